This design comes from an exercise in tuning for a short achievable clock period and few clock cycles on the open sky130 flow, not from production work. Function was checked by simulation only, so behaviour that the tests miss may differ from the original. Runs are listed by start time; runs that overlapped did not see each other's results, and the first one shown may already differ from the original design. Not every run is shown, and edits may drop behaviour that the tests do not exercise. Power figures rest on the tool's default switching activity, not on a simulated workload.

$ cat flow/design.v
module ALU2 (A,B, OpSel,zero, Res);
input [31:0] A;
input [31:0] B;
input [3:0] OpSel;
output zero;
output reg [31:0] Res;
always @(*)
begin
case(OpSel)
	4'h1: Res = A | B;             
	4'h2: Res = A + B;             
	4'h0: Res = A & B;             
	4'h6: Res = A - B;             
	4'h7: Res = (A < B)?  32'b1 : 32'b0;   
	default: Res = 32'b0;
endcase
end
assign zero = (Res==32'b0)? 1'b1 : 1'b0;
endmodule
module ALUControl2 (
	input [1:0] ALUOp,
	input [5:0] funct,
	output reg [3:0] OpSel
	);
	localparam
			AND = 4'h0,
			OR = 4'h1,
			ADD = 4'h2,
			SUB = 4'h6,
			SLT = 4'h7,
			ZERO = 4'hf;
	always @(*) begin
		case(ALUOp)
			2'b00: OpSel = ADD;  
			2'b01: OpSel = SUB;  
			2'b11: OpSel = ADD;  
			default: case(funct)   
				6'h24: OpSel = AND;
				6'h25: OpSel = OR;
				6'h20: OpSel = ADD;
				6'h22: OpSel = SUB;
				6'h2a: OpSel = SLT;
				default: OpSel = ZERO;  
			endcase
		endcase
	end
endmodule
module Control_unit (
	input [5:0] Opcode,
	output RegDst,ALUSrc,MemtoReg,RegWrite,
	       MemRead,MemWrite,Branch,extd,jump,
	output [1:0] ALUOp
	);
	 reg [10:0] controls;
	always @(*) begin
		case(Opcode)
			6'h23: controls = 11'b011_1100_0010;  
			6'h2b: controls = 11'b010_0010_0010;  
			6'h04: controls = 11'b000_0001_0110;  
			6'h08: controls = 11'b010_1000_1110;  
			6'h00: controls = 11'b100_1000_1010;  
			6'h02: controls = 11'b000_0000_0001;  
			default: controls = 11'b000_0000_0000;  
		endcase
	end
assign RegDst = controls[10];   assign ALUSrc = controls[9];
assign MemtoReg = controls[8];  assign RegWrite = controls[7];
assign MemRead = controls[6];   assign MemWrite = controls[5];
assign Branch = controls[4];    assign extd = controls[1];
assign jump = controls[0];      assign ALUOp = controls[3:2];
endmodule
module EX_MEM (input clk, input reset,
input RegWrite_1,input MemtoReg_1,            
input Branch_1,input MemRead_1,input MemWrite_1,    
input [31:0] Add_1,
input Zero_1,
input [31:0] AluRes_1,
input [31:0] ID_EX_1,
input [4:0] Mux_1,
output reg RegWrite_2,output reg MemtoReg_2,            
output reg Branch_2,output reg MemRead_2,output reg MemWrite_2,    
output reg [31:0] Add_2,
output reg Zero_2,
output reg [31:0] AluRes_2,
output reg [31:0] ID_EX_2,
output reg [4:0] Mux_2);
always @ (posedge clk) begin
if(reset==1) begin
RegWrite_2<=0;
Branch_2<=0;
MemRead_2<=0;
MemWrite_2<=0;
end
else begin
RegWrite_2<=RegWrite_1;
Branch_2<=Branch_1;
MemRead_2<=MemRead_1;
MemWrite_2<=MemWrite_1;
end
MemtoReg_2<=MemtoReg_1;
Add_2<=Add_1;
Zero_2<=Zero_1;
AluRes_2<=AluRes_1;
ID_EX_2<=ID_EX_1;
Mux_2<=Mux_1;
end
endmodule
module forwarding_unit
(
	input [4:0] Rs, Rt, ex_mem_Rd, mem_wb_Rd,
	input ex_mem_wb, mem_wb_wb,  
	output reg [1:0] forwardA, forwardB
);
always@*begin
	if(ex_mem_wb && (ex_mem_Rd != 0) && (ex_mem_Rd == Rs))
		forwardA = 2'b10;
	else if(mem_wb_wb && (mem_wb_Rd != 0) && (mem_wb_Rd == Rs))
		forwardA = 2'b01;
	else
		forwardA = 2'b00;
	if(ex_mem_wb && (ex_mem_Rd != 0) && (ex_mem_Rd == Rt))
		forwardB = 2'b10;
	else if(mem_wb_wb && (mem_wb_Rd != 0) && (mem_wb_Rd == Rt))
		forwardB = 2'b01;
	else
		forwardB = 2'b00;
end
endmodule
module Hazard (rt_ex,rs_id,rt_id,memread,branch,branch_b,jump,stall_pc,stall_control);
input [4:0] rt_ex,rs_id,rt_id;  
input memread,branch,branch_b,jump;  
output reg stall_pc,stall_control;  
always @(*)
begin
if ((memread==1 && (rt_ex==rs_id || rt_ex==rt_id)) || branch==1 || branch_b==1 || jump==1) 
stall_control = 1;  
else
stall_control = 0;
if((memread==1 && (rt_ex==rs_id || rt_ex==rt_id)) || branch==1 || branch_b==1)
stall_pc = 1;  
else
stall_pc = 0;
end
endmodule
module ID_EX (clk,reset,
RegWrite_1,MemtoReg_1,            
Branch_1,MemRead_1,MemWrite_1,    
RegDst_1,ALUOp_1,ALUSrc_1,         
IF_ID_1,                           
R1_1,R2_1,                         
SignEx_1,                          
Itwentyfive_1,                       
Itwenty_1,                         
Ififteen_1,                        
RegWrite_2,MemtoReg_2,
Branch_2,MemRead_2,MemWrite_2,
RegDst_2,ALUOp_2,ALUSrc_2,
IF_ID_2,
R1_2,R2_2,
SignEx_2,
Itwentyfive_2,
Itwenty_2,
Ififteen_2);
input clk,reset,RegWrite_1,MemtoReg_1,
Branch_1,MemRead_1,MemWrite_1,
RegDst_1,ALUSrc_1 ;
input [1:0] ALUOp_1;
input [31:0] IF_ID_1,
R1_1,R2_1,
SignEx_1 ;
input [4:0] Itwentyfive_1,Itwenty_1,Ififteen_1;
output reg RegWrite_2,MemtoReg_2,
Branch_2,MemRead_2,MemWrite_2,
RegDst_2,ALUSrc_2 ;
output reg [1:0] ALUOp_2;
output reg [31:0] IF_ID_2,
R1_2,R2_2,
SignEx_2 ;
output reg [4:0] Itwentyfive_2,Itwenty_2,Ififteen_2;
always @ (posedge clk) begin
if(reset==1) begin
RegWrite_2<=0;
Branch_2<=0;
MemRead_2<=0;
MemWrite_2<=0;
end
else begin
RegWrite_2<=RegWrite_1;
Branch_2<=Branch_1;
MemRead_2<=MemRead_1;
MemWrite_2<=MemWrite_1;
end
MemtoReg_2<=MemtoReg_1;
RegDst_2<=RegDst_1;
ALUOp_2<=ALUOp_1;
ALUSrc_2<=ALUSrc_1;
IF_ID_2<=IF_ID_1;
R1_2<=R1_1;
R2_2<=R2_1;
SignEx_2<=SignEx_1;
Itwentyfive_2<= Itwentyfive_1;
Itwenty_2<=Itwenty_1;
Ififteen_2<=Ififteen_1;
end
endmodule
module IF_ID (clk,reset,PCadder_1,InsMem_1,branch_1,stall,PCadder_2,InsMem_2,branch_2,stall_2);
input clk,reset;
input [31:0] PCadder_1;
input [31:0] InsMem_1;
input stall;
input branch_1;
output reg [31:0] PCadder_2;
output reg [31:0] InsMem_2;
output reg stall_2;
output reg branch_2;
always @ (posedge clk) begin
PCadder_2<=PCadder_1;
if(reset==1) begin
InsMem_2<=0;
stall_2<=1;
branch_2<=0;
end
else begin
InsMem_2<=InsMem_1;
stall_2<=stall;
branch_2<=branch_1;
end
end
endmodule
module MEM_WB (input clk, input reset,
input RegWrite_1,input MemtoReg_1,            
input [31:0] Read_data_1,
input [31:0] Address_1,
input [4:0] EX_MEM_1,
output reg RegWrite_2,output reg MemtoReg_2,            
output reg [31:0] Read_data_2,
output reg [31:0] Address_2,
output reg [4:0] EX_MEM_2
);
always @ (posedge clk) begin
if(reset==1)
RegWrite_2<=0;
else
RegWrite_2<=RegWrite_1;
MemtoReg_2<=MemtoReg_1;
Read_data_2<=Read_data_1;
Address_2<=Address_1;
EX_MEM_2<=EX_MEM_1;
end
endmodule
module Extender_32b_2 (
	input [15:0] immediate,	 
	input extd,  
	output [31:0] extendedno  
);
	assign extendedno = (extd==1) ?
	((immediate[15] == 1) ? {16'hFFFF,immediate}: {16'h0000,immediate}):{16'h0000,immediate};
endmodule
module Adder32bits (
	input [31:0] A,
	input [31:0] B,
	input stall,
	output [31:0] added,
	output Carry
);
	wire [32:0] sumandcarry;
	assign sumandcarry = (stall == 0) ? {1'b0,B} + {1'b0,A} : {1'b0,A};
	assign added = sumandcarry[31:0];
	assign Carry = sumandcarry[32];
endmodule
module Mux_2_to_1_32bits (
	input   [31:0]  passzero,
	input   [31:0]  passone,
	input   selection,
	output  [31:0]  selectedout
					);
assign  selectedout = (selection)? passone : passzero;
endmodule
module Mux_2_to_1_5bits (
	input   [4:0]  passzero,
	input   [4:0]  passone,
	input   selection,
	output  [4:0]  selectedout
					);
assign  selectedout = (selection)? passone : passzero;
endmodule
module Mux_3_to_1_32bits (
	input   [31:0]  passzero_zero, passzero_one, passone_zero,
	input   [1:0]   selection,
	output reg  [31:0]  selectedout
					);
	always@(*)begin
		case(selection)
		2'b00: selectedout = passzero_zero;
		2'b01: selectedout = passzero_one;
		default: selectedout = passone_zero;
		endcase
	end
endmodule
module Mux_16_to_8 (
	input RegWrite,MemtoReg,Branch,MemRead,MemWrite,RegDst,
	input [1:0] ALUOp,
	input ALUSrc,
	input selection,
	output reg RegWrite_f,MemtoReg_f,Branch_f,MemRead_f,MemWrite_f,RegDst_f,
	output reg [1:0] ALUOp_f,
	output reg ALUSrc_f
			);
always @(*) begin
if (selection == 0) begin
RegWrite_f = RegWrite; MemtoReg_f = MemtoReg; Branch_f = Branch; MemRead_f = MemRead;
MemWrite_f = MemWrite; RegDst_f = RegDst; ALUOp_f = ALUOp; ALUSrc_f = ALUSrc;
end
else begin
RegWrite_f = 0; MemtoReg_f = 0; Branch_f = 0; MemRead_f = 0;
MemWrite_f = 0; RegDst_f = 0;  ALUOp_f = 0; ALUSrc_f = 0;
end
end
endmodule
module And(input A,B, output c);
assign c = A & B;
endmodule
module shift2_32bits(input [31:0] A, output [31:0] c);
assign c = A << 2;
endmodule
module shift2_Jump(input [25:0] A, output [27:0] c);
assign c = {A ,2'b0};
endmodule
module PC (clk,DataIn,reset,DataOut);
input clk,reset;
input [31:0] DataIn;
output reg [31:0] DataOut;
always @ (posedge clk) begin
if(reset==1)
DataOut<=0;
else
DataOut<=DataIn;
end
endmodule
module registerfile(clk,RegWrite,R1,R2,W,WData,Out1,Out2);
input clk;
input RegWrite;
input [4:0] R1,R2;
input [4:0] W;
input [31:0] WData;
output reg [31:0] Out1,Out2;
reg [31:0] rf[1:31];
always@(*) begin
if(R1==0)
Out1=0;
else if(RegWrite==1 && W==R1)
Out1=WData;
else
Out1=rf[R1];
if(R2==0)
Out2=0;
else if(RegWrite==1 && W==R2)
Out2=WData;
else
Out2=rf[R2];
end
always@(posedge clk)
if(RegWrite ==1)
	if(W!=0) begin
		rf[W]<=WData;
end
endmodule
module mips_pipeline (
input clk,
input reset,
output [31:0] imem_addr,      
input  [31:0] imem_data,      
output [31:0] dmem_addr,      
output [31:0] dmem_wdata,     
output dmem_we,               
input  [31:0] dmem_rdata      
);
wire [31:0] outPC;
wire [31:0] pcin,outAdder4;       
wire [31:0] outInstruction;       
wire addercarr1,addercarr2;
wire [31:0] outInstruction_2;
wire [31:0] outAdder4_2;
wire RegWrite_2,MemtoReg_2,
Branch_2,MemRead_2,MemWrite_2,
RegDst_2,ALUSrc_2 ;
wire [1:0] ALUOp_2;
wire [31:0] outAdder4_3,
ReadData1_2,ReadData2_2,
OutExtender_2;
wire [14:0] outInstruction_3;
wire RegWrite_3,MemtoReg_3,
Branch_3,MemRead_3,MemWrite_3;
wire ALUzero_2;
wire [31:0] outAdderb_2,aluresult_2,ReadData2_3;
wire [4:0] writeRegister_2;
wire RegWrite_4,MemtoReg_4;
wire [31:0] memorydataout_2,aluresult_3;
wire [4:0] writeRegister_3;
wire stall_pc,stall_control,stall_control_2;
PC PC (clk,pcin,reset,outPC);  
assign imem_addr = outPC;
assign outInstruction = imem_data;
Adder32bits MyAdder (outPC,32'h4,stall_pc,outAdder4,addercarr1);   
wire RegWrite;
wire [31:0] W1Data;
wire [31:0] ReadData1;
wire [31:0] ReadData2;
wire [4:0] writeRegister;   
registerfile Register_File(clk,RegWrite_4,outInstruction_2 [25:21],outInstruction_2 [20:16],writeRegister_3,W1Data,ReadData1,ReadData2);
wire [3:0] OpSel;
wire [1:0] ALUOp,ALUOp_f;
wire RegDst,ALUSrc,MemtoReg,MemRead,MemWrite,Branch,extd,jump;
wire RegWrite_f,MemtoReg_f,Branch_f,Branch_b,MemRead_f,MemWrite_f,RegDst_f,ALUSrc_f;
wire ALUzero;
wire [31:0] aluresult;  
wire [31:0] mux_forward1_output, mux_forward2_output, mux_sec_stage_output;
wire [1:0] forwardA, forwardB;
ALU2 ALU (mux_forward1_output,mux_sec_stage_output,OpSel,ALUzero,aluresult);
wire MemRead_v = MemRead & ~stall_control_2;
wire Branch_v = Branch & ~stall_control_2;
wire jump_v = jump & ~stall_control_2;
Hazard my_hazard(outInstruction_2 [20:16],outInstruction [25:21],outInstruction [20:16],MemRead_v,Branch_v,Branch_b,jump_v,stall_pc,stall_control);
forwarding_unit my_fw(outInstruction_3[14:10], outInstruction_3[9:5], writeRegister_2, writeRegister_3,RegWrite_3, RegWrite_4,forwardA, forwardB);
Mux_3_to_1_32bits mux_forward1(ReadData1_2,W1Data, aluresult_2, forwardA,mux_forward1_output);
Mux_3_to_1_32bits mux_forward2(ReadData2_2,W1Data,aluresult_2,forwardB,mux_forward2_output);
Mux_2_to_1_32bits mux_sec_stage(mux_forward2_output,OutExtender_2,ALUSrc_2,mux_sec_stage_output);
Control_unit CU (
	outInstruction_2 [31:26],
	RegDst,ALUSrc,MemtoReg,RegWrite,
	       MemRead,MemWrite,Branch,extd,jump
	,ALUOp);
ALUControl2 CU_ALU (
	ALUOp_2,
OutExtender_2	[5:0],
	OpSel
	);
wire [31:0] OutExtender;   
Extender_32b_2 MyExt (
	outInstruction_2 [15:0],	 
	extd,  
	 OutExtender  
);
Mux_2_to_1_5bits  MuxRegister(
	outInstruction_3 [9:5],
	outInstruction_3 [4:0],
	RegDst_2,
	writeRegister
					);
wire [31:0] memorydataout,shiftout,outAdderb;
wire andgate;
assign dmem_addr = aluresult_2;
assign dmem_wdata = ReadData2_3;
assign dmem_we = MemWrite_3;
assign memorydataout = dmem_rdata;
Mux_2_to_1_32bits MUXdatamemory(aluresult_3,memorydataout_2,MemtoReg_4,W1Data);
Adder32bits MyAdder2 (outAdder4_3,shiftout,1'b0,outAdderb,addercarr2);
wire [31:0] BranchToJumpMuxs;
Mux_2_to_1_32bits MUXbranch(outAdder4,outAdderb,andgate,BranchToJumpMuxs);
And andbranch(Branch_2,ALUzero,andgate);
shift2_32bits branchshift(OutExtender_2,shiftout);
wire [27:0] OutputJumpShifter;
shift2_Jump JumpShifter(outInstruction_2 [25:0], OutputJumpShifter);
wire [31:0] JumpAddress= { outAdder4_2 [31:28] ,OutputJumpShifter};
Mux_2_to_1_32bits MUXjump (
	BranchToJumpMuxs,
	JumpAddress,
	jump_v,
	pcin
					);
IF_ID My_IF_ID (clk,reset,outAdder4,outInstruction,Branch_v,stall_control,
outAdder4_2,outInstruction_2,Branch_b,stall_control_2);
Mux_16_to_8 control_mux(RegWrite,MemtoReg,Branch,MemRead,MemWrite,RegDst,ALUOp,ALUSrc,stall_control_2,
RegWrite_f,MemtoReg_f,Branch_f,MemRead_f,MemWrite_f,RegDst_f,ALUOp_f,ALUSrc_f);
ID_EX My_ID_EX (clk,reset,
RegWrite_f,MemtoReg_f,Branch_f,MemRead_f,MemWrite_f,RegDst_f,ALUOp_f,ALUSrc_f,
outAdder4_2,ReadData1,ReadData2,OutExtender,outInstruction_2[25:21],outInstruction_2 [20:16],outInstruction_2 [15:11],
RegWrite_2,MemtoReg_2,Branch_2,MemRead_2,MemWrite_2,RegDst_2,ALUOp_2,ALUSrc_2,
outAdder4_3,ReadData1_2,ReadData2_2,OutExtender_2,outInstruction_3[14:10],outInstruction_3 [9:5],outInstruction_3 [4:0]);
EX_MEM My_EX_MEM (clk,reset,RegWrite_2,MemtoReg_2,Branch_2,MemRead_2,MemWrite_2,outAdderb,ALUzero,aluresult,mux_forward2_output,writeRegister,
RegWrite_3,MemtoReg_3,Branch_3,MemRead_3,MemWrite_3,outAdderb_2,ALUzero_2,aluresult_2,ReadData2_3,writeRegister_2);
MEM_WB My_MEM_WB (clk,reset,RegWrite_3,MemtoReg_3,memorydataout,aluresult_2,writeRegister_2,
RegWrite_4,MemtoReg_4,memorydataout_2,aluresult_3,writeRegister_3);
endmodule
$ cat flow/run.sh
#!/bin/bash
# synth_recipe.tcl (not shown) runs the flow's synth.tcl, then flattens the netlist and writes it again
# the make line also repeats each setting of config.mk as NAME=value (left out here)
make -C /OpenROAD-flow-scripts/flow DESIGN_CONFIG=/design/flow/config.mk WORK_HOME=/design/flow/orfs CLKGATE_MAP_FILE= SYNTH_SCRIPT=/design/flow/synth_recipe.tcl finish
$ cat flow/config.mk
export PLATFORM = sky130hd
export DESIGN_NAME = mips_pipeline
export DESIGN_NICKNAME = mips_pipeline
export VERILOG_FILES = /design/flow/design.v
export SDC_FILE = /design/flow/constraint.sdc
export NUM_CORES = 4
export LEC_CHECK = 0
export CAP_MARGIN = 20
export CORE_MARGIN = 2
export CORE_UTILIZATION = 40
export SLEW_MARGIN = 20
$ cat flow/constraint.sdc
create_clock -name core_clock -period 8.0 [get_ports {clk}]
set_input_delay 1.6000 -clock core_clock [delete_from_list [all_inputs] [get_ports {clk}]]
set_output_delay 1.6000 -clock core_clock [all_outputs]
set_load 0.01 [all_outputs]
==> results.txt, run 1 <==
Run status
The flow ran to the end and the layout has no timing, DRC or antenna violations.

Die
The initial utilization of the core area, before any placement, comes to 40.27%. The number of primary I/O pins is 163. The vertical die dimension is 406.1 um. The core region is 160600 um^2. The area enclosed by the die boundary is 164900 um^2. The die is 406.1 um wide. In this run the core area contains 147 standard-cell rows.

Worst setup path
The critical path depth in cells is 24. The worst setup path is captured at a flop. The worst path buffer plus inverter count is 3. On the critical path, the stage with the largest delay is an instance of o31ai_1.

The category of cells accounting for the largest share of critical-path delay is compound AO/OA/AOI/OAI gates. Traced cell by cell, the critical path runs through or3_1 > o31ai_1 > nor4_2 > buf_12 > mux2i_1 > o21ai_0 > mux2_2 > ha_1 > inv_1 > fa_1 > nand2b_1 > a211oi_1 > o211a_1 > o31ai_1 > a21oi_1 > o31ai_1 > nand3_1 > nand4b_1 > nor4_1 > nand4b_1 > or3_1 > buf_4 > nor4_1 > a221o_1. In this design, the stage delay of the slowest critical-path cell is 0.89 ns. The cell that appears most often on the critical path is o31ai_1.

The kind of start point of the critical path is a flop. Data arrives at the worst endpoint at 8.17 ns. The depth of the worst register-to-register path is 24. Along the worst path, the maximum fanout reaches 27. The required arrival time at the worst endpoint is 8.74 ns.

The worst setup path is of the flop to flop kind.

Drt
The number of detailed-route iterations in the first pass is 6. The final routed wirelength across all metal layers is 211000 um. The routed wire length per instance is 30.61 um. After detailed routing, the number of remaining DRC violations is 0.

After detailed routing, the number of vias per cell comes to 6.174. Once detail routing completed, the nets flagged for antenna violations numbered 0. The via count is 42570.

For this block, the initial DRC count from the detailed router was 4983.

Synth
A synthesized cell averages 14.34 um^2. The mux cell area share after synthesis is 20.96%. For this run, the leading register cell type out of synthesis is edfxtp_1. The area fraction in compound gates after synthesis is 8.843%. The cell count after synthesis came out at 4508. After Yosys synthesis, full adders, half adders and majority gates account for 2.550% of the synthesized area. The most numerous cell in the Yosys netlist is edfxtp_1. The post-synth design cell area is 64660 um^2. The area fraction of the dominant cell type after synthesis is 46.07%. Counting flops and latches in the post-synthesis netlist gives 1364. The part of the Yosys area used for sequential elements is 57.58%.

The share of flip-flops with an asynchronous set or reset after synthesis is 0%. The number of distinct library cells after synthesis is 83. After synthesis, the cell types taking the most area are edfxtp_1 (46%), mux4_2 (15%), dfxtp_1 (12%). After synthesis, the largest family of logic cells by area is multiplexers. The number of synthesized flops with an enable pin is 992. The commonest cells after synthesis are edfxtp_1 (992), mux4_2 (426), dfxtp_1 (372).

The synthesized netlist devotes 1.382% of its cell area to XOR and XNOR gates. Summed over all instances, the cell type with the most area after synthesis is edfxtp_1. The synthesized netlist devotes 6.112% of its cell area to simple gates. For this run, the number of Yosys warnings is 13.

Global route
The first-pass GRT wire length is 300700 um. Across every metal layer, demand over resource in global routing totals 25.36%. The pin count of the biggest net entering global routing is 79. The initial antenna violation count is 3.

The remaining global-route overflow is 0. The via count of the first global-routing pass is 41490.

Pwr
VDD sags by at most 0.0002474 V. Power spread over the standard cell area amounts to 256.1 nW/um^2. The power share of the clock group is 35.8%. The fraction of power spent switching nets is 28.60%. Power comes to 18.95 mW.

The leakage dissipation is 24.15 nW. The sequential fraction of design power is 46.6%. Combinational logic burns 17.6% of the power. The switching component of the power is 5.417 mW.

The internal power contribution is 13.53 mW.

Timing
Summed over all failing endpoints, the final setup total negative slack is 0 ns. The number of endpoints with negative hold slack in the final report was 0. Setup repair after global routing left no endpoint under its margin. On the final layout, the worst hold slack is 0.3250 ns. Static timing analysis puts the maximum clock frequency at 134.6 MHz. The portion of the clock cycle consumed by the worst path in the final layout is 92.87%. The transition time at the pin with the least slew margin is 1.088 ns. The worst slew margin relative to its limit is 27.09%. The final-report setup violation count is 0. The clock arrives with 0.02655 ns of skew. The final count of pins violating max slew is 0. The final critical-path required period is 7.430 ns.

Cells and area
Once layout is complete, the utilization of the core stands at 46.08%. The relative area change from synthesis to final layout is 14.41%. For this run, the post-layout net count is 4820.

Cells with a size suffix above 1 make up 21.48% of the layout. The total non-filler cell area in the finished layout is 73980 um^2.

Clock tree
The number of buffers inserted by hold repair at cts is 0. The number of gates resized after CTS was 0. Buffers inserted during clock tree synthesis total 147. TritonCTS built the clock tree. Clock tree synthesis selected as its root buffer the cell clkbuf_16. The total number of H-tree levels is 4. The largest buffer count on any clock path is 3. The total setup buffers inserted after CTS is 0. The clock reaches the later pin of the worst-skew pair after 0.79 ns. For this design, the sink count on the clock tree is 1364.

The clock transition time at the flip-flop clock pins of the worst setup and hold paths is 0.07 ns.

Job
The tool flagged a number of max-cap violations equal to 0.

Placement
The number of buffer cells added on primary ports is 162. The HPWL after detailed placement is 128400 um. The placed standard-cell area is 69250 um^2. The weighted congestion reported at the end of routability-driven placement is 0.9332.

Worst hold path
The min-delay analysis places its worst path in the category flop to flop. The cell depth of the worst hold path is 0.
-- routing by layer --
metal	wire length, um	track usage (%)
met1	84550	34.38
met2	97870	39.94
met5	322	0
met3	19730	5.565
met4	8556	9.542
-- stage by stage --
stage	instances	setup WS (ns)
2_1_floorplan	4508	1.859
3_3_place_gp	6635	0.7657
3_5_place_dp	6635	0.6980
4_1_cts	6894	0.6431
5_1_grt	6894	0.1015
6_report	6895	0.5702
-- cell type report --
cell class	count	area, um^2
clock inverters	71	716.9
inverters	117	439.2
repair buffers	285	2703
clock buffers	188	4010
well taps	2160	2703
fillers	13970	86580
multi-input cells	2709	26140
diodes	1	2.502
flip-flops and latches	1364	37270
-- registers in the layout, indices dropped and copies added (netlist names), 13 cells and up, named ones only --
register,flops
Register_File.rf,992
My_EX_MEM.ID_EX_2,32
My_MEM_WB.Read_data_2,32
PC.DataOut,30
My_ID_EX.SignEx_2,13
My_MEM_WB.Address_2,32
My_EX_MEM.AluRes_2,32
My_ID_EX.R2_2,32
My_IF_ID.PCadder_2,32
My_ID_EX.IF_ID_2,32
My_IF_ID.InsMem_2,32
My_ID_EX.R1_2,32
-- logic make-up (layout without fill, tap and decap cells) --
family	count (synthesis)	in the layout
DFF	1364	1364
AOI/OAI and AO/OA	861	861
and+or+nand+nor	816	816
muxes	800	800
buffers and inverters	435	661
adders and majority gates	130	130
xor gates and xnor gates	102	102
other	0	1
-- path summary, 6_finish.rpt --
check                              start                    to  slack [ns]
setup / recovery   My_MEM_WB.EX_MEM_2[2]        PC.DataOut[23]        0.57
hold / removal    My_IF_ID.PCadder_2[12]  My_ID_EX.IF_ID_2[12]        0.32
hold reg to reg   My_IF_ID.PCadder_2[12]  My_ID_EX.IF_ID_2[12]        0.32
setup reg to reg   My_MEM_WB.EX_MEM_2[2]        PC.DataOut[23]        0.57
-- cell usage in the layout (no fill, tap or decap), drive strengths merged, types with 13 or more instances in the layout --
master	netlist	routed
nor2	210	210
a221o	20	20
a211oi	22	22
clkbuf	235	188
o21ai	192	192
and2	18	18
clkdlybuf4s50	0	161
nand4	16	16
edfxtp	992	992
inv	116	122
nor3	112	112
o211ai	47	47
nor2b	80	80
dfxtp	372	372
xor2	38	38
o21a	33	33
and3	13	13
xnor2	64	64
nand2b	25	25
o31ai	23	23
o221ai	31	31
nor4	26	26
buf	83	124
o311ai	14	14
mux4	426	426
nand3	49	49
nand2	207	207
a221oi	110	110
a21oi	253	253
o21bai	13	13
mux2	175	175
or3	17	17
clkinv	1	47
mux2i	199	199
ha	127	127
-- power groups by stage --
| stage | combinational, mW | clock [mW] | sequential, mW |
|---|---|---|---|
| after floorplan | 1.94 | 0 | 8.81 |
| after global placement | 3.26 | 0 | 8.98 |
| after detailed placement | 3.29 | 0 | 8.98 |
| after CTS | 3.30 | 6.87 | 8.83 |
| after global routing | 3.59 | 7.14 | 8.85 |
| final | 3.33 | 6.78 | 8.83 |
Testbench counts, summed over its fixed seeds: cycles 26,068.
==> run 2, diff against run 1 <==
==> flow/design.v (replaced) <==
module mips_pipeline (
  input         clk,
  input         reset,
  output [31:0] imem_addr,
  input  [31:0] imem_data,
  output [31:0] dmem_addr,
  output [31:0] dmem_wdata,
  output        dmem_we,
  input  [31:0] dmem_rdata
);
localparam NB = 4;    
reg  [29:0] pc;                        
reg  [NB-1:0] bv;                      
reg  [29:0]   btag [0:NB-1];
reg  [29:0]   btgt [0:NB-1];
reg  [2:0]    bptr;
reg         v_d;
reg  [31:0] ins_d;
reg  [29:0] pc_d;
reg         hit_d;
reg  [29:0] btgt_d;
reg         beq_e, pred_e, hit_e;
reg         rw_e, ld_e, sw_e;
reg  [4:0]  dst_e;
reg  [29:0] alt_e, pn_e, btgt_e;
reg  [31:0] rsv_e, rtv_e, imm_e;
reg         alusrc_e, sub_e, and_e, or_e, ar_e, slt_e;
reg         fam_e, faw_e, fbm_e, fbw_e;
reg         fix_m;
reg  [29:0] npc_m;
reg         rw_m, ld_m, sw_m;
reg  [4:0]  dst_m;
reg  [31:0] alu_m, sd_m;
reg         rw_w;
reg  [4:0]  dst_w;
reg  [31:0] wbd;
reg  [31:0] rf [1:31];
assign imem_addr = {pc, 2'b00};
wire [NB-1:0] bhit;
genvar gi;
generate
  for (gi = 0; gi < NB; gi = gi + 1) begin : g_hit
    assign bhit[gi] = bv[gi] && (btag[gi] == pc);
  end
endgenerate
wire hit = |bhit;
reg [29:0] btarget;
integer bi;
always @(*) begin
  btarget = 30'd0;
  for (bi = 0; bi < NB; bi = bi + 1)
    btarget = btarget | (btgt[bi] & {30{bhit[bi]}});
end
wire [29:0] pc_inc = pc + 30'd1;
wire [5:0] op    = ins_d[31:26];
wire [4:0] rs    = ins_d[25:21];
wire [4:0] rt    = ins_d[20:16];
wire [4:0] rd    = ins_d[15:11];
wire [5:0] funct = ins_d[5:0];
wire [31:0] simm = {{16{ins_d[15]}}, ins_d[15:0]};
wire is_r    = (op == 6'h00);
wire is_addi = (op == 6'h08);
wire is_lw   = (op == 6'h23);
wire is_sw   = (op == 6'h2b);
wire is_beq  = (op == 6'h04);
wire is_j    = (op == 6'h02);
wire use_rs = is_r | is_addi | is_lw | is_sw | is_beq;
wire use_rt = is_r | is_sw | is_beq;
wire [4:0] dst_d = is_r ? rd : rt;
wire rw_d = (is_r | is_addi | is_lw) && (dst_d != 5'd0);
wire stall = v_d && ld_e &&
             ((use_rs && rs == dst_e) || (use_rt && rt == dst_e));
wire pred_d = is_j | (is_beq & (ins_d[15] | (rs == rt)));
wire [29:0] pc4_d = pc_d + 30'd1;
wire [29:0] brt_d = pc4_d + simm[29:0];
wire [29:0] tgt_d = is_j ? {pc4_d[29:26], ins_d[25:0]} : brt_d;
wire [31:0] wb_rs = (rw_w && dst_w == rs) ? wbd : rf[rs];
wire [31:0] wb_rt = (rw_w && dst_w == rt) ? wbd : rf[rt];
wire [31:0] rsv_d = (rs == 5'd0) ? 32'd0 : wb_rs;
wire [31:0] rtv_d = (rt == 5'd0) ? 32'd0 : wb_rt;
wire [31:0] a  = fam_e ? alu_m : faw_e ? wbd : rsv_e;
wire [31:0] bf = fbm_e ? alu_m : fbw_e ? wbd : rtv_e;
wire [31:0] b  = alusrc_e ? imm_e : bf;
wire [31:0] bx = b ^ {32{sub_e}};
wire [32:0] sum = {1'b0, a} + {1'b0, bx} + {32'd0, sub_e};
wire [31:0] res = ({32{and_e}} & (a & b)) |
                  ({32{or_e}}  & (a | b)) |
                  ({32{ar_e}}  & sum[31:0]) |
                  {31'd0, slt_e & ~sum[32]};
wire eq = (a == bf);
wire ex_mis = beq_e & (eq != pred_e);
wire fix_x = hit_e & (pn_e != btgt_e) & ~ex_mis;
wire mem_redirect = fix_m;
wire ex_redirect  = ex_mis & ~mem_redirect;
wire id_go       = v_d & ~stall & ~ex_redirect & ~mem_redirect;
wire id_redirect = id_go & pred_d & ~hit_d;
wire btb_fill    = v_d & ~stall & pred_d & ~hit_d;
always @(posedge clk) begin
  if (reset)             pc <= 30'd0;
  else if (mem_redirect) pc <= npc_m;
  else if (ex_redirect)  pc <= alt_e;
  else if (id_redirect) pc <= tgt_d;
  else if (stall)       pc <= pc;
  else if (hit)         pc <= btarget;
  else                  pc <= pc_inc;
  if (reset || mem_redirect) begin
    bv   <= {NB{1'b0}};
    bptr <= 3'd0;
  end else if (btb_fill) begin
    bv[bptr] <= 1'b1;
    bptr <= (bptr == NB - 1) ? 3'd0 : bptr + 3'd1;
  end
  if (btb_fill) begin
    btag[bptr] <= pc_d;
    btgt[bptr] <= tgt_d;
  end
  if (reset || mem_redirect || ex_redirect || id_redirect) v_d <= 1'b0;
  else if (!stall)                        v_d <= 1'b1;
  if (!stall) begin
    ins_d  <= imem_data;
    pc_d   <= pc;
    hit_d  <= hit;
    btgt_d <= btarget;
  end
  if (reset || !id_go) begin
    beq_e <= 1'b0; hit_e <= 1'b0; rw_e <= 1'b0; ld_e <= 1'b0; sw_e <= 1'b0;
  end else begin
    beq_e <= is_beq;
    hit_e <= hit_d;
    rw_e  <= rw_d;
    ld_e  <= is_lw & rw_d;
    sw_e  <= is_sw;
  end
  pred_e   <= pred_d;
  dst_e    <= dst_d;
  alt_e    <= pred_d ? pc4_d : brt_d;
  pn_e     <= pred_d ? tgt_d : pc4_d;
  btgt_e   <= btgt_d;
  rsv_e    <= rsv_d;
  rtv_e    <= rtv_d;
  imm_e    <= simm;
  alusrc_e <= ~is_r;
  sub_e    <= is_r & (funct == 6'h22 || funct == 6'h2a);
  and_e    <= is_r & (funct == 6'h24);
  or_e     <= is_r & (funct == 6'h25);
  ar_e     <= ~is_r | (funct == 6'h20) | (funct == 6'h22);
  slt_e    <= is_r & (funct == 6'h2a);
  fam_e    <= rw_e && dst_e == rs;
  faw_e    <= rw_m && dst_m == rs;
  fbm_e    <= rw_e && dst_e == rt;
  fbw_e    <= rw_m && dst_m == rt;
  if (reset || mem_redirect) begin
    fix_m <= 1'b0; rw_m <= 1'b0; ld_m <= 1'b0; sw_m <= 1'b0;
  end else begin
    fix_m <= fix_x; rw_m <= rw_e; ld_m <= ld_e; sw_m <= sw_e;
  end
  npc_m <= pn_e;
  dst_m <= dst_e;
  alu_m <= res;
  sd_m  <= bf;
  if (reset) rw_w <= 1'b0;
  else       rw_w <= rw_m;
  dst_w <= dst_m;
  wbd   <= ld_m ? dmem_rdata : alu_m;
  if (rw_w) rf[dst_w] <= wbd;
end
assign dmem_addr  = alu_m;
assign dmem_wdata = sd_m;
assign dmem_we    = sw_m;
endmodule
--- a/flow/config.mk
+++ b/flow/config.mk
@@ -5,7 +5,9 @@
 export SDC_FILE = /design/flow/constraint.sdc
 export NUM_CORES = 4
 export LEC_CHECK = 0
+export ABC_CLOCK_PERIOD_IN_PS = 2500
 export CAP_MARGIN = 20
 export CORE_MARGIN = 2
 export CORE_UTILIZATION = 40
+export SETUP_SLACK_MARGIN = 5.0
 export SLEW_MARGIN = 20
==> run 2 against run 1 <==
Compared with the run above:
- worst setup slack improved by 3.2 ns
- critical path depth fell by 7
- core utilization rose by 5.0 points
- sequential share of layout area fell by 2.0 points
- sequential power rose by 25%
- area after synthesis rose by 20%
- critical path type unchanged
==> results.txt, run 2 <==
Global route
The remaining global-route overflow is 0. Entering global routing, the biggest net connects 73 pins. The initial antenna violation count is 16.

The first global-routing pass estimated 381800 um of wire. The via count of the first global-routing pass is 51000. For this run, the total global-route usage over all layers was measured as 27.19%.

Pwr
The power share of the clock group is 37.3%. Cell internal power was estimated by the tool at 16.32 mW. In this run the power spent charging and discharging nets is 6.052 mW. The portion of total power attributed to combinational logic is 13.5%.

In this run the static leakage power is 34.69 nW. Across the VDD grid, the largest voltage drop is 0.0002289 V. For this design the ratio of total power to cell area is 228.0 nW/um^2. Total power for the finished layout comes to 22.38 mW.

The sequential fraction of design power is 49.2%. The fraction of power spent switching nets is 27.05%.

Drt
The antenna violation net count after detailed routing is 0. After detailed routing, the average wire length per cell comes to 33.04 um. The detailed router's first-iteration violation count is 7955. The routed design has 284800 um of wire. For this run, design rule violations remaining after detail routing come to 0. The detailed router placed 53890 vias in this run. The number of detailed-route iterations in the first pass is 8. The post-detailed-route via-to-cell ratio is 6.253.

Synth
For this run, the number of Yosys warnings is 1. The post-synthesis area per instance is 14.78 um^2. edfxtp_1 is the most common cell in the netlist.

The share of flip-flops with an asynchronous set or reset after synthesis is 0%. Synthesis inferred 1695 register bits. The most used flip-flop cell after synthesis is edfxtp_1. By count the netlist is led by edfxtp_1 (1325), mux4_2 (452), dfxtp_1 (370). Yosys mapped a number of flops with a built-in enable equal to 1325.

The cell area that synthesis handed to floorplanning was 77290 um^2. The number of distinct library cells after synthesis is 80. Synthesis produced 5229 cells. Summed over all instances, the cell type with the most area after synthesis is edfxtp_1.

The part of the Yosys area used for sequential elements is 61.07%. The area fraction of the dominant cell type after synthesis is 51.48%. Ranked by total cell area, the synthesized netlist is headed by edfxtp_1 (51%), mux4_2 (13%), dfxtp_1 (9.6%).

Cells and area
In the layout the commonest cells are edfxtp_1 (1325), buf_4 (461), mux4_2 (452), a21oi_1 (287), dfxtp_1 (280). The most common cell after layout, fill and taps aside is edfxtp_1. The finished cells cover 98120 um^2.

The relative area change from synthesis to final layout is 26.95%. The fraction of layout instances using a drive strength above 1 is 37.04%. The register with the most flip-flops in the layout has 992 of them. More flip-flops sit in one register than any other, and that register is rf. The filler cell count in the final layout is 15700. The largest registers in the layout are rf x992, btag x120, btgt x120. For this run, the number of standard cells in the final layout without fillers is 8619. The number of nets in the final layout is 6077.

Clock tree
TritonCTS built the clock tree. The insertion delay to the later sink of the worst-skew pair is 0.85 ns. The largest buffer count on any clock path is 3.

Counting every sink on the clock net gives 1695. In this run, post-CTS hold repair placed 0 buffers. The cell sitting at the root of the clock tree is a clkbuf_16. Buffers inserted during clock tree synthesis total 181. The total number of H-tree levels is 4. After clock tree synthesis, the clock-pin slew on the worst setup and hold paths is 0.06 ns.

Worst setup path
The worst setup path is of the flop to flop kind. Data on the critical path is required at its endpoint by 8.66 ns. Walking the worst path, the cells encountered are and4_4 > and3_4 > nand4_1 > buf_4 > buf_4 > or4_1 > xnor2_1 > ha_1 > a21oi_1 > o21ai_2 > xnor2_1 > buf_4 > buf_4 > buf_4 > buf_4 > nor2_4 > xnor2_1. The cell that appears most often on the critical path is buf_4. On the critical path, the stage with the largest delay is an instance of or4_1. In this run the worst path has a maximum fanout of 5. The capturing element type of the critical path is a flop.

The arrival time at the worst endpoint is 4.89 ns. In this design, the stage delay of the slowest critical-path cell is 0.53 ns. STA classifies the critical path startpoint as a flop.

Die
In this run the vertical extent of the chip is 443.6 um. In this run the core area contains 161 standard-cell rows. From left edge to right edge, the die measures 443.6 um. The effective utilization at floorplan is 40.22%.

The core region is 192200 um^2. The number of primary I/O pins is 163. The area enclosed by the die boundary is 196800 um^2.

Placement
The number of buffer cells added on primary ports is 160. Summed over all nets, the half-perimeter wirelength after detailed placement is 159900 um. The placed cell count is 7696. The placed standard-cell area is 82420 um^2. The congestion estimate from routability-driven global placement came to 0.9586.

Timing
Setup repair after global routing could not meet its margin everywhere. The transition time at the pin with the least slew margin is 1.244 ns. The number of endpoints with negative hold slack in the final report was 0. The final-report setup violation count is 0.

Measured against its own limit, the worst slew margin works out to 16.71%. The final count of pins violating max slew is 0. Based on the critical path, the design can be clocked at up to 236.6 MHz. Subtracting the final worst setup slack from the clock period gives 4.226 ns. Adding up every negative setup slack in the final design gives 0 ns. The final clock skew is 0.06583 ns. The portion of the clock cycle consumed by the worst path in the final layout is 52.83%.

Worst hold path
The worst hold path belongs to the class flop to flop.

Job
The tool flagged a number of max-cap violations equal to 0.

Run status
The flow ran to the end and the layout has no timing, DRC or antenna violations.
run 2: cell types whose count changed after synthesis, sizes merged, moves of 54 or more:
cell	delta
a21oi	+94
ha	-54
nor2	+87
xor2	+139
edfxtp	+333
xnor2	+118
buf	+62
run 2: path summary, 6_finish.rpt:
kind,start,endpoint,slack (ns),cells after the start
max,pc_d[13],alt_e[29],3.77,17
min,btgt_d[20],btgt_e[20],0.32,0
max reg2reg,pc_d[13],alt_e[29],3.77,17
min reg2reg,btgt_d[20],btgt_e[20],0.32,0
run 2: power groups by stage:
stage,sequential [mW],clock [mW],combinational [mW]
floorplan,10.9,0,1.16
global placement,11.1,0,2.18
detailed placement,11.1,0,2.20
CTS,11.0,8.41,2.68
global route,11.0,8.76,3.12
finish,11.0,8.35,3.01
run 2: repair_timing:
action                     in CTS  in global routing
cloned                         34                 35
buffers inserted              307                207
pin swaps                     115                165
setup endpoints to repair     871                658
resized for setup            1049                338
run 2: kinds of logic (layout without fill, tap and decap cells):
family / after synthesis / in the layout / synth area share [%]
flops: 1695 / 1695 / 61.07
simple gates: 928 / 936 / 5.616
compound gates: 855 / 855 / 6.934
mux: 847 / 848 / 18.59
buf+inv: 469 / 1315 / 2.483
xor+xnor: 359 / 359 / 4.068
fa+ha+maj: 75 / 75 / 1.234
other cells: 1 / 10 / 0.004852
run 2: critical path, delay by kind of cell (launching register included):
kind,cells,cell delay (ns)
buffers and inverters,6,0.91
XOR/XNOR,3,0.70
adder cells (fa/ha/maj),1,0.38
AND/OR/NAND/NOR,5,1.36
AO/OA/AOI/OAI,2,0.25
flip-flops,1,0.46
run 2: per-stage QoR:
| step | util, % | worst slack (ns) | hold WS (ns) |
|---|---|---|---|
| after floorplan | - | 4.200 | 0.3233 |
| after global placement | 42.89 | 2.778 | 0.3243 |
| after detailed placement | 42.89 | 2.907 | 0.3269 |
| after CTS | 48.99 | 3.883 | 0.3063 |
| after global routing | 51.05 | 3.617 | 0.3345 |
| final | 51.06 | 3.774 | 0.3177 |
run 2: routing by layer:
metal	part of all wire, %	track usage (%)	vias to the layer above
met5	0.061	0.2686	-
met4	4.7	10.79	16
met3	12	7.048	690
met2	44	40.78	3638
met1	39	37.75	27640
li1	-	-	21910
run 2: area by class of cell:
type / instances / area, um^2 / area share, %
tap: 2526 / 3161 / 3.221
multi-input combinational: 3075 / 31630 / 32.23
antenna: 8 / 20.02 / 0.02040
sequential: 1695 / 47500 / 48.41
inverter: 115 / 441.7 / 0.4501
timing repair buffer: 868 / 9475 / 9.657
clock buffer: 244 / 4981 / 5.077
clock inverter: 88 / 910.9 / 0.9283
Testbench counts for the RTL of run 2, summed over its fixed seeds: cycles 20,161.
==> run 3, diff against run 2 <==
==> flow/design.v (replaced) <==
module mips_pipeline (
  input         clk,
  input         reset,
  output [31:0] imem_addr,
  input  [31:0] imem_data,
  output [31:0] dmem_addr,
  output [31:0] dmem_wdata,
  output        dmem_we,
  input  [31:0] dmem_rdata
);
reg  [29:0] pc;                        
reg         v_d;
reg  [31:0] ins_d;
reg         pred_d;
reg  [29:0] alt_d;
reg         beq_e, pred_e;
reg         rw_e, ld_e, sw_e;
reg  [4:0]  dst_e;
reg  [29:0] alt_e;
reg  [31:0] rsv_e, rtv_e, imm_e;
reg         alusrc_e, sub_e, and_e, or_e, ar_e, slt_e;
reg         fam_e, faw_e, fbm_e, fbw_e;
reg         rw_m, ld_m, sw_m;
reg  [4:0]  dst_m;
reg  [31:0] alu_m, sd_m;
reg         rw_w;
reg  [4:0]  dst_w;
reg  [31:0] wbd;
reg  [31:0] rf [1:31];
assign imem_addr = {pc, 2'b00};
wire [29:0] pc_inc = pc + 30'd1;
wire [5:0]  f_op   = imem_data[31:26];
wire        f_j    = (f_op == 6'h02);
wire        f_beq  = (f_op == 6'h04);
wire        f_pred = f_j | (f_beq & (imem_data[15] | (imem_data[25:21] == imem_data[20:16])));
wire [29:0] f_brt  = pc_inc + {{14{imem_data[15]}}, imem_data[15:0]};
wire [29:0] f_tgt  = f_j ? {pc_inc[29:26], imem_data[25:0]} : f_brt;
wire [29:0] f_npc  = f_pred ? f_tgt : pc_inc;
wire [5:0] op    = ins_d[31:26];
wire [4:0] rs    = ins_d[25:21];
wire [4:0] rt    = ins_d[20:16];
wire [4:0] rd    = ins_d[15:11];
wire [5:0] funct = ins_d[5:0];
wire [31:0] simm = {{16{ins_d[15]}}, ins_d[15:0]};
wire is_r    = (op == 6'h00);
wire is_addi = (op == 6'h08);
wire is_lw   = (op == 6'h23);
wire is_sw   = (op == 6'h2b);
wire is_beq  = (op == 6'h04);
wire use_rs = is_r | is_addi | is_lw | is_sw | is_beq;
wire use_rt = is_r | is_sw | is_beq;
wire [4:0] dst_d = is_r ? rd : rt;
wire rw_d = (is_r | is_addi | is_lw) && (dst_d != 5'd0);
wire stall = v_d && ld_e &&
             ((use_rs && rs == dst_e) || (use_rt && rt == dst_e));
wire [31:0] wb_rs = (rw_w && dst_w == rs) ? wbd : rf[rs];
wire [31:0] wb_rt = (rw_w && dst_w == rt) ? wbd : rf[rt];
wire [31:0] rsv_d = (rs == 5'd0) ? 32'd0 : wb_rs;
wire [31:0] rtv_d = (rt == 5'd0) ? 32'd0 : wb_rt;
wire [31:0] a  = fam_e ? alu_m : faw_e ? wbd : rsv_e;
wire [31:0] bf = fbm_e ? alu_m : fbw_e ? wbd : rtv_e;
wire [31:0] b  = alusrc_e ? imm_e : bf;
wire [31:0] bx = b ^ {32{sub_e}};
wire [32:0] sum = {1'b0, a} + {1'b0, bx} + {32'd0, sub_e};
wire [31:0] res = ({32{and_e}} & (a & b)) |
                  ({32{or_e}}  & (a | b)) |
                  ({32{ar_e}}  & sum[31:0]) |
                  {31'd0, slt_e & ~sum[32]};
wire eq = (a == bf);
wire ex_redirect = beq_e & (eq != pred_e);
wire id_go       = v_d & ~stall & ~ex_redirect;
always @(posedge clk) begin
  if (reset)            pc <= 30'd0;
  else if (ex_redirect) pc <= alt_e;
  else if (!stall)      pc <= f_npc;
  if (reset || ex_redirect) v_d <= 1'b0;
  else if (!stall)          v_d <= 1'b1;
  if (!stall) begin
    ins_d  <= imem_data;
    pred_d <= f_pred;
    alt_d  <= f_pred ? pc_inc : f_brt;
  end
  if (reset || !id_go) begin
    beq_e <= 1'b0; rw_e <= 1'b0; ld_e <= 1'b0; sw_e <= 1'b0;
  end else begin
    beq_e <= is_beq;
    rw_e  <= rw_d;
    ld_e  <= is_lw & rw_d;
    sw_e  <= is_sw;
  end
  pred_e   <= pred_d;
  dst_e    <= dst_d;
  alt_e    <= alt_d;
  rsv_e    <= rsv_d;
  rtv_e    <= rtv_d;
  imm_e    <= simm;
  alusrc_e <= ~is_r;
  sub_e    <= is_r & (funct == 6'h22 || funct == 6'h2a);
  and_e    <= is_r & (funct == 6'h24);
  or_e     <= is_r & (funct == 6'h25);
  ar_e     <= ~is_r | (funct == 6'h20) | (funct == 6'h22);
  slt_e    <= is_r & (funct == 6'h2a);
  fam_e    <= rw_e && dst_e == rs;
  faw_e    <= rw_m && dst_m == rs;
  fbm_e    <= rw_e && dst_e == rt;
  fbw_e    <= rw_m && dst_m == rt;
  if (reset) begin
    rw_m <= 1'b0; ld_m <= 1'b0; sw_m <= 1'b0;
  end else begin
    rw_m <= rw_e; ld_m <= ld_e; sw_m <= sw_e;
  end
  dst_m <= dst_e;
  alu_m <= res;
  sd_m  <= bf;
  if (reset) rw_w <= 1'b0;
  else       rw_w <= rw_m;
  dst_w <= dst_m;
  wbd   <= ld_m ? dmem_rdata : alu_m;
  if (rw_w) rf[dst_w] <= wbd;
end
assign dmem_addr  = alu_m;
assign dmem_wdata = sd_m;
assign dmem_we    = sw_m;
endmodule
--- a/flow/config.mk
+++ b/flow/config.mk
@@ -8,6 +8,6 @@
 export ABC_CLOCK_PERIOD_IN_PS = 2500
 export CAP_MARGIN = 20
 export CORE_MARGIN = 2
-export CORE_UTILIZATION = 40
+export CORE_UTILIZATION = 55
 export SETUP_SLACK_MARGIN = 5.0
 export SLEW_MARGIN = 20
==> run 3 against run 2 <==
Compared with the run above:
- still clean on timing, DRC and antenna
- wire length fell by 24%
- core utilization rose by 17 points
- global-route usage rose by 9.0 points
- register-to-register slack improved by 0.40 ns
- via count decreased by 20%
- critical path depth stayed put
- power shrank 20%
- maximum frequency up 11%
- critical path type unchanged
- largest cell class unchanged
==> results.txt, run 3 <==
Pwr
The portion of total power attributed to combinational logic is 14.9%. Cell internal power was estimated by the tool at 12.94 mW. The power share of the clock group is 35.4%.

The fraction of power spent switching nets is 27.52%. The power density over the cells is 228.4 nW/um^2. The design draws 17.85 mW. The leakage dissipation is 26.98 nW.

The sequential fraction of design power is 49.7%. Across the VDD grid, the largest voltage drop is 0.0002428 V. In this run the power spent charging and discharging nets is 4.913 mW.

Worst hold path
The tightest min-delay check is of the flop to flop type.

Synth
The top cell type by area accounts for 49.87% of the synthesized area. Yosys mapped the design onto 82 distinct sky130hd cell types. Yosys attributes the largest share of cell area to edfxtp_1 (50%), mux4_2 (18%), dfxtp_1 (8.5%). The top cell type by total area after synthesis is edfxtp_1.

By count the netlist is led by edfxtp_1 (1055), mux4_2 (514), dfxtp_1 (271). The number of synthesized flops with an enable pin is 1055. The part of the Yosys area used for sequential elements is 58.41%. The post-synthesis area per instance is 15.35 um^2. The most numerous cell in the Yosys netlist is edfxtp_1. In the synthesized netlist the async set-or-reset flop fraction comes to 0%.

The number of standard cells after synthesis is 4139. Counting flops and latches in the post-synthesis netlist gives 1326. Summing every instance area after synthesis gives 63530 um^2. The count of warnings emitted by yosys is 1. Among all flip-flop cells after synthesis, the most frequent one is edfxtp_1.

Worst setup path
The category of cells accounting for the largest share of critical-path delay is simple AND/OR/NAND/NOR gates. The largest stage delay on the critical path is 0.40 ns. The startpoint identified for the worst register-to-register timing path is pc[2]. For flop-to-flop paths, the worst setup slack is 4.18 ns. The arrival time at the worst endpoint is 4.31 ns. In this run the critical register-to-register path is captured at alt_d[29]. The critical path goes through and4_4 > nand4_1 > buf_6 > nor4_4 > nand3_2 > xnor2_2 > buf_6 > ha_4 > a211oi_4 > nor2_4 > nor4_4 > o41a_1 > a21oi_2 > o21a_1 > or3_4 > a31oi_4 > a41oi_1. The worst setup path is captured at a flop. For this design, the slowest cell found on the critical path is or3_4.

The kind of start point of the critical path is a flop. The type of the worst setup path is flop to flop. Along the worst path, the maximum fanout reaches 4. The critical path depth in cells is 17. Measured in cells, the most critical reg-to-reg path has a length of 17. The worst path buffer plus inverter count is 2. The required arrival time at the worst endpoint is 8.48 ns. Following the worst setup path forward leads to its endpoint at alt_d[29]. The critical path starts at pc[2].

Clock tree
The CTS buffer count is 139. The clock root buffer is clkbuf_16. The clock transition time at the flip-flop clock pins of the worst setup and hold paths is 0.06 ns. The insertion delay to the later sink of the worst-skew pair is 0.77 ns. Buffers inserted to repair hold after CTS numbered 0. The total number of H-tree levels is 4. The longest clock path from root to sink contains 3 buffers.

TritonCTS built the clock tree. The clock net in this run drives a total of 1326 sinks.

Global route
The first-pass GRT wire length is 304000 um. The pin count of the biggest net entering global routing is 115. The remaining global-route overflow is 0. The via count of the first global-routing pass was 43720. Global routing used 36.20% of the available tracks. The initial antenna violation count is 4.

Timing
In the final timing run, aggregate negative setup slack is 0 ns. The final-report setup violation count is 0. The worst pin sits at a relative slew slack of 34.87%.

The worst hold slack after final layout is 0.3331 ns. After layout, the minimum clock period comes to 3.821 ns. For the pin with the worst max-slew slack, the measured transition is 0.9769 ns.

The number of endpoints with negative hold slack in the final report is 0. Dividing the final minimum period by the clock period gives 47.77%. Setup repair after global routing could not meet its margin everywhere. Based on the critical path, the design can be clocked at up to 261.7 MHz. The final clock skew is 0.02141 ns. The final count of pins violating max slew came to 0.

Cells and area
Counting flops per register, the top entry is rf. The flip-flop count of the largest register after layout is 992. In the layout the commonest cells are edfxtp_1 (1055), mux4_2 (514), buf_4 (266), a21oi_1 (207), nor2_1 (204). Leaving out fill and tap cells, the most frequent cell in the layout is edfxtp_1. Of the cells placed in the final design, the portion with a size suffix greater than 1 is 38.61%. The number of nets in the final layout is 4708. The relative area change from synthesis to final layout is 23.05%.

Drt
The final routed wirelength across all metal layers is 215100 um. Before antenna repair, the detailed router went through 6 iterations. The detailed router finished its first iteration with 5292 violations.

The antenna violation net count after detailed routing is 0. The via count is 43170. Using the TritonRoute via totals, the vias-per-cell ratio works out to 6.967. Dividing the detail-routed wire length by the instance count gives 34.72 um. The count of unresolved DRC violations after routing is 0.

Placement
The HPWL after detailed placement is 119100 um. Routability-driven placement finished with a final weighted congestion of 0.8786. The number of buffer cells added on primary ports is 160.

Job
The count of maximum capacitance violations is 0.

Die
The floorplan has 124 rows. The die is 343.9 um tall. The effective utilization at floorplan is 55.48%. The core footprint is 114500 um^2. From left edge to right edge, the die measures 343.9 um. The area enclosed by the die boundary is 118200 um^2. The number of primary I/O pins is 163.

Run status
The run finished with no timing, DRC or antenna violations.
-- run 3: changes by cell type after synthesis, sizes merged, moves of 38 or more --
cell    previous run  this run
a21oi            347       245
inv              114        64
mux4             452       514
buf              145        92
mux2             144       100
xnor2            182        85
dfxtp            370       271
xor2             177        87
edfxtp          1325      1055
nor3              99        57
nor2             297       257
nand4             57        19
nand2            237       160
-- run 3: stage by stage --
| step | setup WS (ns) | cell area (um^2) | cells | utilization (%) |
|---|---|---|---|---|
| after floorplan | 4.170 | 64080 | 4140 | - |
| after global placement | 2.829 | 67340 | 5607 | 58.81 |
| after detailed placement | 2.790 | 67350 | 5607 | 58.82 |
| after CTS | 4.244 | 76650 | 6106 | 66.94 |
| after global routing | 4.027 | 78170 | 6195 | 68.27 |
| final | 4.179 | 78170 | 6196 | 68.27 |
-- run 3: repair_timing --
action | CTS | global route
cloned | 26 | 5
gates resized for setup | 944 | 154
pin swaps | 150 | 127
endpoints found under the setup margin | 337 | 320
buffers inserted | 221 | 84
-- run 3: how the worst min path moves through the flow --
stage | to | start | depth (start not counted) | slack [ns]
4_1_cts | imm_e[7] | ins_d[7] | 0 | 0.33
6_report | imm_e[7] | ins_d[7] | 0 | 0.33
3_5_place_dp | pred_e | pred_d | 0 | 0.33
2_1_floorplan | alt_e[0] | alt_d[0] | 0 | 0.32
5_1_grt | imm_e[7] | ins_d[7] | 0 | 0.34
3_3_place_gp | alt_e[28] | alt_d[28] | 0 | 0.33
-- run 3: per-layer routing --
layer  track usage, %  wire length [um]  up-vias
li1                 -                 -    17510
met2            57.91            103000     2659
met1            47.49             77950    22340
met3            6.571             20710      661
met4            19.59             13500        4
met5                0                20        -
-- run 3: layout make-up --
cell class              instances  area, um^2
flip-flops and latches       1326       37410
fillers                      7661       36330
multi-input cells            2462       28080
repair buffers                576        6108
clock buffers                 178        3759
well taps                    1512        1892
clock inverters                74       631.9
inverters                      66       270.3
repair inverters                1       16.27
diodes                          1       2.502
-- run 3: power by group through the flow --
stage	registers, mW	logic [mW]	clock network [mW]
floorplan	8.81	1.12	0
global placement	9.00	2.01	0
detailed placement	9.05	2.03	0
CTS	8.85	2.52	6.36
global route	8.91	2.78	6.63
finish	8.88	2.66	6.32
-- run 3: logic make-up (layout without fill, tap and decap cells) --
kind of cell               after synthesis  after routing  share of synthesized area (%)
DFF                                   1326           1326                          58.41
other                                    1              3                       0.005903
muxes                                  839            842                          23.62
buffers and inverters                  359            895                          2.316
adders and majority gates               70             70                          1.402
AOI/OAI and AO/OA                      690            690                          6.850
xor gates and xnor gates               172            172                          2.371
and+or+nand+nor                        682            686                          5.021
Testbench counts for the RTL of run 3, summed over its fixed seeds: cycles 19,751.
==> run 4, diff against run 3 <==
--- a/flow/design.v
+++ b/flow/design.v
@@ -12,14 +12,17 @@
 reg         v_d;
 reg  [31:0] ins_d;
 reg         pred_d;
-reg  [29:0] alt_d;
+reg  [29:0] pc4_d, brt_d;
 reg         beq_e, pred_e;
 reg         rw_e, ld_e, sw_e;
 reg  [4:0]  dst_e;
 reg  [29:0] alt_e;
 reg  [31:0] rsv_e, rtv_e, imm_e;
-reg         alusrc_e, sub_e, and_e, or_e, ar_e, slt_e;
-reg         fam_e, faw_e, fbm_e, fbw_e;
+reg         sub_e, and_e, or_e, ar_e, slt_e;
+reg         fam_e, faw_e, far_e;           
+reg         bam_e, baw_e, bar_e, bai_e;    
+reg         fbm_e, fbw_e;                  
+reg  [31:0] rtvx_e;                        
 reg         rw_m, ld_m, sw_m;
 reg  [4:0]  dst_m;
 reg  [31:0] alu_m, sd_m;
@@ -33,7 +36,13 @@
 wire        f_j    = (f_op == 6'h02);
 wire        f_beq  = (f_op == 6'h04);
 wire        f_pred = f_j | (f_beq & (imem_data[15] | (imem_data[25:21] == imem_data[20:16])));
-wire [29:0] f_brt  = pc_inc + {{14{imem_data[15]}}, imem_data[15:0]};
+wire [16:0] f_lo   = {1'b0, pc[15:0]} + {1'b0, imem_data[15:0]} + 17'd1;
+wire [13:0] pc_hi  = pc[29:16];
+wire [13:0] pc_hip = pc_hi + 14'd1;
+wire [13:0] pc_him = pc_hi - 14'd1;
+wire [13:0] f_hi   = imem_data[15] ? (f_lo[16] ? pc_hi : pc_him)
+                                   : (f_lo[16] ? pc_hip : pc_hi);
+wire [29:0] f_brt  = {f_hi, f_lo[15:0]};
 wire [29:0] f_tgt  = f_j ? {pc_inc[29:26], imem_data[25:0]} : f_brt;
 wire [29:0] f_npc  = f_pred ? f_tgt : pc_inc;
 wire [5:0] op    = ins_d[31:26];
@@ -51,21 +60,30 @@
 wire use_rt = is_r | is_sw | is_beq;
 wire [4:0] dst_d = is_r ? rd : rt;
 wire rw_d = (is_r | is_addi | is_lw) && (dst_d != 5'd0);
+wire sub_d = is_r & (funct == 6'h22 || funct == 6'h2a);
+wire fa_m = rw_e && dst_e == rs;
+wire fa_w = rw_m && dst_m == rs;
+wire fb_m = rw_e && dst_e == rt;
+wire fb_w = rw_m && dst_m == rt;
 wire stall = v_d && ld_e &&
              ((use_rs && rs == dst_e) || (use_rt && rt == dst_e));
 wire [31:0] wb_rs = (rw_w && dst_w == rs) ? wbd : rf[rs];
 wire [31:0] wb_rt = (rw_w && dst_w == rt) ? wbd : rf[rt];
 wire [31:0] rsv_d = (rs == 5'd0) ? 32'd0 : wb_rs;
 wire [31:0] rtv_d = (rt == 5'd0) ? 32'd0 : wb_rt;
-wire [31:0] a  = fam_e ? alu_m : faw_e ? wbd : rsv_e;
+wire [31:0] a  = ({32{fam_e}} & alu_m) | ({32{faw_e}} & wbd) | ({32{far_e}} & rsv_e);
 wire [31:0] bf = fbm_e ? alu_m : fbw_e ? wbd : rtv_e;
-wire [31:0] b  = alusrc_e ? imm_e : bf;
-wire [31:0] bx = b ^ {32{sub_e}};
-wire [32:0] sum = {1'b0, a} + {1'b0, bx} + {32'd0, sub_e};
-wire [31:0] res = ({32{and_e}} & (a & b)) |
-                  ({32{or_e}}  & (a | b)) |
-                  ({32{ar_e}}  & sum[31:0]) |
-                  {31'd0, slt_e & ~sum[32]};
+wire [31:0] bx = ({32{bam_e}} & (alu_m ^ {32{sub_e}})) |
+                 ({32{baw_e}} & (wbd ^ {32{sub_e}})) |
+                 ({32{bar_e}} & rtvx_e) |
+                 ({32{bai_e}} & imm_e);
+wire [31:0] sum;
+wire        cout;
+ks_add32 u_add (.a(a), .b(bx), .ci(sub_e), .s(sum), .co(cout));
+wire [31:0] res = ({32{and_e}} & (a & bx)) |
+                  ({32{or_e}}  & (a | bx)) |
+                  ({32{ar_e}}  & sum) |
+                  {31'd0, slt_e & ~cout};
 wire eq = (a == bf);
 wire ex_redirect = beq_e & (eq != pred_e);
 wire id_go       = v_d & ~stall & ~ex_redirect;
@@ -78,7 +96,8 @@
   if (!stall) begin
     ins_d  <= imem_data;
     pred_d <= f_pred;
-    alt_d  <= f_pred ? pc_inc : f_brt;
+    pc4_d  <= pc_inc;
+    brt_d  <= f_brt;
   end
   if (reset || !id_go) begin
     beq_e <= 1'b0; rw_e <= 1'b0; ld_e <= 1'b0; sw_e <= 1'b0;
@@ -90,20 +109,25 @@
   end
   pred_e   <= pred_d;
   dst_e    <= dst_d;
-  alt_e    <= alt_d;
+  alt_e    <= pred_d ? pc4_d : brt_d;
   rsv_e    <= rsv_d;
   rtv_e    <= rtv_d;
   imm_e    <= simm;
-  alusrc_e <= ~is_r;
-  sub_e    <= is_r & (funct == 6'h22 || funct == 6'h2a);
+  sub_e    <= sub_d;
   and_e    <= is_r & (funct == 6'h24);
   or_e     <= is_r & (funct == 6'h25);
   ar_e     <= ~is_r | (funct == 6'h20) | (funct == 6'h22);
   slt_e    <= is_r & (funct == 6'h2a);
-  fam_e    <= rw_e && dst_e == rs;
-  faw_e    <= rw_m && dst_m == rs;
-  fbm_e    <= rw_e && dst_e == rt;
-  fbw_e    <= rw_m && dst_m == rt;
+  fam_e    <= fa_m;
+  faw_e    <= ~fa_m & fa_w;
+  far_e    <= ~fa_m & ~fa_w;
+  fbm_e    <= fb_m;
+  fbw_e    <= fb_w;
+  bam_e    <= is_r & fb_m;
+  baw_e    <= is_r & ~fb_m & fb_w;
+  bar_e    <= is_r & ~fb_m & ~fb_w;
+  bai_e    <= ~is_r;
+  rtvx_e   <= rtv_d ^ {32{sub_d}};
   if (reset) begin
     rw_m <= 1'b0; ld_m <= 1'b0; sw_m <= 1'b0;
   end else begin
@@ -122,3 +146,27 @@
 assign dmem_wdata = sd_m;
 assign dmem_we    = sw_m;
 endmodule
+module ks_add32 (
+  input  [31:0] a,
+  input  [31:0] b,
+  input         ci,
+  output [31:0] s,
+  output        co
+);
+wire [31:0] p = a ^ b;
+wire [31:0] g0 = a & b;
+reg  [31:0] g, t;
+integer i, k;
+always @(*) begin
+  g = g0;
+  t = p;
+  g[0] = g0[0] | (p[0] & ci);
+  for (k = 1; k < 32; k = k * 2)
+    for (i = 31; i >= k; i = i - 1) begin
+      g[i] = g[i] | (t[i] & g[i-k]);
+      t[i] = t[i] & t[i-k];
+    end
+end
+assign s  = p ^ {g[30:0], ci};
+assign co = g[31];
+endmodule
==> run 4 against run 3 <==
Compared with the run above:
- critical path type unchanged
- worst setup slack better by 0.18 ns
- largest cell class unchanged
- critical endpoint is now alu_m[29]
- clock skew up 0.0078 ns
- core utilization is 1.5 points lower
- sequential power grew 2.7%
- register-to-register slack gained 0.18 ns
- still clean
- synthesized cell count increased by 5.7%
==> results.txt, run 4 <==
Run status
The flow ran to the end and the layout has no timing, DRC or antenna violations.

Synth
The part of the Yosys area used for sequential elements is 58.41%. By area the synthesized netlist is led by edfxtp_1 (49%), mux4_2 (17%), dfxtp_1 (9.4%). The most used flip-flop cell after synthesis is edfxtp_1. Among all cell types in the netlist, the one instantiated most often is edfxtp_1. The synthesized design contains 1085 enable-type register cells. The top cell type by area accounts for 49.02% of the synthesized area. The share of flip-flops with an asynchronous set or reset after synthesis is 0%. The post-synthesis area per instance is 15.20 um^2.

The total of flip-flops plus latches after synthesis is 1397. The top cell type by total area after synthesis is edfxtp_1. The count of warnings emitted by yosys is 2. The number of standard cells after synthesis is 4374. The commonest cells after synthesis are edfxtp_1 (1085), mux4_2 (490), dfxtp_1 (312). The cell area that synthesis handed to floorplanning was 66470 um^2.

The netlist uses 79 different library cells.

Pwr
The sum of internal, switching and leakage power is 18.48 mW. For this design the ratio of total power to cell area is 230.6 nW/um^2. The worst-case IR drop observed on VDD is 0.0002151 V. In this run the static leakage power is 27.99 nW.

Die
The core footprint is 120000 um^2. The initialized floorplan defines 127 standard-cell rows. The die is 351.6 um tall.

The area enclosed by the die boundary is 123700 um^2. 163 I/O pins were placed. Measured along the x axis, the die boundary spans 351.6 um. The effective utilization at floorplan is 55.40%.

Placement
Port buffering added 160 buffers. Routability-driven placement finished with a final weighted congestion of 0.9129. Before CTS, the worst setup slack after placement is 2.610 ns. The HPWL after detailed placement is 121500 um.

Global route
The initial antenna violation count was 5. The via count of the first global-routing pass is 43520. The first global-routing pass estimated 308100 um of wire. The global routing usage summed across all routing layers is 35.20%. The remaining global-route overflow is 0. Entering global routing, the biggest net connects 97 pins.

Drt
After detailed routing, the number of remaining DRC violations is 0. The post-detailed-route via-to-cell ratio is 6.920. The detailed router's first-iteration violation count is 6059. The pre-antenna-repair detailed-routing pass consisted of 10 iterations. Once detail routing completed, the nets flagged for antenna violations numbered 0. The via count is 45130. Dividing the detail-routed wire length by the instance count gives 34.01 um.

The final routed wirelength across all metal layers is 221800 um.

Timing
Subtracting the final worst setup slack from the clock period gives 3.642 ns. Setup repair after global routing could not meet its margin everywhere. The number of endpoints with negative hold slack in the final report came to 0. Setup violations remaining at the end of the flow were counted as 0. For the final database, setup skew stands at 0.02925 ns. The setup TNS after final layout is 0 ns. The fmax is 274.6 MHz. The final count of pins violating max slew is 0. The final setup slack of the worst path is 4.358 ns. The transition time at the pin with the least slew margin is 1.002 ns.

The worst slew margin relative to its limit is 33.20%. The portion of the clock cycle consumed by the worst path in the final layout is 45.52%.

Clock tree
The largest buffer count on any clock path is 3. The total number of H-tree levels is 4. TritonCTS built the clock tree. The clock transition time at the flip-flop clock pins of the worst setup and hold paths is 0.06 ns. The clock root buffer is clkbuf_16. In this run, CTS created clock tree buffers numbering 149. For the worst-skew pair, the clock arrives at the later sink with an insertion delay of 0.79 ns.

Counting every sink on the clock net gives 1397.

Job
The count of maximum capacitance violations is 0.

Worst setup path
STA classifies the critical path endpoint as a flop. The capturing instance or port of the critical path is alu_m[29]. The origin of the critical flop-to-flop path is baw_e.

The slack of the worst reg-to-reg path is 4.36 ns. The depth of the worst register-to-register path is 21. The startpoint of the most critical setup path is baw_e. The kind of start point of the critical path is a flop.

The required arrival time at the worst endpoint is 8.66 ns. The biggest fanout along the worst timing path is 6. The terminus of the critical flop-to-flop path is alu_m[29]. Data arrives at the worst endpoint at 4.30 ns. The critical path in this run is classified as flop to flop.

Cells and area
Cells with a size suffix above 1 make up 35.45% of the layout. The most common cell after layout, fill and taps aside is edfxtp_1. Counting the fill cells in the layout gives 8328. The relative area change from synthesis to final layout is 20.56%. The number of nets in the final layout is 4944. In the layout the commonest cells are edfxtp_1 (1085), mux4_2 (490), buf_4 (297), dfxtp_1 (221), nor2_1 (201). The flip-flop count of the largest register after layout is 992. Counting flops per register, the top entry is rf.

Worst hold path
Along the worst hold path, the cell count comes to 0. The worst hold path belongs to the class flop to flop.
run 4: timing repair:
action / 4_1_cts / 5_1_grt
cloned: 22 / 11
resized for setup: 686 / 184
buffers inserted: 206 / 84
pin swaps: 82 / 95
endpoints found under the setup margin: 504 / 493
hold buffers: 0 / 0
endpoints found under the hold margin: 0 / 0
run 4: metal layers:
| metal | up-vias | wire [um] | GRT usage, % |
|---|---|---|---|
| met5 | - | 57 | 0 |
| met4 | 8 | 11150 | 16.25 |
| met3 | 557 | 21220 | 6.514 |
| met2 | 2652 | 102900 | 54.70 |
| met1 | 23400 | 86450 | 48.59 |
| li1 | 18520 | - | - |
run 4: logic make-up after synthesis:
group	share of synthesized area, %
other	0.005642
adder cells (fa/ha/maj)	1.668
XOR/XNOR	1.845
AND/OR/NAND/NOR	5.431
multiplexers	21.74
AO/OA/AOI/OAI	8.265
buffers and inverters	2.635
flip-flops	58.41
run 4: power breakdown:
group	leakage, nW	switching [mW]	total, mW	internal [mW]
Combinational	13.2	1.57	2.71	1.15
Sequential	12.6	0.504	9.12	8.62
Clock	2.23	2.83	6.65	3.82
Total	28.0	4.90	18.5	13.6
run 4: layout make-up:
type / count / area (um^2) / area share (%)
inverter: 99 / 412.9 / 0.5152
antenna: 5 / 12.51 / 0.01561
clock inverter: 66 / 551.8 / 0.6885
clock buffer: 198 / 4038 / 5.038
timing repair buffer: 590 / 6121 / 7.638
sequential: 1397 / 39150 / 48.85
tap: 1612 / 2017 / 2.517
multi-input combinational: 2555 / 27840 / 34.74
run 4: worst min-delay path by stage:
stage / startpoint / to / slack [ns]
floorplan: ins_d[10] / imm_e[10] / 0.32
global placement: ins_d[9] / imm_e[9] / 0.33
detailed placement: ins_d[9] / imm_e[9] / 0.35
CTS: ins_d[9] / imm_e[9] / 0.36
global route: ins_d[9] / imm_e[9] / 0.37
finish: ins_d[9] / imm_e[9] / 0.36
run 4: per-stage QoR:
| step | area (um^2) | std cells | utilization [%] | hold WS [ns] |
|---|---|---|---|---|
| 6_report | 80140 | 6522 | 66.80 | 0.3566 |
| 5_1_grt | 80130 | 6518 | 66.79 | 0.3658 |
| 4_1_cts | 78460 | 6422 | 65.40 | 0.3599 |
| 3_5_place_dp | 70430 | 5930 | 58.71 | 0.3458 |
| 3_3_place_gp | 70430 | 5930 | 58.71 | 0.3322 |
| 2_1_floorplan | 67000 | 4375 | - | 0.3233 |
run 4: worst max-delay path, stage by stage (launching register included):
cell and delay, ns:
dfxtp_4 0.36, buf_12 0.14, inv_12 0.06, o22ai_4 0.12
nor2_2 0.06, nor2_1 0.11, a221o_1 0.17, inv_2 0.06
fa_2 0.40, buf_4 0.16, buf_6 0.10, buf_6 0.11
nor2b_4 0.14, o2111ai_4 0.18, a21boi_4 0.20, o221a_4 0.30
buf_6 0.12, a21oi_2 0.06, o21bai_2 0.22, buf_4 0.16
mux2i_1 0.17, a21oi_1 0.08
Testbench counts for the RTL of run 4, summed over its fixed seeds: cycles 19,751.
==> run 5, diff against run 4 <==
--- a/flow/design.v
+++ b/flow/design.v
@@ -21,7 +21,7 @@
 reg         sub_e, and_e, or_e, ar_e, slt_e;
 reg         fam_e, faw_e, far_e;           
 reg         bam_e, baw_e, bar_e, bai_e;    
-reg         fbm_e, fbw_e;                  
+reg         fbm_e, fbw_e, fbr_e;           
 reg  [31:0] rtvx_e;                        
 reg         rw_m, ld_m, sw_m;
 reg  [4:0]  dst_m;
@@ -72,7 +72,7 @@
 wire [31:0] rsv_d = (rs == 5'd0) ? 32'd0 : wb_rs;
 wire [31:0] rtv_d = (rt == 5'd0) ? 32'd0 : wb_rt;
 wire [31:0] a  = ({32{fam_e}} & alu_m) | ({32{faw_e}} & wbd) | ({32{far_e}} & rsv_e);
-wire [31:0] bf = fbm_e ? alu_m : fbw_e ? wbd : rtv_e;
+wire [31:0] bf = ({32{fbm_e}} & alu_m) | ({32{fbw_e}} & wbd) | ({32{fbr_e}} & rtv_e);
 wire [31:0] bx = ({32{bam_e}} & (alu_m ^ {32{sub_e}})) |
                  ({32{baw_e}} & (wbd ^ {32{sub_e}})) |
                  ({32{bar_e}} & rtvx_e) |
@@ -122,7 +122,8 @@
   faw_e    <= ~fa_m & fa_w;
   far_e    <= ~fa_m & ~fa_w;
   fbm_e    <= fb_m;
-  fbw_e    <= fb_w;
+  fbw_e    <= ~fb_m & fb_w;
+  fbr_e    <= ~fb_m & ~fb_w;
   bam_e    <= is_r & fb_m;
   baw_e    <= is_r & ~fb_m & fb_w;
   bar_e    <= is_r & ~fb_m & ~fb_w;
--- a/flow/config.mk
+++ b/flow/config.mk
@@ -8,6 +8,6 @@
 export ABC_CLOCK_PERIOD_IN_PS = 2500
 export CAP_MARGIN = 20
 export CORE_MARGIN = 2
-export CORE_UTILIZATION = 55
-export SETUP_SLACK_MARGIN = 5.0
+export CORE_UTILIZATION = 65
+export SETUP_SLACK_MARGIN = 5
 export SLEW_MARGIN = 20
==> run 5 against run 4 <==
Compared with the run above:
- still clean on timing, DRC and antenna
- first-iteration DRC count increased by 30%
- die area decreased by 17%
- cell area decreased by 1.4%
- wire length decreased by 1.7%
- maximum frequency shrank 5.9%
- worst setup slack worse by 0.23 ns
- global-route usage rose by 6.6 points
- sequential share of layout area rose by 0.72 points
- core utilization increased by 12 points
- power increased by 1.0%
- non-clock buffer count is 4 lower
- sequential power is 0.9% higher
- critical path type unchanged
- largest power group unchanged
==> results.txt, run 5 <==
Synth
The most numerous cell in the Yosys netlist is edfxtp_1. The part of the Yosys area used for sequential elements is 59.61%. The synthesized design contains 1398 register bits. The number of distinct library cells after synthesis is 76. The most used flip-flop cell after synthesis is edfxtp_1. For this run, asynchronously set or reset flops after synthesis account for 0%. The mapped netlist covers 65170 um^2. The number of synthesized flops with an enable pin is 1085.

The post-synthesis area per instance is 15.52 um^2. The commonest cells after synthesis are edfxtp_1 (1085), mux4_2 (483), dfxtp_1 (313). Yosys attributes the largest share of cell area to edfxtp_1 (50%), mux4_2 (17%), dfxtp_1 (9.6%). Yosys printed 2 warnings.

The cell count after synthesis came out at 4198. The synthesized design spends more area on one cell type than any other, namely edfxtp_1. The area fraction of the dominant cell type after synthesis is 49.99%.

Die
The core footprint is 99710 um^2. The area enclosed by the die boundary is 102800 um^2. In this run the horizontal extent of the chip is 320.7 um. The placement row count is 116. The initial utilization of the core area, before any placement, comes to 65.36%. During I/O placement, the number of pins put on the boundary was 163. The vertical die dimension is 320.7 um.

Worst setup path
The largest stage delay on the critical path is 0.36 ns. The signal on the critical path passes through buf_12 > buf_12 > a221oi_2 > nor2_1 > a221o_1 > inv_2 > fa_2 > fa_2 > nand2b_4 > a21oi_4 > o31a_1 > buf_6 > o211ai_1 > a21oi_2 > or2_4 > a21oi_2 > xor2_1 > o221ai_1. The worst setup path is launched from a flop.

The required arrival time at the worst endpoint is 8.59 ns. In this run the worst path has a maximum fanout of 4. The worst setup path is of the flop to flop kind.

In this run the worst setup path terminates at alu_m[16]. The startpoint of the most critical setup path is bam_e. The terminus of the critical flop-to-flop path is alu_m[16]. Counting cells, the worst reg-to-reg path comes to 18. STA puts the critical path data arrival time at 4.46 ns. The category of cells accounting for the largest share of critical-path delay is compound AO/OA/AOI/OAI gates. The capturing element type of the critical path is a flop. The slack of the worst reg-to-reg path is 4.13 ns. Counting buffers and inverters, the worst setup path is 18 cells deep. The worst path buffer plus inverter count is 4. The slowest stage of the critical path is the o31a_1 cell. The origin of the critical flop-to-flop path is bam_e.

Timing
The portion of the clock cycle consumed by the worst path in the final layout is 48.38%. The number of endpoints with negative hold slack in the final report is 0. The worst slew margin relative to its limit is 27.08%.

The final count of pins violating max slew is 0. For the final routed database, the setup TNS stands at 0 ns. The clock arrives with 0.02501 ns of skew. At the pin with the least slew margin, the transition time is 1.094 ns. The final critical-path required period is 3.870 ns. Hold timing on the final database bottoms out at a slack of 0.3345 ns. The final-report setup violation count is 0. Based on the critical path, the design can be clocked at up to 258.4 MHz. Setup repair after global routing could not meet its margin everywhere.

Cells and area
Counting flops per register, the top entry is rf. From synthesis to final layout, the design area changed by 21.23%. Leaving out fill and tap cells, the most frequent cell in the layout is edfxtp_1. The number of nets in the final layout is 4769. Cells with a size suffix above 1 make up 35.65% of the layout. In the layout the commonest cells are edfxtp_1 (1085), mux4_2 (483), buf_4 (285), dfxtp_1 (225), nor2_1 (171). The flip-flop count of the largest register after layout is 992.

Pwr
For this design the static power due to leakage is 27.56 nW. Sequential cells burn 49.3% of the power. The fraction of power spent switching nets is 26.36%. The portion of total power attributed to combinational logic is 14.3%. The power share of the clock group is 36.4%. For this design the total switching power over the nets is 4.924 mW.

Internal power comes to 13.75 mW. Dividing total power by cell area gives a power density of 236.4 nW/um^2. Overall power consumption after layout is estimated at 18.68 mW.

The worst voltage drop across the vdd grid is 0.0001855 V.

Worst hold path
The type of the tightest min-delay check is flop to flop.

Clock tree
The clock reaches the later pin of the worst-skew pair after 0.76 ns. Clock-pin slew was measured on the worst setup and hold paths at 0.06 ns. The CTS tree is done. The H-tree was split into 4 levels. Clock tree synthesis selected as its root buffer the cell clkbuf_16. The CTS buffer count is 145. In this run, post-CTS hold repair placed 0 buffers. The largest buffer count on any clock path is 3. The clock drives 1398 sinks.

Placement
After legalization and detailed placement, the total HPWL measured 113100 um. The number of buffer cells added on primary ports is 160. Routability-driven placement finished with a final weighted congestion of 0.9252.

Run status
The run finished with no timing, DRC or antenna violations.

Global route
The via count of the first global-routing pass was 44340. The global routing usage summed across all routing layers is 41.75%. The pin count of the biggest net entering global routing is 94.

The first-pass GRT wire length is 304800 um. The initial antenna violation count came to 6. After global routing the overflow that remains totals 0.

Drt
Using the TritonRoute via totals, the vias-per-cell ratio works out to 7.501. The detail route stage leaves a number of antenna-violating nets equal to 0. Wires add up to 218000 um. In the final routed layout, each cell accounts on average for 36.14 um. After the first detailed-routing iteration, the DRC count stood at 7899.

The count of unresolved DRC violations after routing is 0. The number of detailed-route iterations in the first pass is 12. The via count is 45260.

Job
Max-cap violations in this run came to 0.
run 5: cell types whose count changed in the layout (fill, tap and decap cells not counted), sizes merged, moves of 24 or more:
cell	previous run	this run
a21o	51	21
a222oi	32	64
mux2	184	122
dlygate4sd2	24	54
and2	39	15
a211o	38	1
o221ai	23	49
buf	450	422
o211ai	64	7
xnor2	60	124
xor2	80	55
nor2	241	216
inv	102	132
run 5: final cells by class:
cell class / count / area, um^2
flip-flops and latches: 1398 / 39170
multi-input cells: 2353 / 26480
fillers: 5322 / 20700
repair buffers: 586 / 6392
clock buffers: 196 / 4126
well taps: 1298 / 1624
clock inverters: 66 / 634.4
inverters: 131 / 563.0
repair inverters: 2 / 17.52
diodes: 3 / 7.507
run 5: repair_timing:
item	4_1_cts	5_1_grt
resized for setup	698	164
setup buffers	217	71
cloned	26	7
pin swaps	149	99
endpoints found under the setup margin	374	178
run 5: cells by family (layout without fill, tap and decap cells):
family	count (synthesis)	count (layout)	share of synthesized area, %
adder cells (fa/ha/maj)	86	86	1.686
XOR/XNOR	179	179	2.405
flip-flops	1398	1398	59.61
multiplexers	764	764	21.24
AO/OA/AOI/OAI	704	704	7.860
buffers and inverters	450	981	2.741
other	1	5	0.005754
AND/OR/NAND/NOR	616	618	4.456
run 5: worst min-delay path by stage:
stage / from / to / slack (ns) / cells past startpoint
after floorplan: ins_d[10] / imm_e[10] / 0.32 / 0
after global placement: ins_d[8] / imm_e[8] / 0.33 / 0
after detailed placement: ins_d[10] / imm_e[10] / 0.33 / 0
after CTS: ins_d[10] / imm_e[10] / 0.34 / 0
after global routing: ins_d[10] / imm_e[10] / 0.34 / 0
final: ins_d[6] / imm_e[6] / 0.33 / 0
run 5: through the flow:
step / cell area (um^2) / util, % / std cells / worst slack [ns]
global placement: 68660 / 68.86 / 5447 / 2.925
floorplan: 65660 / - / 4199 / 3.908
global route: 79010 / 79.24 / 6032 / 4.047
detailed placement: 68660 / 68.86 / 5447 / 2.887
CTS: 77540 / 77.77 / 5952 / 4.331
finish: 79010 / 79.24 / 6033 / 4.130
run 5: per-layer routing:
metal	wire length, um	vias to the layer above	GRT usage [%]
li1	-	17820	-
met1	73200	22760	54.40
met2	99960	3833	63.73
met3	28550	834	10.41
met4	16290	4	26.02
met5	31	-	0
run 5: power by group through the flow:
stage / Clock (mW) / Sequential, mW / Combinational, mW
floorplan: 0 / 9.24 / 1.10
global placement: 0 / 9.31 / 2.07
detailed placement: 0 / 9.33 / 2.09
CTS: 6.80 / 9.16 / 2.47
global route: 7.10 / 9.21 / 2.78
finish: 6.80 / 9.20 / 2.68
Testbench counts for the RTL of run 5, summed over its fixed seeds: cycles 19,751.
==> run 6, diff against run 5 <==
--- a/flow/design.v
+++ b/flow/design.v
@@ -14,7 +14,7 @@
 reg         pred_d;
 reg  [29:0] pc4_d, brt_d;
 reg         beq_e, pred_e;
-reg         rw_e, ld_e, sw_e;
+reg         rw_e, ld_e, sw_e, mem_e;
 reg  [4:0]  dst_e;
 reg  [29:0] alt_e;
 reg  [31:0] rsv_e, rtv_e, imm_e;
@@ -26,6 +26,7 @@
 reg         rw_m, ld_m, sw_m;
 reg  [4:0]  dst_m;
 reg  [31:0] alu_m, sd_m;
+reg  [31:0] da_m;                      
 reg         rw_w;
 reg  [4:0]  dst_w;
 reg  [31:0] wbd;
@@ -100,12 +101,13 @@
     brt_d  <= f_brt;
   end
   if (reset || !id_go) begin
-    beq_e <= 1'b0; rw_e <= 1'b0; ld_e <= 1'b0; sw_e <= 1'b0;
+    beq_e <= 1'b0; rw_e <= 1'b0; ld_e <= 1'b0; sw_e <= 1'b0; mem_e <= 1'b0;
   end else begin
     beq_e <= is_beq;
     rw_e  <= rw_d;
     ld_e  <= is_lw & rw_d;
     sw_e  <= is_sw;
+    mem_e <= is_sw | is_lw;
   end
   pred_e   <= pred_d;
   dst_e    <= dst_d;
@@ -136,6 +138,7 @@
   end
   dst_m <= dst_e;
   alu_m <= res;
+  da_m  <= sum & {32{mem_e}};
   sd_m  <= bf;
   if (reset) rw_w <= 1'b0;
   else       rw_w <= rw_m;
@@ -143,7 +146,7 @@
   wbd   <= ld_m ? dmem_rdata : alu_m;
   if (rw_w) rf[dst_w] <= wbd;
 end
-assign dmem_addr  = alu_m;
+assign dmem_addr  = da_m;
 assign dmem_wdata = sd_m;
 assign dmem_we    = sw_m;
 endmodule
==> run 6 against run 5 <==
Compared with the run above:
- register-to-register slack improved by 0.21 ns
- worst setup slack improved by 0.20 ns
- critical path depth is 2 lower
- area after synthesis grew 2.1%
- critical endpoint is now pc[20]
- non-clock buffer count is 6 higher
==> results.txt, run 6 <==
Drt
The routed wire length per instance is 35.21 um. In the routed design, unresolved DRC markers number 0. After detailed routing, the total wire length is 219900 um.

The number of detailed-route iterations in the first pass is 10. The count of nets left with antenna violations once routing finished came out at 0. The post-detailed-route via-to-cell ratio is 7.449. After the first detailed-routing iteration, the DRC count stood at 7875. The routed layout has 46530 vias.

Clock tree
The tree built by TritonCTS fans out to 1431 sinks. The largest buffer count on any clock path is 3. Clock-pin slew was measured on the worst setup and hold paths at 0.06 ns. The total number of H-tree levels is 4. The clock root buffer is clkbuf_16.

The CTS tree is done. In this run, CTS created clock tree buffers numbering 146. The later pin in the worst-skew pair is clocked with a latency of 0.77 ns.

Worst setup path
The slack of the worst reg-to-reg path is 4.34 ns. Of all nets on the critical path, the largest fanout is 5. The type of the worst setup path is input port to flop. The arrival time at the worst endpoint is 4.32 ns. The most frequent cell on the critical path is buf_6. STA puts the critical path data required time at 8.64 ns. The worst setup path is captured at a flop. The signal on the critical path passes through buf_12 > inv_12 > ha_4 > inv_2 > fa_2 > a211oi_4 > nor4_2 > or3_4 > o21a_4 > buf_6 > buf_6 > buf_6 > o21ai_4 > o21a_1 > o211ai_1 > a22o_1. The library cell contributing the largest single delay on the critical path is or3_4. The largest stage delay on the critical path is 0.44 ns. The kind of start point of the critical path is an input port.

Timing
The worst path needs 3.672 ns of the cycle, external delays included. The final setup slack of the worst path is 4.328 ns. Timing would allow up to 272.4 MHz. For the pin with the worst max-slew slack, the measured transition is 1.270 ns. The final clock skew is 0.03226 ns. Setup repair after global routing could not meet its margin everywhere.

The worst path uses 45.90% of the clock period. The setup TNS after final layout is 0 ns. The final count of pins violating max slew came to 0. Setup violations remaining at the end of the flow were counted as 0. The number of endpoints with negative hold slack in the final report is 0. Headroom to the max-slew limit came out at 14.64%.

Pwr
Of the total power, the share spent switching nets is 26.40%. The power share of the clock group is 36.0%. The sequential fraction of design power is 50.6%. In this run, the combinational gates consume 13.4% of the power. The leakage dissipation is 28.69 nW. The internal power contribution is 13.66 mW. The worst voltage drop across the vdd grid is 0.0002520 V. The power density over the cells is 229.9 nW/um^2. For this design the total switching power over the nets is 4.901 mW.

Synth
The number of standard cells after synthesis is 4338. Synthesis inferred 1431 register bits. In this run, synthesis inferred 1085 flip-flops with an integrated enable.

The top cell type by total area after synthesis is edfxtp_1. Ranked by instance count, the synthesized netlist is headed by edfxtp_1 (1085), mux4_2 (499), dfxtp_1 (346). After synthesis, the cell types taking the most area are edfxtp_1 (49%), mux4_2 (17%), dfxtp_1 (10%). Sequential cells were found to cover 59.35% of the synthesized design area. Yosys mapped the design onto 82 distinct sky130hd cell types. The most used flip-flop cell after synthesis is edfxtp_1. The share of flip-flops with an asynchronous set or reset after synthesis is 0%.

The area fraction of the dominant cell type after synthesis is 48.94%. The post-synth design cell area is 66570 um^2. By instance count, the leading cell after synthesis is edfxtp_1. After synthesis, the mean cell area works out to 15.35 um^2.

The Yosys step of the flow raised 2 warnings.

Global route
In the global route stage, overall resource usage came out at 41.10%. The first-pass GRT wire length is 304900 um. The pin count of the biggest net entering global routing is 83. The initial antenna violation count is 6. The via count of the first global-routing pass is 44720.

The remaining global-route overflow is 0.

Placement
The number of buffer cells added on primary ports is 160. Timing analysis after detailed placement gives a worst setup slack of 2.835 ns. The congestion estimate from routability-driven global placement came to 0.9105. The wire-length estimate of the detail-placed layout is 117200 um.

Cells and area
Cells with a size suffix above 1 make up 35.15% of the layout. In the layout the commonest cells are edfxtp_1 (1085), mux4_2 (499), buf_4 (297), dfxtp_1 (287), nor2_1 (199). The flip-flop count of the largest register after layout is 992. The library cell used most frequently in the layout, excluding fill and tap cells, is edfxtp_1.

Once layout is complete, the utilization of the core stands at 79.36%. Counting the fill cells in the layout gives 5439. The relative area change from synthesis to final layout is 21.29%.

The number of nets in the final layout is 4913. The most flop-heavy register is rf.

Die
After floorplanning, the core was divided into 117 placement rows. During I/O placement, the number of pins put on the boundary was 163. The vertical die dimension is 324.0 um. The region available for standard cell placement spans 101700 um^2. The floorplan step set the die width to 324.0 um. The area enclosed by the die boundary is 105000 um^2.

The effective utilization at floorplan is 65.43%.

Run status
The flow ran to the end and the layout has no timing, DRC or antenna violations.

Worst hold path
The path class of the tightest hold or removal check is flop to flop.

Job
Across the run, the number of max-cap violations was 0.
-- run 6: cell types whose count changed in the layout (fill, tap and decap cells not counted), moves of 28 or more --
cell | previous run | this run
xnor2_1 | 112 | 44
dfxtp_1 | 225 | 287
xor2_1 | 52 | 111
o221ai_1 | 47 | 2
mux2i_1 | 148 | 107
o211ai_1 | 7 | 36
nor2_1 | 171 | 199
-- run 6: layer usage --
layer | part of all wire (%) | GRT usage [%] | vias to the layer above | routed length, um
met2 | 46 | 62.48 | 3810 | 100400
li1 | - | - | 18350 | -
met3 | 12 | 9.409 | 892 | 27390
met5 | 0.0059 | 0 | - | 13
met1 | 34 | 54.76 | 23480 | 75500
met4 | 7.6 | 24.70 | 2 | 16670
-- run 6: layout make-up --
cell class	instances	area, um^2	share of cell area (%)
repair inverters	2	27.53	0.03409
diodes	8	20.02	0.02480
clock inverters	52	381.6	0.4727
flip-flops and latches	1431	39730	49.21
repair buffers	592	6312	7.818
clock buffers	205	4225	5.233
multi-input cells	2458	27780	34.41
inverters	130	551.8	0.6834
well taps	1368	1712	2.120
-- run 6: power groups by stage --
stage	Sequential, mW	Clock (mW)	Combinational, mW
after floorplan	9.36	0	1.11
after global placement	9.53	0	1.85
after detailed placement	9.54	0	1.87
after CTS	9.36	6.69	2.28
after global routing	9.42	6.96	2.59
final	9.39	6.68	2.49
-- run 6: final timing paths --
check                             startpoint   endpoint  depth (start not counted)
worst max-delay path            imem_data[0]     pc[20]                         16
worst min-delay path                ins_d[8]   imm_e[8]                          0
worst max register to register         bam_e  alu_m[28]                         18
worst min register to register      ins_d[8]   imm_e[8]                          0
-- run 6: repair_timing --
item                                    in CTS  in global routing
gates resized for setup                    622                166
hold endpoints to repair                     0                  0
pin swaps                                  194                128
cloned                                      22                 11
hold buffers                                 0                  0
buffers inserted                           224                 76
endpoints found under the setup margin     464                220
-- run 6: cell families after synthesis --
| kind of cell | count (synthesis) | synth area share [%] |
|---|---|---|
| XOR/XNOR | 176 | 2.316 |
| multiplexers | 758 | 21.06 |
| AO/OA/AOI/OAI | 720 | 7.847 |
| flip-flops | 1431 | 59.35 |
| AND/OR/NAND/NOR | 713 | 5.069 |
| buffers and inverters | 453 | 2.703 |
| other | 1 | 0.005633 |
| adder cells (fa/ha/maj) | 86 | 1.650 |
-- run 6: worst max-delay path: cells and delay by family --
family,cells,cell delay [ns]
AOI/OAI and AO/OA,6,1.18
adders and majority gates,2,0.48
buffers and inverters,6,0.52
and+or+nand+nor,2,0.52
-- run 6: per-stage QoR --
step | instance area (um^2) | hold slack [ns] | cells | power [mW]
after floorplan | 67180 | 0.3233 | 4339 | 10.48
after global placement | 70200 | 0.3269 | 5648 | 11.38
after detailed placement | 70200 | 0.3269 | 5648 | 11.41
after CTS | 79130 | 0.3409 | 6151 | 18.32
after global routing | 80730 | 0.3484 | 6244 | 18.98
final | 80740 | 0.3407 | 6246 | 18.56
Testbench counts for the RTL of run 6, summed over its fixed seeds: cycles 19,751.
==> run 7, diff against run 6 <==
--- a/flow/design.v
+++ b/flow/design.v
@@ -17,12 +17,11 @@
 reg         rw_e, ld_e, sw_e, mem_e;
 reg  [4:0]  dst_e;
 reg  [29:0] alt_e;
-reg  [31:0] rsv_e, rtv_e, imm_e;
+reg  [31:0] ap_e;                      
+reg  [31:0] bp_e;                      
+reg  [31:0] rp_e;                      
+reg         fam_e, bam_e, fbm_e;       
 reg         sub_e, and_e, or_e, ar_e, slt_e;
-reg         fam_e, faw_e, far_e;           
-reg         bam_e, baw_e, bar_e, bai_e;    
-reg         fbm_e, fbw_e, fbr_e;           
-reg  [31:0] rtvx_e;                        
 reg         rw_m, ld_m, sw_m;
 reg  [4:0]  dst_m;
 reg  [31:0] alu_m, sd_m;
@@ -62,22 +61,23 @@
 wire [4:0] dst_d = is_r ? rd : rt;
 wire rw_d = (is_r | is_addi | is_lw) && (dst_d != 5'd0);
 wire sub_d = is_r & (funct == 6'h22 || funct == 6'h2a);
-wire fa_m = rw_e && dst_e == rs;
-wire fa_w = rw_m && dst_m == rs;
-wire fb_m = rw_e && dst_e == rt;
-wire fb_w = rw_m && dst_m == rt;
 wire stall = v_d && ld_e &&
              ((use_rs && rs == dst_e) || (use_rt && rt == dst_e));
 wire [31:0] wb_rs = (rw_w && dst_w == rs) ? wbd : rf[rs];
 wire [31:0] wb_rt = (rw_w && dst_w == rt) ? wbd : rf[rt];
 wire [31:0] rsv_d = (rs == 5'd0) ? 32'd0 : wb_rs;
 wire [31:0] rtv_d = (rt == 5'd0) ? 32'd0 : wb_rt;
-wire [31:0] a  = ({32{fam_e}} & alu_m) | ({32{faw_e}} & wbd) | ({32{far_e}} & rsv_e);
-wire [31:0] bf = ({32{fbm_e}} & alu_m) | ({32{fbw_e}} & wbd) | ({32{fbr_e}} & rtv_e);
-wire [31:0] bx = ({32{bam_e}} & (alu_m ^ {32{sub_e}})) |
-                 ({32{baw_e}} & (wbd ^ {32{sub_e}})) |
-                 ({32{bar_e}} & rtvx_e) |
-                 ({32{bai_e}} & imm_e);
+wire [31:0] mem_val = ld_m ? dmem_rdata : alu_m;
+wire fa_m = rw_e && dst_e == rs;
+wire fb_m = rw_e && dst_e == rt;
+wire fa_k = rw_m && dst_m == rs;
+wire fb_k = rw_m && dst_m == rt;
+wire [31:0] ap_d = fa_k ? mem_val : rsv_d;
+wire [31:0] rp_d = fb_k ? mem_val : rtv_d;
+wire [31:0] bp_d = is_r ? (rp_d ^ {32{sub_d}}) : simm;
+wire [31:0] a  = fam_e ? alu_m : ap_e;
+wire [31:0] bf = fbm_e ? alu_m : rp_e;
+wire [31:0] bx = bam_e ? (alu_m ^ {32{sub_e}}) : bp_e;
 wire [31:0] sum;
 wire        cout;
 ks_add32 u_add (.a(a), .b(bx), .ci(sub_e), .s(sum), .co(cout));
@@ -109,28 +109,20 @@
     sw_e  <= is_sw;
     mem_e <= is_sw | is_lw;
   end
-  pred_e   <= pred_d;
-  dst_e    <= dst_d;
-  alt_e    <= pred_d ? pc4_d : brt_d;
-  rsv_e    <= rsv_d;
-  rtv_e    <= rtv_d;
-  imm_e    <= simm;
-  sub_e    <= sub_d;
-  and_e    <= is_r & (funct == 6'h24);
-  or_e     <= is_r & (funct == 6'h25);
-  ar_e     <= ~is_r | (funct == 6'h20) | (funct == 6'h22);
-  slt_e    <= is_r & (funct == 6'h2a);
-  fam_e    <= fa_m;
-  faw_e    <= ~fa_m & fa_w;
-  far_e    <= ~fa_m & ~fa_w;
-  fbm_e    <= fb_m;
-  fbw_e    <= ~fb_m & fb_w;
-  fbr_e    <= ~fb_m & ~fb_w;
-  bam_e    <= is_r & fb_m;
-  baw_e    <= is_r & ~fb_m & fb_w;
-  bar_e    <= is_r & ~fb_m & ~fb_w;
-  bai_e    <= ~is_r;
-  rtvx_e   <= rtv_d ^ {32{sub_d}};
+  pred_e <= pred_d;
+  dst_e  <= dst_d;
+  alt_e  <= pred_d ? pc4_d : brt_d;
+  ap_e   <= ap_d;
+  bp_e   <= bp_d;
+  rp_e   <= rp_d;
+  fam_e  <= fa_m;
+  fbm_e  <= fb_m;
+  bam_e  <= is_r & fb_m;
+  sub_e  <= sub_d;
+  and_e  <= is_r & (funct == 6'h24);
+  or_e   <= is_r & (funct == 6'h25);
+  ar_e   <= ~is_r | (funct == 6'h20) | (funct == 6'h22);
+  slt_e  <= is_r & (funct == 6'h2a);
   if (reset) begin
     rw_m <= 1'b0; ld_m <= 1'b0; sw_m <= 1'b0;
   end else begin
@@ -143,7 +135,7 @@
   if (reset) rw_w <= 1'b0;
   else       rw_w <= rw_m;
   dst_w <= dst_m;
-  wbd   <= ld_m ? dmem_rdata : alu_m;
+  wbd   <= mem_val;
   if (rw_w) rf[dst_w] <= wbd;
 end
 assign dmem_addr  = da_m;
--- a/flow/config.mk
+++ b/flow/config.mk
@@ -8,6 +8,6 @@
 export ABC_CLOCK_PERIOD_IN_PS = 2500
 export CAP_MARGIN = 20
 export CORE_MARGIN = 2
-export CORE_UTILIZATION = 65
+export CORE_UTILIZATION = 55
 export SETUP_SLACK_MARGIN = 5
 export SLEW_MARGIN = 20
==> run 7 against run 6 <==
Compared with the run above:
- largest cell class unchanged
- sequential power grew 4.0%
- non-clock buffer count fell by 52
- highest routed layer unchanged
- synthesized cell count down 0.74%
- power increased by 4.9%
- area after synthesis down 0.13%
- first-iteration DRC count fell by 30%
- die area grew 18%
- clock power increased by 6.0%
- critical path type unchanged
==> results.txt, run 7 <==
Placement
The number of buffer cells added on primary ports is 160. The HPWL after detailed placement is 113300 um. After detailed placement, the design holds a cell count of 5846. The weighted congestion reported at the end of routability-driven placement is 0.8961. The pre-CTS setup slack is 2.838 ns.

Timing
Subtracting the final worst setup slack from the clock period gives 3.771 ns. For the pin with the worst max-slew slack, the measured transition is 1.220 ns. The worst slew margin relative to its limit is 16.36%. Setup repair after global routing could not meet its margin everywhere. Setup violations remaining at the end of the flow were counted as 0. The final count of pins violating max slew is 0.

The final clock skew is 0.01863 ns. The worst hold slack after final layout is 0.3912 ns. Of the available clock period, the critical path in the final layout requires 47.14%. Timing would allow up to 265.2 MHz. The final setup slack of the worst path is 4.229 ns. The number of endpoints with negative hold slack in the final report was 0.

Setup total negative slack on the finished layout was measured at 0 ns.

Worst setup path
The slowest stage of the critical path belongs to the cell or3_4. The critical path goes through buf_12 > inv_12 > ha_4 > inv_2 > fa_2 > a211oi_2 > o211ai_1 > a31oi_4 > o311a_4 > or3_4 > o32ai_4 > xor2_1 > nand2_1 > a311oi_1. The critical path runs through a total of 14 cells.

The category of cells accounting for the largest share of critical-path delay is compound AO/OA/AOI/OAI gates. The capturing instance or port of the critical path is pc[25]. The terminus of the critical flop-to-flop path is alu_m[30]. The arrival time at the worst endpoint is 4.47 ns. The capturing element type of the critical path is a flop. The worst path buffer plus inverter count is 3. The biggest fanout along the worst timing path is 6.

The origin of the critical flop-to-flop path is fam_e. STA classifies the critical path startpoint as an input port. For the worst setup path, the data required time is 8.70 ns. In this design, the stage delay of the slowest critical-path cell is 0.44 ns. The slack of the worst reg-to-reg path is 4.34 ns.

The worst register-to-register path has a depth of 13. The startpoint of the most critical setup path is imem_data[0]. The type of the worst setup path is input port to flop.

Synth
Summing the areas of all xor and xnor instances in the mapped netlist gives 2.925% of the synthesized area. The mux cell area share after synthesis is 23.10%. After synthesis, the largest area contributor takes up 49.01% of total cell area. The synthesized netlist devotes 6.043% of its cell area to compound gates.

During synthesis, Yosys emitted a total of 2 warnings. Among all flip-flop cells after synthesis, the most frequent one is edfxtp_1. Yosys instantiated no cell more often than edfxtp_1.

Of all cell types, the one taking the most synthesized area is edfxtp_1. Counting flops with a built-in enable in the synthesized netlist gives 1085. Sequential cells were found to cover 58.88% of the synthesized design area. The share of flip-flops with an asynchronous set or reset after synthesis is 0%. Synthesis handed over a netlist of 4306 instances. Summing the areas of all and, or, nand and nor instances in the mapped netlist gives 4.724% of the synthesized area. Counting distinct cell types in the post-synthesis netlist gives 89. By count the netlist is led by edfxtp_1 (1085), mux4_2 (548), dfxtp_1 (328). The post-synthesis area per instance is 15.44 um^2. After synthesis the cells add up to 66480 um^2. The main combinational cell family by area after synthesis is multiplexers. Sorting the synthesized cells by area gives the leading types as edfxtp_1 (49%), mux4_2 (19%), dfxtp_1 (9.9%). The total of flip-flops plus latches after synthesis is 1413. Summing the areas of all fa, ha and maj instances in the mapped netlist gives 1.652% of the synthesized area.

Clock tree
TritonCTS created 151 clock buffers. The insertion delay to the later sink of the worst-skew pair is 0.79 ns. Clock-pin slew was measured on the worst setup and hold paths at 0.06 ns. The clock sink count is 1413. The clock tree synthesis step divided the H-tree into 4 levels. The clock passes through at most 3 buffers. The clock root buffer is clkbuf_16. The number of hold buffers added after CTS was 0. TritonCTS built the clock tree.

Cells and area
The area occupied by multi-input gates is 28380 um^2. Compared with the post-synthesis result, the final layout area differs by 22.55%. In the layout the commonest cells are edfxtp_1 (1085), mux4_2 (548), dfxtp_1 (261), nor2_1 (233), buf_4 (218). The filler cells instantiated in the layout total 8217. The non-filler instance count after layout is 6439. The net count of the finished layout is 4852.

Ranked by flip-flop count, first place goes to rf. Leaving out fill and tap cells, the most frequent cell in the layout is edfxtp_1. Cells with a size suffix above 1 make up 35.68% of the layout. The sequential cells in the finished layout cover a total of 39340 um^2. The flip-flop count of the largest register after layout is 992.

Pwr
The sum of internal, switching and leakage power is 19.48 mW. The switching component of the power is 5.322 mW. Dividing total power by cell area gives a power density of 239.0 nW/um^2. For this design the static power due to leakage is 28.46 nW. Combinational cells account for 13.5% of the total power. The worst voltage drop across the vdd grid is 0.0002449 V.

Internal power comes to 14.15 mW. The share of total power dissipated in the clock network is 36.3%. The sequential fraction of design power is 50.2%.

Of the total power, the share spent switching nets is 27.33%.

Global route
The first-pass GRT wire length is 302200 um. Entering global routing, the biggest net connects 89 pins. The global routing usage summed across all routing layers is 35.00%.

The via count of the first global-routing pass is 42000. The remaining global-route overflow is 0. The initial antenna violation count is 4.

Drt
The number of detailed-route iterations in the first pass is 6. The final routed wirelength across all metal layers is 218900 um. The detail route stage leaves a number of antenna-violating nets equal to 0.

The routed wire length per instance is 34.00 um. The count of unresolved DRC violations after routing is 0. In the routed layout, each cell is associated on average with a via count of 6.711.

The via count is 43210. The detailed router's first-iteration violation count is 5527.

Die
In this run the vertical extent of the chip is 351.7 um. The region available for standard cell placement spans 120000 um^2. The area enclosed by the die boundary is 123700 um^2.

The number of primary I/O pins is 163. The placement row count is 127. The initial utilization of the core area, before any placement, comes to 55.42%. The die is 351.7 um wide.

Job
Max-cap violations in this run came to 0.

Worst hold path
The worst hold path belongs to the class flop to flop.

Run status
The run finished with no timing, DRC or antenna violations.
## run 7: changes by cell type after synthesis, moves of 43 or more
cell,change
o21ai_0,-47
nor3_1,-43
xnor2_1,+64
a221oi_1,-62
a222oi_1,-63
a21oi_1,+54
mux4_2,+49
nor2_1,+44
mux2_2,-77
mux2i_1,+103
## run 7: worst min path at each step
stage | cells after the start | to | start
2_1_floorplan | 0 | dst_m[0] | dst_e[0]
3_3_place_gp | 0 | dst_m[3] | dst_e[3]
3_5_place_dp | 0 | dst_m[3] | dst_e[3]
4_1_cts | 0 | dst_m[3] | dst_e[3]
5_1_grt | 0 | dst_m[0] | dst_e[0]
6_report | 0 | dst_m[4] | dst_e[4]
## run 7: power by group through the flow
stage	combinational, mW	clock (mW)	sequential [mW]
after floorplan	1.41	0	9.45
after global placement	2.03	0	9.90
after detailed placement	2.03	0	9.91
after CTS	2.37	7.13	9.76
after global routing	2.75	7.43	9.85
final	2.63	7.08	9.77
## run 7: per-layer routing
metal	global-route usage (%)	share of wire, %	vias up
li1	-	-	17820
met2	54.51	47	2395
met4	14.83	4.3	2
met5	0	0.0073	-
met3	7.062	9.8	433
met1	48.45	39	22560
## run 7: area by class of cell
class,instances,area share [%]
diodes,1,0.003071
inverters,136,0.6481
multi-input cells,2458,34.84
clock buffers,207,5.241
flip-flops and latches,1413,48.29
clock inverters,72,0.8646
well taps,1612,2.476
repair buffers,540,7.645
## run 7: worst reg2reg max path: cells and delay by family (launching register included)
kind                     cells  cell delay, ns
multiplexers                 1            0.31
AND/OR/NAND/NOR              1            0.45
adder cells (fa/ha/maj)      1            0.44
flip-flops                   1            0.36
AO/OA/AOI/OAI                7            1.58
buffers and inverters        2            0.22
XOR/XNOR                     1            0.17
## run 7: stage by stage
step / area [um^2] / utilization, %
6_report: 81480 / 67.91
5_1_grt: 81470 / 67.91
4_1_cts: 79310 / 66.11
3_5_place_dp: 70170 / 58.49
3_3_place_gp: 70170 / 58.49
2_1_floorplan: 66910 / -
## run 7: logic make-up after synthesis
kind of cell | Yosys count
mux | 838
compound gates | 610
other cells | 1
simple gates | 691
buf+inv | 445
flops | 1413
xor+xnor | 222
fa+ha+maj | 86
## run 7: repair_timing
item                       4_1_cts  5_1_grt
setup endpoints to repair      384      219
setup buffers                  178       88
gates cloned                    31       15
gates resized for setup        647      243
pin swaps                      104      117
Testbench counts for the RTL of run 7, summed over its fixed seeds: cycles 19,751.
==> run 8, diff against run 7 <==
--- a/flow/design.v
+++ b/flow/design.v
@@ -31,20 +31,14 @@
 reg  [31:0] wbd;
 reg  [31:0] rf [1:31];
 assign imem_addr = {pc, 2'b00};
-wire [29:0] pc_inc = pc + 30'd1;
-wire [5:0]  f_op   = imem_data[31:26];
-wire        f_j    = (f_op == 6'h02);
-wire        f_beq  = (f_op == 6'h04);
-wire        f_pred = f_j | (f_beq & (imem_data[15] | (imem_data[25:21] == imem_data[20:16])));
-wire [16:0] f_lo   = {1'b0, pc[15:0]} + {1'b0, imem_data[15:0]} + 17'd1;
-wire [13:0] pc_hi  = pc[29:16];
-wire [13:0] pc_hip = pc_hi + 14'd1;
-wire [13:0] pc_him = pc_hi - 14'd1;
-wire [13:0] f_hi   = imem_data[15] ? (f_lo[16] ? pc_hi : pc_him)
-                                   : (f_lo[16] ? pc_hip : pc_hi);
-wire [29:0] f_brt  = {f_hi, f_lo[15:0]};
-wire [29:0] f_tgt  = f_j ? {pc_inc[29:26], imem_data[25:0]} : f_brt;
-wire [29:0] f_npc  = f_pred ? f_tgt : pc_inc;
+wire [29:0] pc_inc, f_brt, pc_nx;
+wire        f_pred;
+wire        ex_redirect, stall;
+if_next u_if (
+  .pc(pc), .ins(imem_data), .reset(reset), .redirect(ex_redirect),
+  .stall(stall), .alt(alt_e),
+  .pc_inc(pc_inc), .pred(f_pred), .brt(f_brt), .pc_nx(pc_nx)
+);
 wire [5:0] op    = ins_d[31:26];
 wire [4:0] rs    = ins_d[25:21];
 wire [4:0] rt    = ins_d[20:16];
@@ -61,7 +55,7 @@
 wire [4:0] dst_d = is_r ? rd : rt;
 wire rw_d = (is_r | is_addi | is_lw) && (dst_d != 5'd0);
 wire sub_d = is_r & (funct == 6'h22 || funct == 6'h2a);
-wire stall = v_d && ld_e &&
+assign stall = v_d && ld_e &&
              ((use_rs && rs == dst_e) || (use_rt && rt == dst_e));
 wire [31:0] wb_rs = (rw_w && dst_w == rs) ? wbd : rf[rs];
 wire [31:0] wb_rt = (rw_w && dst_w == rt) ? wbd : rf[rt];
@@ -86,12 +80,10 @@
                   ({32{ar_e}}  & sum) |
                   {31'd0, slt_e & ~cout};
 wire eq = (a == bf);
-wire ex_redirect = beq_e & (eq != pred_e);
+assign ex_redirect = beq_e & (eq != pred_e);
 wire id_go       = v_d & ~stall & ~ex_redirect;
 always @(posedge clk) begin
-  if (reset)            pc <= 30'd0;
-  else if (ex_redirect) pc <= alt_e;
-  else if (!stall)      pc <= f_npc;
+  pc <= pc_nx;
   if (reset || ex_redirect) v_d <= 1'b0;
   else if (!stall)          v_d <= 1'b1;
   if (!stall) begin
@@ -166,3 +158,30 @@
 assign s  = p ^ {g[30:0], ci};
 assign co = g[31];
 endmodule
+module if_next (
+  input  [29:0] pc,
+  input  [31:0] ins,
+  input         reset,
+  input         redirect,
+  input         stall,
+  input  [29:0] alt,
+  output [29:0] pc_inc,
+  output        pred,
+  output [29:0] brt,
+  output [29:0] pc_nx
+);
+wire [5:0]  op  = ins[31:26];
+wire        j   = (op == 6'h02);
+wire        beq = (op == 6'h04);
+assign pc_inc = pc + 30'd1;
+assign pred = j | (beq & (ins[15] | (ins[25:21] == ins[20:16])));
+wire [16:0] lo   = {1'b0, pc[15:0]} + {1'b0, ins[15:0]} + 17'd1;
+wire [13:0] hi   = pc[29:16];
+wire [13:0] hip  = hi + 14'd1;
+wire [13:0] him  = hi - 14'd1;
+wire [13:0] bhi  = ins[15] ? (lo[16] ? hi : him) : (lo[16] ? hip : hi);
+assign brt = {bhi, lo[15:0]};
+wire [29:0] tgt  = j ? {pc_inc[29:26], ins[25:0]} : brt;
+wire [29:0] npc  = pred ? tgt : pc_inc;
+assign pc_nx = reset ? 30'd0 : redirect ? alt : stall ? pc : npc;
+endmodule
--- a/flow/config.mk
+++ b/flow/config.mk
@@ -11,3 +11,5 @@
 export CORE_UTILIZATION = 55
 export SETUP_SLACK_MARGIN = 5
 export SLEW_MARGIN = 20
+export SYNTH_HIERARCHICAL = 1
+export SYNTH_MINIMUM_KEEP_SIZE = 0
==> run 8 against run 7 <==
Compared with the run above:
- die area up 1.8%
- sequential power down 4.0%
- via count rose by 4.4%
- clock-buffer cell count rose by 9
- wire length up 1.7%
- synthesized cell count up 5.2%
- cell count grew 2.3%
- register-to-register slack lost 0.20 ns
- combinational power up 6%
- sequential share of layout area up 0.32 points
- maximum frequency down 2.2%
- hold slack gained 0.0076 ns
==> results.txt, run 8 <==
Run status
The flow ran to the end and the layout has no timing, DRC or antenna violations.

Cells and area
Ranked by flip-flop count, first place goes to rf. The area growth from synthesis to layout is 19.48%. The library cells used most frequently in the layout, excluding fill and tap cells, are edfxtp_1 (1085), mux4_2 (513), dfxtp_1 (270), nor2_1 (253), buf_4 (212). Once layout is complete, the utilization of the core stands at 66.29%. The count of cells in the finished layout, fillers not included, comes to 6586. The register with the most flip-flops in the layout has 992 of them. Leaving out fill and tap cells, the most frequent cell in the layout is edfxtp_1. In the final layout, the share of cells above drive strength 1 is 32.34%. For this run, the post-layout net count is 4955.

Global route
The via count of the first global-routing pass is 44460. The first global-routing pass estimated 315900 um of wire. The remaining global-route overflow is 0. The initial antenna violation count is 1. The pin count of the biggest net entering global routing is 65.

For this run, the total global-route usage over all layers was measured as 35.06%.

Timing
The portion of the clock cycle consumed by the worst path in the final layout is 48.21%. The final clock skew is 0.02858 ns. The worst hold slack after final layout is 0.3989 ns.

The number of endpoints with negative hold slack in the final report is 0. The final-report setup violation count is 0. Setup repair after global routing could not meet its margin everywhere. After layout, the minimum clock period comes to 3.856 ns.

The transition time at the pin with the least slew margin is 1.072 ns. For this run, the top clock speed supported by timing is 259.3 MHz. The final count of pins violating max slew is 0. Setup total negative slack on the finished layout was measured at 0 ns. The worst slew margin relative to its limit is 28.45%.

Drt
The routed wire length per instance is 33.80 um. The count of unresolved DRC violations after routing is 0. The via count is 45110. In the routed layout, each cell is associated on average with a via count of 6.850. The final routed wirelength across all metal layers is 222600 um. The antenna violation net count after detailed routing is 0. The number of detailed-route iterations in the first pass is 6. The detailed router's first-iteration violation count is 5878.

Worst hold path
In this run the worst hold path is classified as flop to flop. The startpoint identified for the worst hold timing path is dst_m[0]. The cell depth of the worst hold path is 0.

The worst hold path terminates at dst_w[0].

Pwr
For this design the total switching power over the nets is 5.227 mW. The worst voltage drop across the vdd grid is 0.0003195 V. The power density over the cells is 237.1 nW/um^2. The portion of total power attributed to combinational logic is 14.5%.

The power share of the clock group is 36.6%. The analysis attributes to cell leakage a power of 27.73 nW. Sequential cells account for 48.9% of the total power. The internal power contribution is 13.96 mW.

In this run switching power makes up 27.25% of total power.

Die
The placement row count is 128. The effective utilization at floorplan is 55.48%. The vertical die dimension is 354.9 um. 163 I/O pins were placed. The die outline width is 354.9 um.

The area enclosed by the die boundary is 125900 um^2. The core footprint is 122000 um^2.

Clock tree
The H-tree was split into 4 levels. The clock sink count is 1413. TritonCTS built the clock tree.

Counting the buffers created by CTS gives 151. The largest buffer count on any clock path is 3. The number of buffers inserted by hold repair at cts is 0. The clock root buffer is clkbuf_16.

The clock transition time at the flip-flop clock pins of the worst setup and hold paths is 0.06 ns. The insertion delay to the later sink of the worst-skew pair is 0.81 ns.

Synth
In the synthesized netlist the async set-or-reset flop fraction comes to 0%. edfxtp_1 is the most common cell in the netlist. The total of flip-flops plus latches after synthesis is 1413. Summed over its instances, the top area cell type makes up 48.12% of the synthesized netlist area. A synthesized cell averages 14.95 um^2. The count of warnings emitted by yosys is 8. The top cell type by total area after synthesis is edfxtp_1. The number of synthesized flops with an enable pin is 1085. The post-synth design cell area is 67710 um^2.

By area the synthesized netlist is led by edfxtp_1 (48%), mux4_2 (17%), dfxtp_1 (9.7%). In the synthesized netlist, the cells that appear most often are edfxtp_1 (1085), mux4_2 (513), dfxtp_1 (328). The number of standard cells after synthesis is 4529. The part of the Yosys area used for sequential elements is 57.82%. The number of distinct library cells after synthesis is 101.

The most used flip-flop cell after synthesis is edfxtp_1.

Worst setup path
The type of the worst setup path is flop to flop. The depth of the worst register-to-register path is 15. The worst register-to-register path begins at fam_e. The worst setup path is captured at a flop. The slack of the worst reg-to-reg path is 4.14 ns. The endpoint identified for the worst register-to-register timing path is pc[17]. STA classifies the critical path startpoint as a flop. Data arrives at the worst endpoint at 4.54 ns. STA puts the critical path data required time at 8.68 ns. The biggest fanout along the worst timing path is 8.

Job
The count of maximum capacitance violations is 0.

Placement
The HPWL after detailed placement is 126400 um. During placement, the flow inserted port buffers numbering 160. In this run, placement finished with an instance count of 6076. The weighted congestion reported at the end of routability-driven placement is 0.8960.
==> run 8: cell count changes after synthesis, sizes merged, moves of 24 or more <==
cell | before | now
buf | 104 | 160
mux2 | 60 | 108
o21ai | 48 | 96
inv | 135 | 88
xnor2 | 122 | 158
mux4 | 548 | 514
ha | 83 | 50
mux2i | 230 | 205
o221ai | 4 | 28
==> run 8: how the worst max path moves through the flow <==
stage                            start      to  slack [ns]  depth (start not counted)
after global routing             fam_e  pc[17]        4.01                         15
final                            fam_e  pc[17]        4.14                         15
after CTS                        fam_e  pc[17]        4.29                         15
after global placement    imem_data[0]  pc[25]        3.33                         11
after floorplan           imem_data[9]  pc[23]        4.38                          8
after detailed placement  imem_data[0]  pc[25]        3.29                         11
==> run 8: critical path: stages (launching register included) <==
cell      delay [ns]
dfxtp_4         0.37
buf_12          0.15
mux2_4          0.33
xor2_2          0.15
or4_4           0.45
o41ai_4         0.41
o311ai_4        0.22
mux2i_4         0.26
buf_12          0.16
or2_4           0.25
nor2_4          0.10
o21ai_1         0.09
a31oi_1         0.17
o31ai_1         0.10
or3_1           0.32
o32ai_1         0.23
==> run 8: repair_timing <==
action                                  CTS  global route
endpoints found under the hold margin     0             0
gates resized for setup                 619           153
endpoints found under the setup margin  560           234
pin swaps                                97            97
buffers inserted                        154            48
cloned                                   24             6
==> run 8: final cells by class <==
class	instances	area [um^2]
multi-input cells	2684	28810
clock inverters	61	616.8
repair buffers	497	5469
inverters	88	357.8
clock buffers	216	4277
flip-flops and latches	1413	39320
repair inverters	1	7.507
diodes	1	2.502
fillers	8622	41140
well taps	1625	2033
==> run 8: metal layers <==
metal	vias to the layer above	global-route usage [%]	wire length [um]	share of wire, %
met5	-	0	0	0
met4	0	14.74	10030	4.5
met3	478	5.774	19770	8.9
met2	2486	55.65	105700	47
met1	23480	48.55	87090	39
li1	18680	-	-	-
==> run 8: power groups by stage <==
stage          sequential, mW  combinational [mW]  clock (mW)
2_1_floorplan            9.32                1.49           0
3_3_place_gp             9.52                2.35           0
3_5_place_dp             9.53                2.36           0
4_1_cts                  9.36                2.65        7.07
5_1_grt                  9.43                2.94        7.36
6_report                 9.38                2.79        7.02
==> run 8: modules after synthesis, one instance, submodules excluded <==
module,cells inside,times used,cell area (um^2)
mips_pipeline,3722,1,62400
if_next,573,1,3576
ks_add32,234,1,1728
==> run 8: cell families after synthesis <==
kind of cell / synth area share (%)
AO/OA/AOI/OAI: 7.785
XOR/XNOR: 3.040
adder cells (fa/ha/maj): 1.013
buffers and inverters: 2.879
flip-flops: 57.82
multiplexers: 21.94
other: 0.005539
AND/OR/NAND/NOR: 5.518
==> run 8: through the flow <==
stage                     setup WS (ns)  power (mW)  instance area (um^2)
final                             4.144       19.18                 80900
after global routing              4.011       19.72                 80900
after CTS                         4.288       19.08                 79860
after detailed placement          3.294       11.89                 71380
after global placement            3.326       11.87                 71370
after floorplan                   4.383       10.81                 68280
Testbench counts for the RTL of run 8, summed over its fixed seeds: cycles 19,751.
==> run 9, diff against run 8 <==
==> flow/design.v: back to that of run 4 <==
--- a/flow/config.mk
+++ b/flow/config.mk
@@ -9,7 +9,6 @@
 export CAP_MARGIN = 20
 export CORE_MARGIN = 2
 export CORE_UTILIZATION = 55
+export PLACE_DENSITY = 0.72
 export SETUP_SLACK_MARGIN = 5
 export SLEW_MARGIN = 20
-export SYNTH_HIERARCHICAL = 1
-export SYNTH_MINIMUM_KEEP_SIZE = 0
==> run 9 against run 8 <==
Compared with the run above:
- clock power shrank 4.3%
- die area decreased by 1.8%
- hold slack lost 0.061 ns
- via count is 1.8% higher
- non-clock buffer count grew 12
- wire length down 3.1%
- critical path type unchanged
- cell count fell by 2.3%
- largest power group unchanged
- sequential share of layout area up 0.70 points
- cell area down 1.8%
- sequential power down 2%
- clock skew rose by 0.0027 ns
==> results.txt, run 9 <==
Timing
The setup TNS after final layout is 0 ns. Setup repair after global routing could not meet its margin everywhere. Derived from the worst setup path, the maximum achievable clock frequency is 273.1 MHz.

The number of endpoints with negative hold slack in the final report is 0. The final count of pins violating max slew is 0. The transition time at the pin with the least slew margin is 1.294 ns. For the final database, setup skew stands at 0.03123 ns.

The clock period could shrink to 3.661 ns. The worst hold slack after final layout is 0.3383 ns. Measured against its own limit, the worst slew margin works out to 13.74%.

The final critical path takes up 45.77% of the cycle. Setup violations remaining at the end of the flow were counted as 0.

Drt
In the detailed route, the total length drawn on met3 is 27840 um. The highest layer touched by signal routing is met4. The antenna violation net count after detailed routing is 0. In the routed layout, each cell is associated on average with a via count of 7.138. The via count is 45940. The detailed router's first-iteration violation count is 7260. Before antenna repair, the detailed router went through 10 iterations.

The detailed router put a total of 77150 um of wire on met1. For this run, design rule violations remaining after detail routing come to 0. The routed wire length per instance is 33.53 um. Summed over all nets, wire length on met2 after detailed routing comes to 97100 um. The final routed wirelength across all metal layers is 215800 um.

Clock tree
The clock root buffer is clkbuf_16. TritonCTS built the clock tree. The number of clock buffers added by TritonCTS is 143.

The largest buffer count on any clock path is 3. The number of buffers inserted by hold repair at cts is 0. CTS saw 1397 sinks. The total number of H-tree levels is 4. The clock transition time at the flip-flop clock pins of the worst setup and hold paths is 0.06 ns.

Clock latency on the worst-skew pair, taken at its later pin, is 0.77 ns.

Die
The number of primary I/O pins is 163. The placement row count is 127. The die is 351.6 um tall. The effective utilization at floorplan is 55.40%. The floorplan step defined a die boundary enclosing 123700 um^2.

The die is 351.6 um wide. The core footprint is 120000 um^2.

Synth
The share of flip-flops with an asynchronous set or reset after synthesis is 0%. The synthesized netlist devotes 5.431% of its cell area to simple gates. The part of the Yosys area used for sequential elements is 58.41%. The most numerous cell in the Yosys netlist is edfxtp_1.

The synthesized netlist devotes 1.845% of its cell area to XOR and XNOR gates. After synthesis, the cell types taking the most area are edfxtp_1 (49%), mux4_2 (17%), dfxtp_1 (9.4%). Among all flip-flop cells after synthesis, the most frequent one is edfxtp_1. The number of distinct library cells after synthesis is 79. The area fraction in compound gates after synthesis is 8.265%. The total of flip-flops plus latches after synthesis is 1397. The post-synthesis area per instance is 15.20 um^2.

The main combinational cell family by area after synthesis is multiplexers. In this run the cell area of the synthesized design comes to 66470 um^2. The area share of fa/ha/maj cells after synthesis is 1.668%. In the synthesized netlist, the number of instances is 4374. The synthesized design spends more area on one cell type than any other, namely edfxtp_1. Counting instances in the post-synthesis netlist gives the leading cell types as edfxtp_1 (1085), mux4_2 (490), dfxtp_1 (312).

The mux cell area share after synthesis is 21.74%. Summed over its instances, the top area cell type makes up 49.02% of the synthesized netlist area. The Yosys step of the flow raised 2 warnings. The number of synthesized flops with an enable pin is 1085.

Placement
Counting tap cells, the placed design contains a total of 5921 instances. The number of buffer cells added on primary ports is 160. The weighted congestion reported at the end of routability-driven placement is 0.9378. Once detailed placement completed, the half-perimeter wirelength came to 114900 um.

Global route
Global routing consumed, over all layers together, 34.07% of the routing resources. Entering global routing, the biggest net connects 65 pins. The initial antenna violation count is 3.

The first-pass GRT wire length is 302100 um. The remaining global-route overflow is 0. The via count of the first global-routing pass was 44140.

Job
The count of maximum capacitance violations is 0.

Cells and area
The library cell used most frequently in the layout, excluding fill and tap cells, is edfxtp_1. After filler insertion, the fill cell instance count of the layout stands at 7983. The final cell utilization of the core is 66.20%. The library cells used most frequently in the layout, excluding fill and tap cells, are edfxtp_1 (1085), mux4_2 (490), buf_4 (231), dfxtp_1 (221), nor2_1 (198). The register with the most flip-flops in the layout has 992 of them. The fraction of layout instances using a drive strength above 1 is 33.93%. Ranked by flip-flop count, first place goes to rf.

After the flow finishes, the layout carries non-filler instances totaling 6436. The relative area change from synthesis to final layout is 19.48%. The net count of the finished layout is 4852.

Run status
The flow ran to the end and the layout has no timing, DRC or antenna violations.

Worst setup path
Among all stages on the critical path, the largest delay is contributed by or4_4. Broken down by cell family, the worst path's largest delay share belongs to simple AND/OR/NAND/NOR gates. The worst path buffer plus inverter count is 2. The critical path is of the flop to flop type.

The biggest fanout along the worst timing path is 5. For the worst setup path, the data required time is 8.68 ns. The kind of start point of the critical path is a flop. The capturing element type of the critical path is a flop. The critical path goes through buf_12 > mux2_4 > o211ai_1 > nand4_1 > nor4_4 > nand4_1 > mux2i_4 > buf_12 > or4_4 > a21oi_2. On the worst path, the slowest cell contributes a delay of 0.51 ns.

STA puts the critical path data arrival time at 4.34 ns.

Pwr
The analysis attributes to cell leakage a power of 27.59 nW. The worst voltage drop across the vdd grid is 0.0002089 V. The power density over the cells is 232.4 nW/um^2. The sum of internal, switching and leakage power is 18.46 mW.

Worst hold path
In this run the worst hold path is classified as flop to flop.
run 9: cell types whose count changed after synthesis, sizes merged, moves of 53 or more:
cell and delta:
a221oi +53, nor2 -57, a21oi -62, mux2 +76
buf -54, xnor2 -98, mux2i -71
run 9: kinds of logic after synthesis:
| logic type | Yosys count |
|---|---|
| XOR/XNOR | 140 |
| flip-flops | 1397 |
| buffers and inverters | 431 |
| AO/OA/AOI/OAI | 769 |
| other | 1 |
| multiplexers | 808 |
| adder cells (fa/ha/maj) | 87 |
| AND/OR/NAND/NOR | 741 |
run 9: final timing paths:
| path | from | depth (start not counted) | slack (ns) | end |
|---|---|---|---|---|
| hold / removal | ins_d[10] | 0 | 0.34 | imm_e[10] |
| setup reg to reg | fbw_e | 10 | 4.34 | pc[28] |
| hold reg to reg | ins_d[10] | 0 | 0.34 | imm_e[10] |
| setup / recovery | fbw_e | 10 | 4.34 | pc[28] |
run 9: what timing repair did:
item	in CTS	in global routing
setup endpoints to repair	459	157
resized for setup	617	174
pin swaps	91	99
cloned	25	5
endpoints found under the hold margin	0	0
buffers inserted	153	63
run 9: per-layer routing:
metal | track usage (%) | vias up
li1 | - | 18350
met1 | 46.51 | 23220
met2 | 51.27 | 3615
met3 | 7.985 | 764
met4 | 17.90 | 0
met5 | 0 | -
run 9: through the flow:
stage	setup slack, ns	cell area (um^2)
final	4.339	79420
after global routing	4.317	79420
after CTS	4.395	78070
after detailed placement	2.719	70350
after global placement	2.719	70350
after floorplan	3.995	67000
run 9: power by group:
| part | switching, mW | internal [mW] | total [mW] |
|---|---|---|---|
| clock network | 2.93 | 3.78 | 6.72 |
| logic | 1.45 | 1.11 | 2.57 |
| registers | 0.554 | 8.62 | 9.18 |
| total | 4.94 | 13.5 | 18.5 |
run 9: area by class of cell:
type | count | area (um^2) | share of cell area (%)
Clock inverter | 79 | 830.8 | 1.046
Timing Repair Buffer | 509 | 5458 | 6.872
Inverter | 99 | 406.6 | 0.5120
Antenna cell | 2 | 5.005 | 0.006302
Clock buffer | 188 | 3869 | 4.871
Multi-Input combinational cell | 2550 | 27680 | 34.85
Tap cell | 1612 | 2017 | 2.540
Sequential cell | 1397 | 39160 | 49.30
Testbench counts for the RTL of run 9, summed over its fixed seeds: cycles 19,751.
==> run 10, diff against run 9 <==
==> flow/design.v: back to that of run 7 <==
==> flow/flow/run.sh (new file) <==
#!/bin/bash
# Standard synthesis, then the combinational cells of its netlist are turned
# back into plain logic and mapped again by ABC (same script and options as
# the standard synthesis), without the full/half adder cells that the
# standard adder step places; registers keep their cells and names. Then the
# standard layout from floorplan on.
set -euo pipefail
R=orfs/results/sky130hd/mips_pipeline/base
L=orfs/logs/sky130hd/mips_pipeline/base
LIB=$FLOW_HOME/platforms/sky130hd/lib/sky130_fd_sc_hd__tt_025C_1v80.lib

bash standard.sh synth > synth_std.log 2>&1
cp $R/1_2_yosys.v std_1_2_yosys.v

# logic functions of the combinational cells, from the liberty file
python3 flow/unmap.py $LIB std_1_2_yosys.v unmap.v > unmap.log 2>&1
ABC=$(grep -m1 "^abc -script" $L/1_2_yosys.log)
FF=$(grep -oE "sky130_fd_sc_hd__\w*df\w*" std_1_2_yosys.v | sort -u | paste -sd, -)
cat > reabc.ys <<EOS
read_liberty -lib $LIB
read_verilog std_1_2_yosys.v
hierarchy -top $FLOW_TOP
techmap -map unmap.v
techmap
opt -fast
check -assert
# the logic fed by the late instruction word first, on its own, so that ABC
# maps it for its own depth; then the rest
select -set ifc w:imem_data %co*:-$FF
$ABC @ifc
$ABC
setundef -zero
splitnets
opt_clean -purge
hilomap -singleton -hicell sky130_fd_sc_hd__conb_1 HI -locell sky130_fd_sc_hd__conb_1 LO
opt_clean -purge
check -assert -mapped
tee -o reabc_stat.txt stat -liberty $LIB
write_verilog -noattr -nohex -nodec reabc_out.v
EOS
yosys -l reabc.log reabc.ys > /dev/null 2>&1

# same registers (instance name and cell) as the standard synthesis
grep -oE "sky130_fd_sc_hd__\w*df\w* \S+" std_1_2_yosys.v | sort > regs_std.txt
grep -oE "sky130_fd_sc_hd__\w*df\w* \S+" reabc_out.v | sort > regs_new.txt
cmp regs_std.txt regs_new.txt

cp reabc_out.v $R/1_2_yosys.v
rm -f $R/1_synth.odb $R/1_synth.sdc
bash standard.sh > standard.log 2>&1
==> flow/flow/unmap.py (new file) <==
#!/usr/bin/env python3
# Writes Verilog modules giving the logic function of every combinational
# cell that a netlist uses, read from the liberty file.
# usage: unmap.py LIB NETLIST OUT
import re, sys
lib, net, out = sys.argv[1:4]
used = set(re.findall(r'\b(sky130_fd_sc_hd__\w+)\s+\S+\s*\(', open(net).read()))
txt = open(lib).read()
cells = {}
for m in re.finditer(r'\n\s*cell\s*\(\s*"?(\w+)"?\s*\)\s*\{', txt):
    cells[m.group(1)] = m.end()
names = sorted(cells, key=lambda n: cells[n])
def body(n):
    i = names.index(n)
    end = cells[names[i+1]] if i + 1 < len(names) else len(txt)
    return txt[cells[n]:end]
def vexpr(f):
    f = f.replace('!', '~').replace('+', '|')
    f = re.sub(r'\)\s*\(', ') & (', f)
    return f
res = []
for n in sorted(used):
    if n not in cells: continue
    b = body(n)
    if re.search(r'\b(ff|latch|statetable)\s*\(', b): continue
    pins = re.findall(r'\n\s*pin\s*\(\s*"?(\w+)"?\s*\)\s*\{(.*?)\n\s*\}', b, re.S)
    ins, outs = [], []
    for p, pb in pins:
        d = re.search(r'direction\s*:\s*"?(\w+)"?', pb)
        if not d: continue
        if d.group(1) == 'input': ins.append(p)
        elif d.group(1) == 'output':
            f = re.search(r'\bfunction\s*:\s*"([^"]*)"', pb)
            if not f: break
            outs.append((p, vexpr(f.group(1))))
    else:
        if not outs: continue
        ports = ins + [o for o, _ in outs]
        s = 'module %s (%s);\n' % (n, ', '.join(ports))
        for p in ins: s += '  input %s;\n' % p
        for o, f in outs: s += '  output %s;\n  assign %s = %s;\n' % (o, o, f)
        res.append(s + 'endmodule\n')
open(out, 'w').write('\n'.join(res))
print(len(res), 'cells')
==> flow/standard.sh (new file) <==
#!/bin/bash
# synth_recipe.tcl (not shown) runs the flow's synth.tcl, then flattens the netlist and writes it again
# the make line also repeats each setting of config.mk as NAME=value (left out here)
make -C /OpenROAD-flow-scripts/flow DESIGN_CONFIG=/design/flow/config.mk WORK_HOME=/design/flow/orfs CLKGATE_MAP_FILE= SYNTH_SCRIPT=/design/flow/synth_recipe.tcl "${@:-finish}"
--- a/flow/config.mk
+++ b/flow/config.mk
@@ -9,6 +9,5 @@
 export CAP_MARGIN = 20
 export CORE_MARGIN = 2
 export CORE_UTILIZATION = 55
-export PLACE_DENSITY = 0.72
 export SETUP_SLACK_MARGIN = 5
 export SLEW_MARGIN = 20
removed: flow/run.sh
==> run 10 against run 9 <==
Compared with the run above:
- first-iteration DRC count decreased by 9.0%
- sequential cell count is 16 higher
- critical path type unchanged
- highest routed layer is now met5
- largest power group unchanged
- clock power increased by 4.0%
==> results.txt, run 10 <==
Global route
For this run, global-route usage on met2 was measured as 55.49%. The initial antenna violation count is 3. The remaining global-route overflow is 0. The met3 track utilization from global routing is 5.018%.

The via count of the first global-routing pass came to 43610. Global routing used 35.30% of the available tracks across all layers. The pin count of the biggest net entering global routing is 65. The met1 capacity usage during global routing is 50.51%. The first-pass GRT wire length is 314400 um.

After global routing, the most crowded layer is met2.

Clock tree
The clock sink count is 1413. The largest buffer count on any clock path is 3. The insertion delay to the later sink of the worst-skew pair is 0.79 ns. The CTS buffer count is 150. The clock transition time at the flip-flop clock pins of the worst setup and hold paths is 0.06 ns. The clock root buffer is clkbuf_16. The H-tree generated during clock tree synthesis spans 4 levels. TritonCTS built the clock tree.

Placement
Once placement completed, the tool counted placed cells totaling 6017. Summed over all nets, the half-perimeter wirelength after detailed placement is 122100 um. Buffers placed on the I/O ports in this run total 160.

At the end of routability-driven placement, the weighted congestion stood at 0.9172.

Timing
The fmax is 273.7 MHz. Setup repair after global routing could not meet its margin everywhere. In this run the tightest slew margin relative to its limit is 20.74%.

The final clock skew is 0.02468 ns. The worst path uses 45.67% of the clock period. Setup violations remaining at the end of the flow were counted as 0.

Setup total negative slack on the finished layout was measured at 0 ns. The worst path needs 3.653 ns of the cycle, external delays included. The transition time at the pin with the least slew margin is 1.156 ns. The final count of pins violating max slew is 0.

The number of endpoints with negative hold slack in the final report is 0.

Die
The floorplan has 128 rows. The area enclosed by the die boundary is 125400 um^2. The vertical die dimension is 354.1 um. Once the floorplan was initialized, standard cells occupied 55.39% of the core.

The number of primary I/O pins is 163. The die is 354.1 um wide. The core footprint is 121700 um^2.

Drt
After detailed routing, the average wire length per cell comes to 34.23 um. After the first detailed-routing iteration, the DRC count stood at 6606. For this block, the routed nets add up to 225800 um of wire. The via count is 45110.

The post-detailed-route via-to-cell ratio is 6.837. The count of nets left with antenna violations once routing finished came out at 0. The count of unresolved DRC violations after routing is 0. The number of detailed-route iterations in the first pass is 6.

Run status
The flow ran to the end and the layout has no timing, DRC or antenna violations.

Worst setup path
The type of the worst setup path is flop to flop. The largest stage delay on the critical path is 0.40 ns. The critical path goes through buf_6 > mux2i_4 > xnor2_4 > nor4_4 > nand4_1 > nor3_2 > o22ai_2 > xnor2_2 > nand2_2 > buf_12 > or2_4 > a21oi_4 > nand3b_1 > nor4_2 > or3b_4. The library cell contributing the largest single delay on the critical path is dfxtp_4. STA puts the critical path data arrival time at 4.30 ns.

The capturing element type of the critical path is a flop. The required arrival time at the worst endpoint is 8.65 ns. The biggest fanout along the worst timing path is 6.

The kind of start point of the critical path is a flop.

Synth
The post-synthesis area per instance is 15.10 um^2. The post-synth design cell area is 67420 um^2. Counting every instance in the synthesized netlist gives 4465.

The Yosys step of the flow raised 2 warnings.

Cells and area
Once layout is complete, the cells apart from fillers number 6598. The relative area change from synthesis to final layout is 21.31%. More flip-flops sit in one register than any other, and that register is rf. In the layout the commonest cells are edfxtp_1 (1085), mux4_2 (573), dfxtp_1 (255), nor2_1 (242), buf_4 (231). The filler cells instantiated in the layout total 8459.

Cells with a size suffix above 1 make up 34.49% of the layout. The most common cell after layout, fill and taps aside is edfxtp_1. The register with the most flip-flops in the layout has 992 of them. The number of nets in the final layout is 4906.

Job
The tool flagged a number of max-cap violations equal to 0.

Pwr
The leakage dissipation is 28.35 nW. The worst voltage drop across the vdd grid is 0.0002309 V. The power density over the cells is 237.8 nW/um^2.

Worst hold path
The worst hold path belongs to the class flop to flop.
==> run 10: cell types whose count changed in the layout (fill, tap and decap cells not counted), sizes merged, moves of 48 or more <==
cell	before	now
nor2	240	297
a221oi	69	18
mux4	490	573
o211ai	64	16
mux2	184	86
ha	83	0
xnor2	60	157
mux2i	134	229
a21oi	164	253
o22ai	33	90
==> run 10: area by class of cell <==
type	count	area (um^2)	share of cell area [%]
flip-flops and latches	1413	39350	48.11
multi-input cells	2607	28710	35.11
repair buffers	530	6216	7.600
clock buffers	208	4249	5.195
well taps	1625	2033	2.486
clock inverters	74	680.7	0.8322
inverters	138	540.5	0.6609
diodes	3	7.507	0.009179
==> run 10: path summary, 6_finish.rpt <==
check	startpoint	to	slack, ns	cells after the start
setup reg to reg	fam_e	pc[20]	4.35	15
setup / recovery	fam_e	pc[20]	4.35	15
hold reg to reg	dst_e[2]	dst_m[2]	0.39	0
hold / removal	dst_e[2]	dst_m[2]	0.39	0
==> run 10: critical path, delay by kind of cell (launching register included) <==
| kind | cells | cell delay [ns] |
|---|---|---|
| xor+xnor | 2 | 0.38 |
| compound gates | 2 | 0.34 |
| simple gates | 8 | 1.78 |
| buf+inv | 2 | 0.29 |
| flops | 1 | 0.40 |
| mux | 1 | 0.30 |
==> run 10: what timing repair did <==
action	CTS	global route
endpoints found under the setup margin	435	506
hold buffers	0	0
pin swaps	51	66
setup buffers	156	85
cloned	35	20
gates resized for setup	657	181
==> run 10: per-stage QoR <==
| stage | utilization [%] | setup slack (ns) | power [mW] | cell area (um^2) | hold WS, ns |
|---|---|---|---|---|---|
| floorplan | - | 3.888 | 11.01 | 67660 | 0.3732 |
| global placement | 58.35 | 2.705 | 12.11 | 71030 | 0.3831 |
| detailed placement | 58.35 | 2.691 | 12.12 | 71030 | 0.3849 |
| CTS | 65.54 | 4.495 | 19.30 | 79770 | 0.3805 |
| global route | 67.19 | 4.267 | 20.01 | 81780 | 0.3944 |
| finish | 67.20 | 4.347 | 19.45 | 81790 | 0.3922 |
==> run 10: power by group <==
group          switching, mW  internal [mW]  total, mW
Clock                   2.94           4.05       6.99
Combinational           1.40           1.18       2.58
Sequential              1.04           8.84       9.88
Total                   5.39           14.1       19.5
==> run 10: layer usage <==
| metal | share of wire [%] | vias to the layer above |
|---|---|---|
| met5 | 0.018 | - |
| met4 | 4.5 | 6 |
| met3 | 10 | 460 |
| met2 | 47 | 2703 |
| met1 | 39 | 23450 |
| li1 | - | 18490 |
Testbench counts for the RTL of run 10, summed over its fixed seeds: cycles 19,751.
==> run 11, diff against run 10 <==
--- a/flow/design.v
+++ b/flow/design.v
@@ -9,10 +9,16 @@
   input  [31:0] dmem_rdata
 );
 reg  [29:0] pc;                        
+reg  [29:0] pcb;                       
+localparam NB = 4;                     
+reg  [NB-1:0] bv;
+reg  [29:0]   btag [0:NB-1];
+reg  [29:0]   btgt [0:NB-1];
+reg  [1:0]    bptr;
 reg         v_d;
 reg  [31:0] ins_d;
-reg         pred_d;
-reg  [29:0] pc4_d, brt_d;
+reg         hit_d;
+reg  [29:0] pc_d, pc4_d, brt_d, btgt_d;
 reg         beq_e, pred_e;
 reg         rw_e, ld_e, sw_e, mem_e;
 reg  [4:0]  dst_e;
@@ -32,10 +38,22 @@
 reg  [31:0] rf [1:31];
 assign imem_addr = {pc, 2'b00};
 wire [29:0] pc_inc = pc + 30'd1;
-wire [5:0]  f_op   = imem_data[31:26];
-wire        f_j    = (f_op == 6'h02);
-wire        f_beq  = (f_op == 6'h04);
-wire        f_pred = f_j | (f_beq & (imem_data[15] | (imem_data[25:21] == imem_data[20:16])));
+wire        f_j    = (imem_data[31:26] == 6'h02);
+wire [NB-1:0] bhit;
+genvar gi;
+generate
+  for (gi = 0; gi < NB; gi = gi + 1) begin : g_hit
+    assign bhit[gi] = bv[gi] && (btag[gi] == pcb);
+  end
+endgenerate
+wire hit = |bhit;
+reg [29:0] btarget;
+integer bi;
+always @(*) begin
+  btarget = 30'd0;
+  for (bi = 0; bi < NB; bi = bi + 1)
+    btarget = btarget | (btgt[bi] & {30{bhit[bi]}});
+end
 wire [16:0] f_lo   = {1'b0, pc[15:0]} + {1'b0, imem_data[15:0]} + 17'd1;
 wire [13:0] pc_hi  = pc[29:16];
 wire [13:0] pc_hip = pc_hi + 14'd1;
@@ -43,8 +61,7 @@
 wire [13:0] f_hi   = imem_data[15] ? (f_lo[16] ? pc_hi : pc_him)
                                    : (f_lo[16] ? pc_hip : pc_hi);
 wire [29:0] f_brt  = {f_hi, f_lo[15:0]};
-wire [29:0] f_tgt  = f_j ? {pc_inc[29:26], imem_data[25:0]} : f_brt;
-wire [29:0] f_npc  = f_pred ? f_tgt : pc_inc;
+wire [29:0] f_npc  = f_j ? {pc_inc[29:26], imem_data[25:0]} : hit ? btarget : pc_inc;
 wire [5:0] op    = ins_d[31:26];
 wire [4:0] rs    = ins_d[25:21];
 wire [4:0] rt    = ins_d[20:16];
@@ -61,6 +78,8 @@
 wire [4:0] dst_d = is_r ? rd : rt;
 wire rw_d = (is_r | is_addi | is_lw) && (dst_d != 5'd0);
 wire sub_d = is_r & (funct == 6'h22 || funct == 6'h2a);
+wire pred_d = is_beq & (ins_d[15] | (rs == rt));
+wire bbad   = hit_d & (~pred_d | (btgt_d != brt_d));    
 wire stall = v_d && ld_e &&
              ((use_rs && rs == dst_e) || (use_rt && rt == dst_e));
 wire [31:0] wb_rs = (rw_w && dst_w == rs) ? wbd : rf[rs];
@@ -85,20 +104,43 @@
                   ({32{or_e}}  & (a | bx)) |
                   ({32{ar_e}}  & sum) |
                   {31'd0, slt_e & ~cout};
-wire eq = (a == bf);
+wire eq_rr = (ap_e == rp_e);
+wire eq_mr = (alu_m == rp_e);
+wire eq_rm = (ap_e == alu_m);
+wire eq = fam_e ? (fbm_e | eq_mr) : (fbm_e ? eq_rm : eq_rr);
 wire ex_redirect = beq_e & (eq != pred_e);
 wire id_go       = v_d & ~stall & ~ex_redirect;
+wire id_redirect = id_go & ((pred_d & ~hit_d) | bbad);
+wire [29:0] id_addr = pred_d ? brt_d : pc4_d;
+wire btb_fill    = v_d & ~stall & pred_d & ~hit_d;
 always @(posedge clk) begin
   if (reset)            pc <= 30'd0;
   else if (ex_redirect) pc <= alt_e;
+  else if (id_redirect) pc <= id_addr;
   else if (!stall)      pc <= f_npc;
-  if (reset || ex_redirect) v_d <= 1'b0;
-  else if (!stall)          v_d <= 1'b1;
+  if (ex_redirect)      pcb <= alt_e;
+  else if (id_redirect) pcb <= id_addr;
+  else if (!stall)      pcb <= f_npc;
+  if (reset || (v_d && bbad)) begin
+    bv   <= {NB{1'b0}};
+    bptr <= 2'd0;
+  end else if (btb_fill) begin
+    bv[bptr] <= 1'b1;
+    bptr <= bptr + 2'd1;
+  end
+  if (btb_fill) begin
+    btag[bptr] <= pc_d;
+    btgt[bptr] <= brt_d;
+  end
+  if (reset || ex_redirect || id_redirect) v_d <= 1'b0;
+  else if (!stall)                         v_d <= 1'b1;
   if (!stall) begin
     ins_d  <= imem_data;
-    pred_d <= f_pred;
+    hit_d  <= hit & ~f_j;
+    pc_d   <= pc;
     pc4_d  <= pc_inc;
     brt_d  <= f_brt;
+    btgt_d <= btarget;
   end
   if (reset || !id_go) begin
     beq_e <= 1'b0; rw_e <= 1'b0; ld_e <= 1'b0; sw_e <= 1'b0; mem_e <= 1'b0;
==> run 11 against run 10 <==
Compared with the run above:
- largest power group unchanged
- die area is 19% higher
- clock skew is 0.017 ns higher
- combinational power is 8.9% higher
- highest routed layer unchanged
==> results.txt, run 11 <==
Clock tree
Hold repair after CTS inserted 0 buffers. In this run the number of H-tree levels came out at 4. The largest buffer count on any clock path is 3.

The clock root buffer is clkbuf_16. After clock tree synthesis, the clock-pin slew on the worst setup and hold paths is 0.06 ns. The clock sink count is 1749.

The number of clock buffers added by TritonCTS is 181. The CTS tree is done. The insertion delay to the later sink of the worst-skew pair is 0.83 ns.

Die
The effective utilization at floorplan is 55.38%. Measured along the x axis, the die boundary spans 387.1 um. The die covers 149800 um^2. In this run the count of I/O pins placed on the die edge is 163. The core footprint is 145700 um^2.

The vertical die dimension is 387.1 um. The floorplan has 140 rows.

Pwr
The power density over the cells is 230.5 nW/um^2. The sum of internal, switching and leakage power is 23.01 mW. The internal power contribution is 16.77 mW. The leakage dissipation is 34.78 nW. Of the total power, the share spent switching nets is 27.12%. Sequential cells burn 51.4% of the power.

The portion of total power attributed to combinational logic is 12.2%. The worst voltage drop across the vdd grid is 0.0001849 V. Of the total power, the clock network draws 36.4%. Summed over all nets, the switching power comes to 6.241 mW.

Synth
The number of standard cells after synthesis is 5295. The Yosys step of the flow raised 2 warnings. A synthesized cell averages 15.24 um^2. The cell area that synthesis handed to floorplanning was 80710 um^2.

Timing
The final clock skew is 0.04135 ns. The setup TNS after final layout is 0 ns. The final critical-path required period is 3.888 ns. The final count of pins violating max slew is 0.

In this run the tightest slew margin relative to its limit is 12.99%. The transition time at the pin with the least slew margin is 1.269 ns. The portion of the clock cycle consumed by the worst path in the final layout is 48.60%.

Setup repair after global routing could not meet its margin everywhere. The worst hold slack after final layout is 0.4002 ns. For this run, the top clock speed supported by timing is 257.2 MHz.

The final-report setup violation count is 0. The number of endpoints with negative hold slack in the final report is 0.

Cells and area
The number of nets in the final layout is 5891. Summing all flip-flop and latch instances after layout gives 49380 um^2. The most flop-heavy register is rf. Leaving out fill and tap cells, the most frequent cell in the layout is edfxtp_1. The top cell types in the final layout, fill and taps aside, are edfxtp_1 (1415), mux4_2 (567), buf_4 (313), dfxtp_1 (254), nor2_1 (252).

The fraction of layout instances using a drive strength above 1 is 36.28%. The register with the most flip-flops in the layout has 992 of them. The non-filler instance count after layout is 7908. The area growth from synthesis to layout is 23.72%. The largest registers in the layout are rf x992, btag x120, btgt x120. After routing the design area is 99850 um^2. The area occupied by multi-input gates is 33090 um^2. Fill cells in the final layout number 9844.

Placement
The HPWL after detailed placement is 157900 um. The weighted congestion reported at the end of routability-driven placement is 0.9594. The number of buffer cells added on primary ports is 160. The placed standard-cell area is 84770 um^2. The placed cell count is 7111.

Worst setup path
The critical path in this run is classified as flop to flop. The library cell contributing the largest single delay on the critical path is dfxtp_4. The biggest fanout along the worst timing path is 8. The terminus of the critical flop-to-flop path is pc[17].

The capturing instance or port of the critical path is pc[17]. In this run the register-to-register setup slack is 4.11 ns. For this run, the slowest stage of the critical path takes 0.39 ns.

The most frequent cell on the critical path is buf_12. The startpoint of the most critical setup path is fbm_e. The worst register-to-register path has a depth of 17. For the worst setup path, the data required time is 8.74 ns. The worst path buffer plus inverter count is 5. The worst setup path is launched from a flop.

The critical path depth in cells is 17. The origin of the critical flop-to-flop path is fbm_e. In this design, the largest share of critical-path delay is due to simple AND/OR/NAND/NOR gates. The worst setup path is captured at a flop. The signal on the critical path passes through buf_12 > mux2_4 > xor2_4 > nor4_4 > nand4_1 > nor4_4 > a31oi_4 > xnor2_4 > buf_12 > and2_4 > buf_12 > buf_8 > nor2_1 > a211oi_1 > nor2_2 > buf_4 > a211oi_2. Data arrives at the worst endpoint at 4.63 ns.

Drt
After detailed routing, the total wire length is 284300 um. The via count is 54260. The detailed router's first-iteration violation count is 8606.

The antenna violation net count after detailed routing is 0. The count of unresolved DRC violations after routing is 0. The number of detailed-route iterations in the first pass is 9. In the final routed layout, each cell accounts on average for 35.95 um. The post-detailed-route via-to-cell ratio is 6.862.

Global route
The first-pass GRT wire length is 391500 um. In the global route stage, overall resource usage came out at 37.02%. The via count of the first global-routing pass is 51630. Entering global routing, the biggest net connects 62 pins.

The remaining global-route overflow is 0. The initial antenna violation count was 17.

Worst hold path
The worst hold path belongs to the class flop to flop.

Run status
The flow ran to the end and the layout has no timing, DRC or antenna violations.

Job
Across the run, the number of max-cap violations was 0.
## run 11: how the worst min path moves through the flow
| stage | endpoint | depth (start not counted) | slack [ns] | start |
|---|---|---|---|---|
| 4_1_cts | dst_m[0] | 0 | 0.40 | dst_e[0] |
| 3_3_place_gp | dst_m[2] | 0 | 0.39 | dst_e[2] |
| 5_1_grt | dst_m[2] | 0 | 0.41 | dst_e[2] |
| 3_5_place_dp | dst_m[2] | 0 | 0.39 | dst_e[2] |
| 2_1_floorplan | dst_m[0] | 0 | 0.37 | dst_e[0] |
| 6_report | dst_m[0] | 0 | 0.40 | dst_e[0] |
## run 11: worst register-to-register path, cell delays in order, from the launching register on
cell	delay (ns)
dfxtp_4	0.39
buf_12	0.14
mux2_4	0.34
xor2_4	0.17
nor4_4	0.35
nand4_1	0.31
nor4_4	0.30
a31oi_4	0.21
xnor2_4	0.25
buf_12	0.14
and2_4	0.20
buf_12	0.14
buf_8	0.16
nor2_1	0.06
a211oi_1	0.25
nor2_2	0.08
buf_4	0.14
a211oi_2	0.16
## run 11: layout make-up
class | instances | area share (%)
flip-flops and latches | 1749 | 49.45
multi-input cells | 3043 | 33.14
repair buffers | 708 | 8.527
clock buffers | 252 | 4.975
well taps | 1917 | 2.402
clock inverters | 90 | 0.8934
inverters | 140 | 0.5727
diodes | 7 | 0.01754
repair inverters | 2 | 0.01629
## run 11: routing by layer
layer | track usage [%] | part of all wire, % | vias up
li1 | - | - | 21900
met1 | 52.54 | 38 | 27760
met2 | 56.11 | 45 | 3814
met3 | 7.740 | 12 | 787
met4 | 15.63 | 5.2 | 4
met5 | 0.06380 | 0.0095 | -
## run 11: what timing repair did
action | in CTS | in global routing
setup buffers | 250 | 119
endpoints found under the setup margin | 983 | 839
cloned | 59 | 18
pin swaps | 162 | 121
gates resized for setup | 980 | 361
## run 11: power by group through the flow
stage	registers (mW)	logic, mW	clock network (mW)
floorplan	11.4	1.55	0
global placement	12.0	2.09	0
detailed placement	12.0	2.09	0
CTS	11.8	2.50	8.44
global route	11.9	2.94	8.81
finish	11.8	2.81	8.38
## run 11: per-stage QoR
step / utilization [%] / setup slack (ns)
floorplan: - / 4.044
global placement: 58.16 / 2.621
detailed placement: 58.16 / 2.571
CTS: 66.53 / 4.336
global route: 68.51 / 4.058
finish: 68.51 / 4.112
Testbench counts for the RTL of run 11, summed over its fixed seeds: cycles 19,956.
==> run 12, diff against run 11 <==
--- a/flow/design.v
+++ b/flow/design.v
@@ -9,16 +9,10 @@
   input  [31:0] dmem_rdata
 );
 reg  [29:0] pc;                        
-reg  [29:0] pcb;                       
-localparam NB = 4;                     
-reg  [NB-1:0] bv;
-reg  [29:0]   btag [0:NB-1];
-reg  [29:0]   btgt [0:NB-1];
-reg  [1:0]    bptr;
 reg         v_d;
 reg  [31:0] ins_d;
-reg         hit_d;
-reg  [29:0] pc_d, pc4_d, brt_d, btgt_d;
+reg         pred_d;
+reg  [29:0] pc4_d, brt_d;
 reg         beq_e, pred_e;
 reg         rw_e, ld_e, sw_e, mem_e;
 reg  [4:0]  dst_e;
@@ -29,6 +23,8 @@
 reg         fam_e, bam_e, fbm_e;       
 reg         sub_e, and_e, or_e, ar_e, slt_e;
 reg         rw_m, ld_m, sw_m;
+reg         mis_m;                     
+reg  [29:0] alt_m;                     
 reg  [4:0]  dst_m;
 reg  [31:0] alu_m, sd_m;
 reg  [31:0] da_m;                      
@@ -38,22 +34,10 @@
 reg  [31:0] rf [1:31];
 assign imem_addr = {pc, 2'b00};
 wire [29:0] pc_inc = pc + 30'd1;
-wire        f_j    = (imem_data[31:26] == 6'h02);
-wire [NB-1:0] bhit;
-genvar gi;
-generate
-  for (gi = 0; gi < NB; gi = gi + 1) begin : g_hit
-    assign bhit[gi] = bv[gi] && (btag[gi] == pcb);
-  end
-endgenerate
-wire hit = |bhit;
-reg [29:0] btarget;
-integer bi;
-always @(*) begin
-  btarget = 30'd0;
-  for (bi = 0; bi < NB; bi = bi + 1)
-    btarget = btarget | (btgt[bi] & {30{bhit[bi]}});
-end
+wire [5:0]  f_op   = imem_data[31:26];
+wire        f_j    = (f_op == 6'h02);
+wire        f_beq  = (f_op == 6'h04);
+wire        f_pred = f_j | (f_beq & (imem_data[15] | (imem_data[25:21] == imem_data[20:16])));
 wire [16:0] f_lo   = {1'b0, pc[15:0]} + {1'b0, imem_data[15:0]} + 17'd1;
 wire [13:0] pc_hi  = pc[29:16];
 wire [13:0] pc_hip = pc_hi + 14'd1;
@@ -61,7 +45,8 @@
 wire [13:0] f_hi   = imem_data[15] ? (f_lo[16] ? pc_hi : pc_him)
                                    : (f_lo[16] ? pc_hip : pc_hi);
 wire [29:0] f_brt  = {f_hi, f_lo[15:0]};
-wire [29:0] f_npc  = f_j ? {pc_inc[29:26], imem_data[25:0]} : hit ? btarget : pc_inc;
+wire [29:0] f_tgt  = f_j ? {pc_inc[29:26], imem_data[25:0]} : f_brt;
+wire [29:0] f_npc  = f_pred ? f_tgt : pc_inc;
 wire [5:0] op    = ins_d[31:26];
 wire [4:0] rs    = ins_d[25:21];
 wire [4:0] rt    = ins_d[20:16];
@@ -78,8 +63,6 @@
 wire [4:0] dst_d = is_r ? rd : rt;
 wire rw_d = (is_r | is_addi | is_lw) && (dst_d != 5'd0);
 wire sub_d = is_r & (funct == 6'h22 || funct == 6'h2a);
-wire pred_d = is_beq & (ins_d[15] | (rs == rt));
-wire bbad   = hit_d & (~pred_d | (btgt_d != brt_d));    
 wire stall = v_d && ld_e &&
              ((use_rs && rs == dst_e) || (use_rt && rt == dst_e));
 wire [31:0] wb_rs = (rw_w && dst_w == rs) ? wbd : rf[rs];
@@ -108,39 +91,20 @@
 wire eq_mr = (alu_m == rp_e);
 wire eq_rm = (ap_e == alu_m);
 wire eq = fam_e ? (fbm_e | eq_mr) : (fbm_e ? eq_rm : eq_rr);
-wire ex_redirect = beq_e & (eq != pred_e);
-wire id_go       = v_d & ~stall & ~ex_redirect;
-wire id_redirect = id_go & ((pred_d & ~hit_d) | bbad);
-wire [29:0] id_addr = pred_d ? brt_d : pc4_d;
-wire btb_fill    = v_d & ~stall & pred_d & ~hit_d;
+wire ex_mis      = beq_e & (eq != pred_e);
+wire redirect    = mis_m;
+wire id_go       = v_d & ~stall & ~redirect;
 always @(posedge clk) begin
   if (reset)            pc <= 30'd0;
-  else if (ex_redirect) pc <= alt_e;
-  else if (id_redirect) pc <= id_addr;
+  else if (redirect)    pc <= alt_m;
   else if (!stall)      pc <= f_npc;
-  if (ex_redirect)      pcb <= alt_e;
-  else if (id_redirect) pcb <= id_addr;
-  else if (!stall)      pcb <= f_npc;
-  if (reset || (v_d && bbad)) begin
-    bv   <= {NB{1'b0}};
-    bptr <= 2'd0;
-  end else if (btb_fill) begin
-    bv[bptr] <= 1'b1;
-    bptr <= bptr + 2'd1;
-  end
-  if (btb_fill) begin
-    btag[bptr] <= pc_d;
-    btgt[bptr] <= brt_d;
-  end
-  if (reset || ex_redirect || id_redirect) v_d <= 1'b0;
-  else if (!stall)                         v_d <= 1'b1;
+  if (reset || redirect)    v_d <= 1'b0;
+  else if (!stall)          v_d <= 1'b1;
   if (!stall) begin
     ins_d  <= imem_data;
-    hit_d  <= hit & ~f_j;
-    pc_d   <= pc;
+    pred_d <= f_pred;
     pc4_d  <= pc_inc;
     brt_d  <= f_brt;
-    btgt_d <= btarget;
   end
   if (reset || !id_go) begin
     beq_e <= 1'b0; rw_e <= 1'b0; ld_e <= 1'b0; sw_e <= 1'b0; mem_e <= 1'b0;
@@ -165,11 +129,12 @@
   or_e   <= is_r & (funct == 6'h25);
   ar_e   <= ~is_r | (funct == 6'h20) | (funct == 6'h22);
   slt_e  <= is_r & (funct == 6'h2a);
-  if (reset) begin
-    rw_m <= 1'b0; ld_m <= 1'b0; sw_m <= 1'b0;
+  if (reset || redirect) begin
+    rw_m <= 1'b0; ld_m <= 1'b0; sw_m <= 1'b0; mis_m <= 1'b0;
   end else begin
-    rw_m <= rw_e; ld_m <= ld_e; sw_m <= sw_e;
+    rw_m <= rw_e; ld_m <= ld_e; sw_m <= sw_e; mis_m <= ex_mis;
   end
+  alt_m <= alt_e;
   dst_m <= dst_e;
   alu_m <= res;
   da_m  <= sum & {32{mem_e}};
==> run 12 against run 11 <==
Compared with the run above:
- cell area shrank 16%
- global-route usage down 1.2 points
- non-clock buffer count down 85
- largest power group unchanged
- via count down 15%
- clock power fell by 15%
- core utilization shrank 0.63 points
- clock-buffer cell count down 39
- highest routed layer unchanged
- synthesized cell count shrank 13%
- largest cell class unchanged
- first-iteration DRC count fell by 30%
- hold slack worse by 0.079 ns
- wire length shrank 18%
- register-to-register slack improved by 0.34 ns
==> results.txt, run 12 <==
Run status
The flow ran to the end and the layout has no timing, DRC or antenna violations.

Clock tree
The clock root buffer is clkbuf_16. Buffers inserted to repair hold after CTS numbered 0. In this run the deepest clock path goes through 3 buffers. After clock tree synthesis, the clock-pin slew on the worst setup and hold paths is 0.07 ns. TritonCTS built the clock tree. The clock sink count is 1444. The CTS buffer count is 153. For the worst-skew pair, the clock arrives at the later sink with an insertion delay of 0.80 ns. The total number of H-tree levels is 4.

Cells and area
Leaving out fill and tap cells, the most frequent cell in the layout is edfxtp_1. Summing all non-filler instances in the final layout gives an area of 83930 um^2. The relative area change from synthesis to final layout is 22.57%. The fraction of layout instances using a drive strength above 1 is 36.58%. The register with the most flip-flops in the layout has 992 of them. More flip-flops sit in one register than any other, and that register is rf. Leaving out fill and tap cells, the most frequent cells in the layout are edfxtp_1 (1085), mux4_2 (571), buf_4 (317), dfxtp_1 (298), nor2_1 (284). The number of nets in the final layout is 5102.

Timing
The number of endpoints with negative hold slack in the final report came to 0. The final count of pins violating max slew came to 0. Setup repair after global routing could not meet its margin everywhere.

The final clock skew is 0.02037 ns. In the final timing run, aggregate negative setup slack is 0 ns. The worst slew margin relative to its limit is 24.59%. The final critical-path required period is 3.546 ns.

Static timing analysis puts the maximum clock frequency at 282.0 MHz. For the pin with the worst max-slew slack, the measured transition is 1.130 ns. The final-report setup violation count is 0. After layout, the worst path uses 44.32% of the clock period.

Worst setup path
The category of cells accounting for the largest share of critical-path delay is compound AO/OA/AOI/OAI gates. The worst setup path is launched from a flop. The library cell contributing the largest single delay on the critical path is dfxtp_4. The largest stage delay on the critical path is 0.47 ns. For the worst setup path, the data required time is 8.68 ns. The type of the worst setup path is flop to flop. The capturing element type of the critical path is a flop.

At the worst endpoint, the arrival time is 4.22 ns. Traced cell by cell, the critical path runs through buf_12 > mux2_4 > xor2_1 > nand2_1 > a22o_1 > or3_4 > nor4_4 > o221ai_4 > a31oi_4 > a221oi_2 > o21ai_2 > o21ai_2 > xor2_1 > a221o_1. The worst path buffer plus inverter count is 1.

Along the worst path, the maximum fanout reaches 7.

Drt
Summed over all layers, the routed wires come to 232000 um. The routed wire length per instance is 34.09 um. The antenna violation net count after detailed routing is 0. The number of detailed-route iterations in the first pass is 6. For this block, the via count after detailed routing is 46040. Using the TritonRoute via totals, the vias-per-cell ratio works out to 6.765. After detailed routing, the number of remaining DRC violations is 0.

The detailed router's first-iteration violation count is 6018.

Global route
The remaining global-route overflow is 0. The via count of the first global-routing pass was 44920. For this run, global-route usage on met3 was measured as 5.112%.

The first global-routing pass estimated 321600 um of wire. In the global route stage, overall resource usage came out at 35.80%. Global routing used 56.93% of the available met2 tracks.

The met1 capacity usage during global routing is 49.14%. The initial antenna violation count came to 6. The most heavily used metal layer in global routing is met2. Entering global routing, the biggest net connects 70 pins.

Placement
The placed standard-cell area is 72210 um^2. After legalization and detailed placement, the total HPWL measured 123800 um. The weighted congestion reported at the end of routability-driven placement is 0.9208. Port buffering added 160 buffers.

Synth
For this run, the number of Yosys warnings is 2. In this run the mean area of a mapped cell was 14.94 um^2. The post-synth design cell area is 68470 um^2. Synthesis produced a netlist whose cell count is 4583.

Pwr
The leakage dissipation is 29.47 nW. The sum of internal, switching and leakage power is 20.15 mW. Power spread over the standard cell area amounts to 240.1 nW/um^2. IR analysis of the VDD net gives a maximum drop of 0.0003243 V.

Die
The die outline width is 356.8 um. From bottom edge to top edge, the die measures 356.8 um. The floorplan has 129 rows. The floorplan step defined a die boundary enclosing 127300 um^2.

The number of primary I/O pins is 163. Once the floorplan was initialized, standard cells occupied 55.38% of the core. The core footprint is 123600 um^2.

Job
Across the run, the number of max-cap violations was 0.

Worst hold path
The type of the tightest min-delay check is flop to flop.
[run 12: per-stage QoR]
step	setup WS, ns	utilization, %	hold WS [ns]	instances
after global placement	3.186	58.41	0.3105	6133
final	4.454	67.88	0.3211	6805
after detailed placement	3.218	58.41	0.3132	6133
after CTS	4.534	65.96	0.3214	6650
after global routing	4.348	67.88	0.3280	6802
after floorplan	4.418	-	0.3096	4584
[run 12: area by class of cell]
cell class / count / area (um^2)
Clock inverter: 70 / 595.6
Sequential cell: 1444 / 39950
Fill cell: 8554 / 39710
Timing Repair Buffer: 623 / 6843
Tap cell: 1637 / 2048
Inverter: 147 / 576.8
Clock buffer: 213 / 4405
Multi-Input combinational cell: 2667 / 29500
Antenna cell: 4 / 10.01
[run 12: what timing repair did]
item                                    in CTS  in global routing
pin swaps                                   78                115
cloned                                      42                  9
resized for setup                          721                278
setup buffers                              192                141
endpoints found under the setup margin     376                547
[run 12: metal layers]
layer / vias to the layer above / wire length (um)
li1: 19030 / -
met1: 23810 / 87400
met2: 2659 / 110600
met3: 531 / 21640
met4: 6 / 12270
met5: - / 33
[run 12: final timing paths]
kind | slack, ns | cells past startpoint | start | to
min | 0.32 | 0 | alt_e[17] | alt_m[17]
min reg2reg | 0.32 | 0 | alt_e[17] | alt_m[17]
max | 4.45 | 14 | fam_e | alu_m[31]
max reg2reg | 4.45 | 14 | fam_e | alu_m[31]
[run 12: where the power goes]
| group | switching [mW] | internal, mW | total [mW] |
|---|---|---|---|
| Sequential | 1.02 | 9.06 | 10.1 |
| Clock | 2.99 | 4.11 | 7.10 |
| Combinational | 1.64 | 1.33 | 2.97 |
Testbench counts for the RTL of run 12, summed over its fixed seeds: cycles 19,971.
==> run 13, diff against run 12 <==
==> flow/run.sh (new file) <==
#!/bin/bash
# synth_recipe.tcl (not shown) runs the flow's synth.tcl, then flattens the netlist and writes it again
# the make line also repeats each setting of config.mk as NAME=value (left out here)
make -C /OpenROAD-flow-scripts/flow DESIGN_CONFIG=/design/flow/config.mk WORK_HOME=/design/flow/orfs CLKGATE_MAP_FILE= SYNTH_SCRIPT=/design/flow/synth_recipe.tcl finish
--- a/flow/config.mk
+++ b/flow/config.mk
@@ -9,5 +9,5 @@
 export CAP_MARGIN = 20
 export CORE_MARGIN = 2
 export CORE_UTILIZATION = 55
-export SETUP_SLACK_MARGIN = 5
+export SETUP_SLACK_MARGIN = 5.0
 export SLEW_MARGIN = 20
removed: flow/flow/run.sh
removed: flow/flow/unmap.py
removed: flow/standard.sh
==> run 13 against run 12 <==
Compared with the run above:
- wire length is 6.6% lower
- clock skew is 0.0017 ns higher
- core utilization is 1.7 points lower
- non-clock buffer count is 162 lower
- largest cell class unchanged
==> results.txt, run 13 <==
Synth
By area, the combinational part of the netlist is dominated by multiplexers. The synthesized netlist devotes 2.706% of its cell area to XOR and XNOR gates. In the synthesized netlist the async set-or-reset flop fraction comes to 0%.

The part of the Yosys area used for sequential elements is 58.78%. By count the netlist is led by edfxtp_1 (1085), mux4_2 (533), dfxtp_1 (359). The post-synthesis area per instance is 15.22 um^2. The number of synthesized flops with an enable pin is 1085. The most used flip-flop cell after synthesis is edfxtp_1. The top cell type by area accounts for 48.16% of the synthesized area. The post-synth design cell area is 67660 um^2. By instance count, the leading cell after synthesis is edfxtp_1.

The top cell type by total area after synthesis is edfxtp_1. The number of standard cells after synthesis is 4444. The share of synthesized cell area in and, or, nand and nor gates is 4.945%.

The mux cell area share after synthesis is 21.97%. By area the synthesized netlist is led by edfxtp_1 (48%), mux4_2 (18%), dfxtp_1 (11%). The Yosys step of the flow raised 2 warnings. The area share of fa/ha/maj cells after synthesis is 1.624%. The area fraction in compound gates after synthesis is 7.068%. The total of flip-flops plus latches after synthesis is 1444. The number of distinct library cells after synthesis is 82.

Timing
The final critical-path required period is 3.259 ns. The final count of pins violating max slew came to 0. At the pin with the least slew margin, the transition time is 1.108 ns.

Setup violations remaining at the end of the flow were counted as 0. Across the routed clock network, the largest skew measured is 0.02204 ns. The fmax is 306.9 MHz.

Setup repair after global routing could not meet its margin everywhere. The worst slew margin relative to its limit is 26.05%. Dividing the final minimum period by the clock period gives 40.73%. The number of endpoints with negative hold slack in the final report is 0. The setup TNS after final layout is 0 ns.

Worst setup path
The biggest fanout along the worst timing path is 4. The setup check on the worst reg-to-reg path leaves a slack of 4.74 ns. The type of the worst setup path is flop to flop.

Measured in cells, the most critical reg-to-reg path has a length of 11. Walking the worst path, the cells encountered are buf_6 > mux2_4 > fa_2 > a211oi_2 > o21ai_2 > a41o_4 > a2111oi_4 > o21bai_1 > a21oi_1 > xnor2_1 > a221o_1. The worst setup path is captured at a flop. The kind of start point of the critical path is a flop. The category of cells accounting for the largest share of critical-path delay is compound AO/OA/AOI/OAI gates.

The worst register-to-register path ends at alu_m[27]. Together, buffers and inverters on the worst path number 1. The largest single stage delay on the critical path is 0.48 ns. The worst register-to-register path begins at fam_e. The required arrival time at the worst endpoint is 8.66 ns.

The arrival time at the worst endpoint is 3.92 ns. The library cell contributing the largest single delay on the critical path is a2111oi_4.

Cells and area
Leaving out fill and tap cells, the most frequent cells in the layout are edfxtp_1 (1085), mux4_2 (533), dfxtp_1 (301), nor2_1 (261), buf_4 (201). rf holds more flip-flops than any other register. The flip-flop count of the largest register after layout is 992.

The most common cell after layout, fill and taps aside is edfxtp_1. The number of nets in the final layout is 4901. Relative to the synthesized area, the layout overhead comes to 19.15%. The post-route netlist has 32.05% of its cells at a drive strength greater than 1.

Worst hold path
The path class of the tightest hold or removal check is flop to flop. The worst hold endpoint is alt_m[9]. The cell depth of the worst hold path is 0. The startpoint of the most critical hold path is alt_e[9].

Die
The placement row count is 128. For this configuration, the core starts out at a cell density of 55.51%. The core footprint is 121900 um^2. From left edge to right edge, the die measures 354.7 um. The floorplan step set the die height to 354.7 um.

The die covers 125800 um^2. In this run the count of I/O pins placed on the die edge is 163.

Job
The count of maximum capacitance violations is 0.

Clock tree
The insertion delay to the later sink of the worst-skew pair is 0.79 ns. The largest buffer count on any clock path is 3. CTS built an H-tree with a depth of 4. Clock tree synthesis inserted a total of 156 buffers. The clock root buffer is clkbuf_16. The CTS tree is done.

After clock tree synthesis, the clock-pin slew on the worst setup and hold paths is 0.06 ns. For this design, the sink count on the clock tree is 1444. The number of buffers inserted by hold repair at cts is 0.

Drt
The number of detailed-route iterations in the first pass is 6. The post-detailed-route via-to-cell ratio is 6.764. The routed design has 216800 um of wire. The detailed router's first-iteration violation count is 5938.

The routed wire length per instance is 33.35 um. After detailed routing, the number of remaining DRC violations is 0. The via count is 43960. The antenna violation net count after detailed routing is 0.

Pwr
The leakage dissipation is 28.08 nW. The portion of total power attributed to combinational logic is 13.5%. In this run, the clock network consumes 37.0% of the power.

Power comes to 19.58 mW. In this run, flip-flops and latches consume 49.5% of the power. Cell internal power was estimated by the tool at 14.34 mW. Net switching is 26.77% of the power. The worst voltage drop across the vdd grid is 0.0002428 V. The switching component of the power is 5.242 mW.

The power density over the cells is 242.9 nW/um^2.

Global route
The first-pass GRT wire length is 306200 um. The initial antenna violation count came to 4. The via count of the first global-routing pass came to 43150. In the global route stage, overall resource usage came out at 34.06%. The total overflow left after global routing is 0. Entering global routing, the biggest net connects 82 pins.

Placement
Detailed placement finished with a half-perimeter wire length of 119200 um. The number of buffer cells added on primary ports is 160. The congestion estimate from routability-driven global placement came to 0.8847.

Run status
The run finished with no timing, DRC or antenna violations.
## run 13: kinds of logic (layout without fill, tap and decap cells)
| group | count (synthesis) | after routing |
|---|---|---|
| AOI/OAI and AO/OA | 703 | 704 |
| xor gates and xnor gates | 209 | 209 |
| adders and majority gates | 86 | 86 |
| buffers and inverters | 462 | 887 |
| DFF | 1444 | 1444 |
| muxes | 808 | 808 |
| other | 1 | 4 |
| and+or+nand+nor | 731 | 733 |
## run 13: worst max path at each step
stage	to	cells after the start	start
6_report	alu_m[27]	11	fam_e
3_5_place_dp	pc[21]	13	imem_data[0]
5_1_grt	alu_m[29]	12	sub_e
4_1_cts	alu_m[29]	11	fam_e
2_1_floorplan	brt_d[29]	11	imem_data[0]
3_3_place_gp	pc[21]	13	imem_data[0]
## run 13: stage by stage
stage / instance area [um^2] / setup slack, ns / instances / hold slack (ns) / utilization [%]
after floorplan: 67970 / 4.348 / 4445 / 0.3096 / -
final: 80610 / 4.741 / 6500 / 0.3221 / 66.14
after global placement: 71210 / 3.337 / 6003 / 0.3104 / 58.42
after detailed placement: 71210 / 3.313 / 6003 / 0.3121 / 58.43
after global routing: 80610 / 4.693 / 6499 / 0.3288 / 66.14
after CTS: 79490 / 4.749 / 6444 / 0.3157 / 65.22
## run 13: worst register-to-register path: cells and delay by family, from the launching register on
| kind | cells | cell delay [ns] |
|---|---|---|
| AO/OA/AOI/OAI | 7 | 1.80 |
| buffers and inverters | 1 | 0.12 |
| adder cells (fa/ha/maj) | 1 | 0.40 |
| multiplexers | 1 | 0.31 |
| flip-flops | 1 | 0.40 |
| XOR/XNOR | 1 | 0.11 |
## run 13: final cells by class
class                      instances  area, um^2
timing repair buffer             461        5046
sequential                      1444       39950
inverter                         144       565.5
clock inverter                    66       524.3
multi-input combinational       2542       27870
antenna                            2       5.005
fill                            8549       41260
tap                             1625        2033
clock buffer                     216        4624
## run 13: layer usage
| layer | routed length, um | track usage, % |
|---|---|---|
| met4 | 9078 | 12.86 |
| met1 | 84380 | 48.43 |
| met2 | 101800 | 53.58 |
| met3 | 21450 | 5.321 |
| met5 | 25 | 0 |
## run 13: repair_timing
action | in CTS | in global routing
setup buffers | 136 | 42
setup endpoints to repair | 343 | 228
gates resized for setup | 641 | 142
cloned | 23 | 11
pin swaps | 109 | 93
## run 13: power by group through the flow
stage	Sequential [mW]	Combinational (mW)	Clock, mW
2_1_floorplan	9.62	1.38	0
3_3_place_gp	9.86	2.21	0
3_5_place_dp	9.86	2.22	0
4_1_cts	9.69	2.50	7.31
5_1_grt	9.76	2.79	7.62
6_report	9.70	2.64	7.24
==> run 14, diff against run 13 <==
--- a/flow/design.v
+++ b/flow/design.v
@@ -21,7 +21,9 @@
 reg  [31:0] bp_e;                      
 reg  [31:0] rp_e;                      
 reg         fam_e, bam_e, fbm_e;       
+reg         fan_e, ban_e, fbn_e;       
 reg         sub_e, and_e, or_e, ar_e, slt_e;
+reg         subn_e;                    
 reg         rw_m, ld_m, sw_m;
 reg         mis_m;                     
 reg  [29:0] alt_m;                     
@@ -77,9 +79,12 @@
 wire [31:0] ap_d = fa_k ? mem_val : rsv_d;
 wire [31:0] rp_d = fb_k ? mem_val : rtv_d;
 wire [31:0] bp_d = is_r ? (rp_d ^ {32{sub_d}}) : simm;
-wire [31:0] a  = fam_e ? alu_m : ap_e;
-wire [31:0] bf = fbm_e ? alu_m : rp_e;
-wire [31:0] bx = bam_e ? (alu_m ^ {32{sub_e}}) : bp_e;
+wire [31:0] a  = {fan_e ? ap_e[31:16] : alu_m[31:16],
+                  fam_e ? alu_m[15:0] : ap_e[15:0]};
+wire [31:0] bf = {fbn_e ? rp_e[31:16] : alu_m[31:16],
+                  fbm_e ? alu_m[15:0] : rp_e[15:0]};
+wire [31:0] bx = {ban_e ? bp_e[31:16] : (alu_m[31:16] ^ {16{~subn_e}}),
+                  bam_e ? (alu_m[15:0] ^ {16{sub_e}}) : bp_e[15:0]};
 wire [31:0] sum;
 wire        cout;
 ks_add32 u_add (.a(a), .b(bx), .ci(sub_e), .s(sum), .co(cout));
@@ -124,7 +129,11 @@
   fam_e  <= fa_m;
   fbm_e  <= fb_m;
   bam_e  <= is_r & fb_m;
+  fan_e  <= ~fa_m;
+  fbn_e  <= ~fb_m;
+  ban_e  <= ~(is_r & fb_m);
   sub_e  <= sub_d;
+  subn_e <= ~sub_d;
   and_e  <= is_r & (funct == 6'h24);
   or_e   <= is_r & (funct == 6'h25);
   ar_e   <= ~is_r | (funct == 6'h20) | (funct == 6'h22);
==> run 14 against run 13 <==
Compared with the run above:
- global-route usage barely moved
- cell count barely moved
- non-clock buffer count rose by 27
- worst setup slack got worse by 0.34 ns
- clock-buffer cell count rose by 1
- critical path type is now input port to flop
- sequential cell count rose by 4
- largest power group unchanged
- register-to-register slack got worse by 0.31 ns
==> results.txt, run 14 <==
Die
The area enclosed by the die boundary is 126000 um^2. The effective utilization at floorplan is 55.50%. The vertical die dimension is 354.9 um. The placement row count is 128.

The core footprint is 122000 um^2. The number of primary I/O pins is 163. The die outline width is 354.9 um.

Clock tree
The number of buffers inserted by hold repair at cts is 0. The CTS tree is done. The clock tree synthesis step divided the H-tree into 4 levels. The clock root buffer is clkbuf_16. The clock sink count is 1448. Clock-pin slew was measured on the worst setup and hold paths at 0.07 ns.

In this run, CTS created clock tree buffers numbering 154. Counting along the longest clock path gives a buffer depth of 3. At the later pin of the worst-skew pair, clock insertion delay measures 0.80 ns.

Cells and area
The top cell types in the final layout, fill and taps aside, are edfxtp_1 (1085), mux4_2 (550), dfxtp_1 (292), nor2_1 (282), buf_4 (212). The net count of the finished layout is 4891. The flip-flop count of the largest register after layout is 992. The most common cell after layout, fill and taps aside is edfxtp_1.

In the final layout, the multi-input gates occupy 28180 um^2. The layout has 8563 filler cells. The relative area change from synthesis to final layout is 19.93%. The most flop-heavy register is rf.

Registers take 40050 um^2. The fraction of layout instances using a drive strength above 1 is 33.72%.

Synth
In this run, synthesis inferred 1085 flip-flops with an integrated enable. The count of warnings emitted by yosys is 2. After synthesis, the share of flip-flops with an asynchronous set or reset is 0%. Sorting the synthesized cells by how often they occur yields edfxtp_1 (1085), mux4_2 (550), dfxtp_1 (363). The average instance in the mapped netlist occupies 15.42 um^2.

edfxtp_1 takes more of the synthesized area than any other cell. The area fraction of the dominant cell type after synthesis is 48.10%. In the synthesized netlist the dominant register cell turns out to be edfxtp_1. The number of distinct library cells after synthesis is 81. Counting every instance in the synthesized netlist gives 4393. Yosys attributes the largest share of cell area to edfxtp_1 (48%), mux4_2 (18%), dfxtp_1 (11%). Among all cell types in the netlist, the one instantiated most often is edfxtp_1. The total of flip-flops plus latches after synthesis is 1448.

After synthesis, flip-flops and latches occupy 58.83% of the total area. The post-synth design cell area is 67730 um^2.

Placement
The weighted congestion reported at the end of routability-driven placement is 0.9154. The number of buffer cells added on primary ports is 160. The HPWL after detailed placement is 120800 um.

Timing
Timing would allow up to 278.0 MHz. The setup TNS after final layout is 0 ns. Setup violations remaining at the end of the flow were counted as 0. The worst path uses 44.97% of the clock period.

The final count of pins violating max slew came to 0. The final critical-path required period is 3.597 ns. The final clock skew is 0.02602 ns. At the pin with the least slew margin, the transition time is 1.202 ns.

Setup repair after global routing could not meet its margin everywhere. The number of endpoints with negative hold slack in the final report is 0. In this run the tightest slew margin relative to its limit is 19.74%.

Worst setup path
Along the worst path, the maximum fanout reaches 4. STA classifies the critical path startpoint as an input port. The required arrival time at the worst endpoint is 8.70 ns. The capturing element type of the critical path is a flop.

For the worst setup path, the data arrival time is 4.30 ns. The origin of the critical flop-to-flop path is fam_e. Tracing the worst setup path back leads to its startpoint at imem_data[0]. The type of the worst setup path is input port to flop.

Global route
The initial antenna violation count came to 5. Entering global routing, the biggest net connects 78 pins. The via count of the first global-routing pass was 42520. The global routing usage summed across all routing layers is 34.01%. The remaining global-route overflow is 0.

The first global-routing pass estimated 304400 um of wire.

Pwr
Summed over all cells, the static leakage comes to 28.60 nW. The sum of internal, switching and leakage power is 19.90 mW. The worst voltage drop across the vdd grid is 0.0002468 V. The power density over the cells is 245.0 nW/um^2.

Worst hold path
The min-delay analysis places its worst path in the category flop to flop. The startpoint of the most critical hold path is alt_e[5].

Drt
In this run the remaining antenna-violating nets after routing total 0. The final routed wirelength across all metal layers is 217600 um. In the final routed layout, each cell accounts on average for 33.50 um. Using the TritonRoute via totals, the vias-per-cell ratio works out to 6.716. The routed layout has 43630 vias. In the routed design, unresolved DRC markers number 0. The number of detailed-route iterations in the first pass is 7.

For this block, the initial DRC count from the detailed router was 5866.

Job
The count of maximum capacitance violations is 0.

Run status
The run finished with no timing, DRC or antenna violations.
## run 14: changes by cell type after synthesis, moves of 15 or more
cell / change
a211oi_1: -65
a21oi_1: -15
a21o_1: +28
nor2_1: +22
mux4_2: +17
nand2_1: -41
## run 14: timing repair
| item | 4_1_cts | 5_1_grt |
|---|---|---|
| gates cloned | 22 | 12 |
| pin swaps | 101 | 77 |
| gates resized for setup | 610 | 186 |
| setup buffers | 130 | 80 |
| endpoints found under the setup margin | 375 | 193 |
| endpoints found under the hold margin | 0 | 0 |
## run 14: logic make-up after synthesis
logic type,synth area share [%]
other,0.005536
AOI/OAI and AO/OA,6.312
and+or+nand+nor,4.960
muxes,22.82
buffers and inverters,2.738
adders and majority gates,1.622
xor gates and xnor gates,2.715
DFF,58.83
## run 14: power breakdown
group / internal (mW) / switching [mW] / leakage (nW)
sequential: 9.03 / 0.859 / 13.0
combinational: 1.14 / 1.46 / 13.0
clock: 4.39 / 3.01 / 2.57
## run 14: path summary, 6_finish.rpt
kind / endpoint / slack [ns] / cells past startpoint
max: pc[23] / 4.40 / 13
min: alt_m[5] / 0.32 / 0
max reg2reg: alu_m[30] / 4.43 / 14
min reg2reg: alt_m[5] / 0.32 / 0
## run 14: through the flow
step / hold WS, ns / util [%] / area (um^2) / setup WS [ns] / std cells
CTS: 0.3253 / 65.18 / 79550 / 4.414 / 6401
detailed placement: 0.3121 / 58.50 / 71390 / 2.779 / 5963
floorplan: 0.3096 / - / 68160 / 4.120 / 4394
global placement: 0.3096 / 58.49 / 71380 / 2.819 / 5963
global route: 0.3297 / 66.56 / 81230 / 4.331 / 6494
finish: 0.3204 / 66.57 / 81240 / 4.403 / 6496
## run 14: metal layers
layer | up-vias | GRT usage, % | share of wire [%]
met4 | 4 | 13.15 | 4.2
met3 | 424 | 5.595 | 9.4
met5 | - | 0 | 0.015
li1 | 18110 | - | -
met2 | 2338 | 53.57 | 47
met1 | 22750 | 48.02 | 39
## run 14: layout make-up
class | count | share of cell area (%)
diodes | 2 | 0.006161
clock buffers | 217 | 5.512
clock inverters | 69 | 0.9457
inverters | 132 | 0.6253
multi-input cells | 2515 | 34.69
flip-flops and latches | 1448 | 49.30
well taps | 1625 | 2.503
repair buffers | 488 | 6.421
## run 14: critical path, cell delays in order
cell,delay [ns]
buf_12,0.11
inv_12,0.04
ha_4,0.12
inv_2,0.04
fa_2,0.34
a211oi_2,0.24
o211a_1,0.23
o32a_1,0.30
o21ai_4,0.10
or4_4,0.55
o311ai_2,0.28
o21ai_1,0.10
a311oi_1,0.25
Testbench counts for the RTL of run 14, summed over its fixed seeds: cycles 19,971.
==> run 15, diff against run 14 <==
--- a/flow/design.v
+++ b/flow/design.v
@@ -12,11 +12,14 @@
 reg         v_d;
 reg  [31:0] ins_d;
 reg         pred_d;
-reg  [29:0] pc4_d, brt_d;
+reg  [29:0] pc4_d;
+reg         pok_d;
 reg         beq_e, pred_e;
 reg         rw_e, ld_e, sw_e, mem_e;
 reg  [4:0]  dst_e;
 reg  [29:0] alt_e;
+reg  [29:0] tgt_e;                     
+reg         pfix_e;                    
 reg  [31:0] ap_e;                      
 reg  [31:0] bp_e;                      
 reg  [31:0] rp_e;                      
@@ -40,14 +43,10 @@
 wire        f_j    = (f_op == 6'h02);
 wire        f_beq  = (f_op == 6'h04);
 wire        f_pred = f_j | (f_beq & (imem_data[15] | (imem_data[25:21] == imem_data[20:16])));
-wire [16:0] f_lo   = {1'b0, pc[15:0]} + {1'b0, imem_data[15:0]} + 17'd1;
-wire [13:0] pc_hi  = pc[29:16];
-wire [13:0] pc_hip = pc_hi + 14'd1;
-wire [13:0] pc_him = pc_hi - 14'd1;
-wire [13:0] f_hi   = imem_data[15] ? (f_lo[16] ? pc_hi : pc_him)
-                                   : (f_lo[16] ? pc_hip : pc_hi);
-wire [29:0] f_brt  = {f_hi, f_lo[15:0]};
-wire [29:0] f_tgt  = f_j ? {pc_inc[29:26], imem_data[25:0]} : f_brt;
+wire [10:0] f_lo   = {1'b0, pc[9:0]} + {1'b0, imem_data[9:0]} + 11'd1;
+wire        f_pok  = imem_data[15] ? (f_lo[10] & (&imem_data[15:10]))
+                                   : (~f_lo[10] & ~(|imem_data[15:10]));
+wire [29:0] f_tgt  = f_j ? {pc_inc[29:26], imem_data[25:0]} : {pc[29:10], f_lo[9:0]};
 wire [29:0] f_npc  = f_pred ? f_tgt : pc_inc;
 wire [5:0] op    = ins_d[31:26];
 wire [4:0] rs    = ins_d[25:21];
@@ -64,6 +63,7 @@
 wire use_rt = is_r | is_sw | is_beq;
 wire [4:0] dst_d = is_r ? rd : rt;
 wire rw_d = (is_r | is_addi | is_lw) && (dst_d != 5'd0);
+wire [29:0] brt_d = pc4_d + simm[29:0];      
 wire sub_d = is_r & (funct == 6'h22 || funct == 6'h2a);
 wire stall = v_d && ld_e &&
              ((use_rs && rs == dst_e) || (use_rt && rt == dst_e));
@@ -96,7 +96,7 @@
 wire eq_mr = (alu_m == rp_e);
 wire eq_rm = (ap_e == alu_m);
 wire eq = fam_e ? (fbm_e | eq_mr) : (fbm_e ? eq_rm : eq_rr);
-wire ex_mis      = beq_e & (eq != pred_e);
+wire ex_mis      = beq_e & ((eq != pred_e) | (pfix_e & eq));
 wire redirect    = mis_m;
 wire id_go       = v_d & ~stall & ~redirect;
 always @(posedge clk) begin
@@ -109,7 +109,7 @@
     ins_d  <= imem_data;
     pred_d <= f_pred;
     pc4_d  <= pc_inc;
-    brt_d  <= f_brt;
+    pok_d  <= f_pok;
   end
   if (reset || !id_go) begin
     beq_e <= 1'b0; rw_e <= 1'b0; ld_e <= 1'b0; sw_e <= 1'b0; mem_e <= 1'b0;
@@ -123,6 +123,8 @@
   pred_e <= pred_d;
   dst_e  <= dst_d;
   alt_e  <= pred_d ? pc4_d : brt_d;
+  tgt_e  <= brt_d;
+  pfix_e <= is_beq & pred_d & ~pok_d;
   ap_e   <= ap_d;
   bp_e   <= bp_d;
   rp_e   <= rp_d;
@@ -143,7 +145,7 @@
   end else begin
     rw_m <= rw_e; ld_m <= ld_e; sw_m <= sw_e; mis_m <= ex_mis;
   end
-  alt_m <= alt_e;
+  alt_m <= (pfix_e & eq) ? tgt_e : alt_e;
   dst_m <= dst_e;
   alu_m <= res;
   da_m  <= sum & {32{mem_e}};
==> run 15 against run 14 <==
Compared with the run above:
- still clean on timing, DRC and antenna
- first-iteration DRC count shrank 8.2%
- via count grew 0.52%
- non-clock buffer count shrank 49
- core utilization shrank 1.3 points
- critical path type is now flop to flop
==> results.txt, run 15 <==
Drt
Across all layers, the routed design uses 43850 vias. Dividing the detail-routed via count by the number of cells gives 6.646. The number of detailed-route iterations in the first pass is 6. In the routed design, unresolved DRC markers number 0.

The final routed wirelength across all metal layers is 215900 um. Once detail routing completed, the nets flagged for antenna violations numbered 0. The routed wire length per instance is 32.72 um. The detailed router's first-iteration violation count is 5385.

Synth
The number of standard cells after synthesis is 4518. Summing the areas of all compound-gate instances in the mapped netlist gives 7.144% of the synthesized area. The post-synthesis area per instance is 15.10 um^2. The synthesized design contains 1450 register bits. The synthesized design contains 1056 enable-type register cells. The post-synthesis share of cell area spent on xor and xnor gates is 2.888%. The top cell type by total area after synthesis is edfxtp_1. In this run the cell area of the synthesized design comes to 68230 um^2. The mux cell area share after synthesis is 22.35%. Counting instances in the post-synthesis netlist gives the leading cell types as edfxtp_1 (1056), mux4_2 (508), dfxtp_1 (394). Synthesis instantiated 84 different standard cells from the library. The main combinational cell family by area after synthesis is multiplexers.

The part of the Yosys area used for sequential elements is 58.03%. The area share of fa/ha/maj cells after synthesis is 2.024%. Summing the areas of all and, or, nand and nor instances in the mapped netlist gives 4.823% of the synthesized area.

The most numerous cell in the Yosys netlist is edfxtp_1. The synthesized design devotes to its leading area cell type 46.47% of total area. The most used flip-flop cell after synthesis is edfxtp_1. Yosys printed 2 warnings. For this run, asynchronously set or reset flops after synthesis account for 0%.

After synthesis, the cell types taking the most area are edfxtp_1 (46%), mux4_2 (17%), dfxtp_1 (12%).

Cells and area
Counting flops per register, the top entry is rf. The filler cells instantiated in the layout total 8841. The library cell used most frequently in the layout, excluding fill and tap cells, is edfxtp_1.

The number of nets in the final layout is 5002. Relative to the synthesized area, the layout overhead comes to 18.16%. In the layout the commonest cells are edfxtp_1 (1056), mux4_2 (508), dfxtp_1 (332), nor2_1 (242), buf_4 (196). The fraction of layout instances using a drive strength above 1 is 31.47%. Once layout is complete, the utilization of the core stands at 65.29%.

The register with the most flip-flops in the layout has 992 of them. The total non-filler cell area in the finished layout is 80620 um^2. The count of cells in the finished layout, fillers not included, comes to 6598.

Placement
Summing all placed instances gives a cell area of 71970 um^2. At the placement stage, the worst setup path has a slack of 3.462 ns. Input and output buffers added on the ports amount to 160. Routability-driven placement finished with a final weighted congestion of 0.8961. The placed cell count is 6130. After legalization and detailed placement, the total HPWL measured 126100 um.

Timing
At the pin with the least slew margin, the transition time is 1.053 ns. Setup violations remaining at the end of the flow were counted as 0. The number of endpoints with negative hold slack in the final report is 0.

The worst hold slack after final layout is 0.3984 ns. Setup repair after global routing could not meet its margin everywhere. The final critical-path required period is 3.360 ns. The final setup slack of the worst path is 4.640 ns. In the finished design, the share of the clock period the worst path needs comes to 41.99%. For this run, the top clock speed supported by timing is 297.7 MHz.

The worst slew margin relative to its limit is 29.68%. The clock arrives with 0.02332 ns of skew. Setup total negative slack on the finished layout was measured at 0 ns. The final count of pins violating max slew is 0.

Clock tree
The clock transition time at the flip-flop clock pins of the worst setup and hold paths is 0.06 ns. After clock tree synthesis, the flow added hold-fix buffers numbering 0. No sink is reached through more buffers than the 3 on the longest clock path. The CTS tree is done. The total number of H-tree levels is 4. At the later pin of the worst-skew pair, clock insertion delay measures 0.80 ns. Clock tree synthesis selected as its root buffer the cell clkbuf_16. The clock sink count is 1450. The CTS buffer count is 156.

Die
The effective utilization at floorplan is 55.26%. The number of primary I/O pins is 163. The floorplan step defined a core boundary enclosing 123500 um^2. The die outline width is 356.2 um.

The placement row count is 129. The floorplan step defined a die boundary enclosing 126900 um^2. The vertical die dimension is 356.2 um.

Global route
Global routing finished with a remaining overflow of 0. The via count of the first global-routing pass is 43390. The first global-routing pass estimated 306000 um of wire. The pin count of the biggest net entering global routing is 65. The initial antenna violation count is 3.

The global routing usage summed across all routing layers is 33.97%.

Worst setup path
In this run the register-to-register setup slack is 4.64 ns. The category of cells accounting for the largest share of critical-path delay is compound AO/OA/AOI/OAI gates. The terminus of the critical flop-to-flop path is alu_m[20].

In this run the worst path has a maximum fanout of 6. The critical path goes through mux2_4 > fa_2 > fa_2 > a211oi_2 > o21bai_1 > a21oi_2 > o311a_1 > a211oi_4 > or3_4 > a21oi_2 > xnor2_1 > a221o_1. The worst setup path is launched from a flop. In this run the critical register-to-register path is launched from fam_e. The required arrival time at the worst endpoint is 8.67 ns.

The capturing element type of the critical path is a flop. The arrival time at the worst endpoint is 4.03 ns. The worst register-to-register path has a depth of 12. The largest stage delay on the critical path is 0.42 ns.

For this design, the slowest cell found on the critical path is dfxtp_4. The worst path buffer plus inverter count is 0. The critical path is of the flop to flop type.

Worst hold path
Counting instances, the worst hold path has a depth of 0. In this run the most critical hold path is launched from dst_e[1]. The worst hold endpoint is dst_m[1]. The type of the tightest min-delay check is flop to flop.

Pwr
Summed over all cells, the static leakage comes to 28.48 nW. The sum of internal, switching and leakage power is 19.73 mW. Across the VDD grid, the largest voltage drop is 0.0003231 V. The power density over the cells is 244.7 nW/um^2.

Run status
The flow ran to the end and the layout has no timing, DRC or antenna violations.

Job
The count of maximum capacitance violations is 0.
## run 15: worst register-to-register path, stage by stage (launching register included)
cell,delay [ns]
dfxtp_4,0.42
mux2_4,0.34
fa_2,0.40
fa_2,0.37
a211oi_2,0.19
o21bai_1,0.10
a21oi_2,0.20
o311a_1,0.25
a211oi_4,0.08
or3_4,0.34
a21oi_2,0.14
xnor2_1,0.10
a221o_1,0.31
## run 15: layout make-up
class	instances	area [um^2]	area share (%)
Clock inverter	88	893.4	1.108
Antenna cell	1	2.502	0.003104
Multi-Input combinational cell	2641	28580	35.44
Sequential cell	1450	39790	49.35
Timing Repair Buffer	439	4503	5.585
Inverter	140	549.3	0.6813
Tap cell	1637	2048	2.541
Clock buffer	202	4259	5.283
## run 15: cells by family (layout without fill, tap and decap cells)
logic type               count (synthesis)  count (layout)
AO/OA/AOI/OAI                          733             733
XOR/XNOR                               225             225
adder cells (fa/ha/maj)                108             108
buffers and inverters                  433             869
flip-flops                            1450            1450
multiplexers                           858             858
other                                    1               3
AND/OR/NAND/NOR                        710             715
## run 15: power breakdown
part	internal, mW	switching, mW
combinational	1.15	1.71
clock	4.25	3.06
sequential	8.99	0.564
## run 15: worst max-delay path by stage
stage | slack, ns | depth (start not counted) | from | to
2_1_floorplan | 4.38 | 12 | imem_data[0] | pok_d
3_3_place_gp | 3.48 | 10 | imem_data[26] | pc[0]
3_5_place_dp | 3.46 | 10 | imem_data[26] | pc[0]
4_1_cts | 4.66 | 13 | fam_e | alu_m[20]
5_1_grt | 4.52 | 12 | fam_e | alu_m[20]
6_report | 4.64 | 12 | fam_e | alu_m[20]
## run 15: timing repair
action                                 4_1_cts  5_1_grt
setup endpoints to repair                  447      214
buffers inserted                           121       37
endpoints found under the hold margin        0        0
gates cloned                                13        6
pin swaps                                   69       68
resized for setup                          564      162
## run 15: per-layer routing
metal	vias to the layer above	track usage, %	part of all wire [%]	routed length [um]
li1	18490	-	-	-
met1	22680	46.03	39	83740
met2	2213	54.21	48	103300
met3	463	6.005	8.5	18330
met4	2	15.27	4.9	10560
met5	-	0	0.0079	17
Testbench counts for the RTL of run 15, summed over its fixed seeds: cycles 19,971.
==> run 16, diff against run 15 <==
--- a/flow/config.mk
+++ b/flow/config.mk
@@ -9,5 +9,5 @@
 export CAP_MARGIN = 20
 export CORE_MARGIN = 2
 export CORE_UTILIZATION = 55
-export SETUP_SLACK_MARGIN = 5.0
+export SETUP_SLACK_MARGIN = 4.6
 export SLEW_MARGIN = 20
==> run 16 against run 15 <==
Compared with the run above:
- sequential share of layout area increased by 1.2 points
- still clean
- area after synthesis stayed put
- cell area fell by 2.5%
- register-to-register slack got worse by 0.07 ns
- core utilization down 1.6 points
- critical endpoint is now bp_e[21]
- largest power group unchanged
- critical path type unchanged
==> results.txt, run 16 <==
Run status
The run finished with no timing, DRC or antenna violations.

Worst setup path
The worst register-to-register path has a setup slack of 4.57 ns. The library cell contributing the largest single delay on the critical path is mux4_2. Counting both buffers and inverters, the worst setup path holds a total of 1.

The category of cells accounting for the largest share of critical-path delay is multiplexers. STA puts the critical path data required time at 8.65 ns. The largest single stage delay on the critical path is 0.56 ns. The arrival time at the worst endpoint is 4.08 ns. STA classifies the critical path startpoint as a flop. The critical path is of the flop to flop type. The cell that appears most often on the critical path is mux4_2. The worst setup path is captured at a flop. The signal on the critical path passes through buf_16 > mux4_2 > mux4_2 > a21oi_1 > nand2_1 > o21ai_1 > o22ai_1 > mux2i_1.

The biggest fanout along the worst timing path is 36.

Clock tree
The clock passes through at most 3 buffers. The insertion delay to the later sink of the worst-skew pair is 0.80 ns. In this run the number of H-tree levels came out at 4.

The clock root buffer is clkbuf_16. The CTS buffer count is 156. TritonCTS built the clock tree. After clock tree synthesis, the clock-pin slew on the worst setup and hold paths is 0.06 ns.

The tree built by TritonCTS fans out to 1450 sinks. The number of buffers inserted by hold repair at cts is 0.

Global route
The initial antenna violation count is 1. The first global-routing pass estimated 303700 um of wire. Entering global routing, the biggest net connects 94 pins. The via count of the first global-routing pass was 42520.

The remaining global-route overflow is 0. The global routing usage summed across all routing layers is 33.61%.

Timing
At the pin with the least slew margin, the transition time is 1.107 ns. The final count of pins violating max slew is 0. The final-report setup violation count is 0.

Adding up every negative setup slack in the final design gives 0 ns. Setup repair after global routing could not meet its margin everywhere. After layout, the worst path uses 42.90% of the clock period. The worst slew margin relative to its limit is 26.08%. For this run, the top clock speed supported by timing is 291.4 MHz.

The final clock skew is 0.02056 ns. The number of endpoints with negative hold slack in the final report was 0. The final critical-path required period is 3.432 ns.

Drt
Dividing the detail-routed wire length by the instance count gives 32.96 um. The count of unresolved DRC violations after routing is 0. The antenna violation net count after detailed routing is 0. Summed over all layers, the routed wires come to 213900 um. The via count is 43130. The pre-antenna-repair detailed-routing pass consisted of 5 iterations. Dividing the detail-routed via count by the number of cells gives 6.647. The detailed router's first-iteration violation count is 5366.

Cells and area
More flip-flops sit in one register than any other, and that register is rf. The fraction of layout instances using a drive strength above 1 is 26.08%. The finished layout holds 6489 standard cells, fillers aside. The number of nets in the final layout is 4892. The library cells used most frequently in the layout, excluding fill and tap cells, are edfxtp_1 (1056), mux4_2 (508), dfxtp_1 (337), nor2_1 (249), mux2i_1 (199).

Relative to the synthesized area, the layout overhead comes to 15.19%. The flip-flop count of the largest register after layout is 992. The library cell used most frequently in the layout, excluding fill and tap cells, is edfxtp_1.

Synth
The synthesized design contains 1056 enable-type register cells. The post-synthesis area per instance is 15.10 um^2. The most numerous cell in the Yosys netlist is edfxtp_1. In this run the cell area of the synthesized design comes to 68230 um^2. For this run, the leading register cell type out of synthesis is edfxtp_1. The count of warnings emitted by yosys is 2. The share of flip-flops with an asynchronous set or reset after synthesis is 0%.

By count the netlist is led by edfxtp_1 (1056), mux4_2 (508), dfxtp_1 (394). Yosys attributes the largest share of cell area to edfxtp_1 (46%), mux4_2 (17%), dfxtp_1 (12%). After technology mapping, the gate count stands at 4518.

The synthesized netlist contains 84 unique library cells. The part of the Yosys area used for sequential elements is 58.03%. The total of flip-flops plus latches after synthesis is 1450.

The top cell type by area accounts for 46.47% of the synthesized area. The top cell type by total area after synthesis is edfxtp_1.

Placement
The HPWL after detailed placement is 126900 um. Counting tap cells, the placed design contains a total of 6124 instances. At the end of routability-driven placement, the weighted congestion stood at 0.9044. The number of buffer cells added on primary ports is 160.

Die
The core footprint is 123500 um^2. The effective utilization at floorplan is 55.26%. The vertical die dimension is 356.2 um. The area enclosed by the die boundary is 126900 um^2. The number of primary I/O pins is 163. The placement row count is 129. The die is 356.2 um wide.

Pwr
The design draws 19.50 mW. The leakage dissipation is 27.55 nW. Across the VDD grid, the largest voltage drop is 0.0002946 V. Power spread over the standard cell area amounts to 248.2 nW/um^2.

Job
Across the run, the number of max-cap violations was 0.

Worst hold path
The type of the tightest min-delay check is flop to flop.
## run 16: cell counts after synthesis
No cell type changed its count.
## run 16: metal layers
| layer | global-route usage, % | vias up | part of all wire, % |
|---|---|---|---|
| met5 | 0 | - | 0 |
| met4 | 14.19 | 0 | 4.6 |
| met3 | 5.806 | 441 | 8.4 |
| met2 | 53.18 | 2127 | 47 |
| met1 | 46.40 | 22290 | 40 |
| li1 | - | 18280 | - |
## run 16: path summary, 6_finish.rpt
path,from,endpoint,depth (start not counted)
max reg2reg,flop,bp_e[21],8
min reg2reg,dst_e[0],dst_m[0],0
max,flop,bp_e[21],8
min,dst_e[0],dst_m[0],0
## run 16: layout make-up
class	instances	area [um^2]
Antenna cell	2	5.005
Clock buffer	203	4298
Clock inverter	87	854.6
Fill cell	9161	44880
Inverter	140	540.5
Multi-Input combinational cell	2641	27630
Sequential cell	1450	39720
Tap cell	1637	2048
Timing Repair Buffer	329	3508
## run 16: per-stage QoR
stage               instance area, um^2  worst slack [ns]  util, %  hold slack [ns]
floorplan                         68430             4.378        -           0.3462
global placement                  71840             3.513    58.18           0.3842
detailed placement                71870             3.482    58.20           0.3884
CTS                               77940             4.581    63.12           0.3966
global route                      78590             4.494    63.65           0.4026
finish                            78600             4.568    63.66           0.3961
## run 16: kinds of logic (layout without fill, tap and decap cells)
kind of cell	Yosys count	in the layout	synth area share, %
buffers and inverters	433	759	2.734
flip-flops	1450	1450	58.03
XOR/XNOR	225	225	2.888
AO/OA/AOI/OAI	733	733	7.144
adder cells (fa/ha/maj)	108	108	2.024
AND/OR/NAND/NOR	710	715	4.823
other	1	4	0.005496
multiplexers	858	858	22.35
## run 16: report_power, final
| group | internal [mW] | switching, mW | leakage [nW] | total (mW) |
|---|---|---|---|---|
| combinational | 1.02 | 1.54 | 12.1 | 2.57 |
| sequential | 9.00 | 0.652 | 13.0 | 9.65 |
| clock | 4.23 | 3.06 | 2.53 | 7.29 |
## run 16: what timing repair did
| item | 4_1_cts | 5_1_grt |
|---|---|---|
| setup endpoints to repair | 229 | 109 |
| pin swaps | 12 | 32 |
| buffers inserted | 33 | 27 |
| gates resized for setup | 109 | 74 |
| gates cloned | 6 | 6 |
==> run 17, diff against run 16 <==
--- a/flow/design.v
+++ b/flow/design.v
@@ -23,15 +23,18 @@
 reg  [31:0] ap_e;                      
 reg  [31:0] bp_e;                      
 reg  [31:0] rp_e;                      
-reg         fam_e, bam_e, fbm_e;       
-reg         fan_e, ban_e, fbn_e;       
+reg         fas_e, fal_e, fbs_e, fbl_e, bas_e, bal_e;
+reg         fasn_e, faln_e, fbsn_e, fbln_e, basn_e, baln_e;
 reg         sub_e, and_e, or_e, ar_e, slt_e;
 reg         subn_e;                    
 reg         rw_m, ld_m, sw_m;
 reg         mis_m;                     
 reg  [29:0] alt_m;                     
 reg  [4:0]  dst_m;
-reg  [31:0] alu_m, sd_m;
+reg  [31:0] s_m;                       
+reg  [31:0] l_m;                       
+reg         wh_m;                      
+reg  [31:0] sd_m;
 reg  [31:0] da_m;                      
 reg         rw_w;
 reg  [4:0]  dst_w;
@@ -71,6 +74,7 @@
 wire [31:0] wb_rt = (rw_w && dst_w == rt) ? wbd : rf[rt];
 wire [31:0] rsv_d = (rs == 5'd0) ? 32'd0 : wb_rs;
 wire [31:0] rtv_d = (rt == 5'd0) ? 32'd0 : wb_rt;
+wire [31:0] alu_m   = wh_m ? s_m : l_m;
 wire [31:0] mem_val = ld_m ? dmem_rdata : alu_m;
 wire fa_m = rw_e && dst_e == rs;
 wire fb_m = rw_e && dst_e == rt;
@@ -79,23 +83,21 @@
 wire [31:0] ap_d = fa_k ? mem_val : rsv_d;
 wire [31:0] rp_d = fb_k ? mem_val : rtv_d;
 wire [31:0] bp_d = is_r ? (rp_d ^ {32{sub_d}}) : simm;
-wire [31:0] a  = {fan_e ? ap_e[31:16] : alu_m[31:16],
-                  fam_e ? alu_m[15:0] : ap_e[15:0]};
-wire [31:0] bf = {fbn_e ? rp_e[31:16] : alu_m[31:16],
-                  fbm_e ? alu_m[15:0] : rp_e[15:0]};
-wire [31:0] bx = {ban_e ? bp_e[31:16] : (alu_m[31:16] ^ {16{~subn_e}}),
-                  bam_e ? (alu_m[15:0] ^ {16{sub_e}}) : bp_e[15:0]};
+wire [31:0] a  = {~fasn_e ? s_m[31:16] : ~faln_e ? l_m[31:16] : ap_e[31:16],
+                   fas_e  ? s_m[15:0]  : fal_e   ? l_m[15:0]  : ap_e[15:0]};
+wire [31:0] bf = {~fbsn_e ? s_m[31:16] : ~fbln_e ? l_m[31:16] : rp_e[31:16],
+                   fbs_e  ? s_m[15:0]  : fbl_e   ? l_m[15:0]  : rp_e[15:0]};
+wire [31:0] bx = {~basn_e ? (s_m[31:16] ^ {16{~subn_e}}) :
+                  ~baln_e ? (l_m[31:16] ^ {16{~subn_e}}) : bp_e[31:16],
+                   bas_e  ? (s_m[15:0] ^ {16{sub_e}}) :
+                   bal_e  ? (l_m[15:0] ^ {16{sub_e}}) : bp_e[15:0]};
 wire [31:0] sum;
 wire        cout;
 ks_add32 u_add (.a(a), .b(bx), .ci(sub_e), .s(sum), .co(cout));
-wire [31:0] res = ({32{and_e}} & (a & bx)) |
-                  ({32{or_e}}  & (a | bx)) |
-                  ({32{ar_e}}  & sum) |
-                  {31'd0, slt_e & ~cout};
-wire eq_rr = (ap_e == rp_e);
-wire eq_mr = (alu_m == rp_e);
-wire eq_rm = (ap_e == alu_m);
-wire eq = fam_e ? (fbm_e | eq_mr) : (fbm_e ? eq_rm : eq_rr);
+wire [31:0] lres = ({32{and_e}} & (a & bx)) |
+                   ({32{or_e}}  & (a | bx)) |
+                   {31'd0, slt_e & ~cout};
+wire eq = (a == bf);
 wire ex_mis      = beq_e & ((eq != pred_e) | (pfix_e & eq));
 wire redirect    = mis_m;
 wire id_go       = v_d & ~stall & ~redirect;
@@ -128,12 +130,18 @@
   ap_e   <= ap_d;
   bp_e   <= bp_d;
   rp_e   <= rp_d;
-  fam_e  <= fa_m;
-  fbm_e  <= fb_m;
-  bam_e  <= is_r & fb_m;
-  fan_e  <= ~fa_m;
-  fbn_e  <= ~fb_m;
-  ban_e  <= ~(is_r & fb_m);
+  fas_e  <= fa_m & ar_e;
+  fal_e  <= fa_m & ~ar_e;
+  fbs_e  <= fb_m & ar_e;
+  fbl_e  <= fb_m & ~ar_e;
+  bas_e  <= is_r & fb_m & ar_e;
+  bal_e  <= is_r & fb_m & ~ar_e;
+  fasn_e <= ~(fa_m & ar_e);
+  faln_e <= ~(fa_m & ~ar_e);
+  fbsn_e <= ~(fb_m & ar_e);
+  fbln_e <= ~(fb_m & ~ar_e);
+  basn_e <= ~(is_r & fb_m & ar_e);
+  baln_e <= ~(is_r & fb_m & ~ar_e);
   sub_e  <= sub_d;
   subn_e <= ~sub_d;
   and_e  <= is_r & (funct == 6'h24);
@@ -147,7 +155,9 @@
   end
   alt_m <= (pfix_e & eq) ? tgt_e : alt_e;
   dst_m <= dst_e;
-  alu_m <= res;
+  s_m   <= sum;
+  l_m   <= lres;
+  wh_m  <= ar_e;
   da_m  <= sum & {32{mem_e}};
   sd_m  <= bf;
   if (reset) rw_w <= 1'b0;
--- a/flow/config.mk
+++ b/flow/config.mk
@@ -9,5 +9,5 @@
 export CAP_MARGIN = 20
 export CORE_MARGIN = 2
 export CORE_UTILIZATION = 55
-export SETUP_SLACK_MARGIN = 4.6
+export SETUP_SLACK_MARGIN = 5.0
 export SLEW_MARGIN = 20
==> run 17 against run 16 <==
Compared with the run above:
- core utilization grew 1.9 points
- cell count grew 3.9%
- via count grew 3.9%
- sequential cell count grew 39
- power shrank 0.43%
- clock-buffer cell count grew 7
- first-iteration DRC count grew 5.7%
- clock power shrank 3.6%
- clock skew grew 0.0068 ns
- maximum frequency shrank 3.1%
- critical path type unchanged
- critical endpoint is now da_m[28]
- highest routed layer is now met5
==> results.txt, run 17 <==
Run status
The flow ran to the end and the layout has no timing, DRC or antenna violations.

Worst setup path
The critical path depth in cells is 19. The largest stage delay on the critical path is 0.36 ns. The required arrival time at the worst endpoint is 8.69 ns. By instance count, the cell type seen most on the critical path is buf_6. Traced cell by cell, the critical path runs through buf_6 > buf_12 > a22oi_2 > o21ai_1 > a21o_1 > inv_2 > fa_2 > inv_2 > fa_2 > a211oi_2 > o21ai_1 > or3b_4 > nand4b_1 > a21oi_4 > buf_6 > buf_6 > o221ai_2 > xor2_1 > and2_1. The worst setup path is launched from a flop. The library cell contributing the largest single delay on the critical path is fa_2. The worst setup path is captured at a flop. The arrival time at the worst endpoint is 4.23 ns. Broken down by cell family, the worst path's largest delay share belongs to compound AO/OA/AOI/OAI gates. In this run the worst setup path begins at bas_e.

The depth of the worst register-to-register path is 19. The type of the worst setup path is flop to flop. Counting both buffers and inverters, the worst setup path holds a total of 6. The origin of the critical flop-to-flop path is bas_e.

The biggest fanout along the worst timing path is 6.

Global route
The via count of the first global-routing pass was 42840. Entering global routing, the biggest net connects 66 pins. Summed over all layers, the global routing overflow is 0. The first global-routing pass estimated 306600 um of wire. The initial antenna violation count is 5.

The global routing usage summed across all routing layers is 33.03%.

Synth
The synthesized netlist devotes 7.291% of its cell area to compound gates. Summing the sequential cell areas from Yosys gives 57.98% of the chip area. By instance count, the leading cell after synthesis is edfxtp_1.

The mux cell area share after synthesis is 23.08%. After synthesis the cells add up to 69640 um^2. After synthesis, the cell types taking the most area are edfxtp_1 (46%), mux4_2 (18%), dfxtp_1 (12%). Yosys mapped the design onto 82 distinct sky130hd cell types. After Yosys synthesis, XOR and XNOR cells account for 2.070% of the synthesized area. After synthesis, the share of flip-flops with an asynchronous set or reset is 0%. The number of standard cells after synthesis is 4673. Yosys mapped a number of flops with a built-in enable equal to 1056. In the synthesized netlist the dominant register cell turns out to be edfxtp_1. After synthesis the netlist holds a flip-flop and latch count of 1489. The area fraction of the dominant cell type after synthesis is 45.54%. The count of warnings emitted by yosys is 2.

Of the total synthesized cell area, the portion taken by full adders, half adders and majority gates is 1.984%. The main combinational cell family by area after synthesis is multiplexers. The commonest cells after synthesis are edfxtp_1 (1056), mux4_2 (546), dfxtp_1 (433). edfxtp_1 takes more of the synthesized area than any other cell. Summing the areas of all and, or, nand and nor instances in the mapped netlist gives 4.831% of the synthesized area.

The post-synthesis area per instance is 14.90 um^2.

Drt
The via count is 44800. The final layout contains routed wiring with a total length of 218600 um. The count of unresolved DRC violations after routing is 0. In the final routed layout, each cell accounts on average for 32.42 um.

For this run, the detailed router's first-pass iteration total came to 6. The post-detailed-route via-to-cell ratio is 6.644. After the first detailed-routing iteration, the DRC count stood at 5674. The detail route stage leaves a number of antenna-violating nets equal to 0.

Timing
Setup repair after global routing could not meet its margin everywhere. The worst slew margin relative to its limit is 25.83%. Adding up every negative setup slack in the final design gives 0 ns. The number of endpoints with negative hold slack in the final report is 0.

The final clock skew is 0.02737 ns. The final count of pins violating max slew is 0. Once routing completed, OpenROAD measured the worst setup slack at 4.457 ns. Dividing the final minimum period by the clock period gives 44.29%.

The final-report setup violation count is 0. The smallest clock period supported by the final layout is computed as 3.543 ns. At the pin with the least slew margin, the transition time is 1.111 ns. For this run, the top clock speed supported by timing is 282.2 MHz.

Cells and area
The fraction of layout instances using a drive strength above 1 is 30.54%. The most common cell after layout, fill and taps aside is edfxtp_1. The register with the most flip-flops in the final layout is rf. The library cells used most frequently in the layout, excluding fill and tap cells, are edfxtp_1 (1056), mux4_2 (546), dfxtp_1 (361), nor2_1 (271), a21oi_1 (220). The number of nets in the final layout is 5139. The flip-flop count of the largest register after layout is 992. From synthesis to final layout, the design area changed by 18.19%. The non-filler instance count after layout is 6743.

Clock tree
The insertion delay to the later sink of the worst-skew pair is 0.81 ns. The clock passes through at most 3 buffers. Clock tree synthesis inserted a total of 157 buffers. The clock drives 1489 sinks. The clock root buffer is clkbuf_16. The clock transition time at the flip-flop clock pins of the worst setup and hold paths is 0.06 ns. The H-tree was split into 4 levels. TritonCTS built the clock tree.

Placement
The HPWL after detailed placement is 121800 um. At the placement stage, the worst setup path has a slack of 3.485 ns. During placement, the flow inserted port buffers numbering 160. The weighted congestion reported at the end of routability-driven placement is 0.9006.

The number of placed instances, taps included, is 6254.

Die
The core footprint is 125600 um^2. 163 I/O pins were placed. From bottom edge to top edge, the die measures 359.8 um. In this run the core area contains 130 standard-cell rows. The floorplan step defined a die boundary enclosing 129500 um^2. For this configuration, the core starts out at a cell density of 55.46%. The die outline width is 359.8 um.

Worst hold path
Along the worst hold path, the cell count comes to 0. The startpoint of the most critical hold path is dst_m[0]. The worst hold path belongs to the class flop to flop.

Pwr
In this run the power density over the cells is 236.0 nW/um^2. The sum of internal, switching and leakage power is 19.42 mW. The leakage dissipation is 29.28 nW. Across the VDD grid, the largest voltage drop is 0.0002215 V.

Job
Max-cap violations in this run came to 0.
[run 17: changes by cell type after synthesis, sizes merged, moves of 39 or more]
cell,before,now
o211ai,51,10
o22ai,13,83
mux2,150,90
xnor2,129,85
a21oi,203,265
o21ai,117,158
mux2i,200,251
dfxtp,394,433
[run 17: layout make-up]
type,count,area (um^2)
fill,9047,43260
sequential,1489,40580
multi-input combinational,2729,29400
timing repair buffer,439,4758
clock buffer,210,4367
tap,1650,2064
inverter,149,591.8
clock inverter,76,546.8
antenna,1,2.502
[run 17: per-stage QoR]
stage | utilization, % | instance area, um^2 | hold slack (ns)
2_1_floorplan | - | 69970 | 0.3462
3_3_place_gp | 58.31 | 73220 | 0.3875
3_5_place_dp | 58.31 | 73220 | 0.3878
4_1_cts | 64.10 | 80490 | 0.3953
5_1_grt | 65.54 | 82300 | 0.4106
6_report | 65.55 | 82310 | 0.3925
[run 17: routing by layer]
| layer | part of all wire (%) | track usage, % |
|---|---|---|
| met5 | 0.0059 | 0 |
| met4 | 4.4 | 13.05 |
| met3 | 8.9 | 6.022 |
| met2 | 47 | 51.70 |
| met1 | 40 | 46.29 |
[run 17: cells by family (layout without fill, tap and decap cells)]
group	Yosys count	count (layout)
compound gates	818	821
xor+xnor	163	163
fa+ha+maj	108	108
buf+inv	467	874
flops	1489	1489
mux	887	887
other cells	1	3
simple gates	740	748
[run 17: report_power, final]
group          leakage [nW]  switching, mW  internal, mW
registers              13.3          0.834          9.17
logic                  13.6           1.36          1.03
clock network          2.40           3.11          3.92
total                  29.3           5.30          14.1
[run 17: worst paths after layout]
kind                   end  slack, ns
setup / recovery  da_m[28]       4.46
hold / removal    dst_w[0]       0.39
setup reg to reg  da_m[28]       4.46
hold reg to reg   dst_w[0]       0.39
[run 17: repair_timing]
| item | CTS | global route |
|---|---|---|
| pin swaps | 43 | 67 |
| buffers inserted | 86 | 85 |
| endpoints found under the setup margin | 438 | 453 |
| hold buffers | 0 | 0 |
| cloned | 18 | 12 |
| gates resized for setup | 530 | 188 |
Testbench counts for the RTL of run 17, summed over its fixed seeds: cycles 19,971.
==> run 18, diff against run 17 <==
==> flow/design.v: back to that of run 15 <==
--- a/flow/config.mk
+++ b/flow/config.mk
@@ -8,6 +8,6 @@
 export ABC_CLOCK_PERIOD_IN_PS = 2500
 export CAP_MARGIN = 20
 export CORE_MARGIN = 2
-export CORE_UTILIZATION = 55
-export SETUP_SLACK_MARGIN = 5.0
+export CORE_UTILIZATION = 62
+export SETUP_SLACK_MARGIN = 5
 export SLEW_MARGIN = 20
==> run 18 against run 17 <==
Compared with the run above:
- power decreased by 0.61%
- cell area shrank 3.3%
- still clean on timing, DRC and antenna
- die area decreased by 13%
- sequential cell count fell by 39
- area after synthesis shrank 2.0%
- first-iteration DRC count grew 5.7%
- clock skew up 0.0025 ns
- hold slack worse by 0.00072 ns
- sequential share of layout area grew 0.68 points
- cell count fell by 6.2%
- combinational power increased by 7%
==> results.txt, run 18 <==
Worst setup path
The worst setup path is launched from a flop. The required arrival time at the worst endpoint is 8.69 ns. STA classifies the critical path endpoint as a flop. On the critical path, the stage with the largest delay is an instance of or3b_4. The largest single stage delay on the critical path is 0.42 ns.

The biggest fanout along the worst timing path is 7. The type of the worst setup path is flop to flop. The kind of cell with the highest combined delay along the critical path is compound AO/OA/AOI/OAI gates. Data on the critical path arrives at its endpoint at 3.99 ns. The signal on the critical path passes through xnor2_2 > a21oi_2 > fa_2 > fa_2 > a211oi_2 > o21bai_1 > a21oi_2 > buf_4 > buf_6 > o31a_1 > o21a_1 > buf_6 > o211ai_1 > or3b_4 > o221ai_2.

The critical path contains buffers and inverters numbering 3 combined.

Timing
The final count of pins violating max slew was 0. In the final timing run, aggregate negative setup slack is 0 ns. The clock arrives with 0.02987 ns of skew.

The final critical-path required period is 3.294 ns. The fmax is 303.6 MHz. The number of endpoints with negative hold slack in the final report is 0. The transition time at the pin with the least slew margin is 1.147 ns.

Across all setup checks in the final design, the least slack found is 4.706 ns. Measured against its own limit, the worst slew margin works out to 23.46%. The final-report setup violation count is 0. In the finished design, the share of the clock period the worst path needs comes to 41.18%.

Setup repair after global routing could not meet its margin everywhere.

Global route
The pin count of the biggest net entering global routing is 65. The first global-routing pass estimated 296800 um of wire. The remaining global-route overflow is 0. The via count of the first global-routing pass was 43400. Across every metal layer, demand over resource in global routing totals 36.90%. The initial antenna violation count is 3.

Clock tree
The total number of H-tree levels is 4. The cell sitting at the root of the clock tree is a clkbuf_16. The largest buffer count on any clock path is 3. After clock tree synthesis, the clock-pin slew on the worst setup and hold paths is 0.06 ns.

In this run, CTS created clock tree buffers numbering 151. Clock latency on the worst-skew pair, taken at its later pin, is 0.77 ns. The clock sink count is 1450. TritonCTS built the clock tree. The number of buffers inserted by hold repair at cts is 0.

Synth
The share of flip-flops with an asynchronous set or reset after synthesis is 0%. The number of synthesized flops with an enable pin is 1056. The count of warnings emitted by yosys is 2. Synthesis produced a netlist whose cell count is 4518. The area fraction of the dominant cell type after synthesis is 46.47%. By area the synthesized netlist is led by edfxtp_1 (46%), mux4_2 (17%), dfxtp_1 (12%).

By count the netlist is led by edfxtp_1 (1056), mux4_2 (508), dfxtp_1 (394). The number of distinct library cells after synthesis is 84. Averaged over all synthesized cells, the footprint is 15.10 um^2. The part of the Yosys area used for sequential elements is 58.03%. The most numerous cell in the Yosys netlist is edfxtp_1. The post-synth design cell area is 68230 um^2. The most used flip-flop cell after synthesis is edfxtp_1. After synthesis the netlist holds a flip-flop and latch count of 1450.

Of all cell types, the one taking the most synthesized area is edfxtp_1.

Cells and area
The net count of the finished layout is 4961. Cells fill 73.03% of the core in the end. From synthesis to final layout, the design area changed by 16.66%. In the layout the commonest cells are edfxtp_1 (1056), mux4_2 (508), dfxtp_1 (326), nor2_1 (242), mux2i_1 (190). The fraction of layout instances using a drive strength above 1 is 30.32%.

The finished cells cover 79600 um^2. The library cell used most frequently in the layout, excluding fill and tap cells, is edfxtp_1. The most flop-heavy register is rf.

The flip-flop count of the largest register after layout is 992.

Pwr
Across the VDD grid, the largest voltage drop is 0.0002835 V. The sum of internal, switching and leakage power is 19.30 mW. The leakage dissipation is 28.14 nW. The power density over the cells is 242.5 nW/um^2.

Placement
During placement, the flow inserted port buffers numbering 160. Routability-driven placement finished with a final weighted congestion of 0.9192. The wire-length estimate of the detail-placed layout is 119400 um.

The placed standard-cell area is 71580 um^2. OpenSTA, run right after detailed placement, puts the worst setup slack at 3.502 ns.

Die
The die is 335.7 um wide. The area enclosed by the die boundary is 112700 um^2. 163 I/O pins were placed.

Measured along the y axis, the die boundary spans 335.7 um. The region available for standard cell placement spans 109000 um^2. The initialized floorplan defines 121 standard-cell rows.

Once the floorplan was initialized, standard cells occupied 62.60% of the core.

Job
The count of maximum capacitance violations is 0.

Drt
After the first detailed-routing iteration, the DRC count stood at 5996. Dividing the detail-routed wire length by the instance count gives 33.15 um. Using the TritonRoute via totals, the vias-per-cell ratio works out to 6.999. The via count is 44250.

After detailed routing, the number of remaining DRC violations is 0. The count of nets left with antenna violations once routing finished came out at 0. Before antenna repair, the detailed router went through 6 iterations.

The routed design has 209500 um of wire.

Run status
The flow ran to the end and the layout has no timing, DRC or antenna violations.

Worst hold path
The type of the tightest min-delay check is flop to flop.
## run 18: cells by family (layout without fill, tap and decap cells)
family / count (synthesis) / in the layout / share of synthesized area (%)
other: 1 / 3 / 0.005496
AOI/OAI and AO/OA: 733 / 733 / 7.144
adders and majority gates: 108 / 108 / 2.024
buffers and inverters: 433 / 816 / 2.734
and+or+nand+nor: 710 / 715 / 4.823
DFF: 1450 / 1450 / 58.03
xor gates and xnor gates: 225 / 225 / 2.888
muxes: 858 / 858 / 22.35
## run 18: power breakdown
part / switching, mW / total [mW] / leakage, nW / internal, mW
Sequential: 0.798 / 9.80 / 13.0 / 9.00
Clock: 2.93 / 6.95 / 2.38 / 4.02
Combinational: 1.44 / 2.55 / 12.8 / 1.11
## run 18: per-stage QoR
| step | hold slack, ns | instances |
|---|---|---|
| after global placement | 0.3889 | 5891 |
| final | 0.3917 | 6322 |
| after CTS | 0.3898 | 6278 |
| after floorplan | 0.3462 | 4519 |
| after global routing | 0.3994 | 6321 |
| after detailed placement | 0.3865 | 5892 |
## run 18: timing repair
action | in CTS | in global routing
setup buffers | 98 | 35
pin swaps | 68 | 63
setup endpoints to repair | 363 | 150
gates resized for setup | 446 | 144
cloned | 15 | 8
## run 18: worst paths after layout
kind | startpoint | endpoint | slack, ns | cells after the start
max | sub_e | alu_m[18] | 4.71 | 15
min reg2reg | dst_e[1] | dst_m[1] | 0.39 | 0
min | dst_e[1] | dst_m[1] | 0.39 | 0
max reg2reg | sub_e | alu_m[18] | 4.71 | 15
## run 18: layout make-up
| cell class | count | area (um^2) |
|---|---|---|
| inverters | 140 | 543.0 |
| diodes | 1 | 2.502 |
| well taps | 1414 | 1769 |
| clock inverters | 70 | 640.6 |
| multi-input cells | 2641 | 28410 |
| fillers | 6862 | 29400 |
| repair buffers | 403 | 4225 |
| flip-flops and latches | 1450 | 39790 |
| clock buffers | 203 | 4222 |
## run 18: per-layer routing
metal | routed length, um | vias to the layer above | GRT usage (%)
li1 | - | 18370 | -
met1 | 77960 | 22640 | 50.31
met2 | 96860 | 2699 | 56.89
met3 | 22660 | 528 | 7.336
met4 | 12040 | 4 | 19.40
met5 | 27 | - | 0
Testbench counts for the RTL of run 18, summed over its fixed seeds: cycles 19,971.
==> run 19, diff against run 18 <==
==> flow/design.v: back to that of run 17 <==
==> run 19 against run 18 <==
Compared with the run above:
- clock skew rose by 0.0045 ns
- wire length rose by 2.0%
- die area rose by 2.0%
- still clean on timing, DRC and antenna
==> results.txt, run 19 <==
Timing
For this run, the top clock speed supported by timing is 290.9 MHz. Setup repair after global routing could not meet its margin everywhere. Setup violations remaining at the end of the flow were counted as 0. The portion of the clock cycle consumed by the worst path in the final layout is 42.96%. The final clock skew is 0.03432 ns. The worst pin sits at a relative slew slack of 22.88%.

The final count of pins violating max slew was 0. The final critical-path required period is 3.437 ns. The setup TNS after final layout is 0 ns. For the pin with the worst max-slew slack, the measured transition is 1.157 ns. The number of endpoints with negative hold slack in the final report is 0.

Worst setup path
The worst register-to-register path has a depth of 16. The most frequent cell on the critical path is fa_2. Along the worst path, the maximum fanout reaches 10.

The endpoint identified for the worst register-to-register timing path is da_m[28]. The setup check on the worst reg-to-reg path leaves a slack of 4.56 ns. The largest stage delay on the critical path is 0.35 ns. The critical path contains buffers and inverters numbering 3 combined. The required arrival time at the worst endpoint is 8.66 ns. The critical path goes through buf_8 > mux2i_1 > nor2_1 > a21oi_2 > fa_2 > inv_2 > fa_2 > a211oi_2 > o21ai_1 > or3b_4 > nand4b_1 > a21oi_4 > buf_4 > o221ai_2 > xor2_1 > and2_1. By startpoint and endpoint, the worst setup path is classified as flop to flop. In this run the number of cells on the critical path is 16. Among all stages on the critical path, the largest delay is contributed by dfxtp_4. The startpoint identified for the worst register-to-register timing path is fal_e. The worst setup path is launched from a flop. The arrival time at the worst endpoint is 4.10 ns. Among cell families on the critical path, the largest total delay comes from compound AO/OA/AOI/OAI gates. The capturing element type of the critical path is a flop.

Clock tree
Clock-pin slew was measured on the worst setup and hold paths at 0.06 ns. The largest buffer count on any clock path is 3. The clock root buffer is clkbuf_16.

The number of buffers inserted by hold repair at cts is 0. Counting every sink on the clock net gives 1489. The clock tree synthesis step divided the H-tree into 4 levels.

The CTS tree is done. The CTS buffer count is 156. The insertion delay to the later sink of the worst-skew pair is 0.78 ns.

Cells and area
Counting the fill cells in the layout gives 6970. The relative area change from synthesis to final layout is 17.56%. After routing the design area is 81860 um^2. The flip-flop count of the largest register after layout is 992. The fraction of layout instances using a drive strength above 1 is 29.73%. Leaving out fill and tap cells, the most frequent cells in the layout are edfxtp_1 (1056), mux4_2 (546), dfxtp_1 (362), nor2_1 (272), a21oi_1 (228).

Counting flops per register, the top entry is rf. For this run, the post-layout net count is 5127. The library cell used most frequently in the layout, excluding fill and tap cells, is edfxtp_1.

Worst hold path
The cell depth of the worst hold path is 0. The worst hold endpoint is dst_m[2]. The worst hold path begins at dst_e[2]. The worst hold path belongs to the class flop to flop.

Pwr
Across the VDD grid, the largest voltage drop is 0.0002050 V. Dividing total power by cell area gives a power density of 240.1 nW/um^2. The leakage dissipation is 29.31 nW.

Synth
The commonest cells after synthesis are edfxtp_1 (1056), mux4_2 (546), dfxtp_1 (433). After synthesis the netlist holds a flip-flop and latch count of 1489. Yosys mapped a number of flops with a built-in enable equal to 1056. After synthesis, the largest area contributor takes up 45.54% of total cell area.

The netlist uses 82 different library cells. The post-synthesis area per instance is 14.90 um^2. The top cell type by total area after synthesis is edfxtp_1. Synthesis produced 4673 cells. During synthesis, Yosys emitted a total of 2 warnings.

edfxtp_1 is the most common cell in the netlist. The share of the Yosys chip area taken by registers is 57.98%. For this run, asynchronously set or reset flops after synthesis account for 0%. In the synthesized netlist the dominant register cell turns out to be edfxtp_1.

After synthesis, the cell types taking the most area are edfxtp_1 (46%), mux4_2 (18%), dfxtp_1 (12%). The post-synth design cell area is 69640 um^2.

Die
The die outline width is 339.1 um. The initial utilization of the core area, before any placement, comes to 62.75%. The area enclosed by the die boundary is 115000 um^2.

The number of primary I/O pins is 163. The placement row count is 122. The total area inside the core boundary comes to 111000 um^2.

The die is 339.1 um tall.

Job
Across the run, the number of max-cap violations was 0.

Placement
Routability-driven placement finished with a final weighted congestion of 0.9364. Summing all placed instances gives a cell area of 72980 um^2. After legalization and detailed placement, the total HPWL measured 117300 um. The number of buffer cells added on primary ports is 160.

Run status
The run finished with no timing, DRC or antenna violations.

Drt
The final route contains 45520 vias. The first detailed-routing pass took 7 iterations. The detailed router's first-iteration violation count is 6805. The routed wire length per instance is 32.56 um. Summed over all layers, the routed wires come to 213800 um. The post-detailed-route via-to-cell ratio is 6.933.

The detail route stage leaves a number of antenna-violating nets equal to 0. The count of unresolved DRC violations after routing is 0.

Global route
The via count of the first global-routing pass was 44160. The global routing usage summed across all routing layers is 36.47%. The initial antenna violation count is 9.

The first-pass GRT wire length is 302200 um. Entering global routing, the biggest net connects 65 pins. The remaining global-route overflow is 0.
run 19: cell types whose count changed after synthesis, moves of 36 or more:
cell	previous run	this run
o22ai_1	13	83
dfxtp_1	394	433
o21ai_0	56	109
o211ai_1	51	10
mux4_2	508	546
mux2i_1	200	236
a211oi_1	138	102
mux2_2	116	39
a21oi_1	203	264
xnor2_1	129	85
run 19: stage by stage:
| stage | total power [mW] | std cells | setup WS [ns] | hold slack, ns | utilization, % |
|---|---|---|---|---|---|
| after floorplan | 11.09 | 4674 | 4.631 | 0.3462 | - |
| after detailed placement | 12.10 | 6085 | 3.233 | 0.3875 | 65.77 |
| after global placement | 12.07 | 6085 | 3.339 | 0.3902 | 65.76 |
| after global routing | 20.21 | 6565 | 4.404 | 0.4135 | 73.77 |
| after CTS | 19.49 | 6484 | 4.565 | 0.4049 | 72.50 |
| final | 19.66 | 6566 | 4.563 | 0.4015 | 73.77 |
run 19: worst reg2reg max path, stage by stage, from the launching register on:
cell,delay [ns]
dfxtp_4,0.35
buf_8,0.14
mux2i_1,0.20
nor2_1,0.08
a21oi_2,0.22
fa_2,0.29
inv_2,0.04
fa_2,0.35
a211oi_2,0.25
o21ai_1,0.08
or3b_4,0.26
nand4b_1,0.17
a21oi_4,0.29
buf_4,0.19
o221ai_2,0.10
xor2_1,0.17
and2_1,0.14
run 19: worst max-delay path by stage:
stage            from  endpoint  slack [ns]
2_1_floorplan   bas_e  da_m[30]        4.63
4_1_cts         bas_e  da_m[30]        4.56
3_5_place_dp   basn_e  da_m[30]        3.23
6_report        fal_e  da_m[28]        4.56
5_1_grt         bas_e  da_m[30]        4.40
3_3_place_gp   basn_e  da_m[30]        3.34
run 19: cell families after synthesis:
family | share of synthesized area, %
other | 0.005385
xor gates and xnor gates | 2.070
adders and majority gates | 1.984
DFF | 57.98
muxes | 23.08
AOI/OAI and AO/OA | 7.291
buffers and inverters | 2.756
and+or+nand+nor | 4.831
run 19: power by group:
part / switching (mW) / total, mW / internal [mW]
clock: 3.02 / 7.29 / 4.27
sequential: 0.854 / 10.0 / 9.17
combinational: 1.32 / 2.34 / 1.01
total: 5.20 / 19.7 / 14.5
run 19: timing repair:
item                       CTS  global route
buffers inserted            98            73
pin swaps                   49            57
gates cloned                20             7
resized for setup          466           141
setup endpoints to repair  363           232
run 19: layout make-up:
type	count	area [um^2]	share of cell area, %
Inverter	149	584.3	0.7137
Tap cell	1488	1862	2.274
Multi-Input combinational cell	2726	29230	35.71
Clock buffer	199	4244	5.184
Antenna cell	2	5.005	0.006113
Sequential cell	1489	40580	49.56
Timing Repair Buffer	431	4482	5.475
Clock inverter	82	882.1	1.078
run 19: layer usage:
metal	GRT usage [%]	wire length [um]
met1	49.41	78170
met2	57.83	101800
met4	15.33	9653
met5	0	54
met3	7.986	24140
Testbench counts for the RTL of run 19, summed over its fixed seeds: cycles 19,971.
==> run 20, diff against run 19 <==
==> flow/design.v: back to that of run 15 <==
--- a/flow/config.mk
+++ b/flow/config.mk
@@ -8,6 +8,6 @@
 export ABC_CLOCK_PERIOD_IN_PS = 2500
 export CAP_MARGIN = 20
 export CORE_MARGIN = 2
-export CORE_UTILIZATION = 62
+export CORE_UTILIZATION = 70
 export SETUP_SLACK_MARGIN = 5
 export SLEW_MARGIN = 20
==> run 20 against run 19 <==
Compared with the run above:
- clock skew shrank 0.0055 ns
- clock power shrank 5.9%
- global-route usage grew 7.9 points
- core utilization grew 8.9 points
- sequential cell count shrank 39
- synthesized cell count shrank 3.3%
- via count grew 3.6%
- non-clock buffer count grew 8
- critical path depth shrank 2
- cell count shrank 5.4%
- critical path type unchanged
- highest routed layer unchanged
==> results.txt, run 20 <==
Die
The region available for standard cell placement spans 96710 um^2. In this run the count of I/O pins placed on the die edge is 163. The floorplan step set the die width to 316.2 um.

For this configuration, the core starts out at a cell density of 70.56%. The placement row count is 114. The area enclosed by the die boundary is 99990 um^2. In this run the vertical extent of the chip is 316.2 um.

Worst setup path
In this run the worst path has a maximum fanout of 4. The worst setup path is launched from a flop. The critical path goes through mux2_4 > fa_2 > fa_2 > a211oi_2 > o21bai_1 > a21oi_2 > o311a_1 > a211oi_4 > buf_4 > o21ai_4 > a21oi_4 > buf_4 > a211o_1 > o211ai_1. The worst setup path is captured at a flop. For this design, the slowest cell found on the critical path is fa_2.

The number of cells on the worst reg-to-reg path is 14. The origin of the critical flop-to-flop path is fam_e. The terminus of the critical flop-to-flop path is alu_m[0]. The largest stage delay on the critical path is 0.39 ns. The arrival time at the worst endpoint is 4.09 ns.

The type of the worst setup path is flop to flop. The slack of the worst reg-to-reg path is 4.57 ns. STA puts the critical path data required time at 8.66 ns.

Drt
The count of unresolved DRC violations after routing is 0. In the routed layout, each cell is associated on average with a via count of 7.592. After the first detailed-routing iteration, the DRC count stood at 8007. The routed layout has 47140 vias. The pre-antenna-repair detailed-routing pass consisted of 8 iterations.

The routed wire length per instance is 36.45 um. In this run the remaining antenna-violating nets after routing total 0. The routed design has 226300 um of wire.

Pwr
The internal portion of the total power is 14.03 mW. In this run, the clock network consumes 35.5% of the power. The sum of internal, switching and leakage power is 19.35 mW. In this run the power density over the cells is 241.9 nW/um^2.

Of the total power, the share spent switching nets is 27.50%. For this design the total switching power over the nets is 5.320 mW. The worst voltage drop across the vdd grid is 0.0002889 V.

The sequential fraction of design power is 51.0%. Per report_power, the combinational group accounts for 13.6% of the total. The leakage dissipation is 28.42 nW.

Synth
The most used flip-flop cell after synthesis is edfxtp_1. The synthesized design contains 1450 register bits. The part of the Yosys area used for sequential elements is 58.03%.

Ranked by total cell area, the synthesized netlist is headed by edfxtp_1 (46%), mux4_2 (17%), dfxtp_1 (12%). Each instance of the synthesized netlist takes up on average 15.10 um^2. Summing every instance area after synthesis gives 68230 um^2. Counting flops with an async set or reset pin after synthesis yields a share of 0%. The count of warnings emitted by yosys is 2.

The number of standard cells after synthesis is 4518. Yosys instantiated no cell more often than edfxtp_1. The top cell type by total area after synthesis is edfxtp_1. In the synthesized netlist, the cells that appear most often are edfxtp_1 (1056), mux4_2 (508), dfxtp_1 (394). The share of synthesized area in the top cell type comes to 46.47%. The netlist uses 84 different library cells. Counting flops with a built-in enable in the synthesized netlist gives 1056.

Placement
Buffers placed on the I/O ports in this run total 160. The wire-length estimate of the detail-placed layout is 119000 um. The placed standard-cell area is 71310 um^2. The weighted congestion reported at the end of routability-driven placement is 0.9182. The placed cell count is 5749.

Clock tree
The clock transition time at the flip-flop clock pins of the worst setup and hold paths is 0.07 ns. TritonCTS created 147 clock buffers. The clock sink count is 1450. The largest buffer count on any clock path is 3.

The insertion delay to the later sink of the worst-skew pair is 0.78 ns. In this run the number of H-tree levels came out at 4. The clock root buffer is clkbuf_16. TritonCTS built the clock tree.

Cells and area
The antenna cell count is 0. The library cells used most frequently in the layout, excluding fill and tap cells, are edfxtp_1 (1056), mux4_2 (508), dfxtp_1 (318), nor2_1 (242), mux2i_1 (193). rf holds more flip-flops than any other register. The relative area change from synthesis to final layout is 17.23%. The total non-filler cell area in the finished layout is 79990 um^2. The flip-flop count of the largest register after layout is 992. For this run, the post-layout net count is 4995.

The non-filler instance count after layout is 6210. The fraction of layout instances using a drive strength above 1 is 31.52%. The most common cell after layout, fill and taps aside is edfxtp_1. The final cell utilization of the core is 82.71%.

Global route
The first-pass GRT wire length is 314000 um. The via count of the first global-routing pass is 46090. The pin count of the biggest net entering global routing is 72. The remaining global-route overflow is 0. The initial antenna violation count came to 2.

The global routing usage summed across all routing layers is 44.38%.

Run status
The flow ran to the end and the layout has no timing, DRC or antenna violations.

Worst hold path
The worst hold path was traced through 0 stages. The worst hold endpoint is dst_m[0]. The tightest min-delay check is of the flop to flop type.

The startpoint of the most critical hold path is dst_e[0].

Timing
Setup repair after global routing could not meet its margin everywhere. The final count of pins violating max slew came to 0. The final-report setup violation count is 0. The final clock skew is 0.02879 ns. The portion of the clock cycle consumed by the worst path in the final layout is 42.84%.

The smallest clock period supported by the final layout is computed as 3.427 ns. The fmax is 291.8 MHz. The number of endpoints with negative hold slack in the final report is 0. Headroom to the max-slew limit came out at 17.30%. The setup TNS after final layout is 0 ns. For the pin with the worst max-slew slack, the measured transition is 1.239 ns.

Job
The count of maximum capacitance violations is 0.
## run 20: stage by stage
stage               hold WS (ns)  worst slack (ns)
floorplan                 0.3462             4.378
global placement          0.3878             3.537
detailed placement        0.3888             3.521
CTS                       0.3939             4.669
global route              0.4049             4.460
finish                    0.3813             4.573
## run 20: area by class of cell
cell class              instances  area [um^2]
clock buffers                 198         4116
repair buffers                439         4668
fillers                      4794        16720
clock inverters                64        575.6
multi-input cells            2643        28690
flip-flops and latches       1450        39810
inverters                     140        540.5
well taps                    1276         1597
## run 20: kinds of logic (layout without fill, tap and decap cells)
group           after synthesis  count (layout)  synth area share [%]
mux                         858             858                 22.35
other cells                   1               2              0.005496
fa+ha+maj                   108             108                 2.024
buf+inv                     433             841                 2.734
compound gates              733             733                 7.144
simple gates                710             717                 4.823
xor+xnor                    225             225                 2.888
flops                      1450            1450                 58.03
## run 20: how the worst max path moves through the flow
stage	startpoint	end	slack [ns]	depth (start not counted)
finish	fam_e	alu_m[0]	4.57	14
global route	fam_e	alu_m[20]	4.46	12
CTS	fam_e	alu_m[20]	4.67	12
detailed placement	imem_data[17]	pc[18]	3.52	9
global placement	imem_data[17]	pc[18]	3.54	9
floorplan	imem_data[0]	pok_d	4.38	12
## run 20: worst max-delay path, delay by kind of cell (launching register included)
| family | cells | cell delay [ns] |
|---|---|---|
| AOI/OAI and AO/OA | 9 | 1.54 |
| adders and majority gates | 2 | 0.76 |
| buffers and inverters | 2 | 0.32 |
| DFF | 1 | 0.38 |
| muxes | 1 | 0.33 |
## run 20: power groups by stage
stage / combinational (mW) / sequential, mW / clock (mW)
after global placement: 2.09 / 9.96 / 0
after CTS: 2.38 / 9.81 / 6.81
after floorplan: 1.39 / 9.65 / 0
after detailed placement: 2.11 / 9.98 / 0
after global routing: 2.74 / 9.89 / 7.12
final: 2.63 / 9.86 / 6.86
## run 20: what timing repair did
action / in CTS / in global routing
buffers inserted: 111 / 58
endpoints found under the setup margin: 399 / 225
resized for setup: 513 / 157
hold buffers: 0 / 0
cloned: 15 / 15
pin swaps: 75 / 69
## run 20: layer usage
layer	vias up	part of all wire, %	track usage, %
met1	23370	32	56.24
met3	1029	14	11.74
met5	-	0.019	0
li1	18460	-	-
met2	4282	46	68.17
met4	6	8.0	29.85
Testbench counts for the RTL of run 20, summed over its fixed seeds: cycles 19,971.
==> run 21, diff against run 20 <==
--- a/flow/config.mk
+++ b/flow/config.mk
@@ -8,6 +8,8 @@
 export ABC_CLOCK_PERIOD_IN_PS = 2500
 export CAP_MARGIN = 20
 export CORE_MARGIN = 2
-export CORE_UTILIZATION = 70
+export CORE_UTILIZATION = 62
 export SETUP_SLACK_MARGIN = 5
 export SLEW_MARGIN = 20
+export SYNTH_HIERARCHICAL = 1
+export SYNTH_MINIMUM_KEEP_SIZE = 0
==> run 21 against run 20 <==
Compared with the run above:
- still clean
- cell area is 0.82% lower
- critical path depth is 2 lower
- hold slack improved by 0.016 ns
- core utilization is 9.8 points lower
- global-route usage shrank 7.3 points
- sequential cell count unchanged
- sequential share of layout area grew 0.38 points
- power rose by 0.57%
- critical path type unchanged
- largest power group unchanged
- highest routed layer unchanged
==> results.txt, run 21 <==
Placement
The HPWL after detailed placement is 123000 um. The pre-CTS setup slack is 3.618 ns. During placement, the flow inserted port buffers numbering 160.

The weighted congestion reported at the end of routability-driven placement is 0.9230.

Global route
The via count of the first global-routing pass was 43270. The initial antenna violation count was 4. Entering global routing, the biggest net connects 91 pins. The first-pass GRT wire length is 297800 um. Summed over all layers, the global routing overflow is 0. The global routing usage summed across all routing layers is 37.10%.

Timing
The final clock skew is 0.02733 ns. Setup violations remaining at the end of the flow were counted as 0. For the finished layout, the period the worst path requires is 3.262 ns. The fmax is 306.5 MHz. Dividing the final minimum period by the clock period gives 40.78%.

The final count of pins violating max slew is 0. Setup repair after global routing could not meet its margin everywhere. The setup TNS after final layout is 0 ns.

The number of endpoints with negative hold slack in the final report is 0. The transition time at the pin with the least slew margin is 1.159 ns. Setup slack on the critical path of the routed design comes to 4.738 ns.

The worst pin sits at a relative slew slack of 22.75%.

Drt
The routed wire length per instance is 33.76 um. The antenna violation net count after detailed routing is 0. After detailed routing, the number of vias per cell comes to 7.082.

The number of detailed-route iterations in the first pass is 5. The detailed router's first-iteration violation count is 6127. After detailed routing, the number of remaining DRC violations is 0.

The final routed wirelength across all metal layers is 211400 um. Across all layers, the routed design uses 44350 vias.

Worst hold path
In this run the worst hold path is classified as flop to flop. The startpoint of the most critical hold path is dst_e[1]. The worst hold path was traced through 0 stages. The worst hold endpoint is dst_m[1].

Synth
The count of warnings emitted by yosys is 8. In this run the cell area of the synthesized design comes to 68030 um^2. The cell count after synthesis came out at 4486.

In the synthesized netlist the async set-or-reset flop fraction comes to 0%. The most numerous cell in the Yosys netlist is edfxtp_1. In this run, synthesis inferred 1056 flip-flops with an integrated enable. Of the post-synthesis cell area, the dominant cell type holds 46.61%. The total of flip-flops plus latches after synthesis is 1450. The part of the Yosys area used for sequential elements is 58.21%. The top cell type by total area after synthesis is edfxtp_1. Sorting the synthesized cells by area gives the leading types as edfxtp_1 (47%), mux4_2 (17%), dfxtp_1 (12%). The number of distinct library cells after synthesis is 83. In the synthesized netlist the dominant register cell turns out to be edfxtp_1. The average instance in the mapped netlist occupies 15.17 um^2. By count the netlist is led by edfxtp_1 (1056), mux4_2 (510), dfxtp_1 (394).

Cells and area
The filler cell count in the final layout is 6956. The register with the most flip-flops in the layout has 992 of them. The most common cell after layout, fill and taps aside is edfxtp_1. Compared with the post-synthesis result, the final layout area differs by 16.62%. The fraction of layout instances using a drive strength above 1 is 30.42%. Leaving out fill and tap cells, the most frequent cells in the layout are edfxtp_1 (1056), mux4_2 (510), dfxtp_1 (324), nor2_1 (207), nand2_1 (193). The number of nets in the final layout is 4857.

Counting flops per register, the top entry is rf. At the end of the flow the core is filled with cells to 72.88%.

Pwr
The power density over the cells is 245.3 nW/um^2. Across the VDD grid, the largest voltage drop is 0.0002089 V. The leakage dissipation is 28.03 nW.

Worst setup path
The setup path with the least slack is of type flop to flop. The biggest fanout along the worst timing path is 4. The kind of start point of the critical path is a flop. The slack of the worst reg-to-reg path is 4.74 ns. The capturing element type of the critical path is a flop.

The arrival time at the worst endpoint is 3.89 ns. The depth of the worst register-to-register path is 12. The endpoint identified for the worst register-to-register timing path is alu_m[28]. STA puts the critical path data required time at 8.63 ns. The origin of the critical flop-to-flop path is fam_e.

Run status
The run finished with no timing, DRC or antenna violations.

Clock tree
The insertion delay to the later sink of the worst-skew pair is 0.76 ns. Clock-pin slew was measured on the worst setup and hold paths at 0.06 ns. For this design, the sink count on the clock tree is 1450. In this run the number of H-tree levels came out at 4. The CTS buffer count is 149. The largest buffer count on any clock path is 3. The CTS tree is done. In this run the clock root is driven by a clkbuf_16.

Job
The tool flagged a number of max-cap violations equal to 0.

Die
The floorplan step defined a die boundary enclosing 112400 um^2. The vertical die dimension is 335.3 um. From left edge to right edge, the die measures 335.3 um. During I/O placement, the number of pins put on the boundary was 163. The core footprint is 108900 um^2. The effective utilization at floorplan is 62.50%. The placement row count is 121.
==> run 21: power by group <==
part / switching (mW) / leakage [nW] / internal (mW) / total [mW]
Combinational: 1.41 / 12.6 / 1.06 / 2.48
Clock: 2.90 / 2.41 / 4.15 / 7.06
Sequential: 0.899 / 13.0 / 9.02 / 9.92
Total: 5.22 / 28.0 / 14.2 / 19.5
==> run 21: cell families (layout without fill, tap and decap cells) <==
| family | Yosys count | in the layout | share of synthesized area [%] |
|---|---|---|---|
| AOI/OAI and AO/OA | 757 | 758 | 7.344 |
| xor gates and xnor gates | 221 | 221 | 2.845 |
| muxes | 868 | 868 | 22.63 |
| adders and majority gates | 75 | 75 | 1.424 |
| other | 1 | 8 | 0.005512 |
| and+or+nand+nor | 742 | 743 | 5.146 |
| buffers and inverters | 372 | 725 | 2.404 |
| DFF | 1450 | 1450 | 58.21 |
==> run 21: cell type report <==
cell class,instances,area [um^2],share of cell area (%)
flip-flops and latches,1450,39790,50.15
multi-input cells,2667,28380,35.77
repair buffers,379,4174,5.261
clock buffers,210,4161,5.245
well taps,1414,1769,2.230
clock inverters,67,779.5,0.9825
inverters,69,276.5,0.3485
diodes,6,15.01,0.01892
==> run 21: worst max path at each step <==
stage | from | end | slack (ns) | depth (start not counted)
after global routing | fam_e | alu_m[28] | 4.65 | 12
after floorplan | imem_data[0] | pok_d | 4.46 | 11
after global placement | imem_data[0] | pok_d | 3.59 | 12
after CTS | fam_e | alu_m[28] | 4.70 | 12
after detailed placement | imem_data[0] | pok_d | 3.62 | 12
final | fam_e | alu_m[28] | 4.74 | 12
==> run 21: metrics by stage <==
step	power (mW)	cells	hold WS [ns]	cell area, um^2
2_1_floorplan	11.09	4487	0.3730	68240
5_1_grt	19.99	6256	0.4083	79320
3_5_place_dp	12.19	5841	0.3882	71210
3_3_place_gp	12.17	5841	0.3888	71200
6_report	19.46	6262	0.3969	79340
4_1_cts	19.28	6203	0.3971	77920
==> run 21: repair_timing <==
action | in CTS | in global routing
pin swaps | 34 | 50
resized for setup | 399 | 186
setup buffers | 76 | 44
gates cloned | 9 | 9
endpoints found under the setup margin | 351 | 196
hold buffers | 0 | 0
==> run 21: worst max-delay path, cell delays in order (launching register included) <==
cell and delay [ns]:
dfxtp_4 0.38, mux2_4 0.32, fa_2 0.38, fa_2 0.36
a21o_1 0.19, a221o_1 0.36, a41oi_4 0.19, buf_12 0.15
nor4_4 0.05, o32ai_2 0.37, xnor2_1 0.15, a22oi_1 0.19
nand2_1 0.07
==> run 21: metal layers <==
layer | track usage, % | wire (um) | vias up
met5 | 0 | 13 | -
met1 | 50.04 | 76980 | 22650
met2 | 58.88 | 100600 | 2789
met3 | 7.421 | 22830 | 552
li1 | - | - | 18360
met4 | 16.91 | 11020 | 2
==> run 21: per-module statistics from Yosys (local to each module, per instance) <==
module,cells,copies in the design,flops+latches,area (um^2)
mips_pipeline,4228,1,1450,66210
ks_add32,258,1,0,1824
==> run 22, diff against run 21 <==
--- a/flow/config.mk
+++ b/flow/config.mk
@@ -8,7 +8,7 @@
 export ABC_CLOCK_PERIOD_IN_PS = 2500
 export CAP_MARGIN = 20
 export CORE_MARGIN = 2
-export CORE_UTILIZATION = 62
+export CORE_UTILIZATION = 55
 export SETUP_SLACK_MARGIN = 5
 export SLEW_MARGIN = 20
 export SYNTH_HIERARCHICAL = 1
==> run 22 against run 21 <==
Compared with the run above:
- sequential share of layout area fell by 0.15 points
- power rose by 0.24%
- wire length rose by 1.3%
- still clean
- hold slack got worse by 0.0050 ns
- area after synthesis did not move
- highest routed layer unchanged
- first-iteration DRC count fell by 6.6%
- global-route usage fell by 3.4 points
- critical endpoint unchanged
- clock power rose by 1%
==> results.txt, run 22 <==
Drt
Summed over all layers, the routed wires come to 214100 um. The detail route stage leaves a number of antenna-violating nets equal to 0. After the first detailed-routing iteration, the DRC count stood at 5721. After detailed routing, the number of vias per cell comes to 6.708. The via count is 43540. The count of unresolved DRC violations after routing is 0. The routed wire length per instance is 32.99 um.

The pre-antenna-repair detailed-routing pass consisted of 8 iterations.

Synth
After synthesis, the largest family of logic cells by area is multiplexers. Of all flip-flops after synthesis, the portion carrying an async set or reset was 0%. The biggest area contributor in the post-synthesis netlist is edfxtp_1. The most numerous cell in the Yosys netlist is edfxtp_1. The number of synthesized flops with an enable pin is 1056. The mux cell area share after synthesis is 22.63%.

Synthesis produced 4486 cells. Summing the areas of all and, or, nand and nor instances in the mapped netlist gives 5.146% of the synthesized area. The commonest cells after synthesis are edfxtp_1 (1056), mux4_2 (510), dfxtp_1 (394). The area share of fa/ha/maj cells after synthesis is 1.424%. The post-synthesis area per instance is 15.17 um^2. The count of warnings emitted by yosys is 8. The post-synthesis share of cell area spent on xor and xnor gates is 2.845%. The area fraction in compound gates after synthesis is 7.344%.

The most used flip-flop cell after synthesis is edfxtp_1. The total of flip-flops plus latches after synthesis is 1450. The area fraction of the dominant cell type after synthesis is 46.61%. The synthesized netlist occupies a cell area of 68030 um^2. After synthesis, flip-flops and latches occupy 58.21% of the total area.

In this run, distinct cell masters in the synthesized netlist total 83. Sorting the synthesized cells by area gives the leading types as edfxtp_1 (47%), mux4_2 (17%), dfxtp_1 (12%).

Die
The vertical die dimension is 355.7 um. In this run the horizontal extent of the chip is 355.7 um. The effective utilization at floorplan is 55.24%. The region available for standard cell placement spans 123200 um^2. The area enclosed by the die boundary is 126500 um^2.

The placement row count is 129. In this run the count of I/O pins placed on the die edge is 163.

Worst setup path
Along the worst path, the maximum fanout reaches 7. The arrival time at the worst endpoint is 4.00 ns. STA classifies the critical path endpoint as a flop. The type of the worst setup path is flop to flop. For the worst setup path, the data required time is 8.68 ns. The slack of the worst reg-to-reg path is 4.68 ns.

The worst setup path is launched from a flop.

Cells and area
The filler cell count in the final layout is 8952. The most common cell after layout, fill and taps aside is edfxtp_1. In the final layout, the share of cells above drive strength 1 is 30.22%.

The top cell types in the final layout, fill and taps aside, are edfxtp_1 (1056), mux4_2 (510), dfxtp_1 (334), nor2_1 (208), nand2_1 (194). The relative area change from synthesis to final layout is 16.95%. The number of nets in the final layout is 4872. Counting flops per register, the top entry is rf. The flip-flop count of the largest register after layout is 992.

Clock tree
The total number of H-tree levels is 4. The clock sink count is 1450. For this design, the CTS-stage hold fixing added 0 buffers.

The number of clock buffers added by TritonCTS is 154. The insertion delay to the later sink of the worst-skew pair is 0.79 ns. The clock root buffer is clkbuf_16. Counting along the longest clock path gives a buffer depth of 3. Clock-pin slew was measured on the worst setup and hold paths at 0.07 ns. TritonCTS built the clock tree.

Timing
At the pin with the least slew margin, the transition time is 1.134 ns. In the final timing run, aggregate negative setup slack is 0 ns. The worst slew margin relative to its limit is 24.28%.

Setup repair after global routing could not meet its margin everywhere. The worst hold slack after final layout is 0.3919 ns. The final clock skew is 0.02159 ns. Setup violations remaining at the end of the flow were counted as 0. The final critical-path required period is 3.316 ns. Static timing analysis puts the maximum clock frequency at 301.6 MHz. The number of endpoints with negative hold slack in the final report is 0. The final count of pins violating max slew was 0. In the finished design, the share of the clock period the worst path needs comes to 41.45%.

Global route
For this run, the total global-route usage over all layers was measured as 33.66%. The via count of the first global-routing pass is 42780. The initial antenna violation count is 3.

The first-pass GRT wire length is 303400 um. The remaining global-route overflow is 0. Entering global routing, the biggest net connects 97 pins.

Pwr
The power density over the cells is 245.2 nW/um^2. The worst voltage drop across the vdd grid is 0.0002471 V. Summed over all cells, the static leakage comes to 28.06 nW.

Placement
Summed over all nets, the half-perimeter wirelength after detailed placement is 125700 um. At the end of routability-driven placement, the weighted congestion stood at 0.8955. The number of buffer cells added on primary ports is 160.

Worst hold path
The type of the tightest min-delay check is flop to flop.

Run status
The flow ran to the end and the layout has no timing, DRC or antenna violations.

Job
The count of maximum capacitance violations is 0.
[run 22: layer usage]
metal / part of all wire, % / GRT usage (%) / routed length (um) / up-vias
li1: - / - / - / 18380
met1: 40 / 46.75 / 85430 / 22580
met2: 47 / 53.45 / 101400 / 2145
met3: 8.2 / 5.321 / 17590 / 431
met4: 4.5 / 13.90 / 9678 / 4
met5: 0.012 / 0 / 25 / -
[run 22: power by group]
group	total, mW	internal, mW	switching [mW]
Sequential	9.68	9.01	0.662
Combinational	2.69	1.08	1.61
Clock	7.14	4.16	2.98
Total	19.5	14.3	5.25
[run 22: path summary, 6_finish.rpt]
path / to / cells after the start / startpoint
setup / recovery: alu_m[28] / 12 / fam_e
hold / removal: dst_m[3] / 0 / dst_e[3]
setup reg to reg: alu_m[28] / 12 / fam_e
hold reg to reg: dst_m[3] / 0 / dst_e[3]
[run 22: logic make-up after synthesis]
kind of cell | Yosys count
AOI/OAI and AO/OA | 757
xor gates and xnor gates | 221
adders and majority gates | 75
buffers and inverters | 372
DFF | 1450
muxes | 868
other | 1
and+or+nand+nor | 742
[run 22: Yosys stat by module, one instance, submodules excluded]
| module | flip-flops and latches | copies in the design | cell area [um^2] | cells inside |
|---|---|---|---|---|
| mips_pipeline | 1450 | 1 | 66210 | 4228 |
| ks_add32 | 0 | 1 | 1824 | 258 |
[run 22: cell type report]
| class | instances | area [um^2] | share of cell area (%) |
|---|---|---|---|
| Clock buffer | 204 | 4479 | 5.630 |
| Timing Repair Buffer | 387 | 4120 | 5.179 |
| Clock inverter | 72 | 579.3 | 0.7281 |
| Antenna cell | 2 | 5.005 | 0.006291 |
| Tap cell | 1637 | 2048 | 2.574 |
| Sequential cell | 1450 | 39780 | 50.00 |
| Multi-Input combinational cell | 2669 | 28270 | 35.54 |
| Inverter | 69 | 277.8 | 0.3491 |
[run 22: critical path, cell delays in order, from the launching register on]
cell	delay (ns)
dfxtp_4	0.37
mux2_4	0.32
fa_2	0.40
fa_2	0.35
a21o_1	0.18
a221o_1	0.40
a41oi_4	0.19
buf_12	0.16
nor4_4	0.05
o32ai_2	0.36
xnor2_1	0.13
a22oi_1	0.20
nand2_1	0.07
[run 22: stage by stage]
step | utilization [%] | std cells | worst slack (ns) | total power [mW] | instance area (um^2)
after floorplan | - | 4487 | 4.464 | 11.09 | 68240
after global placement | 58.10 | 6077 | 3.559 | 12.24 | 71560
after detailed placement | 58.11 | 6077 | 3.571 | 12.25 | 71560
after CTS | 63.79 | 6446 | 4.661 | 19.45 | 78560
after global routing | 64.60 | 6488 | 4.585 | 20.11 | 79560
final | 64.60 | 6490 | 4.684 | 19.50 | 79560
[run 22: what timing repair did]
item	4_1_cts	5_1_grt
gates resized for setup	474	140
setup endpoints to repair	455	170
gates cloned	11	4
setup buffers	82	38
pin swaps	34	44
endpoints found under the hold margin	0	0
==> run 23, diff against run 22 <==
--- a/flow/config.mk
+++ b/flow/config.mk
@@ -8,7 +8,9 @@
 export ABC_CLOCK_PERIOD_IN_PS = 2500
 export CAP_MARGIN = 20
 export CORE_MARGIN = 2
-export CORE_UTILIZATION = 55
+export CORE_UTILIZATION = 62
+export CTS_CLUSTER_DIAMETER = 100
+export CTS_CLUSTER_SIZE = 30
 export SETUP_SLACK_MARGIN = 5
 export SLEW_MARGIN = 20
 export SYNTH_HIERARCHICAL = 1
==> run 23 against run 22 <==
Compared with the run above:
- clock-buffer cell count decreased by 108
- clock power shrank 49%
- non-clock buffer count shrank 2
- cell count decreased by 6.2%
- sequential power rose by 2.4%
- wire length fell by 3.5%
- worst setup slack improved by 0.065 ns
- clock skew increased by 0.0066 ns
- register-to-register slack better by 0.07 ns
- sequential cell count is the same
- maximum frequency is 2.0% higher
- largest cell class unchanged
==> results.txt, run 23 <==
Run status
The flow ran to the end and the layout has no timing, DRC or antenna violations.

Pwr
In this run the static leakage power is 26.40 nW. The sum of internal, switching and leakage power is 16.01 mW. The worst voltage drop across the vdd grid is 0.0002774 V. In this run the power density over the cells is 211.0 nW/um^2.

Cells and area
Once layout is done, the placed cells without fillers occupy 75850 um^2. At the end of the flow, the number of nets in the layout was 4770. The most flop-heavy register is rf. The flip-flop count of the largest register after layout is 992.

The top cell types in the final layout, fill and taps aside, are edfxtp_1 (1056), mux4_2 (510), dfxtp_1 (325), nor2_1 (211), nand2_1 (194). The fraction of layout instances using a drive strength above 1 is 27.84%. The relative area change from synthesis to final layout is 11.49%.

The filler cell count in the final layout is 7355. The final cell utilization of the core is 69.68%. Leaving out fill and tap cells, the most frequent cell in the layout is edfxtp_1.

The number of antenna diodes in the final layout is 0.

Global route
The remaining global-route overflow is 0. The first-pass GRT wire length is 293300 um. The via count of the first global-routing pass came to 42200. The global routing usage summed across all routing layers is 36.43%. Entering global routing, the biggest net connects 105 pins. The initial antenna violation count is 3.

Worst hold path
The startpoint of the most critical hold path is dst_e[1]. The min-delay analysis places its worst path in the category flop to flop.

Drt
After the first detailed-routing iteration, the DRC count stood at 6057. The count of nets left with antenna violations once routing finished came out at 0. Wires add up to 206700 um. In the routed design, unresolved DRC markers number 0. The post-detailed-route via-to-cell ratio is 7.151.

The first detailed-routing pass took 6 iterations. Dividing the detail-routed wire length by the instance count gives 33.94 um. For this block, the via count after detailed routing is 43550.

Synth
Sorting the synthesized cells by how often they occur yields edfxtp_1 (1056), mux4_2 (510), dfxtp_1 (394). The number of different library cells used by synthesis comes to 83. The most used flip-flop cell after synthesis is edfxtp_1. The count of warnings emitted by yosys is 8. The post-synth design cell area is 68030 um^2. The share of synthesized cell area in and, or, nand and nor gates is 5.146%.

The biggest area contributor in the post-synthesis netlist is edfxtp_1. After synthesis, the largest family of logic cells by area is multiplexers. Sorting the synthesized cells by area gives the leading types as edfxtp_1 (47%), mux4_2 (17%), dfxtp_1 (12%). The most numerous cell in the Yosys netlist is edfxtp_1.

The synthesized design contains 1056 enable-type register cells. The post-synthesis area per instance is 15.17 um^2. The part of the Yosys area used for sequential elements is 58.21%. The area fraction in compound gates after synthesis is 7.344%.

In this run, synthesis produced a sequential element count of 1450. The mux cell area share after synthesis is 22.63%. The synthesized netlist devotes 2.845% of its cell area to XOR and XNOR gates. The number of standard cells after synthesis is 4486. The share of flip-flops with an asynchronous set or reset after synthesis is 0%. The area fraction of the dominant cell type after synthesis is 46.61%. The synthesized netlist devotes 1.424% of its cell area to adder and majority cells.

Worst setup path
Data on the critical path is required at its endpoint by 8.61 ns. The biggest fanout along the worst timing path is 4. The startpoint of the most critical setup path is fam_e.

The arrival time at the worst endpoint is 3.86 ns. The kind of start point of the critical path is a flop. The type of the worst setup path is flop to flop.

STA classifies the critical path endpoint as a flop. The startpoint identified for the worst register-to-register timing path is fam_e.

Placement
The HPWL after detailed placement is 123000 um. At the end of routability-driven placement, the weighted congestion stood at 0.9230. After detailed placement, the total cell area comes to 71210 um^2. The number of buffer cells added on primary ports is 160.

Job
The count of maximum capacitance violations is 0.

Clock tree
TritonCTS built the clock tree. In this run the number of H-tree levels came out at 2. The CTS buffer count is 55.

The largest buffer count on any clock path is 3. The clock transition time at the flip-flop clock pins of the worst setup and hold paths is 0.12 ns. The clock root buffer is clkbuf_16. The insertion delay to the later sink of the worst-skew pair is 0.74 ns. The clock sink count is 1450.

Timing
The final clock skew is 0.02817 ns. In this run the tightest slew margin relative to its limit is 24.00%. The final critical-path required period is 3.251 ns.

After layout, the worst path uses 40.64% of the clock period. The transition time at the pin with the least slew margin is 1.138 ns. Adding up every negative setup slack in the final design gives 0 ns. The final count of pins violating max slew was 0.

The fmax is 307.6 MHz. Setup repair after global routing could not meet its margin everywhere. On the final layout, the worst hold slack is 0.4041 ns. The final-report setup violation count is 0. The number of endpoints with negative hold slack in the final report is 0.

Die
The placement row count is 121. After floorplanning, the core was sized to cover 108900 um^2. The initial utilization of the core area, before any placement, comes to 62.50%. From left edge to right edge, the die measures 335.3 um. 163 I/O pins were placed. The die covers 112400 um^2. The vertical die dimension is 335.3 um.
==> run 23: kinds of logic (layout without fill, tap and decap cells) <==
kind of cell | Yosys count | count (layout)
fa+ha+maj | 75 | 75
flops | 1450 | 1450
other cells | 1 | 2
buf+inv | 372 | 558
xor+xnor | 221 | 221
mux | 868 | 868
simple gates | 742 | 744
compound gates | 757 | 758
==> run 23: where the power goes <==
| group | internal (mW) | switching, mW |
|---|---|---|
| Sequential | 9.01 | 0.900 |
| Clock | 1.36 | 2.30 |
| Combinational | 1.05 | 1.39 |
| Total | 11.4 | 4.59 |
==> run 23: worst max-delay path: stages, from the launching register on <==
cell and delay (ns):
dfxtp_4 0.40, mux2_4 0.32, fa_2 0.37, fa_2 0.35, a21o_1 0.19, a221o_1 0.36
a41oi_4 0.19, buf_12 0.16, nor4_4 0.05, o32ai_2 0.37, xnor2_1 0.14, a22oi_1 0.18
nand2_1 0.07
==> run 23: path summary, 6_finish.rpt <==
kind	to	slack, ns	cells after the start
worst max-delay path	alu_m[28]	4.75	12
worst min-delay path	dst_m[1]	0.40	0
worst max register to register	alu_m[28]	4.75	12
worst min register to register	dst_m[1]	0.40	0
==> run 23: metrics by stage <==
step	cells	setup WS, ns
global placement	5841	3.590
CTS	6040	4.681
global route	6090	4.642
detailed placement	5841	3.618
finish	6090	4.749
floorplan	4487	4.464
==> run 23: per-layer routing <==
layer,up-vias,track usage (%),share of wire (%)
met4,4,14.26,4.7
met2,2756,58.55,48
met3,459,6.953,11
met5,-,0,0.010
met1,22260,49.71,37
li1,18070,-,-
==> run 23: final cells by class <==
| type | instances | area [um^2] | area share, % |
|---|---|---|---|
| repair buffers | 385 | 4091 | 5.394 |
| flip-flops and latches | 1450 | 39790 | 52.46 |
| clock inverters | 8 | 87.58 | 0.1155 |
| well taps | 1414 | 1769 | 2.333 |
| clock buffers | 96 | 1551 | 2.045 |
| inverters | 69 | 281.5 | 0.3712 |
| multi-input cells | 2668 | 28280 | 37.28 |
==> run 23: timing repair <==
| action | CTS | global route |
|---|---|---|
| endpoints found under the setup margin | 349 | 175 |
| gates cloned | 10 | 5 |
| hold buffers | 0 | 0 |
| pin swaps | 32 | 50 |
| buffers inserted | 85 | 45 |
| gates resized for setup | 386 | 153 |
==> run 23: Yosys stat by module, one instance, submodules excluded <==
module | cells inside | flip-flops and latches
ks_add32 | 258 | 0
mips_pipeline | 4228 | 1450
==> run 24, diff against run 23 <==
--- a/flow/config.mk
+++ b/flow/config.mk
@@ -8,9 +8,9 @@
 export ABC_CLOCK_PERIOD_IN_PS = 2500
 export CAP_MARGIN = 20
 export CORE_MARGIN = 2
-export CORE_UTILIZATION = 62
-export CTS_CLUSTER_DIAMETER = 100
-export CTS_CLUSTER_SIZE = 30
+export CORE_UTILIZATION = 66
+export CTS_CLUSTER_DIAMETER = 80
+export CTS_CLUSTER_SIZE = 24
 export SETUP_SLACK_MARGIN = 5
 export SLEW_MARGIN = 20
 export SYNTH_HIERARCHICAL = 1
==> run 24 against run 23 <==
Compared with the run above:
- still clean
- wire length shrank 0.45%
- core utilization grew 5.0 points
- cell count shrank 0.76%
- sequential cell count is the same
- synthesized cell count is the same
- first-iteration DRC count grew 12%
- clock skew grew 0.014 ns
- non-clock buffer count shrank 14
- combinational power grew 3%
- register-to-register slack lost 0.03 ns
- largest power group unchanged
==> results.txt, run 24 <==
Synth
Yosys attributes the largest share of cell area to edfxtp_1 (47%), mux4_2 (17%), dfxtp_1 (12%). The area fraction of the dominant cell type after synthesis is 46.61%. The part of the Yosys area used for sequential elements is 58.21%. Counting flops and latches in the post-synthesis netlist gives 1450. The top cell type by total area after synthesis is edfxtp_1. After synthesis, the most frequently instantiated cells are edfxtp_1 (1056), mux4_2 (510), dfxtp_1 (394). The number of distinct library cells after synthesis is 83. The average instance in the mapped netlist occupies 15.17 um^2. Counting flops with an async set or reset pin after synthesis yields a share of 0%. The post-synth design cell area is 68030 um^2. The number of standard cells after synthesis is 4486. The Yosys step of the flow raised 8 warnings. edfxtp_1 is the most common cell in the netlist. The most used flip-flop cell after synthesis is edfxtp_1. The number of synthesized flops with an enable pin is 1056.

Worst setup path
The arrival time at the worst endpoint is 3.90 ns. The worst setup path is captured at a flop. The biggest fanout along the worst timing path is 3. For the worst flop-to-flop path, the logic depth is 12. The setup check on the worst reg-to-reg path leaves a slack of 4.72 ns.

The origin of the critical flop-to-flop path is fam_e. The worst setup path is launched from a flop. The required arrival time at the worst endpoint is 8.62 ns.

The terminus of the critical flop-to-flop path is alu_m[30]. The critical path is of the flop to flop type.

Cells and area
Leaving out fill and tap cells, the most frequent cell in the layout is edfxtp_1. Of the cells placed in the final design, the portion with a size suffix greater than 1 is 28.09%. The number of nets in the final layout is 4772. The register with the most flip-flops in the layout has 992 of them. The filler cell count in the final layout is 6297. Once layout is done, the placed cells without fillers occupy 76160 um^2. The relative area change from synthesis to final layout is 11.95%. In the layout the commonest cells are edfxtp_1 (1056), mux4_2 (510), dfxtp_1 (325), nor2_1 (207), nand2_1 (193). The most flop-heavy register is rf.

Die
The area enclosed by the die boundary is 105700 um^2. The die outline width is 325.1 um. The number of primary I/O pins is 163. The core region is 102000 um^2. The placement row count is 117. In this run the vertical extent of the chip is 325.1 um. The effective utilization at floorplan is 66.67%.

Timing
The worst slew margin relative to its limit is 18.65%. Dividing the final minimum period by the clock period gives 40.98%. Setup repair after global routing could not meet its margin everywhere. The number of endpoints with negative hold slack in the final report is 0. The clock arrives with 0.04242 ns of skew. The final setup slack of the worst path is 4.721 ns. For the final routed database, the setup TNS stands at 0 ns. The final count of pins violating max slew is 0. The smallest clock period supported by the final layout is computed as 3.279 ns.

Derived from the worst setup path, the maximum achievable clock frequency is 305.0 MHz. Setup violations remaining at the end of the flow were counted as 0. For the pin with the worst max-slew slack, the measured transition is 1.219 ns.

Clock tree
For the worst-skew pair, the clock arrives at the later sink with an insertion delay of 0.71 ns. In this run, CTS created clock tree buffers numbering 72. The number of buffers inserted by hold repair at cts is 0. The H-tree was split into 3 levels. After clock tree synthesis, the clock-pin slew on the worst setup and hold paths is 0.10 ns. The clock root buffer is clkbuf_16.

In this run the deepest clock path goes through 3 buffers. The clock sink count is 1450. TritonCTS built the clock tree.

Placement
OpenSTA, run right after detailed placement, puts the worst setup slack at 3.554 ns. The number of buffer cells added on primary ports is 160. The weighted congestion reported at the end of routability-driven placement is 0.9325. The HPWL after detailed placement is 120200 um. The placed standard-cell area is 71120 um^2.

Job
Max-cap violations in this run came to 0.

Pwr
The analysis attributes to cell leakage a power of 26.67 nW. The worst-case IR drop observed on VDD is 0.0002419 V. The switching component of the power is 4.675 mW. Per report_power, the sequential group accounts for 59.5% of the total.

Net switching is 28.17% of the power. The power density over the cells is 217.9 nW/um^2. Per report_power, the combinational group accounts for 15.1% of the total. The internal power contribution is 11.92 mW.

Total power for the finished layout comes to 16.60 mW. Of the total power, the clock network draws 25.4%.

Run status
The run finished with no timing, DRC or antenna violations.

Drt
The antenna violation net count after detailed routing is 0. The routed wire length per instance is 34.05 um. In the routed layout, each cell is associated on average with a via count of 7.329.

The first detailed-routing pass took 7 iterations. The via count is 44300. After detailed routing, the number of remaining DRC violations is 0. After detailed routing, the total wire length is 205800 um.

The detailed router's first-iteration violation count is 6771.

Worst hold path
The type of the tightest min-delay check is flop to flop. The worst hold path terminates at dst_m[1]. The cell depth of the worst hold path is 0. The startpoint of the most critical hold path is dst_e[1].

Global route
In the global route stage, overall resource usage came out at 37.97%. The pin count of the biggest net entering global routing is 84. For this run the aggregate overflow at the end of global routing stands at 0. The first global-routing pass estimated 289400 um of wire. The via count of the first global-routing pass was 42300. The initial antenna violation count was 3.
==> run 24: cell counts after synthesis <==
Identical to the previous run, type by type.
==> run 24: kinds of logic (layout without fill, tap and decap cells) <==
group	after synthesis	after routing	synth area share [%]
other	1	3	0.005512
multiplexers	868	868	22.63
AND/OR/NAND/NOR	742	744	5.146
AO/OA/AOI/OAI	757	757	7.344
adder cells (fa/ha/maj)	75	75	1.424
buffers and inverters	372	558	2.404
XOR/XNOR	221	221	2.845
flip-flops	1450	1450	58.21
==> run 24: worst max path at each step <==
stage | start | endpoint | slack (ns) | depth (start not counted)
detailed placement | imem_data[0] | pok_d | 3.55 | 12
CTS | fam_e | alu_m[28] | 4.66 | 11
finish | fam_e | alu_m[30] | 4.72 | 12
global route | fam_e | alu_m[22] | 4.64 | 12
floorplan | imem_data[0] | pok_d | 4.46 | 11
global placement | imem_data[0] | pok_d | 3.61 | 12
==> run 24: stage by stage <==
step                utilization (%)  std cells  hold slack (ns)
floorplan                         -       4487           0.3730
global placement              69.70       5799           0.3827
detailed placement            69.70       5799           0.3859
CTS                           73.12       5980           0.3940
global route                  74.64       6043           0.4025
finish                        74.64       6044           0.3941
==> run 24: critical path: stages, from the launching register on <==
cell and delay (ns):
dfxtp_4 0.39, mux2_4 0.32, fa_2 0.39, fa_2 0.37
a21o_1 0.18, a221o_1 0.37, a41oi_4 0.31, buf_6 0.18
a211oi_4 0.05, or4_4 0.42, nand3_2 0.08, a22oi_1 0.08
nand2_1 0.08
==> run 24: modules after synthesis (local to each module, per instance) <==
module / flops+latches / times used
mips_pipeline: 1450 / 1
ks_add32: 0 / 1
==> run 24: repair_timing <==
action,4_1_cts,5_1_grt
pin swaps,32,50
gates cloned,5,9
setup endpoints to repair,362,211
gates resized for setup,323,205
setup buffers,58,54
==> run 24: power groups by stage <==
stage,logic (mW),registers (mW),clock network [mW]
final,2.51,9.87,4.22
after global routing,2.62,9.93,4.49
after CTS,2.27,9.84,4.24
after detailed placement,2.14,10.0,0
after global placement,2.12,10.0,0
after floorplan,1.41,9.69,0
==> run 24: area by class of cell <==
cell class              instances  area, um^2  share of cell area, %
diodes                          1       2.502               0.003286
multi-input cells            2667       28320                  37.19
repair buffers                371        3899                  5.119
clock buffers                 105        2032                  2.668
well taps                    1368        1712                  2.247
clock inverters                13       141.4                 0.1856
flip-flops and latches       1450       39770                  52.23
inverters                      69       272.8                 0.3582
==> run 24: metal layers <==
metal | routed length (um) | vias up | track usage (%)
li1 | - | 18060 | -
met1 | 72660 | 22410 | 51.46
met2 | 96570 | 3203 | 59.61
met3 | 23620 | 618 | 7.189
met4 | 12920 | 2 | 19.40
met5 | 11 | - | 0
==> run 25, diff against run 24 <==
==> flow/design.v: back to that of run 12 <==
--- a/flow/config.mk
+++ b/flow/config.mk
@@ -8,9 +8,9 @@
 export ABC_CLOCK_PERIOD_IN_PS = 2500
 export CAP_MARGIN = 20
 export CORE_MARGIN = 2
-export CORE_UTILIZATION = 66
-export CTS_CLUSTER_DIAMETER = 80
-export CTS_CLUSTER_SIZE = 24
+export CORE_UTILIZATION = 62
+export CTS_CLUSTER_DIAMETER = 100
+export CTS_CLUSTER_SIZE = 30
 export SETUP_SLACK_MARGIN = 5
 export SLEW_MARGIN = 20
 export SYNTH_HIERARCHICAL = 1
==> run 25 against run 24 <==
Compared with the run above:
- wire length increased by 1.8%
- register-to-register slack got worse by 0.15 ns
- maximum frequency is 11% lower
- clock skew is 0.020 ns lower
- cell count up 0.53%
- power fell by 2.7%
- hold slack got worse by 0.055 ns
- die area up 5.2%
- cell area rose by 1.4%
- largest cell class unchanged
==> results.txt, run 25 <==
Cells and area
The footprint of the flip-flops and latches is 39950 um^2. The filler cell count in the final layout is 6866. The relative area change from synthesis to final layout is 14.86%. The number of nets in the final layout is 4763. The register with the most flip-flops in the layout has 992 of them. The library cells used most frequently in the layout, excluding fill and tap cells, are edfxtp_1 (1085), mux4_2 (515), dfxtp_1 (295), nand2_1 (199), buf_4 (197). Leaving out fill and tap cells, the most frequent cell in the layout is edfxtp_1. Summing all multi-input logic gate instances after layout gives 28520 um^2. The fraction of layout instances using a drive strength above 1 is 31.29%. Counting flops per register, the top entry is rf.

Synth
In the synthesized netlist, the cells that appear most often are edfxtp_1 (1085), mux4_2 (515), dfxtp_1 (359). After synthesis, the cell types taking the most area are edfxtp_1 (48%), mux4_2 (17%), dfxtp_1 (11%). The number of synthesized flops with an enable pin is 1085. Sequential elements use 59.13% of the synthesized area. Summed over all instances, the cell type with the most area after synthesis is edfxtp_1. The total of flip-flops plus latches after synthesis is 1444.

The number of standard cells after synthesis is 4423. The Yosys step of the flow raised 8 warnings. In the synthesized netlist the dominant register cell turns out to be edfxtp_1. In the post-synthesis netlist, the cell with the most instances is edfxtp_1. The area fraction of the dominant cell type after synthesis is 48.44%. Counting flops with an async set or reset pin after synthesis yields a share of 0%.

In this run the mean area of a mapped cell was 15.21 um^2. The number of distinct library cells after synthesis is 85. The mapped netlist covers 67250 um^2.

Worst setup path
Data on the critical path arrives at its endpoint at 4.34 ns. The required arrival time at the worst endpoint is 8.67 ns. The worst setup path is launched from an input port.

By startpoint and endpoint, the worst setup path is classified as input port to flop. STA classifies the critical path endpoint as a flop. Of all nets on the critical path, the largest fanout is 6.

Counting cells, the worst reg-to-reg path comes to 14. The slack of the worst reg-to-reg path is 4.57 ns.

Job
The count of maximum capacitance violations is 0.

Placement
The HPWL after detailed placement is 118800 um. The weighted congestion reported at the end of routability-driven placement is 0.9402. Timing analysis after detailed placement gives a worst setup slack of 2.813 ns. During placement, the flow inserted port buffers numbering 160.

Worst hold path
The type of the tightest min-delay check is flop to flop. The cell depth of the worst hold path is 0.

Timing
The smallest clock period supported by the final layout is computed as 3.670 ns. For the pin with the worst max-slew slack, the measured transition is 1.187 ns. The setup TNS after final layout is 0 ns.

The final setup slack of the worst path is 4.330 ns. The final clock skew is 0.02236 ns. Static timing analysis puts the maximum clock frequency at 272.5 MHz. Setup violations remaining at the end of the flow were counted as 0. The final count of pins violating max slew is 0. Setup repair after global routing could not meet its margin everywhere. Of the available clock period, the critical path in the final layout requires 45.88%. The number of endpoints with negative hold slack in the final report is 0.

Measured against its own limit, the worst slew margin works out to 20.74%.

Drt
After detailed routing, the number of remaining DRC violations is 0. The via count is 44020. For this block, the initial DRC count from the detailed router was 6589. Using the TritonRoute via totals, the vias-per-cell ratio works out to 7.244. The final routed wirelength across all metal layers is 209600 um. The number of detailed-route iterations in the first pass is 7. The antenna violation net count after detailed routing is 0. Dividing the detail-routed wire length by the instance count gives 34.49 um.

Die
The floorplan step defined a die boundary enclosing 111100 um^2. The core footprint is 107400 um^2. The die outline width is 333.4 um. The number of primary I/O pins is 163. Once the floorplan was initialized, standard cells occupied 62.65% of the core. The vertical die dimension is 333.4 um. The placement row count is 120.

Clock tree
The clock transition time at the flip-flop clock pins of the worst setup and hold paths is 0.12 ns. The CTS tree is done. Hold repair after CTS inserted 0 buffers. The clock drives 1444 sinks. The CTS buffer count is 55. Clock latency on the worst-skew pair, taken at its later pin, is 0.73 ns. The largest buffer count on any clock path is 3. The H-tree was split into 2 levels. The clock root buffer is clkbuf_16.

Global route
For met2 alone, demand over resource in global routing was 57.31%. The global routing usage summed across all routing layers is 36.82%. The met1 capacity usage during global routing is 51.99%. Entering global routing, the biggest net connects 86 pins. The most heavily used metal layer in global routing is met2. Global routing used 5.279% of the available met3 tracks.

The initial antenna violation count was 4. The via count of the first global-routing pass came to 42520. The first-pass GRT wire length is 294600 um. The remaining global-route overflow is 0.

Run status
The flow ran to the end and the layout has no timing, DRC or antenna violations.

Pwr
The internal power contribution is 11.55 mW. The portion of total power attributed to combinational logic is 16.6%. Net switching is 28.53% of the power. Summed over all nets, the switching power comes to 4.609 mW. Summed over all cells, the static leakage comes to 26.45 nW. Across the VDD grid, the largest voltage drop is 0.0001932 V.

Dividing total power by cell area gives a power density of 209.1 nW/um^2. The power share of the clock group is 22.4%. The sequential fraction of design power is 61.0%.
==> run 25: changes by cell type after synthesis, sizes merged, moves of 16 or more <==
cell    previous run  this run
nor2             254       238
buf              126        95
a22oi             33        51
edfxtp          1056      1085
dfxtp            394       359
xor2             123        76
nor3              32        52
clkbuf           177       221
xnor2             98       134
mux2             168       126
ha                71        50
a211oi           135       108
o22ai             96        56
o21ai             98       142
==> run 25: critical path, stage by stage <==
cell	delay, ns
dlygate4sd2_1	0.36
ha_4	0.28
a2111oi_2	0.33
o21ai_2	0.14
and2_4	0.19
o41ai_4	0.21
buf_6	0.20
mux2i_4	0.08
or3b_4	0.40
a2111oi_4	0.37
a311o_1	0.17
==> run 25: layout make-up <==
| type | instances | share of cell area [%] |
|---|---|---|
| antenna | 4 | 0.01296 |
| clock buffer | 77 | 1.971 |
| clock inverter | 5 | 0.07936 |
| inverter | 62 | 0.3385 |
| multi-input combinational | 2604 | 36.92 |
| sequential | 1444 | 51.71 |
| tap | 1403 | 2.272 |
| timing repair buffer | 477 | 6.694 |
==> run 25: per-stage QoR <==
| step | area, um^2 | hold slack, ns | total power, mW | std cells | utilization (%) |
|---|---|---|---|---|---|
| finish | 77250 | 0.3386 | 16.15 | 6076 | 71.96 |
| global route | 77250 | 0.3418 | 16.60 | 6075 | 71.96 |
| CTS | 75730 | 0.3381 | 15.91 | 6009 | 70.54 |
| detailed placement | 70670 | 0.3121 | 12.13 | 5764 | 65.83 |
| global placement | 70670 | 0.3101 | 12.10 | 5764 | 65.83 |
| floorplan | 67550 | 0.3096 | 11.05 | 4424 | - |
==> run 25: cell families (layout without fill, tap and decap cells) <==
family	count (synthesis)	after routing	share of synthesized area, %
AO/OA/AOI/OAI	730	730	7.131
XOR/XNOR	210	210	2.735
adder cells (fa/ha/maj)	53	53	1.020
buffers and inverters	378	621	2.268
flip-flops	1444	1444	59.13
multiplexers	831	831	22.18
other	1	6	0.005576
AND/OR/NAND/NOR	776	778	5.527
==> run 25: worst paths after layout <==
check,from,end
max,imem_data[7],pc[20]
min,alt_e[24],alt_m[24]
max reg2reg,fam_e,alu_m[20]
min reg2reg,alt_e[24],alt_m[24]
==> run 25: per-module statistics from Yosys, one instance, submodules excluded <==
module / cells / flops+latches / copies in the design / area, um^2
mips_pipeline: 4165 / 1444 / 1 / 65430
ks_add32: 258 / 0 / 1 / 1824
==> run 25: timing repair <==
item	in CTS	in global routing
gates cloned	19	9
gates resized for setup	587	201
hold endpoints to repair	0	0
buffers inserted	144	54
pin swaps	112	104
endpoints found under the setup margin	436	176
==> run 25: metal layers <==
layer  part of all wire (%)  vias up
met5                      0        -
met4                    5.8        0
met3                     11      513
met2                     47     2927
met1                     37    22580
li1                       -    18000
==> run 25: power by group through the flow <==
stage | combinational (mW) | clock, mW | sequential (mW)
4_1_cts | 2.45 | 3.64 | 9.82
3_3_place_gp | 2.11 | 0 | 9.99
2_1_floorplan | 1.38 | 0 | 9.67
6_report | 2.68 | 3.62 | 9.85
5_1_grt | 2.82 | 3.87 | 9.91
3_5_place_dp | 2.12 | 0 | 10.0
Testbench counts for the RTL of run 25, summed over its fixed seeds: cycles 19,971.
==> run 26, diff against run 25 <==
==> flow/design.v: back to that of run 15 <==
--- a/flow/config.mk
+++ b/flow/config.mk
@@ -11,6 +11,7 @@
 export CORE_UTILIZATION = 62
 export CTS_CLUSTER_DIAMETER = 100
 export CTS_CLUSTER_SIZE = 30
+export PLACE_DENSITY = 0.66
 export SETUP_SLACK_MARGIN = 5
 export SLEW_MARGIN = 20
 export SYNTH_HIERARCHICAL = 1
==> run 26 against run 25 <==
Compared with the run above:
- cell area shrank 1.8%
- synthesized cell count grew 1.4%
- critical path depth grew 1
- clock-buffer cell count grew 19
- core utilization shrank 2.3 points
- global-route usage shrank 0.39 points
- combinational power shrank 9.0%
- maximum frequency grew 13%
- wire length shrank 1.4%
- hold slack gained 0.065 ns
- clock skew grew 0.0058 ns
- non-clock buffer count shrank 92
- highest routed layer is now met5
==> results.txt, run 26 <==
Placement
The placed standard-cell area is 71210 um^2. After detailed placement, the design holds a cell count of 5841. Detailed placement finished with a half-perimeter wire length of 123000 um.

The weighted congestion reported at the end of routability-driven placement is 0.9230. Prior to clock tree synthesis, the placed netlist has a worst setup slack of 3.618 ns. The count of buffers added on input and output ports is 160.

Cells and area
The total non-filler cell area in the finished layout is 75850 um^2. The non-filler instance count after layout is 6090. The flip-flop count of the largest register after layout is 992. The most flop-heavy register is rf. The number of antenna diodes in the final layout is 0. The number of nets in the final layout is 4770.

Of the cells placed in the final design, the portion with a size suffix greater than 1 is 27.84%. The relative area change from synthesis to final layout is 11.49%. The filler cell count in the final layout is 7355. Leaving out fill and tap cells, the most frequent cells in the layout are edfxtp_1 (1056), mux4_2 (510), dfxtp_1 (325), nor2_1 (211), nand2_1 (194). The library cell used most frequently in the layout, excluding fill and tap cells, is edfxtp_1.

Synth
The most numerous cell in the Yosys netlist is edfxtp_1. Of the post-synthesis cell area, the dominant cell type holds 46.61%. In this run, synthesis produced a sequential element count of 1450. Of all cell types, the one taking the most synthesized area is edfxtp_1.

By area the synthesized netlist is led by edfxtp_1 (47%), mux4_2 (17%), dfxtp_1 (12%). After synthesis the cells add up to 68030 um^2. The number of distinct library cells after synthesis is 83.

The most used flip-flop cell after synthesis is edfxtp_1. Yosys mapped a number of flops with a built-in enable equal to 1056. Ranked by instance count, the synthesized netlist is headed by edfxtp_1 (1056), mux4_2 (510), dfxtp_1 (394). The share of flip-flops with an asynchronous set or reset after synthesis is 0%. For this run, the number of Yosys warnings is 8.

The share of the Yosys chip area taken by registers is 58.21%. The number of standard cells after synthesis is 4486. The post-synthesis area per instance is 15.17 um^2.

Clock tree
The CTS tree is done. The clock tree synthesis step divided the H-tree into 2 levels. In this run the deepest clock path goes through 3 buffers. The clock transition time at the flip-flop clock pins of the worst setup and hold paths is 0.12 ns. The insertion delay to the later sink of the worst-skew pair is 0.74 ns. Hold repair after CTS inserted 0 buffers.

The clock sink count is 1450. The clock root buffer is clkbuf_16. Buffers inserted during clock tree synthesis total 55.

Worst hold path
The cell depth of the worst hold path is 0. The worst hold path begins at dst_e[1]. The type of the tightest min-delay check is flop to flop. The worst hold endpoint is dst_m[1].

Drt
The routed length on met2 is 98780 um. The post-detailed-route via-to-cell ratio is 7.151. The detailed router used layers up to and including met5.

After detailed routing, the average wire length per cell comes to 33.94 um. For this block, the routed nets add up to 206700 um of wire. The detailed router placed 43550 vias in this run.

The antenna violation net count after detailed routing is 0. The number of detailed-route iterations in the first pass is 6. In the final routing, the length of wire on met1 measures 75870 um. The total length of routed met3 wires is 22240 um.

The count of unresolved DRC violations after routing is 0. The detailed router's first-iteration violation count is 6057.

Pwr
The switching component of the power is 4.587 mW. The portion of total power attributed to combinational logic is 15.2%. The internal power contribution is 11.42 mW. The power density over the cells is 211.0 nW/um^2. The power share of the clock group is 22.8%.

The sequential fraction of design power is 61.9%. The worst-case IR drop observed on VDD is 0.0002774 V. Net switching is 28.66% of the power.

Summed over all cells, the static leakage comes to 26.40 nW.

Global route
For this run the aggregate overflow at the end of global routing stands at 0. The initial antenna violation count is 3. Global routing consumed, over all layers together, 36.43% of the routing resources. The pin count of the biggest net entering global routing is 105.

The first global-routing pass estimated 293300 um of wire. The via count of the first global-routing pass is 42200.

Worst setup path
The setup check on the worst reg-to-reg path leaves a slack of 4.75 ns. The critical path goes through mux2_4 > fa_2 > fa_2 > a21o_1 > a221o_1 > a41oi_4 > buf_12 > nor4_4 > o32ai_2 > xnor2_1 > a22oi_1 > nand2_1. The depth of the worst register-to-register path is 12. The most numerous cell type found on the critical path is fa_2. For this run, the slowest stage of the critical path takes 0.40 ns.

The capturing element type of the critical path is a flop. On the critical path the largest part of the delay comes from compound AO/OA/AOI/OAI gates. The startpoint identified for the worst register-to-register timing path is fam_e. The terminus of the critical flop-to-flop path is alu_m[28].

The worst path buffer plus inverter count is 1. The required arrival time at the worst endpoint is 8.61 ns. STA classifies the critical path startpoint as a flop. The library cell contributing the largest single delay on the critical path is dfxtp_4. At the worst endpoint, the arrival time is 3.86 ns. The type of the worst setup path is flop to flop.

In this run the worst path has a maximum fanout of 4.

Die
The core footprint is 108900 um^2. The die outline width is 335.3 um. The area enclosed by the die boundary is 112400 um^2.

The vertical die dimension is 335.3 um. 163 I/O pins were placed. Once the floorplan was initialized, standard cells occupied 62.50% of the core. The floorplan has 121 rows.

Timing
The final setup slack of the worst path is 4.749 ns. The tightest hold path in the finished design has a slack of 0.4041 ns. For the pin with the worst max-slew slack, the measured transition is 1.138 ns. After layout, the minimum clock period comes to 3.251 ns. Setup repair after global routing could not meet its margin everywhere.

Measured against its own limit, the worst slew margin works out to 24.00%. The portion of the clock cycle consumed by the worst path in the final layout is 40.64%. In the final timing run, aggregate negative setup slack is 0 ns. Setup violations remaining at the end of the flow were counted as 0. Clock skew on the completed layout was measured at 0.02817 ns.

The final count of pins violating max slew is 0. Derived from the worst setup path, the maximum achievable clock frequency is 307.6 MHz. The number of endpoints with negative hold slack in the final report was 0.

Job
The count of maximum capacitance violations is 0.

Run status
The run finished with no timing, DRC or antenna violations.
run 26: changes by cell type in the layout (fill, tap and decap cells not counted), moves of 22 or more:
cell / previous run / this run
xor2_1: 70 / 120
buf_6: 57 / 14
o22ai_1: 53 / 95
buf_4: 197 / 157
a21oi_1: 127 / 162
ha_1: 11 / 45
a211oi_1: 90 / 120
dfxtp_1: 295 / 325
edfxtp_1: 1085 / 1056
mux2_4: 4 / 32
o21ai_0: 88 / 64
xnor2_1: 106 / 82
nor2_1: 189 / 211
run 26: cells by family (layout without fill, tap and decap cells):
logic type / Yosys count / after routing / synth area share, %
buffers and inverters: 372 / 558 / 2.404
other: 1 / 2 / 0.005512
adder cells (fa/ha/maj): 75 / 75 / 1.424
multiplexers: 868 / 868 / 22.63
AO/OA/AOI/OAI: 757 / 758 / 7.344
flip-flops: 1450 / 1450 / 58.21
AND/OR/NAND/NOR: 742 / 744 / 5.146
XOR/XNOR: 221 / 221 / 2.845
run 26: layout make-up:
| class | count | area [um^2] | area share, % |
|---|---|---|---|
| inverters | 69 | 281.5 | 0.3712 |
| well taps | 1414 | 1769 | 2.333 |
| repair buffers | 385 | 4091 | 5.394 |
| multi-input cells | 2668 | 28280 | 37.28 |
| flip-flops and latches | 1450 | 39790 | 52.46 |
| clock inverters | 8 | 87.58 | 0.1155 |
| clock buffers | 96 | 1551 | 2.045 |
run 26: per-module statistics from Yosys (local to each module, per instance):
| module | flops+latches | cells |
|---|---|---|
| ks_add32 | 0 | 258 |
| mips_pipeline | 1450 | 4228 |
run 26: worst max-delay path by stage:
| stage | start | end | slack [ns] | depth (start not counted) |
|---|---|---|---|---|
| 6_report | fam_e | alu_m[28] | 4.75 | 12 |
| 5_1_grt | fam_e | alu_m[0] | 4.64 | 13 |
| 3_3_place_gp | imem_data[0] | pok_d | 3.59 | 12 |
| 3_5_place_dp | imem_data[0] | pok_d | 3.62 | 12 |
| 4_1_cts | fam_e | alu_m[28] | 4.68 | 12 |
| 2_1_floorplan | imem_data[0] | pok_d | 4.46 | 11 |
run 26: power groups by stage:
stage               registers (mW)  logic (mW)  clock network (mW)
CTS                           9.88        2.29                3.69
floorplan                     9.69        1.41                   0
global placement              10.1        2.10                   0
global route                  9.99        2.57                3.93
finish                        9.91        2.44                3.66
detailed placement            10.1        2.11                   0
run 26: repair_timing:
action | CTS | global route
endpoints found under the setup margin | 349 | 175
cloned | 10 | 5
pin swaps | 32 | 50
buffers inserted | 85 | 45
gates resized for setup | 386 | 153
run 26: per-layer routing:
metal	track usage, %	vias up
li1	-	18070
met1	49.71	22260
met2	58.55	2756
met3	6.953	459
met4	14.26	4
met5	0	-
run 26: worst register-to-register path, delay by kind of cell, from the launching register on:
kind,cells,cell delay [ns]
AOI/OAI and AO/OA,5,1.29
xor gates and xnor gates,1,0.14
adders and majority gates,2,0.72
buffers and inverters,1,0.16
DFF,1,0.40
muxes,1,0.32
and+or+nand+nor,2,0.12
run 26: stage by stage:
step / power [mW] / utilization (%)
2_1_floorplan: 11.09 / -
3_3_place_gp: 12.17 / 65.41
3_5_place_dp: 12.19 / 65.42
4_1_cts: 15.86 / 68.65
5_1_grt: 16.48 / 69.68
6_report: 16.01 / 69.68
Testbench counts for the RTL of run 26, summed over its fixed seeds: cycles 19,971.
==> run 27, diff against run 26 <==
--- a/flow/config.mk
+++ b/flow/config.mk
@@ -11,8 +11,5 @@
 export CORE_UTILIZATION = 62
 export CTS_CLUSTER_DIAMETER = 100
 export CTS_CLUSTER_SIZE = 30
-export PLACE_DENSITY = 0.66
 export SETUP_SLACK_MARGIN = 5
 export SLEW_MARGIN = 20
-export SYNTH_HIERARCHICAL = 1
-export SYNTH_MINIMUM_KEEP_SIZE = 0
==> run 27 against run 26 <==
Compared with the run above:
- register-to-register slack got worse by 0.06 ns
- clock power is essentially flat
- core utilization grew 0.44 points
- highest routed layer unchanged
- critical path type unchanged
- largest cell class unchanged
- worst setup slack worse by 0.059 ns
- critical endpoint is now alu_m[16]
- area after synthesis grew 0.30%
- synthesized cell count grew 0.71%
- wire length hardly changed
==> results.txt, run 27 <==
Die
The floorplan has 121 rows. The floorplan step defined a die boundary enclosing 112700 um^2. The core footprint is 109000 um^2.

The initial utilization of the core area, before any placement, comes to 62.60%. Measured along the x axis, the die boundary spans 335.7 um. The die is 335.7 um tall. The number of primary I/O pins is 163.

Placement
The weighted congestion reported at the end of routability-driven placement is 0.9192. During placement, the flow inserted port buffers numbering 160. The HPWL after detailed placement is 119400 um.

Clock tree
The CTS buffer count is 55. The clock root buffer is clkbuf_16. The largest buffer count on any clock path is 3. The CTS tree is done. The clock sink count is 1450. The clock transition time at the flip-flop clock pins of the worst setup and hold paths is 0.12 ns.

In this run the number of H-tree levels came out at 2. The number of buffers inserted by hold repair at cts is 0. The insertion delay to the later sink of the worst-skew pair is 0.72 ns.

Timing
Between clock sinks in the finished design, the worst skew comes to 0.03109 ns. The final count of pins violating max slew came to 0. Setup repair after global routing could not meet its margin everywhere.

The portion of the clock cycle consumed by the worst path in the final layout is 41.38%. Timing would allow up to 302.1 MHz. At the pin with the least slew margin, the transition time is 1.107 ns.

In the final timing run, aggregate negative setup slack is 0 ns. The routed design could run at a clock period as short as 3.310 ns. The worst slew margin relative to its limit is 26.08%.

The final-report setup violation count is 0. The number of endpoints with negative hold slack in the final report is 0.

Synth
The synthesized design devotes to its leading area cell type 46.47% of total area. In the post-synthesis netlist, the biggest area contributors are edfxtp_1 (46%), mux4_2 (17%), dfxtp_1 (12%). In this run, synthesis inferred 1056 flip-flops with an integrated enable. For this run, the number of Yosys warnings is 2. The most numerous cell in the Yosys netlist is edfxtp_1. The share of flip-flops with an asynchronous set or reset after synthesis is 0%. The top cell type by total area after synthesis is edfxtp_1.

The number of distinct library cells after synthesis is 84. After synthesis the cells add up to 68230 um^2. The part of the Yosys area used for sequential elements is 58.03%.

Synthesis produced 4518 cells. The post-synthesis area per instance is 15.10 um^2. The most used flip-flop cell after synthesis is edfxtp_1.

The commonest cells after synthesis are edfxtp_1 (1056), mux4_2 (508), dfxtp_1 (394). The total of flip-flops plus latches after synthesis is 1450.

Worst setup path
The slack of the worst reg-to-reg path is 4.69 ns. The origin of the critical flop-to-flop path is fam_e. STA classifies the critical path endpoint as a flop. The critical path is of the flop to flop type. STA puts the critical path data arrival time at 3.92 ns.

The terminus of the critical flop-to-flop path is alu_m[16]. The required arrival time at the worst endpoint is 8.60 ns. The depth of the worst register-to-register path is 14. The kind of start point of the critical path is a flop. The biggest fanout along the worst timing path is 3.

Cells and area
The filler cell count in the final layout is 7285. After the last flow step, the layout net total stands at 4885. The fraction of layout instances using a drive strength above 1 is 28.10%. The multi-input combinational cells in the finished layout cover a total of 28420 um^2.

The relative area change from synthesis to final layout is 12.02%. In the layout the commonest cells are edfxtp_1 (1056), mux4_2 (508), dfxtp_1 (325), nor2_1 (243), mux2i_1 (190). The footprint of the flip-flops and latches is 39790 um^2. The antenna cell count is 0.

The final cell utilization of the core is 70.12%. The register with the most flip-flops in the layout has 992 of them. Leaving out fill and tap cells, the most frequent cell in the layout is edfxtp_1. The most flop-heavy register is rf.

Global route
The via count of the first global-routing pass was 42180. Global routing consumed, over all layers together, 36.35% of the routing resources. The initial antenna violation count was 4. Entering global routing, the biggest net connects 65 pins.

The first global-routing pass estimated 292800 um of wire. The remaining global-route overflow is 0.

Job
The count of maximum capacitance violations is 0.

Pwr
The analysis attributes to cell leakage a power of 26.64 nW. For this design the total switching power over the nets is 4.500 mW. The portion of total power attributed to combinational logic is 15.9%. In this run the power density over the cells is 208.8 nW/um^2.

The fraction of power spent switching nets is 28.20%. The clock network accounts for 22.8% of the total power. The internal power contribution is 11.46 mW.

The worst voltage drop across the vdd grid is 0.0001749 V. The sequential fraction of design power is 61.3%.

Worst hold path
The type of the tightest min-delay check is flop to flop. Counting instances, the worst hold path has a depth of 0. For hold timing, the worst endpoint is dst_m[2].

The startpoint of the most critical hold path is dst_e[2].

Run status
The run finished with no timing, DRC or antenna violations.

Drt
The antenna violation net count after detailed routing is 0. The detailed router's first-iteration violation count is 6238. The number of detailed-route iterations in the first pass is 6. The via count is 43550.

The routed wire length per instance is 33.54 um. The count of unresolved DRC violations after routing is 0. The final layout contains routed wiring with a total length of 206500 um. The post-detailed-route via-to-cell ratio is 7.074.
run 27: how the worst max path moves through the flow:
stage                endpoint  depth (start not counted)     startpoint
CTS                 alu_m[20]                         12          fam_e
global placement        pok_d                         14   imem_data[0]
global route        alu_m[20]                         13          sub_e
finish              alu_m[16]                         14          fam_e
floorplan               pok_d                         12   imem_data[0]
detailed placement     pc[16]                          9  imem_data[17]
run 27: cell type report:
type,instances,share of cell area [%]
clock buffer,82,2.030
clock inverter,7,0.08512
inverter,140,0.7104
multi-input combinational,2645,37.19
sequential,1450,52.06
tap,1414,2.315
timing repair buffer,419,5.615
run 27: routing by layer:
| layer | GRT usage (%) | vias to the layer above | share of wire, % |
|---|---|---|---|
| met2 | 56.26 | 2692 | 46 |
| li1 | - | 18120 | - |
| met1 | 50.79 | 22270 | 38 |
| met4 | 17.61 | 6 | 5.6 |
| met3 | 6.148 | 463 | 11 |
| met5 | 0 | - | 0.017 |
run 27: cell families after synthesis:
logic type / share of synthesized area, %
buffers and inverters: 2.734
XOR/XNOR: 2.888
adder cells (fa/ha/maj): 2.024
flip-flops: 58.03
AO/OA/AOI/OAI: 7.144
multiplexers: 22.35
other: 0.005496
AND/OR/NAND/NOR: 4.823
run 27: power groups by stage:
stage	combinational (mW)	clock (mW)	sequential, mW
3_5_place_dp	2.18	0	9.95
5_1_grt	2.68	3.91	9.84
2_1_floorplan	1.39	0	9.65
3_3_place_gp	2.15	0	9.95
4_1_cts	2.41	3.68	9.76
6_report	2.53	3.65	9.78
run 27: critical path, cell delays in order, from the launching register on:
cell	delay [ns]
dfxtp_4	0.40
mux2_4	0.32
fa_2	0.41
fa_2	0.37
a211oi_2	0.19
o21bai_1	0.10
a21oi_2	0.19
buf_4	0.15
buf_6	0.10
o31a_1	0.17
o21a_1	0.18
o21bai_1	0.09
a21oi_2	0.15
xnor2_1	0.08
a221o_1	0.29
run 27: stage by stage:
step                setup slack, ns  area (um^2)  total power, mW  hold slack [ns]  std cells
CTS                           4.722        75500            15.85           0.4021       6100
detailed placement            3.502        71580            12.13           0.3865       5892
global placement              3.569        71560            12.10           0.3889       5891
global route                  4.560        76440            16.43           0.4178       6157
floorplan                     4.378        68570            11.05           0.3462       4519
finish                        4.690        76440            15.96           0.4011       6157
run 27: repair_timing:
action,in CTS,in global routing
endpoints found under the setup margin,365,146
buffers inserted,100,51
cloned,19,6
gates resized for setup,446,126
pin swaps,60,51

==> what the ideal ports hide <==
No port has a modelled driver above. Below, the same layouts with a new extraction and two added sets of constraints.
Step 1 sets driving cells, clkbuf_16 on the clock port and buf_2 on the other inputs (assumed; they add their load-dependent delay and slew).
Step 2 adds t to the input delays and takes it off the output delays; t is the mean of the earliest and latest rising clock arrival at the registers after step 1. Input paths then give back, and output paths get back, about the clock's delay inside the block.
Slacks: no drivers / after step 1 / after step 2; pairs: no drivers / after step 1.
run | shift t [ns] | setup WS [ns] | hold WS [ns] | slew at the worst register clock pin (ns) | pins driven straight from the clock port
run 1 | 0.861 | 0.570 / 0.570 / 0.570 | 0.325 / 0.325 / 0.325 | 0.07 / 0.07 | 1
run 2 | 0.906 | 3.774 / 3.774 / 3.774 | 0.318 / 0.318 / 0.318 | 0.07 / 0.07 | 1
run 3 | 0.839 | 4.179 / 4.179 / 3.406 | 0.333 / 0.333 / 0.333 | 0.07 / 0.07 | 1
run 4 | 0.850 | 4.358 / 4.358 / 3.561 | 0.357 / 0.357 / 0.357 | 0.07 / 0.07 | 1
run 5 | 0.822 | 4.130 / 4.130 / 3.384 | 0.334 / 0.334 / 0.334 | 0.07 / 0.07 | 1
run 6 | 0.826 | 4.328 / 4.338 / 3.529 | 0.341 / 0.341 / 0.341 | 0.07 / 0.07 | 1
run 7 | 0.870 | 4.229 / 4.251 / 3.381 | 0.391 / 0.391 / 0.391 | 0.07 / 0.07 | 1
run 8 | 0.877 | 4.144 / 4.144 / 3.614 | 0.399 / 0.399 / 0.399 | 0.07 / 0.07 | 1
run 9 | 0.833 | 4.339 / 4.339 / 3.616 | 0.338 / 0.338 / 0.338 | 0.07 / 0.07 | 1
run 10 | 0.857 | 4.347 / 4.347 / 3.687 | 0.392 / 0.392 / 0.392 | 0.07 / 0.07 | 1
run 11 | 0.901 | 4.112 / 4.112 / 3.857 | 0.400 / 0.400 / 0.400 | 0.07 / 0.07 | 1
run 12 | 0.863 | 4.454 / 4.454 / 4.073 | 0.321 / 0.321 / 0.321 | 0.07 / 0.07 | 1
run 13 | 0.863 | 4.741 / 4.741 / 3.949 | 0.322 / 0.322 / 0.322 | 0.07 / 0.07 | 1
run 14 | 0.875 | 4.403 / 4.424 / 3.549 | 0.320 / 0.320 / 0.320 | 0.07 / 0.07 | 1
run 15 | 0.871 | 4.640 / 4.640 / 4.160 | 0.398 / 0.398 / 0.398 | 0.07 / 0.07 | 1
run 16 | 0.867 | 4.568 / 4.568 / 3.862 | 0.396 / 0.396 / 0.396 | 0.07 / 0.07 | 1
run 17 | 0.865 | 4.457 / 4.457 / 4.165 | 0.392 / 0.392 / 0.392 | 0.07 / 0.07 | 1
run 18 | 0.828 | 4.706 / 4.706 / 4.076 | 0.392 / 0.392 / 0.392 | 0.06 / 0.06 | 1
run 19 | 0.839 | 4.563 / 4.563 / 4.260 | 0.402 / 0.402 / 0.402 | 0.07 / 0.07 | 1
run 20 | 0.850 | 4.573 / 4.573 / 4.051 | 0.381 / 0.381 / 0.381 | 0.07 / 0.07 | 1
run 21 | 0.823 | 4.738 / 4.738 / 4.060 | 0.397 / 0.397 / 0.397 | 0.07 / 0.07 | 1
run 22 | 0.867 | 4.684 / 4.684 / 4.151 | 0.392 / 0.392 / 0.392 | 0.07 / 0.07 | 1
run 23 | 0.801 | 4.749 / 4.749 / 4.090 | 0.404 / 0.404 / 0.404 | 0.12 / 0.12 | 1
run 24 | 0.762 | 4.721 / 4.721 / 4.072 | 0.394 / 0.394 / 0.394 | 0.11 / 0.11 | 1
run 25 | 0.789 | 4.330 / 4.341 / 3.569 | 0.339 / 0.339 / 0.339 | 0.12 / 0.12 | 1
run 26 | 0.801 | 4.749 / 4.749 / 4.090 | 0.404 / 0.404 / 0.404 | 0.12 / 0.12 | 1
run 27 | 0.789 | 4.690 / 4.690 / 4.091 | 0.401 / 0.401 / 0.401 | 0.12 / 0.12 | 1
After both steps setup and hold are still met in every run listed. For run 14, which loses most, drivers alone change the setup slack by +0.021 ns; drivers and shift together by -0.854 ns.
